Source: an optimization exercise on an open RTL-to-GDS flow (aim: small area and a short achievable clock period). Production flows keep margins and buffers that such runs may drop.
RTL that was checked went through simulation tests only; none was proved equivalent to the original.
The runs stand in the order in which they began. Some may have run side by side, so a run need not build on the results above it, and the first need not be the original design.
Some runs may be left out. An edit can pass the tests and still lose a function that they never use.
Function not checked in runs 14 to 16: the RTL went through the layout flow alone.
The flow treats the clock pin as an ideal source, which a real chip does not have.
No activity file was given, so power comes from the tool's default toggle rates.

==> flow/design.v <==
module mul(clk,reset,opcode,go,
	   src_A,
	   src_B,
	   src_hilo,
	   rob_ptr_in,
	   gpr_prf_ptr_in,
	   hilo_prf_ptr_in,
	   y,complete,
	   rob_ptr_out,
	   gpr_prf_ptr_val_out,
	   gpr_prf_ptr_out,
	   hilo_prf_ptr_val_out,
	   hilo_prf_ptr_out);
   input logic clk;
   input logic reset;
   input logic [7:0] opcode;   
   input logic go;
   input logic [31:0] src_A;
   input logic [31:0] src_B;
   input logic [63:0] src_hilo;
   input logic [5-1:0] rob_ptr_in;
   input logic [6-1:0] gpr_prf_ptr_in;
   input logic [2-1:0] hilo_prf_ptr_in;
   output logic [63:0] 			  y;
   output logic 			  complete;
   output logic [5-1:0] rob_ptr_out;
   output logic 		      gpr_prf_ptr_val_out;
   output logic [6-1:0] gpr_prf_ptr_out;
   output logic 			   hilo_prf_ptr_val_out;
   output logic [2-1:0] hilo_prf_ptr_out;
   logic [63:0] 			   r_mul[2:0];
   logic [2:0] 			   r_complete;
   logic [2:0] 			   r_do_madd;
   logic [2:0] 			   r_do_msub;
   logic [2:0] 			   r_hilo_val;
   logic [2-1:0] 	   r_hilo_ptr[2:0];
   logic [2:0] 			   r_gpr_val;
   logic [6-1:0] 	   r_gpr_ptr[2:0];
   logic [63:0] 		   r_madd[2:0];
   logic [5-1:0] 	   r_rob_ptr[2:0];
   logic [63:0] 			   t_mul;
   assign complete = r_complete[2];
   assign rob_ptr_out = r_rob_ptr[2];
   assign gpr_prf_ptr_val_out = r_gpr_val[2];
   assign gpr_prf_ptr_out = r_gpr_ptr[2];
   assign hilo_prf_ptr_val_out = r_hilo_val[2];
   assign hilo_prf_ptr_out = r_hilo_ptr[2];
   always_comb
     begin
	y = r_mul[2];
	if(r_do_madd[2])
	  begin
	     y = r_mul[2] + r_madd[2];
	  end
	else if(r_do_msub[2])
	  begin
	     y = r_madd[2] - r_mul[2];
	  end
     end
   always_comb
     begin
	if(opcode == 8'd12)
	  begin
	     t_mul = src_A * src_B;
	  end
	else
	  begin
	     t_mul = $signed(src_A) * $signed(src_B);
	  end
     end
   always_ff@(posedge clk)
     begin
	if(reset)
	  begin
	     for(integer i = 0; i <= 2; i=i+1)
	       begin
		  r_mul[i] <= 'd0;
		  r_rob_ptr[i] <= 'd0;
		  r_gpr_ptr[i] <= 'd0;
		  r_hilo_ptr[i] <= 'd0;
		  r_madd[i] <= 'd0;
	       end
	     r_complete <= 'd0;
	     r_do_madd <= 'd0;
	     r_do_msub <= 'd0;
	     r_gpr_val <= 'd0;
	     r_hilo_val <= 'd0;
	  end
	else
	  begin
	     for(integer i = 0; i <= 2; i=i+1)
	       begin
		  if(i == 0)
		    begin
		       r_mul[0] <= t_mul;
		       r_do_madd[0] <= go & (opcode == 8'd66);
		       r_do_msub[0] <= go & (opcode == 8'd69);
		       r_complete[0] <= go;
		       r_rob_ptr[0] <= rob_ptr_in;
		       r_gpr_val[0] <= go && (opcode == 8'd68);
		       r_hilo_val[0] <= go && (opcode != 8'd68);
		       r_gpr_ptr[0] <= gpr_prf_ptr_in;
		       r_hilo_ptr[0] <= hilo_prf_ptr_in;
		       r_madd[0] <= src_hilo;
		    end
		  else
		    begin
		       r_mul[i] <= r_mul[i-1];
		       r_do_madd[i] <= r_do_madd[i-1];
		       r_do_msub[i] <= r_do_msub[i-1];
		       r_complete[i] <= r_complete[i-1];
		       r_rob_ptr[i] <= r_rob_ptr[i-1];
		       r_gpr_val[i] <= r_gpr_val[i-1];
		       r_hilo_val[i] <= r_hilo_val[i-1];
		       r_gpr_ptr[i]  <= r_gpr_ptr[i-1];
		       r_hilo_ptr[i] <= r_hilo_ptr[i-1];
		       r_madd[i] <= r_madd[i-1];
		    end
	       end
	  end
     end  
endmodule
==> flow/run.sh <==
#!/bin/bash
# synth_recipe.tcl (not shown) runs the flow's synth.tcl, then flattens the netlist and writes it again
# the make line also repeats each setting of config.mk as NAME=value (left out here)
make -C /OpenROAD-flow-scripts/flow DESIGN_CONFIG=/design/flow/config.mk WORK_HOME=/design/flow/orfs CLKGATE_MAP_FILE= SYNTH_SCRIPT=/design/flow/synth_recipe.tcl finish
==> flow/config.mk <==
export PLATFORM = sky130hd
export DESIGN_NAME = mul
export DESIGN_NICKNAME = mul
export VERILOG_FILES = /design/flow/design.v
export SDC_FILE = /design/flow/constraint.sdc
export NUM_CORES = 4
export LEC_CHECK = 0
export CAP_MARGIN = 20
export CORE_MARGIN = 2
export CORE_UTILIZATION = 40
export SLEW_MARGIN = 20
==> flow/constraint.sdc <==
create_clock -name core_clock -period 10.5 [get_ports {clk}]
set_input_delay 2.1000 -clock core_clock [delete_from_list [all_inputs] [get_ports {clk}]]
set_output_delay 2.1000 -clock core_clock [all_outputs]
set_load 0.01 [all_outputs]
==> results_dict.tcl, run 1 <==
set metrics [dict create \
    grt_overflow 0 \
    relSlewSlack 0.4211 \
    synthMostInstantiatedCell "inv_1" \
    fin_crit_sh 0.9602 \
    avgSynthCellArea_um2 9.145 \
    wl_per_cell_um 20.07 \
    finalSetupViolations 0 \
    drt_iter0_markers 3540 \
    crit_top_cell "fa_1" \
    ant_nets 0 \
    yosys_warnings 6 \
    grt_use_total 0.2311 \
    synth_edf_count 0 \
    required_ps 10910 \
    hold_buffers 0 \
    slowest_stage "nor3_1" \
    clockBufferDepth 3 \
    cts_resized 0 \
    row_count 155 \
    pre_cts_slack_ps -133.3 \
    die_area_mm2 0.1837 \
    start_util 0.4034 \
    cts_setup_buffers 0 \
    clk_pin_slew_ps 70 \
    root_buffer "clkbuf_16" \
    grt_pass1_vias 57600 \
    worstPathArrival_ps 10490 \
    die_y_um 428.6 \
    cts_htree_levels 2 \
    synth_top_area_frac 0.4091 \
    drtPass1Iterations 8 \
    syn2layout_area_growth_pct 11.95 \
    grt_antenna_before_repair 6 \
    dpl.hpwl_mm 181.1 \
    path_class "in -> reg" \
    fillers 17330 \
    netlist_instances 7887 \
    final_nets 10270 \
    slowest_delay_ps 690 \
    synthFlopType "dfxtp_1" \
    synth-seq-area-share 0.1216 \
    hp-class "reg -> reg" \
    die_w_um 428.6 \
    finalCriticalPeriod_ps 10080 \
    hold_viol_final 0 \
    outcome "finished clean" \
    grt_max_degree 139 \
    synth_common_cells "inv_1, fa_1, nand2_1" \
    vias_per_cell 5.085 \
    setup_slack_ps 417.9 \
    synth.largest_area_cell "fa_1" \
    clock-sinks 438 \
    cp-end-kind "register" \
    cp_max_fo 10 \
    clkLatencyLatePin_ps 570 \
    rsz0062_at_grt "false" \
    start_kind "input pin" \
    finalClockSkew_ps 18.09 \
    syn_nets 10030 \
    cts_tree "built" \
    io_buffer_count 231 \
    slew_viol_final 0 \
    netlist_area_mm2 0.07213 \
    cts_buffers 41 \
    cap_violations 0 \
    ys_ff_latch 438 \
    maxClockFrequency_ghz 0.09919 \
    ios 232 \
    routabilityCongestion 0.9559 \
    dr_total_vias 53460 \
    worst_pin_slew_ps 868.4 \
    core_area_mm2 0.1788 \
    yosys.cell_types.count 88 \
    synthArstFlopShare 0 \
    route.final.wire_length_mm 211.0 \
    synthTopCellsByArea "fa_1, dfxtp_1, ha_1" \
    grt_pass1_wl_mm 334.5 \
    drc 0 \
    drive_gt1_frac 0.05419 \
]
==> layer usage <==
metal	up-vias	part of all wire	GRT usage
met5	-	0	0
met4	0	0.020	0.04553
met3	208	0.072	0.03767
met2	1716	0.44	0.3613
met1	27230	0.47	0.3380
li1	24310	-	-
==> flip-flops by register name (all words and copies together) (netlist names) <==
name,count
r_hilo_val,3
r_hilo_ptr,6
r_rob_ptr,15
r_gpr_ptr,18
r_mul,192
r_do_msub,3
r_gpr_val,3
r_madd,192
r_complete,3
r_do_madd,3
==> logic make-up after synthesis <==
logic type,synth area share
buffers and inverters,0.1086
muxes,0.003122
xor gates and xnor gates,0.02756
DFF,0.1216
and+or+nand+nor,0.1577
AOI/OAI and AO/OA,0.08335
adders and majority gates,0.4981
==> placed cells by master (no fill, tap or decap), types with 10 or more instances in the layout <==
cell and instances:
xnor2_1 172, buf_12 66, nor3_1 47, o21a_1 25, nand2_1 702, nand4_1 33
a21o_1 114, and2_1 524, dfxtp_1 436, clkdlybuf4s50_1 229, o31ai_1 18, a31oi_1 29
nor4_1 23, clkbuf_16 41, fa_1 1474, o21ai_0 148, nor2_1 225, a21oi_1 320
a221oi_1 12, xor2_1 55, or4_1 12, o22ai_1 10, nor2b_1 437, o21ai_1 15
inv_1 1703, mux2i_1 18, a211oi_1 58, o211ai_1 20, ha_1 513, nand2b_1 38
nand3_1 66, buf_4 267, or3_1 24, o21bai_1 44, and3_1 29
==> final timing paths <==
path | start | to | slack (ps) | cells past startpoint
setup / recovery | src_B[2] | r_mul[0][62]$_SDFF_PP0_ | 420 | 30
hold / removal | r_mul[1][47]$_SDFF_PP0_ | r_mul[2][47]$_SDFF_PP0_ | 430 | 1
setup reg to reg | r_madd[1][14]$_SDFF_PP0_ | r_madd[2][14]$_SDFF_PP0_ | 9880 | 1
hold reg to reg | r_mul[1][47]$_SDFF_PP0_ | r_mul[2][47]$_SDFF_PP0_ | 430 | 1
==> critical path: cells and delay by family <==
kind            cells  cell delay (ps)
simple gates        3              960
buf+inv             8             1150
compound gates     10             1950
fa+ha+maj           9             4330
==> stage by stage <==
| stage | hold slack, ps | utilization | setup TNS, ps | instances | cell area [um2] |
|---|---|---|---|---|---|
| after CTS | 430.6 | 0.4515 | 0 | 10510 | 80740 |
| after global placement | 415.7 | 0.4437 | -159.9 | 10440 | 79330 |
| final | 425.7 | 0.4516 | 0 | 10520 | 80740 |
| after floorplan | 413.8 | - | 0 | 7887 | 72130 |
| after detailed placement | 420.4 | 0.4437 | -427.9 | 10440 | 79330 |
| after global routing | 448.1 | 0.4516 | 0 | 10510 | 80740 |
==> layout make-up <==
type	count	area, um2	share of cell area
Antenna cell	3	7.507	0.00009298
Clock buffer	49	1106	0.01370
Clock inverter	24	296.5	0.003673
Inverter	1713	6430	0.07963
Multi-Input combinational cell	5369	55550	0.6879
Sequential cell	438	8773	0.1087
Tap cell	2355	2947	0.03649
Timing Repair Buffer	564	5638	0.06982
Power of run 1 is left out: the tool's default activity adds up to more than one toggle a clock period on the data nets, which glitch-free logic cannot reach.
--- run 2: outline of the changes from run 1 ---
flow/design.v: 122 -> 2228 lines; modules unchanged: 0
  mul: edited, 122 -> 2224 lines, shown in part
  mul_fa: new, 4 lines
==> module mul, changes in run 2, first 57 of 2294 lines <==
@@ -13,7 +13,7 @@
 	   hilo_prf_ptr_out);
    input logic clk;
    input logic reset;
-   input logic [7:0] opcode;   
+   input logic [7:0] opcode;
    input logic go;
    input logic [31:0] src_A;
    input logic [31:0] src_B;
@@ -28,95 +28,2197 @@
    output logic [6-1:0] gpr_prf_ptr_out;
    output logic 			   hilo_prf_ptr_val_out;
    output logic [2-1:0] hilo_prf_ptr_out;
-   logic [63:0] 			   r_mul[2:0];
-   logic [2:0] 			   r_complete;
-   logic [2:0] 			   r_do_madd;
-   logic [2:0] 			   r_do_msub;
-   logic [2:0] 			   r_hilo_val;
-   logic [2-1:0] 	   r_hilo_ptr[2:0];
-   logic [2:0] 			   r_gpr_val;
-   logic [6-1:0] 	   r_gpr_ptr[2:0];
-   logic [63:0] 		   r_madd[2:0];
-   logic [5-1:0] 	   r_rob_ptr[2:0];
-   logic [63:0] 			   t_mul;
-   assign complete = r_complete[2];
-   assign rob_ptr_out = r_rob_ptr[2];
-   assign gpr_prf_ptr_val_out = r_gpr_val[2];
-   assign gpr_prf_ptr_out = r_gpr_ptr[2];
-   assign hilo_prf_ptr_val_out = r_hilo_val[2];
-   assign hilo_prf_ptr_out = r_hilo_ptr[2];
-   always_comb
+   wire t_is_mul   = (opcode == 8'd68);
+   wire t_unsigned = (opcode == 8'd12);
+   wire t_acc      = (opcode == 8'd66) | (opcode == 8'd69);
+   wire t_msub     = (opcode == 8'd69);
+   logic        r0_v, r0_mul;
+   logic [31:0] r0_a;
+   logic        r0_as;
+   logic [63:0] r0_h;
+   logic        r0_msub;
+   logic [5-1:0] r0_rob;
+   logic [6-1:0] r0_gpr;
+   logic [2-1:0] r0_hptr;
+   logic [31:0] r0_b;
+   logic        r0_bs;
+   logic        r1_v, r1_mul;
+   logic [190:0] r1_t;
+   logic [5-1:0] r1_rob;
+   logic [6-1:0] r1_gpr;
+   logic [2-1:0] r1_hptr;
+   logic        r2_v, r2_gv, r2_hv;
+   logic [63:0] r2_y;
+   logic [5-1:0] r2_rob;
+   logic [6-1:0] r2_gpr;
+   logic [2-1:0] r2_hptr;
+   assign y = r2_y;
+   assign complete = r2_v;
==> module mul_fa as of run 2 <==
module mul_fa(input logic a, input logic b, input logic c, output logic s, output logic co);
   assign s = a ^ b ^ c;
   assign co = (a & b) | (c & (a ^ b));
endmodule
removed: flow/run.sh
==> flow/flow/run.sh (new file) <==
#!/bin/bash
set -euo pipefail
bash standard.sh SETUP_SLACK_MARGIN=7.0 finish > make_finish.log 2>&1
==> flow/standard.sh (new file) <==
#!/bin/bash
# synth_recipe.tcl (not shown) runs the flow's synth.tcl, then flattens the netlist and writes it again
# the make line also repeats each setting of config.mk as NAME=value (left out here)
make -C /OpenROAD-flow-scripts/flow DESIGN_CONFIG=/design/flow/config.mk WORK_HOME=/design/flow/orfs CLKGATE_MAP_FILE= SYNTH_SCRIPT=/design/flow/synth_recipe.tcl "${@:-finish}"
--- a/flow/config.mk
+++ b/flow/config.mk
@@ -9,3 +9,5 @@
 export CORE_MARGIN = 2
 export CORE_UTILIZATION = 40
 export SLEW_MARGIN = 20
+export SYNTH_HIERARCHICAL = 1
+export SYNTH_MINIMUM_KEEP_SIZE = 0
==> run 2 against run 1 <==
  * Clock skew up 4.5 ps
  * Flip-flop and latch count down 6
  * Area after synthesis down 52%
  * Synthesized cell count down 60%
  * Still clean
  * Maximum frequency rose to 2.6 times the previous value
  * First-iteration DRC count down 7.0%
  * Global-route usage up 4.5 points
  * Highest routed layer is now met5
==> results_dict.tcl, run 2 <==
set metrics [dict create \
    synthTopCellsByArea "fa_1, dfxtp_1, xnor2_1" \
    instances_no_fill 4633 \
    drtPass1Iterations 7 \
    netlist_area_mm2 0.03471 \
    syn2layout_area_growth_pct 35.93 \
    synthArstFlopShare 0 \
    grt_use_total 0.2764 \
    final_common_cell "xnor2_1" \
    fillers 7121 \
    relSlewSlack 0.5578 \
    yosys.cell_types.count 65 \
    cts_tree "built" \
    synth_common_cells "xnor2_1, fa_1, a22oi_1" \
    syn_nets 3960 \
    cp-end-kind "register" \
    fin_area_mm2 0.04718 \
    cp_max_fo 13 \
    die_area_mm2 0.08915 \
    grt_overflow 0 \
    hp-class "reg -> reg" \
    dp.cells 4308 \
    clkLatencyLatePin_ps 630 \
    met2WireLength_mm 55.92 \
    grt_max_degree 65 \
    hold_buffers 0 \
    top_register "r1_t" \
    highest_layer "met5" \
    drc 0 \
    yosys_warnings 7 \
    wl_met1_mm 47.01 \
    outcome "finished clean" \
    io_buffer_count 231 \
    p_total_mw 15.10 \
    peakVddDrop_uv 232.7 \
    core_area_mm2 0.08635 \
    drive_gt1_frac 0.2930 \
    cap_violations 0 \
    hold_viol_final 0 \
    cts_htree_levels 2 \
    dr_total_vias 27250 \
    row_count 108 \
    ys_ff_latch 432 \
    finalClockSkew_ps 22.61 \
    maxClockFrequency_ghz 0.2530 \
    rsz0062_at_grt "true" \
    cts_buffers 52 \
    path_class "reg -> reg" \
    synth_edf_count 0 \
    clock-sinks 432 \
    die_w_um 298.6 \
    dpl.hpwl_mm 73.09 \
    power_density_mw_per_mm2 320.0 \
    synth_top_area_frac 0.3097 \
    required_ps 11000 \
    ios 232 \
    top_regs "r1_t x191, r0_h x64, r2_y x64" \
    finalSetupViolations 0 \
    start_util 0.4020 \
    final_nets 4236 \
    finalCriticalPeriod_ps 3953 \
    vias_per_cell 5.881 \
    grt_pass1_vias 28460 \
    die_y_um 298.6 \
    start_kind "register" \
    fin_crit_sh 0.3765 \
    power_leakage_nw 18.28 \
    slew_viol_final 0 \
    worst_pin_slew_ps 663.3 \
    grt_antenna_before_repair 4 \
    wl_met3_mm 16.61 \
    synth-seq-area-share 0.2492 \
    largest_reg_flops 191 \
    synthFlopType "dfxtp_1" \
    clockBufferDepth 3 \
    synthMostInstantiatedCell "xnor2_1" \
    worstPathArrival_ps 4460 \
    clk_pin_slew_ps 60 \
    drt_iter0_markers 3292 \
    netlist_instances 3154 \
    synth.largest_area_cell "fa_1" \
    grt_pass1_wl_mm 184.2 \
    routabilityCongestion 0.8877 \
    avgSynthCellArea_um2 11.00 \
    root_buffer "clkbuf_16" \
    placed_area_mm2 0.03871 \
    wl_per_cell_um 27.55 \
    tns_ps 0 \
    route.final.wire_length_mm 127.6 \
    final_cell_mix "xnor2_1, a22oi_1, dfxtp_1, fa_1, fa_2" \
    ant_nets 0 \
]
[run 2: cell count changes in the layout (fill, tap and decap cells not counted), moves of 263 or more]
cell     change
fa_1      -1129
a22oi_1    +383
inv_1     -1635
and2_1     -456
a21oi_1    -263
nand2_1    -608
nor2b_1    -430
ha_1       -402
[run 2: power breakdown]
group          internal [mW]  switching, mW  leakage (nW)
logic                   4.87           5.54          13.7
registers               2.37          0.285          3.62
clock network           1.26          0.769         0.961
[run 2: final timing paths]
path	start	end	slack, ps	cells after the start
min	r0_h[0]$_DFF_P_	r1_t[2]$_DFF_P_	320	0
max reg2reg	r0_b[1]$_DFF_P_	r1_t[108]$_DFF_P_	6550	10
min reg2reg	r0_h[0]$_DFF_P_	r1_t[2]$_DFF_P_	320	0
max	r0_b[1]$_DFF_P_	r1_t[108]$_DFF_P_	6550	10
[run 2: what timing repair did]
| action | in CTS | in global routing |
|---|---|---|
| gates cloned | 44 | 11 |
| pin swaps | 234 | 173 |
| endpoints found under the hold margin | 0 | 0 |
| gates resized for setup | 687 | 221 |
| buffers inserted | 122 | 46 |
| endpoints found under the setup margin | 258 | 126 |
[run 2: layout make-up]
class	count	area (um2)	share of cell area
Multi-Input combinational cell	2331	27900	0.5914
Sequential cell	432	8791	0.1863
Timing Repair Buffer	530	6715	0.1423
Clock buffer	66	1454	0.03082
Tap cell	1155	1445	0.03063
Clock inverter	32	500.5	0.01061
Inverter	82	357.8	0.007585
Antenna cell	4	10.01	0.0002122
Timing Repair inverter	1	6.256	0.0001326
[run 2: kinds of logic (layout without fill, tap and decap cells)]
| kind of cell | count (synthesis) | after routing | share of synthesized area |
|---|---|---|---|
| AO/OA/AOI/OAI | 657 | 657 | 0.1367 |
| XOR/XNOR | 675 | 675 | 0.1703 |
| adder cells (fa/ha/maj) | 654 | 654 | 0.3519 |
| buffers and inverters | 391 | 711 | 0.04250 |
| flip-flops | 432 | 432 | 0.2492 |
| multiplexers | 5 | 5 | 0.001442 |
| other | 0 | 4 | 0 |
| AND/OR/NAND/NOR | 340 | 340 | 0.04802 |
[run 2: routing by layer]
metal,vias up,global-route usage
li1,11120,-
met1,13670,0.3478
met2,1875,0.4198
met3,570,0.09960
met4,14,0.1377
met5,-,0
[run 2: worst max-delay path, stage by stage, from the launching register on]
cell and delay (ps):
dfxtp_4 350, buf_12 140, xor2_4 220, buf_12 200
o21ai_0 150, xnor2_1 310, fa_2 610, fa_2 600
fa_2 430, fa_2 350, fa_1 450
[run 2: Yosys stat by module, one instance, submodules excluded]
| module | flip-flops and latches | times used | area [um2] |
|---|---|---|---|
| mul | 432 | 1 | 24080 |
| mul_fa | 0 | 531 | 20.02 |
[run 2: stage by stage]
step           setup slack (ps)  hold slack [ps]  utilization
6_report                   6547            324.5       0.5464
5_1_grt                    6515            319.5       0.5463
4_1_cts                    6651            316.2       0.5276
3_5_place_dp               5303            312.1       0.4483
3_3_place_gp               5369            310.1       0.4483
2_1_floorplan              6779            309.6            -
==> run 3, diff against run 2 <==
==> flow/run.sh (new file) <==
#!/bin/bash
# synth_recipe.tcl (not shown) runs the flow's synth.tcl, then flattens the netlist and writes it again
# the make line also repeats each setting of config.mk as NAME=value (left out here)
make -C /OpenROAD-flow-scripts/flow DESIGN_CONFIG=/design/flow/config.mk WORK_HOME=/design/flow/orfs CLKGATE_MAP_FILE= SYNTH_SCRIPT=/design/flow/synth_recipe.tcl finish
removed: flow/flow/run.sh
removed: flow/standard.sh
==> run 3 against run 2 <==
  * Still clean on timing, DRC and antenna
  * First-iteration DRC count is 31% lower
  * Sequential power hardly changed
  * Core utilization shrank 8.3 points
  * Flip-flop and latch count is the same
  * Cell count down 5.1%
  * Largest cell class unchanged
==> results_dict.tcl, run 3 <==
set metrics [dict create \
    clockBufferDepth 3 \
    cp-end-kind "register" \
    yosys.cell_types.count 65 \
    placed_area_mm2 0.03813 \
    relSlewSlack 0.2813 \
    dp.cells 4301 \
    die_w_um 298.6 \
    synthFlopType "dfxtp_1" \
    fin_area_mm2 0.03997 \
    peakVddDrop_uv 262.1 \
    p_total_mw 13.39 \
    synth_edf_count 0 \
    netlist_area_mm2 0.03471 \
    grt_pass1_vias 25970 \
    outcome "finished clean" \
    root_buffer "clkbuf_16" \
    fin_crit_sh 0.4956 \
    start_kind "register" \
    ios 232 \
    hold_slack_ps 320.7 \
    finalCriticalPeriod_ps 5204 \
    wl_per_cell_um 24.54 \
    instances_no_fill 4399 \
    required_ps 11020 \
    route.final.wire_length_mm 108.0 \
    grt_use_total 0.2451 \
    routabilityCongestion 0.8890 \
    maxClockFrequency_ghz 0.1922 \
    path_class "reg -> reg" \
    cp_max_fo 37 \
    grt_pass1_wl_mm 165.7 \
    io_buffer_count 231 \
    drt_iter0_markers 2258 \
    yosys_warnings 7 \
    core_area_mm2 0.08635 \
    hold_buffers 0 \
    finalSetupViolations 0 \
    clk_pin_slew_ps 60 \
    avgSynthCellArea_um2 11.00 \
    worstPathArrival_ps 5730 \
    synthMostInstantiatedCell "xnor2_1" \
    final_nets 4007 \
    cts_buffers 51 \
    synthTopCellsByArea "fa_1, dfxtp_1, xnor2_1" \
    clkLatencyLatePin_ps 660 \
    final_cell_mix "xnor2_1, fa_1, a22oi_1, dfxtp_1, clkdlybuf4s50_1" \
    top_regs "r1_t x191, r0_h x64, r2_y x64" \
    largest_reg_flops 191 \
    die_y_um 298.6 \
    clock-sinks 432 \
    synth.largest_area_cell "fa_1" \
    rr_worst_depth 9 \
    cap_violations 0 \
    critPathLaunch "r0_msub$_DFF_P_" \
    cts_tree "built" \
    die_area_mm2 0.08915 \
    ant_nets 0 \
    grt_max_degree 50 \
    start_util 0.4020 \
    syn2layout_area_growth_pct 15.16 \
    hp-class "reg -> reg" \
    drtPass1Iterations 7 \
    synth-seq-area-share 0.2492 \
    grt_overflow 0 \
    dr_total_vias 24810 \
    vias_per_cell 5.639 \
    cts_setup_buffers 0 \
    cp-endpoint "r1_t[111]$_DFF_P_" \
    hold_viol_final 0 \
    power_leakage_nw 15.11 \
    r2r-start "r0_msub$_DFF_P_" \
    rrSetupSlack_ps 5300 \
    dpl.hpwl_mm 72.89 \
    grt_antenna_before_repair 4 \
    r2r-end "r1_t[111]$_DFF_P_" \
    top_register "r1_t" \
    finalClockSkew_ps 31.26 \
    cts_resized 0 \
    ys_ff_latch 432 \
    worst_pin_slew_ps 1077 \
    rsz0062_at_grt "false" \
    synthArstFlopShare 0 \
    netlist_instances 3154 \
    drc 0 \
    synth_top_area_frac 0.3097 \
    slew_viol_final 0 \
    tns_ps 0 \
    power_density_mw_per_mm2 334.9 \
    drive_gt1_frac 0.07586 \
    final_common_cell "xnor2_1" \
    cts_htree_levels 2 \
    row_count 108 \
    syn_nets 3960 \
    synth_common_cells "xnor2_1, fa_1, a22oi_1" \
]
run 3: cell counts after synthesis:
Identical to the previous run, type by type.
run 3: routing by layer:
layer / global-route usage / wire, um / vias to the layer above
li1: - / - / 10620
met1: 0.3323 / 45010 / 12540
met2: 0.3736 / 47900 / 1359
met3: 0.06434 / 10790 / 279
met4: 0.09691 / 4119 / 8
met5: 0.007937 / 140 / -
run 3: logic make-up (layout without fill, tap and decap cells):
logic type,Yosys count,after routing,share of synthesized area
xor+xnor,675,675,0.1703
compound gates,657,657,0.1367
fa+ha+maj,654,654,0.3519
flops,432,432,0.2492
buf+inv,391,480,0.04250
simple gates,340,340,0.04802
mux,5,5,0.001442
other cells,0,1,0
run 3: layout make-up:
cell class / count / area, um2
inverters: 82 / 307.8
clock buffers: 63 / 1411
fillers: 7944 / 46380
well taps: 1155 / 1445
flip-flops and latches: 432 / 8667
diodes: 1 / 2.502
clock inverters: 32 / 377.9
multi-input cells: 2331 / 24870
repair buffers: 303 / 2893
run 3: worst min-delay path by stage:
stage                       from                 to  slack (ps)  depth (start not counted)
2_1_floorplan  r0_gpr[0]$_DFF_P_  r1_gpr[0]$_DFF_P_         310                          0
3_3_place_gp   r0_gpr[1]$_DFF_P_  r1_gpr[1]$_DFF_P_         310                          0
3_5_place_dp   r0_gpr[1]$_DFF_P_  r1_gpr[1]$_DFF_P_         310                          0
4_1_cts        r0_gpr[4]$_DFF_P_  r1_gpr[4]$_DFF_P_         320                          0
5_1_grt        r1_gpr[2]$_DFF_P_  r2_gpr[2]$_DFF_P_         330                          0
6_report         r0_h[0]$_DFF_P_    r1_t[2]$_DFF_P_         320                          0
run 3: report_power, final:
part           switching (mW)  leakage (nW)  internal [mW]
registers               0.294          3.61           2.37
clock network           0.771         0.867           1.09
logic                    4.84          10.6           4.02
run 3: modules after synthesis, one instance, submodules excluded:
module	cell area (um2)	flops+latches	copies in the design
mul	24080	432	1
mul_fa	20.02	0	531
run 3: stage by stage:
step	util	setup WS [ps]
after floorplan	-	6322
after global placement	0.4415	5297
after detailed placement	0.4415	5292
after CTS	0.4623	5278
after global routing	0.4629	5097
final	0.4629	5296
run 3: worst max-delay path: stages (launching register included):
cell	delay (ps)
dfxtp_2	640
buf_4	620
xnor2_1	230
inv_2	810
xnor2_1	240
fa_1	510
fa_1	500
fa_1	520
fa_1	460
fa_1	470
==> run 4: too many edits to list; what changed since run 3 <==
flow/design.v: 2228 -> 2255 lines; modules unchanged: 1
  mul: edited, 2224 -> 2244 lines, shown in part
  mul_pg: new, 4 lines
  mul_g: new, 3 lines
==> module mul, changes in run 4, first 47 of 4268 lines <==
@@ -40,8 +40,15 @@
    logic [5-1:0] r0_rob;
    logic [6-1:0] r0_gpr;
    logic [2-1:0] r0_hptr;
-   logic [31:0] r0_b;
-   logic        r0_bs;
+   logic [16:0] r0_one, r0_two, r0_neg;
+   wire [34:0] t_b = {{2{src_B[31] & ~t_unsigned}}, src_B, 1'b0};
+   logic [16:0] t_one, t_two, t_neg;
+   always_comb
+     for (integer i = 0; i < 17; i = i + 1) begin
+        t_one[i] = t_b[2*i+1] ^ t_b[2*i];
+        t_two[i] = (t_b[2*i+2] ^ t_b[2*i+1]) & ~(t_b[2*i+1] ^ t_b[2*i]);
+        t_neg[i] = t_b[2*i+2] ^ t_msub;
+     end
    logic        r1_v, r1_mul;
    logic [190:0] r1_t;
    logic [5-1:0] r1_rob;
@@ -77,8 +84,9 @@
         r0_rob <= rob_ptr_in;
         r0_gpr <= gpr_prf_ptr_in;
         r0_hptr <= hilo_prf_ptr_in;
-        r0_b <= src_B;
-        r0_bs <= src_B[31] & ~t_unsigned;
+        r0_one <= t_one;
+        r0_two <= t_two;
+        r0_neg <= t_neg;
         r1_mul <= r0_mul;
         r1_t <= t_r1;
         r1_rob <= r0_rob;
@@ -89,2136 +97,2148 @@
         r2_gpr <= r1_gpr;
         r2_hptr <= r1_hptr;
      end
-   wire one1 = r0_b[0] ^ 1'b0;
-   wire two2 = (r0_b[1] ^ r0_b[0]) & ~(r0_b[0] ^ 1'b0);
-   wire neg3 = r0_b[1] ^ r0_msub;
-   wire pp4 = (one1 & r0_a[0]) ^ neg3;
-   wire pp5 = ((one1 & r0_a[1]) | (two2 & r0_a[0])) ^ neg3;
-   wire pp6 = ((one1 & r0_a[2]) | (two2 & r0_a[1])) ^ neg3;
-   wire pp7 = ((one1 & r0_a[3]) | (two2 & r0_a[2])) ^ neg3;
-   wire pp8 = ((one1 & r0_a[4]) | (two2 & r0_a[3])) ^ neg3;
-   wire pp9 = ((one1 & r0_a[5]) | (two2 & r0_a[4])) ^ neg3;
-   wire pp10 = ((one1 & r0_a[6]) | (two2 & r0_a[5])) ^ neg3;
-   wire pp11 = ((one1 & r0_a[7]) | (two2 & r0_a[6])) ^ neg3;
-   wire pp12 = ((one1 & r0_a[8]) | (two2 & r0_a[7])) ^ neg3;
-   wire pp13 = ((one1 & r0_a[9]) | (two2 & r0_a[8])) ^ neg3;
==> module mul_pg as of run 4 <==
module mul_pg(input logic gh, input logic ph, input logic gl, input logic pl, output logic g, output logic p);
   assign g = gh | (ph & gl);
   assign p = ph & pl;
endmodule
==> module mul_g as of run 4 <==
module mul_g(input logic gh, input logic ph, input logic gl, output logic g);
   assign g = gh | (ph & gl);
endmodule
removed: flow/run.sh
==> flow/flow/run.sh (new file) <==
#!/bin/bash
set -euo pipefail
bash standard.sh SETUP_SLACK_MARGIN=7.2 "BUFFER_PORTS_ARGS=-buffer_cell sky130_fd_sc_hd__buf_2" finish > make_finish.log 2>&1
==> flow/standard.sh (new file) <==
#!/bin/bash
# synth_recipe.tcl (not shown) runs the flow's synth.tcl, then flattens the netlist and writes it again
# the make line also repeats each setting of config.mk as NAME=value (left out here)
make -C /OpenROAD-flow-scripts/flow DESIGN_CONFIG=/design/flow/config.mk WORK_HOME=/design/flow/orfs CLKGATE_MAP_FILE= SYNTH_SCRIPT=/design/flow/synth_recipe.tcl "${@:-finish}"
--- a/flow/config.mk
+++ b/flow/config.mk
@@ -7,7 +7,8 @@
 export LEC_CHECK = 0
 export CAP_MARGIN = 20
 export CORE_MARGIN = 2
-export CORE_UTILIZATION = 40
+export CORE_UTILIZATION = 55
+export CTS_CLUSTER_SIZE = 50
 export SLEW_MARGIN = 20
 export SYNTH_HIERARCHICAL = 1
 export SYNTH_MINIMUM_KEEP_SIZE = 0
==> run 4 against run 3 <==
  * Power grew 8.3%
  * Setup slack better by 1600 ps
  * Largest cell class unchanged
  * Register-to-register slack better by 1600 ps
  * Still clean on timing, DRC and antenna
  * Die area fell by 25%
==> results_dict.tcl, run 4 <==
set metrics [dict create \
    synth_top_family_by_area "adder cells" \
    worst_pin_slew_ps 796.2 \
    cap_violations 0 \
    slowest_delay_ps 560 \
    finalCriticalPeriod_ps 3555 \
    maxClockFrequency_ghz 0.2813 \
    peakVddDrop_uv 250.1 \
    cp_max_fo 4 \
    utilization 0.6675 \
    yosys_warnings 7 \
    synth-seq-area-share 0.2516 \
    clkLatencyLatePin_ps 620 \
    r2r-start "r0_a[24]$_DFF_P_" \
    grt_antenna_before_repair 18 \
    cts_buffers 51 \
    drive_gt1_frac 0.2339 \
    die_w_um 258.6 \
    die_area_mm2 0.06685 \
    worstPathArrival_ps 4120 \
    core_area_mm2 0.06423 \
    vias_per_cell 6.413 \
    fillers 4903 \
    synth_top_area_frac 0.2983 \
    slew_viol_final 0 \
    final_nets 4121 \
    final_common_cell "xnor2_1" \
    synth-simple-area-share 0.04627 \
    ios 232 \
    rrSetupSlack_ps 6940 \
    drt_iter0_markers 3850 \
    synthAdderAreaFrac 0.3400 \
    avgSynthCellArea_um2 11.21 \
    hp-start "r1_hptr[1]$_DFF_P_" \
    wl_met3_mm 18.08 \
    row_count 93 \
    tns_ps 0 \
    finalClockSkew_ps 29.16 \
    ant_nets 0 \
    fin_area_mm2 0.04287 \
    outcome "finished clean" \
    required_ps 11070 \
    path_class "reg -> reg" \
    relSlewSlack 0.4692 \
    drc 0 \
    grt_use_total 0.3600 \
    synth.largest_area_cell "fa_1" \
    synth_edf_count 0 \
    power_leakage_nw 17.77 \
    grt_pass1_wl_mm 179.0 \
    clockBufferDepth 3 \
    top_regs "r1_t x191, r0_h x64, r2_y x64" \
    instances_no_fill 4225 \
    grt_max_degree 65 \
    clock-sinks 448 \
    grt_pass1_vias 28480 \
    finalSetupViolations 0 \
    cts_htree_levels 2 \
    min_to "r2_hptr[1]$_DFF_P_" \
    syn2layout_area_growth_pct 20.29 \
    root_buffer "clkbuf_16" \
    synthFlopType "dfxtp_1" \
    final_cell_mix "xnor2_1, fa_1, a22oi_1, dfxtp_1, buf_2" \
    slowest_stage "fa_1" \
    routabilityCongestion 0.9466 \
    route.final.wire_length_mm 122.4 \
    start_kind "register" \
    hold_slack_ps 324.2 \
    syn_nets 3980 \
    wl_met1_mm 45.49 \
    hold_viol_final 0 \
    crit_top_cell "fa_1" \
    clk_pin_slew_ps 60 \
    yosys.cell_types.count 30 \
    synth-compound-area-share 0.1523 \
    yosys-mux-area-fraction 0 \
    cts_tree "built" \
    r2r-end "r1_t[90]$_DFF_P_" \
    netlist_area_mm2 0.03564 \
    ys_ff_latch 448 \
    cp_cell_sequence "clkbuf_16 > a22oi_1 > xnor2_1 > fa_1 > fa_1 > fa_1 > fa_2 > fa_2" \
    rsz0062_at_grt "true" \
    dp.cells 3998 \
    largest_reg_flops 191 \
    met2WireLength_mm 51.33 \
    top_register "r1_t" \
    highest_layer "met5" \
    fin_crit_sh 0.3386 \
    grt_overflow 0 \
    hp-class "reg -> reg" \
    wl_per_cell_um 28.98 \
    min_path_cells 0 \
    start_util 0.5549 \
    die_y_um 258.6 \
    rr_worst_depth 8 \
    cp-end-kind "register" \
    synthTopCellsByArea "fa_1, dfxtp_1, xnor2_1" \
    synthXorXnorAreaFrac 0.1672 \
    drtPass1Iterations 9 \
    power_density_mw_per_mm2 338.1 \
    placed_area_mm2 0.03710 \
    netlist_instances 3178 \
    synthMostInstantiatedCell "xnor2_1" \
    synth_common_cells "xnor2_1, fa_1, a22oi_1" \
    dpl.hpwl_mm 71.15 \
    dr_total_vias 27100 \
    io_buffer_count 231 \
    synthArstFlopShare 0 \
]
run 4: metrics by stage:
stage / total power [mW] / setup WS [ps]
global route: 15.70 / 6961
CTS: 14.28 / 7061
floorplan: 9.219 / 7178
global placement: 11.69 / 6631
detailed placement: 11.94 / 6575
finish: 14.50 / 6945
run 4: critical path: cells and delay by family, from the launching register on:
family | cells | cell delay (ps)
fa+ha+maj | 5 | 2500
compound gates | 1 | 260
flops | 1 | 400
xor+xnor | 1 | 170
buf+inv | 1 | 180
run 4: cells by family after synthesis:
group / Yosys count
flops: 448
compound gates: 731
buf+inv: 378
xor+xnor: 672
fa+ha+maj: 650
simple gates: 299
run 4: final cells by class:
| class | instances | area [um2] | share of cell area |
|---|---|---|---|
| antenna | 9 | 22.52 | 0.0005253 |
| clock buffer | 62 | 1369 | 0.03193 |
| clock inverter | 33 | 504.2 | 0.01176 |
| inverter | 40 | 150.1 | 0.003502 |
| multi-input combinational | 2352 | 26000 | 0.6064 |
| sequential | 448 | 9154 | 0.2135 |
| tap | 855 | 1070 | 0.02495 |
| timing repair buffer | 426 | 4607 | 0.1075 |
run 4: timing repair:
action	in CTS	in global routing
gates resized for setup	306	157
hold buffers	0	0
setup endpoints to repair	119	49
gates cloned	35	8
pin swaps	46	99
buffers inserted	43	37
run 4: worst max path at each step:
stage	to	cells past startpoint	from
floorplan	r1_t[108]$_DFF_P_	9	r0_a[26]$_DFF_P_
global placement	r1_t[102]$_DFF_P_	7	r0_a[10]$_DFF_P_
detailed placement	r1_t[102]$_DFF_P_	7	r0_a[10]$_DFF_P_
CTS	r1_t[84]$_DFF_P_	8	r0_a[27]$_DFF_P_
global route	r1_t[84]$_DFF_P_	8	r0_a[24]$_DFF_P_
finish	r1_t[90]$_DFF_P_	8	r0_a[24]$_DFF_P_
run 4: per-module statistics from Yosys (local to each module, per instance):
module / cell area, um2 / cells / times used / flip-flops and latches
mul: 22840 / 2337 / 1 / 448
mul_pg: 13.76 / 2 / 124 / 0
mul_fa: 20.02 / 1 / 531 / 0
mul_g: 7.507 / 1 / 62 / 0
run 4: power by group:
part / leakage (nW) / switching [mW] / total [mW] / internal, mW
Sequential: 3.77 / 0.288 / 2.73 / 2.44
Clock: 0.904 / 0.761 / 1.97 / 1.21
Combinational: 13.1 / 5.17 / 9.80 / 4.63
Total: 17.8 / 6.22 / 14.5 / 8.28
run 4: layer usage:
layer | GRT usage | vias up
met2 | 0.5203 | 2154
li1 | - | 10940
met3 | 0.1559 | 595
met5 | 0 | -
met4 | 0.1671 | 18
met1 | 0.4661 | 13390
==> run 5, diff against run 4 <==
--- a/flow/config.mk
+++ b/flow/config.mk
@@ -7,8 +7,7 @@
 export LEC_CHECK = 0
 export CAP_MARGIN = 20
 export CORE_MARGIN = 2
-export CORE_UTILIZATION = 55
-export CTS_CLUSTER_SIZE = 50
+export CORE_UTILIZATION = 40
 export SLEW_MARGIN = 20
 export SYNTH_HIERARCHICAL = 1
 export SYNTH_MINIMUM_KEEP_SIZE = 0
==> run 5 against run 4 <==
  * Still clean
  * Critical path depth is the same
  * First-iteration DRC count shrank 9.3%
  * Die area up 37%
  * Non-clock buffer count is 25 higher
  * Synthesized cell count did not move
  * Cell count increased by 7.8%
  * Cell area grew 1.7%
  * Count of clock-buffer cells in the layout increased by 2
  * Clock power increased by 3%
  * Flip-flop and latch count unchanged
  * Sequential share of layout area decreased by 0.28 points
==> results_dict.tcl, run 5 <==
set metrics [dict create \
    outcome "finished clean" \
    cts_htree_levels 2 \
    clk_pin_slew_ps 60 \
    top_regs "r1_t x191, r0_h x64, r2_y x64" \
    cp-endpoint "r1_t[102]$_DFF_P_" \
    path_class "reg -> reg" \
    p_int_mw 8.498 \
    largest_reg_flops 191 \
    drt_iter0_markers 3493 \
    clock_power_share 0.135 \
    netlist_area_mm2 0.03564 \
    row_count 109 \
    netlist_instances 3178 \
    clockBufferDepth 3 \
    finalSetupViolations 0 \
    yosys.cell_types.count 30 \
    syn_nets 3980 \
    r2r-start "r0_two[4]$_DFF_P_" \
    clock-sinks 448 \
    vias_per_cell 5.927 \
    slew_viol_final 0 \
    rrSetupSlack_ps 7000 \
    yosys_warnings 7 \
    ant_nets 0 \
    power_density_mw_per_mm2 343.6 \
    synthFlopType "dfxtp_1" \
    wl_per_cell_um 28.20 \
    rr_worst_depth 8 \
    grt_antenna_before_repair 8 \
    synth_top_family_by_area "adder cells" \
    drtPass1Iterations 8 \
    pwr-share-seq 0.183 \
    relSlewSlack 0.5485 \
    grt_use_total 0.2707 \
    combPwrFrac 0.682 \
    hold_viol_final 0 \
    cp_max_fo 4 \
    synthArstFlopShare 0 \
    synth-simple-area-share 0.04627 \
    final_cell_mix "xnor2_1, fa_1, a22oi_1, dfxtp_1, buf_2" \
    cts_tree "built" \
    grt_pass1_vias 27420 \
    root_buffer "clkbuf_16" \
    ys_ff_latch 448 \
    p_total_mw 14.98 \
    die_y_um 302.5 \
    synth_edf_count 0 \
    cp-end-kind "register" \
    clkLatencyLatePin_ps 650 \
    ios 232 \
    power_leakage_nw 17.91 \
    synthTopCellsByArea "fa_1, dfxtp_1, xnor2_1" \
    io_buffer_count 231 \
    die_area_mm2 0.09151 \
    grt_pass1_wl_mm 182.8 \
    required_ps 11060 \
    synthXorXnorAreaFrac 0.1672 \
    synthMostInstantiatedCell "xnor2_1" \
    fin_crit_sh 0.3329 \
    dr_total_vias 26990 \
    maxClockFrequency_ghz 0.2861 \
    die_w_um 302.5 \
    dpl.hpwl_mm 71.30 \
    finalClockSkew_ps 37.12 \
    start_util 0.4033 \
    grt_max_degree 65 \
    rsz0062_at_grt "true" \
    synth_top_area_frac 0.2983 \
    routabilityCongestion 0.8771 \
    final_common_cell "xnor2_1" \
    drc 0 \
    switching_share 0.4329 \
    cts_buffers 50 \
    hp-class "reg -> reg" \
    start_kind "register" \
    synth-compound-area-share 0.1523 \
    drive_gt1_frac 0.2385 \
    power.switching_mw 6.486 \
    grt_overflow 0 \
    peakVddDrop_uv 290.1 \
    worstPathArrival_ps 4050 \
    final_nets 4145 \
    syn2layout_area_growth_pct 22.36 \
    cap_violations 0 \
    synth.largest_area_cell "fa_1" \
    r2r-end "r1_t[102]$_DFF_P_" \
    hold_buffers 0 \
    core_area_mm2 0.08837 \
    avgSynthCellArea_um2 11.21 \
    critPathLaunch "r0_two[4]$_DFF_P_" \
    synth-seq-area-share 0.2516 \
    route.final.wire_length_mm 128.4 \
    finalCriticalPeriod_ps 3495 \
    tns_ps 0 \
    worst_pin_slew_ps 677.3 \
    synth_common_cells "xnor2_1, fa_1, a22oi_1" \
    synthAdderAreaFrac 0.3400 \
    yosys-mux-area-fraction 0 \
    top_register "r1_t" \
]
run 5: cell types whose count changed in the layout (fill, tap and decap cells not counted), sizes merged:
cell and change:
buf +24, diode -5, clkbuf +4, clkinv -4
clkinvlp -2, bufbuf -1, bufinv +1, inv +1
run 5: metrics by stage:
stage,utilization,std cells,setup WS (ps),hold slack [ps],instance area (um2)
CTS,0.4774,4482,7044,322.9,42190
finish,0.4935,4553,7005,320.5,43610
global placement,0.4235,4298,6625,309.7,37430
global route,0.4934,4550,6954,325.1,43600
floorplan,-,3178,7178,309.6,36010
detailed placement,0.4235,4298,6545,312.1,37430
run 5: area by class of cell:
cell class | count | area (um2)
timing repair buffer | 451 | 5011
antenna | 4 | 10.01
fill | 7819 | 44760
inverter | 40 | 150.1
tap | 1165 | 1458
multi-input combinational | 2352 | 25890
clock buffer | 64 | 1385
clock inverter | 29 | 520.5
sequential | 448 | 9188
run 5: worst min-delay path by stage:
stage | from | end | cells past startpoint
after global placement | r0_hptr[1]$_DFF_P_ | r1_hptr[1]$_DFF_P_ | 0
final | r0_gpr[3]$_DFF_P_ | r1_gpr[3]$_DFF_P_ | 0
after CTS | r0_gpr[0]$_DFF_P_ | r1_gpr[0]$_DFF_P_ | 0
after detailed placement | r0_rob[4]$_DFF_P_ | r1_rob[4]$_DFF_P_ | 0
after floorplan | r0_gpr[0]$_DFF_P_ | r1_gpr[0]$_DFF_P_ | 0
after global routing | r0_gpr[3]$_DFF_P_ | r1_gpr[3]$_DFF_P_ | 0
run 5: kinds of logic after synthesis:
logic type                 count (synthesis)
xor gates and xnor gates                 672
and+or+nand+nor                          299
adders and majority gates                650
buffers and inverters                    378
DFF                                      448
AOI/OAI and AO/OA                        731
run 5: power groups by stage:
stage	combinational [mW]	clock [mW]	sequential, mW
2_1_floorplan	6.49	0	2.73
3_3_place_gp	9.10	0	2.80
3_5_place_dp	9.21	0	2.81
4_1_cts	9.84	2.07	2.75
5_1_grt	11.3	2.14	2.80
6_report	10.2	2.02	2.74
run 5: critical path, stage by stage, from the launching register on:
cell and delay [ps]:
dfxtp_4 410, clkbuf_16 190, a22oi_2 190, xnor2_1 170, fa_1 520, fa_2 600
fa_1 430, fa_2 360, fa_2 530
run 5: timing repair:
item / CTS / global route
gates resized for setup: 293 / 139
buffers inserted: 60 / 53
cloned: 31 / 14
pin swaps: 35 / 57
endpoints found under the setup margin: 121 / 51
run 5: layer usage:
metal / track usage / vias to the layer above / part of all wire / routed length, um
met4: 0.1491 / 10 / 0.062 / 7930
met2: 0.3956 / 2018 / 0.43 / 54690
met5: 0 / - / 0.0011 / 136
li1: - / 10990 / - / -
met3: 0.09767 / 479 / 0.13 / 16900
met1: 0.3485 / 13490 / 0.38 / 48730
run 5: modules after synthesis (local to each module, per instance):
module / cells / times used / cell area [um2]
mul: 2337 / 1 / 22840
mul_pg: 2 / 124 / 13.76
mul_fa: 1 / 531 / 20.02
mul_g: 1 / 62 / 7.507
==> run 6, diff against run 5 <==
==> flow/flow/run.sh (replaced) <==
#!/bin/bash
set -euo pipefail
bash standard.sh SETUP_SLACK_MARGIN=6.7 "BUFFER_PORTS_ARGS=-buffer_cell sky130_fd_sc_hd__buf_2" finish > make_finish.log 2>&1
==> run 6 against run 5 <==
  * Highest routed layer unchanged
  * Cell count shrank 3.6%
  * Core utilization is 4.9 points lower
  * Worst hold slack better by 3.1 ps
  * Setup slack lost 260 ps
  * Area after synthesis unchanged
==> results_dict.tcl, run 6 <==
set metrics [dict create \
    finalCriticalPeriod_ps 3758 \
    syn_nets 3980 \
    synth_common_cells "xnor2_1, fa_1, a22oi_1" \
    fin_area_mm2 0.03930 \
    cts_resized 22 \
    wl_per_cell_um 24.83 \
    outcome "finished clean" \
    peakVddDrop_uv 315.0 \
    cp_num_buf_inv 0 \
    ys_ff_latch 448 \
    cap_violations 0 \
    syn2layout_area_growth_pct 10.27 \
    start_util 0.4033 \
    slowest_stage "dfxtp_2" \
    grt_max_degree 65 \
    placed_area_mm2 0.03742 \
    top_register "r1_t" \
    crit_top_cell "fa_1" \
    dp.cells 4298 \
    slew_viol_final 0 \
    drtPass1Iterations 7 \
    hold_buffers 0 \
    yosys.cell_types.count 30 \
    synth_top_area_frac 0.2983 \
    drt_iter0_markers 2699 \
    finalSetupViolations 0 \
    cts_buffers 51 \
    final_common_cell "xnor2_1" \
    synth_edf_count 0 \
    ant_nets 0 \
    synthTopCellsByArea "fa_1, dfxtp_1, xnor2_1" \
    row_count 109 \
    clk_pin_slew_ps 60 \
    instances_no_fill 4390 \
    path_class "reg -> reg" \
    grt_use_total 0.2412 \
    cts_tree "built" \
    clkLatencyLatePin_ps 630 \
    clock-sinks 448 \
    synthArstFlopShare 0 \
    fillers 8260 \
    drc 0 \
    final_nets 3988 \
    relSlewSlack 0.2670 \
    yosys_warnings 7 \
    route.final.wire_length_mm 109.0 \
    netlist_instances 3178 \
    ios 232 \
    top_regs "r1_t x191, r0_h x64, r2_y x64" \
    worstPathArrival_ps 4230 \
    die_area_mm2 0.09151 \
    power_leakage_nw 16.10 \
    cp_cell_sequence "a22oi_1 > xnor2_1 > fa_1 > fa_1 > fa_1 > fa_1" \
    synthFlopType "dfxtp_1" \
    avgSynthCellArea_um2 11.21 \
    worst_pin_slew_ps 1100 \
    dr_total_vias 24780 \
    die_y_um 302.5 \
    hp-class "reg -> reg" \
    grt_antenna_before_repair 11 \
    vias_per_cell 5.645 \
    path_delay_family "adder cells" \
    clockBufferDepth 3 \
    cts_setup_buffers 0 \
    dpl.hpwl_mm 71.47 \
    grt_pass1_wl_mm 166.7 \
    final_cell_mix "xnor2_1, fa_1, a22oi_1, dfxtp_1, buf_2" \
    rsz0062_at_grt "false" \
    netlist_area_mm2 0.03564 \
    maxClockFrequency_ghz 0.2661 \
    start_kind "register" \
    grt_overflow 0 \
    root_buffer "clkbuf_16" \
    fin_crit_sh 0.3579 \
    synthMostInstantiatedCell "xnor2_1" \
    required_ps 10980 \
    slowest_delay_ps 1030 \
    io_buffer_count 231 \
    hold_viol_final 0 \
    grt_pass1_vias 26180 \
    cp-end-kind "register" \
    synth-seq-area-share 0.2516 \
    synth.largest_area_cell "fa_1" \
    power_density_mw_per_mm2 348.7 \
    largest_reg_flops 191 \
    cts_htree_levels 2 \
    tns_ps 0 \
    finalClockSkew_ps 31.28 \
    cp_max_fo 33 \
    routabilityCongestion 0.8915 \
    drive_gt1_frac 0.1353 \
    die_w_um 302.5 \
    core_area_mm2 0.08837 \
]
-- run 6: cell count changes in the layout (fill, tap and decap cells not counted), sizes merged --
cell / previous run / this run
clkbuf: 78 / 75
bufinv: 12 / 4
buf: 407 / 293
inv: 45 / 41
diode: 4 / 2
bufbuf: 30 / 0
clkinvlp: 3 / 1
-- run 6: cells by family (layout without fill, tap and decap cells) --
family                     after synthesis  count (layout)  share of synthesized area
buffers and inverters                  378             423                    0.04248
AOI/OAI and AO/OA                      731             731                     0.1523
other                                    0               2                          0
adders and majority gates              650             650                     0.3400
xor gates and xnor gates               672             672                     0.1672
and+or+nand+nor                        299             299                    0.04627
DFF                                    448             448                     0.2516
-- run 6: cell type report --
class                           instances  area (um2)  area share
Inverter                               40       150.1    0.003820
Multi-Input combinational cell       2352       25160      0.6401
Timing Repair Buffer                  293        1727     0.04393
Antenna cell                            2       5.005   0.0001273
Clock inverter                         15       196.4    0.004998
Tap cell                             1165        1458     0.03709
Clock buffer                           75        1518     0.03862
Sequential cell                       448        9090      0.2313
-- run 6: per-module statistics from Yosys (local to each module, per instance) --
module	cells inside	times used	cell area, um2
mul_pg	2	124	13.76
mul_fa	1	531	20.02
mul	2337	1	22840
mul_g	1	62	7.507
-- run 6: per-layer routing --
metal | wire [um] | track usage | part of all wire
met4 | 2860 | 0.06791 | 0.026
met3 | 11860 | 0.06910 | 0.11
met5 | 161 | 0.008799 | 0.0015
met1 | 46400 | 0.3335 | 0.43
met2 | 47710 | 0.3681 | 0.44
-- run 6: report_power, final --
part	internal (mW)	switching [mW]	leakage [nW]
Sequential	2.44	0.328	3.76
Combinational	4.22	4.88	11.5
Clock	1.09	0.741	0.846
-- run 6: worst paths after layout --
| check | start | endpoint | slack (ps) | depth (start not counted) |
|---|---|---|---|---|
| max | r0_a[1]$_DFF_P_ | r1_t[90]$_DFF_P_ | 6740 | 6 |
| min | r1_gpr[1]$_DFF_P_ | r2_gpr[1]$_DFF_P_ | 320 | 0 |
| max reg2reg | r0_a[1]$_DFF_P_ | r1_t[90]$_DFF_P_ | 6740 | 6 |
| min reg2reg | r1_gpr[1]$_DFF_P_ | r2_gpr[1]$_DFF_P_ | 320 | 0 |
-- run 6: per-stage QoR --
stage                     worst slack, ps  total power [mW]  hold slack, ps  utilization
after floorplan                      7024             9.197           309.6            -
after global placement               6625             11.77           309.6       0.4234
after detailed placement             6599             11.88           313.5       0.4234
after CTS                            6727             13.80           325.5       0.4434
after global routing                 6701             15.10           330.6       0.4447
final                                6742             13.70           323.6       0.4447
==> run 7, diff against run 6 <==
==> flow/flow/run.sh (replaced) <==
#!/bin/bash
set -euo pipefail
bash standard.sh SETUP_SLACK_MARGIN=6.5 "BUFFER_PORTS_ARGS=-buffer_cell sky130_fd_sc_hd__buf_2" finish > make_finish.log 2>&1
==> run 7 against run 6 <==
  * Sequential power about the same
  * Routed wire length rose by 0.24%
  * Power is essentially flat
  * Largest cell class unchanged
==> results_dict.tcl, run 7 <==
set metrics [dict create \
    tns_ps 0 \
    setup_slack_ps 6539 \
    route.final.wire_length_mm 109.2 \
    yosys.cell_types.count 30 \
    hold_buffers 0 \
    finalCriticalPeriod_ps 3961 \
    syn_nets 3980 \
    cts_setup_buffers 0 \
    clock-sinks 448 \
    synth-seq-area-share 0.2516 \
    rrSetupSlack_ps 6540 \
    cap_violations 0 \
    path_class "reg -> reg" \
    rr_worst_depth 7 \
    required_ps 11000 \
    power.switching_mw 5.959 \
    cp.depth 7 \
    vias_per_cell 5.638 \
    grt_max_degree 65 \
    synth.largest_area_cell "fa_1" \
    slew_viol_final 0 \
    drive_gt1_frac 0.1353 \
    min_path_cells 0 \
    peakVddDrop_uv 306.2 \
    grt_pass1_vias 26200 \
    clockBufferDepth 3 \
    clk_pin_slew_ps 60 \
    largest_reg_flops 191 \
    ant_nets 0 \
    clkLatencyLatePin_ps 630 \
    drt_iter0_markers 2780 \
    io_buffer_count 231 \
    path_delay_family "adder cells" \
    dr_total_vias 24760 \
    netlist_area_mm2 0.03564 \
    synth_top_area_frac 0.2983 \
    die_y_um 302.5 \
    fin_crit_sh 0.3773 \
    final_common_cell "xnor2_1" \
    start_kind "register" \
    netlist_instances 3178 \
    drtPass1Iterations 8 \
    syn2layout_area_growth_pct 9.872 \
    r2r-start "r0_a[12]$_DFF_P_" \
    pwr-share-seq 0.202 \
    cp-end-kind "register" \
    worst_pin_slew_ps 1085 \
    hold_viol_final 0 \
    slowest_stage "dfxtp_2" \
    power_leakage_nw 16.06 \
    cp_cell_sequence "a22oi_1 > xnor2_1 > fa_1 > fa_1 > fa_1 > fa_1 > fa_1" \
    outcome "finished clean" \
    root_buffer "clkbuf_16" \
    avgSynthCellArea_um2 11.21 \
    p_int_mw 7.741 \
    hp-start "r1_gpr[1]$_DFF_P_" \
    drc 0 \
    row_count 109 \
    grt_overflow 0 \
    cp_max_fo 33 \
    cts_buffers 51 \
    cp_num_buf_inv 0 \
    hp-class "reg -> reg" \
    synthTopCellsByArea "fa_1, dfxtp_1, xnor2_1" \
    yosys_warnings 7 \
    grt_use_total 0.2411 \
    critPathLaunch "r0_a[12]$_DFF_P_" \
    relSlewSlack 0.2770 \
    worstPathArrival_ps 4460 \
    cts_htree_levels 2 \
    rsz0062_at_grt "true" \
    pre_cts_slack_ps 6599 \
    switching_share 0.4350 \
    routabilityCongestion 0.8915 \
    grt_antenna_before_repair 11 \
    synthArstFlopShare 0 \
    die_area_mm2 0.09151 \
    start_util 0.4033 \
    slowest_delay_ps 980 \
    wl_per_cell_um 24.87 \
    finalClockSkew_ps 35.79 \
    power_density_mw_per_mm2 349.8 \
    core_area_mm2 0.08837 \
    top_regs "r1_t x191, r0_h x64, r2_y x64" \
    maxClockFrequency_ghz 0.2524 \
    combPwrFrac 0.664 \
    synth_common_cells "xnor2_1, fa_1, a22oi_1" \
    cts_tree "built" \
    synthMostInstantiatedCell "xnor2_1" \
    top_register "r1_t" \
    crit_top_cell "fa_1" \
    final_cell_mix "xnor2_1, fa_1, a22oi_1, dfxtp_1, buf_2" \
    die_w_um 302.5 \
    finalSetupViolations 0 \
    ios 232 \
    fillers 8273 \
    final_nets 3988 \
    dpl.hpwl_mm 71.47 \
    ys_ff_latch 448 \
    clock_power_share 0.134 \
    synth_edf_count 0 \
    synthFlopType "dfxtp_1" \
    grt_pass1_wl_mm 166.5 \
    cts_resized 0 \
]
[run 7: per-module statistics from Yosys (local to each module, per instance)]
module | times used | area, um2 | cells | flops+latches
mul_g | 62 | 7.507 | 1 | 0
mul_pg | 124 | 13.76 | 2 | 0
mul_fa | 531 | 20.02 | 1 | 0
mul | 1 | 22840 | 2337 | 448
[run 7: power groups by stage]
stage / registers, mW / logic, mW / clock network (mW)
2_1_floorplan: 2.73 / 6.46 / 0
3_3_place_gp: 2.80 / 8.98 / 0
3_5_place_dp: 2.81 / 9.07 / 0
4_1_cts: 2.77 / 9.14 / 1.89
5_1_grt: 2.82 / 10.3 / 1.95
6_report: 2.77 / 9.10 / 1.83
[run 7: metal layers]
metal | vias up | routed length [um] | GRT usage
met2 | 1437 | 47930 | 0.3679
met4 | 16 | 2876 | 0.06990
met3 | 250 | 12170 | 0.07075
met5 | - | 165 | 0.008799
li1 | 10630 | - | -
met1 | 12430 | 46100 | 0.3317
[run 7: path summary, 6_finish.rpt]
check,endpoint
worst min-delay path,r2_gpr[1]$_DFF_P_
worst max register to register,r1_t[102]$_DFF_P_
worst min register to register,r2_gpr[1]$_DFF_P_
worst max-delay path,r1_t[102]$_DFF_P_
[run 7: logic make-up after synthesis]
logic type	share of synthesized area
xor+xnor	0.1672
flops	0.2516
compound gates	0.1523
simple gates	0.04627
fa+ha+maj	0.3400
buf+inv	0.04248
[run 7: final cells by class]
class	count	area [um2]	area share
inverter	40	150.1	0.003834
clock inverter	15	196.4	0.005016
clock buffer	75	1518	0.03876
timing repair buffer	293	1622	0.04141
multi-input combinational	2352	25160	0.6425
tap	1165	1458	0.03722
antenna	4	10.01	0.0002556
sequential	448	9047	0.2310
[run 7: metrics by stage]
| step | hold slack [ps] | cell area, um2 | power, mW | utilization | std cells |
|---|---|---|---|---|---|
| global placement | 309.6 | 37420 | 11.77 | 0.4234 | 4298 |
| finish | 323.6 | 39160 | 13.70 | 0.4431 | 4392 |
| floorplan | 309.6 | 35640 | 9.197 | - | 3178 |
| detailed placement | 313.5 | 37420 | 11.88 | 0.4234 | 4298 |
| global route | 330.6 | 39150 | 15.09 | 0.4430 | 4388 |
| CTS | 325.5 | 39130 | 13.80 | 0.4428 | 4388 |
==> run 8, diff against run 7 <==
==> flow/flow/run.sh (replaced) <==
#!/bin/bash
set -euo pipefail
bash standard.sh SETUP_SLACK_MARGIN=6.85 "BUFFER_PORTS_ARGS=-buffer_cell sky130_fd_sc_hd__buf_2" finish > make_finish.log 2>&1
==> run 8 against run 7 <==
  * Still clean on timing, DRC and antenna
  * Area after synthesis did not move
  * First-iteration DRC count down 0.90%
  * Setup slack better by 330 ps
  * Register-to-register slack better by 330 ps
  * Cell area grew 2.1%
  * Clock power hardly changed
  * Die area unchanged
  * Non-clock buffer count rose by 15
  * Global-route usage about the same
  * Largest cell class unchanged
  * Worst hold slack barely moved
  * Sequential share of layout area decreased by 0.34 points
==> results_dict.tcl, run 8 <==
set metrics [dict create \
    worstPathArrival_ps 4100 \
    cp_num_buf_inv 1 \
    start_util 0.4033 \
    relSlewSlack 0.4676 \
    crit_top_cell "fa_1" \
    rr_worst_depth 8 \
    route.final.wire_length_mm 111.7 \
    hold_viol_final 0 \
    vias_per_cell 5.666 \
    cp_max_fo 34 \
    critPathLaunch "r0_one[2]$_DFF_P_" \
    cts_tree "built" \
    avgSynthCellArea_um2 11.21 \
    tns_ps 0 \
    grt_max_degree 65 \
    top_register "r1_t" \
    clkLatencyLatePin_ps 630 \
    cp-end-kind "register" \
    largest_reg_flops 191 \
    power_density_mw_per_mm2 345.2 \
    synth.largest_area_cell "fa_1" \
    dpl.hpwl_mm 71.47 \
    rrSetupSlack_ps 6870 \
    cts_htree_levels 2 \
    peakVddDrop_uv 315.3 \
    r2r-end "r1_t[90]$_DFF_P_" \
    synth_edf_count 0 \
    io_buffer_count 231 \
    ant_nets 0 \
    final_common_cell "xnor2_1" \
    clk_pin_slew_ps 60 \
    synthArstFlopShare 0 \
    fin_crit_sh 0.3455 \
    syn2layout_area_growth_pct 12.14 \
    dr_total_vias 24950 \
    cp_cell_sequence "clkbuf_8 > a22oi_1 > xnor2_1 > fa_1 > fa_1 > fa_1 > fa_1 > fa_1" \
    yosys.cell_types.count 30 \
    outcome "finished clean" \
    synthFlopType "dfxtp_1" \
    finalClockSkew_ps 34.06 \
    grt_use_total 0.2408 \
    routabilityCongestion 0.8915 \
    core_area_mm2 0.08837 \
    yosys_warnings 7 \
    hp-start "r1_gpr[1]$_DFF_P_" \
    min_to "r2_gpr[1]$_DFF_P_" \
    root_buffer "clkbuf_16" \
    pre_cts_slack_ps 6599 \
    ys_ff_latch 448 \
    min_path_cells 0 \
    final_nets 4003 \
    drt_iter0_markers 2755 \
    drtPass1Iterations 6 \
    power_leakage_nw 16.36 \
    grt_antenna_before_repair 10 \
    start_kind "register" \
    hp-class "reg -> reg" \
    path_delay_family "adder cells" \
    maxClockFrequency_ghz 0.2756 \
    slowest_delay_ps 610 \
    cts_buffers 51 \
    netlist_area_mm2 0.03564 \
    finalSetupViolations 0 \
    row_count 109 \
    clock-sinks 448 \
    required_ps 10970 \
    die_area_mm2 0.09151 \
    hold_buffers 0 \
    synthTopCellsByArea "fa_1, dfxtp_1, xnor2_1" \
    grt_pass1_vias 26150 \
    syn_nets 3980 \
    synth-seq-area-share 0.2516 \
    drive_gt1_frac 0.1408 \
    wl_per_cell_um 25.35 \
    final_cell_mix "xnor2_1, fa_1, a22oi_1, dfxtp_1, buf_2" \
    drc 0 \
    ios 232 \
    fin_area_mm2 0.03997 \
    grt_overflow 0 \
    die_w_um 302.5 \
    grt_pass1_wl_mm 166.6 \
    cap_violations 0 \
    path_class "reg -> reg" \
    worst_pin_slew_ps 798.6 \
    setup_slack_ps 6872 \
    rsz0062_at_grt "false" \
    synthMostInstantiatedCell "xnor2_1" \
    clockBufferDepth 3 \
    slowest_stage "fa_1" \
    r2r-start "r0_one[2]$_DFF_P_" \
    finalCriticalPeriod_ps 3628 \
    netlist_instances 3178 \
    die_y_um 302.5 \
    synth_top_area_frac 0.2983 \
    slew_viol_final 0 \
    top_regs "r1_t x191, r0_h x64, r2_y x64" \
    synth_common_cells "xnor2_1, fa_1, a22oi_1" \
    placed_area_mm2 0.03742 \
]
-- run 8: cell count changes in the layout (fill, tap and decap cells not counted), sizes merged --
cell and delta:
buf +9, clkbuf +6, diode -3
-- run 8: what timing repair did --
| action | in CTS | in global routing |
|---|---|---|
| endpoints found under the setup margin | 34 | 34 |
| pin swaps | 0 | 0 |
| resized for setup | 55 | 105 |
| setup buffers | 0 | 15 |
-- run 8: through the flow --
stage                     instances  hold slack [ps]    util  power, mW
after floorplan                3178            309.6       -      9.197
final                          4404            323.6  0.4522      13.80
after CTS                      4388            325.5  0.4448      13.80
after global placement         4298            309.6  0.4234      11.77
after detailed placement       4298            313.5  0.4234      11.88
after global routing           4403            330.6  0.4522      15.18
-- run 8: worst max path at each step --
stage | end | slack, ps | cells after the start
after floorplan | r1_t[108]$_DFF_P_ | 7020 | 9
after global placement | r1_t[107]$_DFF_P_ | 6630 | 7
after detailed placement | r1_t[102]$_DFF_P_ | 6600 | 7
after CTS | r1_t[102]$_DFF_P_ | 6850 | 8
after global routing | r1_t[90]$_DFF_P_ | 6830 | 8
final | r1_t[90]$_DFF_P_ | 6870 | 8
-- run 8: where the power goes --
group	leakage (nW)	total, mW	switching, mW	internal (mW)
logic	11.8	9.21	4.94	4.26
registers	3.76	2.75	0.314	2.44
clock network	0.846	1.84	0.742	1.09
-- run 8: layer usage --
metal | share of wire | vias up | GRT usage
met1 | 0.42 | 12490 | 0.3319
li1 | - | 10660 | -
met2 | 0.43 | 1514 | 0.3670
met3 | 0.11 | 276 | 0.07010
met5 | 0.0015 | - | 0
met4 | 0.036 | 18 | 0.07131
-- run 8: cells by family after synthesis --
group / Yosys count / synth area share
AOI/OAI and AO/OA: 731 / 0.1523
xor gates and xnor gates: 672 / 0.1672
adders and majority gates: 650 / 0.3400
DFF: 448 / 0.2516
buffers and inverters: 378 / 0.04248
and+or+nand+nor: 299 / 0.04627
-- run 8: final cells by class --
| type | instances | area [um2] |
|---|---|---|
| Fill cell | 8178 | 48410 |
| Multi-Input combinational cell | 2352 | 25170 |
| Sequential cell | 448 | 9097 |
| Timing Repair Buffer | 308 | 2377 |
| Clock buffer | 75 | 1518 |
| Tap cell | 1165 | 1458 |
| Clock inverter | 15 | 196.4 |
| Inverter | 40 | 150.1 |
| Antenna cell | 1 | 2.502 |
-- run 8: per-module statistics from Yosys, one instance, submodules excluded --
module	cells inside	flip-flops and latches
mul	2337	448
mul_fa	1	0
mul_g	1	0
mul_pg	2	0
==> run 9, diff against run 8 <==
==> flow/flow/run.sh (replaced) <==
#!/bin/bash
set -euo pipefail
bash standard.sh SETUP_SLACK_MARGIN=7.0 "BUFFER_PORTS_ARGS=-buffer_cell sky130_fd_sc_hd__buf_2" finish > make_finish.log 2>&1
==> run 9 against run 8 <==
  * Still clean
  * Sequential power about the same
  * Maximum frequency increased by 3.1%
  * Critical path depth increased by 1
  * Routed wire length increased by 8.2%
  * Power increased by 1.9%
  * Clock power about the same
  * Combinational power increased by 2.7%
  * Largest power group unchanged
==> results_dict.tcl, run 9 <==
set metrics [dict create \
    start_util 0.4033 \
    crit_top_cell "fa_1" \
    synthFlopType "dfxtp_1" \
    worstPathArrival_ps 4010 \
    synthTopCellsByArea "fa_1, dfxtp_1, xnor2_1" \
    ios 232 \
    die_w_um 302.5 \
    clock-sinks 448 \
    hp-class "reg -> reg" \
    synth_top_area_frac 0.2983 \
    start_kind "register" \
    rsz0062_at_grt "true" \
    worst_pin_slew_ps 788.2 \
    ant_nets 0 \
    critPathLaunch "r0_a[23]$_DFF_P_" \
    yosys.cell_types.count 30 \
    cts_htree_levels 2 \
    vias_per_cell 5.796 \
    path_delay_family "adder cells" \
    slew_viol_final 0 \
    route.final.wire_length_mm 120.9 \
    r2r-start "r0_a[23]$_DFF_P_" \
    routabilityCongestion 0.8915 \
    syn_nets 3980 \
    netlist_area_mm2 0.03564 \
    avgSynthCellArea_um2 11.21 \
    synth.largest_area_cell "fa_1" \
    clk_pin_slew_ps 70 \
    grt_antenna_before_repair 11 \
    fin_crit_sh 0.3353 \
    largest_reg_flops 191 \
    relSlewSlack 0.4746 \
    top_regs "r1_t x191, r0_h x64, r2_y x64" \
    final_cell_mix "xnor2_1, fa_1, a22oi_1, dfxtp_1, buf_2" \
    fin_area_mm2 0.04169 \
    drt_iter0_markers 3407 \
    cp_max_fo 13 \
    hp-start "r1_gpr[1]$_DFF_P_" \
    finalClockSkew_ps 36.51 \
    clockBufferDepth 3 \
    synth_common_cells "xnor2_1, fa_1, a22oi_1" \
    slowest_delay_ps 590 \
    row_count 109 \
    drc 0 \
    peakVddDrop_uv 324.4 \
    final_nets 4085 \
    tns_ps 0 \
    top_register "r1_t" \
    path_class "reg -> reg" \
    grt_pass1_vias 26850 \
    core_area_mm2 0.08837 \
    dpl.hpwl_mm 71.47 \
    die_y_um 302.5 \
    cp_num_buf_inv 2 \
    dr_total_vias 26010 \
    fillers 8020 \
    grt_use_total 0.2505 \
    slowest_stage "fa_1" \
    wl_per_cell_um 26.94 \
    synth_edf_count 0 \
    syn2layout_area_growth_pct 16.98 \
    yosys_warnings 7 \
    grt_max_degree 65 \
    finalSetupViolations 0 \
    netlist_instances 3178 \
    cp_cell_sequence "buf_12 > buf_4 > a22oi_2 > xnor2_2 > fa_1 > fa_1 > fa_1 > fa_2 > fa_1" \
    final_common_cell "xnor2_1" \
    placed_area_mm2 0.03742 \
    die_area_mm2 0.09151 \
    cts_buffers 51 \
    synthMostInstantiatedCell "xnor2_1" \
    synth-seq-area-share 0.2516 \
    outcome "finished clean" \
    drive_gt1_frac 0.1819 \
    hold_buffers 0 \
    drtPass1Iterations 7 \
    io_buffer_count 231 \
    ys_ff_latch 448 \
    grt_overflow 0 \
    cap_violations 0 \
    maxClockFrequency_ghz 0.2841 \
    cp-end-kind "register" \
    power_leakage_nw 17.11 \
    power_density_mw_per_mm2 337.2 \
    grt_pass1_wl_mm 171.5 \
    clkLatencyLatePin_ps 630 \
    required_ps 10990 \
    finalCriticalPeriod_ps 3520 \
    hold_slack_ps 323.6 \
    hold_viol_final 0 \
    root_buffer "clkbuf_16" \
    synthArstFlopShare 0 \
    ff_latch_area_mm2 0.009184 \
    multi_input_area_mm2 0.02532 \
    cts_tree "built" \
]
==> run 9: cell counts after synthesis <==
Identical to the previous run, type by type.
==> run 9: routing by layer <==
| metal | wire (um) | track usage |
|---|---|---|
| met3 | 15730 | 0.08636 |
| met4 | 6073 | 0.1005 |
| met1 | 47960 | 0.3335 |
| met5 | 162 | 0.009317 |
| met2 | 50940 | 0.3723 |
==> run 9: where the power goes <==
group | leakage [nW] | internal (mW) | total, mW | switching, mW
sequential | 3.77 | 2.44 | 2.76 | 0.318
combinational | 12.5 | 4.43 | 9.46 | 5.03
clock | 0.846 | 1.09 | 1.84 | 0.747
==> run 9: timing repair <==
action	CTS	global route
resized for setup	149	134
endpoints found under the setup margin	50	43
buffers inserted	21	44
cloned	3	29
pin swaps	2	43
==> run 9: cells by family after synthesis <==
kind of cell / Yosys count / share of synthesized area
buf+inv: 378 / 0.04248
compound gates: 731 / 0.1523
xor+xnor: 672 / 0.1672
flops: 448 / 0.2516
simple gates: 299 / 0.04627
fa+ha+maj: 650 / 0.3400
==> run 9: per-stage QoR <==
stage | power, mW | instances | worst slack, ps | utilization
3_3_place_gp | 11.77 | 4298 | 6625 | 0.4234
2_1_floorplan | 9.197 | 3178 | 7024 | -
6_report | 14.06 | 4487 | 6980 | 0.4718
3_5_place_dp | 11.88 | 4298 | 6599 | 0.4234
4_1_cts | 13.88 | 4412 | 6993 | 0.4542
5_1_grt | 15.40 | 4485 | 6943 | 0.4717
==> run 9: final cells by class <==
cell class | count | share of cell area
diodes | 2 | 0.0001200
repair buffers | 390 | 0.09261
multi-input cells | 2352 | 0.6073
well taps | 1165 | 0.03496
inverters | 40 | 0.003601
flip-flops and latches | 448 | 0.2203
clock buffers | 75 | 0.03640
clock inverters | 15 | 0.004711
==> run 9: worst paths after layout <==
kind,endpoint,depth (start not counted),slack (ps)
worst max-delay path,r1_t[93]$_DFF_P_,9,6980
worst min register to register,r2_gpr[1]$_DFF_P_,0,320
worst min-delay path,r2_gpr[1]$_DFF_P_,0,320
worst max register to register,r1_t[93]$_DFF_P_,9,6980
==> run 9: modules after synthesis (local to each module, per instance) <==
module / area [um2] / times used / cells
mul_fa: 20.02 / 531 / 1
mul_pg: 13.76 / 124 / 2
mul_g: 7.507 / 62 / 1
mul: 22840 / 1 / 2337
==> run 9: worst reg2reg max path, delay by kind of cell (launching register included) <==
kind                       cells  cell delay (ps)
AOI/OAI and AO/OA              1              170
xor gates and xnor gates       1              110
adders and majority gates      5             2400
buffers and inverters          2              330
DFF                            1              370
==> run 10, diff against run 9 <==
==> flow/flow/run.sh (replaced) <==
#!/bin/bash
set -euo pipefail
bash standard.sh SETUP_SLACK_MARGIN=6.7 "BUFFER_PORTS_ARGS=-buffer_cell sky130_fd_sc_hd__buf_1" finish > make_finish.log 2>&1
--- a/flow/config.mk
+++ b/flow/config.mk
@@ -8,6 +8,7 @@
 export CAP_MARGIN = 20
 export CORE_MARGIN = 2
 export CORE_UTILIZATION = 40
+export CTS_BUF_LIST = sky130_fd_sc_hd__clkbuf_8
 export SLEW_MARGIN = 20
 export SYNTH_HIERARCHICAL = 1
 export SYNTH_MINIMUM_KEEP_SIZE = 0
==> run 10 against run 9 <==
  * Still clean on timing, DRC and antenna
  * Maximum frequency down 6.0%
  * Register-to-register slack got worse by 230 ps
  * Flip-flop and latch count unchanged
  * Sequential share of layout area rose by 1.3 points
  * Non-clock buffer count shrank 92
  * Global-route usage down 0.39 points
  * Combinational power decreased by 2.5%
  * Synthesized cell count did not move
  * Cell area shrank 6.6%
  * Setup slack got worse by 230 ps
==> results_dict.tcl, run 10 <==
set metrics [dict create \
    outcome "finished clean" \
    ios 232 \
    cts_buffers 79 \
    cp.depth 7 \
    clkLatencyLatePin_ps 730 \
    grt_pass1_vias 26860 \
    clock-sinks 448 \
    slowest_delay_ps 720 \
    ys_ff_latch 448 \
    path_class "reg -> reg" \
    yosys.cell_types.count 30 \
    grt_max_degree 65 \
    final_nets 4021 \
    cp-endpoint "r1_t[90]$_DFF_P_" \
    avgSynthCellArea_um2 11.21 \
    cp-end-kind "register" \
    slowest_stage "dfxtp_4" \
    finalClockSkew_ps 55.28 \
    relSlewSlack 0.4202 \
    fin_area_mm2 0.03895 \
    path_delay_family "adder cells" \
    worstPathArrival_ps 4320 \
    drtPass1Iterations 9 \
    hold_viol_final 0 \
    finalCriticalPeriod_ps 3746 \
    grt_use_total 0.2465 \
    power_density_mw_per_mm2 349.9 \
    largest_reg_flops 191 \
    synth_common_cells "xnor2_1, fa_1, a22oi_1" \
    rr_worst_depth 7 \
    ff_latch_area_mm2 0.009072 \
    min_path_cells 0 \
    dpl.hpwl_mm 70.58 \
    cts_htree_levels 3 \
    final_common_cell "xnor2_1" \
    synthFlopType "dfxtp_1" \
    tns_ps 0 \
    placed_area_mm2 0.03716 \
    yosys_warnings 7 \
    syn2layout_area_growth_pct 9.300 \
    cp_cell_sequence "a22oi_1 > xnor2_1 > fa_1 > fa_1 > fa_1 > fa_1 > fa_1" \
    route.final.wire_length_mm 111.9 \
    crit_top_cell "fa_1" \
    die_area_mm2 0.09151 \
    finalSetupViolations 0 \
    clockBufferDepth 3 \
    top_register "r1_t" \
    root_buffer "clkbuf_8" \
    utilization 0.4408 \
    dr_total_vias 25240 \
    drc 0 \
    clk_pin_slew_ps 60 \
    start_kind "register" \
    netlist_area_mm2 0.03564 \
    start_util 0.4033 \
    top_regs "r1_t x191, r0_h x64, r2_y x64" \
    fin_crit_sh 0.3568 \
    synth-seq-area-share 0.2516 \
    core_area_mm2 0.08837 \
    synthArstFlopShare 0 \
    r2r-start "r0_a[16]$_DFF_P_" \
    cap_violations 0 \
    hp-class "reg -> reg" \
    drt_iter0_markers 2780 \
    synth_top_area_frac 0.2983 \
    drive_gt1_frac 0.07530 \
    syn_nets 3980 \
    cp_num_buf_inv 0 \
    fillers 8428 \
    multi_input_area_mm2 0.02516 \
    synth.largest_area_cell "fa_1" \
    p_total_mw 13.63 \
    synth_edf_count 0 \
    cts_setup_buffers 0 \
    peakVddDrop_uv 255.0 \
    synthMostInstantiatedCell "xnor2_1" \
    grt_overflow 0 \
    worst_pin_slew_ps 869.6 \
    final_cell_mix "xnor2_1, fa_1, a22oi_1, dfxtp_1, buf_1" \
    slew_viol_final 0 \
    grt_pass1_wl_mm 169.1 \
    netlist_instances 3178 \
    grt_antenna_before_repair 8 \
    power_leakage_nw 15.55 \
    io_buffer_count 231 \
    required_ps 11080 \
    ant_nets 0 \
    wl_per_cell_um 25.16 \
    r2r-end "r1_t[90]$_DFF_P_" \
    cp_max_fo 33 \
    synthTopCellsByArea "fa_1, dfxtp_1, xnor2_1" \
    die_y_um 302.5 \
    row_count 109 \
    cts_tree "built" \
    routabilityCongestion 0.8831 \
    rrSetupSlack_ps 6750 \
    vias_per_cell 5.678 \
    maxClockFrequency_ghz 0.2669 \
    critPathLaunch "r0_a[16]$_DFF_P_" \
    die_w_um 302.5 \
    rsz0062_at_grt "true" \
]
[run 10: cell counts after synthesis]
Identical to the previous run, type by type.
[run 10: kinds of logic after synthesis]
kind of cell             after synthesis  synth area share
AO/OA/AOI/OAI                        731            0.1523
XOR/XNOR                             672            0.1672
adder cells (fa/ha/maj)              650            0.3400
flip-flops                           448            0.2516
buffers and inverters                378           0.04248
AND/OR/NAND/NOR                      299           0.04627
[run 10: repair_timing]
action,in CTS,in global routing
endpoints found under the setup margin,23,27
hold buffers,0,0
gates resized for setup,17,34
[run 10: per-module statistics from Yosys (local to each module, per instance)]
| module | times used | flops+latches | cells inside | area [um2] |
|---|---|---|---|---|
| mul_pg | 124 | 0 | 2 | 13.76 |
| mul_fa | 531 | 0 | 1 | 20.02 |
| mul_g | 62 | 0 | 1 | 7.507 |
| mul | 1 | 448 | 2337 | 22840 |
[run 10: worst register-to-register path: cells and delay by family, from the launching register on]
| kind | cells | cell delay (ps) |
|---|---|---|
| xor+xnor | 1 | 170 |
| flops | 1 | 720 |
| compound gates | 1 | 220 |
| fa+ha+maj | 5 | 2480 |
[run 10: where the power goes]
part           internal (mW)  switching, mW  leakage [nW]
clock                  0.885          0.766         0.918
sequential              2.44          0.315          3.76
combinational           4.22           5.01          10.9
[run 10: final cells by class]
type	instances	share of cell area
clock inverters	43	0.006906
repair buffers	298	0.03803
diodes	1	0.00006424
well taps	1165	0.03742
multi-input cells	2352	0.6459
inverters	40	0.003854
clock buffers	99	0.03498
flip-flops and latches	448	0.2329
[run 10: how the worst min path moves through the flow]
| stage | start | to | slack [ps] |
|---|---|---|---|
| floorplan | r0_gpr[0]$_DFF_P_ | r1_gpr[0]$_DFF_P_ | 310 |
| global placement | r0_gpr[2]$_DFF_P_ | r1_gpr[2]$_DFF_P_ | 310 |
| detailed placement | r0_gpr[0]$_DFF_P_ | r1_gpr[0]$_DFF_P_ | 310 |
| CTS | r0_h[1]$_DFF_P_ | r1_t[3]$_DFF_P_ | 320 |
| global route | r0_h[0]$_DFF_P_ | r1_t[0]$_DFF_P_ | 320 |
| finish | r0_h[1]$_DFF_P_ | r1_t[3]$_DFF_P_ | 320 |
[run 10: through the flow]
stage               hold slack (ps)  cells  worst slack, ps
finish                        317.8   4446             6754
global route                  323.0   4446             6662
CTS                           316.1   4445             6684
detailed placement            312.1   4303             6576
global placement              309.8   4303             6558
floorplan                     309.6   3178             7024
[run 10: routing by layer]
metal	share of wire	global-route usage	vias to the layer above
met1	0.42	0.3371	12600
met4	0.035	0.09465	10
met3	0.12	0.07877	294
met5	0.00063	0	-
met2	0.43	0.3637	1633
li1	-	-	10710
==> run 11, diff against run 10 <==
==> flow/flow/run.sh (replaced) <==
#!/bin/bash
set -euo pipefail
bash standard.sh SETUP_SLACK_MARGIN=6.85 "BUFFER_PORTS_ARGS=-buffer_cell sky130_fd_sc_hd__buf_1" finish > make_finish.log 2>&1
--- a/flow/config.mk
+++ b/flow/config.mk
@@ -9,6 +9,7 @@
 export CORE_MARGIN = 2
 export CORE_UTILIZATION = 40
 export CTS_BUF_LIST = sky130_fd_sc_hd__clkbuf_8
+export PLACE_DENSITY = 0.75
 export SLEW_MARGIN = 20
 export SYNTH_HIERARCHICAL = 1
 export SYNTH_MINIMUM_KEEP_SIZE = 0
==> run 11 against run 10 <==
  * Clock power up 4%
  * Worst hold slack improved by 3.8 ps
  * Clock skew is 10 ps higher
  * Non-clock buffer count rose by 1
  * Core utilization is 0.37 points higher
  * Highest routed layer unchanged
==> results_dict.tcl, run 11 <==
set metrics [dict create \
    avgSynthCellArea_um2 11.21 \
    synthArstFlopShare 0 \
    yosys.cell_types.count 30 \
    crit_top_cell "fa_1" \
    rsz0062_at_grt "true" \
    worstPathArrival_ps 4220 \
    cts_tree "built" \
    grt_antenna_before_repair 4 \
    grt_overflow 0 \
    netlist_instances 3178 \
    path_delay_family "adder cells" \
    p_total_mw 13.81 \
    worst_pin_slew_ps 1068 \
    dpl.hpwl_mm 70.03 \
    synth_top_area_frac 0.2983 \
    die_w_um 302.5 \
    clk_pin_slew_ps 60 \
    hold_viol_final 0 \
    cts_buffers 81 \
    hp-class "reg -> reg" \
    slew_viol_final 0 \
    clockBufferDepth 3 \
    largest_reg_flops 191 \
    grt_pass1_wl_mm 163.7 \
    grt_use_total 0.2363 \
    die_y_um 302.5 \
    io_buffer_count 231 \
    slowest_stage "dfxtp_4" \
    relSlewSlack 0.2882 \
    grt_pass1_vias 27370 \
    vias_per_cell 5.796 \
    synthFlopType "dfxtp_1" \
    finalSetupViolations 0 \
    clkLatencyLatePin_ps 740 \
    path_class "reg -> reg" \
    synth_edf_count 0 \
    synth.largest_area_cell "fa_1" \
    power_leakage_nw 15.65 \
    top_regs "r1_t x191, r0_h x64, r2_y x64" \
    finalClockSkew_ps 65.27 \
    cp_num_buf_inv 0 \
    ys_ff_latch 448 \
    row_count 109 \
    drt_iter0_markers 3296 \
    syn2layout_area_growth_pct 10.21 \
    final_common_cell "xnor2_1" \
    dr_total_vias 25810 \
    start_kind "register" \
    clock-sinks 448 \
    root_buffer "clkbuf_8" \
    slowest_delay_ps 690 \
    peakVddDrop_uv 291.1 \
    required_ps 11080 \
    cts_htree_levels 3 \
    grt_max_degree 65 \
    synth_common_cells "xnor2_1, fa_1, a22oi_1" \
    final_nets 4024 \
    cp-end-kind "register" \
    synth-seq-area-share 0.2516 \
    netlist_area_mm2 0.03564 \
    drtPass1Iterations 7 \
    routabilityCongestion 0.9530 \
    finalCriticalPeriod_ps 3639 \
    drc 0 \
    die_area_mm2 0.09151 \
    drive_gt1_frac 0.08224 \
    cp_max_fo 33 \
    ios 232 \
    cap_violations 0 \
    route.final.wire_length_mm 109.0 \
    outcome "finished clean" \
    fin_crit_sh 0.3466 \
    tns_ps 0 \
    cp_cell_sequence "a22oi_1 > xnor2_1 > fa_1 > fa_1 > fa_1 > fa_1 > fa_1" \
    syn_nets 3980 \
    wl_per_cell_um 24.47 \
    ant_nets 0 \
    synthTopCellsByArea "fa_1, dfxtp_1, xnor2_1" \
    power_density_mw_per_mm2 351.6 \
    start_util 0.4033 \
    synthMostInstantiatedCell "xnor2_1" \
    final_cell_mix "xnor2_1, fa_1, a22oi_1, dfxtp_1, buf_1" \
    maxClockFrequency_ghz 0.2748 \
    yosys_warnings 7 \
    hold_buffers 0 \
    core_area_mm2 0.08837 \
    top_register "r1_t" \
]
run 11: cell count changes in the layout (fill, tap and decap cells not counted), sizes merged:
cell	previous run	this run
clkinv	12	17
buf	297	293
diode	1	5
inv	66	62
bufinv	1	3
clkbuf	100	102
clkinvlp	4	6
run 11: per-stage QoR:
step           worst slack, ps    util  hold WS [ps]  instance area, um2  instances
3_3_place_gp              6657  0.4202         309.9               37130       4297
5_1_grt                   6835  0.4444         327.9               39270       4450
3_5_place_dp              6641  0.4202         312.1               37130       4297
2_1_floorplan             7024       -         309.6               35640       3178
4_1_cts                   6856  0.4405         321.6               38920       4441
6_report                  6861  0.4444         321.6               39280       4453
run 11: area by class of cell:
cell class,count,area (um2)
diodes,5,12.51
clock buffers,96,1321
clock inverters,48,350.3
fillers,8110,49100
inverters,40,150.1
multi-input cells,2352,25160
flip-flops and latches,448,9109
well taps,1165,1458
repair buffers,299,1718
run 11: path summary, 6_finish.rpt:
check,startpoint,end,slack [ps],cells after the start
setup reg to reg,r0_two[6]$_DFF_P_,r1_t[114]$_DFF_P_,6860,7
hold / removal,r1_gpr[5]$_DFF_P_,r2_gpr[5]$_DFF_P_,320,0
hold reg to reg,r1_gpr[5]$_DFF_P_,r2_gpr[5]$_DFF_P_,320,0
setup / recovery,r0_two[6]$_DFF_P_,r1_t[114]$_DFF_P_,6860,7
run 11: per-layer routing:
layer	wire (um)	share of wire	vias up	track usage
li1	-	-	10730	-
met1	40340	0.37	12710	0.2937
met2	48380	0.44	1947	0.3608
met3	14250	0.13	422	0.07934
met4	5970	0.055	2	0.1332
met5	16	0.00015	-	0
run 11: timing repair:
item                       CTS  global route
buffers inserted             0             7
setup endpoints to repair   35            37
hold endpoints to repair     0             0
gates resized for setup     41            61
run 11: kinds of logic (layout without fill, tap and decap cells):
group / after synthesis / after routing / share of synthesized area
other: 0 / 5 / 0
buffers and inverters: 378 / 483 / 0.04248
XOR/XNOR: 672 / 672 / 0.1672
AND/OR/NAND/NOR: 299 / 299 / 0.04627
flip-flops: 448 / 448 / 0.2516
AO/OA/AOI/OAI: 731 / 731 / 0.1523
adder cells (fa/ha/maj): 650 / 650 / 0.3400
run 11: power by group:
| group | internal (mW) | total (mW) | switching, mW | leakage [nW] |
|---|---|---|---|---|
| combinational | 4.22 | 9.32 | 5.10 | 11.0 |
| sequential | 2.44 | 2.78 | 0.342 | 3.76 |
| clock | 0.916 | 1.71 | 0.794 | 0.923 |
| total | 7.58 | 13.8 | 6.23 | 15.7 |
run 11: modules after synthesis, one instance, submodules excluded:
module	flip-flops and latches	cells inside
mul_g	0	1
mul_fa	0	1
mul_pg	0	2
mul	448	2337
==> run 12, diff against run 11 <==
--- a/flow/config.mk
+++ b/flow/config.mk
@@ -7,9 +7,8 @@
 export LEC_CHECK = 0
 export CAP_MARGIN = 20
 export CORE_MARGIN = 2
-export CORE_UTILIZATION = 40
+export CORE_UTILIZATION = 55
 export CTS_BUF_LIST = sky130_fd_sc_hd__clkbuf_8
-export PLACE_DENSITY = 0.75
 export SLEW_MARGIN = 20
 export SYNTH_HIERARCHICAL = 1
 export SYNTH_MINIMUM_KEEP_SIZE = 0
==> run 12 against run 11 <==
  * First-iteration DRC count shrank 8.8%
  * Critical path depth is 1 higher
  * Clock skew fell by 15 ps
  * Highest routed layer unchanged
  * Register-to-register slack gained 20 ps
  * Flip-flop and latch count is the same
  * Largest power group unchanged
  * Non-clock buffer count up 25
  * Sequential power fell by 3%
==> results_dict.tcl, run 12 <==
set metrics [dict create \
    grt_antenna_before_repair 9 \
    cts_htree_levels 3 \
    hold_slack_ps 323.9 \
    cap_violations 0 \
    final_cell_mix "xnor2_1, fa_1, a22oi_1, dfxtp_1, buf_1" \
    rsz0062_at_grt "true" \
    maxClockFrequency_ghz 0.2764 \
    slew_viol_final 0 \
    synth_common_cells "xnor2_1, fa_1, a22oi_1" \
    cp_cell_sequence "buf_12 > o21ai_1 > xor2_2 > fa_1 > fa_1 > fa_1 > fa_1 > fa_1" \
    hold_viol_final 0 \
    synth_edf_count 0 \
    grt_pass1_vias 27620 \
    fin_crit_sh 0.3445 \
    die_area_mm2 0.06685 \
    grt_max_degree 65 \
    fillers 5339 \
    path_class "reg -> reg" \
    yosys.cell_types.count 30 \
    clockBufferDepth 3 \
    ios 232 \
    crit_top_cell "fa_1" \
    hp-start "r1_gpr[3]$_DFF_P_" \
    clock-sinks 448 \
    hp-class "reg -> reg" \
    r2r-end "r1_t[114]$_DFF_P_" \
    tns_ps 0 \
    start_kind "register" \
    die_w_um 258.6 \
    top_register "r1_t" \
    dpl.hpwl_mm 71.07 \
    cp-end-kind "register" \
    cts_tree "built" \
    root_buffer "clkbuf_8" \
    cp_max_fo 34 \
    final_nets 4048 \
    ant_nets 0 \
    dr_total_vias 25790 \
    finalSetupViolations 0 \
    die_y_um 258.6 \
    worst_pin_slew_ps 977.2 \
    synthTopCellsByArea "fa_1, dfxtp_1, xnor2_1" \
    required_ps 11040 \
    top_regs "r1_t x191, r0_h x64, r2_y x64" \
    route.final.wire_length_mm 110.2 \
    vias_per_cell 6.183 \
    power_density_mw_per_mm2 346.3 \
    syn_nets 3980 \
    min_to "r2_gpr[3]$_DFF_P_" \
    slowest_stage "fa_1" \
    finalClockSkew_ps 50.23 \
    clk_pin_slew_ps 60 \
    power_leakage_nw 15.98 \
    dp.cells 4000 \
    rr_worst_depth 8 \
    netlist_instances 3178 \
    synthMostInstantiatedCell "xnor2_1" \
    grt_overflow 0 \
    synth.largest_area_cell "fa_1" \
    largest_reg_flops 191 \
    grt-busiest-layer "met2" \
    netlist_area_mm2 0.03564 \
    wl_per_cell_um 26.43 \
    min_path_cells 0 \
    finalCriticalPeriod_ps 3617 \
    syn2layout_area_growth_pct 10.97 \
    outcome "finished clean" \
    start_util 0.5549 \
    avgSynthCellArea_um2 11.21 \
    ys_ff_latch 448 \
    slowest_delay_ps 590 \
    synth_top_area_frac 0.2983 \
    routabilityCongestion 0.8839 \
    instances_no_fill 4170 \
    synthArstFlopShare 0 \
    cts_buffers 80 \
    io_buffer_count 231 \
    relSlewSlack 0.3485 \
    row_count 93 \
    use_met3 0.1001 \
    synthFlopType "dfxtp_1" \
    drc 0 \
    drt_iter0_markers 3007 \
    r2r-start "r0_one[2]$_DFF_P_" \
    drive_gt1_frac 0.08736 \
    clkLatencyLatePin_ps 710 \
    core_area_mm2 0.06423 \
    rrSetupSlack_ps 6880 \
    synth-seq-area-share 0.2516 \
    drtPass1Iterations 6 \
    yosys_warnings 7 \
    peakVddDrop_uv 341.3 \
    hold_buffers 0 \
    final_common_cell "xnor2_1" \
    use_met1 0.4363 \
    worstPathArrival_ps 4160 \
    grt_use_total 0.3252 \
    gr-usage-met2 0.4990 \
    grt_pass1_wl_mm 165.4 \
]
[run 12: cell counts after synthesis]
No cell type changed its count.
[run 12: power by group]
group,total [mW],internal (mW),switching (mW)
logic,9.26,4.27,4.99
clock network,1.72,0.956,0.766
registers,2.71,2.44,0.270
[run 12: worst max path at each step]
stage	from	to	slack, ps
2_1_floorplan	r0_one[4]$_DFF_P_	r1_t[108]$_DFF_P_	7020
3_3_place_gp	r0_a[24]$_DFF_P_	r1_t[120]$_DFF_P_	6520
3_5_place_dp	r0_a[24]$_DFF_P_	r1_t[120]$_DFF_P_	6510
4_1_cts	r0_two[5]$_DFF_P_	r1_t[105]$_DFF_P_	6850
5_1_grt	r0_one[2]$_DFF_P_	r1_t[114]$_DFF_P_	6820
6_report	r0_one[2]$_DFF_P_	r1_t[114]$_DFF_P_	6880
[run 12: cells by family (layout without fill, tap and decap cells)]
kind of cell,count (synthesis),count (layout),share of synthesized area
other cells,0,7,0
simple gates,299,299,0.04627
compound gates,731,731,0.1523
xor+xnor,672,672,0.1672
flops,448,448,0.2516
buf+inv,378,508,0.04248
fa+ha+maj,650,650,0.3400
[run 12: metrics by stage]
step / worst slack [ps] / instance area (um2) / power [mW] / util
2_1_floorplan: 7024 / 35640 / 9.197 / -
3_3_place_gp: 6525 / 36810 / 11.64 / 0.5731
3_5_place_dp: 6508 / 36810 / 11.85 / 0.5731
4_1_cts: 6855 / 38740 / 13.66 / 0.6031
5_1_grt: 6817 / 39540 / 15.04 / 0.6156
6_report: 6883 / 39550 / 13.70 / 0.6158
[run 12: final cells by class]
cell class / count / area [um2] / area share
antenna: 7 / 17.52 / 0.0004429
clock buffer: 101 / 1390 / 0.03515
clock inverter: 43 / 327.8 / 0.008288
inverter: 40 / 150.1 / 0.003796
multi-input combinational: 2352 / 25220 / 0.6377
sequential: 448 / 9066 / 0.2292
tap: 855 / 1070 / 0.02705
timing repair buffer: 324 / 2308 / 0.05837
[run 12: critical path, delay by kind of cell (launching register included)]
family                     cells  cell delay, ps
DFF                            1             330
buffers and inverters          1             170
adders and majority gates      5            2370
AOI/OAI and AO/OA              1             260
xor gates and xnor gates       1             300
[run 12: per-module statistics from Yosys, one instance, submodules excluded]
module,copies in the design,cell area [um2]
mul,1,22840
mul_pg,124,13.76
mul_g,62,7.507
mul_fa,531,20.02
[run 12: metal layers]
layer  up-vias  share of wire
met1     13040           0.39
met5         -        0.00044
met2      1665           0.45
li1      10770              -
met4         8          0.036
met3       302           0.12
[run 12: repair_timing]
item	in CTS	in global routing
pin swaps	0	9
cloned	0	4
gates resized for setup	64	125
endpoints found under the setup margin	42	32
setup buffers	0	15
==> run 13, diff against run 12 <==
--- a/flow/config.mk
+++ b/flow/config.mk
@@ -7,7 +7,7 @@
 export LEC_CHECK = 0
 export CAP_MARGIN = 20
 export CORE_MARGIN = 2
-export CORE_UTILIZATION = 55
+export CORE_UTILIZATION = 40
 export CTS_BUF_LIST = sky130_fd_sc_hd__clkbuf_8
 export SLEW_MARGIN = 20
 export SYNTH_HIERARCHICAL = 1
==> run 13 against run 12 <==
  * Still clean on timing, DRC and antenna
  * Sequential power about the same
  * Area after synthesis is the same
  * Cell count increased by 7.1%
  * Clock skew is 3.9 ps higher
  * Maximum frequency is 0.30% higher
  * Clock power fell by 4%
  * Power is 0.16% higher
  * Synthesized cell count is the same
  * Via count fell by 0.77%
  * Combinational power rose by 0.6%
  * Setup slack better by 11 ps
  * Flip-flop and latch count unchanged
  * Highest routed layer unchanged
==> results_dict.tcl, run 13 <==
set metrics [dict create \
    top_regs "r1_t x191, r0_h x64, r2_y x64" \
    yosys.cell_types.count 30 \
    synthTopCellsByArea "fa_1, dfxtp_1, xnor2_1" \
    avgSynthCellArea_um2 11.21 \
    hold_viol_final 0 \
    netlist_instances 3178 \
    ios 232 \
    grt_antenna_before_repair 8 \
    hold_slack_ps 317.8 \
    synth_top_area_frac 0.2983 \
    setup_slack_ps 6893 \
    maxClockFrequency_ghz 0.2773 \
    dr_total_vias 25590 \
    cp_max_fo 33 \
    clock-sinks 448 \
    rr_worst_depth 7 \
    p_int_mw 7.599 \
    synthFlopType "dfxtp_1" \
    cts_tree "built" \
    grt_pass1_vias 26780 \
    synthArstFlopShare 0 \
    relSlewSlack 0.4778 \
    dpl.hpwl_mm 70.58 \
    path_delay_family "adder cells" \
    final_cell_mix "xnor2_1, fa_1, a22oi_1, dfxtp_1, buf_1" \
    cts_htree_levels 3 \
    power.switching_mw 6.118 \
    critPathLaunch "r0_two[7]$_DFF_P_" \
    path_class "reg -> reg" \
    cp_cell_sequence "a22oi_1 > xnor2_1 > fa_1 > fa_1 > fa_1 > fa_1 > fa_1" \
    power_leakage_nw 15.83 \
    synth-seq-area-share 0.2516 \
    drt_iter0_markers 3062 \
    peakVddDrop_uv 320.0 \
    rrSetupSlack_ps 6890 \
    grt_use_total 0.2460 \
    slowest_delay_ps 690 \
    largest_reg_flops 191 \
    r2r-start "r0_two[7]$_DFF_P_" \
    combPwrFrac 0.679 \
    worstPathArrival_ps 4190 \
    switching_share 0.4460 \
    routabilityCongestion 0.8831 \
    io_buffer_count 231 \
    cp_num_buf_inv 0 \
    grt_overflow 0 \
    start_util 0.4033 \
    synth_edf_count 0 \
    route.final.wire_length_mm 114.4 \
    clkLatencyLatePin_ps 740 \
    ys_ff_latch 448 \
    drc 0 \
    grt_max_degree 65 \
    hold_buffers 0 \
    tns_ps 0 \
    top_register "r1_t" \
    die_y_um 302.5 \
    outcome "finished clean" \
    synth_common_cells "xnor2_1, fa_1, a22oi_1" \
    drtPass1Iterations 6 \
    cp-endpoint "r1_t[107]$_DFF_P_" \
    start_kind "register" \
    clockBufferDepth 3 \
    syn2layout_area_growth_pct 11.28 \
    cp-end-kind "register" \
    syn_nets 3980 \
    vias_per_cell 5.732 \
    yosys_warnings 7 \
    fillers 8361 \
    wl_per_cell_um 25.63 \
    required_ps 11080 \
    finalCriticalPeriod_ps 3607 \
    hp-class "reg -> reg" \
    clock_power_share 0.121 \
    core_area_mm2 0.08837 \
    die_w_um 302.5 \
    pre_cts_slack_ps 6576 \
    slew_viol_final 0 \
    grt_pass1_wl_mm 168.8 \
    finalClockSkew_ps 54.10 \
    cts_buffers 79 \
    clk_pin_slew_ps 60 \
    slowest_stage "dfxtp_4" \
    cap_violations 0 \
    r2r-end "r1_t[107]$_DFF_P_" \
    rsz0062_at_grt "true" \
    synthMostInstantiatedCell "xnor2_1" \
    final_nets 4037 \
    row_count 109 \
    final_common_cell "xnor2_1" \
    fin_crit_sh 0.3435 \
    ant_nets 0 \
    crit_top_cell "fa_1" \
    drive_gt1_frac 0.08252 \
    synth.largest_area_cell "fa_1" \
    power_density_mw_per_mm2 345.9 \
    netlist_area_mm2 0.03564 \
    worst_pin_slew_ps 783.3 \
    root_buffer "clkbuf_8" \
    die_area_mm2 0.09151 \
    cp.depth 7 \
    pwr-share-seq 0.200 \
    finalSetupViolations 0 \
]
-- run 13: cell counts after synthesis --
Identical to the previous run, type by type.
-- run 13: how the worst min path moves through the flow --
stage	endpoint	slack (ps)	cells after the start	from
finish	r1_t[3]$_DFF_P_	320	0	r0_h[1]$_DFF_P_
global placement	r1_gpr[2]$_DFF_P_	310	0	r0_gpr[2]$_DFF_P_
floorplan	r1_gpr[0]$_DFF_P_	310	0	r0_gpr[0]$_DFF_P_
CTS	r1_t[3]$_DFF_P_	320	0	r0_h[1]$_DFF_P_
global route	r1_t[0]$_DFF_P_	320	0	r0_h[0]$_DFF_P_
detailed placement	r1_gpr[0]$_DFF_P_	310	0	r0_gpr[0]$_DFF_P_
-- run 13: stage by stage --
step / instance area (um2) / std cells / power, mW / utilization
global placement: 37160 / 4303 / 11.84 / 0.4205
global route: 39660 / 4464 / 15.05 / 0.4488
finish: 39660 / 4464 / 13.72 / 0.4488
floorplan: 35640 / 3178 / 9.197 / -
detailed placement: 37160 / 4303 / 11.96 / 0.4205
CTS: 38930 / 4445 / 13.71 / 0.4405
-- run 13: per-module statistics from Yosys (local to each module, per instance) --
| module | copies in the design | cells | flops+latches | area [um2] |
|---|---|---|---|---|
| mul_pg | 124 | 2 | 0 | 13.76 |
| mul_g | 62 | 1 | 0 | 7.507 |
| mul_fa | 531 | 1 | 0 | 20.02 |
| mul | 1 | 2337 | 448 | 22840 |
-- run 13: power by group through the flow --
stage	clock network (mW)	registers, mW	logic, mW
finish	1.65	2.74	9.32
global route	1.80	2.80	10.4
CTS	1.71	2.76	9.24
detailed placement	0	2.80	9.16
global placement	0	2.79	9.04
floorplan	0	2.73	6.46
-- run 13: repair_timing --
item / 4_1_cts / 5_1_grt
setup endpoints to repair: 33 / 42
buffers inserted: 0 / 13
resized for setup: 43 / 115
cloned: 0 / 3
pin swaps: 0 / 2
-- run 13: cells by family (layout without fill, tap and decap cells) --
family          count (synthesis)  count (layout)  share of synthesized area
xor+xnor                      672             672                     0.1672
flops                         448             448                     0.2516
simple gates                  299             299                    0.04627
fa+ha+maj                     650             650                     0.3400
compound gates                731             731                     0.1523
other cells                     0               3                          0
buf+inv                       378             496                    0.04248
-- run 13: area by class of cell --
cell class	count	area, um2	share of cell area
Clock buffer	99	1363	0.03436
Sequential cell	448	9084	0.2290
Clock inverter	43	269.0	0.006783
Antenna cell	3	7.507	0.0001893
Tap cell	1165	1458	0.03675
Timing Repair Buffer	314	2156	0.05436
Multi-Input combinational cell	2352	25170	0.6347
Inverter	40	150.1	0.003786
-- run 13: metal layers --
layer / global-route usage / wire length (um) / vias up
met2: 0.3632 / 48600 / 1681
met3: 0.07562 / 14070 / 311
met4: 0.09313 / 4654 / 10
li1: - / - / 10760
met5: 0 / 71 / -
met1: 0.3385 / 47020 / 12830
-- run 13: worst reg2reg max path: stages (launching register included) --
cell     delay [ps]
dfxtp_4         690
a22oi_1         210
xnor2_1         190
fa_1            480
fa_1            600
fa_1            460
fa_1            420
fa_1            440
==> run 14, diff against run 13 <==
--- a/flow/design.v
+++ b/flow/design.v
@@ -37,6 +37,7 @@
    logic        r0_as;
    logic [63:0] r0_h;
    logic        r0_msub;
+   logic        r0_inv;
    logic [5-1:0] r0_rob;
    logic [6-1:0] r0_gpr;
    logic [2-1:0] r0_hptr;
@@ -49,8 +50,8 @@
         t_two[i] = (t_b[2*i+2] ^ t_b[2*i+1]) & ~(t_b[2*i+1] ^ t_b[2*i]);
         t_neg[i] = t_b[2*i+2] ^ t_msub;
      end
-   logic        r1_v, r1_mul;
-   logic [190:0] r1_t;
+   logic        r1_v, r1_mul, r1_inv;
+   logic [178:0] r1_t;
    logic [5-1:0] r1_rob;
    logic [6-1:0] r1_gpr;
    logic [2-1:0] r1_hptr;
@@ -79,8 +80,9 @@
         r0_mul <= t_is_mul;
         r0_a <= src_A;
         r0_as <= src_A[31] & ~t_unsigned;
-        r0_h <= src_hilo & {64{t_acc}};
+        r0_h <= src_hilo & {{64{{t_acc}}}};
         r0_msub <= t_msub;
+        r0_inv <= ~t_msub;
         r0_rob <= rob_ptr_in;
         r0_gpr <= gpr_prf_ptr_in;
         r0_hptr <= hilo_prf_ptr_in;
@@ -88,6 +90,7 @@
         r0_two <= t_two;
         r0_neg <= t_neg;
         r1_mul <= r0_mul;
+        r1_inv <= r0_inv;
         r1_t <= t_r1;
         r1_rob <= r0_rob;
         r1_gpr <= r0_gpr;
@@ -1723,301 +1726,301 @@
    mul_fa u_s1623 (.a(s1502), .b(pp543), .c(pp575), .s(s1623), .co(c1624));
    wire s1625, c1626;
    mul_fa u_s1625 (.a(r0_h[63]), .b(r0_h[62]), .c(pp544), .s(s1625), .co(c1626));
-   wire [190:0] t_r1 = {pp576, s1625, c1624, c1501, s1623, c1622, s1500, s1621, c1620, c1495, s1619, c1618, c1491, s1617, c1616, s1490, s1615, c1614, s1486, s1613, c1612, s1482, s1611, c1610, s1478, s1609, c1608, c1471, s1607, c1606, c1467, s1605, c1604, c1463, s1603, c1602, c1459, s1601, c1600, s1458, s1599, c1598, c1451, s1597, c1596, s1450, s1595, c1594, s1446, s1593, c1592, s1442, s1591, c1590, c1435, s1589, c1588, c1431, s1587, c1586, c1427, s1585, c1584, s1426, s1583, c1582, s1422, s1581, c1580, s1418, s1579, c1578, s1414, s1577, c1576, s1410, s1575, c1574, s1406, s1573, c1572, s1402, s1571, c1570, s1398, s1569, c1568, s1394, s1567, c1566, s1390, s1565, c1564, s1386, s1563, c1562, s1382, s1561, c1560, s1378, s1559, c1558, s1374, s1557, c1556, s1370, s1555, c1554, s1366, s1553, c1552, s1362, s1551, c1550, s1358, s1549, c1548, s1354, s1547, c1546, s1350, s1545, c1544, s1346, s1543, c1542, s1342, s1541, c1540, s1338, s1539, c1538, s1334, s1537, c1536, s1330, s1535, c1534, s1326, s1533, c1532, s1322, s1531, c1530, s1318, s1529, c1528, s1314, s1527, c1526, s1310, s1525, c1524, s1306, s1523, c1522, s1302, s1521, c1520, s1298, s1519, c1518, s1294, s1517, c1516, s1290, s1515, c1514, s1284, s1513, c1512, s1280, s1511, c1510, s1278, s1509, c1508, pp69, s1507, c1506, pp36, s1505, c1504, pp35, pp3, s1503, pp2, r0_h[1], pp1, r0_neg[0], r0_h[0]};
-   wire s1627 = r1_t[0] ^ r1_t[1];
-   wire c1628 = r1_t[0] & r1_t[1];
-   wire s1629 = r1_t[3] ^ r1_t[4];
-   wire c1630 = r1_t[3] & r1_t[4];
+   wire s1627 = c1463 ^ s1603;
+   wire c1628 = c1463 & s1603;
+   wire s1629, c1630;
+   mul_fa u_s1629 (.a(c1467), .b(s1605), .c(c1604), .s(s1629), .co(c1630));
    wire s1631, c1632;
-   mul_fa u_s1631 (.a(r1_t[5]), .b(r1_t[6]), .c(r1_t[7]), .s(s1631), .co(c1632));
+   mul_fa u_s1631 (.a(c1471), .b(s1607), .c(c1606), .s(s1631), .co(c1632));
    wire s1633, c1634;
-   mul_fa u_s1633 (.a(r1_t[8]), .b(r1_t[9]), .c(r1_t[10]), .s(s1633), .co(c1634));
+   mul_fa u_s1633 (.a(s1478), .b(s1609), .c(c1608), .s(s1633), .co(c1634));
    wire s1635, c1636;
-   mul_fa u_s1635 (.a(r1_t[11]), .b(r1_t[12]), .c(r1_t[13]), .s(s1635), .co(c1636));
+   mul_fa u_s1635 (.a(s1482), .b(c1610), .c(s1611), .s(s1635), .co(c1636));
    wire s1637, c1638;
-   mul_fa u_s1637 (.a(r1_t[14]), .b(r1_t[15]), .c(r1_t[16]), .s(s1637), .co(c1638));
+   mul_fa u_s1637 (.a(s1486), .b(s1613), .c(c1612), .s(s1637), .co(c1638));
    wire s1639, c1640;
-   mul_fa u_s1639 (.a(r1_t[17]), .b(r1_t[18]), .c(r1_t[19]), .s(s1639), .co(c1640));
+   mul_fa u_s1639 (.a(s1490), .b(c1614), .c(s1615), .s(s1639), .co(c1640));
    wire s1641, c1642;
-   mul_fa u_s1641 (.a(r1_t[20]), .b(r1_t[21]), .c(r1_t[22]), .s(s1641), .co(c1642));
+   mul_fa u_s1641 (.a(c1491), .b(s1617), .c(c1616), .s(s1641), .co(c1642));
    wire s1643, c1644;
-   mul_fa u_s1643 (.a(r1_t[23]), .b(r1_t[24]), .c(r1_t[25]), .s(s1643), .co(c1644));
+   mul_fa u_s1643 (.a(c1495), .b(s1619), .c(c1618), .s(s1643), .co(c1644));
    wire s1645, c1646;
-   mul_fa u_s1645 (.a(r1_t[26]), .b(r1_t[27]), .c(r1_t[28]), .s(s1645), .co(c1646));
+   mul_fa u_s1645 (.a(s1500), .b(s1621), .c(c1620), .s(s1645), .co(c1646));
    wire s1647, c1648;
-   mul_fa u_s1647 (.a(r1_t[29]), .b(r1_t[30]), .c(r1_t[31]), .s(s1647), .co(c1648));
+   mul_fa u_s1647 (.a(c1501), .b(s1623), .c(c1622), .s(s1647), .co(c1648));
    wire s1649, c1650;
-   mul_fa u_s1649 (.a(r1_t[32]), .b(r1_t[33]), .c(r1_t[34]), .s(s1649), .co(c1650));
-   wire s1651, c1652;
-   mul_fa u_s1651 (.a(r1_t[35]), .b(r1_t[36]), .c(r1_t[37]), .s(s1651), .co(c1652));
-   wire s1653, c1654;
-   mul_fa u_s1653 (.a(r1_t[38]), .b(r1_t[39]), .c(r1_t[40]), .s(s1653), .co(c1654));
+   mul_fa u_s1649 (.a(pp576), .b(s1625), .c(c1624), .s(s1649), .co(c1650));
+   wire [178:0] t_r1 = {s1649, c1648, s1647, c1646, s1645, c1644, s1643, c1642, s1641, c1640, s1639, c1638, s1637, c1636, s1635, c1634, s1633, c1632, s1631, c1630, s1629, c1628, c1602, s1627, c1459, s1601, c1600, s1458, s1599, c1598, c1451, s1597, c1596, s1450, s1595, c1594, s1446, s1593, c1592, s1442, s1591, c1590, c1435, s1589, c1588, c1431, s1587, c1586, c1427, s1585, c1584, s1426, s1583, c1582, s1422, s1581, c1580, s1418, s1579, c1578, s1414, s1577, c1576, s1410, s1575, c1574, s1406, s1573, c1572, s1402, s1571, c1570, s1398, s1569, c1568, s1394, s1567, c1566, s1390, s1565, c1564, s1386, s1563, c1562, s1382, s1561, c1560, s1378, s1559, c1558, s1374, s1557, c1556, s1370, s1555, c1554, s1366, s1553, c1552, s1362, s1551, c1550, s1358, s1549, c1548, s1354, s1547, c1546, s1350, s1545, c1544, s1346, s1543, c1542, s1342, s1541, c1540, s1338, s1539, c1538, s1334, s1537, c1536, s1330, s1535, c1534, s1326, s1533, c1532, s1322, s1531, c1530, s1318, s1529, c1528, s1314, s1527, c1526, s1310, s1525, c1524, s1306, s1523, c1522, s1302, s1521, c1520, s1298, s1519, c1518, s1294, s1517, c1516, s1290, s1515, c1514, s1284, s1513, c1512, s1280, s1511, c1510, s1278, s1509, c1508, pp69, s1507, c1506, pp36, s1505, c1504, pp35, pp3, s1503, pp2, r0_h[1], pp1, r0_neg[0], r0_h[0]};
+   wire s1651 = r1_t[0] ^ r1_t[1];
+   wire c1652 = r1_t[0] & r1_t[1];
+   wire s1653 = r1_t[3] ^ r1_t[4];
+   wire c1654 = r1_t[3] & r1_t[4];
    wire s1655, c1656;
-   mul_fa u_s1655 (.a(r1_t[41]), .b(r1_t[42]), .c(r1_t[43]), .s(s1655), .co(c1656));
+   mul_fa u_s1655 (.a(r1_t[5]), .b(r1_t[6]), .c(r1_t[7]), .s(s1655), .co(c1656));
    wire s1657, c1658;
-   mul_fa u_s1657 (.a(r1_t[44]), .b(r1_t[45]), .c(r1_t[46]), .s(s1657), .co(c1658));
+   mul_fa u_s1657 (.a(r1_t[8]), .b(r1_t[9]), .c(r1_t[10]), .s(s1657), .co(c1658));
    wire s1659, c1660;
-   mul_fa u_s1659 (.a(r1_t[47]), .b(r1_t[48]), .c(r1_t[49]), .s(s1659), .co(c1660));
+   mul_fa u_s1659 (.a(r1_t[11]), .b(r1_t[12]), .c(r1_t[13]), .s(s1659), .co(c1660));
    wire s1661, c1662;
-   mul_fa u_s1661 (.a(r1_t[50]), .b(r1_t[51]), .c(r1_t[52]), .s(s1661), .co(c1662));
+   mul_fa u_s1661 (.a(r1_t[14]), .b(r1_t[15]), .c(r1_t[16]), .s(s1661), .co(c1662));
    wire s1663, c1664;
-   mul_fa u_s1663 (.a(r1_t[53]), .b(r1_t[54]), .c(r1_t[55]), .s(s1663), .co(c1664));
+   mul_fa u_s1663 (.a(r1_t[17]), .b(r1_t[18]), .c(r1_t[19]), .s(s1663), .co(c1664));
    wire s1665, c1666;
-   mul_fa u_s1665 (.a(r1_t[56]), .b(r1_t[57]), .c(r1_t[58]), .s(s1665), .co(c1666));
+   mul_fa u_s1665 (.a(r1_t[20]), .b(r1_t[21]), .c(r1_t[22]), .s(s1665), .co(c1666));
    wire s1667, c1668;
-   mul_fa u_s1667 (.a(r1_t[59]), .b(r1_t[60]), .c(r1_t[61]), .s(s1667), .co(c1668));
+   mul_fa u_s1667 (.a(r1_t[23]), .b(r1_t[24]), .c(r1_t[25]), .s(s1667), .co(c1668));
    wire s1669, c1670;
-   mul_fa u_s1669 (.a(r1_t[62]), .b(r1_t[63]), .c(r1_t[64]), .s(s1669), .co(c1670));
+   mul_fa u_s1669 (.a(r1_t[26]), .b(r1_t[27]), .c(r1_t[28]), .s(s1669), .co(c1670));
    wire s1671, c1672;
-   mul_fa u_s1671 (.a(r1_t[65]), .b(r1_t[66]), .c(r1_t[67]), .s(s1671), .co(c1672));
+   mul_fa u_s1671 (.a(r1_t[29]), .b(r1_t[30]), .c(r1_t[31]), .s(s1671), .co(c1672));
    wire s1673, c1674;
-   mul_fa u_s1673 (.a(r1_t[68]), .b(r1_t[69]), .c(r1_t[70]), .s(s1673), .co(c1674));
+   mul_fa u_s1673 (.a(r1_t[32]), .b(r1_t[33]), .c(r1_t[34]), .s(s1673), .co(c1674));
    wire s1675, c1676;
-   mul_fa u_s1675 (.a(r1_t[71]), .b(r1_t[72]), .c(r1_t[73]), .s(s1675), .co(c1676));
+   mul_fa u_s1675 (.a(r1_t[35]), .b(r1_t[36]), .c(r1_t[37]), .s(s1675), .co(c1676));
    wire s1677, c1678;
-   mul_fa u_s1677 (.a(r1_t[74]), .b(r1_t[75]), .c(r1_t[76]), .s(s1677), .co(c1678));
+   mul_fa u_s1677 (.a(r1_t[38]), .b(r1_t[39]), .c(r1_t[40]), .s(s1677), .co(c1678));
    wire s1679, c1680;
-   mul_fa u_s1679 (.a(r1_t[77]), .b(r1_t[78]), .c(r1_t[79]), .s(s1679), .co(c1680));
+   mul_fa u_s1679 (.a(r1_t[41]), .b(r1_t[42]), .c(r1_t[43]), .s(s1679), .co(c1680));
    wire s1681, c1682;
-   mul_fa u_s1681 (.a(r1_t[80]), .b(r1_t[81]), .c(r1_t[82]), .s(s1681), .co(c1682));
+   mul_fa u_s1681 (.a(r1_t[44]), .b(r1_t[45]), .c(r1_t[46]), .s(s1681), .co(c1682));
    wire s1683, c1684;
-   mul_fa u_s1683 (.a(r1_t[83]), .b(r1_t[84]), .c(r1_t[85]), .s(s1683), .co(c1684));
+   mul_fa u_s1683 (.a(r1_t[47]), .b(r1_t[48]), .c(r1_t[49]), .s(s1683), .co(c1684));
    wire s1685, c1686;
-   mul_fa u_s1685 (.a(r1_t[86]), .b(r1_t[87]), .c(r1_t[88]), .s(s1685), .co(c1686));
+   mul_fa u_s1685 (.a(r1_t[50]), .b(r1_t[51]), .c(r1_t[52]), .s(s1685), .co(c1686));
    wire s1687, c1688;
-   mul_fa u_s1687 (.a(r1_t[89]), .b(r1_t[90]), .c(r1_t[91]), .s(s1687), .co(c1688));
+   mul_fa u_s1687 (.a(r1_t[53]), .b(r1_t[54]), .c(r1_t[55]), .s(s1687), .co(c1688));
    wire s1689, c1690;
-   mul_fa u_s1689 (.a(r1_t[92]), .b(r1_t[93]), .c(r1_t[94]), .s(s1689), .co(c1690));
+   mul_fa u_s1689 (.a(r1_t[56]), .b(r1_t[57]), .c(r1_t[58]), .s(s1689), .co(c1690));
    wire s1691, c1692;
-   mul_fa u_s1691 (.a(r1_t[95]), .b(r1_t[96]), .c(r1_t[97]), .s(s1691), .co(c1692));
+   mul_fa u_s1691 (.a(r1_t[59]), .b(r1_t[60]), .c(r1_t[61]), .s(s1691), .co(c1692));
    wire s1693, c1694;
-   mul_fa u_s1693 (.a(r1_t[98]), .b(r1_t[99]), .c(r1_t[100]), .s(s1693), .co(c1694));
+   mul_fa u_s1693 (.a(r1_t[62]), .b(r1_t[63]), .c(r1_t[64]), .s(s1693), .co(c1694));
    wire s1695, c1696;
-   mul_fa u_s1695 (.a(r1_t[101]), .b(r1_t[102]), .c(r1_t[103]), .s(s1695), .co(c1696));
+   mul_fa u_s1695 (.a(r1_t[65]), .b(r1_t[66]), .c(r1_t[67]), .s(s1695), .co(c1696));
    wire s1697, c1698;
-   mul_fa u_s1697 (.a(r1_t[104]), .b(r1_t[105]), .c(r1_t[106]), .s(s1697), .co(c1698));
+   mul_fa u_s1697 (.a(r1_t[68]), .b(r1_t[69]), .c(r1_t[70]), .s(s1697), .co(c1698));
    wire s1699, c1700;
-   mul_fa u_s1699 (.a(r1_t[107]), .b(r1_t[108]), .c(r1_t[109]), .s(s1699), .co(c1700));
+   mul_fa u_s1699 (.a(r1_t[71]), .b(r1_t[72]), .c(r1_t[73]), .s(s1699), .co(c1700));
    wire s1701, c1702;
-   mul_fa u_s1701 (.a(r1_t[110]), .b(r1_t[111]), .c(r1_t[112]), .s(s1701), .co(c1702));
+   mul_fa u_s1701 (.a(r1_t[74]), .b(r1_t[75]), .c(r1_t[76]), .s(s1701), .co(c1702));
    wire s1703, c1704;
-   mul_fa u_s1703 (.a(r1_t[113]), .b(r1_t[114]), .c(r1_t[115]), .s(s1703), .co(c1704));
+   mul_fa u_s1703 (.a(r1_t[77]), .b(r1_t[78]), .c(r1_t[79]), .s(s1703), .co(c1704));
    wire s1705, c1706;
-   mul_fa u_s1705 (.a(r1_t[116]), .b(r1_t[117]), .c(r1_t[118]), .s(s1705), .co(c1706));
+   mul_fa u_s1705 (.a(r1_t[80]), .b(r1_t[81]), .c(r1_t[82]), .s(s1705), .co(c1706));
    wire s1707, c1708;
-   mul_fa u_s1707 (.a(r1_t[119]), .b(r1_t[120]), .c(r1_t[121]), .s(s1707), .co(c1708));
+   mul_fa u_s1707 (.a(r1_t[83]), .b(r1_t[84]), .c(r1_t[85]), .s(s1707), .co(c1708));
    wire s1709, c1710;
-   mul_fa u_s1709 (.a(r1_t[122]), .b(r1_t[123]), .c(r1_t[124]), .s(s1709), .co(c1710));
+   mul_fa u_s1709 (.a(r1_t[86]), .b(r1_t[87]), .c(r1_t[88]), .s(s1709), .co(c1710));
    wire s1711, c1712;
-   mul_fa u_s1711 (.a(r1_t[125]), .b(r1_t[126]), .c(r1_t[127]), .s(s1711), .co(c1712));
+   mul_fa u_s1711 (.a(r1_t[89]), .b(r1_t[90]), .c(r1_t[91]), .s(s1711), .co(c1712));
    wire s1713, c1714;
-   mul_fa u_s1713 (.a(r1_t[128]), .b(r1_t[129]), .c(r1_t[130]), .s(s1713), .co(c1714));
+   mul_fa u_s1713 (.a(r1_t[92]), .b(r1_t[93]), .c(r1_t[94]), .s(s1713), .co(c1714));
    wire s1715, c1716;
-   mul_fa u_s1715 (.a(r1_t[131]), .b(r1_t[132]), .c(r1_t[133]), .s(s1715), .co(c1716));
+   mul_fa u_s1715 (.a(r1_t[95]), .b(r1_t[96]), .c(r1_t[97]), .s(s1715), .co(c1716));
    wire s1717, c1718;
-   mul_fa u_s1717 (.a(r1_t[134]), .b(r1_t[135]), .c(r1_t[136]), .s(s1717), .co(c1718));
+   mul_fa u_s1717 (.a(r1_t[98]), .b(r1_t[99]), .c(r1_t[100]), .s(s1717), .co(c1718));
    wire s1719, c1720;
-   mul_fa u_s1719 (.a(r1_t[137]), .b(r1_t[138]), .c(r1_t[139]), .s(s1719), .co(c1720));
+   mul_fa u_s1719 (.a(r1_t[101]), .b(r1_t[102]), .c(r1_t[103]), .s(s1719), .co(c1720));
    wire s1721, c1722;
-   mul_fa u_s1721 (.a(r1_t[140]), .b(r1_t[141]), .c(r1_t[142]), .s(s1721), .co(c1722));
+   mul_fa u_s1721 (.a(r1_t[104]), .b(r1_t[105]), .c(r1_t[106]), .s(s1721), .co(c1722));
    wire s1723, c1724;
-   mul_fa u_s1723 (.a(r1_t[143]), .b(r1_t[144]), .c(r1_t[145]), .s(s1723), .co(c1724));
+   mul_fa u_s1723 (.a(r1_t[107]), .b(r1_t[108]), .c(r1_t[109]), .s(s1723), .co(c1724));
    wire s1725, c1726;
-   mul_fa u_s1725 (.a(r1_t[146]), .b(r1_t[147]), .c(r1_t[148]), .s(s1725), .co(c1726));
+   mul_fa u_s1725 (.a(r1_t[110]), .b(r1_t[111]), .c(r1_t[112]), .s(s1725), .co(c1726));
    wire s1727, c1728;
-   mul_fa u_s1727 (.a(r1_t[149]), .b(r1_t[150]), .c(r1_t[151]), .s(s1727), .co(c1728));
+   mul_fa u_s1727 (.a(r1_t[113]), .b(r1_t[114]), .c(r1_t[115]), .s(s1727), .co(c1728));
    wire s1729, c1730;
-   mul_fa u_s1729 (.a(r1_t[152]), .b(r1_t[153]), .c(r1_t[154]), .s(s1729), .co(c1730));
+   mul_fa u_s1729 (.a(r1_t[116]), .b(r1_t[117]), .c(r1_t[118]), .s(s1729), .co(c1730));
    wire s1731, c1732;
-   mul_fa u_s1731 (.a(r1_t[155]), .b(r1_t[156]), .c(r1_t[157]), .s(s1731), .co(c1732));
+   mul_fa u_s1731 (.a(r1_t[119]), .b(r1_t[120]), .c(r1_t[121]), .s(s1731), .co(c1732));
    wire s1733, c1734;
-   mul_fa u_s1733 (.a(r1_t[158]), .b(r1_t[159]), .c(r1_t[160]), .s(s1733), .co(c1734));
+   mul_fa u_s1733 (.a(r1_t[122]), .b(r1_t[123]), .c(r1_t[124]), .s(s1733), .co(c1734));
    wire s1735, c1736;
-   mul_fa u_s1735 (.a(r1_t[161]), .b(r1_t[162]), .c(r1_t[163]), .s(s1735), .co(c1736));
+   mul_fa u_s1735 (.a(r1_t[125]), .b(r1_t[126]), .c(r1_t[127]), .s(s1735), .co(c1736));
    wire s1737, c1738;
-   mul_fa u_s1737 (.a(r1_t[164]), .b(r1_t[165]), .c(r1_t[166]), .s(s1737), .co(c1738));
+   mul_fa u_s1737 (.a(r1_t[128]), .b(r1_t[129]), .c(r1_t[130]), .s(s1737), .co(c1738));
    wire s1739, c1740;
-   mul_fa u_s1739 (.a(r1_t[167]), .b(r1_t[168]), .c(r1_t[169]), .s(s1739), .co(c1740));
+   mul_fa u_s1739 (.a(r1_t[131]), .b(r1_t[132]), .c(r1_t[133]), .s(s1739), .co(c1740));
    wire s1741, c1742;
-   mul_fa u_s1741 (.a(r1_t[170]), .b(r1_t[171]), .c(r1_t[172]), .s(s1741), .co(c1742));
+   mul_fa u_s1741 (.a(r1_t[134]), .b(r1_t[135]), .c(r1_t[136]), .s(s1741), .co(c1742));
    wire s1743, c1744;
-   mul_fa u_s1743 (.a(r1_t[173]), .b(r1_t[174]), .c(r1_t[175]), .s(s1743), .co(c1744));
+   mul_fa u_s1743 (.a(r1_t[137]), .b(r1_t[138]), .c(r1_t[139]), .s(s1743), .co(c1744));
    wire s1745, c1746;
-   mul_fa u_s1745 (.a(r1_t[176]), .b(r1_t[177]), .c(r1_t[178]), .s(s1745), .co(c1746));
+   mul_fa u_s1745 (.a(r1_t[140]), .b(r1_t[141]), .c(r1_t[142]), .s(s1745), .co(c1746));
    wire s1747, c1748;
-   mul_fa u_s1747 (.a(r1_t[179]), .b(r1_t[180]), .c(r1_t[181]), .s(s1747), .co(c1748));
+   mul_fa u_s1747 (.a(r1_t[143]), .b(r1_t[144]), .c(r1_t[145]), .s(s1747), .co(c1748));
    wire s1749, c1750;
-   mul_fa u_s1749 (.a(r1_t[182]), .b(r1_t[183]), .c(r1_t[184]), .s(s1749), .co(c1750));
+   mul_fa u_s1749 (.a(r1_t[146]), .b(r1_t[147]), .c(r1_t[148]), .s(s1749), .co(c1750));
    wire s1751, c1752;
-   mul_fa u_s1751 (.a(r1_t[185]), .b(r1_t[186]), .c(r1_t[187]), .s(s1751), .co(c1752));
+   mul_fa u_s1751 (.a(r1_t[149]), .b(r1_t[150]), .c(r1_t[151]), .s(s1751), .co(c1752));
    wire s1753, c1754;
-   mul_fa u_s1753 (.a(r1_t[188]), .b(r1_t[189]), .c(r1_t[190]), .s(s1753), .co(c1754));
-   wire [63:0] fa_x = {c1752, c1750, c1748, c1746, c1744, c1742, c1740, c1738, c1736, c1734, c1732, c1730, c1728, c1726, c1724, c1722, c1720, c1718, c1716, c1714, c1712, c1710, c1708, c1706, c1704, c1702, c1700, c1698, c1696, c1694, c1692, c1690, c1688, c1686, c1684, c1682, c1680, c1678, c1676, c1674, c1672, c1670, c1668, c1666, c1664, c1662, c1660, c1658, c1656, c1654, c1652, c1650, c1648, c1646, c1644, c1642, c1640, c1638, c1636, c1634, c1632, c1630, c1628, s1627};
-   wire [63:0] fa_y = {s1753, s1751, s1749, s1747, s1745, s1743, s1741, s1739, s1737, s1735, s1733, s1731, s1729, s1727, s1725, s1723, s1721, s1719, s1717, s1715, s1713, s1711, s1709, s1707, s1705, s1703, s1701, s1699, s1697, s1695, s1693, s1691, s1689, s1687, s1685, s1683, s1681, s1679, s1677, s1675, s1673, s1671, s1669, s1667, s1665, s1663, s1661, s1659, s1657, s1655, s1653, s1651, s1649, s1647, s1645, s1643, s1641, s1639, s1637, s1635, s1633, s1631, s1629, r1_t[2]};
+   mul_fa u_s1753 (.a(r1_t[152]), .b(r1_t[153]), .c(r1_t[154]), .s(s1753), .co(c1754));
+   wire s1755 = r1_t[155] ^ r1_t[156];
+   wire c1756 = r1_t[155] & r1_t[156];
+   wire s1757 = r1_t[157] ^ r1_t[158];
+   wire c1758 = r1_t[157] & r1_t[158];
+   wire s1759 = r1_t[159] ^ r1_t[160];
+   wire c1760 = r1_t[159] & r1_t[160];
+   wire s1761 = r1_t[161] ^ r1_t[162];
+   wire c1762 = r1_t[161] & r1_t[162];
+   wire s1763 = r1_t[163] ^ r1_t[164];
+   wire c1764 = r1_t[163] & r1_t[164];
+   wire s1765 = r1_t[165] ^ r1_t[166];
+   wire c1766 = r1_t[165] & r1_t[166];
+   wire s1767 = r1_t[167] ^ r1_t[168];
+   wire c1768 = r1_t[167] & r1_t[168];
+   wire s1769 = r1_t[169] ^ r1_t[170];
+   wire c1770 = r1_t[169] & r1_t[170];
+   wire s1771 = r1_t[171] ^ r1_t[172];
+   wire c1772 = r1_t[171] & r1_t[172];
+   wire s1773 = r1_t[173] ^ r1_t[174];
+   wire c1774 = r1_t[173] & r1_t[174];
+   wire s1775 = r1_t[175] ^ r1_t[176];
+   wire c1776 = r1_t[175] & r1_t[176];
+   wire s1777 = r1_t[177] ^ r1_t[178];
+   wire c1778 = r1_t[177] & r1_t[178];
+   wire [63:0] fa_x = {c1776, c1774, c1772, c1770, c1768, c1766, c1764, c1762, c1760, c1758, c1756, c1754, c1752, c1750, c1748, c1746, c1744, c1742, c1740, c1738, c1736, c1734, c1732, c1730, c1728, c1726, c1724, c1722, c1720, c1718, c1716, c1714, c1712, c1710, c1708, c1706, c1704, c1702, c1700, c1698, c1696, c1694, c1692, c1690, c1688, c1686, c1684, c1682, c1680, c1678, c1676, c1674, c1672, c1670, c1668, c1666, c1664, c1662, c1660, c1658, c1656, c1654, c1652, s1651};
+   wire [63:0] fa_y = {s1777, s1775, s1773, s1771, s1769, s1767, s1765, s1763, s1761, s1759, s1757, s1755, s1753, s1751, s1749, s1747, s1745, s1743, s1741, s1739, s1737, s1735, s1733, s1731, s1729, s1727, s1725, s1723, s1721, s1719, s1717, s1715, s1713, s1711, s1709, s1707, s1705, s1703, s1701, s1699, s1697, s1695, s1693, s1691, s1689, s1687, s1685, s1683, s1681, s1679, s1677, s1675, s1673, s1671, s1669, s1667, s1665, s1663, s1661, s1659, s1657, s1655, s1653, r1_t[2]};
    wire [63:0] g0 = fa_x & fa_y;
    wire [63:0] p0 = fa_x ^ fa_y;
-   wire g1755;
-   mul_g u_g1755 (.gh(g0[1]), .ph(p0[1]), .gl(g0[0]), .g(g1755));
-   wire g1756, p1757;
-   mul_pg u_g1756 (.gh(g0[3]), .ph(p0[3]), .gl(g0[2]), .pl(p0[2]), .g(g1756), .p(p1757));
-   wire g1758, p1759;
-   mul_pg u_g1758 (.gh(g0[5]), .ph(p0[5]), .gl(g0[4]), .pl(p0[4]), .g(g1758), .p(p1759));
-   wire g1760, p1761;
-   mul_pg u_g1760 (.gh(g0[7]), .ph(p0[7]), .gl(g0[6]), .pl(p0[6]), .g(g1760), .p(p1761));
-   wire g1762, p1763;
-   mul_pg u_g1762 (.gh(g0[9]), .ph(p0[9]), .gl(g0[8]), .pl(p0[8]), .g(g1762), .p(p1763));
-   wire g1764, p1765;
-   mul_pg u_g1764 (.gh(g0[11]), .ph(p0[11]), .gl(g0[10]), .pl(p0[10]), .g(g1764), .p(p1765));
-   wire g1766, p1767;
-   mul_pg u_g1766 (.gh(g0[13]), .ph(p0[13]), .gl(g0[12]), .pl(p0[12]), .g(g1766), .p(p1767));
-   wire g1768, p1769;
-   mul_pg u_g1768 (.gh(g0[15]), .ph(p0[15]), .gl(g0[14]), .pl(p0[14]), .g(g1768), .p(p1769));
-   wire g1770, p1771;
-   mul_pg u_g1770 (.gh(g0[17]), .ph(p0[17]), .gl(g0[16]), .pl(p0[16]), .g(g1770), .p(p1771));
-   wire g1772, p1773;
-   mul_pg u_g1772 (.gh(g0[19]), .ph(p0[19]), .gl(g0[18]), .pl(p0[18]), .g(g1772), .p(p1773));
-   wire g1774, p1775;
-   mul_pg u_g1774 (.gh(g0[21]), .ph(p0[21]), .gl(g0[20]), .pl(p0[20]), .g(g1774), .p(p1775));
-   wire g1776, p1777;
-   mul_pg u_g1776 (.gh(g0[23]), .ph(p0[23]), .gl(g0[22]), .pl(p0[22]), .g(g1776), .p(p1777));
-   wire g1778, p1779;
-   mul_pg u_g1778 (.gh(g0[25]), .ph(p0[25]), .gl(g0[24]), .pl(p0[24]), .g(g1778), .p(p1779));
+   wire g1779;
+   mul_g u_g1779 (.gh(g0[1]), .ph(p0[1]), .gl(g0[0]), .g(g1779));
    wire g1780, p1781;
-   mul_pg u_g1780 (.gh(g0[27]), .ph(p0[27]), .gl(g0[26]), .pl(p0[26]), .g(g1780), .p(p1781));
+   mul_pg u_g1780 (.gh(g0[3]), .ph(p0[3]), .gl(g0[2]), .pl(p0[2]), .g(g1780), .p(p1781));
    wire g1782, p1783;
-   mul_pg u_g1782 (.gh(g0[29]), .ph(p0[29]), .gl(g0[28]), .pl(p0[28]), .g(g1782), .p(p1783));
+   mul_pg u_g1782 (.gh(g0[5]), .ph(p0[5]), .gl(g0[4]), .pl(p0[4]), .g(g1782), .p(p1783));
    wire g1784, p1785;
-   mul_pg u_g1784 (.gh(g0[31]), .ph(p0[31]), .gl(g0[30]), .pl(p0[30]), .g(g1784), .p(p1785));
+   mul_pg u_g1784 (.gh(g0[7]), .ph(p0[7]), .gl(g0[6]), .pl(p0[6]), .g(g1784), .p(p1785));
    wire g1786, p1787;
-   mul_pg u_g1786 (.gh(g0[33]), .ph(p0[33]), .gl(g0[32]), .pl(p0[32]), .g(g1786), .p(p1787));
+   mul_pg u_g1786 (.gh(g0[9]), .ph(p0[9]), .gl(g0[8]), .pl(p0[8]), .g(g1786), .p(p1787));
    wire g1788, p1789;
-   mul_pg u_g1788 (.gh(g0[35]), .ph(p0[35]), .gl(g0[34]), .pl(p0[34]), .g(g1788), .p(p1789));
+   mul_pg u_g1788 (.gh(g0[11]), .ph(p0[11]), .gl(g0[10]), .pl(p0[10]), .g(g1788), .p(p1789));
    wire g1790, p1791;
-   mul_pg u_g1790 (.gh(g0[37]), .ph(p0[37]), .gl(g0[36]), .pl(p0[36]), .g(g1790), .p(p1791));
+   mul_pg u_g1790 (.gh(g0[13]), .ph(p0[13]), .gl(g0[12]), .pl(p0[12]), .g(g1790), .p(p1791));
    wire g1792, p1793;
-   mul_pg u_g1792 (.gh(g0[39]), .ph(p0[39]), .gl(g0[38]), .pl(p0[38]), .g(g1792), .p(p1793));
+   mul_pg u_g1792 (.gh(g0[15]), .ph(p0[15]), .gl(g0[14]), .pl(p0[14]), .g(g1792), .p(p1793));
    wire g1794, p1795;
-   mul_pg u_g1794 (.gh(g0[41]), .ph(p0[41]), .gl(g0[40]), .pl(p0[40]), .g(g1794), .p(p1795));
+   mul_pg u_g1794 (.gh(g0[17]), .ph(p0[17]), .gl(g0[16]), .pl(p0[16]), .g(g1794), .p(p1795));
    wire g1796, p1797;
-   mul_pg u_g1796 (.gh(g0[43]), .ph(p0[43]), .gl(g0[42]), .pl(p0[42]), .g(g1796), .p(p1797));
+   mul_pg u_g1796 (.gh(g0[19]), .ph(p0[19]), .gl(g0[18]), .pl(p0[18]), .g(g1796), .p(p1797));
    wire g1798, p1799;
-   mul_pg u_g1798 (.gh(g0[45]), .ph(p0[45]), .gl(g0[44]), .pl(p0[44]), .g(g1798), .p(p1799));
+   mul_pg u_g1798 (.gh(g0[21]), .ph(p0[21]), .gl(g0[20]), .pl(p0[20]), .g(g1798), .p(p1799));
    wire g1800, p1801;
-   mul_pg u_g1800 (.gh(g0[47]), .ph(p0[47]), .gl(g0[46]), .pl(p0[46]), .g(g1800), .p(p1801));
+   mul_pg u_g1800 (.gh(g0[23]), .ph(p0[23]), .gl(g0[22]), .pl(p0[22]), .g(g1800), .p(p1801));
    wire g1802, p1803;
-   mul_pg u_g1802 (.gh(g0[49]), .ph(p0[49]), .gl(g0[48]), .pl(p0[48]), .g(g1802), .p(p1803));
+   mul_pg u_g1802 (.gh(g0[25]), .ph(p0[25]), .gl(g0[24]), .pl(p0[24]), .g(g1802), .p(p1803));
    wire g1804, p1805;
-   mul_pg u_g1804 (.gh(g0[51]), .ph(p0[51]), .gl(g0[50]), .pl(p0[50]), .g(g1804), .p(p1805));
+   mul_pg u_g1804 (.gh(g0[27]), .ph(p0[27]), .gl(g0[26]), .pl(p0[26]), .g(g1804), .p(p1805));
    wire g1806, p1807;
-   mul_pg u_g1806 (.gh(g0[53]), .ph(p0[53]), .gl(g0[52]), .pl(p0[52]), .g(g1806), .p(p1807));
+   mul_pg u_g1806 (.gh(g0[29]), .ph(p0[29]), .gl(g0[28]), .pl(p0[28]), .g(g1806), .p(p1807));
    wire g1808, p1809;
-   mul_pg u_g1808 (.gh(g0[55]), .ph(p0[55]), .gl(g0[54]), .pl(p0[54]), .g(g1808), .p(p1809));
+   mul_pg u_g1808 (.gh(g0[31]), .ph(p0[31]), .gl(g0[30]), .pl(p0[30]), .g(g1808), .p(p1809));
    wire g1810, p1811;
-   mul_pg u_g1810 (.gh(g0[57]), .ph(p0[57]), .gl(g0[56]), .pl(p0[56]), .g(g1810), .p(p1811));
+   mul_pg u_g1810 (.gh(g0[33]), .ph(p0[33]), .gl(g0[32]), .pl(p0[32]), .g(g1810), .p(p1811));
    wire g1812, p1813;
-   mul_pg u_g1812 (.gh(g0[59]), .ph(p0[59]), .gl(g0[58]), .pl(p0[58]), .g(g1812), .p(p1813));
+   mul_pg u_g1812 (.gh(g0[35]), .ph(p0[35]), .gl(g0[34]), .pl(p0[34]), .g(g1812), .p(p1813));
    wire g1814, p1815;
-   mul_pg u_g1814 (.gh(g0[61]), .ph(p0[61]), .gl(g0[60]), .pl(p0[60]), .g(g1814), .p(p1815));
+   mul_pg u_g1814 (.gh(g0[37]), .ph(p0[37]), .gl(g0[36]), .pl(p0[36]), .g(g1814), .p(p1815));
    wire g1816, p1817;
-   mul_pg u_g1816 (.gh(g0[63]), .ph(p0[63]), .gl(g0[62]), .pl(p0[62]), .g(g1816), .p(p1817));
-   wire g1818;
-   mul_g u_g1818 (.gh(g0[2]), .ph(p0[2]), .gl(g1755), .g(g1818));
-   wire g1819;
-   mul_g u_g1819 (.gh(g1756), .ph(p1757), .gl(g1755), .g(g1819));
+   mul_pg u_g1816 (.gh(g0[39]), .ph(p0[39]), .gl(g0[38]), .pl(p0[38]), .g(g1816), .p(p1817));
+   wire g1818, p1819;
+   mul_pg u_g1818 (.gh(g0[41]), .ph(p0[41]), .gl(g0[40]), .pl(p0[40]), .g(g1818), .p(p1819));
    wire g1820, p1821;
-   mul_pg u_g1820 (.gh(g0[6]), .ph(p0[6]), .gl(g1758), .pl(p1759), .g(g1820), .p(p1821));
+   mul_pg u_g1820 (.gh(g0[43]), .ph(p0[43]), .gl(g0[42]), .pl(p0[42]), .g(g1820), .p(p1821));
    wire g1822, p1823;
-   mul_pg u_g1822 (.gh(g1760), .ph(p1761), .gl(g1758), .pl(p1759), .g(g1822), .p(p1823));
+   mul_pg u_g1822 (.gh(g0[45]), .ph(p0[45]), .gl(g0[44]), .pl(p0[44]), .g(g1822), .p(p1823));
    wire g1824, p1825;
-   mul_pg u_g1824 (.gh(g0[10]), .ph(p0[10]), .gl(g1762), .pl(p1763), .g(g1824), .p(p1825));
+   mul_pg u_g1824 (.gh(g0[47]), .ph(p0[47]), .gl(g0[46]), .pl(p0[46]), .g(g1824), .p(p1825));
    wire g1826, p1827;
-   mul_pg u_g1826 (.gh(g1764), .ph(p1765), .gl(g1762), .pl(p1763), .g(g1826), .p(p1827));
+   mul_pg u_g1826 (.gh(g0[49]), .ph(p0[49]), .gl(g0[48]), .pl(p0[48]), .g(g1826), .p(p1827));
    wire g1828, p1829;
-   mul_pg u_g1828 (.gh(g0[14]), .ph(p0[14]), .gl(g1766), .pl(p1767), .g(g1828), .p(p1829));
+   mul_pg u_g1828 (.gh(g0[51]), .ph(p0[51]), .gl(g0[50]), .pl(p0[50]), .g(g1828), .p(p1829));
    wire g1830, p1831;
-   mul_pg u_g1830 (.gh(g1768), .ph(p1769), .gl(g1766), .pl(p1767), .g(g1830), .p(p1831));
+   mul_pg u_g1830 (.gh(g0[53]), .ph(p0[53]), .gl(g0[52]), .pl(p0[52]), .g(g1830), .p(p1831));
    wire g1832, p1833;
-   mul_pg u_g1832 (.gh(g0[18]), .ph(p0[18]), .gl(g1770), .pl(p1771), .g(g1832), .p(p1833));
+   mul_pg u_g1832 (.gh(g0[55]), .ph(p0[55]), .gl(g0[54]), .pl(p0[54]), .g(g1832), .p(p1833));
    wire g1834, p1835;
-   mul_pg u_g1834 (.gh(g1772), .ph(p1773), .gl(g1770), .pl(p1771), .g(g1834), .p(p1835));
+   mul_pg u_g1834 (.gh(g0[57]), .ph(p0[57]), .gl(g0[56]), .pl(p0[56]), .g(g1834), .p(p1835));
    wire g1836, p1837;
-   mul_pg u_g1836 (.gh(g0[22]), .ph(p0[22]), .gl(g1774), .pl(p1775), .g(g1836), .p(p1837));
+   mul_pg u_g1836 (.gh(g0[59]), .ph(p0[59]), .gl(g0[58]), .pl(p0[58]), .g(g1836), .p(p1837));
    wire g1838, p1839;
-   mul_pg u_g1838 (.gh(g1776), .ph(p1777), .gl(g1774), .pl(p1775), .g(g1838), .p(p1839));
+   mul_pg u_g1838 (.gh(g0[61]), .ph(p0[61]), .gl(g0[60]), .pl(p0[60]), .g(g1838), .p(p1839));
    wire g1840, p1841;
-   mul_pg u_g1840 (.gh(g0[26]), .ph(p0[26]), .gl(g1778), .pl(p1779), .g(g1840), .p(p1841));
-   wire g1842, p1843;
-   mul_pg u_g1842 (.gh(g1780), .ph(p1781), .gl(g1778), .pl(p1779), .g(g1842), .p(p1843));
+   mul_pg u_g1840 (.gh(g0[63]), .ph(p0[63]), .gl(g0[62]), .pl(p0[62]), .g(g1840), .p(p1841));
+   wire g1842;
+   mul_g u_g1842 (.gh(g0[2]), .ph(p0[2]), .gl(g1779), .g(g1842));
+   wire g1843;
+   mul_g u_g1843 (.gh(g1780), .ph(p1781), .gl(g1779), .g(g1843));
    wire g1844, p1845;
-   mul_pg u_g1844 (.gh(g0[30]), .ph(p0[30]), .gl(g1782), .pl(p1783), .g(g1844), .p(p1845));
+   mul_pg u_g1844 (.gh(g0[6]), .ph(p0[6]), .gl(g1782), .pl(p1783), .g(g1844), .p(p1845));
    wire g1846, p1847;
    mul_pg u_g1846 (.gh(g1784), .ph(p1785), .gl(g1782), .pl(p1783), .g(g1846), .p(p1847));
    wire g1848, p1849;
-   mul_pg u_g1848 (.gh(g0[34]), .ph(p0[34]), .gl(g1786), .pl(p1787), .g(g1848), .p(p1849));
+   mul_pg u_g1848 (.gh(g0[10]), .ph(p0[10]), .gl(g1786), .pl(p1787), .g(g1848), .p(p1849));
    wire g1850, p1851;
    mul_pg u_g1850 (.gh(g1788), .ph(p1789), .gl(g1786), .pl(p1787), .g(g1850), .p(p1851));
    wire g1852, p1853;
-   mul_pg u_g1852 (.gh(g0[38]), .ph(p0[38]), .gl(g1790), .pl(p1791), .g(g1852), .p(p1853));
+   mul_pg u_g1852 (.gh(g0[14]), .ph(p0[14]), .gl(g1790), .pl(p1791), .g(g1852), .p(p1853));
    wire g1854, p1855;
    mul_pg u_g1854 (.gh(g1792), .ph(p1793), .gl(g1790), .pl(p1791), .g(g1854), .p(p1855));
    wire g1856, p1857;
-   mul_pg u_g1856 (.gh(g0[42]), .ph(p0[42]), .gl(g1794), .pl(p1795), .g(g1856), .p(p1857));
+   mul_pg u_g1856 (.gh(g0[18]), .ph(p0[18]), .gl(g1794), .pl(p1795), .g(g1856), .p(p1857));
    wire g1858, p1859;
    mul_pg u_g1858 (.gh(g1796), .ph(p1797), .gl(g1794), .pl(p1795), .g(g1858), .p(p1859));
    wire g1860, p1861;
-   mul_pg u_g1860 (.gh(g0[46]), .ph(p0[46]), .gl(g1798), .pl(p1799), .g(g1860), .p(p1861));
+   mul_pg u_g1860 (.gh(g0[22]), .ph(p0[22]), .gl(g1798), .pl(p1799), .g(g1860), .p(p1861));
    wire g1862, p1863;
    mul_pg u_g1862 (.gh(g1800), .ph(p1801), .gl(g1798), .pl(p1799), .g(g1862), .p(p1863));
    wire g1864, p1865;
-   mul_pg u_g1864 (.gh(g0[50]), .ph(p0[50]), .gl(g1802), .pl(p1803), .g(g1864), .p(p1865));
+   mul_pg u_g1864 (.gh(g0[26]), .ph(p0[26]), .gl(g1802), .pl(p1803), .g(g1864), .p(p1865));
    wire g1866, p1867;
    mul_pg u_g1866 (.gh(g1804), .ph(p1805), .gl(g1802), .pl(p1803), .g(g1866), .p(p1867));
    wire g1868, p1869;
-   mul_pg u_g1868 (.gh(g0[54]), .ph(p0[54]), .gl(g1806), .pl(p1807), .g(g1868), .p(p1869));
+   mul_pg u_g1868 (.gh(g0[30]), .ph(p0[30]), .gl(g1806), .pl(p1807), .g(g1868), .p(p1869));
    wire g1870, p1871;
    mul_pg u_g1870 (.gh(g1808), .ph(p1809), .gl(g1806), .pl(p1807), .g(g1870), .p(p1871));
    wire g1872, p1873;
-   mul_pg u_g1872 (.gh(g0[58]), .ph(p0[58]), .gl(g1810), .pl(p1811), .g(g1872), .p(p1873));
+   mul_pg u_g1872 (.gh(g0[34]), .ph(p0[34]), .gl(g1810), .pl(p1811), .g(g1872), .p(p1873));
    wire g1874, p1875;
    mul_pg u_g1874 (.gh(g1812), .ph(p1813), .gl(g1810), .pl(p1811), .g(g1874), .p(p1875));
    wire g1876, p1877;
-   mul_pg u_g1876 (.gh(g0[62]), .ph(p0[62]), .gl(g1814), .pl(p1815), .g(g1876), .p(p1877));
+   mul_pg u_g1876 (.gh(g0[38]), .ph(p0[38]), .gl(g1814), .pl(p1815), .g(g1876), .p(p1877));
    wire g1878, p1879;
    mul_pg u_g1878 (.gh(g1816), .ph(p1817), .gl(g1814), .pl(p1815), .g(g1878), .p(p1879));
-   wire g1880;
-   mul_g u_g1880 (.gh(g0[4]), .ph(p0[4]), .gl(g1819), .g(g1880));
-   wire g1881;
-   mul_g u_g1881 (.gh(g1758), .ph(p1759), .gl(g1819), .g(g1881));
-   wire g1882;
-   mul_g u_g1882 (.gh(g1820), .ph(p1821), .gl(g1819), .g(g1882));
-   wire g1883;
-   mul_g u_g1883 (.gh(g1822), .ph(p1823), .gl(g1819), .g(g1883));
+   wire g1880, p1881;
+   mul_pg u_g1880 (.gh(g0[42]), .ph(p0[42]), .gl(g1818), .pl(p1819), .g(g1880), .p(p1881));
+   wire g1882, p1883;
+   mul_pg u_g1882 (.gh(g1820), .ph(p1821), .gl(g1818), .pl(p1819), .g(g1882), .p(p1883));
    wire g1884, p1885;
-   mul_pg u_g1884 (.gh(g0[12]), .ph(p0[12]), .gl(g1826), .pl(p1827), .g(g1884), .p(p1885));
+   mul_pg u_g1884 (.gh(g0[46]), .ph(p0[46]), .gl(g1822), .pl(p1823), .g(g1884), .p(p1885));
    wire g1886, p1887;
-   mul_pg u_g1886 (.gh(g1766), .ph(p1767), .gl(g1826), .pl(p1827), .g(g1886), .p(p1887));
+   mul_pg u_g1886 (.gh(g1824), .ph(p1825), .gl(g1822), .pl(p1823), .g(g1886), .p(p1887));
    wire g1888, p1889;
-   mul_pg u_g1888 (.gh(g1828), .ph(p1829), .gl(g1826), .pl(p1827), .g(g1888), .p(p1889));
+   mul_pg u_g1888 (.gh(g0[50]), .ph(p0[50]), .gl(g1826), .pl(p1827), .g(g1888), .p(p1889));
    wire g1890, p1891;
-   mul_pg u_g1890 (.gh(g1830), .ph(p1831), .gl(g1826), .pl(p1827), .g(g1890), .p(p1891));
+   mul_pg u_g1890 (.gh(g1828), .ph(p1829), .gl(g1826), .pl(p1827), .g(g1890), .p(p1891));
    wire g1892, p1893;
-   mul_pg u_g1892 (.gh(g0[20]), .ph(p0[20]), .gl(g1834), .pl(p1835), .g(g1892), .p(p1893));
+   mul_pg u_g1892 (.gh(g0[54]), .ph(p0[54]), .gl(g1830), .pl(p1831), .g(g1892), .p(p1893));
    wire g1894, p1895;
-   mul_pg u_g1894 (.gh(g1774), .ph(p1775), .gl(g1834), .pl(p1835), .g(g1894), .p(p1895));
+   mul_pg u_g1894 (.gh(g1832), .ph(p1833), .gl(g1830), .pl(p1831), .g(g1894), .p(p1895));
    wire g1896, p1897;
-   mul_pg u_g1896 (.gh(g1836), .ph(p1837), .gl(g1834), .pl(p1835), .g(g1896), .p(p1897));
+   mul_pg u_g1896 (.gh(g0[58]), .ph(p0[58]), .gl(g1834), .pl(p1835), .g(g1896), .p(p1897));
    wire g1898, p1899;
-   mul_pg u_g1898 (.gh(g1838), .ph(p1839), .gl(g1834), .pl(p1835), .g(g1898), .p(p1899));
+   mul_pg u_g1898 (.gh(g1836), .ph(p1837), .gl(g1834), .pl(p1835), .g(g1898), .p(p1899));
    wire g1900, p1901;
-   mul_pg u_g1900 (.gh(g0[28]), .ph(p0[28]), .gl(g1842), .pl(p1843), .g(g1900), .p(p1901));
+   mul_pg u_g1900 (.gh(g0[62]), .ph(p0[62]), .gl(g1838), .pl(p1839), .g(g1900), .p(p1901));
    wire g1902, p1903;
-   mul_pg u_g1902 (.gh(g1782), .ph(p1783), .gl(g1842), .pl(p1843), .g(g1902), .p(p1903));
-   wire g1904, p1905;
-   mul_pg u_g1904 (.gh(g1844), .ph(p1845), .gl(g1842), .pl(p1843), .g(g1904), .p(p1905));
-   wire g1906, p1907;
-   mul_pg u_g1906 (.gh(g1846), .ph(p1847), .gl(g1842), .pl(p1843), .g(g1906), .p(p1907));
+   mul_pg u_g1902 (.gh(g1840), .ph(p1841), .gl(g1838), .pl(p1839), .g(g1902), .p(p1903));
+   wire g1904;
+   mul_g u_g1904 (.gh(g0[4]), .ph(p0[4]), .gl(g1843), .g(g1904));
+   wire g1905;
+   mul_g u_g1905 (.gh(g1782), .ph(p1783), .gl(g1843), .g(g1905));
+   wire g1906;
+   mul_g u_g1906 (.gh(g1844), .ph(p1845), .gl(g1843), .g(g1906));
+   wire g1907;
+   mul_g u_g1907 (.gh(g1846), .ph(p1847), .gl(g1843), .g(g1907));
    wire g1908, p1909;
-   mul_pg u_g1908 (.gh(g0[36]), .ph(p0[36]), .gl(g1850), .pl(p1851), .g(g1908), .p(p1909));
+   mul_pg u_g1908 (.gh(g0[12]), .ph(p0[12]), .gl(g1850), .pl(p1851), .g(g1908), .p(p1909));
    wire g1910, p1911;
    mul_pg u_g1910 (.gh(g1790), .ph(p1791), .gl(g1850), .pl(p1851), .g(g1910), .p(p1911));
    wire g1912, p1913;
@@ -2025,7 +2028,7 @@
    wire g1914, p1915;
    mul_pg u_g1914 (.gh(g1854), .ph(p1855), .gl(g1850), .pl(p1851), .g(g1914), .p(p1915));
    wire g1916, p1917;
-   mul_pg u_g1916 (.gh(g0[44]), .ph(p0[44]), .gl(g1858), .pl(p1859), .g(g1916), .p(p1917));
+   mul_pg u_g1916 (.gh(g0[20]), .ph(p0[20]), .gl(g1858), .pl(p1859), .g(g1916), .p(p1917));
    wire g1918, p1919;
    mul_pg u_g1918 (.gh(g1798), .ph(p1799), .gl(g1858), .pl(p1859), .g(g1918), .p(p1919));
    wire g1920, p1921;
@@ -2033,7 +2036,7 @@
    wire g1922, p1923;
    mul_pg u_g1922 (.gh(g1862), .ph(p1863), .gl(g1858), .pl(p1859), .g(g1922), .p(p1923));
    wire g1924, p1925;
-   mul_pg u_g1924 (.gh(g0[52]), .ph(p0[52]), .gl(g1866), .pl(p1867), .g(g1924), .p(p1925));
+   mul_pg u_g1924 (.gh(g0[28]), .ph(p0[28]), .gl(g1866), .pl(p1867), .g(g1924), .p(p1925));
    wire g1926, p1927;
    mul_pg u_g1926 (.gh(g1806), .ph(p1807), .gl(g1866), .pl(p1867), .g(g1926), .p(p1927));
    wire g1928, p1929;
@@ -2041,206 +2044,230 @@
    wire g1930, p1931;
    mul_pg u_g1930 (.gh(g1870), .ph(p1871), .gl(g1866), .pl(p1867), .g(g1930), .p(p1931));
    wire g1932, p1933;
-   mul_pg u_g1932 (.gh(g0[60]), .ph(p0[60]), .gl(g1874), .pl(p1875), .g(g1932), .p(p1933));
+   mul_pg u_g1932 (.gh(g0[36]), .ph(p0[36]), .gl(g1874), .pl(p1875), .g(g1932), .p(p1933));
    wire g1934, p1935;
    mul_pg u_g1934 (.gh(g1814), .ph(p1815), .gl(g1874), .pl(p1875), .g(g1934), .p(p1935));
    wire g1936, p1937;
    mul_pg u_g1936 (.gh(g1876), .ph(p1877), .gl(g1874), .pl(p1875), .g(g1936), .p(p1937));
    wire g1938, p1939;
    mul_pg u_g1938 (.gh(g1878), .ph(p1879), .gl(g1874), .pl(p1875), .g(g1938), .p(p1939));
-   wire g1940;
-   mul_g u_g1940 (.gh(g0[8]), .ph(p0[8]), .gl(g1883), .g(g1940));
-   wire g1941;
-   mul_g u_g1941 (.gh(g1762), .ph(p1763), .gl(g1883), .g(g1941));
-   wire g1942;
-   mul_g u_g1942 (.gh(g1824), .ph(p1825), .gl(g1883), .g(g1942));
-   wire g1943;
-   mul_g u_g1943 (.gh(g1826), .ph(p1827), .gl(g1883), .g(g1943));
-   wire g1944;
-   mul_g u_g1944 (.gh(g1884), .ph(p1885), .gl(g1883), .g(g1944));
-   wire g1945;
-   mul_g u_g1945 (.gh(g1886), .ph(p1887), .gl(g1883), .g(g1945));
-   wire g1946;
-   mul_g u_g1946 (.gh(g1888), .ph(p1889), .gl(g1883), .g(g1946));
-   wire g1947;
-   mul_g u_g1947 (.gh(g1890), .ph(p1891), .gl(g1883), .g(g1947));
+   wire g1940, p1941;
+   mul_pg u_g1940 (.gh(g0[44]), .ph(p0[44]), .gl(g1882), .pl(p1883), .g(g1940), .p(p1941));
+   wire g1942, p1943;
+   mul_pg u_g1942 (.gh(g1822), .ph(p1823), .gl(g1882), .pl(p1883), .g(g1942), .p(p1943));
+   wire g1944, p1945;
+   mul_pg u_g1944 (.gh(g1884), .ph(p1885), .gl(g1882), .pl(p1883), .g(g1944), .p(p1945));
+   wire g1946, p1947;
+   mul_pg u_g1946 (.gh(g1886), .ph(p1887), .gl(g1882), .pl(p1883), .g(g1946), .p(p1947));
    wire g1948, p1949;
-   mul_pg u_g1948 (.gh(g0[24]), .ph(p0[24]), .gl(g1898), .pl(p1899), .g(g1948), .p(p1949));
+   mul_pg u_g1948 (.gh(g0[52]), .ph(p0[52]), .gl(g1890), .pl(p1891), .g(g1948), .p(p1949));
    wire g1950, p1951;
-   mul_pg u_g1950 (.gh(g1778), .ph(p1779), .gl(g1898), .pl(p1899), .g(g1950), .p(p1951));
+   mul_pg u_g1950 (.gh(g1830), .ph(p1831), .gl(g1890), .pl(p1891), .g(g1950), .p(p1951));
    wire g1952, p1953;
-   mul_pg u_g1952 (.gh(g1840), .ph(p1841), .gl(g1898), .pl(p1899), .g(g1952), .p(p1953));
+   mul_pg u_g1952 (.gh(g1892), .ph(p1893), .gl(g1890), .pl(p1891), .g(g1952), .p(p1953));
    wire g1954, p1955;
-   mul_pg u_g1954 (.gh(g1842), .ph(p1843), .gl(g1898), .pl(p1899), .g(g1954), .p(p1955));
+   mul_pg u_g1954 (.gh(g1894), .ph(p1895), .gl(g1890), .pl(p1891), .g(g1954), .p(p1955));
    wire g1956, p1957;
-   mul_pg u_g1956 (.gh(g1900), .ph(p1901), .gl(g1898), .pl(p1899), .g(g1956), .p(p1957));
+   mul_pg u_g1956 (.gh(g0[60]), .ph(p0[60]), .gl(g1898), .pl(p1899), .g(g1956), .p(p1957));
    wire g1958, p1959;
-   mul_pg u_g1958 (.gh(g1902), .ph(p1903), .gl(g1898), .pl(p1899), .g(g1958), .p(p1959));
+   mul_pg u_g1958 (.gh(g1838), .ph(p1839), .gl(g1898), .pl(p1899), .g(g1958), .p(p1959));
    wire g1960, p1961;
-   mul_pg u_g1960 (.gh(g1904), .ph(p1905), .gl(g1898), .pl(p1899), .g(g1960), .p(p1961));
+   mul_pg u_g1960 (.gh(g1900), .ph(p1901), .gl(g1898), .pl(p1899), .g(g1960), .p(p1961));
    wire g1962, p1963;
-   mul_pg u_g1962 (.gh(g1906), .ph(p1907), .gl(g1898), .pl(p1899), .g(g1962), .p(p1963));
-   wire g1964, p1965;
-   mul_pg u_g1964 (.gh(g0[40]), .ph(p0[40]), .gl(g1914), .pl(p1915), .g(g1964), .p(p1965));
-   wire g1966, p1967;
-   mul_pg u_g1966 (.gh(g1794), .ph(p1795), .gl(g1914), .pl(p1915), .g(g1966), .p(p1967));
-   wire g1968, p1969;
-   mul_pg u_g1968 (.gh(g1856), .ph(p1857), .gl(g1914), .pl(p1915), .g(g1968), .p(p1969));
-   wire g1970, p1971;
-   mul_pg u_g1970 (.gh(g1858), .ph(p1859), .gl(g1914), .pl(p1915), .g(g1970), .p(p1971));
+   mul_pg u_g1962 (.gh(g1902), .ph(p1903), .gl(g1898), .pl(p1899), .g(g1962), .p(p1963));
+   wire g1964;
+   mul_g u_g1964 (.gh(g0[8]), .ph(p0[8]), .gl(g1907), .g(g1964));
+   wire g1965;
+   mul_g u_g1965 (.gh(g1786), .ph(p1787), .gl(g1907), .g(g1965));
+   wire g1966;
+   mul_g u_g1966 (.gh(g1848), .ph(p1849), .gl(g1907), .g(g1966));
+   wire g1967;
+   mul_g u_g1967 (.gh(g1850), .ph(p1851), .gl(g1907), .g(g1967));
+   wire g1968;
+   mul_g u_g1968 (.gh(g1908), .ph(p1909), .gl(g1907), .g(g1968));
+   wire g1969;
+   mul_g u_g1969 (.gh(g1910), .ph(p1911), .gl(g1907), .g(g1969));
+   wire g1970;
+   mul_g u_g1970 (.gh(g1912), .ph(p1913), .gl(g1907), .g(g1970));
+   wire g1971;
+   mul_g u_g1971 (.gh(g1914), .ph(p1915), .gl(g1907), .g(g1971));
    wire g1972, p1973;
-   mul_pg u_g1972 (.gh(g1916), .ph(p1917), .gl(g1914), .pl(p1915), .g(g1972), .p(p1973));
+   mul_pg u_g1972 (.gh(g0[24]), .ph(p0[24]), .gl(g1922), .pl(p1923), .g(g1972), .p(p1973));
    wire g1974, p1975;
-   mul_pg u_g1974 (.gh(g1918), .ph(p1919), .gl(g1914), .pl(p1915), .g(g1974), .p(p1975));
+   mul_pg u_g1974 (.gh(g1802), .ph(p1803), .gl(g1922), .pl(p1923), .g(g1974), .p(p1975));
    wire g1976, p1977;
-   mul_pg u_g1976 (.gh(g1920), .ph(p1921), .gl(g1914), .pl(p1915), .g(g1976), .p(p1977));
+   mul_pg u_g1976 (.gh(g1864), .ph(p1865), .gl(g1922), .pl(p1923), .g(g1976), .p(p1977));
    wire g1978, p1979;
-   mul_pg u_g1978 (.gh(g1922), .ph(p1923), .gl(g1914), .pl(p1915), .g(g1978), .p(p1979));
+   mul_pg u_g1978 (.gh(g1866), .ph(p1867), .gl(g1922), .pl(p1923), .g(g1978), .p(p1979));
    wire g1980, p1981;
-   mul_pg u_g1980 (.gh(g0[56]), .ph(p0[56]), .gl(g1930), .pl(p1931), .g(g1980), .p(p1981));
+   mul_pg u_g1980 (.gh(g1924), .ph(p1925), .gl(g1922), .pl(p1923), .g(g1980), .p(p1981));
    wire g1982, p1983;
-   mul_pg u_g1982 (.gh(g1810), .ph(p1811), .gl(g1930), .pl(p1931), .g(g1982), .p(p1983));
+   mul_pg u_g1982 (.gh(g1926), .ph(p1927), .gl(g1922), .pl(p1923), .g(g1982), .p(p1983));
    wire g1984, p1985;
-   mul_pg u_g1984 (.gh(g1872), .ph(p1873), .gl(g1930), .pl(p1931), .g(g1984), .p(p1985));
+   mul_pg u_g1984 (.gh(g1928), .ph(p1929), .gl(g1922), .pl(p1923), .g(g1984), .p(p1985));
    wire g1986, p1987;
-   mul_pg u_g1986 (.gh(g1874), .ph(p1875), .gl(g1930), .pl(p1931), .g(g1986), .p(p1987));
+   mul_pg u_g1986 (.gh(g1930), .ph(p1931), .gl(g1922), .pl(p1923), .g(g1986), .p(p1987));
    wire g1988, p1989;
-   mul_pg u_g1988 (.gh(g1932), .ph(p1933), .gl(g1930), .pl(p1931), .g(g1988), .p(p1989));
+   mul_pg u_g1988 (.gh(g0[40]), .ph(p0[40]), .gl(g1938), .pl(p1939), .g(g1988), .p(p1989));
    wire g1990, p1991;
-   mul_pg u_g1990 (.gh(g1934), .ph(p1935), .gl(g1930), .pl(p1931), .g(g1990), .p(p1991));
+   mul_pg u_g1990 (.gh(g1818), .ph(p1819), .gl(g1938), .pl(p1939), .g(g1990), .p(p1991));
    wire g1992, p1993;
-   mul_pg u_g1992 (.gh(g1936), .ph(p1937), .gl(g1930), .pl(p1931), .g(g1992), .p(p1993));
+   mul_pg u_g1992 (.gh(g1880), .ph(p1881), .gl(g1938), .pl(p1939), .g(g1992), .p(p1993));
    wire g1994, p1995;
-   mul_pg u_g1994 (.gh(g1938), .ph(p1939), .gl(g1930), .pl(p1931), .g(g1994), .p(p1995));
-   wire g1996;
-   mul_g u_g1996 (.gh(g0[16]), .ph(p0[16]), .gl(g1947), .g(g1996));
-   wire g1997;
-   mul_g u_g1997 (.gh(g1770), .ph(p1771), .gl(g1947), .g(g1997));
-   wire g1998;
-   mul_g u_g1998 (.gh(g1832), .ph(p1833), .gl(g1947), .g(g1998));
-   wire g1999;
-   mul_g u_g1999 (.gh(g1834), .ph(p1835), .gl(g1947), .g(g1999));
-   wire g2000;
-   mul_g u_g2000 (.gh(g1892), .ph(p1893), .gl(g1947), .g(g2000));
-   wire g2001;
-   mul_g u_g2001 (.gh(g1894), .ph(p1895), .gl(g1947), .g(g2001));
-   wire g2002;
-   mul_g u_g2002 (.gh(g1896), .ph(p1897), .gl(g1947), .g(g2002));
-   wire g2003;
-   mul_g u_g2003 (.gh(g1898), .ph(p1899), .gl(g1947), .g(g2003));
-   wire g2004;
-   mul_g u_g2004 (.gh(g1948), .ph(p1949), .gl(g1947), .g(g2004));
-   wire g2005;
-   mul_g u_g2005 (.gh(g1950), .ph(p1951), .gl(g1947), .g(g2005));
-   wire g2006;
-   mul_g u_g2006 (.gh(g1952), .ph(p1953), .gl(g1947), .g(g2006));
-   wire g2007;
-   mul_g u_g2007 (.gh(g1954), .ph(p1955), .gl(g1947), .g(g2007));
-   wire g2008;
-   mul_g u_g2008 (.gh(g1956), .ph(p1957), .gl(g1947), .g(g2008));
-   wire g2009;
-   mul_g u_g2009 (.gh(g1958), .ph(p1959), .gl(g1947), .g(g2009));
-   wire g2010;
-   mul_g u_g2010 (.gh(g1960), .ph(p1961), .gl(g1947), .g(g2010));
-   wire g2011;
-   mul_g u_g2011 (.gh(g1962), .ph(p1963), .gl(g1947), .g(g2011));
+   mul_pg u_g1994 (.gh(g1882), .ph(p1883), .gl(g1938), .pl(p1939), .g(g1994), .p(p1995));
+   wire g1996, p1997;
+   mul_pg u_g1996 (.gh(g1940), .ph(p1941), .gl(g1938), .pl(p1939), .g(g1996), .p(p1997));
+   wire g1998, p1999;
+   mul_pg u_g1998 (.gh(g1942), .ph(p1943), .gl(g1938), .pl(p1939), .g(g1998), .p(p1999));
+   wire g2000, p2001;
+   mul_pg u_g2000 (.gh(g1944), .ph(p1945), .gl(g1938), .pl(p1939), .g(g2000), .p(p2001));
+   wire g2002, p2003;
+   mul_pg u_g2002 (.gh(g1946), .ph(p1947), .gl(g1938), .pl(p1939), .g(g2002), .p(p2003));
+   wire g2004, p2005;
+   mul_pg u_g2004 (.gh(g0[56]), .ph(p0[56]), .gl(g1954), .pl(p1955), .g(g2004), .p(p2005));
+   wire g2006, p2007;
+   mul_pg u_g2006 (.gh(g1834), .ph(p1835), .gl(g1954), .pl(p1955), .g(g2006), .p(p2007));
+   wire g2008, p2009;
+   mul_pg u_g2008 (.gh(g1896), .ph(p1897), .gl(g1954), .pl(p1955), .g(g2008), .p(p2009));
+   wire g2010, p2011;
+   mul_pg u_g2010 (.gh(g1898), .ph(p1899), .gl(g1954), .pl(p1955), .g(g2010), .p(p2011));
    wire g2012, p2013;
-   mul_pg u_g2012 (.gh(g0[48]), .ph(p0[48]), .gl(g1978), .pl(p1979), .g(g2012), .p(p2013));
+   mul_pg u_g2012 (.gh(g1956), .ph(p1957), .gl(g1954), .pl(p1955), .g(g2012), .p(p2013));
    wire g2014, p2015;
-   mul_pg u_g2014 (.gh(g1802), .ph(p1803), .gl(g1978), .pl(p1979), .g(g2014), .p(p2015));
+   mul_pg u_g2014 (.gh(g1958), .ph(p1959), .gl(g1954), .pl(p1955), .g(g2014), .p(p2015));
    wire g2016, p2017;
-   mul_pg u_g2016 (.gh(g1864), .ph(p1865), .gl(g1978), .pl(p1979), .g(g2016), .p(p2017));
+   mul_pg u_g2016 (.gh(g1960), .ph(p1961), .gl(g1954), .pl(p1955), .g(g2016), .p(p2017));
    wire g2018, p2019;
-   mul_pg u_g2018 (.gh(g1866), .ph(p1867), .gl(g1978), .pl(p1979), .g(g2018), .p(p2019));
-   wire g2020, p2021;
-   mul_pg u_g2020 (.gh(g1924), .ph(p1925), .gl(g1978), .pl(p1979), .g(g2020), .p(p2021));
-   wire g2022, p2023;
-   mul_pg u_g2022 (.gh(g1926), .ph(p1927), .gl(g1978), .pl(p1979), .g(g2022), .p(p2023));
-   wire g2024, p2025;
-   mul_pg u_g2024 (.gh(g1928), .ph(p1929), .gl(g1978), .pl(p1979), .g(g2024), .p(p2025));
-   wire g2026, p2027;
-   mul_pg u_g2026 (.gh(g1930), .ph(p1931), .gl(g1978), .pl(p1979), .g(g2026), .p(p2027));
-   wire g2028, p2029;
-   mul_pg u_g2028 (.gh(g1980), .ph(p1981), .gl(g1978), .pl(p1979), .g(g2028), .p(p2029));
-   wire g2030, p2031;
-   mul_pg u_g2030 (.gh(g1982), .ph(p1983), .gl(g1978), .pl(p1979), .g(g2030), .p(p2031));
-   wire g2032, p2033;
-   mul_pg u_g2032 (.gh(g1984), .ph(p1985), .gl(g1978), .pl(p1979), .g(g2032), .p(p2033));
-   wire g2034, p2035;
-   mul_pg u_g2034 (.gh(g1986), .ph(p1987), .gl(g1978), .pl(p1979), .g(g2034), .p(p2035));
+   mul_pg u_g2018 (.gh(g1962), .ph(p1963), .gl(g1954), .pl(p1955), .g(g2018), .p(p2019));
+   wire g2020;
+   mul_g u_g2020 (.gh(g0[16]), .ph(p0[16]), .gl(g1971), .g(g2020));
+   wire g2021;
+   mul_g u_g2021 (.gh(g1794), .ph(p1795), .gl(g1971), .g(g2021));
+   wire g2022;
+   mul_g u_g2022 (.gh(g1856), .ph(p1857), .gl(g1971), .g(g2022));
+   wire g2023;
+   mul_g u_g2023 (.gh(g1858), .ph(p1859), .gl(g1971), .g(g2023));
+   wire g2024;
+   mul_g u_g2024 (.gh(g1916), .ph(p1917), .gl(g1971), .g(g2024));
+   wire g2025;
+   mul_g u_g2025 (.gh(g1918), .ph(p1919), .gl(g1971), .g(g2025));
+   wire g2026;
+   mul_g u_g2026 (.gh(g1920), .ph(p1921), .gl(g1971), .g(g2026));
+   wire g2027;
+   mul_g u_g2027 (.gh(g1922), .ph(p1923), .gl(g1971), .g(g2027));
+   wire g2028;
+   mul_g u_g2028 (.gh(g1972), .ph(p1973), .gl(g1971), .g(g2028));
+   wire g2029;
+   mul_g u_g2029 (.gh(g1974), .ph(p1975), .gl(g1971), .g(g2029));
+   wire g2030;
+   mul_g u_g2030 (.gh(g1976), .ph(p1977), .gl(g1971), .g(g2030));
+   wire g2031;
+   mul_g u_g2031 (.gh(g1978), .ph(p1979), .gl(g1971), .g(g2031));
+   wire g2032;
+   mul_g u_g2032 (.gh(g1980), .ph(p1981), .gl(g1971), .g(g2032));
+   wire g2033;
+   mul_g u_g2033 (.gh(g1982), .ph(p1983), .gl(g1971), .g(g2033));
+   wire g2034;
+   mul_g u_g2034 (.gh(g1984), .ph(p1985), .gl(g1971), .g(g2034));
+   wire g2035;
+   mul_g u_g2035 (.gh(g1986), .ph(p1987), .gl(g1971), .g(g2035));
    wire g2036, p2037;
-   mul_pg u_g2036 (.gh(g1988), .ph(p1989), .gl(g1978), .pl(p1979), .g(g2036), .p(p2037));
+   mul_pg u_g2036 (.gh(g0[48]), .ph(p0[48]), .gl(g2002), .pl(p2003), .g(g2036), .p(p2037));
    wire g2038, p2039;
-   mul_pg u_g2038 (.gh(g1990), .ph(p1991), .gl(g1978), .pl(p1979), .g(g2038), .p(p2039));
+   mul_pg u_g2038 (.gh(g1826), .ph(p1827), .gl(g2002), .pl(p2003), .g(g2038), .p(p2039));
    wire g2040, p2041;
-   mul_pg u_g2040 (.gh(g1992), .ph(p1993), .gl(g1978), .pl(p1979), .g(g2040), .p(p2041));
+   mul_pg u_g2040 (.gh(g1888), .ph(p1889), .gl(g2002), .pl(p2003), .g(g2040), .p(p2041));
    wire g2042, p2043;
-   mul_pg u_g2042 (.gh(g1994), .ph(p1995), .gl(g1978), .pl(p1979), .g(g2042), .p(p2043));
-   wire g2044;
-   mul_g u_g2044 (.gh(g0[32]), .ph(p0[32]), .gl(g2011), .g(g2044));
-   wire g2045;
-   mul_g u_g2045 (.gh(g1786), .ph(p1787), .gl(g2011), .g(g2045));
-   wire g2046;
-   mul_g u_g2046 (.gh(g1848), .ph(p1849), .gl(g2011), .g(g2046));
-   wire g2047;
-   mul_g u_g2047 (.gh(g1850), .ph(p1851), .gl(g2011), .g(g2047));
-   wire g2048;
-   mul_g u_g2048 (.gh(g1908), .ph(p1909), .gl(g2011), .g(g2048));
-   wire g2049;
-   mul_g u_g2049 (.gh(g1910), .ph(p1911), .gl(g2011), .g(g2049));
-   wire g2050;
-   mul_g u_g2050 (.gh(g1912), .ph(p1913), .gl(g2011), .g(g2050));
-   wire g2051;
-   mul_g u_g2051 (.gh(g1914), .ph(p1915), .gl(g2011), .g(g2051));
-   wire g2052;
-   mul_g u_g2052 (.gh(g1964), .ph(p1965), .gl(g2011), .g(g2052));
-   wire g2053;
-   mul_g u_g2053 (.gh(g1966), .ph(p1967), .gl(g2011), .g(g2053));
-   wire g2054;
-   mul_g u_g2054 (.gh(g1968), .ph(p1969), .gl(g2011), .g(g2054));
-   wire g2055;
-   mul_g u_g2055 (.gh(g1970), .ph(p1971), .gl(g2011), .g(g2055));
-   wire g2056;
-   mul_g u_g2056 (.gh(g1972), .ph(p1973), .gl(g2011), .g(g2056));
-   wire g2057;
-   mul_g u_g2057 (.gh(g1974), .ph(p1975), .gl(g2011), .g(g2057));
-   wire g2058;
-   mul_g u_g2058 (.gh(g1976), .ph(p1977), .gl(g2011), .g(g2058));
-   wire g2059;
-   mul_g u_g2059 (.gh(g1978), .ph(p1979), .gl(g2011), .g(g2059));
-   wire g2060;
-   mul_g u_g2060 (.gh(g2012), .ph(p2013), .gl(g2011), .g(g2060));
-   wire g2061;
-   mul_g u_g2061 (.gh(g2014), .ph(p2015), .gl(g2011), .g(g2061));
-   wire g2062;
-   mul_g u_g2062 (.gh(g2016), .ph(p2017), .gl(g2011), .g(g2062));
-   wire g2063;
-   mul_g u_g2063 (.gh(g2018), .ph(p2019), .gl(g2011), .g(g2063));
-   wire g2064;
-   mul_g u_g2064 (.gh(g2020), .ph(p2021), .gl(g2011), .g(g2064));
-   wire g2065;
-   mul_g u_g2065 (.gh(g2022), .ph(p2023), .gl(g2011), .g(g2065));
-   wire g2066;
-   mul_g u_g2066 (.gh(g2024), .ph(p2025), .gl(g2011), .g(g2066));
-   wire g2067;
-   mul_g u_g2067 (.gh(g2026), .ph(p2027), .gl(g2011), .g(g2067));
+   mul_pg u_g2042 (.gh(g1890), .ph(p1891), .gl(g2002), .pl(p2003), .g(g2042), .p(p2043));
+   wire g2044, p2045;
+   mul_pg u_g2044 (.gh(g1948), .ph(p1949), .gl(g2002), .pl(p2003), .g(g2044), .p(p2045));
+   wire g2046, p2047;
+   mul_pg u_g2046 (.gh(g1950), .ph(p1951), .gl(g2002), .pl(p2003), .g(g2046), .p(p2047));
+   wire g2048, p2049;
+   mul_pg u_g2048 (.gh(g1952), .ph(p1953), .gl(g2002), .pl(p2003), .g(g2048), .p(p2049));
+   wire g2050, p2051;
+   mul_pg u_g2050 (.gh(g1954), .ph(p1955), .gl(g2002), .pl(p2003), .g(g2050), .p(p2051));
+   wire g2052, p2053;
+   mul_pg u_g2052 (.gh(g2004), .ph(p2005), .gl(g2002), .pl(p2003), .g(g2052), .p(p2053));
+   wire g2054, p2055;
+   mul_pg u_g2054 (.gh(g2006), .ph(p2007), .gl(g2002), .pl(p2003), .g(g2054), .p(p2055));
+   wire g2056, p2057;
+   mul_pg u_g2056 (.gh(g2008), .ph(p2009), .gl(g2002), .pl(p2003), .g(g2056), .p(p2057));
+   wire g2058, p2059;
+   mul_pg u_g2058 (.gh(g2010), .ph(p2011), .gl(g2002), .pl(p2003), .g(g2058), .p(p2059));
+   wire g2060, p2061;
+   mul_pg u_g2060 (.gh(g2012), .ph(p2013), .gl(g2002), .pl(p2003), .g(g2060), .p(p2061));
+   wire g2062, p2063;
+   mul_pg u_g2062 (.gh(g2014), .ph(p2015), .gl(g2002), .pl(p2003), .g(g2062), .p(p2063));
+   wire g2064, p2065;
+   mul_pg u_g2064 (.gh(g2016), .ph(p2017), .gl(g2002), .pl(p2003), .g(g2064), .p(p2065));
+   wire g2066, p2067;
+   mul_pg u_g2066 (.gh(g2018), .ph(p2019), .gl(g2002), .pl(p2003), .g(g2066), .p(p2067));
    wire g2068;
-   mul_g u_g2068 (.gh(g2028), .ph(p2029), .gl(g2011), .g(g2068));
+   mul_g u_g2068 (.gh(g0[32]), .ph(p0[32]), .gl(g2035), .g(g2068));
    wire g2069;
-   mul_g u_g2069 (.gh(g2030), .ph(p2031), .gl(g2011), .g(g2069));
+   mul_g u_g2069 (.gh(g1810), .ph(p1811), .gl(g2035), .g(g2069));
    wire g2070;
-   mul_g u_g2070 (.gh(g2032), .ph(p2033), .gl(g2011), .g(g2070));
+   mul_g u_g2070 (.gh(g1872), .ph(p1873), .gl(g2035), .g(g2070));
    wire g2071;
-   mul_g u_g2071 (.gh(g2034), .ph(p2035), .gl(g2011), .g(g2071));
+   mul_g u_g2071 (.gh(g1874), .ph(p1875), .gl(g2035), .g(g2071));
    wire g2072;
-   mul_g u_g2072 (.gh(g2036), .ph(p2037), .gl(g2011), .g(g2072));
+   mul_g u_g2072 (.gh(g1932), .ph(p1933), .gl(g2035), .g(g2072));
    wire g2073;
-   mul_g u_g2073 (.gh(g2038), .ph(p2039), .gl(g2011), .g(g2073));
+   mul_g u_g2073 (.gh(g1934), .ph(p1935), .gl(g2035), .g(g2073));
    wire g2074;
-   mul_g u_g2074 (.gh(g2040), .ph(p2041), .gl(g2011), .g(g2074));
+   mul_g u_g2074 (.gh(g1936), .ph(p1937), .gl(g2035), .g(g2074));
    wire g2075;
-   mul_g u_g2075 (.gh(g2042), .ph(p2043), .gl(g2011), .g(g2075));
-   wire [63:0] t_sum = {p0[63] ^ g2074, p0[62] ^ g2073, p0[61] ^ g2072, p0[60] ^ g2071, p0[59] ^ g2070, p0[58] ^ g2069, p0[57] ^ g2068, p0[56] ^ g2067, p0[55] ^ g2066, p0[54] ^ g2065, p0[53] ^ g2064, p0[52] ^ g2063, p0[51] ^ g2062, p0[50] ^ g2061, p0[49] ^ g2060, p0[48] ^ g2059, p0[47] ^ g2058, p0[46] ^ g2057, p0[45] ^ g2056, p0[44] ^ g2055, p0[43] ^ g2054, p0[42] ^ g2053, p0[41] ^ g2052, p0[40] ^ g2051, p0[39] ^ g2050, p0[38] ^ g2049, p0[37] ^ g2048, p0[36] ^ g2047, p0[35] ^ g2046, p0[34] ^ g2045, p0[33] ^ g2044, p0[32] ^ g2011, p0[31] ^ g2010, p0[30] ^ g2009, p0[29] ^ g2008, p0[28] ^ g2007, p0[27] ^ g2006, p0[26] ^ g2005, p0[25] ^ g2004, p0[24] ^ g2003, p0[23] ^ g2002, p0[22] ^ g2001, p0[21] ^ g2000, p0[20] ^ g1999, p0[19] ^ g1998, p0[18] ^ g1997, p0[17] ^ g1996, p0[16] ^ g1947, p0[15] ^ g1946, p0[14] ^ g1945, p0[13] ^ g1944, p0[12] ^ g1943, p0[11] ^ g1942, p0[10] ^ g1941, p0[9] ^ g1940, p0[8] ^ g1883, p0[7] ^ g1882, p0[6] ^ g1881, p0[5] ^ g1880, p0[4] ^ g1819, p0[3] ^ g1818, p0[2] ^ g1755, p0[1] ^ g0[0], p0[0]};
+   mul_g u_g2075 (.gh(g1938), .ph(p1939), .gl(g2035), .g(g2075));
+   wire g2076;
+   mul_g u_g2076 (.gh(g1988), .ph(p1989), .gl(g2035), .g(g2076));
+   wire g2077;
+   mul_g u_g2077 (.gh(g1990), .ph(p1991), .gl(g2035), .g(g2077));
+   wire g2078;
+   mul_g u_g2078 (.gh(g1992), .ph(p1993), .gl(g2035), .g(g2078));
+   wire g2079;
+   mul_g u_g2079 (.gh(g1994), .ph(p1995), .gl(g2035), .g(g2079));
+   wire g2080;
+   mul_g u_g2080 (.gh(g1996), .ph(p1997), .gl(g2035), .g(g2080));
+   wire g2081;
+   mul_g u_g2081 (.gh(g1998), .ph(p1999), .gl(g2035), .g(g2081));
+   wire g2082;
+   mul_g u_g2082 (.gh(g2000), .ph(p2001), .gl(g2035), .g(g2082));
+   wire g2083;
+   mul_g u_g2083 (.gh(g2002), .ph(p2003), .gl(g2035), .g(g2083));
+   wire g2084;
+   mul_g u_g2084 (.gh(g2036), .ph(p2037), .gl(g2035), .g(g2084));
+   wire g2085;
+   mul_g u_g2085 (.gh(g2038), .ph(p2039), .gl(g2035), .g(g2085));
+   wire g2086;
+   mul_g u_g2086 (.gh(g2040), .ph(p2041), .gl(g2035), .g(g2086));
+   wire g2087;
+   mul_g u_g2087 (.gh(g2042), .ph(p2043), .gl(g2035), .g(g2087));
+   wire g2088;
+   mul_g u_g2088 (.gh(g2044), .ph(p2045), .gl(g2035), .g(g2088));
+   wire g2089;
+   mul_g u_g2089 (.gh(g2046), .ph(p2047), .gl(g2035), .g(g2089));
+   wire g2090;
+   mul_g u_g2090 (.gh(g2048), .ph(p2049), .gl(g2035), .g(g2090));
+   wire g2091;
+   mul_g u_g2091 (.gh(g2050), .ph(p2051), .gl(g2035), .g(g2091));
+   wire g2092;
+   mul_g u_g2092 (.gh(g2052), .ph(p2053), .gl(g2035), .g(g2092));
+   wire g2093;
+   mul_g u_g2093 (.gh(g2054), .ph(p2055), .gl(g2035), .g(g2093));
+   wire g2094;
+   mul_g u_g2094 (.gh(g2056), .ph(p2057), .gl(g2035), .g(g2094));
+   wire g2095;
+   mul_g u_g2095 (.gh(g2058), .ph(p2059), .gl(g2035), .g(g2095));
+   wire g2096;
+   mul_g u_g2096 (.gh(g2060), .ph(p2061), .gl(g2035), .g(g2096));
+   wire g2097;
+   mul_g u_g2097 (.gh(g2062), .ph(p2063), .gl(g2035), .g(g2097));
+   wire g2098;
+   mul_g u_g2098 (.gh(g2064), .ph(p2065), .gl(g2035), .g(g2098));
+   wire g2099;
+   mul_g u_g2099 (.gh(g2066), .ph(p2067), .gl(g2035), .g(g2099));
+   wire [63:0] t_sum = {p0[63] ^ g2098, p0[62] ^ g2097, p0[61] ^ g2096, p0[60] ^ g2095, p0[59] ^ g2094, p0[58] ^ g2093, p0[57] ^ g2092, p0[56] ^ g2091, p0[55] ^ g2090, p0[54] ^ g2089, p0[53] ^ g2088, p0[52] ^ g2087, p0[51] ^ g2086, p0[50] ^ g2085, p0[49] ^ g2084, p0[48] ^ g2083, p0[47] ^ g2082, p0[46] ^ g2081, p0[45] ^ g2080, p0[44] ^ g2079, p0[43] ^ g2078, p0[42] ^ g2077, p0[41] ^ g2076, p0[40] ^ g2075, p0[39] ^ g2074, p0[38] ^ g2073, p0[37] ^ g2072, p0[36] ^ g2071, p0[35] ^ g2070, p0[34] ^ g2069, p0[33] ^ g2068, p0[32] ^ g2035, p0[31] ^ g2034, p0[30] ^ g2033, p0[29] ^ g2032, p0[28] ^ g2031, p0[27] ^ g2030, p0[26] ^ g2029, p0[25] ^ g2028, p0[24] ^ g2027, p0[23] ^ g2026, p0[22] ^ g2025, p0[21] ^ g2024, p0[20] ^ g2023, p0[19] ^ g2022, p0[18] ^ g2021, p0[17] ^ g2020, p0[16] ^ g1971, p0[15] ^ g1970, p0[14] ^ g1969, p0[13] ^ g1968, p0[12] ^ g1967, p0[11] ^ g1966, p0[10] ^ g1965, p0[9] ^ g1964, p0[8] ^ g1907, p0[7] ^ g1906, p0[6] ^ g1905, p0[5] ^ g1904, p0[4] ^ g1843, p0[3] ^ g1842, p0[2] ^ g1779, p0[1] ^ g0[0], p0[0]};
 endmodule
 module mul_pg(input logic gh, input logic ph, input logic gl, input logic pl, output logic g, output logic p);
    assign g = gh | (ph & gl);
--- a/flow/config.mk
+++ b/flow/config.mk
@@ -9,6 +9,7 @@
 export CORE_MARGIN = 2
 export CORE_UTILIZATION = 40
 export CTS_BUF_LIST = sky130_fd_sc_hd__clkbuf_8
+export PLACE_DENSITY = 0.75
 export SLEW_MARGIN = 20
 export SYNTH_HIERARCHICAL = 1
 export SYNTH_MINIMUM_KEEP_SIZE = 0
==> run 14 against run 13 <==
  * Critical path depth unchanged
  * Sequential power fell by 1%
  * Clock power increased by 3%
  * Routed wire length is 6.0% lower
  * Flip-flop and latch count shrank 12
  * Count of clock-buffer cells in the layout is 1 higher
  * Cell area is 0.71% lower
  * Critical endpoint is now r1_t[111]$_DFF_P_
  * Largest power group unchanged
  * Highest routed layer is now met4
==> results_dict.tcl, run 14 <==
set metrics [dict create \
    outcome "finished clean" \
    use_met1 0.2819 \
    clk_pin_slew_ps 60 \
    cap_violations 0 \
    gr-usage-met2 0.3787 \
    rsz0062_at_grt "true" \
    hold_viol_final 0 \
    grt_overflow 0 \
    dpl.hpwl_mm 69.57 \
    start_kind "register" \
    cp_cell_sequence "a22oi_1 > xnor2_1 > fa_1 > fa_1 > fa_1 > fa_1 > fa_1" \
    io_buffer_count 231 \
    synthXorXnorAreaFrac 0.1658 \
    wl_per_cell_um 24.10 \
    relSlewSlack 0.3190 \
    cp.depth 7 \
    cts_buffers 77 \
    min_to "r1_hptr[1]$_DFF_P_" \
    top_regs "r1_t x179, r0_h x64, r2_y x64" \
    grt_pass1_wl_mm 161.8 \
    synth-simple-area-share 0.04849 \
    slowest_delay_ps 720 \
    core_area_mm2 0.08824 \
    finalSetupViolations 0 \
    rr_worst_depth 7 \
    worst_pin_slew_ps 1022 \
    row_count 109 \
    cts_htree_levels 3 \
    ios 232 \
    start_util 0.4024 \
    finalCriticalPeriod_ps 3614 \
    synthArstFlopShare 0 \
    die_y_um 301.9 \
    dr_total_vias 25740 \
    drc 0 \
    grt-busiest-layer "met2" \
    hp-class "reg -> reg" \
    use_met3 0.05674 \
    syn2layout_area_growth_pct 10.90 \
    vias_per_cell 5.768 \
    synthMostInstantiatedCell "xnor2_1" \
    yosys-mux-area-fraction 0 \
    top_register "r1_t" \
    yosys_warnings 7 \
    grt_max_degree 36 \
    crit_top_cell "fa_1" \
    cp_num_buf_inv 0 \
    synth_top_area_frac 0.2988 \
    synth.largest_area_cell "fa_1" \
    grt_use_total 0.2331 \
    final_nets 4042 \
    largest_reg_flops 179 \
    fin_crit_sh 0.3442 \
    slowest_stage "dfxtp_4" \
    netlist_instances 3180 \
    peakVddDrop_uv 325.7 \
    grt_pass1_vias 27120 \
    die_area_mm2 0.09116 \
    rrSetupSlack_ps 6890 \
    cp_max_fo 33 \
    root_buffer "clkbuf_8" \
    clock-sinks 436 \
    ys_ff_latch 436 \
    path_class "reg -> reg" \
    synthTopCellsByArea "fa_1, dfxtp_1, xnor2_1" \
    drive_gt1_frac 0.09566 \
    drtPass1Iterations 8 \
    power_density_mw_per_mm2 339.0 \
    synth-seq-area-share 0.2458 \
    syn_nets 3993 \
    final_cell_mix "xnor2_1, fa_1, a22oi_1, dfxtp_1, buf_1" \
    min_path_cells 0 \
    worstPathArrival_ps 4180 \
    synth-compound-area-share 0.1535 \
    synth_top_family_by_area "adder cells" \
    p_total_mw 13.35 \
    slew_viol_final 0 \
    clkLatencyLatePin_ps 730 \
    avgSynthCellArea_um2 11.17 \
    synthAdderAreaFrac 0.3450 \
    grt_antenna_before_repair 5 \
    die_w_um 301.9 \
    r2r-end "r1_t[111]$_DFF_P_" \
    maxClockFrequency_ghz 0.2767 \
    cp-end-kind "register" \
    drt_iter0_markers 2967 \
    r2r-start "r0_a[10]$_DFF_P_" \
    ant_nets 0 \
    yosys.cell_types.count 31 \
    clockBufferDepth 3 \
    cts_tree "built" \
    hp-start "r0_hptr[1]$_DFF_P_" \
    tns_ps 0 \
    required_ps 11070 \
    fin_area_mm2 0.03938 \
    synthFlopType "dfxtp_1" \
    power_leakage_nw 15.81 \
    final_common_cell "xnor2_1" \
    route.final.wire_length_mm 107.5 \
    synth_edf_count 0 \
    placed_area_mm2 0.03705 \
    synth_common_cells "xnor2_1, fa_1, a22oi_1" \
    routabilityCongestion 0.9220 \
    netlist_area_mm2 0.03551 \
    path_delay_family "adder cells" \
    finalClockSkew_ps 53.78 \
]
==> run 14: cell types whose count changed after synthesis, moves of 12 or more <==
| cell | previous run | this run |
|---|---|---|
| and2_1 | 190 | 138 |
| and2_2 | 0 | 51 |
| buf_1 | 0 | 14 |
| buf_2 | 51 | 37 |
| dfxtp_1 | 448 | 436 |
| ha_1 | 119 | 131 |
==> run 14: what timing repair did <==
item | 4_1_cts | 5_1_grt
hold buffers | 0 | 0
setup buffers | 0 | 13
setup endpoints to repair | 38 | 30
resized for setup | 38 | 73
==> run 14: layer usage <==
metal	up-vias	part of all wire
li1	10760	-
met1	12630	0.35
met2	1880	0.47
met3	475	0.12
met4	0	0.068
met5	-	0
==> run 14: layout make-up <==
type | instances | area [um2]
fill | 8094 | 48860
multi-input combinational | 2366 | 25330
sequential | 436 | 8851
timing repair buffer | 307 | 1889
tap | 1165 | 1458
clock buffer | 100 | 1376
clock inverter | 43 | 309.0
inverter | 41 | 153.9
antenna | 4 | 10.01
==> run 14: power breakdown <==
part           switching, mW  total [mW]  leakage [nW]  internal (mW)
clock network          0.760        1.70         0.935          0.941
registers              0.312        2.70          3.66           2.38
logic                   4.82        8.95          11.2           4.14
==> run 14: cell families (layout without fill, tap and decap cells) <==
family,Yosys count,after routing
AOI/OAI and AO/OA,734,734
xor gates and xnor gates,672,672
adders and majority gates,661,661
DFF,436,436
buffers and inverters,378,491
and+or+nand+nor,299,299
other,0,4
==> run 14: per-stage QoR <==
| stage | std cells | hold WS, ps | setup slack (ps) | utilization |
|---|---|---|---|---|
| 6_report | 4462 | 323.2 | 6886 | 0.4463 |
| 5_1_grt | 4462 | 330.0 | 6758 | 0.4463 |
| 4_1_cts | 4445 | 324.1 | 6850 | 0.4402 |
| 3_5_place_dp | 4302 | 312.1 | 6585 | 0.4199 |
| 3_3_place_gp | 4302 | 309.7 | 6651 | 0.4199 |
| 2_1_floorplan | 3180 | 309.6 | 6859 | - |
==> run 14: worst max-delay path by stage <==
stage                        from           endpoint  slack (ps)
6_report         r0_a[10]$_DFF_P_  r1_t[111]$_DFF_P_        6890
5_1_grt        r0_one[16]$_DFF_P_   r1_t[96]$_DFF_P_        6760
4_1_cts          r0_a[27]$_DFF_P_  r1_t[114]$_DFF_P_        6850
3_5_place_dp    r0_one[4]$_DFF_P_  r1_t[126]$_DFF_P_        6580
3_3_place_gp    r0_one[4]$_DFF_P_  r1_t[126]$_DFF_P_        6650
2_1_floorplan   r0_neg[4]$_DFF_P_  r1_t[102]$_DFF_P_        6860
==> run 14: Yosys stat by module (local to each module, per instance) <==
module  times used  flip-flops and latches
mul_g           62                       0
mul              1                     436
mul_pg         124                       0
mul_fa         530                       0
==> run 15, diff against run 14 <==
--- a/flow/config.mk
+++ b/flow/config.mk
@@ -7,7 +7,7 @@
 export LEC_CHECK = 0
 export CAP_MARGIN = 20
 export CORE_MARGIN = 2
-export CORE_UTILIZATION = 40
+export CORE_UTILIZATION = 50
 export CTS_BUF_LIST = sky130_fd_sc_hd__clkbuf_8
 export PLACE_DENSITY = 0.75
 export SLEW_MARGIN = 20
==> run 15 against run 14 <==
  * Routed wire length shrank 2.8%
  * Clock skew shrank 21 ps
  * Via count shrank 0.33%
  * Synthesized cell count is the same
  * Combinational power shrank 1%
  * Global-route usage grew 5.2 points
  * Core utilization grew 11 points
  * Worst hold slack lost 12 ps
  * Area after synthesis is the same
  * Die area shrank 20%
==> results_dict.tcl, run 15 <==
set metrics [dict create \
    min_path_cells 0 \
    synth.largest_area_cell "fa_1" \
    root_buffer "clkbuf_8" \
    synthMostInstantiatedCell "xnor2_1" \
    synth_common_cells "xnor2_1, fa_1, a22oi_1" \
    start_util 0.5062 \
    final_nets 4034 \
    syn2layout_area_growth_pct 9.627 \
    start_kind "register" \
    path_class "reg -> reg" \
    hp-class "reg -> reg" \
    synth-seq-area-share 0.2458 \
    row_count 97 \
    maxClockFrequency_ghz 0.2754 \
    outcome "finished clean" \
    setup_slack_ps 6869 \
    grt_pass1_vias 27880 \
    slew_viol_final 0 \
    die_area_mm2 0.07316 \
    clk_pin_slew_ps 60 \
    peakVddDrop_uv 277.9 \
    grt_use_total 0.2847 \
    finalSetupViolations 0 \
    required_ps 11070 \
    top_register "r1_t" \
    drive_gt1_frac 0.09077 \
    worst_pin_slew_ps 995.6 \
    power_leakage_nw 15.73 \
    synthArstFlopShare 0 \
    synth_top_area_frac 0.2988 \
    cts_tree "built" \
    cap_violations 0 \
    drt_iter0_markers 2679 \
    yosys.cell_types.count 31 \
    relSlewSlack 0.3362 \
    core_area_mm2 0.07015 \
    cp_max_fo 34 \
    wl_per_cell_um 24.73 \
    grt_pass1_wl_mm 160.1 \
    largest_reg_flops 179 \
    fillers 6054 \
    synth_edf_count 0 \
    grt_antenna_before_repair 1 \
    finalClockSkew_ps 32.62 \
    ys_ff_latch 436 \
    netlist_area_mm2 0.03551 \
    top_regs "r1_t x179, r0_h x64, r2_y x64" \
    rsz0062_at_grt "true" \
    ios 232 \
    routabilityCongestion 0.9147 \
    avgSynthCellArea_um2 11.17 \
    cts_buffers 79 \
    drtPass1Iterations 7 \
    cp-end-kind "register" \
    worstPathArrival_ps 4200 \
    syn_nets 3993 \
    cts_htree_levels 3 \
    vias_per_cell 6.072 \
    synthFlopType "dfxtp_1" \
    ant_nets 0 \
    finalCriticalPeriod_ps 3631 \
    clockBufferDepth 3 \
    clock-sinks 436 \
    grt_overflow 0 \
    pre_cts_slack_ps 6585 \
    rr_worst_depth 7 \
    final_common_cell "xnor2_1" \
    dpl.hpwl_mm 66.06 \
    synthTopCellsByArea "fa_1, dfxtp_1, xnor2_1" \
    fin_crit_sh 0.3458 \
    tns_ps 0 \
    yosys_warnings 7 \
    io_buffer_count 231 \
    clkLatencyLatePin_ps 710 \
    netlist_instances 3180 \
    die_y_um 270.5 \
    final_cell_mix "xnor2_1, fa_1, a22oi_1, dfxtp_1, buf_1" \
    die_w_um 270.5 \
    hold_viol_final 0 \
    drc 0 \
    route.final.wire_length_mm 104.5 \
    dr_total_vias 25650 \
    power_density_mw_per_mm2 343.2 \
    grt_max_degree 65 \
]
-- run 15: cell families (layout without fill, tap and decap cells) --
family | count (synthesis) | count (layout) | share of synthesized area
AO/OA/AOI/OAI | 734 | 734 | 0.1535
XOR/XNOR | 672 | 672 | 0.1658
adder cells (fa/ha/maj) | 661 | 661 | 0.3450
flip-flops | 436 | 436 | 0.2458
buffers and inverters | 378 | 481 | 0.04148
AND/OR/NAND/NOR | 299 | 299 | 0.04849
other | 0 | 2 | 0
-- run 15: path summary, 6_finish.rpt --
path / start / to / slack, ps
worst max register to register: r0_one[7]$_DFF_P_ / r1_t[99]$_DFF_P_ / 6870
worst min register to register: r0_h[1]$_DFF_P_ / r1_t[3]$_DFF_P_ / 310
worst min-delay path: r0_h[1]$_DFF_P_ / r1_t[3]$_DFF_P_ / 310
worst max-delay path: r0_one[7]$_DFF_P_ / r1_t[99]$_DFF_P_ / 6870
-- run 15: final cells by class --
class | instances | area (um2) | area share
Timing Repair Buffer | 297 | 1630 | 0.04188
Clock buffer | 98 | 1349 | 0.03465
Tap cell | 940 | 1176 | 0.03022
Multi-Input combinational cell | 2366 | 25320 | 0.6504
Antenna cell | 2 | 5.005 | 0.0001286
Clock inverter | 45 | 449.2 | 0.01154
Inverter | 41 | 153.9 | 0.003954
Sequential cell | 436 | 8846 | 0.2273
-- run 15: metrics by stage --
step	cells	area, um2	hold WS, ps	utilization	power [mW]
after detailed placement	4077	36760	312.1	0.5240	11.50
after global routing	4224	38920	309.0	0.5548	14.61
final	4225	38920	311.3	0.5549	13.36
after global placement	4077	36760	309.8	0.5240	11.29
after floorplan	3180	35510	309.6	-	8.988
after CTS	4220	38660	301.1	0.5512	13.43
-- run 15: per-layer routing --
layer  wire [um]  track usage
met1       37260       0.3383
met2       49320       0.4692
met3       11170      0.07154
met4        6744       0.1652
met5           0            0
-- run 15: modules after synthesis, one instance, submodules excluded --
module	area, um2	flip-flops and latches
mul_pg	13.76	0
mul_g	7.507	0
mul	22720	436
mul_fa	20.02	0
-- run 15: repair_timing --
action                                  4_1_cts  5_1_grt
setup buffers                                 0        3
hold buffers                                  0        0
endpoints found under the setup margin       38       33
resized for setup                            40       61
cloned                                        0        0
-- run 15: report_power, final --
part	switching, mW	total (mW)	internal, mW
Clock	0.780	1.81	1.03
Sequential	0.320	2.70	2.38
Combinational	4.74	8.84	4.10
-- run 15: worst max-delay path, stage by stage (launching register included) --
cell	delay [ps]
dfxtp_4	690
a22oi_1	190
xnor2_1	200
fa_2	500
fa_1	450
fa_1	530
fa_1	460
fa_1	450
==> run 16, diff against run 15 <==
==> flow/flow/run.sh (replaced) <==
#!/bin/bash
set -euo pipefail
bash standard.sh SETUP_SLACK_MARGIN=7.0 "BUFFER_PORTS_ARGS=-buffer_cell sky130_fd_sc_hd__buf_1" finish > make_finish.log 2>&1
--- a/flow/config.mk
+++ b/flow/config.mk
@@ -7,7 +7,7 @@
 export LEC_CHECK = 0
 export CAP_MARGIN = 20
 export CORE_MARGIN = 2
-export CORE_UTILIZATION = 50
+export CORE_UTILIZATION = 40
 export CTS_BUF_LIST = sky130_fd_sc_hd__clkbuf_8
 export PLACE_DENSITY = 0.75
 export SLEW_MARGIN = 20
==> run 16 against run 15 <==
  * Still clean
  * Core utilization fell by 9.8 points
  * Clock power fell by 14%
  * Area after synthesis did not move
  * Clock skew rose by 1.2 ps
  * Critical path type unchanged
  * Critical endpoint unchanged
==> results_dict.tcl, run 16 <==
set metrics [dict create \
    p_total_mw 13.34 \
    ios 232 \
    netlist_area_mm2 0.03551 \
    cp_max_fo 34 \
    slowest_delay_ps 570 \
    final_nets 4084 \
    die_y_um 301.9 \
    hold_viol_final 0 \
    syn_nets 3993 \
    wl_per_cell_um 25.43 \
    grt_overflow 0 \
    final_cell_mix "xnor2_1, fa_1, a22oi_1, dfxtp_1, buf_1" \
    finalSetupViolations 0 \
    outcome "finished clean" \
    grt_pass1_vias 27600 \
    synthArstFlopShare 0 \
    drt_iter0_markers 3589 \
    drive_gt1_frac 0.1118 \
    drtPass1Iterations 12 \
    worstPathArrival_ps 4120 \
    clockBufferDepth 3 \
    tns_ps 0 \
    start_kind "register" \
    path_class "reg -> reg" \
    hp-class "reg -> reg" \
    synth_edf_count 0 \
    r2r-end "r1_t[99]$_DFF_P_" \
    peakVddDrop_uv 306.0 \
    fin_crit_sh 0.3371 \
    dp.cells 4313 \
    synth-seq-area-share 0.2458 \
    top_regs "r1_t x179, r0_h x64, r2_y x64" \
    power_density_mw_per_mm2 330.7 \
    finalClockSkew_ps 33.86 \
    yosys_warnings 7 \
    grt_use_total 0.2387 \
    cp-end-kind "register" \
    cp_num_buf_inv 1 \
    slew_viol_final 0 \
    min_path_cells 0 \
    worst_pin_slew_ps 905.7 \
    die_w_um 301.9 \
    slowest_stage "fa_2" \
    antenna_cells 0 \
    path_delay_family "adder cells" \
    instances_no_fill 4483 \
    cap_violations 0 \
    synthFlopType "dfxtp_1" \
    grt_pass1_wl_mm 165.2 \
    hp-start "r1_rob[0]$_DFF_P_" \
    ys_ff_latch 436 \
    hold_slack_ps 321.6 \
    routabilityCongestion 0.9347 \
    start_util 0.4024 \
    rrSetupSlack_ps 6960 \
    io_buffer_count 231 \
    required_ps 11080 \
    dr_total_vias 26610 \
    min_to "r2_rob[0]$_DFF_P_" \
    cts_htree_levels 3 \
    die_area_mm2 0.09116 \
    top_register "r1_t" \
    core_area_mm2 0.08824 \
    crit_top_cell "fa_1" \
    clkLatencyLatePin_ps 720 \
    vias_per_cell 5.935 \
    relSlewSlack 0.3947 \
    clock-sinks 436 \
    netlist_instances 3180 \
    critPathLaunch "r0_one[0]$_DFF_P_" \
    cts_tree "built" \
    root_buffer "clkbuf_8" \
    synth_common_cells "xnor2_1, fa_1, a22oi_1" \
    largest_reg_flops 179 \
    dpl.hpwl_mm 70.13 \
    route.final.wire_length_mm 114.0 \
    synthMostInstantiatedCell "xnor2_1" \
    utilization 0.4571 \
    finalCriticalPeriod_ps 3540 \
    final_common_cell "xnor2_1" \
    ant_nets 0 \
    synthTopCellsByArea "fa_1, dfxtp_1, xnor2_1" \
    yosys.cell_types.count 31 \
    rsz0062_at_grt "true" \
    rr_worst_depth 8 \
    power_leakage_nw 16.17 \
    synth_top_area_frac 0.2988 \
    row_count 109 \
    drc 0 \
    grt_antenna_before_repair 2 \
    grt_max_degree 36 \
    r2r-start "r0_one[0]$_DFF_P_" \
    clk_pin_slew_ps 60 \
    cts_buffers 76 \
    avgSynthCellArea_um2 11.17 \
    cp_cell_sequence "buf_12 > a22oi_1 > xnor2_1 > fa_1 > fa_2 > fa_1 > fa_1 > fa_1" \
    syn2layout_area_growth_pct 13.60 \
    maxClockFrequency_ghz 0.2825 \
    synth.largest_area_cell "fa_1" \
]
==> run 16: changes by cell type in the layout (fill, tap and decap cells not counted), moves of 13 or more <==
cell / change
buf_6: -27
dfxtp_1: -17
a22oi_1: -13
clkbuf_16: +20
dfxtp_2: +14
a22oi_2: +13
buf_12: +40
==> run 16: cells by family (layout without fill, tap and decap cells) <==
logic type | Yosys count | in the layout | share of synthesized area
fa+ha+maj | 661 | 661 | 0.3450
xor+xnor | 672 | 672 | 0.1658
compound gates | 734 | 734 | 0.1535
buf+inv | 378 | 516 | 0.04148
simple gates | 299 | 299 | 0.04849
flops | 436 | 436 | 0.2458
==> run 16: power by group <==
group	switching [mW]	internal, mW
Clock	0.728	0.825
Combinational	4.91	4.20
Sequential	0.293	2.39
Total	5.93	7.41
==> run 16: routing by layer <==
layer | GRT usage | share of wire
met5 | 0 | 0
met4 | 0.1462 | 0.067
met3 | 0.06457 | 0.13
met2 | 0.3830 | 0.46
met1 | 0.2864 | 0.35
==> run 16: how the worst max path moves through the flow <==
stage / to / slack [ps] / cells past startpoint
after floorplan: r1_t[158]$_DFF_P_ / 7010 / 8
after global placement: r0_neg[16]$_DFF_P_ / 6650 / 4
after detailed placement: r0_neg[16]$_DFF_P_ / 6560 / 4
after CTS: r1_t[111]$_DFF_P_ / 6990 / 8
after global routing: r1_t[99]$_DFF_P_ / 6910 / 8
final: r1_t[99]$_DFF_P_ / 6960 / 8
==> run 16: modules after synthesis, one instance, submodules excluded <==
module | area (um2) | flip-flops and latches | times used | cells
mul | 22720 | 436 | 1 | 2340
mul_pg | 13.76 | 0 | 124 | 2
mul_fa | 20.02 | 0 | 530 | 1
mul_g | 7.507 | 0 | 62 | 1
==> run 16: layout make-up <==
type,instances,area [um2]
clock buffer,90,1239
clock inverter,35,230.2
fill,7882,47900
inverter,41,153.9
multi-input combinational,2366,25430
sequential,436,8875
tap,1165,1458
timing repair buffer,350,2945
==> run 16: stage by stage <==
step,area [um2],setup slack (ps)
final,40330,6960
after global routing,40330,6914
after CTS,39060,6994
after detailed placement,37120,6557
after global placement,37120,6650
after floorplan,35520,7007
==> run 16: what timing repair did <==
item	in CTS	in global routing
setup buffers	4	21
pin swaps	2	16
setup endpoints to repair	56	36
cloned	0	20
hold buffers	0	0
gates resized for setup	114	168
--- run 17: outline of the changes from run 16 ---
flow/design.v: 2282 -> 2286 lines; modules unchanged: 3
  mul: edited, 2271 -> 2275 lines, shown in part
==> module mul, changes in run 17, first 44 of 2519 lines <==
@@ -41,7 +41,8 @@
    logic [5-1:0] r0_rob;
    logic [6-1:0] r0_gpr;
    logic [2-1:0] r0_hptr;
-   logic [16:0] r0_one, r0_two, r0_neg;
+   logic        r0_u31;
+   logic [15:0] r0_one, r0_two, r0_neg;
    wire [34:0] t_b = {{2{src_B[31] & ~t_unsigned}}, src_B, 1'b0};
    logic [16:0] t_one, t_two, t_neg;
    always_comb
@@ -51,7 +52,7 @@
         t_neg[i] = t_b[2*i+2] ^ t_msub;
      end
    logic        r1_v, r1_mul, r1_inv;
-   logic [178:0] r1_t;
+   logic [176:0] r1_t;
    logic [5-1:0] r1_rob;
    logic [6-1:0] r1_gpr;
    logic [2-1:0] r1_hptr;
@@ -86,9 +87,10 @@
         r0_rob <= rob_ptr_in;
         r0_gpr <= gpr_prf_ptr_in;
         r0_hptr <= hilo_prf_ptr_in;
-        r0_one <= t_one;
-        r0_two <= t_two;
-        r0_neg <= t_neg;
+        r0_one <= t_one[15:0];
+        r0_two <= t_two[15:0];
+        r0_neg <= t_neg[15:0];
+        r0_u31 <= src_B[31] & t_unsigned;
         r1_mul <= r0_mul;
         r1_inv <= r0_inv;
         r1_t <= t_r1;
@@ -644,38 +646,38 @@
    wire pp542 = ((r0_one[15] & r0_a[31]) | (r0_two[15] & r0_a[30])) ^ r0_neg[15];
    wire pp543 = ((r0_one[15] & r0_as) | (r0_two[15] & r0_a[31])) ^ r0_neg[15];
    wire pp544 = ~(((r0_one[15] & r0_as) | (r0_two[15] & r0_as)) ^ r0_neg[15]);
-   wire pp545 = (r0_one[16] & r0_a[0]) ^ r0_neg[16];
-   wire pp546 = ((r0_one[16] & r0_a[1]) | (r0_two[16] & r0_a[0])) ^ r0_neg[16];
-   wire pp547 = ((r0_one[16] & r0_a[2]) | (r0_two[16] & r0_a[1])) ^ r0_neg[16];
-   wire pp548 = ((r0_one[16] & r0_a[3]) | (r0_two[16] & r0_a[2])) ^ r0_neg[16];
-   wire pp549 = ((r0_one[16] & r0_a[4]) | (r0_two[16] & r0_a[3])) ^ r0_neg[16];
-   wire pp550 = ((r0_one[16] & r0_a[5]) | (r0_two[16] & r0_a[4])) ^ r0_neg[16];
-   wire pp551 = ((r0_one[16] & r0_a[6]) | (r0_two[16] & r0_a[5])) ^ r0_neg[16];
==> flow/flow/run.sh (replaced) <==
#!/bin/bash
set -euo pipefail
bash standard.sh SETUP_SLACK_MARGIN=6.85 "BUFFER_PORTS_ARGS=-buffer_cell sky130_fd_sc_hd__buf_1" finish > make_finish.log 2>&1
--- a/flow/config.mk
+++ b/flow/config.mk
@@ -7,7 +7,7 @@
 export LEC_CHECK = 0
 export CAP_MARGIN = 20
 export CORE_MARGIN = 2
-export CORE_UTILIZATION = 40
+export CORE_UTILIZATION = 50
 export CTS_BUF_LIST = sky130_fd_sc_hd__clkbuf_8
 export PLACE_DENSITY = 0.75
 export SLEW_MARGIN = 20
==> run 17 against run 16 <==
  * Still clean on timing, DRC and antenna
  * Via count decreased by 1.2%
  * Flip-flop and latch count decreased by 3
  * Synthesized cell count is 0.94% lower
  * Global-route usage grew 4.7 points
  * Critical path type unchanged
  * Critical endpoint unchanged
==> results_dict.tcl, run 17 <==
set metrics [dict create \
    ys_ff_latch 433 \
    power_leakage_nw 15.90 \
    power_density_mw_per_mm2 337.8 \
    yosys_warnings 7 \
    cts_tree "built" \
    cts_htree_levels 3 \
    drt_iter0_markers 3767 \
    synth_common_cells "xnor2_1, fa_1, a22oi_1" \
    pre_cts_slack_ps 6301 \
    synthFlopType "dfxtp_1" \
    hold_buffers 0 \
    rr_worst_depth 8 \
    synth_edf_count 0 \
    netlist_instances 3150 \
    slowest_stage "fa_1" \
    clock-sinks 433 \
    synthTopCellsByArea "fa_1, dfxtp_1, xnor2_1" \
    cp-endpoint "r1_t[99]$_DFF_P_" \
    route.final.wire_length_mm 107.5 \
    drive_gt1_frac 0.08021 \
    synth_top_area_frac 0.2989 \
    multi_input_area_mm2 0.02513 \
    maxClockFrequency_ghz 0.2741 \
    p_int_mw 7.368 \
    setup_slack_ps 6852 \
    path_class "reg -> reg" \
    hp-class "reg -> reg" \
    cap_violations 0 \
    slowest_delay_ps 540 \
    hold_viol_final 0 \
    pwr-share-seq 0.200 \
    clk_pin_slew_ps 60 \
    ff_latch_area_mm2 0.008795 \
    wl_per_cell_um 25.62 \
    dpl.hpwl_mm 65.58 \
    grt_overflow 0 \
    start_kind "register" \
    final_nets 4011 \
    path_delay_family "adder cells" \
    final_cell_mix "xnor2_1, fa_1, a22oi_1, dfxtp_1, buf_1" \
    syn_nets 3964 \
    synth.largest_area_cell "fa_1" \
    root_buffer "clkbuf_8" \
    worstPathArrival_ps 4210 \
    worst_pin_slew_ps 833.4 \
    clockBufferDepth 3 \
    vias_per_cell 6.263 \
    synthMostInstantiatedCell "xnor2_1" \
    cp_cell_sequence "buf_6 > a22oi_1 > xnor2_1 > fa_1 > fa_1 > fa_1 > fa_1 > fa_1" \
    die_w_um 270.2 \
    cts_buffers 79 \
    netlist_area_mm2 0.03543 \
    r2r-end "r1_t[99]$_DFF_P_" \
    drtPass1Iterations 9 \
    synth-seq-area-share 0.2447 \
    clkLatencyLatePin_ps 730 \
    combPwrFrac 0.668 \
    rsz0062_at_grt "true" \
    drc 0 \
    synthArstFlopShare 0 \
    finalClockSkew_ps 54.36 \
    start_util 0.5051 \
    cp_num_buf_inv 1 \
    slew_viol_final 0 \
    utilization 0.5556 \
    die_area_mm2 0.07301 \
    p_total_mw 13.17 \
    power.switching_mw 5.798 \
    ant_nets 0 \
    relSlewSlack 0.4444 \
    switching_share 0.4404 \
    core_area_mm2 0.07015 \
    crit_top_cell "fa_1" \
    cp-end-kind "register" \
    ios 232 \
    grt_antenna_before_repair 1 \
    clock_power_share 0.132 \
    peakVddDrop_uv 315.3 \
    die_y_um 270.2 \
    finalSetupViolations 0 \
    syn2layout_area_growth_pct 10.00 \
    r2r-start "r0_a[24]$_DFF_P_" \
    row_count 97 \
    critPathLaunch "r0_a[24]$_DFF_P_" \
    largest_reg_flops 177 \
    grt_max_degree 68 \
    io_buffer_count 231 \
    fillers 5997 \
    fin_crit_sh 0.3474 \
    outcome "finished clean" \
    cp_max_fo 33 \
    avgSynthCellArea_um2 11.25 \
    routabilityCongestion 0.8753 \
    yosys.cell_types.count 29 \
    grt_pass1_wl_mm 161.5 \
    grt_pass1_vias 27930 \
    finalCriticalPeriod_ps 3648 \
    placed_area_mm2 0.03655 \
    tns_ps 0 \
    fin_area_mm2 0.03898 \
    grt_use_total 0.2860 \
    required_ps 11060 \
    rrSetupSlack_ps 6850 \
    top_register "r1_t" \
    cp.depth 8 \
    top_regs "r1_t x177, r0_h x64, r2_y x64" \
    dr_total_vias 26280 \
    final_common_cell "xnor2_1" \
]
[run 17: cell types whose count changed in the layout (fill, tap and decap cells not counted), sizes merged, moves of 3 or more]
| cell | previous run | this run |
|---|---|---|
| and2 | 189 | 146 |
| and4 | 0 | 64 |
| buf | 320 | 302 |
| bufinv | 2 | 6 |
| clkbuf | 120 | 110 |
| clkinv | 7 | 11 |
| dfxtp | 436 | 433 |
| nand2 | 78 | 57 |
| xnor2 | 568 | 531 |
| xor2 | 104 | 109 |
[run 17: cells by family after synthesis]
family	Yosys count	synth area share
flops	433	0.2446
fa+ha+maj	662	0.3459
simple gates	296	0.05219
buf+inv	389	0.04658
xor+xnor	640	0.1582
compound gates	730	0.1525
[run 17: timing repair]
action                     CTS  global route
buffers inserted             0            18
gates cloned                 0             0
resized for setup           32            76
setup endpoints to repair   38            37
[run 17: worst min-delay path by stage]
stage,from,to,depth (start not counted)
4_1_cts,r0_hptr[0]$_DFF_P_,r1_hptr[0]$_DFF_P_,0
3_5_place_dp,r0_gpr[5]$_DFF_P_,r1_gpr[5]$_DFF_P_,0
3_3_place_gp,r1_gpr[3]$_DFF_P_,r2_gpr[3]$_DFF_P_,0
6_report,r0_hptr[0]$_DFF_P_,r1_hptr[0]$_DFF_P_,0
2_1_floorplan,r0_gpr[0]$_DFF_P_,r1_gpr[0]$_DFF_P_,0
5_1_grt,r0_hptr[0]$_DFF_P_,r1_hptr[0]$_DFF_P_,0
[run 17: through the flow]
| stage | cells | hold WS (ps) |
|---|---|---|
| finish | 4196 | 319.3 |
| global route | 4195 | 326.2 |
| CTS | 4176 | 316.4 |
| detailed placement | 4038 | 313.2 |
| global placement | 4038 | 309.6 |
| floorplan | 3150 | 309.6 |
[run 17: layout make-up]
type / instances / area share
Multi-Input combinational cell: 2328 / 0.6448
Sequential cell: 433 / 0.2256
Timing Repair Buffer: 314 / 0.05162
Clock buffer: 98 / 0.03461
Tap cell: 940 / 0.03018
Clock inverter: 40 / 0.009117
Inverter: 41 / 0.003949
Antenna cell: 2 / 0.0001284
[run 17: layer usage]
layer  vias to the layer above  part of all wire  track usage
met5                         -            0.0015            0
met4                         6             0.052       0.1418
met3                       499              0.14       0.1097
met2                      2161              0.44       0.4346
met1                     12850              0.36       0.3566
li1                      10760                 -            -
[run 17: per-module statistics from Yosys, one instance, submodules excluded]
module  copies in the design  cells  flops+latches  cell area [um2]
mul_fa                   529      1              0            20.02
mul_pg                   124      2              0            13.76
mul                        1   2311            433            22670
mul_g                     62      1              0            7.507
[run 17: power by group through the flow]
stage | registers [mW] | clock network, mW | logic (mW)
floorplan | 2.63 | 0 | 6.16
global placement | 2.68 | 0 | 8.35
detailed placement | 2.69 | 0 | 8.59
CTS | 2.65 | 1.77 | 8.65
global route | 2.69 | 1.85 | 9.77
finish | 2.64 | 1.74 | 8.79
==> run 18, diff against run 17 <==
--- a/flow/config.mk
+++ b/flow/config.mk
@@ -8,7 +8,8 @@
 export CAP_MARGIN = 20
 export CORE_MARGIN = 2
 export CORE_UTILIZATION = 50
-export CTS_BUF_LIST = sky130_fd_sc_hd__clkbuf_8
+export CTS_CLUSTER_DIAMETER = 120
+export CTS_CLUSTER_SIZE = 28
 export PLACE_DENSITY = 0.75
 export SLEW_MARGIN = 20
 export SYNTH_HIERARCHICAL = 1
==> run 18 against run 17 <==
  * Area after synthesis is the same
  * First-iteration DRC count shrank 6.8%
  * Clock power shrank 43%
  * Largest power group unchanged
  * Non-clock buffer count shrank 1
  * Flip-flop and latch count is the same
  * Maximum frequency shrank 0.35%
  * Critical path type unchanged
  * Still clean
  * Sequential share of layout area grew 0.66 points
  * Core utilization shrank 1.6 points
==> results_dict.tcl, run 18 <==
set metrics [dict create \
    outcome "finished clean" \
    top_regs "r1_t x177, r0_h x64, r2_y x64" \
    grt_pass1_vias 27270 \
    grt_overflow 0 \
    grt_pass1_wl_mm 159.2 \
    wl_per_cell_um 25.87 \
    setup_slack_ps 6839 \
    placed_area_mm2 0.03655 \
    cp-end-kind "register" \
    netlist_area_mm2 0.03543 \
    hp-class "reg -> reg" \
    yosys_warnings 7 \
    cap_violations 0 \
    path_delay_family "adder cells" \
    drtPass1Iterations 9 \
    r2r-start "r0_neg[15]$_DFF_P_" \
    cp-endpoint "r1_t[96]$_DFF_P_" \
    required_ps 10970 \
    fin_crit_sh 0.3487 \
    synth_top_area_frac 0.2989 \
    pre_cts_slack_ps 6301 \
    row_count 97 \
    drt_iter0_markers 3509 \
    ff_latch_area_mm2 0.008795 \
    finalSetupViolations 0 \
    fin_area_mm2 0.03787 \
    die_y_um 270.2 \
    largest_reg_flops 177 \
    finalCriticalPeriod_ps 3661 \
    power.switching_mw 5.606 \
    switching_share 0.4528 \
    relSlewSlack 0.4479 \
    root_buffer "clkbuf_16" \
    netlist_instances 3150 \
    final_cell_mix "xnor2_1, fa_1, a22oi_1, dfxtp_1, buf_1" \
    crit_top_cell "fa_1" \
    r2r-end "r1_t[96]$_DFF_P_" \
    cts_tree "built" \
    p_int_mw 6.775 \
    rr_worst_depth 6 \
    power_leakage_nw 15.26 \
    syn_nets 3964 \
    rrSetupSlack_ps 6840 \
    power_density_mw_per_mm2 326.9 \
    routabilityCongestion 0.8753 \
    cp_max_fo 35 \
    drive_gt1_frac 0.05407 \
    synthMostInstantiatedCell "xnor2_1" \
    hold_viol_final 0 \
    tns_ps 0 \
    core_area_mm2 0.07015 \
    cp.depth 6 \
    start_util 0.5051 \
    route.final.wire_length_mm 105.7 \
    worst_pin_slew_ps 828.1 \
    ios 232 \
    path_class "reg -> reg" \
    grt_antenna_before_repair 1 \
    peakVddDrop_uv 319.5 \
    synth_common_cells "xnor2_1, fa_1, a22oi_1" \
    drc 0 \
    vias_per_cell 6.300 \
    die_area_mm2 0.07301 \
    maxClockFrequency_ghz 0.2731 \
    synth_edf_count 0 \
    clock_power_share 0.080 \
    synthFlopType "dfxtp_1" \
    hold_slack_ps 334.1 \
    multi_input_area_mm2 0.02513 \
    combPwrFrac 0.707 \
    clock-sinks 433 \
    die_w_um 270.2 \
    clk_pin_slew_ps 110 \
    clkLatencyLatePin_ps 590 \
    cts_buffers 21 \
    dpl.hpwl_mm 65.58 \
    grt_max_degree 68 \
    synth.largest_area_cell "fa_1" \
    cts_htree_levels 1 \
    hold_buffers 0 \
    slew_viol_final 0 \
    ant_nets 0 \
    finalClockSkew_ps 23.77 \
    yosys.cell_types.count 29 \
    dr_total_vias 25740 \
    clockBufferDepth 3 \
    slowest_stage "buf_4" \
    synthArstFlopShare 0 \
    pwr-share-seq 0.212 \
    avgSynthCellArea_um2 11.25 \
    final_common_cell "xnor2_1" \
    syn2layout_area_growth_pct 6.883 \
    top_register "r1_t" \
    cp_cell_sequence "buf_4 > fa_1 > fa_1 > fa_1 > fa_1 > fa_1" \
    cp_num_buf_inv 1 \
    grt_use_total 0.2795 \
    critPathLaunch "r0_neg[15]$_DFF_P_" \
    worstPathArrival_ps 4130 \
    final_nets 3952 \
    rsz0062_at_grt "true" \
    io_buffer_count 231 \
    synthTopCellsByArea "fa_1, dfxtp_1, xnor2_1" \
    slowest_delay_ps 600 \
    ys_ff_latch 433 \
    start_kind "register" \
    fillers 6142 \
    synth-seq-area-share 0.2447 \
]
==> run 18: cell type report <==
class	count	area share
Multi-Input combinational cell	2328	0.6636
Sequential cell	433	0.2322
Clock inverter	7	0.003040
Clock buffer	22	0.01424
Tap cell	940	0.03106
Timing Repair Buffer	313	0.05167
Inverter	41	0.004064
Antenna cell	1	0.00006608
==> run 18: worst register-to-register path, delay by kind of cell, from the launching register on <==
family / cells / cell delay, ps
flops: 1 / 330
buf+inv: 1 / 600
fa+ha+maj: 5 / 2640
==> run 18: power groups by stage <==
stage / Clock (mW) / Combinational, mW / Sequential (mW)
6_report: 0.996 / 8.76 / 2.63
4_1_cts: 1.03 / 8.64 / 2.65
3_3_place_gp: 0 / 8.35 / 2.68
3_5_place_dp: 0 / 8.59 / 2.69
2_1_floorplan: 0 / 6.16 / 2.63
5_1_grt: 1.08 / 9.77 / 2.68
==> run 18: logic make-up after synthesis <==
group,count (synthesis),share of synthesized area
xor gates and xnor gates,640,0.1582
AOI/OAI and AO/OA,730,0.1525
adders and majority gates,662,0.3459
buffers and inverters,389,0.04658
and+or+nand+nor,296,0.05219
DFF,433,0.2446
==> run 18: modules after synthesis (local to each module, per instance) <==
module	cell area [um2]	cells inside	flops+latches
mul_fa	20.02	1	0
mul	22670	2311	433
mul_pg	13.76	2	0
mul_g	7.507	1	0
==> run 18: worst min path at each step <==
| stage | end | depth (start not counted) | slack, ps | startpoint |
|---|---|---|---|---|
| 4_1_cts | r1_gpr[1]$_DFF_P_ | 0 | 330 | r0_gpr[1]$_DFF_P_ |
| 5_1_grt | r1_gpr[0]$_DFF_P_ | 0 | 340 | r0_gpr[0]$_DFF_P_ |
| 2_1_floorplan | r1_gpr[0]$_DFF_P_ | 0 | 310 | r0_gpr[0]$_DFF_P_ |
| 3_3_place_gp | r2_gpr[3]$_DFF_P_ | 0 | 310 | r1_gpr[3]$_DFF_P_ |
| 6_report | r1_gpr[1]$_DFF_P_ | 0 | 330 | r0_gpr[1]$_DFF_P_ |
| 3_5_place_dp | r1_gpr[5]$_DFF_P_ | 0 | 310 | r0_gpr[5]$_DFF_P_ |
==> run 18: per-layer routing <==
layer	vias up	track usage	wire length [um]
met5	-	0	49
met4	4	0.1191	5697
met3	449	0.09851	15120
met2	2070	0.4315	46460
met1	12610	0.3562	38370
li1	10600	-	-
==> run 18: stage by stage <==
stage                     utilization  total power [mW]  cells
after detailed placement       0.5210             11.28   4038
final                          0.5398             12.38   4085
after global placement         0.5210             11.03   4038
after global routing           0.5398             13.54   4084
after floorplan                     -             8.791   3150
after CTS                      0.5317             12.32   4067
==> run 18: what timing repair did <==
action	CTS	global route
endpoints found under the setup margin	38	51
resized for setup	33	72
buffers inserted	0	17
==> run 19, diff against run 18 <==
--- a/flow/config.mk
+++ b/flow/config.mk
@@ -8,8 +8,8 @@
 export CAP_MARGIN = 20
 export CORE_MARGIN = 2
 export CORE_UTILIZATION = 50
-export CTS_CLUSTER_DIAMETER = 120
-export CTS_CLUSTER_SIZE = 28
+export CTS_CLUSTER_DIAMETER = 100
+export CTS_CLUSTER_SIZE = 20
 export PLACE_DENSITY = 0.75
 export SLEW_MARGIN = 20
 export SYNTH_HIERARCHICAL = 1
==> run 19 against run 18 <==
  * Count of clock-buffer cells in the layout is 7 higher
  * Maximum frequency is 0.86% higher
  * Still clean
  * Cell area is 0.49% higher
  * Cell count is 0.24% higher
  * Clock power is 13% higher
  * Largest cell class unchanged
  * Core utilization is 0.26 points higher
  * Flip-flop and latch count stayed put
  * Highest routed layer unchanged
  * Combinational power hardly changed
  * Critical endpoint unchanged
  * Global-route usage is 0.10 points higher
  * Setup slack better by 31 ps
  * Non-clock buffer count stayed put
==> results_dict.tcl, run 19 <==
set metrics [dict create \
    fillers 6121 \
    power_leakage_nw 15.34 \
    rrSetupSlack_ps 6870 \
    power.switching_mw 5.651 \
    p_int_mw 6.879 \
    yosys.cell_types.count 29 \
    required_ps 11000 \
    route.final.wire_length_mm 106.3 \
    synth_common_cells "xnor2_1, fa_1, a22oi_1" \
    final_nets 3960 \
    drt_iter0_markers 3666 \
    finalCriticalPeriod_ps 3630 \
    clkLatencyLatePin_ps 620 \
    top_register "r1_t" \
    slowest_delay_ps 590 \
    avgSynthCellArea_um2 11.25 \
    root_buffer "clkbuf_16" \
    rsz0062_at_grt "true" \
    clock-sinks 433 \
    hp-class "reg -> reg" \
    use_met3 0.1001 \
    grt_pass1_vias 27420 \
    final_common_cell "xnor2_1" \
    final_cell_mix "xnor2_1, fa_1, a22oi_1, dfxtp_1, buf_1" \
    peakVddDrop_uv 318.5 \
    netlist_instances 3150 \
    drtPass1Iterations 8 \
    die_w_um 270.2 \
    switching_share 0.4510 \
    yosys-mux-area-fraction 0 \
    synth-simple-area-share 0.05219 \
    clockBufferDepth 3 \
    outcome "finished clean" \
    cp-end-kind "register" \
    ios 232 \
    grt_antenna_before_repair 0 \
    clk_pin_slew_ps 80 \
    hold_slack_ps 329.5 \
    finalSetupViolations 0 \
    drc 0 \
    path_class "reg -> reg" \
    ys_ff_latch 433 \
    synth.largest_area_cell "fa_1" \
    synth-compound-area-share 0.1525 \
    top_regs "r1_t x177, r0_h x64, r2_y x64" \
    synthArstFlopShare 0 \
    start_util 0.5051 \
    synthMostInstantiatedCell "xnor2_1" \
    grt_use_total 0.2806 \
    cts_tree "built" \
    synthXorXnorAreaFrac 0.1582 \
    synthFlopType "dfxtp_1" \
    combPwrFrac 0.700 \
    slowest_stage "buf_4" \
    synthTopCellsByArea "fa_1, dfxtp_1, xnor2_1" \
    utilization 0.5425 \
    syn_nets 3964 \
    routabilityCongestion 0.8753 \
    cts_buffers 29 \
    die_area_mm2 0.07301 \
    netlist_area_mm2 0.03543 \
    drive_gt1_frac 0.05737 \
    worst_pin_slew_ps 830.3 \
    cts_htree_levels 1 \
    cp_cell_sequence "buf_4 > fa_1 > fa_1 > fa_1 > fa_1 > fa_1" \
    grt_pass1_wl_mm 159.8 \
    dpl.hpwl_mm 65.58 \
    syn2layout_area_growth_pct 7.405 \
    row_count 97 \
    dr_total_vias 25830 \
    grt-busiest-layer "met2" \
    finalClockSkew_ps 13.68 \
    yosys_warnings 7 \
    largest_reg_flops 177 \
    synth_top_area_frac 0.2989 \
    hold_viol_final 0 \
    wl_per_cell_um 25.95 \
    fin_crit_sh 0.3457 \
    core_area_mm2 0.07015 \
    grt_overflow 0 \
    ant_nets 0 \
    tns_ps 0 \
    die_y_um 270.2 \
    clock_power_share 0.090 \
    slew_viol_final 0 \
    antenna_cells 0 \
    grt_max_degree 68 \
    synthAdderAreaFrac 0.3459 \
    crit_top_cell "fa_1" \
    pwr-share-seq 0.210 \
    synth_top_family_by_area "adder cells" \
    start_kind "register" \
    power_density_mw_per_mm2 329.2 \
    gr-usage-met2 0.4311 \
    worstPathArrival_ps 4130 \
    relSlewSlack 0.4465 \
    synth_edf_count 0 \
    synth-seq-area-share 0.2447 \
    cp_max_fo 35 \
    cap_violations 0 \
    maxClockFrequency_ghz 0.2755 \
    use_met1 0.3564 \
    path_delay_family "adder cells" \
    cp_num_buf_inv 1 \
    io_buffer_count 231 \
    vias_per_cell 6.307 \
]
run 19: worst paths after layout:
kind,start,to,cells after the start
max,r0_neg[15]$_DFF_P_,r1_t[96]$_DFF_P_,6
min,r0_gpr[5]$_DFF_P_,r1_gpr[5]$_DFF_P_,0
max reg2reg,r0_neg[15]$_DFF_P_,r1_t[96]$_DFF_P_,6
min reg2reg,r0_gpr[5]$_DFF_P_,r1_gpr[5]$_DFF_P_,0
run 19: kinds of logic (layout without fill, tap and decap cells):
family,after synthesis,in the layout
AOI/OAI and AO/OA,730,730
xor gates and xnor gates,640,640
adders and majority gates,662,662
buffers and inverters,389,394
DFF,433,433
and+or+nand+nor,296,296
run 19: metrics by stage:
stage                     setup slack [ps]  cells  area, um2  power (mW)
after floorplan                       7042   3150      35430       8.791
after global placement                6361   4038      36550       11.03
after detailed placement              6301   4038      36550       11.28
after CTS                             6832   4078      37480       12.46
after global routing                  6813   4095      38060       13.68
final                                 6870   4095      38060       12.53
run 19: modules after synthesis (local to each module, per instance):
module  cells  cell area [um2]
mul      2311            22670
mul_fa      1            20.02
mul_g       1            7.507
mul_pg      2            13.76
run 19: power by group through the flow:
stage          Clock, mW  Combinational, mW  Sequential (mW)
5_1_grt             1.23               9.77             2.69
2_1_floorplan          0               6.16             2.63
6_report            1.13               8.77             2.63
3_3_place_gp           0               8.35             2.68
3_5_place_dp           0               8.59             2.69
4_1_cts             1.17               8.65             2.65
run 19: routing by layer:
metal | vias to the layer above | part of all wire
li1 | 10610 | -
met1 | 12630 | 0.36
met4 | 4 | 0.053
met3 | 461 | 0.14
met2 | 2123 | 0.44
met5 | - | 0.00075
run 19: cell type report:
cell class / count / area [um2] / share of cell area
clock buffer: 29 / 725.7 / 0.01907
clock inverter: 11 / 126.4 / 0.003321
inverter: 41 / 153.9 / 0.004044
multi-input combinational: 2328 / 25130 / 0.6604
sequential: 433 / 8795 / 0.2311
tap: 940 / 1176 / 0.03091
timing repair buffer: 313 / 1947 / 0.05116
run 19: what timing repair did:
| item | 4_1_cts | 5_1_grt |
|---|---|---|
| buffers inserted | 0 | 17 |
| endpoints found under the setup margin | 37 | 50 |
| hold buffers | 0 | 0 |
| cloned | 0 | 0 |
| gates resized for setup | 29 | 79 |
| pin swaps | 0 | 0 |
run 19: worst reg2reg max path, stage by stage (launching register included):
cell and delay, ps:
dfxtp_2 320, buf_4 590, fa_1 600, fa_1 540, fa_1 490, fa_1 540
fa_1 450
==> run 20, diff against run 19 <==
--- a/flow/design.v
+++ b/flow/design.v
@@ -1887,391 +1887,293 @@
    wire [63:0] fa_y = {s1779, s1777, s1775, s1773, s1771, s1769, s1767, s1765, s1763, s1761, s1759, s1757, s1755, s1753, s1751, s1749, s1747, s1745, s1743, s1741, s1739, s1737, s1735, s1733, s1731, s1729, s1727, s1725, s1723, s1721, s1719, s1717, s1715, s1713, s1711, s1709, s1707, s1705, s1703, s1701, s1699, s1697, s1695, s1693, s1691, s1689, s1687, s1685, s1683, s1681, s1679, s1677, s1675, s1673, s1671, s1669, s1667, s1665, s1663, s1661, s1659, s1657, s1655, r1_t[2]};
    wire [63:0] g0 = fa_x & fa_y;
    wire [63:0] p0 = fa_x ^ fa_y;
-   wire g1781;
-   mul_g u_g1781 (.gh(g0[1]), .ph(p0[1]), .gl(g0[0]), .g(g1781));
-   wire g1782, p1783;
-   mul_pg u_g1782 (.gh(g0[3]), .ph(p0[3]), .gl(g0[2]), .pl(p0[2]), .g(g1782), .p(p1783));
-   wire g1784, p1785;
-   mul_pg u_g1784 (.gh(g0[5]), .ph(p0[5]), .gl(g0[4]), .pl(p0[4]), .g(g1784), .p(p1785));
-   wire g1786, p1787;
-   mul_pg u_g1786 (.gh(g0[7]), .ph(p0[7]), .gl(g0[6]), .pl(p0[6]), .g(g1786), .p(p1787));
-   wire g1788, p1789;
-   mul_pg u_g1788 (.gh(g0[9]), .ph(p0[9]), .gl(g0[8]), .pl(p0[8]), .g(g1788), .p(p1789));
-   wire g1790, p1791;
-   mul_pg u_g1790 (.gh(g0[11]), .ph(p0[11]), .gl(g0[10]), .pl(p0[10]), .g(g1790), .p(p1791));
-   wire g1792, p1793;
-   mul_pg u_g1792 (.gh(g0[13]), .ph(p0[13]), .gl(g0[12]), .pl(p0[12]), .g(g1792), .p(p1793));
-   wire g1794, p1795;
-   mul_pg u_g1794 (.gh(g0[15]), .ph(p0[15]), .gl(g0[14]), .pl(p0[14]), .g(g1794), .p(p1795));
-   wire g1796, p1797;
-   mul_pg u_g1796 (.gh(g0[17]), .ph(p0[17]), .gl(g0[16]), .pl(p0[16]), .g(g1796), .p(p1797));
-   wire g1798, p1799;
-   mul_pg u_g1798 (.gh(g0[19]), .ph(p0[19]), .gl(g0[18]), .pl(p0[18]), .g(g1798), .p(p1799));
-   wire g1800, p1801;
-   mul_pg u_g1800 (.gh(g0[21]), .ph(p0[21]), .gl(g0[20]), .pl(p0[20]), .g(g1800), .p(p1801));
-   wire g1802, p1803;
-   mul_pg u_g1802 (.gh(g0[23]), .ph(p0[23]), .gl(g0[22]), .pl(p0[22]), .g(g1802), .p(p1803));
-   wire g1804, p1805;
-   mul_pg u_g1804 (.gh(g0[25]), .ph(p0[25]), .gl(g0[24]), .pl(p0[24]), .g(g1804), .p(p1805));
-   wire g1806, p1807;
-   mul_pg u_g1806 (.gh(g0[27]), .ph(p0[27]), .gl(g0[26]), .pl(p0[26]), .g(g1806), .p(p1807));
-   wire g1808, p1809;
-   mul_pg u_g1808 (.gh(g0[29]), .ph(p0[29]), .gl(g0[28]), .pl(p0[28]), .g(g1808), .p(p1809));
-   wire g1810, p1811;
-   mul_pg u_g1810 (.gh(g0[31]), .ph(p0[31]), .gl(g0[30]), .pl(p0[30]), .g(g1810), .p(p1811));
-   wire g1812, p1813;
-   mul_pg u_g1812 (.gh(g0[33]), .ph(p0[33]), .gl(g0[32]), .pl(p0[32]), .g(g1812), .p(p1813));
-   wire g1814, p1815;
-   mul_pg u_g1814 (.gh(g0[35]), .ph(p0[35]), .gl(g0[34]), .pl(p0[34]), .g(g1814), .p(p1815));
-   wire g1816, p1817;
-   mul_pg u_g1816 (.gh(g0[37]), .ph(p0[37]), .gl(g0[36]), .pl(p0[36]), .g(g1816), .p(p1817));
-   wire g1818, p1819;
-   mul_pg u_g1818 (.gh(g0[39]), .ph(p0[39]), .gl(g0[38]), .pl(p0[38]), .g(g1818), .p(p1819));
-   wire g1820, p1821;
-   mul_pg u_g1820 (.gh(g0[41]), .ph(p0[41]), .gl(g0[40]), .pl(p0[40]), .g(g1820), .p(p1821));
-   wire g1822, p1823;
-   mul_pg u_g1822 (.gh(g0[43]), .ph(p0[43]), .gl(g0[42]), .pl(p0[42]), .g(g1822), .p(p1823));
-   wire g1824, p1825;
-   mul_pg u_g1824 (.gh(g0[45]), .ph(p0[45]), .gl(g0[44]), .pl(p0[44]), .g(g1824), .p(p1825));
-   wire g1826, p1827;
-   mul_pg u_g1826 (.gh(g0[47]), .ph(p0[47]), .gl(g0[46]), .pl(p0[46]), .g(g1826), .p(p1827));
-   wire g1828, p1829;
-   mul_pg u_g1828 (.gh(g0[49]), .ph(p0[49]), .gl(g0[48]), .pl(p0[48]), .g(g1828), .p(p1829));
-   wire g1830, p1831;
-   mul_pg u_g1830 (.gh(g0[51]), .ph(p0[51]), .gl(g0[50]), .pl(p0[50]), .g(g1830), .p(p1831));
-   wire g1832, p1833;
-   mul_pg u_g1832 (.gh(g0[53]), .ph(p0[53]), .gl(g0[52]), .pl(p0[52]), .g(g1832), .p(p1833));
-   wire g1834, p1835;
-   mul_pg u_g1834 (.gh(g0[55]), .ph(p0[55]), .gl(g0[54]), .pl(p0[54]), .g(g1834), .p(p1835));
-   wire g1836, p1837;
-   mul_pg u_g1836 (.gh(g0[57]), .ph(p0[57]), .gl(g0[56]), .pl(p0[56]), .g(g1836), .p(p1837));
-   wire g1838, p1839;
-   mul_pg u_g1838 (.gh(g0[59]), .ph(p0[59]), .gl(g0[58]), .pl(p0[58]), .g(g1838), .p(p1839));
-   wire g1840, p1841;
-   mul_pg u_g1840 (.gh(g0[61]), .ph(p0[61]), .gl(g0[60]), .pl(p0[60]), .g(g1840), .p(p1841));
-   wire g1842, p1843;
-   mul_pg u_g1842 (.gh(g0[63]), .ph(p0[63]), .gl(g0[62]), .pl(p0[62]), .g(g1842), .p(p1843));
-   wire g1844;
-   mul_g u_g1844 (.gh(g0[2]), .ph(p0[2]), .gl(g1781), .g(g1844));
+   wire g1781, p1782;
+   mul_pg u_g1781 (.gh(g0[1]), .ph(p0[1]), .gl(g0[0]), .pl(p0[0]), .g(g1781), .p(p1782));
+   wire g1783, p1784;
+   mul_pg u_g1783 (.gh(g0[3]), .ph(p0[3]), .gl(g0[2]), .pl(p0[2]), .g(g1783), .p(p1784));
+   wire g1785, p1786;
+   mul_pg u_g1785 (.gh(g0[5]), .ph(p0[5]), .gl(g0[4]), .pl(p0[4]), .g(g1785), .p(p1786));
+   wire g1787, p1788;
+   mul_pg u_g1787 (.gh(g0[7]), .ph(p0[7]), .gl(g0[6]), .pl(p0[6]), .g(g1787), .p(p1788));
+   wire g1789, p1790;
+   mul_pg u_g1789 (.gh(g0[9]), .ph(p0[9]), .gl(g0[8]), .pl(p0[8]), .g(g1789), .p(p1790));
+   wire g1791, p1792;
+   mul_pg u_g1791 (.gh(g0[11]), .ph(p0[11]), .gl(g0[10]), .pl(p0[10]), .g(g1791), .p(p1792));
+   wire g1793, p1794;
+   mul_pg u_g1793 (.gh(g0[13]), .ph(p0[13]), .gl(g0[12]), .pl(p0[12]), .g(g1793), .p(p1794));
+   wire g1795, p1796;
+   mul_pg u_g1795 (.gh(g0[15]), .ph(p0[15]), .gl(g0[14]), .pl(p0[14]), .g(g1795), .p(p1796));
+   wire g1797, p1798;
+   mul_pg u_g1797 (.gh(g0[17]), .ph(p0[17]), .gl(g0[16]), .pl(p0[16]), .g(g1797), .p(p1798));
+   wire g1799, p1800;
+   mul_pg u_g1799 (.gh(g0[19]), .ph(p0[19]), .gl(g0[18]), .pl(p0[18]), .g(g1799), .p(p1800));
+   wire g1801, p1802;
+   mul_pg u_g1801 (.gh(g0[21]), .ph(p0[21]), .gl(g0[20]), .pl(p0[20]), .g(g1801), .p(p1802));
+   wire g1803, p1804;
+   mul_pg u_g1803 (.gh(g0[23]), .ph(p0[23]), .gl(g0[22]), .pl(p0[22]), .g(g1803), .p(p1804));
+   wire g1805, p1806;
+   mul_pg u_g1805 (.gh(g0[25]), .ph(p0[25]), .gl(g0[24]), .pl(p0[24]), .g(g1805), .p(p1806));
+   wire g1807, p1808;
+   mul_pg u_g1807 (.gh(g0[27]), .ph(p0[27]), .gl(g0[26]), .pl(p0[26]), .g(g1807), .p(p1808));
+   wire g1809, p1810;
+   mul_pg u_g1809 (.gh(g0[29]), .ph(p0[29]), .gl(g0[28]), .pl(p0[28]), .g(g1809), .p(p1810));
+   wire g1811, p1812;
+   mul_pg u_g1811 (.gh(g0[31]), .ph(p0[31]), .gl(g0[30]), .pl(p0[30]), .g(g1811), .p(p1812));
+   wire g1813, p1814;
+   mul_pg u_g1813 (.gh(g0[33]), .ph(p0[33]), .gl(g0[32]), .pl(p0[32]), .g(g1813), .p(p1814));
+   wire g1815, p1816;
+   mul_pg u_g1815 (.gh(g0[35]), .ph(p0[35]), .gl(g0[34]), .pl(p0[34]), .g(g1815), .p(p1816));
+   wire g1817, p1818;
+   mul_pg u_g1817 (.gh(g0[37]), .ph(p0[37]), .gl(g0[36]), .pl(p0[36]), .g(g1817), .p(p1818));
+   wire g1819, p1820;
+   mul_pg u_g1819 (.gh(g0[39]), .ph(p0[39]), .gl(g0[38]), .pl(p0[38]), .g(g1819), .p(p1820));
+   wire g1821, p1822;
+   mul_pg u_g1821 (.gh(g0[41]), .ph(p0[41]), .gl(g0[40]), .pl(p0[40]), .g(g1821), .p(p1822));
+   wire g1823, p1824;
+   mul_pg u_g1823 (.gh(g0[43]), .ph(p0[43]), .gl(g0[42]), .pl(p0[42]), .g(g1823), .p(p1824));
+   wire g1825, p1826;
+   mul_pg u_g1825 (.gh(g0[45]), .ph(p0[45]), .gl(g0[44]), .pl(p0[44]), .g(g1825), .p(p1826));
+   wire g1827, p1828;
+   mul_pg u_g1827 (.gh(g0[47]), .ph(p0[47]), .gl(g0[46]), .pl(p0[46]), .g(g1827), .p(p1828));
+   wire g1829, p1830;
+   mul_pg u_g1829 (.gh(g0[49]), .ph(p0[49]), .gl(g0[48]), .pl(p0[48]), .g(g1829), .p(p1830));
+   wire g1831, p1832;
+   mul_pg u_g1831 (.gh(g0[51]), .ph(p0[51]), .gl(g0[50]), .pl(p0[50]), .g(g1831), .p(p1832));
+   wire g1833, p1834;
+   mul_pg u_g1833 (.gh(g0[53]), .ph(p0[53]), .gl(g0[52]), .pl(p0[52]), .g(g1833), .p(p1834));
+   wire g1835, p1836;
+   mul_pg u_g1835 (.gh(g0[55]), .ph(p0[55]), .gl(g0[54]), .pl(p0[54]), .g(g1835), .p(p1836));
+   wire g1837, p1838;
+   mul_pg u_g1837 (.gh(g0[57]), .ph(p0[57]), .gl(g0[56]), .pl(p0[56]), .g(g1837), .p(p1838));
+   wire g1839, p1840;
+   mul_pg u_g1839 (.gh(g0[59]), .ph(p0[59]), .gl(g0[58]), .pl(p0[58]), .g(g1839), .p(p1840));
+   wire g1841, p1842;
+   mul_pg u_g1841 (.gh(g0[61]), .ph(p0[61]), .gl(g0[60]), .pl(p0[60]), .g(g1841), .p(p1842));
+   wire g1843, p1844;
+   mul_pg u_g1843 (.gh(g0[63]), .ph(p0[63]), .gl(g0[62]), .pl(p0[62]), .g(g1843), .p(p1844));
    wire g1845;
-   mul_g u_g1845 (.gh(g1782), .ph(p1783), .gl(g1781), .g(g1845));
+   mul_g u_g1845 (.gh(g1783), .ph(p1784), .gl(g1781), .g(g1845));
    wire g1846, p1847;
-   mul_pg u_g1846 (.gh(g0[6]), .ph(p0[6]), .gl(g1784), .pl(p1785), .g(g1846), .p(p1847));
+   mul_pg u_g1846 (.gh(g1787), .ph(p1788), .gl(g1785), .pl(p1786), .g(g1846), .p(p1847));
    wire g1848, p1849;
-   mul_pg u_g1848 (.gh(g1786), .ph(p1787), .gl(g1784), .pl(p1785), .g(g1848), .p(p1849));
+   mul_pg u_g1848 (.gh(g1791), .ph(p1792), .gl(g1789), .pl(p1790), .g(g1848), .p(p1849));
    wire g1850, p1851;
-   mul_pg u_g1850 (.gh(g0[10]), .ph(p0[10]), .gl(g1788), .pl(p1789), .g(g1850), .p(p1851));
+   mul_pg u_g1850 (.gh(g1795), .ph(p1796), .gl(g1793), .pl(p1794), .g(g1850), .p(p1851));
    wire g1852, p1853;
-   mul_pg u_g1852 (.gh(g1790), .ph(p1791), .gl(g1788), .pl(p1789), .g(g1852), .p(p1853));
+   mul_pg u_g1852 (.gh(g1799), .ph(p1800), .gl(g1797), .pl(p1798), .g(g1852), .p(p1853));
    wire g1854, p1855;
-   mul_pg u_g1854 (.gh(g0[14]), .ph(p0[14]), .gl(g1792), .pl(p1793), .g(g1854), .p(p1855));
+   mul_pg u_g1854 (.gh(g1803), .ph(p1804), .gl(g1801), .pl(p1802), .g(g1854), .p(p1855));
    wire g1856, p1857;
-   mul_pg u_g1856 (.gh(g1794), .ph(p1795), .gl(g1792), .pl(p1793), .g(g1856), .p(p1857));
+   mul_pg u_g1856 (.gh(g1807), .ph(p1808), .gl(g1805), .pl(p1806), .g(g1856), .p(p1857));
    wire g1858, p1859;
-   mul_pg u_g1858 (.gh(g0[18]), .ph(p0[18]), .gl(g1796), .pl(p1797), .g(g1858), .p(p1859));
+   mul_pg u_g1858 (.gh(g1811), .ph(p1812), .gl(g1809), .pl(p1810), .g(g1858), .p(p1859));
    wire g1860, p1861;
-   mul_pg u_g1860 (.gh(g1798), .ph(p1799), .gl(g1796), .pl(p1797), .g(g1860), .p(p1861));
+   mul_pg u_g1860 (.gh(g1815), .ph(p1816), .gl(g1813), .pl(p1814), .g(g1860), .p(p1861));
    wire g1862, p1863;
-   mul_pg u_g1862 (.gh(g0[22]), .ph(p0[22]), .gl(g1800), .pl(p1801), .g(g1862), .p(p1863));
+   mul_pg u_g1862 (.gh(g1819), .ph(p1820), .gl(g1817), .pl(p1818), .g(g1862), .p(p1863));
    wire g1864, p1865;
-   mul_pg u_g1864 (.gh(g1802), .ph(p1803), .gl(g1800), .pl(p1801), .g(g1864), .p(p1865));
+   mul_pg u_g1864 (.gh(g1823), .ph(p1824), .gl(g1821), .pl(p1822), .g(g1864), .p(p1865));
    wire g1866, p1867;
-   mul_pg u_g1866 (.gh(g0[26]), .ph(p0[26]), .gl(g1804), .pl(p1805), .g(g1866), .p(p1867));
+   mul_pg u_g1866 (.gh(g1827), .ph(p1828), .gl(g1825), .pl(p1826), .g(g1866), .p(p1867));
    wire g1868, p1869;
-   mul_pg u_g1868 (.gh(g1806), .ph(p1807), .gl(g1804), .pl(p1805), .g(g1868), .p(p1869));
+   mul_pg u_g1868 (.gh(g1831), .ph(p1832), .gl(g1829), .pl(p1830), .g(g1868), .p(p1869));
    wire g1870, p1871;
-   mul_pg u_g1870 (.gh(g0[30]), .ph(p0[30]), .gl(g1808), .pl(p1809), .g(g1870), .p(p1871));
+   mul_pg u_g1870 (.gh(g1835), .ph(p1836), .gl(g1833), .pl(p1834), .g(g1870), .p(p1871));
    wire g1872, p1873;
-   mul_pg u_g1872 (.gh(g1810), .ph(p1811), .gl(g1808), .pl(p1809), .g(g1872), .p(p1873));
+   mul_pg u_g1872 (.gh(g1839), .ph(p1840), .gl(g1837), .pl(p1838), .g(g1872), .p(p1873));
    wire g1874, p1875;
-   mul_pg u_g1874 (.gh(g0[34]), .ph(p0[34]), .gl(g1812), .pl(p1813), .g(g1874), .p(p1875));
-   wire g1876, p1877;
-   mul_pg u_g1876 (.gh(g1814), .ph(p1815), .gl(g1812), .pl(p1813), .g(g1876), .p(p1877));
+   mul_pg u_g1874 (.gh(g1843), .ph(p1844), .gl(g1841), .pl(p1842), .g(g1874), .p(p1875));
+   wire g1876;
+   mul_g u_g1876 (.gh(g1785), .ph(p1786), .gl(g1845), .g(g1876));
+   wire g1877;
+   mul_g u_g1877 (.gh(g1846), .ph(p1847), .gl(g1845), .g(g1877));
    wire g1878, p1879;
-   mul_pg u_g1878 (.gh(g0[38]), .ph(p0[38]), .gl(g1816), .pl(p1817), .g(g1878), .p(p1879));
+   mul_pg u_g1878 (.gh(g1793), .ph(p1794), .gl(g1848), .pl(p1849), .g(g1878), .p(p1879));
    wire g1880, p1881;
-   mul_pg u_g1880 (.gh(g1818), .ph(p1819), .gl(g1816), .pl(p1817), .g(g1880), .p(p1881));
+   mul_pg u_g1880 (.gh(g1850), .ph(p1851), .gl(g1848), .pl(p1849), .g(g1880), .p(p1881));
    wire g1882, p1883;
-   mul_pg u_g1882 (.gh(g0[42]), .ph(p0[42]), .gl(g1820), .pl(p1821), .g(g1882), .p(p1883));
+   mul_pg u_g1882 (.gh(g1801), .ph(p1802), .gl(g1852), .pl(p1853), .g(g1882), .p(p1883));
    wire g1884, p1885;
-   mul_pg u_g1884 (.gh(g1822), .ph(p1823), .gl(g1820), .pl(p1821), .g(g1884), .p(p1885));
+   mul_pg u_g1884 (.gh(g1854), .ph(p1855), .gl(g1852), .pl(p1853), .g(g1884), .p(p1885));
    wire g1886, p1887;
-   mul_pg u_g1886 (.gh(g0[46]), .ph(p0[46]), .gl(g1824), .pl(p1825), .g(g1886), .p(p1887));
+   mul_pg u_g1886 (.gh(g1809), .ph(p1810), .gl(g1856), .pl(p1857), .g(g1886), .p(p1887));
    wire g1888, p1889;
-   mul_pg u_g1888 (.gh(g1826), .ph(p1827), .gl(g1824), .pl(p1825), .g(g1888), .p(p1889));
+   mul_pg u_g1888 (.gh(g1858), .ph(p1859), .gl(g1856), .pl(p1857), .g(g1888), .p(p1889));
    wire g1890, p1891;
-   mul_pg u_g1890 (.gh(g0[50]), .ph(p0[50]), .gl(g1828), .pl(p1829), .g(g1890), .p(p1891));
+   mul_pg u_g1890 (.gh(g1817), .ph(p1818), .gl(g1860), .pl(p1861), .g(g1890), .p(p1891));
    wire g1892, p1893;
-   mul_pg u_g1892 (.gh(g1830), .ph(p1831), .gl(g1828), .pl(p1829), .g(g1892), .p(p1893));
+   mul_pg u_g1892 (.gh(g1862), .ph(p1863), .gl(g1860), .pl(p1861), .g(g1892), .p(p1893));
    wire g1894, p1895;
-   mul_pg u_g1894 (.gh(g0[54]), .ph(p0[54]), .gl(g1832), .pl(p1833), .g(g1894), .p(p1895));
+   mul_pg u_g1894 (.gh(g1825), .ph(p1826), .gl(g1864), .pl(p1865), .g(g1894), .p(p1895));
    wire g1896, p1897;
-   mul_pg u_g1896 (.gh(g1834), .ph(p1835), .gl(g1832), .pl(p1833), .g(g1896), .p(p1897));
+   mul_pg u_g1896 (.gh(g1866), .ph(p1867), .gl(g1864), .pl(p1865), .g(g1896), .p(p1897));
    wire g1898, p1899;
-   mul_pg u_g1898 (.gh(g0[58]), .ph(p0[58]), .gl(g1836), .pl(p1837), .g(g1898), .p(p1899));
+   mul_pg u_g1898 (.gh(g1833), .ph(p1834), .gl(g1868), .pl(p1869), .g(g1898), .p(p1899));
    wire g1900, p1901;
-   mul_pg u_g1900 (.gh(g1838), .ph(p1839), .gl(g1836), .pl(p1837), .g(g1900), .p(p1901));
+   mul_pg u_g1900 (.gh(g1870), .ph(p1871), .gl(g1868), .pl(p1869), .g(g1900), .p(p1901));
    wire g1902, p1903;
-   mul_pg u_g1902 (.gh(g0[62]), .ph(p0[62]), .gl(g1840), .pl(p1841), .g(g1902), .p(p1903));
+   mul_pg u_g1902 (.gh(g1841), .ph(p1842), .gl(g1872), .pl(p1873), .g(g1902), .p(p1903));
    wire g1904, p1905;
-   mul_pg u_g1904 (.gh(g1842), .ph(p1843), .gl(g1840), .pl(p1841), .g(g1904), .p(p1905));
+   mul_pg u_g1904 (.gh(g1874), .ph(p1875), .gl(g1872), .pl(p1873), .g(g1904), .p(p1905));
    wire g1906;
-   mul_g u_g1906 (.gh(g0[4]), .ph(p0[4]), .gl(g1845), .g(g1906));
+   mul_g u_g1906 (.gh(g1789), .ph(p1790), .gl(g1877), .g(g1906));
    wire g1907;
-   mul_g u_g1907 (.gh(g1784), .ph(p1785), .gl(g1845), .g(g1907));
+   mul_g u_g1907 (.gh(g1848), .ph(p1849), .gl(g1877), .g(g1907));
    wire g1908;
-   mul_g u_g1908 (.gh(g1846), .ph(p1847), .gl(g1845), .g(g1908));
+   mul_g u_g1908 (.gh(g1878), .ph(p1879), .gl(g1877), .g(g1908));
    wire g1909;
-   mul_g u_g1909 (.gh(g1848), .ph(p1849), .gl(g1845), .g(g1909));
+   mul_g u_g1909 (.gh(g1880), .ph(p1881), .gl(g1877), .g(g1909));
    wire g1910, p1911;
-   mul_pg u_g1910 (.gh(g0[12]), .ph(p0[12]), .gl(g1852), .pl(p1853), .g(g1910), .p(p1911));
+   mul_pg u_g1910 (.gh(g1805), .ph(p1806), .gl(g1884), .pl(p1885), .g(g1910), .p(p1911));
    wire g1912, p1913;
-   mul_pg u_g1912 (.gh(g1792), .ph(p1793), .gl(g1852), .pl(p1853), .g(g1912), .p(p1913));
+   mul_pg u_g1912 (.gh(g1856), .ph(p1857), .gl(g1884), .pl(p1885), .g(g1912), .p(p1913));
    wire g1914, p1915;
-   mul_pg u_g1914 (.gh(g1854), .ph(p1855), .gl(g1852), .pl(p1853), .g(g1914), .p(p1915));
+   mul_pg u_g1914 (.gh(g1886), .ph(p1887), .gl(g1884), .pl(p1885), .g(g1914), .p(p1915));
    wire g1916, p1917;
-   mul_pg u_g1916 (.gh(g1856), .ph(p1857), .gl(g1852), .pl(p1853), .g(g1916), .p(p1917));
+   mul_pg u_g1916 (.gh(g1888), .ph(p1889), .gl(g1884), .pl(p1885), .g(g1916), .p(p1917));
    wire g1918, p1919;
-   mul_pg u_g1918 (.gh(g0[20]), .ph(p0[20]), .gl(g1860), .pl(p1861), .g(g1918), .p(p1919));
+   mul_pg u_g1918 (.gh(g1821), .ph(p1822), .gl(g1892), .pl(p1893), .g(g1918), .p(p1919));
    wire g1920, p1921;
-   mul_pg u_g1920 (.gh(g1800), .ph(p1801), .gl(g1860), .pl(p1861), .g(g1920), .p(p1921));
+   mul_pg u_g1920 (.gh(g1864), .ph(p1865), .gl(g1892), .pl(p1893), .g(g1920), .p(p1921));
    wire g1922, p1923;
-   mul_pg u_g1922 (.gh(g1862), .ph(p1863), .gl(g1860), .pl(p1861), .g(g1922), .p(p1923));
+   mul_pg u_g1922 (.gh(g1894), .ph(p1895), .gl(g1892), .pl(p1893), .g(g1922), .p(p1923));
    wire g1924, p1925;
-   mul_pg u_g1924 (.gh(g1864), .ph(p1865), .gl(g1860), .pl(p1861), .g(g1924), .p(p1925));
+   mul_pg u_g1924 (.gh(g1896), .ph(p1897), .gl(g1892), .pl(p1893), .g(g1924), .p(p1925));
    wire g1926, p1927;
-   mul_pg u_g1926 (.gh(g0[28]), .ph(p0[28]), .gl(g1868), .pl(p1869), .g(g1926), .p(p1927));
+   mul_pg u_g1926 (.gh(g1837), .ph(p1838), .gl(g1900), .pl(p1901), .g(g1926), .p(p1927));
    wire g1928, p1929;
-   mul_pg u_g1928 (.gh(g1808), .ph(p1809), .gl(g1868), .pl(p1869), .g(g1928), .p(p1929));
+   mul_pg u_g1928 (.gh(g1872), .ph(p1873), .gl(g1900), .pl(p1901), .g(g1928), .p(p1929));
    wire g1930, p1931;
-   mul_pg u_g1930 (.gh(g1870), .ph(p1871), .gl(g1868), .pl(p1869), .g(g1930), .p(p1931));
+   mul_pg u_g1930 (.gh(g1902), .ph(p1903), .gl(g1900), .pl(p1901), .g(g1930), .p(p1931));
    wire g1932, p1933;
-   mul_pg u_g1932 (.gh(g1872), .ph(p1873), .gl(g1868), .pl(p1869), .g(g1932), .p(p1933));
-   wire g1934, p1935;
-   mul_pg u_g1934 (.gh(g0[36]), .ph(p0[36]), .gl(g1876), .pl(p1877), .g(g1934), .p(p1935));
-   wire g1936, p1937;
-   mul_pg u_g1936 (.gh(g1816), .ph(p1817), .gl(g1876), .pl(p1877), .g(g1936), .p(p1937));
-   wire g1938, p1939;
-   mul_pg u_g1938 (.gh(g1878), .ph(p1879), .gl(g1876), .pl(p1877), .g(g1938), .p(p1939));
-   wire g1940, p1941;
-   mul_pg u_g1940 (.gh(g1880), .ph(p1881), .gl(g1876), .pl(p1877), .g(g1940), .p(p1941));
+   mul_pg u_g1932 (.gh(g1904), .ph(p1905), .gl(g1900), .pl(p1901), .g(g1932), .p(p1933));
+   wire g1934;
+   mul_g u_g1934 (.gh(g1797), .ph(p1798), .gl(g1909), .g(g1934));
+   wire g1935;
+   mul_g u_g1935 (.gh(g1852), .ph(p1853), .gl(g1909), .g(g1935));
+   wire g1936;
+   mul_g u_g1936 (.gh(g1882), .ph(p1883), .gl(g1909), .g(g1936));
+   wire g1937;
+   mul_g u_g1937 (.gh(g1884), .ph(p1885), .gl(g1909), .g(g1937));
+   wire g1938;
+   mul_g u_g1938 (.gh(g1910), .ph(p1911), .gl(g1909), .g(g1938));
+   wire g1939;
+   mul_g u_g1939 (.gh(g1912), .ph(p1913), .gl(g1909), .g(g1939));
+   wire g1940;
+   mul_g u_g1940 (.gh(g1914), .ph(p1915), .gl(g1909), .g(g1940));
+   wire g1941;
+   mul_g u_g1941 (.gh(g1916), .ph(p1917), .gl(g1909), .g(g1941));
    wire g1942, p1943;
-   mul_pg u_g1942 (.gh(g0[44]), .ph(p0[44]), .gl(g1884), .pl(p1885), .g(g1942), .p(p1943));
+   mul_pg u_g1942 (.gh(g1829), .ph(p1830), .gl(g1924), .pl(p1925), .g(g1942), .p(p1943));
    wire g1944, p1945;
-   mul_pg u_g1944 (.gh(g1824), .ph(p1825), .gl(g1884), .pl(p1885), .g(g1944), .p(p1945));
+   mul_pg u_g1944 (.gh(g1868), .ph(p1869), .gl(g1924), .pl(p1925), .g(g1944), .p(p1945));
    wire g1946, p1947;
-   mul_pg u_g1946 (.gh(g1886), .ph(p1887), .gl(g1884), .pl(p1885), .g(g1946), .p(p1947));
+   mul_pg u_g1946 (.gh(g1898), .ph(p1899), .gl(g1924), .pl(p1925), .g(g1946), .p(p1947));
    wire g1948, p1949;
-   mul_pg u_g1948 (.gh(g1888), .ph(p1889), .gl(g1884), .pl(p1885), .g(g1948), .p(p1949));
+   mul_pg u_g1948 (.gh(g1900), .ph(p1901), .gl(g1924), .pl(p1925), .g(g1948), .p(p1949));
    wire g1950, p1951;
-   mul_pg u_g1950 (.gh(g0[52]), .ph(p0[52]), .gl(g1892), .pl(p1893), .g(g1950), .p(p1951));
+   mul_pg u_g1950 (.gh(g1926), .ph(p1927), .gl(g1924), .pl(p1925), .g(g1950), .p(p1951));
    wire g1952, p1953;
-   mul_pg u_g1952 (.gh(g1832), .ph(p1833), .gl(g1892), .pl(p1893), .g(g1952), .p(p1953));
+   mul_pg u_g1952 (.gh(g1928), .ph(p1929), .gl(g1924), .pl(p1925), .g(g1952), .p(p1953));
    wire g1954, p1955;
-   mul_pg u_g1954 (.gh(g1894), .ph(p1895), .gl(g1892), .pl(p1893), .g(g1954), .p(p1955));
+   mul_pg u_g1954 (.gh(g1930), .ph(p1931), .gl(g1924), .pl(p1925), .g(g1954), .p(p1955));
    wire g1956, p1957;
-   mul_pg u_g1956 (.gh(g1896), .ph(p1897), .gl(g1892), .pl(p1893), .g(g1956), .p(p1957));
-   wire g1958, p1959;
-   mul_pg u_g1958 (.gh(g0[60]), .ph(p0[60]), .gl(g1900), .pl(p1901), .g(g1958), .p(p1959));
-   wire g1960, p1961;
-   mul_pg u_g1960 (.gh(g1840), .ph(p1841), .gl(g1900), .pl(p1901), .g(g1960), .p(p1961));
-   wire g1962, p1963;
-   mul_pg u_g1962 (.gh(g1902), .ph(p1903), .gl(g1900), .pl(p1901), .g(g1962), .p(p1963));
-   wire g1964, p1965;
-   mul_pg u_g1964 (.gh(g1904), .ph(p1905), .gl(g1900), .pl(p1901), .g(g1964), .p(p1965));
+   mul_pg u_g1956 (.gh(g1932), .ph(p1933), .gl(g1924), .pl(p1925), .g(g1956), .p(p1957));
+   wire g1958;
+   mul_g u_g1958 (.gh(g1813), .ph(p1814), .gl(g1941), .g(g1958));
+   wire g1959;
+   mul_g u_g1959 (.gh(g1860), .ph(p1861), .gl(g1941), .g(g1959));
+   wire g1960;
+   mul_g u_g1960 (.gh(g1890), .ph(p1891), .gl(g1941), .g(g1960));
+   wire g1961;
+   mul_g u_g1961 (.gh(g1892), .ph(p1893), .gl(g1941), .g(g1961));
+   wire g1962;
+   mul_g u_g1962 (.gh(g1918), .ph(p1919), .gl(g1941), .g(g1962));
+   wire g1963;
+   mul_g u_g1963 (.gh(g1920), .ph(p1921), .gl(g1941), .g(g1963));
+   wire g1964;
+   mul_g u_g1964 (.gh(g1922), .ph(p1923), .gl(g1941), .g(g1964));
+   wire g1965;
+   mul_g u_g1965 (.gh(g1924), .ph(p1925), .gl(g1941), .g(g1965));
    wire g1966;
-   mul_g u_g1966 (.gh(g0[8]), .ph(p0[8]), .gl(g1909), .g(g1966));
+   mul_g u_g1966 (.gh(g1942), .ph(p1943), .gl(g1941), .g(g1966));
    wire g1967;
-   mul_g u_g1967 (.gh(g1788), .ph(p1789), .gl(g1909), .g(g1967));
+   mul_g u_g1967 (.gh(g1944), .ph(p1945), .gl(g1941), .g(g1967));
    wire g1968;
-   mul_g u_g1968 (.gh(g1850), .ph(p1851), .gl(g1909), .g(g1968));
+   mul_g u_g1968 (.gh(g1946), .ph(p1947), .gl(g1941), .g(g1968));
    wire g1969;
-   mul_g u_g1969 (.gh(g1852), .ph(p1853), .gl(g1909), .g(g1969));
+   mul_g u_g1969 (.gh(g1948), .ph(p1949), .gl(g1941), .g(g1969));
    wire g1970;
-   mul_g u_g1970 (.gh(g1910), .ph(p1911), .gl(g1909), .g(g1970));
+   mul_g u_g1970 (.gh(g1950), .ph(p1951), .gl(g1941), .g(g1970));
    wire g1971;
-   mul_g u_g1971 (.gh(g1912), .ph(p1913), .gl(g1909), .g(g1971));
+   mul_g u_g1971 (.gh(g1952), .ph(p1953), .gl(g1941), .g(g1971));
    wire g1972;
-   mul_g u_g1972 (.gh(g1914), .ph(p1915), .gl(g1909), .g(g1972));
+   mul_g u_g1972 (.gh(g1954), .ph(p1955), .gl(g1941), .g(g1972));
    wire g1973;
-   mul_g u_g1973 (.gh(g1916), .ph(p1917), .gl(g1909), .g(g1973));
-   wire g1974, p1975;
-   mul_pg u_g1974 (.gh(g0[24]), .ph(p0[24]), .gl(g1924), .pl(p1925), .g(g1974), .p(p1975));
-   wire g1976, p1977;
-   mul_pg u_g1976 (.gh(g1804), .ph(p1805), .gl(g1924), .pl(p1925), .g(g1976), .p(p1977));
-   wire g1978, p1979;
-   mul_pg u_g1978 (.gh(g1866), .ph(p1867), .gl(g1924), .pl(p1925), .g(g1978), .p(p1979));
-   wire g1980, p1981;
-   mul_pg u_g1980 (.gh(g1868), .ph(p1869), .gl(g1924), .pl(p1925), .g(g1980), .p(p1981));
-   wire g1982, p1983;
-   mul_pg u_g1982 (.gh(g1926), .ph(p1927), .gl(g1924), .pl(p1925), .g(g1982), .p(p1983));
-   wire g1984, p1985;
-   mul_pg u_g1984 (.gh(g1928), .ph(p1929), .gl(g1924), .pl(p1925), .g(g1984), .p(p1985));
-   wire g1986, p1987;
-   mul_pg u_g1986 (.gh(g1930), .ph(p1931), .gl(g1924), .pl(p1925), .g(g1986), .p(p1987));
-   wire g1988, p1989;
-   mul_pg u_g1988 (.gh(g1932), .ph(p1933), .gl(g1924), .pl(p1925), .g(g1988), .p(p1989));
-   wire g1990, p1991;
-   mul_pg u_g1990 (.gh(g0[40]), .ph(p0[40]), .gl(g1940), .pl(p1941), .g(g1990), .p(p1991));
-   wire g1992, p1993;
-   mul_pg u_g1992 (.gh(g1820), .ph(p1821), .gl(g1940), .pl(p1941), .g(g1992), .p(p1993));
-   wire g1994, p1995;
-   mul_pg u_g1994 (.gh(g1882), .ph(p1883), .gl(g1940), .pl(p1941), .g(g1994), .p(p1995));
-   wire g1996, p1997;
-   mul_pg u_g1996 (.gh(g1884), .ph(p1885), .gl(g1940), .pl(p1941), .g(g1996), .p(p1997));
-   wire g1998, p1999;
-   mul_pg u_g1998 (.gh(g1942), .ph(p1943), .gl(g1940), .pl(p1941), .g(g1998), .p(p1999));
-   wire g2000, p2001;
-   mul_pg u_g2000 (.gh(g1944), .ph(p1945), .gl(g1940), .pl(p1941), .g(g2000), .p(p2001));
-   wire g2002, p2003;
-   mul_pg u_g2002 (.gh(g1946), .ph(p1947), .gl(g1940), .pl(p1941), .g(g2002), .p(p2003));
-   wire g2004, p2005;
-   mul_pg u_g2004 (.gh(g1948), .ph(p1949), .gl(g1940), .pl(p1941), .g(g2004), .p(p2005));
-   wire g2006, p2007;
-   mul_pg u_g2006 (.gh(g0[56]), .ph(p0[56]), .gl(g1956), .pl(p1957), .g(g2006), .p(p2007));
-   wire g2008, p2009;
-   mul_pg u_g2008 (.gh(g1836), .ph(p1837), .gl(g1956), .pl(p1957), .g(g2008), .p(p2009));
-   wire g2010, p2011;
-   mul_pg u_g2010 (.gh(g1898), .ph(p1899), .gl(g1956), .pl(p1957), .g(g2010), .p(p2011));
-   wire g2012, p2013;
-   mul_pg u_g2012 (.gh(g1900), .ph(p1901), .gl(g1956), .pl(p1957), .g(g2012), .p(p2013));
-   wire g2014, p2015;
-   mul_pg u_g2014 (.gh(g1958), .ph(p1959), .gl(g1956), .pl(p1957), .g(g2014), .p(p2015));
-   wire g2016, p2017;
-   mul_pg u_g2016 (.gh(g1960), .ph(p1961), .gl(g1956), .pl(p1957), .g(g2016), .p(p2017));
-   wire g2018, p2019;
-   mul_pg u_g2018 (.gh(g1962), .ph(p1963), .gl(g1956), .pl(p1957), .g(g2018), .p(p2019));
-   wire g2020, p2021;
-   mul_pg u_g2020 (.gh(g1964), .ph(p1965), .gl(g1956), .pl(p1957), .g(g2020), .p(p2021));
-   wire g2022;
-   mul_g u_g2022 (.gh(g0[16]), .ph(p0[16]), .gl(g1973), .g(g2022));
-   wire g2023;
-   mul_g u_g2023 (.gh(g1796), .ph(p1797), .gl(g1973), .g(g2023));
-   wire g2024;
-   mul_g u_g2024 (.gh(g1858), .ph(p1859), .gl(g1973), .g(g2024));
-   wire g2025;
-   mul_g u_g2025 (.gh(g1860), .ph(p1861), .gl(g1973), .g(g2025));
-   wire g2026;
-   mul_g u_g2026 (.gh(g1918), .ph(p1919), .gl(g1973), .g(g2026));
-   wire g2027;
-   mul_g u_g2027 (.gh(g1920), .ph(p1921), .gl(g1973), .g(g2027));
-   wire g2028;
-   mul_g u_g2028 (.gh(g1922), .ph(p1923), .gl(g1973), .g(g2028));
-   wire g2029;
-   mul_g u_g2029 (.gh(g1924), .ph(p1925), .gl(g1973), .g(g2029));
-   wire g2030;
-   mul_g u_g2030 (.gh(g1974), .ph(p1975), .gl(g1973), .g(g2030));
-   wire g2031;
-   mul_g u_g2031 (.gh(g1976), .ph(p1977), .gl(g1973), .g(g2031));
-   wire g2032;
-   mul_g u_g2032 (.gh(g1978), .ph(p1979), .gl(g1973), .g(g2032));
-   wire g2033;
-   mul_g u_g2033 (.gh(g1980), .ph(p1981), .gl(g1973), .g(g2033));
-   wire g2034;
-   mul_g u_g2034 (.gh(g1982), .ph(p1983), .gl(g1973), .g(g2034));
-   wire g2035;
-   mul_g u_g2035 (.gh(g1984), .ph(p1985), .gl(g1973), .g(g2035));
-   wire g2036;
-   mul_g u_g2036 (.gh(g1986), .ph(p1987), .gl(g1973), .g(g2036));
-   wire g2037;
-   mul_g u_g2037 (.gh(g1988), .ph(p1989), .gl(g1973), .g(g2037));
-   wire g2038, p2039;
-   mul_pg u_g2038 (.gh(g0[48]), .ph(p0[48]), .gl(g2004), .pl(p2005), .g(g2038), .p(p2039));
-   wire g2040, p2041;
-   mul_pg u_g2040 (.gh(g1828), .ph(p1829), .gl(g2004), .pl(p2005), .g(g2040), .p(p2041));
-   wire g2042, p2043;
-   mul_pg u_g2042 (.gh(g1890), .ph(p1891), .gl(g2004), .pl(p2005), .g(g2042), .p(p2043));
-   wire g2044, p2045;
-   mul_pg u_g2044 (.gh(g1892), .ph(p1893), .gl(g2004), .pl(p2005), .g(g2044), .p(p2045));
-   wire g2046, p2047;
-   mul_pg u_g2046 (.gh(g1950), .ph(p1951), .gl(g2004), .pl(p2005), .g(g2046), .p(p2047));
-   wire g2048, p2049;
-   mul_pg u_g2048 (.gh(g1952), .ph(p1953), .gl(g2004), .pl(p2005), .g(g2048), .p(p2049));
-   wire g2050, p2051;
-   mul_pg u_g2050 (.gh(g1954), .ph(p1955), .gl(g2004), .pl(p2005), .g(g2050), .p(p2051));
-   wire g2052, p2053;
-   mul_pg u_g2052 (.gh(g1956), .ph(p1957), .gl(g2004), .pl(p2005), .g(g2052), .p(p2053));
-   wire g2054, p2055;
-   mul_pg u_g2054 (.gh(g2006), .ph(p2007), .gl(g2004), .pl(p2005), .g(g2054), .p(p2055));
-   wire g2056, p2057;
-   mul_pg u_g2056 (.gh(g2008), .ph(p2009), .gl(g2004), .pl(p2005), .g(g2056), .p(p2057));
-   wire g2058, p2059;
-   mul_pg u_g2058 (.gh(g2010), .ph(p2011), .gl(g2004), .pl(p2005), .g(g2058), .p(p2059));
-   wire g2060, p2061;
-   mul_pg u_g2060 (.gh(g2012), .ph(p2013), .gl(g2004), .pl(p2005), .g(g2060), .p(p2061));
-   wire g2062, p2063;
-   mul_pg u_g2062 (.gh(g2014), .ph(p2015), .gl(g2004), .pl(p2005), .g(g2062), .p(p2063));
-   wire g2064, p2065;
-   mul_pg u_g2064 (.gh(g2016), .ph(p2017), .gl(g2004), .pl(p2005), .g(g2064), .p(p2065));
-   wire g2066, p2067;
-   mul_pg u_g2066 (.gh(g2018), .ph(p2019), .gl(g2004), .pl(p2005), .g(g2066), .p(p2067));
-   wire g2068, p2069;
-   mul_pg u_g2068 (.gh(g2020), .ph(p2021), .gl(g2004), .pl(p2005), .g(g2068), .p(p2069));
-   wire g2070;
-   mul_g u_g2070 (.gh(g0[32]), .ph(p0[32]), .gl(g2037), .g(g2070));
-   wire g2071;
-   mul_g u_g2071 (.gh(g1812), .ph(p1813), .gl(g2037), .g(g2071));
-   wire g2072;
-   mul_g u_g2072 (.gh(g1874), .ph(p1875), .gl(g2037), .g(g2072));
-   wire g2073;
-   mul_g u_g2073 (.gh(g1876), .ph(p1877), .gl(g2037), .g(g2073));
-   wire g2074;
-   mul_g u_g2074 (.gh(g1934), .ph(p1935), .gl(g2037), .g(g2074));
-   wire g2075;
-   mul_g u_g2075 (.gh(g1936), .ph(p1937), .gl(g2037), .g(g2075));
-   wire g2076;
-   mul_g u_g2076 (.gh(g1938), .ph(p1939), .gl(g2037), .g(g2076));
-   wire g2077;
-   mul_g u_g2077 (.gh(g1940), .ph(p1941), .gl(g2037), .g(g2077));
-   wire g2078;
-   mul_g u_g2078 (.gh(g1990), .ph(p1991), .gl(g2037), .g(g2078));
-   wire g2079;
-   mul_g u_g2079 (.gh(g1992), .ph(p1993), .gl(g2037), .g(g2079));
-   wire g2080;
-   mul_g u_g2080 (.gh(g1994), .ph(p1995), .gl(g2037), .g(g2080));
-   wire g2081;
-   mul_g u_g2081 (.gh(g1996), .ph(p1997), .gl(g2037), .g(g2081));
-   wire g2082;
-   mul_g u_g2082 (.gh(g1998), .ph(p1999), .gl(g2037), .g(g2082));
-   wire g2083;
-   mul_g u_g2083 (.gh(g2000), .ph(p2001), .gl(g2037), .g(g2083));
-   wire g2084;
-   mul_g u_g2084 (.gh(g2002), .ph(p2003), .gl(g2037), .g(g2084));
-   wire g2085;
-   mul_g u_g2085 (.gh(g2004), .ph(p2005), .gl(g2037), .g(g2085));
-   wire g2086;
-   mul_g u_g2086 (.gh(g2038), .ph(p2039), .gl(g2037), .g(g2086));
-   wire g2087;
-   mul_g u_g2087 (.gh(g2040), .ph(p2041), .gl(g2037), .g(g2087));
-   wire g2088;
-   mul_g u_g2088 (.gh(g2042), .ph(p2043), .gl(g2037), .g(g2088));
-   wire g2089;
-   mul_g u_g2089 (.gh(g2044), .ph(p2045), .gl(g2037), .g(g2089));
-   wire g2090;
-   mul_g u_g2090 (.gh(g2046), .ph(p2047), .gl(g2037), .g(g2090));
-   wire g2091;
-   mul_g u_g2091 (.gh(g2048), .ph(p2049), .gl(g2037), .g(g2091));
-   wire g2092;
-   mul_g u_g2092 (.gh(g2050), .ph(p2051), .gl(g2037), .g(g2092));
-   wire g2093;
-   mul_g u_g2093 (.gh(g2052), .ph(p2053), .gl(g2037), .g(g2093));
-   wire g2094;
-   mul_g u_g2094 (.gh(g2054), .ph(p2055), .gl(g2037), .g(g2094));
-   wire g2095;
-   mul_g u_g2095 (.gh(g2056), .ph(p2057), .gl(g2037), .g(g2095));
-   wire g2096;
-   mul_g u_g2096 (.gh(g2058), .ph(p2059), .gl(g2037), .g(g2096));
-   wire g2097;
-   mul_g u_g2097 (.gh(g2060), .ph(p2061), .gl(g2037), .g(g2097));
-   wire g2098;
-   mul_g u_g2098 (.gh(g2062), .ph(p2063), .gl(g2037), .g(g2098));
-   wire g2099;
-   mul_g u_g2099 (.gh(g2064), .ph(p2065), .gl(g2037), .g(g2099));
-   wire g2100;
-   mul_g u_g2100 (.gh(g2066), .ph(p2067), .gl(g2037), .g(g2100));
-   wire g2101;
-   mul_g u_g2101 (.gh(g2068), .ph(p2069), .gl(g2037), .g(g2101));
-   wire [63:0] t_sum = {p0[63] ^ g2100, p0[62] ^ g2099, p0[61] ^ g2098, p0[60] ^ g2097, p0[59] ^ g2096, p0[58] ^ g2095, p0[57] ^ g2094, p0[56] ^ g2093, p0[55] ^ g2092, p0[54] ^ g2091, p0[53] ^ g2090, p0[52] ^ g2089, p0[51] ^ g2088, p0[50] ^ g2087, p0[49] ^ g2086, p0[48] ^ g2085, p0[47] ^ g2084, p0[46] ^ g2083, p0[45] ^ g2082, p0[44] ^ g2081, p0[43] ^ g2080, p0[42] ^ g2079, p0[41] ^ g2078, p0[40] ^ g2077, p0[39] ^ g2076, p0[38] ^ g2075, p0[37] ^ g2074, p0[36] ^ g2073, p0[35] ^ g2072, p0[34] ^ g2071, p0[33] ^ g2070, p0[32] ^ g2037, p0[31] ^ g2036, p0[30] ^ g2035, p0[29] ^ g2034, p0[28] ^ g2033, p0[27] ^ g2032, p0[26] ^ g2031, p0[25] ^ g2030, p0[24] ^ g2029, p0[23] ^ g2028, p0[22] ^ g2027, p0[21] ^ g2026, p0[20] ^ g2025, p0[19] ^ g2024, p0[18] ^ g2023, p0[17] ^ g2022, p0[16] ^ g1973, p0[15] ^ g1972, p0[14] ^ g1971, p0[13] ^ g1970, p0[12] ^ g1969, p0[11] ^ g1968, p0[10] ^ g1967, p0[9] ^ g1966, p0[8] ^ g1909, p0[7] ^ g1908, p0[6] ^ g1907, p0[5] ^ g1906, p0[4] ^ g1845, p0[3] ^ g1844, p0[2] ^ g1781, p0[1] ^ g0[0], p0[0]};
+   mul_g u_g1973 (.gh(g1956), .ph(p1957), .gl(g1941), .g(g1973));
+   wire g1974;
+   mul_g u_g1974 (.gh(g0[2]), .ph(p0[2]), .gl(g1781), .g(g1974));
+   wire g1975;
+   mul_g u_g1975 (.gh(g0[4]), .ph(p0[4]), .gl(g1845), .g(g1975));
+   wire g1976;
+   mul_g u_g1976 (.gh(g0[6]), .ph(p0[6]), .gl(g1876), .g(g1976));
+   wire g1977;
+   mul_g u_g1977 (.gh(g0[8]), .ph(p0[8]), .gl(g1877), .g(g1977));
+   wire g1978;
+   mul_g u_g1978 (.gh(g0[10]), .ph(p0[10]), .gl(g1906), .g(g1978));
+   wire g1979;
+   mul_g u_g1979 (.gh(g0[12]), .ph(p0[12]), .gl(g1907), .g(g1979));
+   wire g1980;
+   mul_g u_g1980 (.gh(g0[14]), .ph(p0[14]), .gl(g1908), .g(g1980));
+   wire g1981;
+   mul_g u_g1981 (.gh(g0[16]), .ph(p0[16]), .gl(g1909), .g(g1981));
+   wire g1982;
+   mul_g u_g1982 (.gh(g0[18]), .ph(p0[18]), .gl(g1934), .g(g1982));
+   wire g1983;
+   mul_g u_g1983 (.gh(g0[20]), .ph(p0[20]), .gl(g1935), .g(g1983));
+   wire g1984;
+   mul_g u_g1984 (.gh(g0[22]), .ph(p0[22]), .gl(g1936), .g(g1984));
+   wire g1985;
+   mul_g u_g1985 (.gh(g0[24]), .ph(p0[24]), .gl(g1937), .g(g1985));
+   wire g1986;
+   mul_g u_g1986 (.gh(g0[26]), .ph(p0[26]), .gl(g1938), .g(g1986));
+   wire g1987;
+   mul_g u_g1987 (.gh(g0[28]), .ph(p0[28]), .gl(g1939), .g(g1987));
+   wire g1988;
+   mul_g u_g1988 (.gh(g0[30]), .ph(p0[30]), .gl(g1940), .g(g1988));
+   wire g1989;
+   mul_g u_g1989 (.gh(g0[32]), .ph(p0[32]), .gl(g1941), .g(g1989));
+   wire g1990;
+   mul_g u_g1990 (.gh(g0[34]), .ph(p0[34]), .gl(g1958), .g(g1990));
+   wire g1991;
+   mul_g u_g1991 (.gh(g0[36]), .ph(p0[36]), .gl(g1959), .g(g1991));
+   wire g1992;
+   mul_g u_g1992 (.gh(g0[38]), .ph(p0[38]), .gl(g1960), .g(g1992));
+   wire g1993;
+   mul_g u_g1993 (.gh(g0[40]), .ph(p0[40]), .gl(g1961), .g(g1993));
+   wire g1994;
+   mul_g u_g1994 (.gh(g0[42]), .ph(p0[42]), .gl(g1962), .g(g1994));
+   wire g1995;
+   mul_g u_g1995 (.gh(g0[44]), .ph(p0[44]), .gl(g1963), .g(g1995));
+   wire g1996;
+   mul_g u_g1996 (.gh(g0[46]), .ph(p0[46]), .gl(g1964), .g(g1996));
+   wire g1997;
+   mul_g u_g1997 (.gh(g0[48]), .ph(p0[48]), .gl(g1965), .g(g1997));
+   wire g1998;
+   mul_g u_g1998 (.gh(g0[50]), .ph(p0[50]), .gl(g1966), .g(g1998));
+   wire g1999;
+   mul_g u_g1999 (.gh(g0[52]), .ph(p0[52]), .gl(g1967), .g(g1999));
+   wire g2000;
+   mul_g u_g2000 (.gh(g0[54]), .ph(p0[54]), .gl(g1968), .g(g2000));
+   wire g2001;
+   mul_g u_g2001 (.gh(g0[56]), .ph(p0[56]), .gl(g1969), .g(g2001));
+   wire g2002;
+   mul_g u_g2002 (.gh(g0[58]), .ph(p0[58]), .gl(g1970), .g(g2002));
+   wire g2003;
+   mul_g u_g2003 (.gh(g0[60]), .ph(p0[60]), .gl(g1971), .g(g2003));
+   wire g2004;
+   mul_g u_g2004 (.gh(g0[62]), .ph(p0[62]), .gl(g1972), .g(g2004));
+   wire [63:0] t_sum = {p0[63] ^ g2004, p0[62] ^ g1972, p0[61] ^ g2003, p0[60] ^ g1971, p0[59] ^ g2002, p0[58] ^ g1970, p0[57] ^ g2001, p0[56] ^ g1969, p0[55] ^ g2000, p0[54] ^ g1968, p0[53] ^ g1999, p0[52] ^ g1967, p0[51] ^ g1998, p0[50] ^ g1966, p0[49] ^ g1997, p0[48] ^ g1965, p0[47] ^ g1996, p0[46] ^ g1964, p0[45] ^ g1995, p0[44] ^ g1963, p0[43] ^ g1994, p0[42] ^ g1962, p0[41] ^ g1993, p0[40] ^ g1961, p0[39] ^ g1992, p0[38] ^ g1960, p0[37] ^ g1991, p0[36] ^ g1959, p0[35] ^ g1990, p0[34] ^ g1958, p0[33] ^ g1989, p0[32] ^ g1941, p0[31] ^ g1988, p0[30] ^ g1940, p0[29] ^ g1987, p0[28] ^ g1939, p0[27] ^ g1986, p0[26] ^ g1938, p0[25] ^ g1985, p0[24] ^ g1937, p0[23] ^ g1984, p0[22] ^ g1936, p0[21] ^ g1983, p0[20] ^ g1935, p0[19] ^ g1982, p0[18] ^ g1934, p0[17] ^ g1981, p0[16] ^ g1909, p0[15] ^ g1980, p0[14] ^ g1908, p0[13] ^ g1979, p0[12] ^ g1907, p0[11] ^ g1978, p0[10] ^ g1906, p0[9] ^ g1977, p0[8] ^ g1877, p0[7] ^ g1976, p0[6] ^ g1876, p0[5] ^ g1975, p0[4] ^ g1845, p0[3] ^ g1974, p0[2] ^ g1781, p0[1] ^ g0[0], p0[0]};
 endmodule
 module mul_pg(input logic gh, input logic ph, input logic gl, input logic pl, output logic g, output logic p);
    assign g = gh | (ph & gl);
==> run 20 against run 19 <==
  * Cell count is 3.0% lower
  * Sequential share of layout area is 0.57 points higher
  * Critical path type unchanged
  * Sequential power hardly changed
  * Still clean on timing, DRC and antenna
  * Count of clock-buffer cells in the layout is 1 lower
  * Critical path depth is 2 higher
  * Non-clock buffer count is 10 lower
  * Synthesized cell count is 3.1% lower
  * Highest routed layer is now met4
  * Via count is 2.9% lower
  * Largest cell class unchanged
  * Critical endpoint is now r1_t[93]$_DFF_P_
==> results_dict.tcl, run 20 <==
set metrics [dict create \
    outcome "finished clean" \
    start_util 0.5060 \
    grt_pass1_wl_mm 155.6 \
    rrSetupSlack_ps 6850 \
    cp_cell_sequence "buf_6 > a22oi_1 > xnor2_1 > fa_1 > fa_1 > fa_1 > fa_1 > fa_1" \
    clkLatencyLatePin_ps 620 \
    io_buffer_count 231 \
    ant_nets 0 \
    clockBufferDepth 3 \
    rsz0062_at_grt "true" \
    dpl.hpwl_mm 64.50 \
    fin_crit_sh 0.3472 \
    min_path_cells 0 \
    fillers 5952 \
    top_regs "r1_t x177, r0_h x64, r2_y x64" \
    switching_share 0.4463 \
    hold_slack_ps 324.8 \
    cap_violations 0 \
    peakVddDrop_uv 205.0 \
    grt_overflow 0 \
    row_count 96 \
    tns_ps 0 \
    grt_max_degree 68 \
    cp_max_fo 33 \
    cts_buffers 28 \
    drc 0 \
    utilization 0.5409 \
    hp-class "reg -> reg" \
    worst_pin_slew_ps 822.1 \
    finalClockSkew_ps 27.57 \
    drt_iter0_markers 3196 \
    die_w_um 267.7 \
    min_to "r1_t[3]$_DFF_P_" \
    antenna_cells 0 \
    netlist_area_mm2 0.03476 \
    final_nets 3851 \
    dp.cells 3928 \
    required_ps 11010 \
    cp-end-kind "register" \
    combPwrFrac 0.684 \
    top_register "r1_t" \
    ios 232 \
    slowest_stage "fa_1" \
    final_cell_mix "xnor2_1, fa_1, a22oi_1, dfxtp_1, buf_1" \
    yosys_warnings 7 \
    die_y_um 267.7 \
    power_density_mw_per_mm2 318.6 \
    hold_viol_final 0 \
    syn2layout_area_growth_pct 6.904 \
    cts_tree "built" \
    worstPathArrival_ps 4150 \
    hold_buffers 0 \
    p_int_mw 6.556 \
    route.final.wire_length_mm 102.8 \
    avgSynthCellArea_um2 11.39 \
    drive_gt1_frac 0.05521 \
    finalSetupViolations 0 \
    grt_pass1_vias 26570 \
    hp-start "r0_h[1]$_DFF_P_" \
    finalCriticalPeriod_ps 3646 \
    rr_worst_depth 8 \
    largest_reg_flops 177 \
    power_leakage_nw 14.69 \
    start_kind "register" \
    vias_per_cell 6.308 \
    clock-sinks 433 \
    clock_power_share 0.093 \
    instances_no_fill 3974 \
    final_common_cell "xnor2_1" \
    root_buffer "clkbuf_16" \
    routabilityCongestion 0.8768 \
    drtPass1Iterations 10 \
    r2r-start "r0_a[30]$_DFF_P_" \
    grt_use_total 0.2843 \
    slowest_delay_ps 660 \
    syn_nets 3866 \
    clk_pin_slew_ps 90 \
    dr_total_vias 25070 \
    die_area_mm2 0.07165 \
    core_area_mm2 0.06871 \
    wl_per_cell_um 25.87 \
    relSlewSlack 0.4520 \
    r2r-end "r1_t[93]$_DFF_P_" \
    slew_viol_final 0 \
    grt_antenna_before_repair 1 \
    p_total_mw 11.84 \
    crit_top_cell "fa_1" \
    power.switching_mw 5.284 \
    netlist_instances 3052 \
    pwr-share-seq 0.223 \
    cts_htree_levels 1 \
    maxClockFrequency_ghz 0.2743 \
    path_class "reg -> reg" \
]
==> run 20: how the worst max path moves through the flow <==
stage,start,endpoint,slack (ps),cells after the start
6_report,r0_a[30]$_DFF_P_,r1_t[93]$_DFF_P_,6850,8
5_1_grt,r0_a[16]$_DFF_P_,r1_t[99]$_DFF_P_,6820,7
4_1_cts,r0_one[2]$_DFF_P_,r1_t[114]$_DFF_P_,6840,8
3_5_place_dp,opcode[5],r0_neg[14]$_DFF_P_,6310,5
3_3_place_gp,opcode[5],r0_neg[11]$_DFF_P_,6400,5
2_1_floorplan,r0_a[31]$_DFF_P_,r1_t[108]$_DFF_P_,7040,9
==> run 20: critical path: cells and delay by family (launching register included) <==
family                     cells  cell delay [ps]
xor gates and xnor gates       1              210
adders and majority gates      5             2510
buffers and inverters          1              310
DFF                            1              340
AOI/OAI and AO/OA              1              160
==> run 20: power by group through the flow <==
stage / Sequential, mW / Clock [mW] / Combinational [mW]
4_1_cts: 2.66 / 1.13 / 8.03
3_3_place_gp: 2.68 / 0 / 7.75
5_1_grt: 2.69 / 1.19 / 9.04
2_1_floorplan: 2.63 / 0 / 5.65
3_5_place_dp: 2.69 / 0 / 7.98
6_report: 2.65 / 1.10 / 8.10
==> run 20: metrics by stage <==
stage	instance area [um2]	setup WS, ps
after CTS	36750	6843
final	37160	6854
after detailed placement	35840	6306
after floorplan	34760	7042
after global placement	35840	6401
after global routing	37160	6822
==> run 20: layout make-up <==
cell class	instances	area, um2	share of cell area
Multi-Input combinational cell	2230	24460	0.6582
Sequential cell	433	8801	0.2368
Timing Repair Buffer	303	1783	0.04798
Tap cell	931	1165	0.03135
Clock buffer	28	700.7	0.01885
Inverter	41	153.9	0.004141
Clock inverter	8	98.84	0.002660
==> run 20: per-layer routing <==
metal | GRT usage | share of wire | wire length (um)
met5 | 0 | 0 | 0
met4 | 0.1232 | 0.054 | 5535
met3 | 0.09185 | 0.13 | 13840
met2 | 0.4388 | 0.45 | 45770
met1 | 0.3667 | 0.37 | 37660
==> run 20: timing repair <==
action / in CTS / in global routing
gates cloned: 0 / 0
resized for setup: 37 / 63
endpoints found under the setup margin: 37 / 47
buffers inserted: 0 / 10
==> run 21, diff against run 20 <==
==> flow/flow/run.sh (replaced) <==
#!/bin/bash
set -euo pipefail
bash standard.sh SETUP_SLACK_MARGIN=6.85 "BUFFER_PORTS_ARGS=-buffer_cell sky130_fd_sc_hd__buf_1" MATCH_CELL_FOOTPRINT=0 finish > make_finish.log 2>&1
==> run 21 against run 20 <==
  * Routed wire length did not move
  * Count of clock-buffer cells in the layout unchanged
  * Sequential share of layout area unchanged
  * Setup slack stayed put
  * Worst hold slack unchanged
  * Maximum frequency stayed put
  * Area after synthesis is the same
  * Critical endpoint unchanged
  * Synthesized cell count did not move
  * Largest cell class unchanged
  * Core utilization unchanged
  * Global-route usage unchanged
  * Critical path depth unchanged
  * Via count did not move
  * Still clean on timing, DRC and antenna
==> results_dict.tcl, run 21 <==
set metrics [dict create \
    cp_max_fo 33 \
    antenna_cells 0 \
    p_total_mw 11.84 \
    slew_viol_final 0 \
    die_area_mm2 0.07165 \
    highest_layer "met4" \
    final_cell_mix "xnor2_1, fa_1, a22oi_1, dfxtp_1, buf_1" \
    clkLatencyLatePin_ps 620 \
    required_ps 11010 \
    drive_gt1_frac 0.05521 \
    drt_iter0_markers 3196 \
    top_register "r1_t" \
    route.final.wire_length_mm 102.8 \
    tns_ps 0 \
    maxClockFrequency_ghz 0.2743 \
    power_leakage_nw 14.69 \
    routabilityCongestion 0.8768 \
    grt_pass1_wl_mm 155.6 \
    vias_per_cell 6.308 \
    utilization 0.5409 \
    placed_area_mm2 0.03584 \
    io_buffer_count 231 \
    outcome "finished clean" \
    met2WireLength_mm 45.77 \
    finalCriticalPeriod_ps 3646 \
    syn_nets 3866 \
    wl_per_cell_um 25.87 \
    wl_met3_mm 13.84 \
    fin_crit_sh 0.3472 \
    wl_met1_mm 37.66 \
    largest_reg_flops 177 \
    grt_max_degree 68 \
    clk_pin_slew_ps 90 \
    setup_slack_ps 6854 \
    cts_buffers 28 \
    peakVddDrop_uv 205.0 \
    drtPass1Iterations 10 \
    hp-class "reg -> reg" \
    row_count 96 \
    p_int_mw 6.556 \
    dpl.hpwl_mm 64.50 \
    cts_htree_levels 1 \
    combPwrFrac 0.684 \
    power.switching_mw 5.284 \
    top_regs "r1_t x177, r0_h x64, r2_y x64" \
    cts_tree "built" \
    path_class "reg -> reg" \
    avgSynthCellArea_um2 11.39 \
    pre_cts_slack_ps 6306 \
    root_buffer "clkbuf_16" \
    grt_antenna_before_repair 1 \
    drc 0 \
    worstPathArrival_ps 4150 \
    fillers 5952 \
    pwr-share-seq 0.223 \
    grt_use_total 0.2843 \
    netlist_area_mm2 0.03476 \
    grt_pass1_vias 26570 \
    start_kind "register" \
    finalSetupViolations 0 \
    yosys_warnings 7 \
    rsz0062_at_grt "true" \
    relSlewSlack 0.4520 \
    dr_total_vias 25070 \
    core_area_mm2 0.06871 \
    hold_viol_final 0 \
    die_w_um 267.7 \
    start_util 0.5060 \
    grt_overflow 0 \
    cap_violations 0 \
    worst_pin_slew_ps 822.1 \
    final_nets 3851 \
    clock-sinks 433 \
    netlist_instances 3052 \
    ios 232 \
    cp-end-kind "register" \
    clockBufferDepth 3 \
    final_common_cell "xnor2_1" \
    power_density_mw_per_mm2 318.6 \
    die_y_um 267.7 \
    finalClockSkew_ps 27.57 \
    ant_nets 0 \
    fin_area_mm2 0.03716 \
    clock_power_share 0.093 \
    syn2layout_area_growth_pct 6.904 \
    switching_share 0.4463 \
]
-- run 21: layout make-up --
class | count | area (um2) | share of cell area
clock buffers | 28 | 700.7 | 0.01885
clock inverters | 8 | 98.84 | 0.002660
inverters | 41 | 153.9 | 0.004141
multi-input cells | 2230 | 24460 | 0.6582
flip-flops and latches | 433 | 8801 | 0.2368
well taps | 931 | 1165 | 0.03135
repair buffers | 303 | 1783 | 0.04798
-- run 21: per-layer routing --
layer / track usage / vias to the layer above
met5: 0 / -
met4: 0.1232 / 0
met3: 0.09185 / 435
met2: 0.4388 / 2005
met1: 0.3667 / 12380
li1: - / 10250
-- run 21: worst paths after layout --
check / depth (start not counted) / slack [ps] / start / end
worst max-delay path: 8 / 6850 / r0_a[30]$_DFF_P_ / r1_t[93]$_DFF_P_
worst min-delay path: 0 / 320 / r0_h[1]$_DFF_P_ / r1_t[3]$_DFF_P_
worst max register to register: 8 / 6850 / r0_a[30]$_DFF_P_ / r1_t[93]$_DFF_P_
worst min register to register: 0 / 320 / r0_h[1]$_DFF_P_ / r1_t[3]$_DFF_P_
-- run 21: through the flow --
step	cells	hold slack, ps
finish	3974	324.8
floorplan	3052	309.6
CTS	3964	326.9
detailed placement	3928	312.1
global route	3974	334.5
global placement	3928	309.6
-- run 21: critical path: stages (launching register included) --
cell and delay (ps):
dfxtp_1 340, buf_6 310, a22oi_1 160, xnor2_1 210, fa_1 470, fa_1 660, fa_1 470, fa_1 470
fa_1 440
-- run 21: what timing repair did --
action,in CTS,in global routing
setup endpoints to repair,37,47
resized for setup,37,63
hold buffers,0,0
buffers inserted,0,10
cloned,0,0
hold endpoints to repair,0,0
pin swaps,0,0
-- run 21: power groups by stage --
stage	logic [mW]	registers, mW	clock network, mW
after floorplan	5.65	2.63	0
after global placement	7.75	2.68	0
after detailed placement	7.98	2.69	0
after CTS	8.03	2.66	1.13
after global routing	9.04	2.69	1.19
final	8.10	2.65	1.10
==> run 22, diff against run 21 <==
==> flow/flow/run.sh (replaced) <==
#!/bin/bash
set -euo pipefail
bash standard.sh SETUP_SLACK_MARGIN=7.0 "BUFFER_PORTS_ARGS=-buffer_cell sky130_fd_sc_hd__buf_1" MATCH_CELL_FOOTPRINT=0 finish > make_finish.log 2>&1
==> run 22 against run 21 <==
  * Core utilization rose by 2.1 points
  * Cell count rose by 1.4%
  * Clock power barely moved
  * Sequential power barely moved
  * Routed wire length rose by 7.2%
  * Via count rose by 2.9%
  * Count of clock-buffer cells in the layout did not move
  * Setup slack improved by 150 ps
==> results_dict.tcl, run 22 <==
set metrics [dict create \
    wl_per_cell_um 27.36 \
    cp_num_buf_inv 1 \
    cp_max_fo 17 \
    grt_overflow 0 \
    top_register "r1_t" \
    grt-busiest-layer "met2" \
    use_met3 0.09553 \
    fin_crit_sh 0.3326 \
    cts_htree_levels 1 \
    die_area_mm2 0.07165 \
    worst_pin_slew_ps 783.7 \
    hp-class "reg -> reg" \
    drtPass1Iterations 8 \
    clock-sinks 433 \
    antenna_cells 0 \
    ios 232 \
    utilization 0.5614 \
    final_cell_mix "xnor2_1, fa_1, a22oi_1, dfxtp_1, buf_1" \
    cap_violations 0 \
    cp_cell_sequence "buf_12 > o21ai_0 > xor2_1 > fa_1 > fa_1 > fa_1 > fa_1 > fa_1" \
    syn_nets 3866 \
    tns_ps 0 \
    dr_total_vias 25790 \
    routabilityCongestion 0.8768 \
    io_buffer_count 231 \
    netlist_instances 3052 \
    cp-end-kind "register" \
    route.final.wire_length_mm 110.2 \
    die_w_um 267.7 \
    avgSynthCellArea_um2 11.39 \
    p_total_mw 12.03 \
    drive_gt1_frac 0.08783 \
    grt_pass1_wl_mm 158.9 \
    cts_buffers 28 \
    gr-usage-met2 0.4506 \
    required_ps 11010 \
    power_density_mw_per_mm2 312.0 \
    top_regs "r1_t x177, r0_h x64, r2_y x64" \
    clockBufferDepth 3 \
    slew_viol_final 0 \
    yosys_warnings 7 \
    dpl.hpwl_mm 64.50 \
    grt_antenna_before_repair 0 \
    outcome "finished clean" \
    largest_reg_flops 177 \
    ant_nets 0 \
    peakVddDrop_uv 206.8 \
    die_y_um 267.7 \
    grt_use_total 0.2923 \
    core_area_mm2 0.06871 \
    grt_pass1_vias 26640 \
    maxClockFrequency_ghz 0.2864 \
    vias_per_cell 6.403 \
    use_met1 0.3724 \
    finalCriticalPeriod_ps 3492 \
    row_count 96 \
    clk_pin_slew_ps 90 \
    critPathLaunch "r0_one[0]$_DFF_P_" \
    path_delay_family "adder cells" \
    slowest_delay_ps 560 \
    path_class "reg -> reg" \
    finalSetupViolations 0 \
    crit_top_cell "fa_1" \
    start_kind "register" \
    slowest_stage "fa_1" \
    hp-start "r0_h[1]$_DFF_P_" \
    grt_max_degree 68 \
    final_nets 3905 \
    clkLatencyLatePin_ps 630 \
    syn2layout_area_growth_pct 10.97 \
    power_leakage_nw 15.27 \
    worstPathArrival_ps 4000 \
    drc 0 \
    netlist_area_mm2 0.03476 \
    drt_iter0_markers 3840 \
    finalClockSkew_ps 28.24 \
    cts_tree "built" \
    rsz0062_at_grt "true" \
    r2r-start "r0_one[0]$_DFF_P_" \
    hold_viol_final 0 \
    start_util 0.5060 \
    relSlewSlack 0.4776 \
    final_common_cell "xnor2_1" \
    root_buffer "clkbuf_16" \
]
## run 22: worst register-to-register path: cells and delay by family (launching register included)
kind | cells | cell delay [ps]
compound gates | 1 | 230
xor+xnor | 1 | 260
fa+ha+maj | 5 | 2310
buf+inv | 1 | 170
flops | 1 | 400
## run 22: routing by layer
layer	wire (um)	vias up
li1	-	10370
met1	38700	12640
met2	48020	2185
met3	16110	601
met4	7363	2
met5	29	-
## run 22: power breakdown
group          leakage, nW  internal, mW  switching [mW]
Sequential            3.64          2.35           0.285
Combinational         11.2          3.82            4.48
Clock                0.392         0.492           0.610
## run 22: area by class of cell
cell class	count	area, um2
clock buffer	28	700.7
clock inverter	8	98.84
fill	5746	30130
inverter	41	153.9
multi-input combinational	2230	24600
sequential	433	8860
tap	931	1165
timing repair buffer	357	2992
## run 22: through the flow
stage / hold WS (ps) / cell area [um2] / setup slack (ps) / instances
floorplan: 309.6 / 34760 / 7042 / 3052
finish: 324.5 / 38570 / 7008 / 4028
global route: 334.5 / 38570 / 6952 / 4028
global placement: 309.6 / 35840 / 6401 / 3928
CTS: 326.9 / 37260 / 6941 / 3979
detailed placement: 312.1 / 35840 / 6306 / 3928
## run 22: final timing paths
check,to,slack (ps),cells after the start
worst max-delay path,r1_t[102]$_DFF_P_,7010,8
worst min-delay path,r1_t[3]$_DFF_P_,320,0
worst max register to register,r1_t[102]$_DFF_P_,7010,8
worst min register to register,r1_t[3]$_DFF_P_,320,0
## run 22: what timing repair did
item | 4_1_cts | 5_1_grt
cloned | 1 | 19
pin swaps | 0 | 24
setup endpoints to repair | 57 | 35
resized for setup | 111 | 150
hold buffers | 0 | 0
hold endpoints to repair | 0 | 0
buffers inserted | 14 | 30
==> run 23, diff against run 22 <==
==> flow/flow/run.sh (replaced) <==
#!/bin/bash
set -euo pipefail
export SKEW_BUF=sky130_fd_sc_hd__clkbuf_16
bash standard.sh SETUP_SLACK_MARGIN=6.85 "BUFFER_PORTS_ARGS=-buffer_cell sky130_fd_sc_hd__buf_1" \
  "POST_CTS_TCL=$PWD/flow/skew.tcl" finish > make_finish.log 2>&1
==> flow/flow/skew.tcl (new file) <==
# Run after clock tree synthesis (POST_CTS_TCL): give the stage-1 registers (r1_*) their
# clock through one more small buffer per clock leaf, so they clock a little later than
# r0/r2. This moves slack from the r1 -> r2 paths to the r0 -> r1 paths. Only registers
# whose paths start and end at other registers are moved: r1_v, which reset feeds,
# keeps its clock.
set block [ord::get_db_block]
array unset grp
foreach inst [$block getInsts] {
  set n [$inst getName]
  if {![string match {r1_*} $n] || [string match {r1_v*} $n]} { continue }
  set it [$inst findITerm CLK]
  if {$it == "NULL"} { continue }
  set net [$it getNet]
  if {$net == "NULL"} { continue }
  lappend grp([$net getName]) $inst
}
set i 0
foreach netname [lsort [array names grp]] {
  set sx 0; set sy 0; set cnt 0
  foreach inst $grp($netname) {
    set loc [$inst getLocation]
    set sx [expr {$sx + [lindex $loc 0]}]
    set sy [expr {$sy + [lindex $loc 1]}]
    incr cnt
  }
  set dbu [$block getDbUnitsPerMicron]
  set x [expr {double($sx) / $cnt / $dbu}]
  set y [expr {double($sy) / $cnt / $dbu}]
  set pins {}
  foreach p [get_pins -of_objects [get_nets $netname]] {
    set pn [get_full_name $p]
    if {[string match {r1_*/CLK} $pn] && ![string match {r1_v*} $pn]} { lappend pins $p }
  }
  if {[llength $pins] == 0} { continue }
  set bsta [insert_buffer -buffer_cell $::env(SKEW_BUF) -net [get_nets $netname] -load_pins $pins \
    -location [list $x $y] -buffer_name skew_buf_$i -net_name skew_net_$i]
  set bi [sta::sta_to_db_inst $bsta]
  [[$bi findITerm X] getNet] setSigType CLOCK
  incr i
}
puts "skew: inserted $i buffers for the r1 registers"
detailed_placement
check_placement -verbose
estimate_parasitics -placement
report_clock_skew
==> run 23 against run 22 <==
  * Global-route usage fell by 0.49 points
  * Via count is 3.0% lower
  * Flip-flop and latch count stayed put
  * First-iteration DRC count shrank 15%
  * Combinational power decreased by 2.8%
  * Worst hold slack worse by 160 ps
  * Synthesized cell count did not move
  * Core utilization shrank 1.7 points
  * Sequential share of layout area grew 0.55 points
  * Critical path depth did not move
  * Area after synthesis stayed put
  * Critical path type unchanged
  * Largest cell class unchanged
  * Largest power group unchanged
==> results_dict.tcl, run 23 <==
set metrics [dict create \
    worst_pin_slew_ps 1088 \
    io_buffer_count 231 \
    dpl.hpwl_mm 64.50 \
    dr_total_vias 25010 \
    final_nets 3866 \
    peakVddDrop_uv 193.1 \
    netlist_area_mm2 0.03476 \
    slowest_stage "fa_1" \
    avgSynthCellArea_um2 11.39 \
    start_util 0.5060 \
    start_kind "register" \
    drt_iter0_markers 3266 \
    cp_max_fo 33 \
    clock-sinks 433 \
    cp_cell_sequence "buf_4 > a22oi_1 > xnor2_1 > fa_1 > fa_1 > fa_1 > fa_1 > fa_1" \
    drive_gt1_frac 0.05952 \
    routabilityCongestion 0.8768 \
    antenna_cells 0 \
    fin_crit_sh 0.3442 \
    r2r-start "r0_a[30]$_DFF_P_" \
    die_w_um 267.7 \
    top_register "r1_t" \
    cap_violations 0 \
    worstPathArrival_ps 4250 \
    hold_viol_final 0 \
    final_cell_mix "xnor2_1, fa_1, a22oi_1, dfxtp_1, buf_1" \
    p_total_mw 12.32 \
    die_area_mm2 0.07165 \
    grt_pass1_vias 26780 \
    syn_nets 3866 \
    cts_tree "built" \
    wl_per_cell_um 25.66 \
    crit_top_cell "fa_1" \
    critPathLaunch "r0_a[30]$_DFF_P_" \
    finalSetupViolations 0 \
    min_path_cells 0 \
    finalClockSkew_ps 172.9 \
    path_class "reg -> reg" \
    rr_worst_depth 8 \
    slew_viol_final 0 \
    grt_overflow 0 \
    netlist_instances 3052 \
    finalCriticalPeriod_ps 3614 \
    row_count 96 \
    hold_slack_ps 166.2 \
    grt_pass1_wl_mm 157.2 \
    slowest_delay_ps 640 \
    clk_pin_slew_ps 80 \
    ant_nets 0 \
    utilization 0.5443 \
    relSlewSlack 0.2746 \
    r2r-end "r1_t[93]$_DFF_P_" \
    min_to "r1_t[3]$_DFF_P_" \
    top_regs "r1_t x177, r0_h x64, r2_y x64" \
    power_density_mw_per_mm2 329.5 \
    route.final.wire_length_mm 102.3 \
    grt_antenna_before_repair 1 \
    pre_cts_slack_ps 6306 \
    vias_per_cell 6.269 \
    maxClockFrequency_ghz 0.2767 \
    yosys_warnings 7 \
    outcome "finished clean" \
    final_common_cell "xnor2_1" \
    ios 232 \
    tns_ps 0 \
    drtPass1Iterations 8 \
    cp-end-kind "register" \
    setup_slack_ps 6886 \
    syn2layout_area_growth_pct 7.569 \
    clkLatencyLatePin_ps 760 \
    drc 0 \
    core_area_mm2 0.06871 \
    path_delay_family "adder cells" \
    rrSetupSlack_ps 6890 \
    grt_max_degree 68 \
    cp_num_buf_inv 1 \
    rsz0062_at_grt "true" \
    largest_reg_flops 177 \
    power_leakage_nw 14.83 \
    hp-class "reg -> reg" \
    hp-start "r0_h[1]$_DFF_P_" \
    required_ps 11140 \
    grt_use_total 0.2875 \
    die_y_um 267.7 \
]
-- run 23: worst register-to-register path, delay by kind of cell, from the launching register on --
| kind | cells | cell delay, ps |
|---|---|---|
| AO/OA/AOI/OAI | 1 | 200 |
| XOR/XNOR | 1 | 220 |
| adder cells (fa/ha/maj) | 5 | 2480 |
| buffers and inverters | 1 | 410 |
| flip-flops | 1 | 320 |
-- run 23: stage by stage --
stage          cells  area, um2
6_report        3989      37390
5_1_grt         3989      37390
3_5_place_dp    3928      35840
3_3_place_gp    3928      35840
2_1_floorplan   3052      34760
-- run 23: worst max-delay path by stage --
stage	endpoint	slack, ps	cells past startpoint
global placement	r0_neg[11]$_DFF_P_	6400	5
detailed placement	r0_neg[14]$_DFF_P_	6310	5
global route	r2_y[63]$_DFF_P_	6790	12
finish	r1_t[93]$_DFF_P_	6890	8
floorplan	r1_t[108]$_DFF_P_	7040	9
-- run 23: power breakdown --
group | internal [mW] | leakage, nW | switching (mW)
clock network | 0.900 | 0.700 | 0.701
logic | 3.69 | 10.5 | 4.36
registers | 2.36 | 3.63 | 0.308
total | 6.95 | 14.8 | 5.37
-- run 23: routing by layer --
metal	global-route usage	vias up	wire, um
met5	0	-	0
met3	0.09103	428	13940
met1	0.3687	12350	37400
met4	0.1295	0	5181
li1	-	10290	-
met2	0.4450	1944	45830
-- run 23: layout make-up, clock buffers not listed --
class / count / area, um2
Fill cell: 5925 / 31310
Multi-Input combinational cell: 2230 / 24460
Sequential cell: 433 / 8796
Timing Repair Buffer: 293 / 1398
Tap cell: 931 / 1165
Inverter: 41 / 153.9
Clock inverter: 8 / 98.84
==> run 24, diff against run 23 <==
==> flow/flow/run.sh (replaced) <==
#!/bin/bash
set -euo pipefail
export SKEW_BUF=sky130_fd_sc_hd__clkbuf_16
bash standard.sh SETUP_SLACK_MARGIN=7.0 "BUFFER_PORTS_ARGS=-buffer_cell sky130_fd_sc_hd__buf_1" \
  "POST_CTS_TCL=$PWD/flow/skew.tcl" MATCH_CELL_FOOTPRINT=0 finish > make_finish.log 2>&1
==> run 24 against run 23 <==
  * Clock power about the same
  * Routed wire length grew 3.6%
  * Flip-flop and latch count did not move
  * Synthesized cell count is the same
  * First-iteration DRC count grew 5.1%
  * Critical path type unchanged
  * Combinational power is 2% higher
  * Maximum frequency rose by 3.9%
  * Cell area up 1.9%
  * Die area did not move
  * Power grew 1.4%
  * Critical endpoint unchanged
==> results_dict.tcl, run 24 <==
set metrics [dict create \
    outcome "finished clean" \
    grt_use_total 0.2951 \
    clock-sinks 433 \
    route.final.wire_length_mm 106.0 \
    drive_gt1_frac 0.06846 \
    cts_tree "built" \
    final_nets 3890 \
    finalCriticalPeriod_ps 3480 \
    final_common_cell "xnor2_1" \
    die_y_um 267.7 \
    vias_per_cell 6.345 \
    avgSynthCellArea_um2 11.39 \
    power_leakage_nw 15.13 \
    io_buffer_count 231 \
    grt_pass1_wl_mm 160.6 \
    clkLatencyLatePin_ps 760 \
    fin_crit_sh 0.3315 \
    final_cell_mix "xnor2_1, fa_1, a22oi_1, dfxtp_1, buf_1" \
    dpl.hpwl_mm 64.50 \
    tns_ps 0 \
    slew_viol_final 0 \
    finalClockSkew_ps 175.5 \
    start_kind "register" \
    worstPathArrival_ps 4120 \
    multi_input_area_mm2 0.02448 \
    path_class "reg -> reg" \
    grt_max_degree 68 \
    start_util 0.5060 \
    netlist_instances 3052 \
    die_w_um 267.7 \
    core_area_mm2 0.06871 \
    finalSetupViolations 0 \
    hp-class "reg -> reg" \
    relSlewSlack 0.4595 \
    routabilityCongestion 0.8768 \
    ant_nets 0 \
    grt_antenna_before_repair 1 \
    yosys_warnings 7 \
    grt_overflow 0 \
    wl_per_cell_um 26.43 \
    netlist_area_mm2 0.03476 \
    hold_slack_ps 165.8 \
    crit_top_cell "fa_1" \
    grt_pass1_vias 27020 \
    required_ps 11140 \
    worst_pin_slew_ps 810.8 \
    ios 232 \
    slowest_delay_ps 660 \
    drtPass1Iterations 10 \
    cp_cell_sequence "buf_8 > a22oi_1 > xnor2_1 > fa_1 > fa_1 > fa_1 > fa_1 > fa_1" \
    antenna_cells 0 \
    row_count 96 \
    maxClockFrequency_ghz 0.2873 \
    utilization 0.5545 \
    rsz0062_at_grt "true" \
    ff_latch_area_mm2 0.008803 \
    fillers 5833 \
    rrSetupSlack_ps 7020 \
    largest_reg_flops 177 \
    dp.cells 3928 \
    syn_nets 3866 \
    drt_iter0_markers 3432 \
    top_regs "r1_t x177, r0_h x64, r2_y x64" \
    top_register "r1_t" \
    hold_viol_final 0 \
    instances_no_fill 4013 \
    syn2layout_area_growth_pct 9.603 \
    dr_total_vias 25460 \
    slowest_stage "fa_1" \
    power_density_mw_per_mm2 327.9 \
    cp_max_fo 33 \
    peakVddDrop_uv 201.8 \
    clk_pin_slew_ps 70 \
    drc 0 \
    cap_violations 0 \
    die_area_mm2 0.07165 \
    cp-end-kind "register" \
]
==> run 24: cell count changes in the layout (fill, tap and decap cells not counted), moves of 8 or more <==
cell,change
buf_4,-33
buf_8,+22
buf_6,+16
buf_12,+8
==> run 24: layout make-up, clock buffers not listed <==
| cell class | instances | area share |
|---|---|---|
| inverter | 41 | 0.004039 |
| timing repair buffer | 317 | 0.05438 |
| sequential | 433 | 0.2311 |
| multi-input combinational | 2230 | 0.6425 |
| clock inverter | 8 | 0.002594 |
| tap | 931 | 0.03057 |
==> run 24: layer usage <==
| metal | track usage | up-vias | share of wire |
|---|---|---|---|
| met5 | 0 | - | 0 |
| met2 | 0.4534 | 2106 | 0.45 |
| li1 | - | 10340 | - |
| met3 | 0.09544 | 482 | 0.14 |
| met4 | 0.1466 | 0 | 0.059 |
| met1 | 0.3748 | 12530 | 0.36 |
==> run 24: critical path: cells and delay by family, from the launching register on <==
kind | cells | cell delay (ps)
adder cells (fa/ha/maj) | 5 | 2510
AO/OA/AOI/OAI | 1 | 130
flip-flops | 1 | 350
XOR/XNOR | 1 | 210
buffers and inverters | 1 | 290
==> run 24: path summary, 6_finish.rpt <==
path,start,to,cells past startpoint
hold / removal,r0_h[1]$_DFF_P_,r1_t[3]$_DFF_P_,0
hold reg to reg,r0_h[1]$_DFF_P_,r1_t[3]$_DFF_P_,0
setup reg to reg,r0_two[0]$_DFF_P_,r1_t[93]$_DFF_P_,8
setup / recovery,r0_two[0]$_DFF_P_,r1_t[93]$_DFF_P_,8
==> run 24: power by group <==
group | internal [mW] | switching, mW
combinational | 3.79 | 4.46
sequential | 2.36 | 0.281
clock | 0.900 | 0.704
==> run 24: stage by stage <==
| step | setup WS [ps] | area (um2) | power [mW] |
|---|---|---|---|
| 6_report | 7020 | 38100 | 12.49 |
| 5_1_grt | 6985 | 38100 | 13.57 |
| 3_5_place_dp | 6306 | 35840 | 10.67 |
| 3_3_place_gp | 6401 | 35840 | 10.43 |
| 2_1_floorplan | 7042 | 34760 | 8.279 |
==> run 25, diff against run 24 <==
==> flow/flow/run.sh (replaced) <==
#!/bin/bash
set -euo pipefail
export SKEW_BUF=sky130_fd_sc_hd__clkbuf_16
bash standard.sh SETUP_SLACK_MARGIN=7.15 "BUFFER_PORTS_ARGS=-buffer_cell sky130_fd_sc_hd__buf_1" \
  "POST_CTS_TCL=$PWD/flow/skew.tcl" MATCH_CELL_FOOTPRINT=0 finish > make_finish.log 2>&1
==> run 25 against run 24 <==
  * Area after synthesis stayed put
  * Clock power barely moved
  * Core utilization is 2.3 points higher
  * Power rose by 6.3%
  * Global-route usage rose by 1.1 points
  * First-iteration DRC count rose by 11%
  * Maximum frequency up 1.8%
  * Register-to-register slack gained 60 ps
  * Combinational power grew 9.6%
  * Routed wire length up 6.7%
  * Setup slack better by 61 ps
  * Via count increased by 2.6%
  * Largest cell class unchanged
  * Highest routed layer is now met5
==> results_dict.tcl, run 25 <==
set metrics [dict create \
    drive_gt1_frac 0.1132 \
    cp-endpoint "r2_y[63]$_DFF_P_" \
    final_cell_mix "xnor2_1, fa_1, a22oi_1, dfxtp_1, buf_1" \
    grt_overflow 0 \
    drtPass1Iterations 8 \
    finalSetupViolations 0 \
    hp-class "reg -> reg" \
    die_w_um 267.7 \
    final_nets 3942 \
    multi_input_area_mm2 0.02487 \
    tns_ps 0 \
    cp.depth 12 \
    netlist_instances 3052 \
    final_common_cell "xnor2_1" \
    dr_total_vias 26120 \
    grt_max_degree 68 \
    grt_pass1_wl_mm 164.9 \
    worst_pin_slew_ps 704.2 \
    r2r-start "r1_t[58]$_DFF_P_" \
    required_ps 11040 \
    rsz0062_at_grt "true" \
    largest_reg_flops 177 \
    slowest_delay_ps 640 \
    io_buffer_count 231 \
    syn2layout_area_growth_pct 14.24 \
    utilization 0.5780 \
    switching_share 0.4387 \
    hold_viol_final 0 \
    fin_crit_sh 0.3257 \
    vias_per_cell 6.423 \
    route.final.wire_length_mm 113.1 \
    grt_antenna_before_repair 4 \
    avgSynthCellArea_um2 11.39 \
    path_class "reg -> reg" \
    yosys_warnings 7 \
    peakVddDrop_uv 291.2 \
    netlist_area_mm2 0.03476 \
    ant_nets 0 \
    syn_nets 3866 \
    clk_pin_slew_ps 80 \
    clock_power_share 0.120 \
    row_count 96 \
    rrSetupSlack_ps 7080 \
    start_util 0.5060 \
    critPathLaunch "r1_t[58]$_DFF_P_" \
    cts_tree "built" \
    top_regs "r1_t x177, r0_h x64, r2_y x64" \
    combPwrFrac 0.681 \
    p_int_mw 7.457 \
    outcome "finished clean" \
    crit_top_cell "a21o_1" \
    power.switching_mw 5.827 \
    top_register "r1_t" \
    worstPathArrival_ps 3960 \
    hold_slack_ps 195.9 \
    grt_use_total 0.3062 \
    r2r-end "r2_y[63]$_DFF_P_" \
    dp.cells 3928 \
    pwr-share-seq 0.200 \
    maxClockFrequency_ghz 0.2924 \
    die_y_um 267.7 \
    start_kind "register" \
    instances_no_fill 4067 \
    path_delay_family "compound AO/OA/AOI/OAI gates" \
    ios 232 \
    cp_cell_sequence "fa_1 > ha_4 > and2_1 > a21o_4 > a21o_1 > a21o_1 > a21o_1 > buf_12 > a21o_1 > a21o_1 > xor2_2 > xnor2_1" \
    cap_violations 0 \
    routabilityCongestion 0.8951 \
    rr_worst_depth 12 \
    finalClockSkew_ps 192.1 \
    core_area_mm2 0.06871 \
    finalCriticalPeriod_ps 3420 \
    cp_num_buf_inv 1 \
    ff_latch_area_mm2 0.008866 \
    grt_pass1_vias 27010 \
    fillers 5545 \
    relSlewSlack 0.5305 \
    wl_per_cell_um 27.82 \
    clock-sinks 433 \
    slowest_stage "fa_1" \
    dpl.hpwl_mm 65.24 \
    power_density_mw_per_mm2 334.5 \
    cp-end-kind "register" \
    drt_iter0_markers 3807 \
    cp_max_fo 6 \
    slew_viol_final 0 \
    drc 0 \
    power_leakage_nw 15.71 \
    die_area_mm2 0.07165 \
    clkLatencyLatePin_ps 780 \
]
## run 25: power groups by stage
stage | Clock, mW | Sequential [mW] | Combinational, mW
floorplan | 0 | 2.63 | 5.65
global placement | 0 | 2.68 | 7.83
detailed placement | 0 | 2.69 | 8.03
global route | 1.68 | 2.70 | 9.94
finish | 1.59 | 2.65 | 9.04
## run 25: cell type report, clock buffers not listed
| class | instances | share of cell area |
|---|---|---|
| diodes | 1 | 0.00006301 |
| clock inverters | 9 | 0.002489 |
| inverters | 41 | 0.003875 |
| multi-input cells | 2230 | 0.6262 |
| flip-flops and latches | 433 | 0.2233 |
| well taps | 931 | 0.02933 |
| repair buffers | 370 | 0.08201 |
## run 25: how the worst min path moves through the flow
| stage | start | endpoint | slack (ps) | cells after the start |
|---|---|---|---|---|
| 3_3_place_gp | r0_rob[1]$_DFF_P_ | r1_rob[1]$_DFF_P_ | 310 | 0 |
| 2_1_floorplan | r0_gpr[0]$_DFF_P_ | r1_gpr[0]$_DFF_P_ | 310 | 0 |
| 5_1_grt | r0_gpr[4]$_DFF_P_ | r1_gpr[4]$_DFF_P_ | 190 | 0 |
| 6_report | r0_gpr[4]$_DFF_P_ | r1_gpr[4]$_DFF_P_ | 200 | 0 |
| 3_5_place_dp | r0_rob[3]$_DFF_P_ | r1_rob[3]$_DFF_P_ | 310 | 0 |
## run 25: through the flow
step / total power [mW] / setup WS [ps] / area, um2
2_1_floorplan: 8.283 / 7136 / 34830
3_3_place_gp: 10.51 / 6458 / 35830
3_5_place_dp: 10.72 / 6383 / 35830
5_1_grt: 14.33 / 7018 / 39710
6_report: 13.28 / 7080 / 39710
## run 25: worst reg2reg max path: cells and delay by family (launching register included)
| family | cells | cell delay [ps] |
|---|---|---|
| compound gates | 6 | 1240 |
| fa+ha+maj | 2 | 880 |
| xor+xnor | 2 | 380 |
| flops | 1 | 330 |
| simple gates | 1 | 180 |
| buf+inv | 1 | 160 |
## run 25: routing by layer
layer  vias up  track usage  wire length [um]
met2      2268       0.4600             48730
met5         -            0                38
li1      10440            -                 -
met1     12790       0.3843             39970
met3       616       0.1136             16910
met4         6       0.1614              7500
==> run 26, diff against run 25 <==
==> flow/flow/run.sh (replaced) <==
#!/bin/bash
set -euo pipefail
export SKEW_BUF=sky130_fd_sc_hd__clkbuf_8
export SKEW_MAX=12
bash standard.sh SETUP_SLACK_MARGIN=7.0 "BUFFER_PORTS_ARGS=-buffer_cell sky130_fd_sc_hd__buf_1" \
  "POST_CTS_TCL=$PWD/flow/skew.tcl" MATCH_CELL_FOOTPRINT=0 finish > make_finish.log 2>&1
==> flow/flow/skew.tcl (replaced) <==
# Run after clock tree synthesis (POST_CTS_TCL): give the stage-1 registers (r1_*) their
# clock through one more small buffer, at most SKEW_MAX registers per buffer, so they
# clock a little later than r0/r2. This moves slack from the r1 -> r2 paths to the
# r0 -> r1 paths. Only registers whose paths start and end at other registers are moved:
# r1_v, which reset feeds, keeps its clock.
set block [ord::get_db_block]
set dbu [$block getDbUnitsPerMicron]
set maxn $::env(SKEW_MAX)
array unset grp
foreach inst [$block getInsts] {
  set n [$inst getName]
  if {![string match {r1_*} $n] || [string match {r1_v*} $n]} { continue }
  set it [$inst findITerm CLK]
  if {$it == "NULL"} { continue }
  set net [$it getNet]
  if {$net == "NULL"} { continue }
  set loc [$inst getLocation]
  lappend grp([$net getName]) [list [lindex $loc 0] [lindex $loc 1] "$n/CLK"]
}
set i 0
foreach netname [lsort [array names grp]] {
  # sinks of this clock net sorted by x, cut into chunks of at most maxn
  set sinks [lsort -integer -index 0 $grp($netname)]
  set nchunks [expr {([llength $sinks] + $maxn - 1) / $maxn}]
  set per [expr {([llength $sinks] + $nchunks - 1) / $nchunks}]
  for {set c 0} {$c < [llength $sinks]} {incr c $per} {
    set chunk [lrange $sinks $c [expr {$c + $per - 1}]]
    set sx 0; set sy 0; set names {}
    foreach s $chunk {
      set sx [expr {$sx + [lindex $s 0]}]
      set sy [expr {$sy + [lindex $s 1]}]
      lappend names [lindex $s 2]
    }
    set x [expr {double($sx) / [llength $chunk] / $dbu}]
    set y [expr {double($sy) / [llength $chunk] / $dbu}]
    set pins {}
    foreach p [get_pins -of_objects [get_nets $netname]] {
      set it [sta::sta_to_db_pin $p]
      if {$it == "NULL"} { continue }
      if {[lsearch -exact $names "[[$it getInst] getName]/CLK"] >= 0} { lappend pins $p }
    }
    if {[llength $pins] != [llength $chunk]} { error "skew: lost pins on $netname" }
    set bsta [insert_buffer -buffer_cell $::env(SKEW_BUF) -net [get_nets $netname] -load_pins $pins \
      -location [list $x $y] -buffer_name skew_buf_$i -net_name skew_net_$i]
    set bi [sta::sta_to_db_inst $bsta]
    [[$bi findITerm X] getNet] setSigType CLOCK
    incr i
  }
}
puts "skew: inserted $i buffers for the r1 registers"
detailed_placement
check_placement -verbose
estimate_parasitics -placement
report_clock_skew
==> run 26 against run 25 <==
  * Clock skew shrank 1.9 ps
  * Routed wire length shrank 7.1%
  * Via count shrank 3.2%
  * Cell area shrank 4.8%
  * Flip-flop and latch count is the same
  * Power shrank 7.8%
  * Die area is the same
  * Critical path type unchanged
==> results_dict.tcl, run 26 <==
set metrics [dict create \
    outcome "finished clean" \
    yosys_warnings 7 \
    drtPass1Iterations 9 \
    die_w_um 267.7 \
    largest_reg_flops 177 \
    clock-sinks 433 \
    pwr-share-seq 0.216 \
    die_area_mm2 0.07165 \
    cp_max_fo 33 \
    ios 232 \
    top_regs "r1_t x177, r0_h x64, r2_y x64" \
    path_class "reg -> reg" \
    worstPathArrival_ps 4110 \
    clk_pin_slew_ps 70 \
    grt_pass1_vias 26870 \
    finalClockSkew_ps 190.2 \
    grt_max_degree 68 \
    grt_use_total 0.2942 \
    grt_overflow 0 \
    netlist_instances 3052 \
    finalSetupViolations 0 \
    die_y_um 267.7 \
    final_cell_mix "xnor2_1, fa_1, a22oi_1, dfxtp_1, buf_1" \
    clock_power_share 0.115 \
    start_kind "register" \
    syn_nets 3866 \
    relSlewSlack 0.4355 \
    slew_viol_final 0 \
    drt_iter0_markers 3288 \
    drc 0 \
    dpl.hpwl_mm 64.50 \
    avgSynthCellArea_um2 11.39 \
    grt_antenna_before_repair 0 \
    final_common_cell "xnor2_1" \
    cts_tree "built" \
    required_ps 11130 \
    vias_per_cell 6.301 \
    worst_pin_slew_ps 846.8 \
    netlist_area_mm2 0.03476 \
    dr_total_vias 25280 \
    io_buffer_count 231 \
    hold_slack_ps 171.6 \
    combPwrFrac 0.670 \
    start_util 0.5060 \
    finalCriticalPeriod_ps 3481 \
    core_area_mm2 0.06871 \
    wl_per_cell_um 26.21 \
    fin_crit_sh 0.3316 \
    power_leakage_nw 14.98 \
    top_register "r1_t" \
    cp-end-kind "register" \
    power_density_mw_per_mm2 323.9 \
    hp-class "reg -> reg" \
    hold_viol_final 0 \
    route.final.wire_length_mm 105.2 \
    row_count 96 \
    final_nets 3889 \
    rsz0062_at_grt "true" \
    switching_share 0.4400 \
    ant_nets 0 \
    tns_ps 0 \
    cap_violations 0 \
    p_int_mw 6.857 \
    power.switching_mw 5.387 \
    maxClockFrequency_ghz 0.2872 \
    clkLatencyLatePin_ps 780 \
    syn2layout_area_growth_pct 8.732 \
    drive_gt1_frac 0.06848 \
    routabilityCongestion 0.8768 \
    peakVddDrop_uv 215.8 \
    antenna_cells 0 \
    grt_pass1_wl_mm 159.9 \
]
run 26: path summary, 6_finish.rpt:
| path | start | endpoint | slack, ps | cells past startpoint |
|---|---|---|---|---|
| max | r0_two[3]$_DFF_P_ | r1_t[87]$_DFF_P_ | 7020 | 8 |
| min reg2reg | r0_h[1]$_DFF_P_ | r1_t[3]$_DFF_P_ | 170 | 0 |
| min | r0_h[1]$_DFF_P_ | r1_t[3]$_DFF_P_ | 170 | 0 |
| max reg2reg | r0_two[3]$_DFF_P_ | r1_t[87]$_DFF_P_ | 7020 | 8 |
run 26: worst max-delay path, stage by stage, from the launching register on:
cell	delay [ps]
dfxtp_1	380
buf_8	290
a22oi_1	170
xnor2_1	240
fa_1	510
fa_1	530
fa_1	490
fa_1	420
fa_1	430
run 26: power by group through the flow:
stage               combinational (mW)  clock (mW)  sequential, mW
floorplan                         5.65           0            2.63
global route                      9.16        1.51            2.69
detailed placement                7.98           0            2.69
finish                            8.20        1.41            2.64
global placement                  7.75           0            2.68
run 26: area by class of cell, clock buffers not listed:
type	count	area, um2
clock inverter	8	98.84
sequential	433	8803
fill	5864	30910
tap	931	1165
inverter	41	153.9
multi-input combinational	2230	24490
timing repair buffer	313	2003
run 26: per-layer routing:
layer  vias to the layer above  global-route usage  share of wire
met2                      2023              0.4528           0.45
met5                         -                   0              0
met4                         0              0.1428          0.054
met1                     12460              0.3726           0.36
met3                       466             0.09774           0.13
li1                      10330                   -              -
run 26: stage by stage:
step | total power, mW | instances | worst slack (ps) | area [um2] | utilization
2_1_floorplan | 8.279 | 3052 | 7042 | 34760 | -
6_report | 12.24 | 4012 | 7019 | 37800 | 0.5501
5_1_grt | 13.36 | 4012 | 6994 | 37800 | 0.5501
3_5_place_dp | 10.67 | 3928 | 6306 | 35840 | 0.5216
3_3_place_gp | 10.43 | 3928 | 6401 | 35840 | 0.5216
==> run 27, diff against run 26 <==
==> flow/flow/run.sh (replaced) <==
#!/bin/bash
set -euo pipefail
export SKEW_BUF=sky130_fd_sc_hd__clkbuf_4
export SKEW_MAX=6
bash standard.sh SETUP_SLACK_MARGIN=7.0 "BUFFER_PORTS_ARGS=-buffer_cell sky130_fd_sc_hd__buf_1" \
  "POST_CTS_TCL=$PWD/flow/skew.tcl" MATCH_CELL_FOOTPRINT=0 finish > make_finish.log 2>&1
==> run 27 against run 26 <==
  * Via count up 0.50%
  * Critical endpoint is now r1_t[99]$_DFF_P_
  * Power down 0.32%
  * Worst hold slack worse by 18 ps
  * Critical path depth down 1
  * Maximum frequency down 0.42%
  * Largest power group unchanged
  * Clock power down 4%
  * Cell area down 0.32%
==> results_dict.tcl, run 27 <==
set metrics [dict create \
    dr_total_vias 25400 \
    clkLatencyLatePin_ps 790 \
    grt_use_total 0.2947 \
    netlist_area_mm2 0.03476 \
    final_common_cell "xnor2_1" \
    route.final.wire_length_mm 105.4 \
    crit_top_cell "fa_1" \
    start_kind "register" \
    drt_iter0_markers 3281 \
    outcome "finished clean" \
    use_met1 0.3718 \
    hold_viol_final 0 \
    die_w_um 267.7 \
    largest_reg_flops 177 \
    relSlewSlack 0.4505 \
    slowest_delay_ps 730 \
    fillers 5893 \
    ios 232 \
    cp_cell_sequence "a22oi_1 > xnor2_1 > fa_1 > fa_1 > fa_1 > fa_1 > fa_1" \
    row_count 96 \
    cap_violations 0 \
    die_y_um 267.7 \
    rrSetupSlack_ps 7000 \
    fin_crit_sh 0.3330 \
    path_class "reg -> reg" \
    fin_area_mm2 0.03768 \
    cp_num_buf_inv 0 \
    top_register "r1_t" \
    drive_gt1_frac 0.07240 \
    yosys_warnings 7 \
    start_util 0.5060 \
    power_leakage_nw 14.96 \
    top_regs "r1_t x177, r0_h x64, r2_y x64" \
    worst_pin_slew_ps 824.3 \
    routabilityCongestion 0.8768 \
    cp_max_fo 33 \
    tns_ps 0 \
    worstPathArrival_ps 4100 \
    gr-usage-met2 0.4575 \
    use_met3 0.09636 \
    syn2layout_area_growth_pct 8.386 \
    required_ps 11100 \
    hp-class "reg -> reg" \
    finalClockSkew_ps 197.7 \
    wl_per_cell_um 26.18 \
    cp-end-kind "register" \
    grt-busiest-layer "met2" \
    core_area_mm2 0.06871 \
    drc 0 \
    clock-sinks 433 \
    rsz0062_at_grt "false" \
    die_area_mm2 0.07165 \
    avgSynthCellArea_um2 11.39 \
    grt_overflow 0 \
    cts_tree "built" \
    final_cell_mix "xnor2_1, fa_1, a22oi_1, dfxtp_1, buf_1" \
    power_density_mw_per_mm2 323.9 \
    dpl.hpwl_mm 64.50 \
    grt_pass1_vias 26980 \
    grt_antenna_before_repair 0 \
    finalCriticalPeriod_ps 3496 \
    drtPass1Iterations 9 \
    path_delay_family "adder cells" \
    io_buffer_count 231 \
    grt_max_degree 68 \
    ant_nets 0 \
    finalSetupViolations 0 \
    vias_per_cell 6.312 \
    syn_nets 3866 \
    netlist_instances 3052 \
    peakVddDrop_uv 220.7 \
    slowest_stage "dfxtp_4" \
    antenna_cells 0 \
    final_nets 3902 \
    slew_viol_final 0 \
    grt_pass1_wl_mm 160.1 \
    clk_pin_slew_ps 70 \
    maxClockFrequency_ghz 0.2860 \
    placed_area_mm2 0.03584 \
]
## run 27: cell types whose count changed in the layout (fill, tap and decap cells not counted)
cell | previous run | this run
buf_16 | 3 | 2
buf_12 | 7 | 6
clkbuf_8 | 31 | 3
clkbuf_4 | 0 | 42
clkbuf_16 | 33 | 32
buf_4 | 13 | 14
buf_8 | 20 | 21
## run 27: layout make-up, clock buffers not listed
| class | count | area (um2) | share of cell area |
|---|---|---|---|
| sequential | 433 | 8803 | 0.2337 |
| multi-input combinational | 2230 | 24490 | 0.6499 |
| inverter | 41 | 153.9 | 0.004085 |
| clock inverter | 8 | 98.84 | 0.002623 |
| tap | 931 | 1165 | 0.03092 |
| timing repair buffer | 312 | 1953 | 0.05184 |
## run 27: final timing paths
kind                     from               end  depth (start not counted)
min           r0_h[1]$_DFF_P_   r1_t[3]$_DFF_P_                          0
max reg2reg  r0_a[11]$_DFF_P_  r1_t[99]$_DFF_P_                          7
min reg2reg   r0_h[1]$_DFF_P_   r1_t[3]$_DFF_P_                          0
max          r0_a[11]$_DFF_P_  r1_t[99]$_DFF_P_                          7
## run 27: per-stage QoR
stage	setup WS [ps]	hold WS, ps	instances	power [mW]	utilization
final	7004	154.1	4025	12.21	0.5484
after detailed placement	6306	312.1	3928	10.67	0.5216
after floorplan	7042	309.6	3052	8.279	-
after global routing	7000	156.6	4025	13.30	0.5484
after global placement	6401	309.6	3928	10.43	0.5216
## run 27: routing by layer
metal / up-vias / share of wire
met5: - / 0
met4: 0 / 0.059
met3: 507 / 0.13
met2: 2008 / 0.45
met1: 12520 / 0.36
li1: 10370 / -
## run 27: power by group
group / leakage (nW) / internal, mW / switching [mW]
clock: 0.585 / 0.671 / 0.684
combinational: 10.7 / 3.78 / 4.43
sequential: 3.63 / 2.35 / 0.286
total: 15.0 / 6.81 / 5.40

[afterwards: timing with drivers on the ports]
Ports are ideal in the flow. The routed layouts listed here were re-timed in OpenROAD. Step 1 (the two cells are an assumption about what drives the block):
set clk [get_ports {clk}]
set_driving_cell -lib_cell sky130_fd_sc_hd__clkbuf_16 $clk
set_driving_cell -lib_cell sky130_fd_sc_hd__buf_2 [delete_from_list [all_inputs] $clk]
Step 2 moves the port delays by t, midway between the first and last clock arrival at a register: inputs arrive t later, outputs are due t later. That takes back most of the time a late clock gives input paths. Slacks: ideal / step 1 / step 2; pairs: ideal / step 1.
run | t, ns | slack for setup (ns) | hold WS [ns] | worst setup path at the end | worst register clock-pin slew, ns
run 1 | 0.625 | 0.418 / 0.457 / -0.168 | 0.426 / 0.426 / 0.426 | input to register | 0.08 / 0.08
run 2 | 0.689 | 6.547 / 6.547 / 6.537 | 0.325 / 0.325 / 0.325 | input to register | 0.07 / 0.07
run 3 | 0.708 | 5.296 / 5.296 / 5.296 | 0.321 / 0.321 / 0.321 | register to register | 0.08 / 0.08
run 4 | 0.672 | 6.945 / 6.945 / 6.783 | 0.324 / 0.324 / 0.324 | input to register | 0.07 / 0.07
run 5 | 0.697 | 7.005 / 7.005 / 6.841 | 0.320 / 0.320 / 0.320 | input to register | 0.07 / 0.07
run 6 | 0.675 | 6.742 / 6.742 / 6.742 | 0.324 / 0.324 / 0.324 | register to register | 0.08 / 0.08
run 7 | 0.674 | 6.539 / 6.539 / 6.539 | 0.324 / 0.324 / 0.324 | register to register | 0.08 / 0.08
run 8 | 0.677 | 6.872 / 6.872 / 6.745 | 0.324 / 0.324 / 0.324 | input to register | 0.08 / 0.08
run 9 | 0.681 | 6.980 / 6.980 / 6.750 | 0.324 / 0.324 / 0.324 | input to register | 0.08 / 0.08
run 10 | 0.764 | 6.754 / 6.754 / 6.745 | 0.318 / 0.318 / 0.318 | input to register | 0.08 / 0.08
run 11 | 0.772 | 6.861 / 6.861 / 6.861 | 0.322 / 0.322 / 0.322 | register to register | 0.07 / 0.07
run 12 | 0.742 | 6.883 / 6.883 / 6.861 | 0.324 / 0.324 / 0.324 | input to register | 0.07 / 0.07
run 13 | 0.770 | 6.893 / 6.893 / 6.760 | 0.318 / 0.318 / 0.318 | input to register | 0.08 / 0.08
run 14 | 0.760 | 6.886 / 6.886 / 6.573 | 0.323 / 0.323 / 0.323 | input to register | 0.08 / 0.08
run 15 | 0.754 | 6.869 / 6.869 / 6.595 | 0.311 / 0.311 / 0.311 | input to register | 0.07 / 0.07
run 16 | 0.762 | 6.960 / 6.960 / 6.505 | 0.322 / 0.322 / 0.322 | input to register | 0.07 / 0.07
run 17 | 0.756 | 6.852 / 6.852 / 6.549 | 0.319 / 0.319 / 0.319 | input to register | 0.08 / 0.08
run 18 | 0.643 | 6.839 / 6.839 / 6.595 | 0.334 / 0.334 / 0.334 | input to register | 0.11 / 0.11
run 19 | 0.675 | 6.870 / 6.870 / 6.596 | 0.329 / 0.329 / 0.329 | input to register | 0.09 / 0.09
run 20 | 0.674 | 6.854 / 6.854 / 6.568 | 0.325 / 0.325 / 0.325 | input to register | 0.09 / 0.09
run 21 | 0.674 | 6.854 / 6.854 / 6.568 | 0.325 / 0.325 / 0.325 | input to register | 0.09 / 0.09
run 22 | 0.684 | 7.008 / 7.008 / 6.535 | 0.324 / 0.324 / 0.324 | input to register | 0.09 / 0.09
run 23 | 0.737 | 6.886 / 6.886 / 6.491 | 0.166 / 0.166 / 0.166 | input to register | 0.08 / 0.08
run 24 | 0.740 | 7.020 / 7.020 / 6.488 | 0.166 / 0.166 / 0.166 | input to register | 0.09 / 0.09
run 25 | 0.748 | 7.080 / 7.080 / 6.541 | 0.196 / 0.196 / 0.196 | input to register | 0.08 / 0.08
run 26 | 0.748 | 7.019 / 7.019 / 6.489 | 0.172 / 0.172 / 0.172 | input to register | 0.09 / 0.09
run 27 | 0.750 | 7.004 / 7.004 / 6.465 | 0.154 / 0.154 / 0.154 | input to register | 0.10 / 0.10
With both steps, setup timing fails in run 1, where it was met with ideal ports. The setup slack of run 1, which loses most, moves by +0.039 ns with the drivers and by -0.586 ns with both steps.
